From an optimization exercise on the open Yosys and OpenROAD flow, aimed at small area, a short achievable clock period and few clock cycles; shortcuts taken in it are not production practice. RTL that was checked went through simulation tests only; none was proved equivalent to the original. The runs stand in the order in which they began. Some may have run side by side, so a run need not build on the results above it, and the first need not be the original design. Some runs may be left out. An edit can pass the tests and still lose a function that they never use. Only the layout flow was run in runs 5 to 8, 10, 12 to 21, 23, 24 and 36 to 38; the RTL was not checked for function there.

==> flow/design.v <==
module MatrixMultUnit(
  input wire reset_n                      ,  
  input wire clk                          ,
  input wire dut_valid                    , 
  output wire dut_ready                   ,
  output wire                           dut__tb__sram_input_write_enable  ,
  output wire [16-1 : 0     ]   dut__tb__sram_input_write_address ,
  output wire [32-1 : 0     ]   dut__tb__sram_input_write_data    ,
  output reg  [16-1 : 0     ]   dut__tb__sram_input_read_address  , 
  input  wire [32-1 : 0     ]   tb__dut__sram_input_read_data     ,     
  output wire                           dut__tb__sram_weight_write_enable  ,
  output wire [16-1 : 0     ]   dut__tb__sram_weight_write_address ,
  output wire [32-1 : 0     ]   dut__tb__sram_weight_write_data    ,
  output reg  [16-1 : 0     ]   dut__tb__sram_weight_read_address  , 
  input  wire [32-1 : 0     ]   tb__dut__sram_weight_read_data     ,     
  output wire                           dut__tb__sram_result_write_enable  ,
  output reg  [16-1 : 0     ]   dut__tb__sram_result_write_address ,
  output wire [32-1 : 0     ]   dut__tb__sram_result_write_data    ,
  output reg  [16-1 : 0     ]   dut__tb__sram_result_read_address  , 
  input  wire [32-1 : 0     ]   tb__dut__sram_result_read_data     ,    
  output wire                           dut__tb__sram_scratchpad_write_enable  ,
  output reg  [16-1 : 0     ]   dut__tb__sram_scratchpad_write_address ,
  output wire [32-1 : 0     ]   dut__tb__sram_scratchpad_write_data    ,
  output reg  [16-1 : 0     ]   dut__tb__sram_scratchpad_read_address  , 
  input  wire [32-1 : 0     ]   tb__dut__sram_scratchpad_read_data  
);
parameter one_address_offset = 12'h1;
parameter idle_state = 4'd0;
parameter get_dimension_state = 4'd1;
parameter accumulating_state = 4'd2;
parameter writing_state = 4'd3;
parameter next_multiplication_setup_state = 4'd4;
parameter setup_multiplication_2_state = 4'd5;
parameter setup_multiplication_3_state = 4'd6;
parameter setup_multiplication_4_state = 4'd7;
parameter setup_multiplication_5_state = 4'd8;
wire my_clock; 
assign my_clock = clk; 
reg [3:0] next_state, current_state;
reg  [32-1 : 0     ]  input_data;
reg  [32-1 : 0     ]  weight_data;
reg  [32-1 : 0     ]  accumulated_result; 
wire [32-1 : 0     ]  mac_result_z;
reg [16-1 : 0     ] input_read_address_next;
reg [16-1 : 0     ] weight_read_address_next;
reg [16-1 : 0     ] result_write_address_next;
reg [16-1 : 0     ] scratchpad_write_address_next;
reg [16-1 : 0     ] next_input_matrix_first_address;
reg [16-1 : 0     ] next_weight_matrix_first_address;
reg [16-1 : 0     ] first_element_of_calculated_input_row_address;
reg [16-1 : 0     ] last_element_of_calculated_input_row_address;
reg [16-1 : 0     ] first_element_of_calculated_weight_matrix_address;
reg [16-1 : 0     ] last_element_of_calculated_weight_matrix_address;
reg [7:0] counter_total_element_in_result_matrix; 
reg [7:0] counter_go_write; 
reg [2:0] counter_next_step;
reg [1:0] counter_3_cycle;
reg [7:0] number_of_input_rows, number_of_input_cols;
reg [7:0] number_of_weight_rows, number_of_weight_cols;
assign dut__tb__sram_input_write_enable = 0;
assign dut__tb__sram_weight_write_enable = 0;
assign dut__tb__sram_input_write_address = 0;
assign dut__tb__sram_input_write_data = 0;
assign dut__tb__sram_weight_write_address = 0;
assign dut__tb__sram_weight_write_data = 0;
always @(posedge clk or negedge reset_n)begin
  if(!reset_n)
    input_read_address_next <= 0;
  else if(current_state == idle_state)
    input_read_address_next <= dut_valid ? one_address_offset : 0;
  else if(dut_valid == 1)
    input_read_address_next <= input_read_address_next + one_address_offset; 
  else if(current_state == idle_state)
    input_read_address_next <= 0;
  else if(current_state == get_dimension_state)
    input_read_address_next <= input_read_address_next + one_address_offset;
  else if((counter_next_step == 6) && (weight_read_address_next == last_element_of_calculated_weight_matrix_address + number_of_weight_cols)) 
    input_read_address_next <= last_element_of_calculated_input_row_address + one_address_offset; 
  else if((counter_next_step == 6) && (weight_read_address_next > last_element_of_calculated_weight_matrix_address))
    input_read_address_next <= first_element_of_calculated_input_row_address; 
  else if((weight_read_address_next == last_element_of_calculated_weight_matrix_address + one_address_offset) && ((current_state == accumulating_state) || (current_state == writing_state) || (current_state == get_dimension_state) || (current_state == setup_multiplication_2_state) || (current_state == setup_multiplication_3_state) || (current_state == setup_multiplication_4_state) || (current_state == setup_multiplication_5_state)))
    input_read_address_next <= last_element_of_calculated_input_row_address + one_address_offset; 
  else if((input_read_address_next == last_element_of_calculated_input_row_address + one_address_offset) && ((current_state == accumulating_state) || (current_state == writing_state) || (current_state == get_dimension_state) || (current_state == setup_multiplication_2_state) || (current_state == setup_multiplication_3_state) || (current_state == setup_multiplication_4_state) || (current_state == setup_multiplication_5_state)))
    input_read_address_next <= first_element_of_calculated_input_row_address; 
  else if((current_state == accumulating_state) || (current_state == writing_state))
    input_read_address_next <= input_read_address_next + one_address_offset;
  else if((current_state == next_multiplication_setup_state) && (counter_next_step == 2))
    input_read_address_next <= next_input_matrix_first_address;
  else if((current_state == next_multiplication_setup_state) && (counter_next_step == 3))
    input_read_address_next <= next_input_matrix_first_address;
  else if((current_state == next_multiplication_setup_state) && (counter_next_step == 4))
    input_read_address_next <= next_input_matrix_first_address;
  else if((current_state == next_multiplication_setup_state) && (counter_next_step == 5))
    input_read_address_next <= next_input_matrix_first_address;
  else 
    input_read_address_next <= input_read_address_next + one_address_offset;
end
always @(posedge clk or negedge reset_n) begin
  if(!reset_n)
    dut__tb__sram_input_read_address <= 0; 
  else if((current_state == idle_state) || (next_state == idle_state))
    dut__tb__sram_input_read_address <= 0; 
  else if(counter_next_step <= 4)
    dut__tb__sram_input_read_address <= input_read_address_next;
end
always @(posedge clk or negedge reset_n) begin
  if(!reset_n)
    dut__tb__sram_result_read_address <= 0;
  else if(current_state == idle_state)
    dut__tb__sram_result_read_address <= 0;
  else if(counter_next_step > 4)
    dut__tb__sram_result_read_address <= input_read_address_next; 
end
always @(posedge clk or negedge reset_n)begin
  if(!reset_n)
    weight_read_address_next <= 0; 
  else if(current_state == idle_state)
    weight_read_address_next <= dut_valid ? one_address_offset : 0;
  else if(dut_valid == 1)
    weight_read_address_next <= weight_read_address_next + one_address_offset;
  else if(current_state == idle_state)
    weight_read_address_next <= 0;
  else if(current_state == get_dimension_state)
    weight_read_address_next <= weight_read_address_next + one_address_offset;
  else if((counter_next_step == 6) && (weight_read_address_next == last_element_of_calculated_weight_matrix_address + number_of_weight_cols) && ((current_state == accumulating_state) || (current_state == writing_state) || (current_state == get_dimension_state) || (current_state == setup_multiplication_2_state) || (current_state == setup_multiplication_3_state) || (current_state == setup_multiplication_4_state) || (current_state == setup_multiplication_5_state)))
    weight_read_address_next <= first_element_of_calculated_weight_matrix_address;
  else if((counter_next_step == 6) && (weight_read_address_next > last_element_of_calculated_weight_matrix_address) && ((current_state == accumulating_state) || (current_state == writing_state) || (current_state == get_dimension_state) || (current_state == setup_multiplication_2_state) || (current_state == setup_multiplication_3_state) || (current_state == setup_multiplication_4_state) || (current_state == setup_multiplication_5_state)))
    weight_read_address_next <= weight_read_address_next - number_of_input_rows*(number_of_weight_cols) + one_address_offset;  
  else if(counter_next_step == 6) 
    weight_read_address_next <= weight_read_address_next + number_of_weight_cols;  
  else if((counter_next_step < 6) && (weight_read_address_next == last_element_of_calculated_weight_matrix_address + one_address_offset) && (input_read_address_next == last_element_of_calculated_input_row_address + one_address_offset)) 
    weight_read_address_next <= first_element_of_calculated_weight_matrix_address; 
  else if(input_read_address_next == last_element_of_calculated_input_row_address + one_address_offset)
    weight_read_address_next <= weight_read_address_next; 
  else if((current_state == next_multiplication_setup_state) && (counter_next_step == 2))
    weight_read_address_next <= next_weight_matrix_first_address;
  else if((current_state == next_multiplication_setup_state) && (counter_next_step == 3))
    weight_read_address_next <= next_weight_matrix_first_address;
  else if((current_state == next_multiplication_setup_state) && (counter_next_step == 4))
    weight_read_address_next <= next_weight_matrix_first_address;
  else if((current_state == next_multiplication_setup_state) && (counter_next_step == 5))
    weight_read_address_next <= next_weight_matrix_first_address;
  else 
    weight_read_address_next <= weight_read_address_next + one_address_offset;
end
always @(posedge clk or negedge reset_n) begin
  if(!reset_n)
    dut__tb__sram_weight_read_address <= 0; 
  else if((current_state == idle_state) || (next_state == idle_state))
    dut__tb__sram_weight_read_address <= 0; 
  else if(counter_next_step <= 4)
    dut__tb__sram_weight_read_address <= weight_read_address_next;
end
always @(posedge clk or negedge reset_n) begin
  if(!reset_n)
    dut__tb__sram_scratchpad_read_address <= 0;
  else if(current_state == idle_state)
    dut__tb__sram_scratchpad_read_address <= 0; 
  else if(counter_next_step > 4)
    dut__tb__sram_scratchpad_read_address <= weight_read_address_next; 
end
always @(posedge clk or negedge reset_n) begin
  if(!reset_n)
    result_write_address_next <= 0;
  else if(current_state == idle_state)
    result_write_address_next <= 0;
  else if(current_state == writing_state)
    result_write_address_next <= result_write_address_next + one_address_offset;
  else 
    result_write_address_next <= result_write_address_next;
end
always @(posedge clk or negedge reset_n) 
begin
    if (!reset_n) 
      dut__tb__sram_result_write_address <= 0;         
    else if(current_state == idle_state)
      dut__tb__sram_result_write_address <= 0; 
    else
      dut__tb__sram_result_write_address <= result_write_address_next;           
end
always @(posedge clk or negedge reset_n)begin
  if(!reset_n)
      scratchpad_write_address_next <= 0;            
  else if(current_state == idle_state)
      scratchpad_write_address_next <= 0;  
  else if(current_state == writing_state)
      scratchpad_write_address_next <= scratchpad_write_address_next + one_address_offset; 
  else 
      scratchpad_write_address_next <= scratchpad_write_address_next; 
end
always @(posedge clk or negedge reset_n)begin
  if (!reset_n) 
    dut__tb__sram_scratchpad_write_address <= 0;         
  else if(current_state == idle_state)
    dut__tb__sram_scratchpad_write_address <= 0;
  else
    dut__tb__sram_scratchpad_write_address <= scratchpad_write_address_next;           
end
always @(posedge clk or negedge reset_n) begin
  if(!reset_n)  
    first_element_of_calculated_input_row_address <= 0;
  else if(current_state == idle_state)
    first_element_of_calculated_input_row_address <= 0;
  else if(current_state == get_dimension_state) 
    first_element_of_calculated_input_row_address <= 1;
  else if((counter_next_step == 6) && (weight_read_address_next == last_element_of_calculated_weight_matrix_address + number_of_weight_cols))  
    first_element_of_calculated_input_row_address <= first_element_of_calculated_input_row_address + number_of_input_rows;
  else if((counter_next_step == 5) && (weight_read_address_next == last_element_of_calculated_weight_matrix_address + one_address_offset))
    first_element_of_calculated_input_row_address <= first_element_of_calculated_input_row_address + number_of_weight_cols;
  else if((counter_next_step < 5) && (weight_read_address_next == last_element_of_calculated_weight_matrix_address + one_address_offset))
    first_element_of_calculated_input_row_address <= first_element_of_calculated_input_row_address + number_of_input_cols;
  else if((current_state == next_multiplication_setup_state) && (counter_next_step == 2))
    first_element_of_calculated_input_row_address <= 1;
  else if((current_state == next_multiplication_setup_state) && (counter_next_step == 3))
    first_element_of_calculated_input_row_address <= 1;
  else if((current_state == next_multiplication_setup_state) && (counter_next_step == 4))
    first_element_of_calculated_input_row_address <= 0;
  else if((current_state == next_multiplication_setup_state) && (counter_next_step == 5))
    first_element_of_calculated_input_row_address <= 3*(number_of_input_rows * number_of_weight_cols);  
  else 
    first_element_of_calculated_input_row_address <= first_element_of_calculated_input_row_address;
end
always @(posedge clk or negedge reset_n) begin
  if(!reset_n)
    last_element_of_calculated_input_row_address <= 0;
  else if(current_state == idle_state)
    last_element_of_calculated_input_row_address <= 0;
  else if(current_state == get_dimension_state)
    last_element_of_calculated_input_row_address <= input_data[15:0];
  else if((counter_next_step == 6) && (weight_read_address_next == last_element_of_calculated_weight_matrix_address + number_of_weight_cols) && (input_read_address_next == last_element_of_calculated_input_row_address + one_address_offset))
    last_element_of_calculated_input_row_address <= last_element_of_calculated_input_row_address + number_of_input_rows; 
  else if((counter_next_step == 5) && (weight_read_address_next == last_element_of_calculated_weight_matrix_address + one_address_offset) && (input_read_address_next == last_element_of_calculated_input_row_address + one_address_offset))
    last_element_of_calculated_input_row_address <= last_element_of_calculated_input_row_address + number_of_weight_cols;
  else if((counter_next_step < 5) && (weight_read_address_next == last_element_of_calculated_weight_matrix_address + one_address_offset) && (input_read_address_next == last_element_of_calculated_input_row_address + one_address_offset))
    last_element_of_calculated_input_row_address <= last_element_of_calculated_input_row_address + number_of_input_cols;
  else if((current_state == next_multiplication_setup_state) && (counter_next_step == 2))
    last_element_of_calculated_input_row_address <= number_of_input_cols;
  else if((current_state == next_multiplication_setup_state) && (counter_next_step == 3))
    last_element_of_calculated_input_row_address <= number_of_input_cols; 
  else if((current_state == next_multiplication_setup_state) && (counter_next_step == 4))
    last_element_of_calculated_input_row_address <= number_of_weight_cols - 1;
  else if((current_state == next_multiplication_setup_state) && (counter_next_step == 5))
    last_element_of_calculated_input_row_address <=  (3*(number_of_input_rows * number_of_weight_cols)) + number_of_input_rows - 1;  
  else 
    last_element_of_calculated_input_row_address <= last_element_of_calculated_input_row_address;
end
always @(posedge clk or negedge reset_n) begin
  if(!reset_n)
    first_element_of_calculated_weight_matrix_address <= 0;
  else if(current_state == idle_state)
    first_element_of_calculated_weight_matrix_address <= 0;
  else if(current_state == get_dimension_state)
    first_element_of_calculated_weight_matrix_address <= 1;  
  else if((current_state == next_multiplication_setup_state) && (counter_next_step == 2))
    first_element_of_calculated_weight_matrix_address <= first_element_of_calculated_weight_matrix_address + number_of_weight_rows * number_of_weight_cols;  
  else if((current_state == next_multiplication_setup_state) && (counter_next_step == 3))
    first_element_of_calculated_weight_matrix_address <= first_element_of_calculated_weight_matrix_address + number_of_weight_rows * number_of_weight_cols;  
  else if((current_state == next_multiplication_setup_state) && (counter_next_step == 4))
    first_element_of_calculated_weight_matrix_address <= number_of_input_rows * number_of_weight_cols;  
  else if((current_state == next_multiplication_setup_state) && (counter_next_step == 5))
    first_element_of_calculated_weight_matrix_address <= first_element_of_calculated_weight_matrix_address + (number_of_input_rows * number_of_weight_cols);  
  else
    first_element_of_calculated_weight_matrix_address <= first_element_of_calculated_weight_matrix_address;
end
always @(posedge clk or negedge reset_n) begin
  if(!reset_n)
    last_element_of_calculated_weight_matrix_address <= 0;
  else if(current_state == idle_state)
    last_element_of_calculated_weight_matrix_address <= 0;
  else if(current_state == get_dimension_state)
    last_element_of_calculated_weight_matrix_address <= number_of_weight_rows * number_of_weight_cols;  
  else if((current_state == next_multiplication_setup_state) && (counter_next_step == 2))
    last_element_of_calculated_weight_matrix_address <= last_element_of_calculated_weight_matrix_address + number_of_weight_rows * number_of_weight_cols;  
  else if((current_state == next_multiplication_setup_state) && (counter_next_step == 3))
    last_element_of_calculated_weight_matrix_address <= last_element_of_calculated_weight_matrix_address + number_of_weight_rows * number_of_weight_cols;  
  else if((current_state == next_multiplication_setup_state) && (counter_next_step == 4))
    last_element_of_calculated_weight_matrix_address <= 2 * number_of_input_rows * number_of_weight_cols - 1;  
  else if((current_state == next_multiplication_setup_state) && (counter_next_step == 5))
    last_element_of_calculated_weight_matrix_address <= last_element_of_calculated_weight_matrix_address + (number_of_input_rows * number_of_weight_cols);  
  else
    last_element_of_calculated_weight_matrix_address <= last_element_of_calculated_weight_matrix_address;
end
always @(posedge clk or negedge reset_n)
begin
  if(!reset_n) 
    next_input_matrix_first_address <= 0;
  else if(current_state == idle_state)
    next_input_matrix_first_address <= 0;
  else if(current_state == get_dimension_state)
    next_input_matrix_first_address <= 1; 
  else if((current_state == next_multiplication_setup_state) && (counter_next_step == 2))
    next_input_matrix_first_address <= 1; 
  else if((current_state == next_multiplication_setup_state) && (counter_next_step == 3))
    next_input_matrix_first_address <= 0; 
  else if((current_state == next_multiplication_setup_state) && (counter_next_step == 4))
    next_input_matrix_first_address <= 3*(number_of_input_rows * number_of_weight_cols);  
  else 
    next_input_matrix_first_address <= next_input_matrix_first_address;
end
always @(posedge clk or negedge reset_n)begin
  if(!reset_n)
    next_weight_matrix_first_address <= 0;
  else if(current_state == idle_state)
    next_weight_matrix_first_address <= 0;
  else if(current_state == get_dimension_state)
    next_weight_matrix_first_address <= number_of_weight_rows * number_of_weight_cols + 1;  
  else if((current_state == next_multiplication_setup_state) && ((counter_next_step == 2)))
    next_weight_matrix_first_address <= next_weight_matrix_first_address + (number_of_weight_rows * number_of_weight_cols);  
  else if((current_state == next_multiplication_setup_state) && (counter_next_step == 3))
    next_weight_matrix_first_address <= number_of_input_rows * number_of_weight_cols;  
  else if((current_state == next_multiplication_setup_state) && (counter_next_step == 4))
    next_weight_matrix_first_address <= 2 * number_of_input_rows * number_of_weight_cols;  
  else 
    next_weight_matrix_first_address <= next_weight_matrix_first_address;
end
always @(posedge clk or negedge reset_n) 
begin
    if(!reset_n)begin
      number_of_input_rows <= 0;
      number_of_input_cols <= 0;
      number_of_weight_rows <= 0;
      number_of_weight_cols <= 0;
    end else if(current_state == idle_state)begin
      number_of_input_rows <= 0;
      number_of_input_cols <= 0;
      number_of_weight_rows <= 0;
      number_of_weight_cols <= 0;
    end else if(current_state == get_dimension_state)   begin
      number_of_input_rows <= input_data[31:16];  
      number_of_input_cols <= input_data[15:0];
      number_of_weight_rows <= weight_data[31:16];
      number_of_weight_cols <= weight_data[15:0];
    end else begin
      number_of_input_rows <= number_of_input_rows;
      number_of_input_cols <= number_of_input_cols;
      number_of_weight_rows <= number_of_weight_rows;
      number_of_weight_cols <= number_of_weight_cols;
    end        
end
always @(posedge clk or negedge reset_n)begin
  if(!reset_n)
    counter_go_write <= 0;
  else if(current_state == idle_state)
    counter_go_write <= 0; 
  else if(current_state == get_dimension_state)
    counter_go_write <= input_data[15:0] - 1;  
  else if(current_state == accumulating_state) 
    counter_go_write <= counter_go_write - 1;
  else if((current_state == writing_state) && (counter_next_step == 6))
    counter_go_write <= number_of_input_rows - 1; 
  else if((current_state == writing_state) && (counter_next_step == 5)) 
    counter_go_write <= number_of_weight_cols - 1;  
  else if((current_state == writing_state) && (counter_next_step < 5))
    counter_go_write <= number_of_input_cols - 1;
  else if(current_state == setup_multiplication_2_state)
    counter_go_write <= number_of_input_cols - 1;
  else if(current_state == setup_multiplication_3_state)
    counter_go_write <= number_of_input_cols - 1;
  else if(current_state == setup_multiplication_4_state)
    counter_go_write <= number_of_weight_cols - 1;  
  else if(current_state == setup_multiplication_5_state)
    counter_go_write <= number_of_input_rows - 1;  
  else 
    counter_go_write <= counter_go_write; 
end
always @(posedge clk or negedge reset_n) 
begin
  if(!reset_n)
    counter_total_element_in_result_matrix <= 0;
  else if (current_state == idle_state)
    counter_total_element_in_result_matrix <= 0;     
  else if (current_state == get_dimension_state)
    counter_total_element_in_result_matrix <= (input_data[31:16] * weight_data[15:0]) - 1; 
  else if (current_state == writing_state) 
    counter_total_element_in_result_matrix <= counter_total_element_in_result_matrix - 1;
  else if (current_state == setup_multiplication_2_state) 
    counter_total_element_in_result_matrix <= (number_of_input_rows * number_of_weight_cols) - 1;
  else if (current_state == setup_multiplication_3_state) 
    counter_total_element_in_result_matrix <= (number_of_input_rows * number_of_weight_cols) - 1;
  else if (current_state == setup_multiplication_4_state) 
    counter_total_element_in_result_matrix <= (number_of_input_rows * number_of_input_rows) - 1;   
  else if (current_state == setup_multiplication_5_state) 
    counter_total_element_in_result_matrix <= (number_of_input_rows * number_of_weight_cols) - 1; 
  else 
    counter_total_element_in_result_matrix <= counter_total_element_in_result_matrix;  
end
always @(posedge clk or negedge reset_n) begin
  if(!reset_n)begin
    counter_next_step <= 0;
  end else if(current_state == idle_state) begin
    counter_next_step <= 2;
  end else if(current_state == next_multiplication_setup_state)begin
    counter_next_step <= counter_next_step + 1;
  end else
    counter_next_step <= counter_next_step;
end
always @(posedge clk or negedge reset_n)begin
  if(!reset_n)
    counter_3_cycle <= 0;
  else if(current_state == idle_state) 
    counter_3_cycle <= 2;
  else if (current_state == get_dimension_state)
    counter_3_cycle <= counter_3_cycle - 1;
  else if(current_state == setup_multiplication_2_state) 
    counter_3_cycle <= counter_3_cycle - 1;
  else if(current_state == setup_multiplication_3_state) 
    counter_3_cycle <= counter_3_cycle - 1;
  else if(current_state == setup_multiplication_4_state) 
    counter_3_cycle <= counter_3_cycle - 1;
  else if(current_state == setup_multiplication_5_state) 
    counter_3_cycle <= counter_3_cycle - 1;
  else 
    counter_3_cycle <= 2;
end
always @(posedge clk or negedge reset_n) 
begin
    if(!reset_n)begin
      input_data <= 0;      
      weight_data <= 0;        
    end else if(current_state == idle_state)begin
      input_data <= 0;      
      weight_data <= 0;  
    end else if(counter_next_step <= 4)begin 
      input_data <= tb__dut__sram_input_read_data;      
      weight_data <= tb__dut__sram_weight_read_data;
    end else begin 
      input_data <= tb__dut__sram_result_read_data;      
      weight_data <= tb__dut__sram_scratchpad_read_data;
    end 
end
interger_accumulated_matrix_multiplication u1( 
  .input_data(input_data),   
  .weight_data(weight_data),  
  .accumulated_result_data(accumulated_result),
  .result_data(mac_result_z)
);
always @(posedge clk or negedge reset_n)begin
  if(!reset_n)
    accumulated_result <= 0;
  else if (current_state == idle_state)
    accumulated_result <= 0;
  else if((current_state == accumulating_state))
    accumulated_result <= mac_result_z;
  else if(current_state == writing_state)
    accumulated_result <= 0;
  else if(current_state == next_multiplication_setup_state)
    accumulated_result <= 0;
  else if(current_state == setup_multiplication_2_state)
    accumulated_result <= 0;
  else if(current_state == setup_multiplication_3_state)
    accumulated_result <= 0;
  else if(current_state == setup_multiplication_4_state)
    accumulated_result <= 0;
  else if(current_state == setup_multiplication_5_state)
    accumulated_result <= 0;
  else 
    accumulated_result <= accumulated_result;
end
assign dut__tb__sram_result_write_data = accumulated_result;
assign dut__tb__sram_result_write_enable = (current_state == writing_state) ? 1 : 0;
assign dut__tb__sram_scratchpad_write_data = accumulated_result;
assign dut__tb__sram_scratchpad_write_enable = (current_state == writing_state) ? 1 : 0;
always @(posedge clk or negedge reset_n) begin
  if(!reset_n)
    current_state <= 0;
  else 
    current_state <= next_state;
end
always @(*) begin
  case (current_state)
    idle_state:begin
      if (dut_valid == 1)  
        next_state = get_dimension_state;
      else  
        next_state = idle_state;
    end
    get_dimension_state:begin
      if(counter_3_cycle != 0)
        next_state = get_dimension_state;
      else 
        next_state = accumulating_state;
    end
    accumulating_state: begin 
      if(counter_go_write == 0)
        next_state = writing_state;
      else 
        next_state = accumulating_state;
    end
    writing_state:begin
      if(counter_total_element_in_result_matrix != 0) 
        next_state = accumulating_state;
      else 
        next_state = next_multiplication_setup_state;
    end
    next_multiplication_setup_state:begin
      if(counter_next_step == 2)
        next_state = setup_multiplication_2_state;
      else if(counter_next_step == 3)
        next_state = setup_multiplication_3_state;
      else if(counter_next_step == 4)
        next_state = setup_multiplication_4_state;
      else if(counter_next_step == 5)
        next_state = setup_multiplication_5_state;
      else if(counter_next_step == 6)
        next_state = idle_state; 
      else 
        next_state = next_multiplication_setup_state;
    end
    setup_multiplication_2_state:begin
      if(counter_3_cycle == 0) 
        next_state = accumulating_state;
      else  
        next_state = setup_multiplication_2_state;
    end
    setup_multiplication_3_state:begin
      if(counter_3_cycle == 0) 
        next_state = accumulating_state;
      else  
        next_state = setup_multiplication_3_state;
    end
    setup_multiplication_4_state:begin
      if(counter_3_cycle == 0) 
        next_state = accumulating_state;
      else  
        next_state = setup_multiplication_4_state;
    end
    setup_multiplication_5_state:begin
      if(counter_3_cycle == 0) 
        next_state = accumulating_state;
      else  
        next_state = setup_multiplication_5_state;
    end
    default: next_state = idle_state;
  endcase
end
assign dut_ready = (current_state == idle_state) ? 1:0;
endmodule
module interger_accumulated_matrix_multiplication ( 
  input wire [32-1  : 0] input_data,
  input wire [32-1  : 0] weight_data,
  input wire [32-1 : 0] accumulated_result_data,
  output wire [32-1 : 0] result_data
);
  assign result_data = (input_data * weight_data) + accumulated_result_data;
endmodule
==> flow/run.sh <==
#!/bin/bash
# synth_recipe.tcl (not shown) runs the flow's synth.tcl, then flattens the netlist and writes it again
# the make line also repeats each setting of config.mk as NAME=value (left out here)
make -C /OpenROAD-flow-scripts/flow DESIGN_CONFIG=/design/flow/config.mk WORK_HOME=/design/flow/orfs CLKGATE_MAP_FILE= SYNTH_SCRIPT=/design/flow/synth_recipe.tcl finish
==> flow/config.mk <==
export PLATFORM = sky130hd
export DESIGN_NAME = MatrixMultUnit
export DESIGN_NICKNAME = MatrixMultUnit
export VERILOG_FILES = /design/flow/design.v
export SDC_FILE = /design/flow/constraint.sdc
export NUM_CORES = 4
export LEC_CHECK = 0
export CAP_MARGIN = 20
export CORE_MARGIN = 2
export CORE_UTILIZATION = 40
export SLEW_MARGIN = 20
==> flow/constraint.sdc <==
create_clock -name core_clock -period 10.0 [get_ports {clk}]
set_input_delay 2.0000 -clock core_clock [delete_from_list [all_inputs] [get_ports {clk}]]
set_output_delay 2.0000 -clock core_clock [all_outputs]
set_load 0.01 [all_outputs]
==> results of run 1 <==
through the flow:
stage	hold slack, ns	area, um2	setup WS (ns)	std cells
5_1_grt	0.4577	61300	1.429	8590
3_3_place_gp	0.4148	59370	2.110	8489
6_report	0.4243	61300	1.830	8593
3_5_place_dp	0.4178	59370	1.962	8489
2_1_floorplan	0.4021	55660	2.621	6793
4_1_cts	0.4251	61290	1.944	8590
cell type report:
class                      instances  area [um2]  area share, %
clock inverter                    32       392.9         0.6409
inverter                         826        3105          5.066
sequential                       409       10230          16.70
timing repair buffer             398        3739          6.099
multi-input combinational       5062       40050          65.33
antenna                            3       7.507        0.01225
clock buffer                      69        1529          2.494
tap                             1794        2245          3.662
final timing paths:
| path | from | to | slack, ns | depth (start not counted) |
|---|---|---|---|---|
| worst max-delay path | weight_data[2] | accumulated_result[31] | 1.83 | 25 |
| worst min-delay path | counter_3_cycle[0] | counter_3_cycle[0] | 0.42 | 1 |
| worst max register to register | weight_data[2] | accumulated_result[31] | 1.83 | 25 |
| worst min register to register | counter_3_cycle[0] | counter_3_cycle[0] | 0.42 | 1 |
| max in group asynchronous | reset_n | number_of_weight_cols[7] | 6.62 | 3 |
| min in group asynchronous | reset_n | dut__tb__sram_scratchpad_read_address[8] | 1.38 | 1 |
metal layers:
layer / global-route usage, % / routed length (um) / vias to the layer above
li1: - / - / 21896
met1: 36.62 / 80340 / 23581
met2: 42.54 / 85790 / 2048
met3: 4.346 / 15890 / 332
met4: 8.578 / 6673 / 0
met5: 0 / 0 / -
kinds of logic (layout without fill, tap and decap cells):
kind of cell,Yosys count,count (layout),synth area share (%)
other cells,1,101,0.006781
buf+inv,1322,1325,9.938
xor+xnor,479,479,7.639
simple gates,2099,2099,17.35
fa+ha+maj,1030,1030,30.84
mux,28,28,0.5317
flops,409,409,18.51
compound gates,1328,1328,15.19
critical path, delay by kind of cell (launching register included):
| kind | cells | cell delay [ns] |
|---|---|---|
| fa+ha+maj | 9 | 4.00 |
| compound gates | 9 | 2.26 |
| xor+xnor | 1 | 0.12 |
| buf+inv | 4 | 0.48 |
| simple gates | 2 | 0.31 |
| flops | 1 | 0.90 |
cell usage after synthesis (all sizes together), types with 69 or more instances:
master     n
dfrtp    409
nor3      82
fa       555
xor2     147
and2     233
nor2     325
a21o      69
clkbuf   320
nand2   1097
buf      176
ha       475
inv      820
nand3     96
xnor2    330
a21oi    426
o21ai    303
==> results by group, run 1 <==
Run status
  • Outcome: timing/DRC/antenna clean

Detailed routing
  • DRT Wirelength: 188,700 um
  • Post-route DRC violation count: 0
  • Routed wire per std cell: 21.96 um
  • Total number of vias: 47,857
  • TritonRoute pass-1 iters: 6
  • DRT iter0 DRCs: 4,332
  • Remaining antenna violation count: 0
  • Vias per std cell: 5.569

Global routing
  • Vias in the first global route: 47,381
  • Initial antenna violation count: 1
  • First-pass GRT wire length: 289,500 um
  • GRT Overall Usage: 26.59%
  • Pin count of the biggest net entering global routing: 134
  • GRT Residual Overflow: 0

Floorplan
  • # IOs: 392
  • Die Span X: 375.8 um
  • Die area: 141,200 um2
  • Die height: 375.8 um
  • Starting Density: 40.27%
  • Rows: 136
  • Core area: 137,300 um2

Synthesis
  • Post-Syn Area: 55,300 um2
  • Post-Syn Area per Cell: 8.258 um2
  • Cells after Synth: 6,696
  • Register area share after synthesis: 18.51%
  • Asr flop ratio synth: 100.0%
  • Post-synth cell types: 89
  • Register bit total from synthesis: 409
  • Yosys top cell area share: 20.09%
  • Main synth FF type: dfrtp_1
  • Top post-synthesis cells by area: fa_1 20%, dfrtp_1 19%, ha_1 11%
  • Yosys warnings: 1
  • Area leader, netlist: fa_1
  • EDFF count, synth: 0

Finish
  • Commonest cells after routing, fill and taps aside: 1,096 x nand2_1, 820 x inv_1, 555 x fa_1
  • Largest regs: accumulated_result x32, input_data x32, weight_data x32
  • # fillers: 13,516
  • Commonest non-fill, non-tap cell in the layout: nand2_1
  • Final core occ: 44.64%
  • Layout cells sized above 1: 4.149%
  • Synthesis-to-finish area growth: 10.86%
  • Nets: 7,912

Timing
  • RSZ-0062 raised after global routing: no
  • Slew margin rel.: 31.41%
  • Tightest Pin Transition: 1.029 ns
  • Max frequency: 122.4 MHz
  • Final slew viol count: 0
  • Hold Fails Final Rpt: 0
  • Final Setup Violations: 0
  • Period utilization: 81.70%
  • Min Tclk post-route: 8.170 ns
  • Setup TNS: 0 ns
  • Clock skew: 0.02904 ns

Clock network
  • Clock slew at reported path FFs: 0.06 ns
  • Post-CTS Setup Inserts: 0
  • CTS sink cnt: 409
  • Maximum clock insertion buffer count: 3
  • CTS Hold Bufs: 0
  • Clock Tree Root: clkbuf_16
  • H-tree levels: 2
  • Clk Latency, worst-skew pair: 0.68 ns
  • CTS tree: built
  • TritonCTS Buffers: 54
  • # resized after CTS: 0

Worst setup path
  • Cell mode on critical path: fa_1
  • Worst Path Class, Setup: reg -> reg
  • CP peak stage delay: 0.90 ns
  • Worst Path Required: 10.59 ns
  • Peak fanout along the critical path: 20
  • Crit path launch type: register
  • Worst path slowest cell: dfrtp_1
  • Critical Path AT: 8.76 ns
  • CP Capture Type: register

Min path
  • Min-delay worst type: reg -> reg

Placement
  • I/O Buffers: 293
  • HPWL after detailed placement: 145,100 um
  • Final Wtd Congestion: 0.9596

Flow run
  • Max Cap Viol: 0
Testbench counts, summed over its fixed seeds: cycles 595,934.
Power of run 1 is not shown: default switching activity piles up to over one toggle a cycle in this logic, so the estimate is an artifact.
## Run 2: large edit since run 1, in outline
flow/design.v: 545 -> 2930 lines; modules unchanged: 0
  MatrixMultUnit: edited, 537 -> 222 lines, not shown
  mmu_mac: new, 2708 lines, shown in part
  removed: interger_accumulated_matrix_multiplication
==> module mmu_mac as of run 2, first 99 of 2708 lines <==
module mmu_mac(
  input  wire        clk,
  input  wire [31:0] a,
  input  wire [31:0] b,
  input  wire        zero_acc,
  output reg  [31:0] acc
);
wire xs1;
wire xc2;
wire xs3;
wire xc4;
wire xs5;
wire xc6;
wire xs7;
wire xc8;
wire xs9;
wire xc10;
wire xs11;
wire xc12;
wire xs13;
wire xs14;
wire xs15;
wire xs16;
wire xs17;
wire xc18;
wire xs19;
wire xc20;
wire xs21;
wire xc22;
wire xs23;
wire xc24;
wire xs25;
wire xc26;
wire xs27;
wire xc28;
wire xs29;
wire xc30;
wire xs31;
wire xc32;
wire xs33;
wire xc34;
wire xs35;
wire xc36;
wire xs37;
wire xc38;
wire xs39;
wire xc40;
wire xs41;
wire xc42;
wire xs43;
wire xc44;
wire xs45;
wire xc46;
wire xs47;
wire xc48;
wire xs49;
wire xc50;
wire xs51;
wire xc52;
wire xs53;
wire xc54;
wire xs55;
wire xc56;
wire xs57;
wire xc58;
wire xs59;
wire xc60;
wire xs61;
wire xc62;
wire xs63;
wire xc64;
wire xs65;
wire xc66;
wire xs67;
wire xc68;
wire xs69;
wire xc70;
wire xs71;
wire xc72;
wire xs73;
wire xc74;
wire xs75;
wire xc76;
wire xs77;
wire xc78;
wire xs79;
wire xc80;
wire xs81;
wire xc82;
wire xs83;
wire xc84;
wire xs85;
wire xc86;
wire xs87;
wire xc88;
wire xs89;
wire xc90;
wire xs91;
wire xc92;
==> results by group, run 2 <==
Run status
  • Outcome: timing/DRC/antenna clean

Synthesis
  • Post-Syn Area: 31,060 um2
  • Area leader, netlist: fa_1
  • EDFF count, synth: 96
  • Synth top cells by count: 535 x inv_1, 446 x fa_1, 381 x and2_1
  • Asr flop ratio synth: 2.299%
  • Top post-synthesis cells by area: fa_1 29%, dfxtp_1 16%, edfxtp_1 9.3%
  • Register area share after synthesis: 25.65%
  • Yosys warnings: 2
  • Main synth FF type: dfxtp_1
  • Yosys top cell area share: 28.74%
  • Post-Syn Area per Cell: 9.708 um2
  • Register bit total from synthesis: 348
  • Cells after Synth: 3,200
  • Most frequent cell after synthesis: inv_1
  • Post-synth cell types: 75

Global routing
  • First-pass GRT wire length: 131,700 um
  • GRT Residual Overflow: 0
  • Pin count of the biggest net entering global routing: 59
  • GRT Overall Usage: 21.96%
  • Initial antenna violation count: 3
  • Vias in the first global route: 22,383

Timing
  • Slew margin rel.: 24.81%
  • Max frequency: 220.0 MHz
  • Tightest Pin Transition: 1.126 ns
  • Clock skew: 0.02287 ns
  • RSZ-0062 raised after global routing: no
  • Hold Fails Final Rpt: 0
  • Final Setup Violations: 0
  • Period utilization: 45.46%
  • Final slew viol count: 0
  • Min Tclk post-route: 4.546 ns
  • Setup TNS: 0 ns

Worst setup path
  • CP Buf/Inv Count: 3
  • CP Capture Type: register
  • Crit path launch type: register
  • Crit-path cells: buf_4 > nor2b_1 > fa_1 > inv_1 > fa_1 > inv_1 > ha_1 > a211oi_1 > o21bai_1 > o31a_1 > a221o_1 > a311o_1 > a2111o_1 > o211a_1
  • Worst path slowest cell: fa_1
  • Reg2Reg Setup Slack: 5.45 ns
  • Worst Path Required: 10.45 ns
  • CP peak stage delay: 0.55 ns
  • CP delay by family, top: compound AO/OA/AOI/OAI gates
  • Critical Path AT: 5.00 ns
  • Worst Path Class, Setup: reg -> reg
  • Peak fanout along the critical path: 32

Detailed routing
  • DRT iter0 DRCs: 1,270
  • Total number of vias: 21,472
  • Vias per std cell: 4.867
  • Remaining antenna violation count: 0
  • Met1 WL: 35,840 um
  • TritonRoute pass-1 iters: 6
  • DRT Wirelength: 85,290 um
  • Met3 wire len: 5451 um
  • Routed wire per std cell: 19.33 um
  • Highest metal used: met4
  • Post-route DRC violation count: 0
  • Met2 routed WL: 41,630 um

Placement
  • I/O Buffers: 265
  • HPWL after detailed placement: 61,590 um
  • Final Wtd Congestion: 0.8605

Clock network
  • # resized after CTS: 0
  • Clock slew at reported path FFs: 0.06 ns
  • TritonCTS Buffers: 41
  • Clock Tree Root: clkbuf_16
  • CTS sink cnt: 348
  • CTS Hold Bufs: 0
  • Maximum clock insertion buffer count: 3
  • Post-CTS Setup Inserts: 0
  • H-tree levels: 2
  • CTS tree: built
  • Clk Latency, worst-skew pair: 0.58 ns

Finish
  • Ant diodes: 0
  • Commonest cells after routing, fill and taps aside: 535 x inv_1, 446 x fa_1, 381 x and2_1
  • Area of the multi-input gates: 19,610 um2
  • Storage element area: 7978 um2
  • # fillers: 7,501
  • Largest regs: op_a x32, op_b x32, u_mac.acc x32
  • Nets: 4,018
  • Commonest non-fill, non-tap cell in the layout: inv_1
  • Layout cells sized above 1: 6.109%
  • Synthesis-to-finish area growth: 13.51%

Floorplan
  • Rows: 102
  • Die height: 282.7 um
  • Starting Density: 40.23%
  • # IOs: 392
  • Die Span X: 282.7 um
  • Core area: 77,210 um2
  • Die area: 79,910 um2

Min path
  • Min-delay worst type: reg -> reg

Flow run
  • Max Cap Viol: 0
## run 2: path summary, 6_finish.rpt
| check | endpoint | from | cells past startpoint |
|---|---|---|---|
| max | u_mac.acc[28] | first3 | 14 |
| max reg2reg | u_mac.acc[28] | first3 | 14 |
| min | first2 | first1 | 0 |
| min reg2reg | first2 | first1 | 0 |
| max in group asynchronous | ready | reset_n | 1 |
| min in group asynchronous | last1 | reset_n | 1 |
## run 2: worst register-to-register path: stages (launching register included)
cell and delay (ns):
dfxtp_1 0.31, buf_4 0.31, nor2b_1 0.14, fa_1 0.55, inv_1 0.05, fa_1 0.47
inv_1 0.04, ha_1 0.35, a211oi_1 0.28, o21bai_1 0.16, o31a_1 0.34, a221o_1 0.46
a311o_1 0.44, a2111o_1 0.42, o211a_1 0.11
## run 2: cell families after synthesis
| kind of cell | Yosys count | share of synthesized area (%) |
|---|---|---|
| buffers and inverters | 867 | 12.81 |
| other | 1 | 0.01207 |
| xor gates and xnor gates | 164 | 4.624 |
| AOI/OAI and AO/OA | 278 | 6.054 |
| and+or+nand+nor | 919 | 15.30 |
| muxes | 76 | 2.739 |
| DFF | 348 | 25.65 |
| adders and majority gates | 547 | 32.81 |
## run 2: area by class of cell
cell class / instances / area share, %
Inverter: 535 / 5.695
Multi-Input combinational cell: 2110 / 55.61
Clock inverter: 23 / 0.6777
Sequential cell: 348 / 22.62
Tap cell: 1040 / 3.690
Clock buffer: 52 / 3.350
Timing Repair Buffer: 304 / 8.353
## run 2: metal layers
layer	track usage [%]	vias up
met2	37.36	702
met4	6.227	0
li1	-	9796
met5	0	-
met1	28.58	10825
met3	3.989	149
## run 2: through the flow
step                util (%)  instances  area [um2]  worst slack [ns]  hold WS [ns]
floorplan                  -       3325       31530             5.779        0.3096
global placement       43.83       4337       33840             5.557        0.3148
detailed placement     43.83       4337       33840             5.506        0.3147
CTS                    45.67       4412       35260             5.452        0.3290
global route           45.67       4412       35260             5.308        0.3425
finish                 45.67       4412       35260             5.454        0.3274
Testbench counts for the RTL of run 2, summed over its fixed seeds: cycles 565,045.
Power of run 2 is left out for the same reason.
==> run 3, diff against run 2 <==
==> flow/flow/run.sh (new file) <==
#!/bin/bash
# Standard layout, with timing repair aiming at 6 ns of setup slack.
set -euo pipefail
bash standard.sh SETUP_SLACK_MARGIN=6 finish > standard_flow.log 2>&1
==> flow/standard.sh (new file) <==
#!/bin/bash
# synth_recipe.tcl (not shown) runs the flow's synth.tcl, then flattens the netlist and writes it again
# the make line also repeats each setting of config.mk as NAME=value (left out here)
make -C /OpenROAD-flow-scripts/flow DESIGN_CONFIG=/design/flow/config.mk WORK_HOME=/design/flow/orfs CLKGATE_MAP_FILE= SYNTH_SCRIPT=/design/flow/synth_recipe.tcl "${@:-finish}"
--- a/flow/config.mk
+++ b/flow/config.mk
@@ -5,6 +5,7 @@
 export SDC_FILE = /design/flow/constraint.sdc
 export NUM_CORES = 4
 export LEC_CHECK = 0
+export ABC_CLOCK_PERIOD_IN_PS = 3000
 export CAP_MARGIN = 20
 export CORE_MARGIN = 2
 export CORE_UTILIZATION = 40
removed: flow/run.sh
==> results by group, run 3 <==
Worst setup path
  • CP Buf/Inv Count: 4
  • Peak fanout along the critical path: 4
  • RR Startpoint: u_mac.q4_0
  • Worst Path Class, Setup: reg -> reg
  • Critical Path AT: 4.37 ns
  • CP delay by family, top: adder cells
  • R2R depth: 15
  • Worst r2r dst: u_mac.acc[20]
  • Worst path slowest cell: fa_1
  • Crit-path cells: fa_2 > fa_1 > inv_1 > fa_1 > inv_2 > ha_4 > a211oi_2 > o21bai_2 > o31a_1 > a221o_1 > buf_4 > buf_4 > a21boi_0 > o21ai_0 > xor2_1
  • CP peak stage delay: 0.53 ns
  • Worst Path Required: 10.46 ns
  • Reg2Reg Setup Slack: 6.09 ns
  • Crit path launch type: register
  • CP Capture Type: register

Clock network
  • Maximum clock insertion buffer count: 3
  • Clock Tree Root: clkbuf_16
  • Clock slew at reported path FFs: 0.06 ns
  • H-tree levels: 2
  • Clk Latency, worst-skew pair: 0.59 ns
  • CTS sink cnt: 348
  • TritonCTS Buffers: 42
  • CTS tree: built

Synthesis
  • Post-Syn Area per Cell: 9.708 um2
  • EDFF count, synth: 96
  • Register area share after synthesis: 25.65%
  • Top post-synthesis cells by area: fa_1 29%, dfxtp_1 16%, edfxtp_1 9.3%
  • Area leader, netlist: fa_1
  • Synth top cells by count: 535 x inv_1, 446 x fa_1, 381 x and2_1
  • Main synth FF type: dfxtp_1
  • Yosys warnings: 2
  • Register bit total from synthesis: 348
  • Cells after Synth: 3,200
  • Post-Syn Area: 31,060 um2
  • Asr flop ratio synth: 2.299%
  • Most frequent cell after synthesis: inv_1
  • Post-synth cell types: 75
  • Yosys top cell area share: 28.74%

Detailed routing
  • Post-route DRC violation count: 0
  • Remaining antenna violation count: 0
  • Total number of vias: 21,595
  • Vias per std cell: 4.884
  • DRT Wirelength: 85,610 um
  • TritonRoute pass-1 iters: 6
  • Routed wire per std cell: 19.36 um
  • DRT iter0 DRCs: 1,564

Finish
  • Nets: 4,026
  • Synthesis-to-finish area growth: 14.47%
  • Commonest cells after routing, fill and taps aside: 532 x inv_1, 445 x fa_1, 380 x and2_1
  • # fillers: 7,426
  • Layout cells sized above 1: 7.098%
  • Commonest non-fill, non-tap cell in the layout: inv_1
  • Largest regs: op_a x32, op_b x32, u_mac.acc x32

Placement
  • HPWL after detailed placement: 61,070 um
  • Final Wtd Congestion: 0.8784
  • I/O Buffers: 265
  • Dpl ws: 5.747 ns

Global routing
  • Vias in the first global route: 22,274
  • Initial antenna violation count: 4
  • GRT Overall Usage: 22.08%
  • GRT Residual Overflow: 0
  • First-pass GRT wire length: 132,000 um
  • Pin count of the biggest net entering global routing: 65

Timing
  • Period utilization: 39.12%
  • Final Setup Violations: 0
  • Slew margin rel.: 34.03%
  • RSZ-0062 raised after global routing: yes
  • Setup TNS: 0 ns
  • Tightest Pin Transition: 0.9896 ns
  • Max frequency: 255.6 MHz
  • Hold Fails Final Rpt: 0
  • Clock skew: 0.02195 ns
  • Final slew viol count: 0
  • Min Tclk post-route: 3.912 ns
  • Setup ws final: 6.088 ns

Floorplan
  • Starting Density: 40.23%
  • Rows: 102
  • Core area: 77,210 um2
  • Die Span X: 282.7 um
  • Die area: 79,910 um2
  • Die height: 282.7 um
  • # IOs: 392

Min path
  • HP Start: first1
  • Min-delay worst type: reg -> reg
  • Hold Crit Depth: 0
  • Worst hold endpoint: first2

Run status
  • Outcome: timing/DRC/antenna clean

Flow run
  • Max Cap Viol: 0
[run 3: cell types whose count changed in the layout (fill, tap and decap cells not counted), sizes merged]
cell | previous run | this run
bufinv | 2 | 6
clkinvlp | 6 | 4
bufbuf | 0 | 1
clkinv | 7 | 12
clkbuf | 52 | 47
buf | 39 | 45
diode | 0 | 1
[run 3: stage by stage]
stage	hold slack (ns)	instances	instance area [um2]	utilization (%)
2_1_floorplan	0.3096	3325	31550	-
3_3_place_gp	0.3166	4336	33850	43.84
3_5_place_dp	0.3157	4336	33850	43.84
4_1_cts	0.3301	4418	35470	45.94
5_1_grt	0.3465	4421	35560	46.05
6_report	0.3288	4422	35560	46.06
[run 3: final cells by class]
class,instances,area (um2),area share [%]
Multi-Input combinational cell,2110,19730,55.49
Clock inverter,30,379.1,1.066
Antenna cell,1,2.502,0.007037
Timing Repair Buffer,311,3035,8.536
Tap cell,1040,1301,3.659
Inverter,535,2008,5.647
Sequential cell,348,7990,22.47
Clock buffer,47,1110,3.121
[run 3: worst max-delay path by stage]
stage,startpoint,endpoint,cells past startpoint
2_1_floorplan,u_mac.q4_2,u_mac.acc[28],13
3_3_place_gp,first3,u_mac.acc[28],14
3_5_place_dp,first3,u_mac.acc[28],14
4_1_cts,u_mac.q4_0,u_mac.acc[28],13
5_1_grt,u_mac.q5_2,u_mac.acc[28],15
6_report,u_mac.q4_0,u_mac.acc[20],15
[run 3: kinds of logic after synthesis]
kind of cell	count (synthesis)	synth area share [%]
xor gates and xnor gates	164	4.624
buffers and inverters	867	12.81
and+or+nand+nor	919	15.30
other	1	0.01207
adders and majority gates	547	32.81
muxes	76	2.739
AOI/OAI and AO/OA	278	6.054
DFF	348	25.65
[run 3: what timing repair did]
item | in CTS | in global routing
resized for setup | 16 | 20
setup endpoints to repair | 7 | 19
setup buffers | 4 | 3
cloned | 1 | 0
hold buffers | 0 | 0
endpoints found under the hold margin | 0 | 0
pin swaps | 10 | 6
[run 3: metal layers]
metal / global-route usage, % / share of wire, % / up-vias
met5: 0 / 0 / -
met4: 6.105 / 2.4 / 0
met3: 4.295 / 7.8 / 120
met2: 36.93 / 48 / 802
met1: 29.16 / 42 / 10836
li1: - / - / 9837
Power of run 3 is left out for the same reason.
==> run 4, diff against run 3 <==
==> flow/flow/run.sh (replaced) <==
#!/bin/bash
# Standard layout, with timing repair aiming at 7 ns of setup slack.
set -euo pipefail
bash standard.sh SETUP_SLACK_MARGIN=7 finish > standard_flow.log 2>&1
==> results by group, run 4 <==
Run status
  • Outcome: timing/DRC/antenna clean

Placement
  • I/O Buffers: 265
  • Area post-placement: 34,020 um2
  • Final Wtd Congestion: 0.8686
  • HPWL after detailed placement: 61,660 um

Synthesis
  • Cells after Synth: 3,200
  • Yosys warnings: 2
  • Synth top cells by count: 535 x inv_1, 446 x fa_1, 381 x and2_1
  • Area leader, netlist: fa_1
  • Post-Syn Area per Cell: 9.708 um2
  • Register bit total from synthesis: 348
  • Main synth FF type: dfxtp_1
  • Asr flop ratio synth: 2.299%
  • Top post-synthesis cells by area: fa_1 29%, dfxtp_1 16%, edfxtp_1 9.3%
  • Register area share after synthesis: 25.65%
  • Post-synth cell types: 75
  • Post-Syn Area: 31,060 um2
  • Yosys top cell area share: 28.74%
  • EDFF count, synth: 96
  • Most frequent cell after synthesis: inv_1

Global routing
  • GRT Residual Overflow: 0
  • Initial antenna violation count: 8
  • Vias in the first global route: 24,563
  • Pin count of the biggest net entering global routing: 65
  • First-pass GRT wire length: 148,500 um
  • GRT Overall Usage: 25.03%

Detailed routing
  • Vias per std cell: 4.994
  • Post-route DRC violation count: 0
  • DRT Wirelength: 100,000 um
  • Total number of vias: 23,681
  • Routed wire per std cell: 21.09 um
  • Remaining antenna violation count: 0
  • DRT iter0 DRCs: 1,549
  • TritonRoute pass-1 iters: 5

Timing
  • Final Setup Violations: 0
  • RSZ-0062 raised after global routing: yes
  • Final slew viol count: 0
  • Min Tclk post-route: 3.915 ns
  • Clock skew: 0.03943 ns
  • Setup TNS: 0 ns
  • Slew margin rel.: 28.96%
  • Tightest Pin Transition: 1.066 ns
  • Max frequency: 255.4 MHz
  • Period utilization: 39.15%
  • Hold Fails Final Rpt: 0

Clock network
  • CTS Hold Bufs: 0
  • Clock Tree Root: clkbuf_16
  • H-tree levels: 2
  • Clock slew at reported path FFs: 0.06 ns
  • CTS sink cnt: 348
  • Maximum clock insertion buffer count: 3
  • CTS tree: built
  • Clk Latency, worst-skew pair: 0.61 ns
  • TritonCTS Buffers: 41

Worst setup path
  • CP Capture Type: register
  • Crit path launch type: register
  • Peak fanout along the critical path: 4
  • Worst Path Class, Setup: reg -> reg
  • Critical Path AT: 4.38 ns
  • Worst Path Required: 10.47 ns

Floorplan
  • Die Span X: 282.7 um
  • Die area: 79,910 um2
  • Starting Density: 40.23%
  • Core area: 77,210 um2
  • # IOs: 392
  • Rows: 102
  • Die height: 282.7 um

Flow run
  • Max Cap Viol: 0

Finish
  • Storage element area: 8284 um2
  • # fillers: 6,824
  • Nets: 4,345
  • Largest regs: op_a x32, op_b x32, u_mac.acc x32
  • Design area: 40,750 um2
  • Commonest cells after routing, fill and taps aside: 451 x inv_1, 340 x fa_1, 303 x and2_1
  • Area of the multi-input gates: 20,880 um2
  • Commonest non-fill, non-tap cell in the layout: inv_1
  • Synthesis-to-finish area growth: 31.16%
  • Layout cells sized above 1: 30.77%

Min path
  • Min-delay worst type: reg -> reg
-- run 4: cell counts after synthesis --
No cell type changed its count.
-- run 4: per-layer routing --
| layer | up-vias | wire length, um | global-route usage (%) |
|---|---|---|---|
| met1 | 11971 | 39390 | 31.45 |
| met3 | 256 | 7693 | 4.551 |
| met4 | 4 | 4583 | 10.88 |
| met5 | - | 26 | 0 |
| li1 | 10501 | - | - |
| met2 | 949 | 48320 | 42.14 |
-- run 4: cell type report --
class	count	area share (%)
inverter	535	4.929
antenna	4	0.02457
sequential	348	20.33
tap	1040	3.194
multi-input combinational	2110	51.25
clock inverter	23	0.6019
timing repair buffer	631	16.90
clock buffer	51	2.764
-- run 4: stage by stage --
step / hold slack [ns] / worst slack, ns / utilization [%] / std cells
6_report: 0.3284 / 6.085 / 52.77 / 4742
5_1_grt: 0.3336 / 5.942 / 52.76 / 4739
4_1_cts: 0.3305 / 6.054 / 50.85 / 4650
3_5_place_dp: 0.3164 / 5.564 / 44.06 / 4329
3_3_place_gp: 0.3135 / 5.655 / 44.06 / 4329
2_1_floorplan: 0.3095 / 6.249 / - / 3325
-- run 4: timing repair --
action                      CTS  global route
hold endpoints to repair      0             0
setup buffers               231            83
gates resized for setup    1081           272
cloned                       16             5
pin swaps                   123           121
setup endpoints to repair   310           283
-- run 4: logic make-up after synthesis --
| family | share of synthesized area [%] |
|---|---|
| adder cells (fa/ha/maj) | 32.81 |
| XOR/XNOR | 4.624 |
| AND/OR/NAND/NOR | 15.30 |
| other | 0.01207 |
| AO/OA/AOI/OAI | 6.054 |
| flip-flops | 25.65 |
| multiplexers | 2.739 |
| buffers and inverters | 12.81 |
-- run 4: final timing paths --
kind,start,to,slack [ns],depth (start not counted)
hold / removal,first1,first2,0.33,0
setup / recovery,u_mac.q4_0,u_mac.acc[28],6.08,13
min in group asynchronous,reset_n,last2,1.71,1
hold reg to reg,first1,first2,0.33,0
setup reg to reg,u_mac.q4_0,u_mac.acc[28],6.08,13
max in group asynchronous,reset_n,ready,7.98,1
-- run 4: worst max-delay path, cell delays in order (launching register included) --
cell and delay [ns]:
dfxtp_2 0.32, fa_2 0.39, fa_1 0.50, inv_2 0.04, fa_1 0.53, inv_2 0.05, ha_4 0.22, a211oi_2 0.20
o21bai_2 0.10, o31a_1 0.29, a221o_1 0.38, a311o_1 0.32, a2111o_1 0.37, o211a_1 0.11
Power of run 4 is left out for the same reason.
--- run 5: outline of the changes from run 4 ---
flow/design.v: 2930 -> 2924 lines; modules unchanged: 0
  MatrixMultUnit: edited, 222 -> 225 lines, not shown
  mmu_mac: edited, 2708 -> 2699 lines, shown in part
==> module mmu_mac, changes in run 5, first 75 of 1269 lines <==
@@ -681,114 +681,114 @@
 wire xs674;
 wire xs675;
 wire xs676;
-wire xs677;
-wire xc678;
-wire xs679;
-wire xc680;
-wire xs681;
-wire xc682;
-wire xs683;
-wire xc684;
-wire xs685;
-wire xc686;
-wire xs687;
-wire xc688;
-wire xs689;
-wire xc690;
-wire xs691;
-wire xc692;
-wire xs693;
-wire xc694;
-wire xs695;
-wire xc696;
-wire xs697;
-wire xc698;
-wire xs699;
-wire xc700;
-wire xs701;
-wire xc702;
-wire xs703;
-wire xc704;
-wire xs705;
-wire xc706;
-wire xs707;
-wire xc708;
-wire xs709;
-wire xc710;
-wire xs711;
-wire xc712;
-wire xs713;
-wire xc714;
-wire xs715;
-wire xc716;
-wire xs717;
-wire xc718;
-wire xs719;
-wire xc720;
-wire xs721;
-wire xc722;
-wire xs723;
-wire xc724;
-wire xs725;
-wire xc726;
-wire xs727;
-wire xc728;
-wire xs729;
-wire xc730;
-wire xs731;
-wire xc732;
-wire xs733;
-wire xc734;
-wire xs735;
-wire xc736;
-wire xs737;
-wire xc738;
-wire xs739;
-wire xc740;
-wire xs741;
-wire xc742;
-wire xs743;
-wire xc744;
-wire xs745;
-wire xc746;
-wire xs747;
==> flow/flow/run.sh (replaced) <==
#!/bin/bash
# The standard layout, with timing repair aiming at 6.5 ns of setup slack.
set -euo pipefail
bash standard.sh SETUP_SLACK_MARGIN=6.5 finish > standard_flow.log 2>&1
==> results by group, run 5 <==
Run status
  • Outcome: timing/DRC/antenna clean

Clock network
  • Clock slew at reported path FFs: 0.06 ns
  • CTS Hold Bufs: 0
  • Clock Tree Root: clkbuf_16
  • Clk Latency, worst-skew pair: 0.63 ns
  • CTS sink cnt: 469
  • H-tree levels: 2
  • Maximum clock insertion buffer count: 3
  • CTS tree: built
  • TritonCTS Buffers: 54

Timing
  • Slew margin rel.: 24.52%
  • Final Setup Violations: 0
  • Hold Fails Final Rpt: 0
  • Min Tclk post-route: 3.523 ns
  • Tightest Pin Transition: 1.131 ns
  • Final slew viol count: 0
  • Hold_ws: 0.3260 ns
  • Setup TNS: 0 ns
  • RSZ-0062 raised after global routing: yes
  • Max frequency: 283.8 MHz
  • Clock skew: 0.03968 ns
  • Period utilization: 35.23%

Global routing
  • Pin count of the biggest net entering global routing: 63
  • Initial antenna violation count: 4
  • M2 GR Usage: 36.51%
  • Global routing usage on met1: 26.71%
  • GRT Residual Overflow: 0
  • GR Layer Usage met3: 3.380%
  • Most Used Layer, Global Route: met2
  • Vias in the first global route: 23,555
  • GRT Overall Usage: 21.34%
  • First-pass GRT wire length: 138,300 um

Synthesis
  • Post-Syn Area per Cell: 9.975 um2
  • Yosys top cell area share: 26.98%
  • Most frequent cell after synthesis: inv_1
  • Top post-synthesis cells by area: fa_1 27%, dfxtp_1 22%, edfxtp_1 8.7%
  • Register bit total from synthesis: 469
  • Synth top cells by count: 629 x inv_1, 447 x fa_1, 364 x dfxtp_1
  • Asr flop ratio synth: 1.919%
  • Cells after Synth: 3,325
  • Yosys warnings: 2
  • Area leader, netlist: fa_1
  • EDFF count, synth: 96
  • Post-synth cell types: 71
  • Register area share after synthesis: 31.34%
  • Post-Syn Area: 33,170 um2
  • Main synth FF type: dfxtp_1

Detailed routing
  • DRT Wirelength: 88,750 um
  • Total number of vias: 22,261
  • Routed wire per std cell: 19.07 um
  • TritonRoute pass-1 iters: 7
  • Vias per std cell: 4.782
  • Remaining antenna violation count: 0
  • Post-route DRC violation count: 0
  • DRT iter0 DRCs: 1,365

Flow run
  • Max Cap Viol: 0

Finish
  • Nets: 4,216
  • Storage element area: 10,460 um2
  • Commonest non-fill, non-tap cell in the layout: inv_1
  • Layout cells sized above 1: 9.830%
  • Synthesis-to-finish area growth: 15.72%
  • Commonest cells after routing, fill and taps aside: 629 x inv_1, 446 x fa_1, 329 x dfxtp_1
  • Area of the multi-input gates: 19,130 um2
  • # fillers: 7,700

Placement
  • HPWL after detailed placement: 62,270 um
  • Final Wtd Congestion: 0.8605
  • I/O Buffers: 265

Worst setup path
  • Worst path slowest cell: edfxtp_1
  • CP Capture Type: output port
  • R2R depth: 14
  • CP Buf/Inv Count: 2
  • CP peak stage delay: 0.45 ns
  • Worst Path Class, Setup: reg -> out
  • Crit-path cells: buf_4 > dlygate4sd2_1
  • Critical Path AT: 1.52 ns
  • Reg2Reg Setup Slack: 6.51 ns
  • Peak fanout along the critical path: 3
  • Worst r2r dst: u_mac.acc[31]
  • RR Startpoint: first4
  • Worst Path Required: 8.00 ns
  • CP delay by family, top: flip-flops
  • Crit path launch type: register

Min path
  • Worst hold endpoint: u_mac.pc[2]
  • Min-delay worst type: reg -> reg
  • Hold Crit Depth: 0
  • HP Start: u_mac.q2_2

Floorplan
  • # IOs: 392
  • Die height: 292.0 um
  • Die area: 85,240 um2
  • Starting Density: 40.39%
  • Core area: 82,110 um2
  • Rows: 105
  • Die Span X: 292.0 um
## run 5: cell count changes in the layout (fill, tap and decap cells not counted), sizes merged, moves of 14 or more
cell	before	now
o21ai	39	53
nand2	281	309
a21o	34	12
buf	473	93
and2	382	322
inv	537	634
dlygate4sd2	0	132
dfxtp	244	364
nand2b	19	35
## run 5: worst reg2reg max path: stages, from the launching register on
cell	delay, ns
dfxtp_1	0.32
buf_12	0.16
nand2b_1	0.22
fa_1	0.54
inv_1	0.04
ha_2	0.37
o21ai_1	0.14
a2111oi_2	0.40
o211ai_1	0.17
nand3_2	0.16
o31ai_4	0.09
o311a_1	0.36
o21bai_1	0.17
a21oi_1	0.10
xnor2_1	0.13
## run 5: how the worst max path moves through the flow
stage               slack [ns]       from                                   end  cells past startpoint
floorplan                 6.76     first4                         u_mac.acc[31]                     16
global placement          6.22       t[5]                             a_base[9]                      9
detailed placement        6.31     first4                         u_mac.acc[30]                     13
CTS                       6.31  a_addr[0]  dut__tb__sram_result_read_address[0]                      1
global route              6.37     first4                         u_mac.acc[30]                     13
finish                    6.48  a_addr[0]   dut__tb__sram_input_read_address[0]                      2
## run 5: through the flow
| stage | cells | utilization, % | cell area (um2) | setup slack (ns) |
|---|---|---|---|---|
| final | 4655 | 46.74 | 38380 | 6.477 |
| after CTS | 4620 | 46.24 | 37970 | 6.308 |
| after global routing | 4652 | 46.73 | 38370 | 6.366 |
| after floorplan | 3450 | - | 33640 | 6.762 |
| after global placement | 4489 | 43.77 | 35940 | 6.220 |
| after detailed placement | 4489 | 43.78 | 35950 | 6.312 |
## run 5: cell families (layout without fill, tap and decap cells)
| group | after synthesis | after routing | share of synthesized area [%] |
|---|---|---|---|
| DFF | 469 | 469 | 31.34 |
| adders and majority gates | 548 | 548 | 30.79 |
| AOI/OAI and AO/OA | 238 | 238 | 4.798 |
| xor gates and xnor gates | 169 | 169 | 4.463 |
| and+or+nand+nor | 873 | 873 | 13.17 |
| other | 1 | 130 | 0.01131 |
| muxes | 71 | 71 | 2.403 |
| buffers and inverters | 956 | 1087 | 13.02 |
## run 5: timing repair
| item | in CTS | in global routing |
|---|---|---|
| setup buffers | 31 | 31 |
| resized for setup | 172 | 40 |
| pin swaps | 4 | 9 |
| endpoints found under the setup margin | 157 | 58 |
## run 5: layer usage
layer / share of wire, % / vias to the layer above
met5: 0.015 / -
met4: 4.4 / 2
met3: 6.6 / 216
met2: 49 / 907
met1: 40 / 10997
li1: - / 10139
## run 5: cell type report
class,instances,share of cell area (%)
Sequential cell,469,27.24
Clock inverter,28,0.8932
Antenna cell,4,0.02608
Clock buffer,72,3.958
Multi-Input combinational cell,2025,49.84
Timing Repair Buffer,358,8.401
Tap cell,1070,3.488
Inverter,629,6.152
Power of run 5 is not shown: the default activity estimate is doubtful for this run.
==> run 6, diff against run 5 <==
==> flow/flow/run.sh (replaced) <==
#!/bin/bash
# The standard layout, with timing repair aiming at 6.8 ns of setup slack.
set -euo pipefail
bash standard.sh SETUP_SLACK_MARGIN=6.8 finish > standard_flow.log 2>&1
==> results by group, run 6 <==
Synthesis
  • Yosys top cell area share: 26.98%
  • Adder-cell area share of the yosys netlist: 30.79%
  • Post-synth cell types: 71
  • Area leader, netlist: fa_1
  • Yosys warnings: 2
  • Cells after Synth: 3,325
  • Top post-synthesis cells by area: fa_1 27%, dfxtp_1 22%, edfxtp_1 8.7%
  • Mux cell area share after synthesis: 2.403%
  • Asr flop ratio synth: 1.919%
  • Compound-Gate Fraction of Synth Area: 4.798%
  • Synth top cells by count: 629 x inv_1, 447 x fa_1, 364 x dfxtp_1
  • Simple-gate share of the synthesized area: 13.17%
  • EDFF count, synth: 96
  • Register area share after synthesis: 31.34%
  • Largest family of logic cells by synthesized area: adder cells
  • Main synth FF type: dfxtp_1
  • Post-Syn Area per Cell: 9.975 um2
  • Most frequent cell after synthesis: inv_1
  • Register bit total from synthesis: 469
  • Post-Syn Area: 33,170 um2
  • Post-synthesis xor/xnor area fraction: 4.463%

Placement
  • HPWL after detailed placement: 62,540 um
  • Placed Cells: 4,492
  • I/O Buffers: 265
  • Area post-placement: 35,970 um2
  • Final Wtd Congestion: 0.8997

Floorplan
  • Die Span X: 292.0 um
  • # IOs: 392
  • Rows: 105
  • Starting Density: 40.39%
  • Core area: 82,110 um2
  • Die area: 85,240 um2
  • Die height: 292.0 um

Timing
  • Setup TNS: 0 ns
  • Tightest Pin Transition: 0.8667 ns
  • Min Tclk post-route: 3.421 ns
  • Final Setup Violations: 0
  • Max frequency: 292.3 MHz
  • Slew margin rel.: 42.22%
  • Period utilization: 34.21%
  • Final slew viol count: 0
  • Clock skew: 0.04498 ns
  • Hold Fails Final Rpt: 0
  • RSZ-0062 raised after global routing: yes

Worst setup path
  • Peak fanout along the critical path: 2
  • Cell mode on critical path: buf_6
  • Worst path slowest cell: edfxtp_1
  • Worst Path Class, Setup: reg -> out
  • CP Capture Type: output port
  • Critical Path AT: 1.42 ns
  • CP peak stage delay: 0.43 ns
  • Worst Path Required: 8.00 ns
  • Crit path launch type: register
  • Crit-path cells: buf_6 > buf_6 > buf_6

Clock network
  • Maximum clock insertion buffer count: 3
  • CTS Hold Bufs: 0
  • CTS sink cnt: 469
  • CTS tree: built
  • Clock slew at reported path FFs: 0.06 ns
  • Clock Tree Root: clkbuf_16
  • Clk Latency, worst-skew pair: 0.63 ns
  • H-tree levels: 2
  • TritonCTS Buffers: 53

Global routing
  • GRT Residual Overflow: 0
  • GR Layer Usage met3: 3.311%
  • Most Used Layer, Global Route: met2
  • Global routing usage on met1: 28.04%
  • GRT Overall Usage: 21.70%
  • First-pass GRT wire length: 141,300 um
  • Initial antenna violation count: 2
  • M2 GR Usage: 36.86%
  • Pin count of the biggest net entering global routing: 62
  • Vias in the first global route: 24,135

Finish
  • # fillers: 7,608
  • Commonest non-fill, non-tap cell in the layout: inv_1
  • Final Non-Filler Cells: 4,723
  • Layout cells sized above 1: 17.83%
  • Commonest cells after routing, fill and taps aside: 620 x inv_1, 443 x fa_1, 319 x and2_1
  • Synthesis-to-finish area growth: 18.88%
  • Design area: 39,430 um2
  • Nets: 4,285

Detailed routing
  • TritonRoute pass-1 iters: 5
  • Remaining antenna violation count: 0
  • DRT iter0 DRCs: 1,420
  • Post-route DRC violation count: 0
  • DRT Wirelength: 91,610 um
  • Routed wire per std cell: 19.40 um
  • Vias per std cell: 4.795
  • Total number of vias: 22,649

Min path
  • Min-delay worst type: reg -> reg

Flow run
  • Max Cap Viol: 0

Run status
  • Outcome: timing/DRC/antenna clean
==> run 6: cell counts after synthesis <==
Identical to the previous run, type by type.
==> run 6: metrics by stage <==
stage / hold slack [ns] / worst slack [ns] / util (%)
6_report: 0.3236 / 6.579 / 48.02
5_1_grt: 0.3248 / 6.502 / 48.02
4_1_cts: 0.3252 / 6.550 / 47.13
3_5_place_dp: 0.3143 / 6.369 / 43.80
3_3_place_gp: 0.3102 / 6.463 / 43.80
2_1_floorplan: 0.3096 / 6.808 / -
==> run 6: kinds of logic (layout without fill, tap and decap cells) <==
group	Yosys count	in the layout
adder cells (fa/ha/maj)	548	548
multiplexers	71	71
other	1	128
flip-flops	469	469
buffers and inverters	956	1157
AO/OA/AOI/OAI	238	238
XOR/XNOR	169	169
AND/OR/NAND/NOR	873	873
==> run 6: worst paths after layout <==
check | startpoint | to | slack [ns] | cells after the start
min in group asynchronous | reset_n | state[1] | 1.70 | 1
worst min register to register | first2 | first3 | 0.32 | 0
worst max register to register | first4 | u_mac.acc[31] | 6.64 | 15
worst max-delay path | b_addr[1] | dut__tb__sram_scratchpad_read_address[1] | 6.58 | 3
max in group asynchronous | reset_n | we | 7.95 | 1
worst min-delay path | first2 | first3 | 0.32 | 0
==> run 6: critical path: cells and delay by family (launching register included) <==
| family | cells | cell delay [ns] |
|---|---|---|
| DFF | 1 | 0.43 |
| buffers and inverters | 3 | 0.36 |
==> run 6: cell type report <==
| type | count | area (um2) | share of cell area (%) |
|---|---|---|---|
| antenna | 2 | 5.005 | 0.01269 |
| clock inverter | 25 | 381.6 | 0.9678 |
| timing repair buffer | 428 | 3689 | 9.354 |
| inverter | 629 | 2365 | 5.997 |
| multi-input combinational | 2025 | 19570 | 49.63 |
| sequential | 469 | 10570 | 26.81 |
| clock buffer | 75 | 1510 | 3.830 |
| tap | 1070 | 1339 | 3.395 |
==> run 6: per-layer routing <==
layer | part of all wire [%] | up-vias
li1 | - | 10265
met1 | 41 | 11382
met2 | 48 | 815
met3 | 6.4 | 187
met4 | 3.9 | 0
met5 | 0 | -
==> run 6: what timing repair did <==
action | in CTS | in global routing
resized for setup | 739 | 105
pin swaps | 43 | 64
cloned | 2 | 0
setup buffers | 90 | 37
setup endpoints to repair | 236 | 135
Power of run 6 is not shown: the default activity estimate is doubtful for this run.
--- run 7: outline of the changes from run 6 ---
flow/design.v: 2924 -> 2504 lines; modules unchanged: 0
  MatrixMultUnit: edited, 225 -> 230 lines, not shown
  mmu_mac: edited, 2699 -> 2266 lines, not shown
  mmu_fa: new, 4 lines
  mmu_han: new, 4 lines
==> module mmu_fa as of run 7 <==
module mmu_fa(input wire a, input wire b, input wire c, output wire s, output wire co);
assign s  = a ^ b ^ c;
assign co = (a & b) | (a & c) | (b & c);
endmodule
==> module mmu_han as of run 7 <==
module mmu_han(input wire a, input wire b, output wire s, output wire co);
assign s  = ~(a ^ b);
assign co = a | b;
endmodule
==> flow/flow/run.sh (replaced) <==
#!/bin/bash
# The standard layout, with timing repair aiming at 7.0 ns of setup slack.
set -euo pipefail
bash standard.sh SETUP_SLACK_MARGIN=7.0 finish > standard_flow.log 2>&1
--- a/flow/config.mk
+++ b/flow/config.mk
@@ -10,3 +10,4 @@
 export CORE_MARGIN = 2
 export CORE_UTILIZATION = 40
 export SLEW_MARGIN = 20
+export SYNTH_HIERARCHICAL = 1
==> results by group, run 7 <==
Detailed routing
  • Remaining antenna violation count: 0
  • Routed wire per std cell: 20.83 um
  • TritonRoute pass-1 iters: 5
  • Vias per std cell: 5.065
  • Post-route DRC violation count: 0
  • DRT Wirelength: 91,380 um
  • Total number of vias: 22,224
  • DRT iter0 DRCs: 1,786

Synthesis
  • Post-Syn Area: 31,530 um2
  • Yosys warnings: 8
  • Post-synth cell types: 84
  • Area leader, netlist: fa_1
  • Compound-Gate Fraction of Synth Area: 5.647%
  • Register bit total from synthesis: 469
  • Main synth FF type: dfxtp_1
  • Largest family of logic cells by synthesized area: adder cells
  • Cells after Synth: 3,020
  • Mux cell area share after synthesis: 2.790%
  • Top post-synthesis cells by area: fa_1 28%, dfxtp_1 23%, edfxtp_1 9.1%
  • Synth top cells by count: 638 x nand2_1, 447 x fa_1, 364 x dfxtp_1
  • Post-synthesis xor/xnor area fraction: 4.611%
  • Adder-cell area share of the yosys netlist: 32.43%
  • Register area share after synthesis: 32.97%
  • Yosys top cell area share: 28.38%
  • Simple-gate share of the synthesized area: 12.53%
  • Most frequent cell after synthesis: nand2_1
  • Post-Syn Area per Cell: 10.44 um2
  • Asr flop ratio synth: 1.919%
  • EDFF count, synth: 96

Timing
  • Period utilization: 33.38%
  • Final slew viol count: 0
  • Max frequency: 299.5 MHz
  • Final Setup Violations: 0
  • Min Tclk post-route: 3.338 ns
  • Slew margin rel.: 30.03%
  • Clock skew: 0.02121 ns
  • Hold Fails Final Rpt: 0
  • Setup TNS: 0 ns
  • RSZ-0062 raised after global routing: yes
  • Tightest Pin Transition: 1.046 ns

Global routing
  • GRT Overall Usage: 22.02%
  • Vias in the first global route: 23,120
  • Pin count of the biggest net entering global routing: 63
  • Initial antenna violation count: 0
  • GRT Residual Overflow: 0
  • First-pass GRT wire length: 137,600 um

Floorplan
  • Die height: 284.7 um
  • # IOs: 392
  • Die area: 81,080 um2
  • Rows: 102
  • Die Span X: 284.7 um
  • Core area: 77,720 um2
  • Starting Density: 40.56%

Clock network
  • Clk Latency, worst-skew pair: 0.62 ns
  • Clock slew at reported path FFs: 0.06 ns
  • CTS tree: built
  • CTS sink cnt: 469
  • TritonCTS Buffers: 52
  • H-tree levels: 2
  • Maximum clock insertion buffer count: 3
  • Clock Tree Root: clkbuf_16
  • CTS Hold Bufs: 0

Finish
  • Commonest cells after routing, fill and taps aside: 630 x nand2_1, 442 x fa_1, 282 x dfxtp_1
  • Layout cells sized above 1: 20.79%
  • Ant diodes: 0
  • Nets: 3,984
  • Synthesis-to-finish area growth: 22.20%
  • # fillers: 6,988
  • Storage element area: 10,650 um2
  • Commonest non-fill, non-tap cell in the layout: nand2_1
  • Area of the multi-input gates: 19,450 um2

Worst setup path
  • CP delay by family, top: flip-flops
  • Worst Path Required: 8.00 ns
  • Worst Path Class, Setup: reg -> out
  • CP Buf/Inv Count: 2
  • CP Capture Type: output port
  • Critical Path AT: 1.34 ns
  • Worst path slowest cell: edfxtp_1
  • Crit-path cells: buf_12 > buf_6
  • CP peak stage delay: 0.44 ns
  • Peak fanout along the critical path: 3
  • Crit path launch type: register

Placement
  • HPWL after detailed placement: 60,210 um
  • Final Wtd Congestion: 0.8786
  • I/O Buffers: 265

Min path
  • Min-delay worst type: reg -> reg

Run status
  • Outcome: timing/DRC/antenna clean

Flow run
  • Max Cap Viol: 0
## run 7: cell families after synthesis
family | count (synthesis)
other | 1
AOI/OAI and AO/OA | 264
xor gates and xnor gates | 166
DFF | 469
buffers and inverters | 560
and+or+nand+nor | 932
adders and majority gates | 549
muxes | 79
## run 7: layout make-up
cell class | count | share of cell area, %
Sequential cell | 469 | 27.63
Tap cell | 1040 | 3.377
Inverter | 216 | 2.127
Timing Repair Buffer | 449 | 11.34
Clock buffer | 71 | 4.131
Multi-Input combinational cell | 2116 | 50.47
Clock inverter | 27 | 0.9190
## run 7: worst paths after layout
| kind | from | to | slack (ns) | cells after the start |
|---|---|---|---|---|
| max | a_addr[0] | dut__tb__sram_input_read_address[0] | 6.66 | 2 |
| min | first2 | first3 | 0.33 | 0 |
| max reg2reg | first4 | u_mac.acc[31] | 6.77 | 12 |
| min reg2reg | first2 | first3 | 0.33 | 0 |
| max in group asynchronous | reset_n | ready | 8.02 | 1 |
| min in group asynchronous | reset_n | state[0] | 1.67 | 1 |
## run 7: metal layers
| metal | vias to the layer above | part of all wire, % | global-route usage [%] |
|---|---|---|---|
| li1 | 9852 | - | - |
| met1 | 11104 | 41 | 29.85 |
| met2 | 1093 | 48 | 36.02 |
| met3 | 175 | 8.6 | 4.240 |
| met4 | 0 | 2.7 | 6.171 |
| met5 | - | 0 | 0 |
## run 7: repair_timing
item | 4_1_cts | 5_1_grt
pin swaps | 37 | 47
resized for setup | 827 | 101
endpoints found under the setup margin | 259 | 212
buffers inserted | 111 | 41
gates cloned | 1 | 2
## run 7: modules after synthesis, one instance, submodules excluded
module	area, um2	copies in the design
MatrixMultUnit	11580	1
mmu_fa	20.02	406
mmu_mac	11030	1
mmu_han	27.53	29
## run 7: stage by stage
| step | hold WS, ns | util (%) | setup slack (ns) | area [um2] | std cells |
|---|---|---|---|---|---|
| after floorplan | 0.3095 | - | 6.850 | 32110 | 3145 |
| after detailed placement | 0.3136 | 44.08 | 6.191 | 34260 | 4135 |
| after global routing | 0.3353 | 49.57 | 6.632 | 38530 | 4388 |
| after CTS | 0.3277 | 48.47 | 6.644 | 37670 | 4345 |
| after global placement | 0.3115 | 44.08 | 6.210 | 34260 | 4135 |
| final | 0.3269 | 49.57 | 6.662 | 38530 | 4388 |
Power of run 7 is not shown: the default activity estimate is doubtful for this run.
==> run 8, diff against run 7 <==
==> flow/flow/run.sh (replaced) <==
#!/bin/bash
# The standard layout, with timing repair aiming at 6.8 ns of setup slack.
set -euo pipefail
bash standard.sh SETUP_SLACK_MARGIN=6.8 finish > standard_flow.log 2>&1
==> results by group, run 8 <==
Synthesis
  • Synth top cells by count: 638 x nand2_1, 447 x fa_1, 364 x dfxtp_1
  • Post-Syn Area: 31,530 um2
  • Post-Syn Area per Cell: 10.44 um2
  • Post-synth cell types: 84
  • Register bit total from synthesis: 469
  • Main synth FF type: dfxtp_1
  • Yosys warnings: 8
  • Area leader, netlist: fa_1
  • Most frequent cell after synthesis: nand2_1
  • Cells after Synth: 3,020
  • Asr flop ratio synth: 1.919%
  • Yosys top cell area share: 28.38%
  • Top post-synthesis cells by area: fa_1 28%, dfxtp_1 23%, edfxtp_1 9.1%
  • EDFF count, synth: 96
  • Register area share after synthesis: 32.97%

Global routing
  • Vias in the first global route: 23,532
  • GRT Overall Usage: 21.90%
  • First-pass GRT wire length: 136,400 um
  • Initial antenna violation count: 3
  • Pin count of the biggest net entering global routing: 63
  • GRT Residual Overflow: 0

Detailed routing
  • Total number of vias: 21,938
  • DRT iter0 DRCs: 1,677
  • Routed wire per std cell: 20.38 um
  • Remaining antenna violation count: 0
  • DRT Wirelength: 88,490 um
  • TritonRoute pass-1 iters: 7
  • Post-route DRC violation count: 0
  • Vias per std cell: 5.051

Finish
  • Synthesis-to-finish area growth: 17.26%
  • Final Non-Filler Cells: 4,343
  • Layout cells sized above 1: 18.32%
  • Commonest cells after routing, fill and taps aside: 635 x nand2_1, 444 x fa_1, 294 x dfxtp_1
  • Nets: 3,940
  • # fillers: 7,194
  • Commonest non-fill, non-tap cell in the layout: nand2_1

Worst setup path
  • Worst Path Required: 10.49 ns
  • Crit path launch type: register
  • CP Capture Type: register
  • Worst Path Class, Setup: reg -> reg
  • Critical Path AT: 3.84 ns
  • Peak fanout along the critical path: 7
  • Reg2Reg Setup Slack: 6.65 ns

Clock network
  • TritonCTS Buffers: 51
  • Clock slew at reported path FFs: 0.06 ns
  • H-tree levels: 2
  • Clk Latency, worst-skew pair: 0.62 ns
  • CTS sink cnt: 469
  • Maximum clock insertion buffer count: 3
  • CTS Hold Bufs: 0
  • Clock Tree Root: clkbuf_16
  • CTS tree: built

Timing
  • Hold Fails Final Rpt: 0
  • Period utilization: 33.46%
  • Slew margin rel.: 21.53%
  • Setup TNS: 0 ns
  • RSZ-0062 raised after global routing: yes
  • Final slew viol count: 0
  • Clock skew: 0.03919 ns
  • Max frequency: 298.8 MHz
  • Min Tclk post-route: 3.346 ns
  • Tightest Pin Transition: 1.173 ns
  • Final Setup Violations: 0

Floorplan
  • Die area: 81,080 um2
  • Die height: 284.7 um
  • Die Span X: 284.7 um
  • Rows: 102
  • Core area: 77,720 um2
  • Starting Density: 40.56%
  • # IOs: 392

Flow run
  • Max Cap Viol: 0

Run status
  • Outcome: timing/DRC/antenna clean

Min path
  • Min-delay worst type: reg -> reg

Placement
  • Placed Cells: 4,142
  • HPWL after detailed placement: 61,020 um
  • Final Wtd Congestion: 0.8833
  • I/O Buffers: 265
==> run 8: cell counts after synthesis <==
Identical to the previous run, type by type.
==> run 8: critical path, cell delays in order (launching register included) <==
cell,delay (ns)
dfxtp_4,0.38
buf_12,0.13
buf_16,0.14
nor2b_4,0.11
fa_1,0.46
ha_4,0.19
or4_4,0.54
o221ai_4,0.20
a31oi_1,0.13
o21ai_1,0.25
a21boi_2,0.11
buf_4,0.14
buf_4,0.12
a311o_1,0.33
==> run 8: Yosys stat by module (local to each module, per instance) <==
module / cells / times used / cell area, um2 / flip-flops and latches
mmu_han: 5 / 29 / 27.53 / 0
mmu_mac: 1320 / 1 / 11030 / 272
MatrixMultUnit: 1149 / 1 / 11580 / 197
mmu_fa: 1 / 406 / 20.02 / 0
==> run 8: cell families after synthesis <==
| group | count (synthesis) | share of synthesized area [%] |
|---|---|---|
| AOI/OAI and AO/OA | 264 | 5.647 |
| xor gates and xnor gates | 166 | 4.611 |
| adders and majority gates | 549 | 32.43 |
| buffers and inverters | 560 | 9.005 |
| DFF | 469 | 32.97 |
| muxes | 79 | 2.790 |
| other | 1 | 0.01189 |
| and+or+nand+nor | 932 | 12.53 |
==> run 8: area by class of cell <==
cell class                      count  area (um2)  share of cell area, %
Clock inverter                     29       341.6                 0.9239
Inverter                          216       814.5                  2.203
Multi-Input combinational cell   2116       19250                  52.08
Clock buffer                       66        1435                  3.882
Timing Repair Buffer              406        3268                  8.840
Antenna cell                        1       2.502               0.006769
Sequential cell                   469       10550                  28.55
Tap cell                         1040        1301                  3.520
==> run 8: through the flow <==
stage               hold slack (ns)  utilization (%)  setup slack (ns)  area [um2]
floorplan                    0.3096                -             6.802       32000
global placement             0.3127            44.02             6.395       34210
detailed placement           0.3121            44.02             6.323       34210
CTS                          0.3259            47.07             6.660       36580
global route                 0.3341            47.56             6.541       36970
finish                       0.3252            47.57             6.654       36970
==> run 8: timing repair <==
action / CTS / global route
pin swaps: 38 / 36
gates resized for setup: 686 / 76
buffers inserted: 83 / 20
gates cloned: 2 / 0
endpoints found under the setup margin: 194 / 125
==> run 8: path summary, 6_finish.rpt <==
check / endpoint / startpoint / depth (start not counted)
setup reg to reg: u_mac.acc[19] / first4 / 13
hold / removal: first2 / first1 / 0
min in group asynchronous: we / reset_n / 1
setup / recovery: u_mac.acc[19] / first4 / 13
max in group asynchronous: ready / reset_n / 1
hold reg to reg: first2 / first1 / 0
==> run 8: layer usage <==
| layer | global-route usage (%) | routed length, um | up-vias |
|---|---|---|---|
| met2 | 35.75 | 41520 | 970 |
| met1 | 28.77 | 37080 | 11001 |
| met5 | 0 | 13 | - |
| li1 | - | - | 9770 |
| met3 | 4.536 | 6736 | 195 |
| met4 | 8.079 | 3140 | 2 |
Power of run 8 is not shown: the default activity estimate is doubtful for this run.
==> run 9, diff against run 8 <==
--- a/flow/design.v
+++ b/flow/design.v
@@ -154,8 +154,11 @@
             a_base <= nd3;
             b_addr <= nd2;
             b_base <= nd2;
-          end else
-            phase <= P_END;
+          end else begin
+            phase  <= P_END;
+            a_addr <= a_base;
+            b_addr <= b_base;
+          end
         end
       end
     end
@@ -171,7 +174,7 @@
   else dcnt <= dcnt - 3'd1;
 end
 reg        src1;
-reg        first1, first2, first3, first4;
+reg        first1, first2, first3;
 reg        last1, last2, last3, last4, we;
 reg [31:0] op_a, op_b;
 wire [31:0] acc;
@@ -180,7 +183,6 @@
   first1 <= (t == 7'd1);
   first2 <= first1;
   first3 <= first2;
-  first4 <= first3;
   op_a   <= src1 ? tb__dut__sram_result_read_data : tb__dut__sram_input_read_data;
   op_b   <= src1 ? tb__dut__sram_scratchpad_read_data : tb__dut__sram_weight_read_data;
 end
@@ -207,7 +209,7 @@
   .clk(clk),
   .a(op_a),
   .b(op_b),
-  .zero_acc(first4),
+  .zero_acc(first3),
   .acc(acc)
 );
 assign dut_ready = ready;
@@ -1076,65 +1078,189 @@
 wire ys1244;
 wire yc1245;
 wire ys1247;
-wire ys1248;
-wire yc1249;
-wire ys1251;
-wire yc1252;
-wire ys1254;
-wire yc1255;
-wire ys1257;
-wire yc1258;
-wire ys1260;
-wire yc1261;
-wire ys1263;
-wire yc1264;
-wire ys1266;
-wire yc1267;
-wire ys1269;
-wire yc1270;
-wire ys1272;
-wire yc1273;
-wire ys1275;
-wire yc1276;
-wire ys1278;
-wire yc1279;
-wire ys1281;
-wire yc1282;
-wire ys1284;
-wire yc1285;
-wire ys1287;
-wire yc1288;
-wire ys1290;
-wire yc1291;
-wire ys1293;
-wire yc1294;
-wire ys1296;
-wire yc1297;
-wire ys1299;
-wire yc1300;
-wire ys1302;
-wire yc1303;
-wire ys1305;
-wire yc1306;
-wire ys1308;
-wire yc1309;
-wire ys1311;
-wire yc1312;
-wire ys1314;
-wire yc1315;
-wire ys1317;
-wire yc1318;
-wire ys1320;
-wire yc1321;
-wire ys1323;
-wire yc1324;
-wire ys1326;
-wire yc1327;
-wire ys1329;
-wire yc1330;
-wire ys1332;
-wire yc1333;
+wire yc1248;
+wire ys1250;
+wire yc1251;
+wire ys1253;
+wire yc1254;
+wire ys1256;
+wire yc1257;
+wire ys1259;
+wire yc1260;
+wire ys1262;
+wire yc1263;
+wire ys1265;
+wire yc1266;
+wire ys1268;
+wire yc1269;
+wire ys1271;
+wire yc1272;
+wire ys1274;
+wire yc1275;
+wire ys1277;
+wire yc1278;
+wire ys1280;
+wire yc1281;
+wire ys1283;
+wire yc1284;
+wire ys1286;
+wire yc1287;
+wire ys1289;
+wire yc1290;
+wire ys1292;
+wire yc1293;
+wire ys1295;
+wire yc1296;
+wire ys1298;
+wire yc1299;
+wire ys1301;
+wire yc1302;
+wire ys1304;
+wire yc1305;
+wire ys1307;
+wire yc1308;
+wire ys1310;
+wire yc1311;
+wire ys1313;
+wire yc1314;
+wire ys1316;
+wire yc1317;
+wire ys1319;
+wire yc1320;
+wire ys1322;
+wire yc1323;
+wire ys1325;
+wire yc1326;
+wire ys1328;
+wire yc1329;
+wire ys1331;
+wire yc1332;
+wire ys1334;
 wire ys1335;
+wire ys1336;
+wire yc1337;
+wire ys1339;
+wire yc1340;
+wire ys1342;
+wire yc1343;
+wire ys1345;
+wire yc1346;
+wire ys1348;
+wire yc1349;
+wire ys1351;
+wire yc1352;
+wire ys1354;
+wire yc1355;
+wire ys1357;
+wire yc1358;
+wire ys1360;
+wire yc1361;
+wire ys1363;
+wire yc1364;
+wire ys1366;
+wire yc1367;
+wire ys1369;
+wire yc1370;
+wire ys1372;
+wire yc1373;
+wire ys1375;
+wire yc1376;
+wire ys1378;
+wire yc1379;
+wire ys1381;
+wire yc1382;
+wire ys1384;
+wire yc1385;
+wire ys1387;
+wire yc1388;
+wire ys1390;
+wire yc1391;
+wire ys1393;
+wire yc1394;
+wire ys1396;
+wire yc1397;
+wire ys1399;
+wire yc1400;
+wire ys1402;
+wire yc1403;
+wire ys1405;
+wire yc1406;
+wire ys1408;
+wire yc1409;
+wire ys1411;
+wire yc1412;
+wire ys1414;
+wire yc1415;
+wire ys1417;
+wire yc1418;
+wire ys1420;
+wire yc1421;
+wire ys1423;
+wire yc1424;
+wire ys1426;
+wire ys1427;
+wire yc1428;
+wire ys1430;
+wire yc1431;
+wire ys1433;
+wire yc1434;
+wire ys1436;
+wire yc1437;
+wire ys1439;
+wire yc1440;
+wire ys1442;
+wire yc1443;
+wire ys1445;
+wire yc1446;
+wire ys1448;
+wire yc1449;
+wire ys1451;
+wire yc1452;
+wire ys1454;
+wire yc1455;
+wire ys1457;
+wire yc1458;
+wire ys1460;
+wire yc1461;
+wire ys1463;
+wire yc1464;
+wire ys1466;
+wire yc1467;
+wire ys1469;
+wire yc1470;
+wire ys1472;
+wire yc1473;
+wire ys1475;
+wire yc1476;
+wire ys1478;
+wire yc1479;
+wire ys1481;
+wire yc1482;
+wire ys1484;
+wire yc1485;
+wire ys1487;
+wire yc1488;
+wire ys1490;
+wire yc1491;
+wire ys1493;
+wire yc1494;
+wire ys1496;
+wire yc1497;
+wire ys1499;
+wire yc1500;
+wire ys1502;
+wire yc1503;
+wire ys1505;
+wire yc1506;
+wire ys1508;
+wire yc1509;
+wire ys1511;
+wire yc1512;
+wire ys1514;
+wire yc1515;
+wire ys1517;
+wire yc1518;
+wire ys1520;
 reg q0_0;
 reg q1_0;
 reg q1_1;
@@ -1312,7 +1438,9 @@
 reg q31_3;
 reg q31_4;
 reg q31_5;
-reg [31:0] ps_n, pc_n;    
+reg [31:0] acc_s, acc_c;
+wire [31:0] am_s = acc_s | {32{zero_acc}};
+wire [31:0] am_c = acc_c | {32{zero_acc}};
 wire pp0_0 = ~(a[0] & b[0]);
 wire pp0_1 = ~(a[1] & b[0]);
 wire pp0_2 = ~(a[2] & b[0]);
@@ -2247,70 +2375,130 @@
 mmu_fa f1160 (.a(q30_3), .b(q30_4), .c(q30_5), .s(ys1158), .co(yc1159));
 assign ys1161 = q31_0 ^ q31_1 ^ q31_2;
 assign ys1162 = q31_3 ^ q31_4 ^ q31_5;
-mmu_han h1165 (.a(q3_0), .b(q3_1), .s(ys1163), .co(yc1164));
-mmu_fa f1168 (.a(q4_2), .b(q4_3), .c(q4_4), .s(ys1166), .co(yc1167));
-mmu_fa f1171 (.a(q5_5), .b(yc1003), .c(ys1008), .s(ys1169), .co(yc1170));
-mmu_fa f1174 (.a(yc1009), .b(yc1006), .c(ys1011), .s(ys1172), .co(yc1173));
-mmu_fa f1177 (.a(yc1012), .b(yc1015), .c(ys1017), .s(ys1175), .co(yc1176));
-mmu_fa f1180 (.a(yc1018), .b(yc1021), .c(ys1023), .s(ys1178), .co(yc1179));
-mmu_fa f1183 (.a(yc1024), .b(yc1027), .c(ys1029), .s(ys1181), .co(yc1182));
-mmu_fa f1186 (.a(yc1030), .b(yc1033), .c(ys1035), .s(ys1184), .co(yc1185));
-mmu_fa f1189 (.a(yc1036), .b(yc1039), .c(ys1041), .s(ys1187), .co(yc1188));
-mmu_fa f1192 (.a(yc1042), .b(yc1045), .c(ys1047), .s(ys1190), .co(yc1191));
-mmu_fa f1195 (.a(yc1048), .b(yc1051), .c(ys1053), .s(ys1193), .co(yc1194));
-mmu_fa f1198 (.a(yc1054), .b(yc1057), .c(ys1059), .s(ys1196), .co(yc1197));
-mmu_fa f1201 (.a(yc1060), .b(yc1063), .c(ys1065), .s(ys1199), .co(yc1200));
-mmu_fa f1204 (.a(yc1066), .b(yc1069), .c(ys1071), .s(ys1202), .co(yc1203));
-mmu_fa f1207 (.a(yc1072), .b(yc1075), .c(ys1077), .s(ys1205), .co(yc1206));
-mmu_fa f1210 (.a(yc1078), .b(yc1081), .c(ys1083), .s(ys1208), .co(yc1209));
-mmu_fa f1213 (.a(yc1084), .b(yc1087), .c(ys1089), .s(ys1211), .co(yc1212));
-mmu_fa f1216 (.a(yc1090), .b(yc1093), .c(ys1095), .s(ys1214), .co(yc1215));
-mmu_fa f1219 (.a(yc1096), .b(yc1099), .c(ys1101), .s(ys1217), .co(yc1218));
-mmu_fa f1222 (.a(yc1102), .b(yc1105), .c(ys1107), .s(ys1220), .co(yc1221));
-mmu_fa f1225 (.a(yc1108), .b(yc1111), .c(ys1113), .s(ys1223), .co(yc1224));
-mmu_fa f1228 (.a(yc1114), .b(yc1117), .c(ys1119), .s(ys1226), .co(yc1227));
-mmu_fa f1231 (.a(yc1120), .b(yc1123), .c(ys1125), .s(ys1229), .co(yc1230));
-mmu_fa f1234 (.a(yc1126), .b(yc1129), .c(ys1131), .s(ys1232), .co(yc1233));
-mmu_fa f1237 (.a(yc1132), .b(yc1135), .c(ys1137), .s(ys1235), .co(yc1236));
-mmu_fa f1240 (.a(yc1138), .b(yc1141), .c(ys1143), .s(ys1238), .co(yc1239));
-mmu_fa f1243 (.a(yc1144), .b(yc1147), .c(ys1149), .s(ys1241), .co(yc1242));
-mmu_fa f1246 (.a(yc1150), .b(yc1153), .c(ys1155), .s(ys1244), .co(yc1245));
-assign ys1247 = yc1156 ^ yc1159 ^ ys1161;
-mmu_han h1250 (.a(q2_0), .b(q2_1), .s(ys1248), .co(yc1249));
-mmu_fa f1253 (.a(q3_2), .b(q3_3), .c(ys1163), .s(ys1251), .co(yc1252));
-mmu_fa f1256 (.a(yc1164), .b(ys1002), .c(ys1166), .s(ys1254), .co(yc1255));
-mmu_fa f1259 (.a(yc1167), .b(ys1005), .c(ys1169), .s(ys1257), .co(yc1258));
-mmu_fa f1262 (.a(ys1014), .b(yc1170), .c(ys1172), .s(ys1260), .co(yc1261));
-mmu_fa f1265 (.a(ys1020), .b(yc1173), .c(ys1175), .s(ys1263), .co(yc1264));
-mmu_fa f1268 (.a(ys1026), .b(yc1176), .c(ys1178), .s(ys1266), .co(yc1267));
-mmu_fa f1271 (.a(ys1032), .b(yc1179), .c(ys1181), .s(ys1269), .co(yc1270));
-mmu_fa f1274 (.a(ys1038), .b(yc1182), .c(ys1184), .s(ys1272), .co(yc1273));
-mmu_fa f1277 (.a(ys1044), .b(yc1185), .c(ys1187), .s(ys1275), .co(yc1276));
-mmu_fa f1280 (.a(ys1050), .b(yc1188), .c(ys1190), .s(ys1278), .co(yc1279));
-mmu_fa f1283 (.a(ys1056), .b(yc1191), .c(ys1193), .s(ys1281), .co(yc1282));
-mmu_fa f1286 (.a(ys1062), .b(yc1194), .c(ys1196), .s(ys1284), .co(yc1285));
-mmu_fa f1289 (.a(ys1068), .b(yc1197), .c(ys1199), .s(ys1287), .co(yc1288));
-mmu_fa f1292 (.a(ys1074), .b(yc1200), .c(ys1202), .s(ys1290), .co(yc1291));
-mmu_fa f1295 (.a(ys1080), .b(yc1203), .c(ys1205), .s(ys1293), .co(yc1294));
-mmu_fa f1298 (.a(ys1086), .b(yc1206), .c(ys1208), .s(ys1296), .co(yc1297));
-mmu_fa f1301 (.a(ys1092), .b(yc1209), .c(ys1211), .s(ys1299), .co(yc1300));
-mmu_fa f1304 (.a(ys1098), .b(yc1212), .c(ys1214), .s(ys1302), .co(yc1303));
-mmu_fa f1307 (.a(ys1104), .b(yc1215), .c(ys1217), .s(ys1305), .co(yc1306));
-mmu_fa f1310 (.a(ys1110), .b(yc1218), .c(ys1220), .s(ys1308), .co(yc1309));
-mmu_fa f1313 (.a(ys1116), .b(yc1221), .c(ys1223), .s(ys1311), .co(yc1312));
-mmu_fa f1316 (.a(ys1122), .b(yc1224), .c(ys1226), .s(ys1314), .co(yc1315));
-mmu_fa f1319 (.a(ys1128), .b(yc1227), .c(ys1229), .s(ys1317), .co(yc1318));
-mmu_fa f1322 (.a(ys1134), .b(yc1230), .c(ys1232), .s(ys1320), .co(yc1321));
-mmu_fa f1325 (.a(ys1140), .b(yc1233), .c(ys1235), .s(ys1323), .co(yc1324));
-mmu_fa f1328 (.a(ys1146), .b(yc1236), .c(ys1238), .s(ys1326), .co(yc1327));
-mmu_fa f1331 (.a(ys1152), .b(yc1239), .c(ys1241), .s(ys1329), .co(yc1330));
-mmu_fa f1334 (.a(ys1158), .b(yc1242), .c(ys1244), .s(ys1332), .co(yc1333));
-assign ys1335 = ys1162 ^ yc1245 ^ ys1247;
-wire [31:0] ps = ~ps_n;
-wire [31:0] pc = ~pc_n;
-wire [31:0] accm = zero_acc ? 32'd0 : acc;
-wire [31:0] fs = ps ^ pc ^ accm;
-wire [31:0] fc = (ps & pc) | (ps & accm) | (pc & accm);
+mmu_han h1165 (.a(q2_0), .b(q2_1), .s(ys1163), .co(yc1164));
+mmu_fa f1168 (.a(q3_0), .b(q3_1), .c(q3_2), .s(ys1166), .co(yc1167));
+mmu_han h1171 (.a(q3_3), .b(am_s[3]), .s(ys1169), .co(yc1170));
+mmu_fa f1174 (.a(q4_2), .b(q4_3), .c(q4_4), .s(ys1172), .co(yc1173));
+mmu_fa f1177 (.a(am_s[4]), .b(am_c[4]), .c(ys1002), .s(ys1175), .co(yc1176));
+mmu_fa f1180 (.a(q5_5), .b(am_s[5]), .c(am_c[5]), .s(ys1178), .co(yc1179));
+mmu_fa f1183 (.a(yc1003), .b(ys1008), .c(ys1005), .s(ys1181), .co(yc1182));
+mmu_fa f1186 (.a(am_s[6]), .b(am_c[6]), .c(yc1009), .s(ys1184), .co(yc1185));
+mmu_fa f1189 (.a(yc1006), .b(ys1011), .c(ys1014), .s(ys1187), .co(yc1188));
+mmu_fa f1192 (.a(am_s[7]), .b(am_c[7]), .c(yc1012), .s(ys1190), .co(yc1191));
+mmu_fa f1195 (.a(yc1015), .b(ys1017), .c(ys1020), .s(ys1193), .co(yc1194));
+mmu_fa f1198 (.a(am_s[8]), .b(am_c[8]), .c(yc1018), .s(ys1196), .co(yc1197));
+mmu_fa f1201 (.a(yc1021), .b(ys1023), .c(ys1026), .s(ys1199), .co(yc1200));
+mmu_fa f1204 (.a(am_s[9]), .b(am_c[9]), .c(yc1024), .s(ys1202), .co(yc1203));
+mmu_fa f1207 (.a(yc1027), .b(ys1029), .c(ys1032), .s(ys1205), .co(yc1206));
+mmu_fa f1210 (.a(am_s[10]), .b(am_c[10]), .c(yc1030), .s(ys1208), .co(yc1209));
+mmu_fa f1213 (.a(yc1033), .b(ys1035), .c(ys1038), .s(ys1211), .co(yc1212));
+mmu_fa f1216 (.a(am_s[11]), .b(am_c[11]), .c(yc1036), .s(ys1214), .co(yc1215));
+mmu_fa f1219 (.a(yc1039), .b(ys1041), .c(ys1044), .s(ys1217), .co(yc1218));
+mmu_fa f1222 (.a(am_s[12]), .b(am_c[12]), .c(yc1042), .s(ys1220), .co(yc1221));
+mmu_fa f1225 (.a(yc1045), .b(ys1047), .c(ys1050), .s(ys1223), .co(yc1224));
+mmu_fa f1228 (.a(am_s[13]), .b(am_c[13]), .c(yc1048), .s(ys1226), .co(yc1227));
+mmu_fa f1231 (.a(yc1051), .b(ys1053), .c(ys1056), .s(ys1229), .co(yc1230));
+mmu_fa f1234 (.a(am_s[14]), .b(am_c[14]), .c(yc1054), .s(ys1232), .co(yc1233));
+mmu_fa f1237 (.a(yc1057), .b(ys1059), .c(ys1062), .s(ys1235), .co(yc1236));
+mmu_fa f1240 (.a(am_s[15]), .b(am_c[15]), .c(yc1060), .s(ys1238), .co(yc1239));
+mmu_fa f1243 (.a(yc1063), .b(ys1065), .c(ys1068), .s(ys1241), .co(yc1242));
+mmu_fa f1246 (.a(am_s[16]), .b(am_c[16]), .c(yc1066), .s(ys1244), .co(yc1245));
+mmu_fa f1249 (.a(yc1069), .b(ys1071), .c(ys1074), .s(ys1247), .co(yc1248));
+mmu_fa f1252 (.a(am_s[17]), .b(am_c[17]), .c(yc1072), .s(ys1250), .co(yc1251));
+mmu_fa f1255 (.a(yc1075), .b(ys1077), .c(ys1080), .s(ys1253), .co(yc1254));
+mmu_fa f1258 (.a(am_s[18]), .b(am_c[18]), .c(yc1078), .s(ys1256), .co(yc1257));
+mmu_fa f1261 (.a(yc1081), .b(ys1083), .c(ys1086), .s(ys1259), .co(yc1260));
+mmu_fa f1264 (.a(am_s[19]), .b(am_c[19]), .c(yc1084), .s(ys1262), .co(yc1263));
+mmu_fa f1267 (.a(yc1087), .b(ys1089), .c(ys1092), .s(ys1265), .co(yc1266));
+mmu_fa f1270 (.a(am_s[20]), .b(am_c[20]), .c(yc1090), .s(ys1268), .co(yc1269));
+mmu_fa f1273 (.a(yc1093), .b(ys1095), .c(ys1098), .s(ys1271), .co(yc1272));
+mmu_fa f1276 (.a(am_s[21]), .b(am_c[21]), .c(yc1096), .s(ys1274), .co(yc1275));
+mmu_fa f1279 (.a(yc1099), .b(ys1101), .c(ys1104), .s(ys1277), .co(yc1278));
+mmu_fa f1282 (.a(am_s[22]), .b(am_c[22]), .c(yc1102), .s(ys1280), .co(yc1281));
+mmu_fa f1285 (.a(yc1105), .b(ys1107), .c(ys1110), .s(ys1283), .co(yc1284));
+mmu_fa f1288 (.a(am_s[23]), .b(am_c[23]), .c(yc1108), .s(ys1286), .co(yc1287));
+mmu_fa f1291 (.a(yc1111), .b(ys1113), .c(ys1116), .s(ys1289), .co(yc1290));
+mmu_fa f1294 (.a(am_s[24]), .b(am_c[24]), .c(yc1114), .s(ys1292), .co(yc1293));
+mmu_fa f1297 (.a(yc1117), .b(ys1119), .c(ys1122), .s(ys1295), .co(yc1296));
+mmu_fa f1300 (.a(am_s[25]), .b(am_c[25]), .c(yc1120), .s(ys1298), .co(yc1299));
+mmu_fa f1303 (.a(yc1123), .b(ys1125), .c(ys1128), .s(ys1301), .co(yc1302));
+mmu_fa f1306 (.a(am_s[26]), .b(am_c[26]), .c(yc1126), .s(ys1304), .co(yc1305));
+mmu_fa f1309 (.a(yc1129), .b(ys1131), .c(ys1134), .s(ys1307), .co(yc1308));
+mmu_fa f1312 (.a(am_s[27]), .b(am_c[27]), .c(yc1132), .s(ys1310), .co(yc1311));
+mmu_fa f1315 (.a(yc1135), .b(ys1137), .c(ys1140), .s(ys1313), .co(yc1314));
+mmu_fa f1318 (.a(am_s[28]), .b(am_c[28]), .c(yc1138), .s(ys1316), .co(yc1317));
+mmu_fa f1321 (.a(yc1141), .b(ys1143), .c(ys1146), .s(ys1319), .co(yc1320));
+mmu_fa f1324 (.a(am_s[29]), .b(am_c[29]), .c(yc1144), .s(ys1322), .co(yc1323));
+mmu_fa f1327 (.a(yc1147), .b(ys1149), .c(ys1152), .s(ys1325), .co(yc1326));
+mmu_fa f1330 (.a(am_s[30]), .b(am_c[30]), .c(yc1150), .s(ys1328), .co(yc1329));
+mmu_fa f1333 (.a(yc1153), .b(ys1155), .c(ys1158), .s(ys1331), .co(yc1332));
+assign ys1334 = am_s[31] ^ am_c[31] ^ yc1156;
+assign ys1335 = yc1159 ^ ys1161 ^ ys1162;
+mmu_han h1338 (.a(q1_0), .b(q1_1), .s(ys1336), .co(yc1337));
+mmu_fa f1341 (.a(q2_2), .b(am_s[2]), .c(am_c[2]), .s(ys1339), .co(yc1340));
+mmu_fa f1344 (.a(am_c[3]), .b(yc1164), .c(ys1169), .s(ys1342), .co(yc1343));
+mmu_fa f1347 (.a(yc1170), .b(yc1167), .c(ys1172), .s(ys1345), .co(yc1346));
+mmu_fa f1350 (.a(yc1173), .b(ys1178), .c(yc1176), .s(ys1348), .co(yc1349));
+mmu_fa f1353 (.a(yc1179), .b(ys1184), .c(yc1182), .s(ys1351), .co(yc1352));
+mmu_fa f1356 (.a(yc1185), .b(yc1188), .c(ys1190), .s(ys1354), .co(yc1355));
+mmu_fa f1359 (.a(yc1191), .b(yc1194), .c(ys1196), .s(ys1357), .co(yc1358));
+mmu_fa f1362 (.a(yc1197), .b(yc1200), .c(ys1202), .s(ys1360), .co(yc1361));
+mmu_fa f1365 (.a(yc1203), .b(yc1206), .c(ys1208), .s(ys1363), .co(yc1364));
+mmu_fa f1368 (.a(yc1209), .b(yc1212), .c(ys1214), .s(ys1366), .co(yc1367));
+mmu_fa f1371 (.a(yc1215), .b(yc1218), .c(ys1220), .s(ys1369), .co(yc1370));
+mmu_fa f1374 (.a(yc1221), .b(yc1224), .c(ys1226), .s(ys1372), .co(yc1373));
+mmu_fa f1377 (.a(yc1227), .b(yc1230), .c(ys1232), .s(ys1375), .co(yc1376));
+mmu_fa f1380 (.a(yc1233), .b(yc1236), .c(ys1238), .s(ys1378), .co(yc1379));
+mmu_fa f1383 (.a(yc1239), .b(yc1242), .c(ys1244), .s(ys1381), .co(yc1382));
+mmu_fa f1386 (.a(yc1245), .b(yc1248), .c(ys1250), .s(ys1384), .co(yc1385));
+mmu_fa f1389 (.a(yc1251), .b(yc1254), .c(ys1256), .s(ys1387), .co(yc1388));
+mmu_fa f1392 (.a(yc1257), .b(yc1260), .c(ys1262), .s(ys1390), .co(yc1391));
+mmu_fa f1395 (.a(yc1263), .b(yc1266), .c(ys1268), .s(ys1393), .co(yc1394));
+mmu_fa f1398 (.a(yc1269), .b(yc1272), .c(ys1274), .s(ys1396), .co(yc1397));
+mmu_fa f1401 (.a(yc1275), .b(yc1278), .c(ys1280), .s(ys1399), .co(yc1400));
+mmu_fa f1404 (.a(yc1281), .b(yc1284), .c(ys1286), .s(ys1402), .co(yc1403));
+mmu_fa f1407 (.a(yc1287), .b(yc1290), .c(ys1292), .s(ys1405), .co(yc1406));
+mmu_fa f1410 (.a(yc1293), .b(yc1296), .c(ys1298), .s(ys1408), .co(yc1409));
+mmu_fa f1413 (.a(yc1299), .b(yc1302), .c(ys1304), .s(ys1411), .co(yc1412));
+mmu_fa f1416 (.a(yc1305), .b(yc1308), .c(ys1310), .s(ys1414), .co(yc1415));
+mmu_fa f1419 (.a(yc1311), .b(yc1314), .c(ys1316), .s(ys1417), .co(yc1418));
+mmu_fa f1422 (.a(yc1317), .b(yc1320), .c(ys1322), .s(ys1420), .co(yc1421));
+mmu_fa f1425 (.a(yc1323), .b(yc1326), .c(ys1328), .s(ys1423), .co(yc1424));
+assign ys1426 = yc1329 ^ yc1332 ^ ys1334;
+mmu_han h1429 (.a(q0_0), .b(am_s[0]), .s(ys1427), .co(yc1428));
+mmu_fa f1432 (.a(am_s[1]), .b(am_c[1]), .c(ys1336), .s(ys1430), .co(yc1431));
+mmu_fa f1435 (.a(yc1337), .b(ys1163), .c(ys1339), .s(ys1433), .co(yc1434));
+mmu_fa f1438 (.a(yc1340), .b(ys1166), .c(ys1342), .s(ys1436), .co(yc1437));
+mmu_fa f1441 (.a(yc1343), .b(ys1175), .c(ys1345), .s(ys1439), .co(yc1440));
+mmu_fa f1444 (.a(yc1346), .b(ys1181), .c(ys1348), .s(ys1442), .co(yc1443));
+mmu_fa f1447 (.a(ys1187), .b(yc1349), .c(ys1351), .s(ys1445), .co(yc1446));
+mmu_fa f1450 (.a(ys1193), .b(yc1352), .c(ys1354), .s(ys1448), .co(yc1449));
+mmu_fa f1453 (.a(ys1199), .b(yc1355), .c(ys1357), .s(ys1451), .co(yc1452));
+mmu_fa f1456 (.a(ys1205), .b(yc1358), .c(ys1360), .s(ys1454), .co(yc1455));
+mmu_fa f1459 (.a(ys1211), .b(yc1361), .c(ys1363), .s(ys1457), .co(yc1458));
+mmu_fa f1462 (.a(ys1217), .b(yc1364), .c(ys1366), .s(ys1460), .co(yc1461));
+mmu_fa f1465 (.a(ys1223), .b(yc1367), .c(ys1369), .s(ys1463), .co(yc1464));
+mmu_fa f1468 (.a(ys1229), .b(yc1370), .c(ys1372), .s(ys1466), .co(yc1467));
+mmu_fa f1471 (.a(ys1235), .b(yc1373), .c(ys1375), .s(ys1469), .co(yc1470));
+mmu_fa f1474 (.a(ys1241), .b(yc1376), .c(ys1378), .s(ys1472), .co(yc1473));
+mmu_fa f1477 (.a(ys1247), .b(yc1379), .c(ys1381), .s(ys1475), .co(yc1476));
+mmu_fa f1480 (.a(ys1253), .b(yc1382), .c(ys1384), .s(ys1478), .co(yc1479));
+mmu_fa f1483 (.a(ys1259), .b(yc1385), .c(ys1387), .s(ys1481), .co(yc1482));
+mmu_fa f1486 (.a(ys1265), .b(yc1388), .c(ys1390), .s(ys1484), .co(yc1485));
+mmu_fa f1489 (.a(ys1271), .b(yc1391), .c(ys1393), .s(ys1487), .co(yc1488));
+mmu_fa f1492 (.a(ys1277), .b(yc1394), .c(ys1396), .s(ys1490), .co(yc1491));
+mmu_fa f1495 (.a(ys1283), .b(yc1397), .c(ys1399), .s(ys1493), .co(yc1494));
+mmu_fa f1498 (.a(ys1289), .b(yc1400), .c(ys1402), .s(ys1496), .co(yc1497));
+mmu_fa f1501 (.a(ys1295), .b(yc1403), .c(ys1405), .s(ys1499), .co(yc1500));
+mmu_fa f1504 (.a(ys1301), .b(yc1406), .c(ys1408), .s(ys1502), .co(yc1503));
+mmu_fa f1507 (.a(ys1307), .b(yc1409), .c(ys1411), .s(ys1505), .co(yc1506));
+mmu_fa f1510 (.a(ys1313), .b(yc1412), .c(ys1414), .s(ys1508), .co(yc1509));
+mmu_fa f1513 (.a(ys1319), .b(yc1415), .c(ys1417), .s(ys1511), .co(yc1512));
+mmu_fa f1516 (.a(ys1325), .b(yc1418), .c(ys1420), .s(ys1514), .co(yc1515));
+mmu_fa f1519 (.a(ys1331), .b(yc1421), .c(ys1423), .s(ys1517), .co(yc1518));
+assign ys1520 = ys1335 ^ yc1424 ^ ys1426;
+wire [31:0] as_t = ~acc_s;
+wire [31:0] ac_t = ~acc_c;
 always @(posedge clk) begin
   q0_0 <= pp0_0;
   q1_0 <= pp0_1;
@@ -2489,9 +2677,9 @@
   q31_3 <= xs999;
   q31_4 <= xs1000;
   q31_5 <= xs1001;
-  ps_n <= {yc1333, yc1330, yc1327, yc1324, yc1321, yc1318, yc1315, yc1312, yc1309, yc1306, yc1303, yc1300, yc1297, yc1294, yc1291, yc1288, yc1285, yc1282, yc1279, yc1276, yc1273, yc1270, yc1267, yc1264, yc1261, yc1258, yc1255, yc1252, yc1249, ys1248, q1_0, q0_0};
-  pc_n <= {ys1335, ys1332, ys1329, ys1326, ys1323, ys1320, ys1317, ys1314, ys1311, ys1308, ys1305, ys1302, ys1299, ys1296, ys1293, ys1290, ys1287, ys1284, ys1281, ys1278, ys1275, ys1272, ys1269, ys1266, ys1263, ys1260, ys1257, ys1254, ys1251, q2_2, q1_1, 1'b1};
-  acc  <= fs + {fc[30:0], 1'b0};
+  acc_s <= {yc1518, yc1515, yc1512, yc1509, yc1506, yc1503, yc1500, yc1497, yc1494, yc1491, yc1488, yc1485, yc1482, yc1479, yc1476, yc1473, yc1470, yc1467, yc1464, yc1461, yc1458, yc1455, yc1452, yc1449, yc1446, yc1443, yc1440, yc1437, yc1434, yc1431, yc1428, ys1427};
+  acc_c <= {ys1520, ys1517, ys1514, ys1511, ys1508, ys1505, ys1502, ys1499, ys1496, ys1493, ys1490, ys1487, ys1484, ys1481, ys1478, ys1475, ys1472, ys1469, ys1466, ys1463, ys1460, ys1457, ys1454, ys1451, ys1448, ys1445, ys1442, ys1439, ys1436, ys1433, ys1430, am_c[0]};
+  acc   <= as_t + ac_t;
 end
 endmodule
 module mmu_fa(input wire a, input wire b, input wire c, output wire s, output wire co);
==> flow/flow/run.sh (replaced) <==
#!/bin/bash
# The standard layout (standard synthesis included), with timing repair
# aiming at 6.9 ns of setup slack instead of 0.
set -euo pipefail
bash standard.sh SETUP_SLACK_MARGIN=6.9 finish > standard_flow.log 2>&1
==> results by group, run 9 <==
Run status
  • Outcome: timing/DRC/antenna clean

Synthesis
  • Cells after Synth: 3,117
  • Simple-gate share of the synthesized area: 12.27%
  • Adder-cell area share of the yosys netlist: 33.26%
  • Post-synth cell types: 90
  • Top post-synthesis cells by area: fa_1 29%, dfxtp_1 24%, nand2_1 7.1%
  • Most frequent cell after synthesis: nand2_1
  • Post-synthesis xor/xnor area fraction: 4.410%
  • EDFF count, synth: 73
  • Synth top cells by count: 614 x nand2_1, 476 x fa_1, 387 x dfxtp_1
  • Area leader, netlist: fa_1
  • Compound-Gate Fraction of Synth Area: 6.858%
  • Yosys top cell area share: 29.26%
  • Post-Syn Area: 32,570 um2
  • Largest family of logic cells by synthesized area: adder cells
  • Yosys warnings: 8
  • Register bit total from synthesis: 469
  • Asr flop ratio synth: 1.919%
  • Main synth FF type: dfxtp_1
  • Post-Syn Area per Cell: 10.45 um2
  • Register area share after synthesis: 31.22%
  • Mux cell area share after synthesis: 2.989%

Detailed routing
  • TritonRoute pass-1 iters: 5
  • Routed wire per std cell: 20.44 um
  • Post-route DRC violation count: 0
  • DRT Wirelength: 90,380 um
  • Vias per std cell: 5.065
  • DRT iter0 DRCs: 1,567
  • Total number of vias: 22,398
  • Remaining antenna violation count: 0

Worst setup path
  • CP Buf/Inv Count: 1
  • CP peak stage delay: 0.54 ns
  • CP Capture Type: output port
  • Critical Path AT: 1.26 ns
  • Worst path slowest cell: dfstp_2
  • Peak fanout along the critical path: 2
  • Crit path launch type: register
  • CP delay by family, top: flip-flops
  • Worst Path Required: 8.00 ns
  • Worst Path Class, Setup: reg -> out
  • Crit-path cells: buf_6

Placement
  • Final Wtd Congestion: 0.8952
  • I/O Buffers: 265
  • HPWL after detailed placement: 62,810 um

Clock network
  • Clock slew at reported path FFs: 0.06 ns
  • Clk Latency, worst-skew pair: 0.64 ns
  • CTS Hold Bufs: 0
  • Maximum clock insertion buffer count: 3
  • H-tree levels: 2
  • CTS sink cnt: 469
  • Clock Tree Root: clkbuf_16
  • CTS tree: built
  • TritonCTS Buffers: 54

Finish
  • Commonest non-fill, non-tap cell in the layout: nand2_1
  • Commonest cells after routing, fill and taps aside: 612 x nand2_1, 475 x fa_1, 289 x dfxtp_1
  • Nets: 4,027
  • Ant diodes: 0
  • Layout cells sized above 1: 18.68%
  • Synthesis-to-finish area growth: 17.67%

Timing
  • Period utilization: 32.58%
  • Hold Fails Final Rpt: 0
  • Slew margin rel.: 30.42%
  • Min Tclk post-route: 3.258 ns
  • Clock skew: 0.03767 ns
  • Final Setup Violations: 0
  • RSZ-0062 raised after global routing: yes
  • Final slew viol count: 0
  • Setup TNS: 0 ns
  • Tightest Pin Transition: 1.044 ns
  • Max frequency: 306.9 MHz

Floorplan
  • Starting Density: 40.43%
  • Core area: 80,550 um2
  • # IOs: 392
  • Die Span X: 289.3 um
  • Rows: 104
  • Die height: 289.3 um
  • Die area: 83,720 um2

Min path
  • Min-delay worst type: reg -> reg

Flow run
  • Max Cap Viol: 0

Global routing
  • Vias in the first global route: 23,262
  • GRT Residual Overflow: 0
  • First-pass GRT wire length: 137,300 um
  • Initial antenna violation count: 0
  • Pin count of the biggest net entering global routing: 65
  • GRT Overall Usage: 21.44%
## run 9: cell type report
| type | count | area [um2] |
|---|---|---|
| inverter | 226 | 864.6 |
| sequential | 469 | 10420 |
| tap | 1060 | 1326 |
| fill | 7351 | 42220 |
| timing repair buffer | 370 | 3706 |
| multi-input combinational | 2195 | 20090 |
| clock inverter | 35 | 409.1 |
| clock buffer | 67 | 1514 |
## run 9: path summary, 6_finish.rpt
path                       depth (start not counted)  slack, ns  startpoint   endpoint
max                                                1       6.74       ready  dut_ready
min                                                0       0.33      first2     first3
max reg2reg                                       13       6.91      d_r[3]      nd[8]
min reg2reg                                        0       0.33      first2     first3
max in group asynchronous                          1       8.02     reset_n      ready
min in group asynchronous                          1       1.66     reset_n      last2
## run 9: routing by layer
layer	up-vias	track usage, %	part of all wire [%]
met5	-	0	0
met4	0	7.861	3.9
met3	191	3.843	8.1
met2	1087	33.80	46
met1	11081	29.59	42
li1	10039	-	-
## run 9: what timing repair did
action / CTS / global route
pin swaps: 7 / 8
endpoints found under the setup margin: 236 / 173
gates resized for setup: 780 / 63
cloned: 0 / 5
setup buffers: 55 / 11
## run 9: cell families (layout without fill, tap and decap cells)
kind of cell	after synthesis	after routing
AO/OA/AOI/OAI	316	316
XOR/XNOR	164	164
adder cells (fa/ha/maj)	580	580
buffers and inverters	578	698
flip-flops	469	469
multiplexers	88	88
other	1	126
AND/OR/NAND/NOR	921	921
## run 9: per-module statistics from Yosys (local to each module, per instance)
| module | flops+latches | times used | area, um2 | cells inside |
|---|---|---|---|---|
| MatrixMultUnit | 196 | 1 | 11570 | 1167 |
| mmu_fa | 0 | 465 | 20.02 | 1 |
| mmu_han | 0 | 31 | 27.53 | 5 |
| mmu_mac | 273 | 1 | 10830 | 1330 |
## run 9: stage by stage
step                      setup slack [ns]  instances  cell area [um2]  hold WS, ns  utilization (%)
after floorplan                      6.909       3242            33050       0.3096                -
after global placement               6.234       4249            35250       0.3115            43.77
after detailed placement             6.169       4249            35250       0.3216            43.77
after CTS                            6.709       4406            37900       0.3361            47.06
after global routing                 6.712       4422            38320       0.3410            47.58
final                                6.742       4422            38320       0.3308            47.58
Testbench counts for the RTL of run 9, summed over its fixed seeds: cycles 565,141.
Power of run 9 is not shown: the default activity estimate is doubtful for this run.
==> run 10, diff against run 9 <==
--- a/flow/design.v
+++ b/flow/design.v
@@ -35,7 +35,7 @@
 localparam P_Z   = 2'd2;
 localparam P_END = 2'd3;
 reg  [2:0]  state;
-reg         ready;
+reg         busy;
 reg  [1:0]  phase;
 reg  [1:0]  m;           
 reg  [6:0]  t;           
@@ -62,19 +62,19 @@
 always @(posedge clk or negedge reset_n) begin
   if (!reset_n) begin
     state <= S_IDLE;
-    ready <= 1'b1;
+    busy  <= 1'b0;
   end else begin
     case (state)
-      S_IDLE:  if (dut_valid) begin state <= S_LOAD0; ready <= 1'b0; end
+      S_IDLE:  if (dut_valid) begin state <= S_LOAD0; busy <= 1'b1; end
       S_LOAD0: state <= S_LOAD1;
       S_LOAD1: state <= S_LOAD2;
       S_LOAD2: state <= S_RUN;
       S_RUN:   if (lt & lj & li & (phase != P_QKV)) state <= S_DRAIN;
       S_DRAIN: if (dcnt == 3'd0) begin
-                 if (phase == P_END) begin state <= S_IDLE; ready <= 1'b1; end
+                 if (phase == P_END) begin state <= S_IDLE; busy <= 1'b0; end
                  else state <= S_RUN;
                end
-      default: begin state <= S_IDLE; ready <= 1'b1; end
+      default: begin state <= S_IDLE; busy <= 1'b0; end
     endcase
   end
 end
@@ -212,7 +212,7 @@
   .zero_acc(first3),
   .acc(acc)
 );
-assign dut_ready = ready;
+assign dut_ready = ~busy;
 assign dut__tb__sram_input_write_enable   = 1'b0;
 assign dut__tb__sram_input_write_address  = 16'd0;
 assign dut__tb__sram_input_write_data     = 32'd0;
==> flow/flow/run.sh (replaced) <==
#!/bin/bash
# The standard layout (standard synthesis included), with timing repair
# aiming at 7.0 ns of setup slack instead of 0.
set -euo pipefail
bash standard.sh SETUP_SLACK_MARGIN=7.0 finish > standard_flow.log 2>&1
==> results by group, run 10 <==
Timing
  • Slew margin rel.: 42.53%
  • Tightest Pin Transition: 0.8611 ns
  • Clock skew: 0.03949 ns
  • RSZ-0062 raised after global routing: yes
  • Max frequency: 313.1 MHz
  • Min Tclk post-route: 3.194 ns
  • Period utilization: 31.94%
  • Final slew viol count: 0
  • Final Setup Violations: 0
  • Hold Fails Final Rpt: 0
  • Setup TNS: 0 ns

Synthesis
  • Post-synth cell types: 93
  • Synth top cells by count: 616 x nand2_1, 476 x fa_1, 387 x dfxtp_1
  • Yosys warnings: 8
  • Post-synthesis xor/xnor area fraction: 4.469%
  • Cells after Synth: 3,134
  • Area leader, netlist: fa_1
  • Simple-gate share of the synthesized area: 12.54%
  • Largest family of logic cells by synthesized area: adder cells
  • Main synth FF type: dfxtp_1
  • Adder-cell area share of the yosys netlist: 33.29%
  • Post-Syn Area per Cell: 10.38 um2
  • Register area share after synthesis: 31.25%
  • Post-Syn Area: 32,530 um2
  • Register bit total from synthesis: 469
  • Asr flop ratio synth: 1.919%
  • Mux cell area share after synthesis: 2.735%
  • EDFF count, synth: 73
  • Compound-Gate Fraction of Synth Area: 6.454%
  • Most frequent cell after synthesis: nand2_1
  • Yosys top cell area share: 29.29%
  • Top post-synthesis cells by area: fa_1 29%, dfxtp_1 24%, nand2_1 7.1%

Floorplan
  • Die height: 289.2 um
  • Core area: 80,550 um2
  • # IOs: 392
  • Die Span X: 289.2 um
  • Starting Density: 40.39%
  • Die area: 83,630 um2
  • Rows: 104

Worst setup path
  • CP startpoint: busy
  • Worst r2r dst: nd[8]
  • Worst Path Required: 8.00 ns
  • Peak fanout along the critical path: 2
  • CP Capture Type: output port
  • RR Startpoint: d_r[2]
  • Setup crit end: dut_ready
  • R2R depth: 12
  • Critical Path AT: 1.19 ns
  • Reg2Reg Setup Slack: 6.98 ns
  • Worst Path Class, Setup: reg -> out
  • Crit path launch type: register

Global routing
  • Initial antenna violation count: 0
  • Vias in the first global route: 23,515
  • Pin count of the biggest net entering global routing: 65
  • GRT Residual Overflow: 0
  • GRT Overall Usage: 21.11%
  • First-pass GRT wire length: 134,900 um

Clock network
  • Clock slew at reported path FFs: 0.06 ns
  • Clock Tree Root: clkbuf_16
  • H-tree levels: 2
  • CTS sink cnt: 469
  • TritonCTS Buffers: 54
  • Maximum clock insertion buffer count: 3
  • CTS tree: built
  • Clk Latency, worst-skew pair: 0.64 ns

Detailed routing
  • Post-route DRC violation count: 0
  • DRT iter0 DRCs: 1,681
  • TritonRoute pass-1 iters: 5
  • Total number of vias: 22,550
  • Routed wire per std cell: 20.14 um
  • Vias per std cell: 5.081
  • Remaining antenna violation count: 0
  • DRT Wirelength: 89,360 um

Finish
  • Ant diodes: 0
  • Commonest cells after routing, fill and taps aside: 614 x nand2_1, 472 x fa_1, 288 x dfxtp_1
  • Layout cells sized above 1: 18.68%
  • Commonest non-fill, non-tap cell in the layout: nand2_1
  • # fillers: 7,401
  • Synthesis-to-finish area growth: 17.98%
  • Nets: 4,045

Placement
  • I/O Buffers: 265
  • Final Wtd Congestion: 0.8953
  • HPWL after detailed placement: 61,510 um

Flow run
  • Max Cap Viol: 0

Min path
  • Min-delay worst type: reg -> reg

Run status
  • Outcome: timing/DRC/antenna clean
[run 10: cells by family (layout without fill, tap and decap cells)]
group / Yosys count / after routing
xor+xnor: 166 / 166
fa+ha+maj: 580 / 580
mux: 80 / 80
buf+inv: 595 / 714
flops: 469 / 469
simple gates: 940 / 940
other cells: 1 / 126
compound gates: 303 / 303
[run 10: through the flow]
stage	cells	utilization, %	setup slack, ns	cell area (um2)	hold slack, ns
floorplan	3259	-	6.999	33050	0.3096
global placement	4260	43.63	6.226	35150	0.3113
detailed placement	4260	43.64	6.086	35150	0.3136
CTS	4415	47.00	6.754	37860	0.3292
global route	4438	47.65	6.754	38380	0.3512
finish	4438	47.65	6.806	38380	0.3262
[run 10: area by class of cell]
class	instances	area, um2	area share [%]
multi-input cells	2195	20010	52.13
flip-flops and latches	469	10420	27.14
repair buffers	375	3855	10.04
clock buffers	74	1501	3.912
well taps	1060	1326	3.455
inverters	239	903.4	2.354
clock inverters	26	372.9	0.9714
[run 10: repair_timing]
| action | CTS | global route |
|---|---|---|
| hold buffers | 0 | 0 |
| gates resized for setup | 810 | 72 |
| gates cloned | 0 | 3 |
| buffers inserted | 55 | 20 |
| endpoints found under the setup margin | 244 | 206 |
| pin swaps | 10 | 20 |
[run 10: how the worst min path moves through the flow]
stage	start	endpoint	slack, ns	cells after the start
2_1_floorplan	first1	first2	0.31	0
3_3_place_gp	first2	first3	0.31	0
3_5_place_dp	first1	first2	0.31	0
4_1_cts	first1	first2	0.33	0
5_1_grt	first2	first3	0.35	0
6_report	first1	first2	0.33	0
[run 10: worst max-delay path, stage by stage (launching register included)]
cell,delay [ns]
dfrtp_1,0.39
inv_2,0.07
buf_6,0.10
[run 10: Yosys stat by module (local to each module, per instance)]
module | flip-flops and latches | area, um2 | cells | times used
MatrixMultUnit | 196 | 11540 | 1184 | 1
mmu_fa | 0 | 20.02 | 1 | 465
mmu_han | 0 | 27.53 | 5 | 31
mmu_mac | 273 | 10830 | 1330 | 1
[run 10: metal layers]
metal	global-route usage, %	routed length, um	vias to the layer above
met5	0	0	-
met4	6.340	2909	0
met3	4.142	7233	184
met2	34.03	41220	1063
met1	28.81	38000	11253
li1	-	-	10050
Power of run 10 is not shown: the default activity estimate is doubtful for this run.
==> run 11, diff against run 10 <==
--- a/flow/design.v
+++ b/flow/design.v
@@ -24,194 +24,386 @@
   output wire [15:0] dut__tb__sram_scratchpad_read_address,
   input  wire [31:0] tb__dut__sram_scratchpad_read_data
 );
-localparam S_IDLE  = 3'd0;
-localparam S_LOAD0 = 3'd1;    
-localparam S_LOAD1 = 3'd2;    
-localparam S_LOAD2 = 3'd3;    
-localparam S_RUN   = 3'd4;    
-localparam S_DRAIN = 3'd5;    
-localparam P_QKV = 2'd0;
-localparam P_S   = 2'd1;
-localparam P_Z   = 2'd2;
-localparam P_END = 2'd3;
-reg  [2:0]  state;
+localparam ST_IDLE  = 4'd0;
+localparam ST_LOAD0 = 4'd1;    
+localparam ST_LOAD1 = 4'd2;    
+localparam ST_LOAD2 = 4'd3;
+localparam ST_LOAD3 = 4'd4;
+localparam ST_CP    = 4'd5;
+localparam ST_CPEND = 4'd6;    
+localparam ST_PF    = 4'd7;    
+localparam ST_MN    = 4'd8;
+localparam ST_PL    = 4'd9;    
+localparam ST_DRAIN = 4'd10;
+localparam SL_ETA = 2'd0;
+localparam SL_BUB = 2'd1;
+localparam SL_ROW = 2'd2;
+localparam K_ACC = 2'd0;       
+localparam K_ROW = 2'd1;       
+localparam K_ETA = 2'd2;       
+localparam K_CPY = 2'd3;       
+reg  [3:0]  st;
 reg         busy;
-reg  [1:0]  phase;
-reg  [1:0]  m;           
-reg  [6:0]  t;           
-reg  [4:0]  j;           
-reg  [4:0]  i;           
+reg         zph;         
+reg         fin;         
+reg  [2:0]  dcnt;
+reg         sbf;         
 reg  [4:0]  n_r, d_r;
 reg  [6:0]  k_r;
-reg  [6:0]  tl;
-reg  [4:0]  jl;
 reg  [8:0]  nd;
-reg  [10:0] a_addr, a_base;
-reg  [11:0] b_addr, b_base;
-reg  [10:0] waddr;
-reg  [2:0]  dcnt;
+reg  [8:0]  lastoff;     
+reg  [9:0]  ndm;         
+reg  [6:0]  tl;          
+reg  [5:0]  jl;          
+reg  [4:0]  pl;          
+reg  [6:0]  t;           
+reg  [5:0]  j;           
+reg  [4:0]  jj;          
+reg  [4:0]  i;
+reg  [1:0]  slot;
+reg  [10:0] a_addr, a_base;      
+reg  [11:0] b_addr, b_base;      
+reg  [10:0] oaddr;               
+reg  [10:0] rra;                 
+wire kodd = k_r[0];
 wire lt = (t == tl);
 wire lj = (j == jl);
 wire li = (i == n_r);
-wire is_z = (phase == P_Z);
+wire [10:0] nd3 = {2'b00, nd} + {1'b0, nd, 1'b0};
+wire [11:0] nd2 = {2'b00, nd, 1'b0};
+reg  [3:0]  st_n;
+reg         busy_n, zph_n, fin_n, sbf_n;
+reg  [2:0]  dcnt_n;
+reg  [6:0]  t_n, tl_n;
+reg  [5:0]  j_n, jl_n;
+reg  [4:0]  jj_n, i_n;
+reg  [1:0]  slot_n;
+reg  [10:0] a_n, ab_n, oa_n, rra_n;
+reg  [11:0] b_n, bb_n;
+reg         o_v;                
+reg  [1:0]  o_kind;
+reg         o_first, o_p0, o_plast, o_wres, o_wscr, o_cin;
+reg         o_ax, o_ayw, o_ayr, o_bx, o_by, o_one;
+reg         o_xs, o_xab, o_xbm, o_xa_cp;
+reg  [12:0] o_wa;
 wire [10:0] a_inc = a_addr + 11'd1;
-wire [11:0] b_inc = b_addr + (is_z ? {7'd0, d_r} : 12'd1);
+wire [11:0] b_inc = b_addr + (zph ? {7'd0, d_r} : 12'd1);
 wire [11:0] b_col = b_base + 12'd1;
-wire [11:0] nd2 = {2'b00, nd, 1'b0};
-wire [10:0] nd3 = {2'b00, nd} + {1'b0, nd, 1'b0};
-always @(posedge clk or negedge reset_n) begin
-  if (!reset_n) begin
-    state <= S_IDLE;
-    busy  <= 1'b0;
-  end else begin
-    case (state)
-      S_IDLE:  if (dut_valid) begin state <= S_LOAD0; busy <= 1'b1; end
-      S_LOAD0: state <= S_LOAD1;
-      S_LOAD1: state <= S_LOAD2;
-      S_LOAD2: state <= S_RUN;
-      S_RUN:   if (lt & lj & li & (phase != P_QKV)) state <= S_DRAIN;
-      S_DRAIN: if (dcnt == 3'd0) begin
-                 if (phase == P_END) begin state <= S_IDLE; busy <= 1'b0; end
-                 else state <= S_RUN;
-               end
-      default: begin state <= S_IDLE; busy <= 1'b0; end
-    endcase
-  end
-end
-always @(posedge clk) begin
-  case (state)
-    S_IDLE, S_LOAD0: begin
-      a_addr <= 11'd0;
-      b_addr <= 12'd0;
+wire [11:0] b_k   = b_addr + {5'd0, k_r};
+wire [10:0] colnx = (jj == d_r - 5'd1) ? a_base + ndm[9:0] : a_base + 11'd1;
+wire        col_wrap = (jj == d_r - 5'd1);
+wire        p0 = (t[4:0] == 5'd0);
+wire        plast = (t[4:0] == pl);
+wire        li0 = (i == n_r - 5'd1);    
+wire        has_next = !(plast && li0);
+wire        next_plast = !plast && (t[4:0] + 5'd1 == pl);
+always @(*) begin
+  st_n = st; busy_n = busy; zph_n = zph; fin_n = fin; sbf_n = sbf;
+  dcnt_n = dcnt - 3'd1;
+  t_n = t; tl_n = tl; j_n = j; jl_n = jl; jj_n = jj; i_n = i; slot_n = slot;
+  a_n = a_addr; ab_n = a_base; oa_n = oaddr;
+  b_n = b_addr; bb_n = b_base;
+  o_v = 1'b0; o_kind = K_ACC; o_first = 1'b0; o_p0 = 1'b0; o_plast = 1'b0;
+  o_wres = 1'b0; o_wscr = 1'b0; o_cin = 1'b0;
+  o_ax = 1'b0; o_ayw = 1'b0; o_ayr = 1'b0; o_bx = 1'b0; o_by = 1'b0; o_one = 1'b0;
+  o_xs = 1'b0; o_xab = 1'b0; o_xbm = 1'b0; o_xa_cp = 1'b0;
+  o_wa = {2'b00, oaddr};
+  rra_n = rra;
+  case (st)
+    ST_IDLE: begin
+      a_n = 11'd0;
+      b_n = 12'd0;
+      if (dut_valid) begin st_n = ST_LOAD0; busy_n = 1'b1; end
+    end
+    ST_LOAD0: begin
+      a_n = 11'd0;
+      b_n = 12'd0;
+      st_n = ST_LOAD1;
     end
-    S_LOAD1: begin
-      a_addr <= 11'd0;
-      b_addr <= 12'd0;
-      n_r <= tb__dut__sram_input_read_data[20:16];
-      k_r <= tb__dut__sram_input_read_data[6:0];
-      d_r <= tb__dut__sram_weight_read_data[4:0];
+    ST_LOAD1: st_n = ST_LOAD2;
+    ST_LOAD2: begin
+      tl_n = k_r - 7'd1 - {6'd0, kodd};                  
+      jl_n = {1'b0, d_r} + {d_r, 1'b0} - 6'd1;           
+      st_n = ST_LOAD3;
+    end
+    ST_LOAD3: begin
+      t_n = 7'd0; j_n = 6'd0; jj_n = 5'd0;
+      ab_n = 11'd0;
+      b_n = 12'd1;
+      sbf_n = 1'b1;
+      zph_n = 1'b0;
+      st_n = ST_CP;
+    end
+    ST_CP, ST_CPEND: begin
+      o_v = (st == ST_CP);
+      o_xa_cp = 1'b1;
+      o_ayw = 1'b1;
+      if (t[0]) begin
+        o_kind = K_ETA; o_bx = 1'b1;
+        o_first = (t == 7'd1);
+        o_wres = (t == tl);
+        o_wa = {2'b00, a_base + {2'b00, lastoff}};
+      end else begin
+        o_kind = K_CPY; o_ayw = 1'b0; o_one = 1'b1; o_bx = 1'b1;
+        o_wscr = (b_addr != 12'd1);
+        o_wa = {1'b1, b_addr - 12'd2};
+        o_v = 1'b1;
+      end
+      b_n = b_inc;
+      if (st == ST_CPEND) begin
+        st_n = ST_PF;
+        t_n = 7'd0; i_n = 5'd0; j_n = 6'd0; jj_n = 5'd0;
+        a_n = 11'd1; ab_n = 11'd0; oa_n = 11'd0;
+        b_n = 12'd1; bb_n = 12'd1;
+      end else if (t == k_r - 7'd1) begin
+        t_n = 7'd0;
+        j_n = j + 6'd1;
+        jj_n = col_wrap ? 5'd0 : jj + 5'd1;
+        ab_n = colnx;
+        if (lj) st_n = ST_CPEND;
+      end else
+        t_n = t + 7'd1;
     end
-    S_LOAD2: begin
-      phase  <= P_QKV;
-      m      <= 2'd0;
-      t      <= 7'd1;
-      j      <= 5'd1;
-      i      <= 5'd1;
-      tl     <= k_r;
-      jl     <= d_r;
-      a_addr <= 11'd1;
-      a_base <= 11'd1;
-      b_addr <= 12'd1;
-      b_base <= 12'd1;
+    ST_PF: begin
+      a_n = a_inc;
+      if (!t[0]) begin
+        o_xs = 1'b1;
+        t_n = 7'd1;
+      end else begin
+        o_xab = 1'b1;
+        t_n = 7'd0;
+        slot_n = SL_ETA;
+        st_n = ST_MN;
+      end
     end
-    S_RUN: begin
+    ST_MN: begin
+      case (slot)
+        SL_ETA: begin
+          o_v = 1'b1; o_kind = K_ETA; o_ax = 1'b1; o_bx = 1'b1; o_p0 = p0;
+          slot_n = plast ? SL_BUB : SL_ROW;
+        end
+        SL_BUB: slot_n = SL_ROW;
+        default: begin
+          o_v = 1'b1; o_kind = K_ROW;
+          o_ax = 1'b1; o_ayw = 1'b1; o_bx = 1'b1; o_by = !(kodd && plast);
+          o_p0 = p0; o_plast = plast; o_cin = p0 | plast;
+          o_wres = 1'b1; o_wscr = 1'b1;
+          o_wa = {2'b00, a_base + oaddr};
+          if (has_next && j == jl - 6'd1) begin
+            o_xs = 1'b1;
+            a_n = a_inc;
+          end
+          if (has_next && lj) begin
+            o_xab = 1'b1;
+            o_xbm = kodd && (plast ? 1'b0 : next_plast);
+            a_n = (kodd && (plast ? 1'b0 : next_plast)) ? a_addr : a_inc;
+          end
+          b_n = b_k;
+          j_n = j + 6'd1;
+          jj_n = col_wrap ? 5'd0 : jj + 5'd1;
+          ab_n = colnx;
+          if (lj) begin
+            j_n = 6'd0; jj_n = 5'd0; ab_n = 11'd0;
+            slot_n = SL_ETA;
+            if (plast) begin
+              t_n = 7'd0;
+              bb_n = 12'd1;
+              b_n = 12'd1;
+              oa_n = oaddr + {6'd0, d_r};
+              i_n = i + 5'd1;
+              if (li0) begin
+                st_n = ST_DRAIN; dcnt_n = 3'd0; fin_n = 1'b0;
+                sbf_n = 1'b0; zph_n = 1'b0;
+                t_n = 7'd1; j_n = 6'd1; i_n = 5'd1;
+                tl_n = {2'b00, d_r}; jl_n = {1'b0, n_r};
+                a_n = 11'd0; ab_n = 11'd0;
+                b_n = {3'b000, nd}; bb_n = {3'b000, nd};
+                oa_n = nd3;
+              end
+            end else begin
+              t_n = t + 7'd1;
+              bb_n = b_base + 12'd2;
+              b_n = b_base + 12'd2;
+            end
+          end
+        end
+      endcase
+    end
+    ST_PL: begin
+      o_v = 1'b1; o_kind = K_ACC; o_ayr = 1'b1; o_by = 1'b1;
+      o_first = (t == 7'd1);
+      o_wres = lt; o_wscr = lt;
       if (!lt) begin
-        t      <= t + 7'd1;
-        a_addr <= a_inc;
-        b_addr <= b_inc;
+        t_n = t + 7'd1;
+        a_n = a_inc;
+        b_n = b_inc;
       end else begin
-        t <= 7'd1;
+        t_n = 7'd1;
+        oa_n = oaddr + 11'd1;
         if (!lj) begin
-          j      <= j + 5'd1;
-          a_addr <= a_base;
-          if (is_z) begin
-            b_addr <= b_col;
-            b_base <= b_col;
-          end else
-            b_addr <= b_inc;
+          j_n = j + 6'd1;
+          a_n = a_base;
+          if (zph) begin b_n = b_col; bb_n = b_col; end
+          else b_n = b_inc;
         end else if (!li) begin
-          j      <= 5'd1;
-          i      <= i + 5'd1;
-          a_addr <= a_inc;
-          a_base <= a_inc;
-          if (is_z) begin
-            b_addr <= nd2;
-            b_base <= nd2;
-          end else
-            b_addr <= b_base;
+          j_n = 6'd1;
+          i_n = i + 5'd1;
+          a_n = a_inc; ab_n = a_inc;
+          if (zph) begin b_n = nd2; bb_n = nd2; end
+          else b_n = b_base;
+        end else if (!zph) begin
+          j_n = 6'd1; i_n = 5'd1;
+          st_n = ST_DRAIN; dcnt_n = 3'd4; fin_n = 1'b0;
+          zph_n = 1'b1;
+          tl_n = {2'b00, n_r}; jl_n = {1'b0, d_r};
+          a_n = nd3; ab_n = nd3;
+          b_n = nd2; bb_n = nd2;
         end else begin
-          j <= 5'd1;
-          i <= 5'd1;
-          if (phase == P_QKV && m != 2'd2) begin
-            m      <= m + 2'd1;
-            a_addr <= 11'd1;
-            a_base <= 11'd1;
-            b_addr <= b_inc;
-            b_base <= b_inc;
-          end else if (phase == P_QKV) begin
-            phase  <= P_S;
-            tl     <= {2'b00, d_r};
-            jl     <= n_r;
-            a_addr <= 11'd0;
-            a_base <= 11'd0;
-            b_addr <= {3'b000, nd};
-            b_base <= {3'b000, nd};
-          end else if (phase == P_S) begin
-            phase  <= P_Z;
-            tl     <= {2'b00, n_r};
-            jl     <= d_r;
-            a_addr <= nd3;
-            a_base <= nd3;
-            b_addr <= nd2;
-            b_base <= nd2;
-          end else begin
-            phase  <= P_END;
-            a_addr <= a_base;
-            b_addr <= b_base;
-          end
+          st_n = ST_DRAIN; dcnt_n = 3'd4; fin_n = 1'b1;
+          a_n = a_base; b_n = b_base;
         end
       end
     end
-    default: begin
-      a_addr <= a_base;
-      b_addr <= b_base;
+    ST_DRAIN: begin
+      if (dcnt == 3'd0) begin
+        if (fin) begin st_n = ST_IDLE; busy_n = 1'b0; end
+        else st_n = ST_PL;
+      end
     end
+    default: begin st_n = ST_IDLE; busy_n = 1'b0; end
   endcase
+  if (st == ST_MN && slot == SL_ROW)
+    rra_n = a_base + (p0 ? {2'b00, lastoff} : oaddr);
+  else if (st_n == ST_PL || st_n == ST_DRAIN)
+    rra_n = a_n;
+end
+always @(posedge clk or negedge reset_n) begin
+  if (!reset_n) begin
+    st   <= ST_IDLE;
+    busy <= 1'b0;
+  end else begin
+    st   <= st_n;
+    busy <= busy_n;
+  end
 end
 always @(posedge clk) begin
-  nd <= n_r * d_r;
-  if (state == S_RUN) dcnt <= 3'd4;
-  else dcnt <= dcnt - 3'd1;
+  zph <= zph_n; fin <= fin_n; sbf <= sbf_n; dcnt <= dcnt_n;
+  t <= t_n; tl <= tl_n; j <= j_n; jl <= jl_n; jj <= jj_n; i <= i_n;
+  slot <= slot_n;
+  a_addr <= a_n; a_base <= ab_n; oaddr <= oa_n;
+  b_addr <= b_n; b_base <= bb_n;
+  rra <= rra_n;
+  if (st == ST_LOAD1) begin
+    n_r <= tb__dut__sram_input_read_data[20:16];
+    k_r <= tb__dut__sram_input_read_data[6:0];
+    d_r <= tb__dut__sram_weight_read_data[4:0];
+  end
+  if (st == ST_LOAD2) begin
+    nd <= n_r * d_r;
+    pl <= k_r[5:1] - {4'd0, ~kodd} + {k_r[6], 4'd0} + {k_r[6], 4'd0};    
+  end
+  if (st == ST_LOAD3) begin
+    lastoff <= nd - {4'd0, d_r};
+    ndm     <= {1'b0, nd} - {5'd0, d_r} + 10'd1;
+  end
 end
-reg        src1;
-reg        first1, first2, first3;
-reg        last1, last2, last3, last4, we;
-reg [31:0] op_a, op_b;
-wire [31:0] acc;
+reg        f1_v, f1_xa_cp, f1_ax, f1_ayw, f1_ayr, f1_bx, f1_by, f1_one;
+reg        f1_xs, f1_xab, f1_xbm;
+reg  [1:0] f1_kind;
+reg        f1_first, f1_p0, f1_plast, f1_cin;
+reg  [12:0] f1_wa;
+reg  [1:0] f2_kind, f3_kind;
+reg        f2_first, f3_first, f2_p0, f3_p0, f2_plast, f3_plast;
+reg        f2_cin, f3_cin, f4_cin, f4_eta;
+reg  [12:0] f2_wa, f3_wa, f4_wa;
+reg        f1_wres, f2_wres, f3_wres, f4_wres;
+reg        f1_wscr, f2_wscr, f3_wscr, f4_wscr;
+reg        we_res, we_scr;
+reg  [12:0] wa;
 always @(posedge clk) begin
-  src1   <= (phase != P_QKV);
-  first1 <= (t == 7'd1);
-  first2 <= first1;
-  first3 <= first2;
-  op_a   <= src1 ? tb__dut__sram_result_read_data : tb__dut__sram_input_read_data;
-  op_b   <= src1 ? tb__dut__sram_scratchpad_read_data : tb__dut__sram_weight_read_data;
+  f1_xa_cp <= o_xa_cp;
+  f1_ax <= o_ax; f1_ayw <= o_ayw; f1_ayr <= o_ayr;
+  f1_bx <= o_bx; f1_by <= o_by; f1_one <= o_one;
+  f1_xs <= o_xs; f1_xab <= o_xab; f1_xbm <= o_xbm;
+  f1_kind <= o_kind; f1_first <= o_first; f1_p0 <= o_p0; f1_plast <= o_plast;
+  f1_cin <= o_cin; f1_wa <= o_wa;
+  f2_kind <= f1_kind; f2_first <= f1_first; f2_p0 <= f1_p0; f2_plast <= f1_plast;
+  f2_cin <= f1_cin; f2_wa <= f1_wa;
+  f3_kind <= f2_kind; f3_first <= f2_first; f3_p0 <= f2_p0; f3_plast <= f2_plast;
+  f3_cin <= f2_cin; f3_wa <= f2_wa;
+  f4_cin <= f3_cin; f4_eta <= (f3_kind == K_ETA); f4_wa <= f3_wa;
+  wa <= f4_wa;
 end
 always @(posedge clk or negedge reset_n) begin
   if (!reset_n) begin
-    last1 <= 1'b0;
-    last2 <= 1'b0;
-    last3 <= 1'b0;
-    last4 <= 1'b0;
-    we    <= 1'b0;
+    f1_v <= 1'b0;
+    f1_wres <= 1'b0; f2_wres <= 1'b0; f3_wres <= 1'b0; f4_wres <= 1'b0;
+    f1_wscr <= 1'b0; f2_wscr <= 1'b0; f3_wscr <= 1'b0; f4_wscr <= 1'b0;
+    we_res <= 1'b0; we_scr <= 1'b0;
   end else begin
-    last1 <= (state == S_RUN) & lt;
-    last2 <= last1;
-    last3 <= last2;
-    last4 <= last3;
-    we    <= last4;
+    f1_v <= o_v;
+    f1_wres <= o_v & o_wres; f2_wres <= f1_wres; f3_wres <= f2_wres; f4_wres <= f3_wres;
+    f1_wscr <= o_v & o_wscr; f2_wscr <= f1_wscr; f3_wscr <= f2_wscr; f4_wscr <= f3_wscr;
+    we_res <= f4_wres; we_scr <= f4_wscr;
   end
 end
+reg  [31:0] xa, xb, xs;
+reg  [31:0] pa, pb;
+reg  [31:0] r, h, w;
+wire [31:0] d_in = tb__dut__sram_input_read_data;
+wire [31:0] d_w  = tb__dut__sram_weight_read_data;
+wire [31:0] d_r_ = tb__dut__sram_result_read_data;
+wire [31:0] d_s  = tb__dut__sram_scratchpad_read_data;
+wire [31:0] ax = f1_ax ? xb : 32'd0;
+wire [31:0] ay = (f1_ayw ? d_w : 32'd0) | (f1_ayr ? d_r_ : 32'd0) | {31'd0, f1_one};
+wire [31:0] bx = f1_bx ? xa : 32'd0;
+wire [31:0] by = f1_by ? d_s : 32'd0;
 always @(posedge clk) begin
-  if (state == S_LOAD2) waddr <= 11'd0;
-  else waddr <= waddr + {10'd0, we};
+  if (f1_xs) xs <= d_in;
+  if (f1_xa_cp) xa <= d_w;
+  else if (f1_xab) xa <= xs;
+  if (f1_xab) xb <= f1_xbm ? 32'd0 : d_in;
+  pa <= ax + ay;
+  pb <= bx + by;
+  r  <= d_r_;
+end
+wire [31:0] acc_s, acc_c, sum;
+reg  [31:0] e1, e2;
+always @(*) begin
+  case (f3_kind)
+    K_ACC: begin
+      e1 = acc_s | {32{f3_first}};
+      e2 = acc_c | {32{f3_first}};
+    end
+    K_ROW: begin
+      e1 = r ^ {32{~f3_p0}};               
+      e2 = f3_plast ? h : 32'hffffffff;    
+    end
+    K_ETA: begin
+      e1 = f3_first | f3_p0 ? 32'hffffffff : ~h;
+      e2 = 32'hffffffff;
+    end
+    default: begin
+      e1 = 32'hffffffff;
+      e2 = 32'hffffffff;
+    end
+  endcase
 end
 mmu_mac u_mac (
   .clk(clk),
-  .a(op_a),
-  .b(op_b),
-  .zero_acc(first3),
-  .acc(acc)
+  .a(pa),
+  .b(pb),
+  .e1(e1),
+  .e2(e2),
+  .cin(f4_cin),
+  .acc_s(acc_s),
+  .acc_c(acc_c),
+  .sum(sum)
 );
+always @(posedge clk) begin
+  w <= sum;
+  if (f4_eta) h <= sum;
+end
 assign dut_ready = ~busy;
 assign dut__tb__sram_input_write_enable   = 1'b0;
 assign dut__tb__sram_input_write_address  = 16'd0;
@@ -220,22 +412,26 @@
 assign dut__tb__sram_weight_write_address = 16'd0;
 assign dut__tb__sram_weight_write_data    = 32'd0;
 assign dut__tb__sram_input_read_address      = {5'd0, a_addr};
-assign dut__tb__sram_result_read_address     = {5'd0, a_addr};
 assign dut__tb__sram_weight_read_address     = {4'd0, b_addr};
-assign dut__tb__sram_scratchpad_read_address = {4'd0, b_addr};
-assign dut__tb__sram_result_write_enable      = we;
-assign dut__tb__sram_result_write_address     = {5'd0, waddr};
-assign dut__tb__sram_result_write_data        = acc;
-assign dut__tb__sram_scratchpad_write_enable  = we;
-assign dut__tb__sram_scratchpad_write_address = {5'd0, waddr};
-assign dut__tb__sram_scratchpad_write_data    = acc;
+assign dut__tb__sram_result_read_address     = {5'd0, rra};
+assign dut__tb__sram_scratchpad_read_address = {3'd0, sbf, b_addr};
+assign dut__tb__sram_result_write_enable      = we_res;
+assign dut__tb__sram_result_write_address     = {5'd0, wa[10:0]};
+assign dut__tb__sram_result_write_data        = w;
+assign dut__tb__sram_scratchpad_write_enable  = we_scr;
+assign dut__tb__sram_scratchpad_write_address = {3'd0, wa};
+assign dut__tb__sram_scratchpad_write_data    = w;
 endmodule
 module mmu_mac(
   input  wire        clk,
   input  wire [31:0] a,
   input  wire [31:0] b,
-  input  wire        zero_acc,
-  output reg  [31:0] acc
+  input  wire [31:0] e1,
+  input  wire [31:0] e2,
+  input  wire        cin,
+  output reg  [31:0] acc_s,
+  output reg  [31:0] acc_c,
+  output wire [31:0] sum
 );
 wire xs1;
 wire xc2;
@@ -1438,9 +1634,6 @@
 reg q31_3;
 reg q31_4;
 reg q31_5;
-reg [31:0] acc_s, acc_c;
-wire [31:0] am_s = acc_s | {32{zero_acc}};
-wire [31:0] am_c = acc_c | {32{zero_acc}};
 wire pp0_0 = ~(a[0] & b[0]);
 wire pp0_1 = ~(a[1] & b[0]);
 wire pp0_2 = ~(a[2] & b[0]);
@@ -2377,68 +2570,68 @@
 assign ys1162 = q31_3 ^ q31_4 ^ q31_5;
 mmu_han h1165 (.a(q2_0), .b(q2_1), .s(ys1163), .co(yc1164));
 mmu_fa f1168 (.a(q3_0), .b(q3_1), .c(q3_2), .s(ys1166), .co(yc1167));
-mmu_han h1171 (.a(q3_3), .b(am_s[3]), .s(ys1169), .co(yc1170));
+mmu_han h1171 (.a(q3_3), .b(e1[3]), .s(ys1169), .co(yc1170));
 mmu_fa f1174 (.a(q4_2), .b(q4_3), .c(q4_4), .s(ys1172), .co(yc1173));
-mmu_fa f1177 (.a(am_s[4]), .b(am_c[4]), .c(ys1002), .s(ys1175), .co(yc1176));
-mmu_fa f1180 (.a(q5_5), .b(am_s[5]), .c(am_c[5]), .s(ys1178), .co(yc1179));
+mmu_fa f1177 (.a(e1[4]), .b(e2[4]), .c(ys1002), .s(ys1175), .co(yc1176));
+mmu_fa f1180 (.a(q5_5), .b(e1[5]), .c(e2[5]), .s(ys1178), .co(yc1179));
 mmu_fa f1183 (.a(yc1003), .b(ys1008), .c(ys1005), .s(ys1181), .co(yc1182));
-mmu_fa f1186 (.a(am_s[6]), .b(am_c[6]), .c(yc1009), .s(ys1184), .co(yc1185));
+mmu_fa f1186 (.a(e1[6]), .b(e2[6]), .c(yc1009), .s(ys1184), .co(yc1185));
 mmu_fa f1189 (.a(yc1006), .b(ys1011), .c(ys1014), .s(ys1187), .co(yc1188));
-mmu_fa f1192 (.a(am_s[7]), .b(am_c[7]), .c(yc1012), .s(ys1190), .co(yc1191));
+mmu_fa f1192 (.a(e1[7]), .b(e2[7]), .c(yc1012), .s(ys1190), .co(yc1191));
 mmu_fa f1195 (.a(yc1015), .b(ys1017), .c(ys1020), .s(ys1193), .co(yc1194));
-mmu_fa f1198 (.a(am_s[8]), .b(am_c[8]), .c(yc1018), .s(ys1196), .co(yc1197));
+mmu_fa f1198 (.a(e1[8]), .b(e2[8]), .c(yc1018), .s(ys1196), .co(yc1197));
 mmu_fa f1201 (.a(yc1021), .b(ys1023), .c(ys1026), .s(ys1199), .co(yc1200));
-mmu_fa f1204 (.a(am_s[9]), .b(am_c[9]), .c(yc1024), .s(ys1202), .co(yc1203));
+mmu_fa f1204 (.a(e1[9]), .b(e2[9]), .c(yc1024), .s(ys1202), .co(yc1203));
 mmu_fa f1207 (.a(yc1027), .b(ys1029), .c(ys1032), .s(ys1205), .co(yc1206));
-mmu_fa f1210 (.a(am_s[10]), .b(am_c[10]), .c(yc1030), .s(ys1208), .co(yc1209));
+mmu_fa f1210 (.a(e1[10]), .b(e2[10]), .c(yc1030), .s(ys1208), .co(yc1209));
 mmu_fa f1213 (.a(yc1033), .b(ys1035), .c(ys1038), .s(ys1211), .co(yc1212));
-mmu_fa f1216 (.a(am_s[11]), .b(am_c[11]), .c(yc1036), .s(ys1214), .co(yc1215));
+mmu_fa f1216 (.a(e1[11]), .b(e2[11]), .c(yc1036), .s(ys1214), .co(yc1215));
 mmu_fa f1219 (.a(yc1039), .b(ys1041), .c(ys1044), .s(ys1217), .co(yc1218));
-mmu_fa f1222 (.a(am_s[12]), .b(am_c[12]), .c(yc1042), .s(ys1220), .co(yc1221));
+mmu_fa f1222 (.a(e1[12]), .b(e2[12]), .c(yc1042), .s(ys1220), .co(yc1221));
 mmu_fa f1225 (.a(yc1045), .b(ys1047), .c(ys1050), .s(ys1223), .co(yc1224));
-mmu_fa f1228 (.a(am_s[13]), .b(am_c[13]), .c(yc1048), .s(ys1226), .co(yc1227));
+mmu_fa f1228 (.a(e1[13]), .b(e2[13]), .c(yc1048), .s(ys1226), .co(yc1227));
 mmu_fa f1231 (.a(yc1051), .b(ys1053), .c(ys1056), .s(ys1229), .co(yc1230));
-mmu_fa f1234 (.a(am_s[14]), .b(am_c[14]), .c(yc1054), .s(ys1232), .co(yc1233));
+mmu_fa f1234 (.a(e1[14]), .b(e2[14]), .c(yc1054), .s(ys1232), .co(yc1233));
 mmu_fa f1237 (.a(yc1057), .b(ys1059), .c(ys1062), .s(ys1235), .co(yc1236));
-mmu_fa f1240 (.a(am_s[15]), .b(am_c[15]), .c(yc1060), .s(ys1238), .co(yc1239));
+mmu_fa f1240 (.a(e1[15]), .b(e2[15]), .c(yc1060), .s(ys1238), .co(yc1239));
 mmu_fa f1243 (.a(yc1063), .b(ys1065), .c(ys1068), .s(ys1241), .co(yc1242));
-mmu_fa f1246 (.a(am_s[16]), .b(am_c[16]), .c(yc1066), .s(ys1244), .co(yc1245));
+mmu_fa f1246 (.a(e1[16]), .b(e2[16]), .c(yc1066), .s(ys1244), .co(yc1245));
 mmu_fa f1249 (.a(yc1069), .b(ys1071), .c(ys1074), .s(ys1247), .co(yc1248));
-mmu_fa f1252 (.a(am_s[17]), .b(am_c[17]), .c(yc1072), .s(ys1250), .co(yc1251));
+mmu_fa f1252 (.a(e1[17]), .b(e2[17]), .c(yc1072), .s(ys1250), .co(yc1251));
 mmu_fa f1255 (.a(yc1075), .b(ys1077), .c(ys1080), .s(ys1253), .co(yc1254));
-mmu_fa f1258 (.a(am_s[18]), .b(am_c[18]), .c(yc1078), .s(ys1256), .co(yc1257));
+mmu_fa f1258 (.a(e1[18]), .b(e2[18]), .c(yc1078), .s(ys1256), .co(yc1257));
 mmu_fa f1261 (.a(yc1081), .b(ys1083), .c(ys1086), .s(ys1259), .co(yc1260));
-mmu_fa f1264 (.a(am_s[19]), .b(am_c[19]), .c(yc1084), .s(ys1262), .co(yc1263));
+mmu_fa f1264 (.a(e1[19]), .b(e2[19]), .c(yc1084), .s(ys1262), .co(yc1263));
 mmu_fa f1267 (.a(yc1087), .b(ys1089), .c(ys1092), .s(ys1265), .co(yc1266));
-mmu_fa f1270 (.a(am_s[20]), .b(am_c[20]), .c(yc1090), .s(ys1268), .co(yc1269));
+mmu_fa f1270 (.a(e1[20]), .b(e2[20]), .c(yc1090), .s(ys1268), .co(yc1269));
 mmu_fa f1273 (.a(yc1093), .b(ys1095), .c(ys1098), .s(ys1271), .co(yc1272));
-mmu_fa f1276 (.a(am_s[21]), .b(am_c[21]), .c(yc1096), .s(ys1274), .co(yc1275));
+mmu_fa f1276 (.a(e1[21]), .b(e2[21]), .c(yc1096), .s(ys1274), .co(yc1275));
 mmu_fa f1279 (.a(yc1099), .b(ys1101), .c(ys1104), .s(ys1277), .co(yc1278));
-mmu_fa f1282 (.a(am_s[22]), .b(am_c[22]), .c(yc1102), .s(ys1280), .co(yc1281));
+mmu_fa f1282 (.a(e1[22]), .b(e2[22]), .c(yc1102), .s(ys1280), .co(yc1281));
 mmu_fa f1285 (.a(yc1105), .b(ys1107), .c(ys1110), .s(ys1283), .co(yc1284));
-mmu_fa f1288 (.a(am_s[23]), .b(am_c[23]), .c(yc1108), .s(ys1286), .co(yc1287));
+mmu_fa f1288 (.a(e1[23]), .b(e2[23]), .c(yc1108), .s(ys1286), .co(yc1287));
 mmu_fa f1291 (.a(yc1111), .b(ys1113), .c(ys1116), .s(ys1289), .co(yc1290));
-mmu_fa f1294 (.a(am_s[24]), .b(am_c[24]), .c(yc1114), .s(ys1292), .co(yc1293));
+mmu_fa f1294 (.a(e1[24]), .b(e2[24]), .c(yc1114), .s(ys1292), .co(yc1293));
 mmu_fa f1297 (.a(yc1117), .b(ys1119), .c(ys1122), .s(ys1295), .co(yc1296));
-mmu_fa f1300 (.a(am_s[25]), .b(am_c[25]), .c(yc1120), .s(ys1298), .co(yc1299));
+mmu_fa f1300 (.a(e1[25]), .b(e2[25]), .c(yc1120), .s(ys1298), .co(yc1299));
 mmu_fa f1303 (.a(yc1123), .b(ys1125), .c(ys1128), .s(ys1301), .co(yc1302));
-mmu_fa f1306 (.a(am_s[26]), .b(am_c[26]), .c(yc1126), .s(ys1304), .co(yc1305));
+mmu_fa f1306 (.a(e1[26]), .b(e2[26]), .c(yc1126), .s(ys1304), .co(yc1305));
 mmu_fa f1309 (.a(yc1129), .b(ys1131), .c(ys1134), .s(ys1307), .co(yc1308));
-mmu_fa f1312 (.a(am_s[27]), .b(am_c[27]), .c(yc1132), .s(ys1310), .co(yc1311));
+mmu_fa f1312 (.a(e1[27]), .b(e2[27]), .c(yc1132), .s(ys1310), .co(yc1311));
 mmu_fa f1315 (.a(yc1135), .b(ys1137), .c(ys1140), .s(ys1313), .co(yc1314));
-mmu_fa f1318 (.a(am_s[28]), .b(am_c[28]), .c(yc1138), .s(ys1316), .co(yc1317));
+mmu_fa f1318 (.a(e1[28]), .b(e2[28]), .c(yc1138), .s(ys1316), .co(yc1317));
 mmu_fa f1321 (.a(yc1141), .b(ys1143), .c(ys1146), .s(ys1319), .co(yc1320));
-mmu_fa f1324 (.a(am_s[29]), .b(am_c[29]), .c(yc1144), .s(ys1322), .co(yc1323));
+mmu_fa f1324 (.a(e1[29]), .b(e2[29]), .c(yc1144), .s(ys1322), .co(yc1323));
 mmu_fa f1327 (.a(yc1147), .b(ys1149), .c(ys1152), .s(ys1325), .co(yc1326));
-mmu_fa f1330 (.a(am_s[30]), .b(am_c[30]), .c(yc1150), .s(ys1328), .co(yc1329));
+mmu_fa f1330 (.a(e1[30]), .b(e2[30]), .c(yc1150), .s(ys1328), .co(yc1329));
 mmu_fa f1333 (.a(yc1153), .b(ys1155), .c(ys1158), .s(ys1331), .co(yc1332));
-assign ys1334 = am_s[31] ^ am_c[31] ^ yc1156;
+assign ys1334 = e1[31] ^ e2[31] ^ yc1156;
 assign ys1335 = yc1159 ^ ys1161 ^ ys1162;
 mmu_han h1338 (.a(q1_0), .b(q1_1), .s(ys1336), .co(yc1337));
-mmu_fa f1341 (.a(q2_2), .b(am_s[2]), .c(am_c[2]), .s(ys1339), .co(yc1340));
-mmu_fa f1344 (.a(am_c[3]), .b(yc1164), .c(ys1169), .s(ys1342), .co(yc1343));
-mmu_fa f1347 (.a(yc1170), .b(yc1167), .c(ys1172), .s(ys1345), .co(yc1346));
-mmu_fa f1350 (.a(yc1173), .b(ys1178), .c(yc1176), .s(ys1348), .co(yc1349));
+mmu_fa f1341 (.a(q2_2), .b(e1[2]), .c(e2[2]), .s(ys1339), .co(yc1340));
+mmu_fa f1344 (.a(e2[3]), .b(yc1164), .c(ys1166), .s(ys1342), .co(yc1343));
+mmu_fa f1347 (.a(yc1167), .b(yc1170), .c(ys1172), .s(ys1345), .co(yc1346));
+mmu_fa f1350 (.a(yc1173), .b(yc1176), .c(ys1178), .s(ys1348), .co(yc1349));
 mmu_fa f1353 (.a(yc1179), .b(ys1184), .c(yc1182), .s(ys1351), .co(yc1352));
 mmu_fa f1356 (.a(yc1185), .b(yc1188), .c(ys1190), .s(ys1354), .co(yc1355));
 mmu_fa f1359 (.a(yc1191), .b(yc1194), .c(ys1196), .s(ys1357), .co(yc1358));
@@ -2465,11 +2658,11 @@
 mmu_fa f1422 (.a(yc1317), .b(yc1320), .c(ys1322), .s(ys1420), .co(yc1421));
 mmu_fa f1425 (.a(yc1323), .b(yc1326), .c(ys1328), .s(ys1423), .co(yc1424));
 assign ys1426 = yc1329 ^ yc1332 ^ ys1334;
-mmu_han h1429 (.a(q0_0), .b(am_s[0]), .s(ys1427), .co(yc1428));
-mmu_fa f1432 (.a(am_s[1]), .b(am_c[1]), .c(ys1336), .s(ys1430), .co(yc1431));
+mmu_han h1429 (.a(q0_0), .b(e1[0]), .s(ys1427), .co(yc1428));
+mmu_fa f1432 (.a(e1[1]), .b(e2[1]), .c(ys1336), .s(ys1430), .co(yc1431));
 mmu_fa f1435 (.a(yc1337), .b(ys1163), .c(ys1339), .s(ys1433), .co(yc1434));
-mmu_fa f1438 (.a(yc1340), .b(ys1166), .c(ys1342), .s(ys1436), .co(yc1437));
-mmu_fa f1441 (.a(yc1343), .b(ys1175), .c(ys1345), .s(ys1439), .co(yc1440));
+mmu_fa f1438 (.a(ys1169), .b(yc1340), .c(ys1342), .s(ys1436), .co(yc1437));
+mmu_fa f1441 (.a(ys1175), .b(yc1343), .c(ys1345), .s(ys1439), .co(yc1440));
 mmu_fa f1444 (.a(yc1346), .b(ys1181), .c(ys1348), .s(ys1442), .co(yc1443));
 mmu_fa f1447 (.a(ys1187), .b(yc1349), .c(ys1351), .s(ys1445), .co(yc1446));
 mmu_fa f1450 (.a(ys1193), .b(yc1352), .c(ys1354), .s(ys1448), .co(yc1449));
@@ -2497,8 +2690,7 @@
 mmu_fa f1516 (.a(ys1325), .b(yc1418), .c(ys1420), .s(ys1514), .co(yc1515));
 mmu_fa f1519 (.a(ys1331), .b(yc1421), .c(ys1423), .s(ys1517), .co(yc1518));
 assign ys1520 = ys1335 ^ yc1424 ^ ys1426;
-wire [31:0] as_t = ~acc_s;
-wire [31:0] ac_t = ~acc_c;
+assign sum = ~acc_s + ~acc_c + {31'd0, cin};
 always @(posedge clk) begin
   q0_0 <= pp0_0;
   q1_0 <= pp0_1;
@@ -2678,8 +2870,7 @@
   q31_4 <= xs1000;
   q31_5 <= xs1001;
   acc_s <= {yc1518, yc1515, yc1512, yc1509, yc1506, yc1503, yc1500, yc1497, yc1494, yc1491, yc1488, yc1485, yc1482, yc1479, yc1476, yc1473, yc1470, yc1467, yc1464, yc1461, yc1458, yc1455, yc1452, yc1449, yc1446, yc1443, yc1440, yc1437, yc1434, yc1431, yc1428, ys1427};
-  acc_c <= {ys1520, ys1517, ys1514, ys1511, ys1508, ys1505, ys1502, ys1499, ys1496, ys1493, ys1490, ys1487, ys1484, ys1481, ys1478, ys1475, ys1472, ys1469, ys1466, ys1463, ys1460, ys1457, ys1454, ys1451, ys1448, ys1445, ys1442, ys1439, ys1436, ys1433, ys1430, am_c[0]};
-  acc   <= as_t + ac_t;
+  acc_c <= {ys1520, ys1517, ys1514, ys1511, ys1508, ys1505, ys1502, ys1499, ys1496, ys1493, ys1490, ys1487, ys1484, ys1481, ys1478, ys1475, ys1472, ys1469, ys1466, ys1463, ys1460, ys1457, ys1454, ys1451, ys1448, ys1445, ys1442, ys1439, ys1436, ys1433, ys1430, e2[0]};
 end
 endmodule
 module mmu_fa(input wire a, input wire b, input wire c, output wire s, output wire co);
==> flow/flow/run.sh (replaced) <==
#!/bin/bash
# The standard layout (standard synthesis included), with timing repair
# aiming at 6.8 ns of setup slack instead of 0.
set -euo pipefail
bash standard.sh SETUP_SLACK_MARGIN=6.8 finish > standard_flow.log 2>&1
==> results by group, run 11 <==
Finish
  • Final Non-Filler Cells: 7,002
  • Commonest non-fill, non-tap cell in the layout: nand2_1
  • Layout cells sized above 1: 21.80%
  • Nets: 6,154
  • Synthesis-to-finish area growth: 23.16%
  • Design area: 61,790 um2
  • Commonest cells after routing, fill and taps aside: 754 x nand2_1, 479 x fa_1, 398 x dfxtp_1

Worst setup path
  • Peak fanout along the critical path: 3
  • Critical Path AT: 4.63 ns
  • Worst Path Required: 10.57 ns
  • Worst Path Class, Setup: in -> reg
  • Crit path launch type: input pin
  • CP Capture Type: register

Synthesis
  • Area leader, netlist: fa_1
  • Most frequent cell after synthesis: nand2_1
  • Register area share after synthesis: 36.34%
  • Post-synth cell types: 102
  • EDFF count, synth: 276
  • Asr flop ratio synth: 1.951%
  • Synth top cells by count: 768 x nand2_1, 489 x fa_1, 478 x dfxtp_1
  • Top post-synthesis cells by area: fa_1 20%, dfxtp_1 19%, edfxtp_1 17%
  • Yosys warnings: 8
  • Post-Syn Area per Cell: 10.32 um2
  • Main synth FF type: dfxtp_1
  • Yosys top cell area share: 19.51%
  • Post-Syn Area: 50,170 um2
  • Register bit total from synthesis: 769
  • Cells after Synth: 4,860

Floorplan
  • # IOs: 392
  • Rows: 129
  • Die height: 358.1 um
  • Die Span X: 358.1 um
  • Starting Density: 40.42%
  • Die area: 128,300 um2
  • Core area: 124,100 um2

Global routing
  • Vias in the first global route: 37,509
  • Most Used Layer, Global Route: met2
  • Initial antenna violation count: 11
  • Pin count of the biggest net entering global routing: 68
  • GRT Overall Usage: 25.52%
  • GR Layer Usage met3: 6.473%
  • M2 GR Usage: 37.49%
  • Global routing usage on met1: 36.72%
  • GRT Residual Overflow: 0
  • First-pass GRT wire length: 242,600 um

Run status
  • Outcome: timing/DRC/antenna clean

Clock network
  • Clock slew at reported path FFs: 0.06 ns
  • Maximum clock insertion buffer count: 3
  • Clk Latency, worst-skew pair: 0.72 ns
  • CTS Hold Bufs: 0
  • CTS sink cnt: 769
  • Clock Tree Root: clkbuf_16
  • H-tree levels: 3
  • CTS tree: built
  • TritonCTS Buffers: 89

Timing
  • Setup TNS: 0 ns
  • Clock skew: 0.04058 ns
  • RSZ-0062 raised after global routing: yes
  • Hold Fails Final Rpt: 0
  • Setup ws final: 5.940 ns
  • Slew margin rel.: 30.41%
  • Tightest Pin Transition: 1.044 ns
  • Max frequency: 246.3 MHz
  • Final Setup Violations: 0
  • Min Tclk post-route: 4.060 ns
  • Period utilization: 40.60%
  • Final slew viol count: 0

Detailed routing
  • DRT iter0 DRCs: 3,993
  • TritonRoute pass-1 iters: 7
  • Total number of vias: 37,923
  • Post-route DRC violation count: 0
  • Routed wire per std cell: 24.03 um
  • Vias per std cell: 5.416
  • DRT Wirelength: 168,300 um
  • Remaining antenna violation count: 0

Placement
  • I/O Buffers: 268
  • Area post-placement: 54,040 um2
  • HPWL after detailed placement: 118,500 um
  • Dpl ws: 4.626 ns
  • Final Wtd Congestion: 0.9190
  • Placed Cells: 6,534

Min path
  • Min-delay worst type: reg -> reg

Flow run
  • Max Cap Viol: 0
run 11: cell families (layout without fill, tap and decap cells):
family,after synthesis,count (layout),share of synthesized area [%]
and+or+nand+nor,1369,1369,12.09
AOI/OAI and AO/OA,810,811,10.83
DFF,769,769,36.34
adders and majority gates,740,740,25.77
buffers and inverters,729,1105,6.899
xor gates and xnor gates,383,383,6.754
muxes,59,59,1.294
other,1,129,0.007475
run 11: critical path, cell delays in order:
cell,delay (ns)
buf_8,0.11
a221o_1,0.34
ha_4,0.18
fa_2,0.34
a21o_1,0.18
nand4_1,0.12
nand3_4,0.13
a21oi_4,0.28
o21ai_2,0.10
or4b_4,0.50
o2111ai_2,0.11
a21oi_2,0.08
xor2_1,0.15
run 11: worst paths after layout:
| kind | startpoint | to | slack (ns) | cells past startpoint |
|---|---|---|---|---|
| worst max-delay path | tb__dut__sram_weight_read_data[0] | pa[24] | 5.94 | 13 |
| worst min-delay path | f3_wa[2] | f4_wa[2] | 0.32 | 0 |
| worst max register to register | d_r[0] | a_base[8] | 6.44 | 18 |
| worst min register to register | f3_wa[2] | f4_wa[2] | 0.32 | 0 |
| max in group asynchronous | reset_n | st[0] | 7.48 | 1 |
| min in group asynchronous | reset_n | f1_wscr | 1.84 | 1 |
run 11: routing by layer:
| metal | wire length (um) | share of wire, % |
|---|---|---|
| met1 | 73120 | 43 |
| met3 | 17980 | 11 |
| met5 | 27 | 0.016 |
| met2 | 71620 | 43 |
| met4 | 5500 | 3.3 |
run 11: layout make-up:
class,instances,area [um2]
Fill cell,11082,62330
Timing Repair Buffer,623,5791
Multi-Input combinational cell,3485,31200
Antenna cell,6,15.01
Clock buffer,117,2516
Clock inverter,50,568.0
Sequential cell,769,18420
Inverter,315,1234
Tap cell,1637,2048
run 11: repair_timing:
item | 4_1_cts | 5_1_grt
gates cloned | 1 | 7
pin swaps | 172 | 105
resized for setup | 1115 | 200
setup endpoints to repair | 416 | 219
buffers inserted | 198 | 88
run 11: per-stage QoR:
stage                     util (%)  hold slack [ns]
final                        49.78           0.3187
after global routing         49.77           0.3237
after CTS                    48.40           0.3141
after detailed placement     43.54           0.3121
after global placement       43.54           0.3099
after floorplan                  -           0.3096
run 11: modules after synthesis (local to each module, per instance):
module	cell area [um2]	times used	cells inside	flip-flops and latches
mmu_fa	20.02	465	1	0
MatrixMultUnit	30410	1	3019	528
mmu_han	27.53	31	5	0
mmu_mac	9595	1	1221	241
Testbench counts for the RTL of run 11, summed over its fixed seeds: cycles 401,826.
Power of run 11 is not shown: the default activity estimate is doubtful for this run.
==> run 12, diff against run 11 <==
==> flow/design.v: back to that of run 10 <==
==> flow/flow/run.sh (replaced) <==
#!/bin/bash
# The standard layout (standard synthesis included), with timing repair
# aiming at 7.0 ns of setup slack instead of 0.
set -euo pipefail
bash standard.sh SETUP_SLACK_MARGIN=7.0 finish > standard_flow.log 2>&1
--- a/flow/config.mk
+++ b/flow/config.mk
@@ -9,5 +9,7 @@
 export CAP_MARGIN = 20
 export CORE_MARGIN = 2
 export CORE_UTILIZATION = 40
+export CTS_CLUSTER_DIAMETER = 60
+export CTS_CLUSTER_SIZE = 25
 export SLEW_MARGIN = 20
 export SYNTH_HIERARCHICAL = 1
==> results by group, run 12 <==
Run status
  • Outcome: timing/DRC/antenna clean

Synthesis
  • Yosys top cell area share: 29.29%
  • Post-Syn Area: 32,530 um2
  • Register bit total from synthesis: 469
  • Most frequent cell after synthesis: nand2_1
  • Main synth FF type: dfxtp_1
  • EDFF count, synth: 73
  • Register area share after synthesis: 31.25%
  • Cells after Synth: 3,134
  • Post-Syn Area per Cell: 10.38 um2
  • Synth top cells by count: 616 x nand2_1, 476 x fa_1, 387 x dfxtp_1
  • Area leader, netlist: fa_1
  • Yosys warnings: 8
  • Post-synth cell types: 93
  • Top post-synthesis cells by area: fa_1 29%, dfxtp_1 24%, nand2_1 7.1%
  • Asr flop ratio synth: 1.919%

Detailed routing
  • DRT Wirelength: 88,270 um
  • Remaining antenna violation count: 0
  • Vias per std cell: 5.053
  • Routed wire per std cell: 19.96 um
  • Post-route DRC violation count: 0
  • TritonRoute pass-1 iters: 5
  • Total number of vias: 22,349
  • DRT iter0 DRCs: 1,721

Global routing
  • Initial antenna violation count: 0
  • GRT Residual Overflow: 0
  • Vias in the first global route: 23,324
  • GRT Overall Usage: 20.92%
  • First-pass GRT wire length: 134,000 um
  • Pin count of the biggest net entering global routing: 65

Worst setup path
  • Worst Path Required: 8.00 ns
  • Crit path launch type: register
  • Critical Path AT: 1.19 ns
  • Peak fanout along the critical path: 2
  • CP peak stage delay: 0.39 ns
  • CP Buf/Inv Count: 2
  • Worst Path Class, Setup: reg -> out
  • Crit-path cells: inv_2 > buf_6
  • CP Capture Type: output port
  • CP delay by family, top: flip-flops
  • Worst path slowest cell: dfrtp_1

Placement
  • Final Wtd Congestion: 0.8953
  • I/O Buffers: 265
  • HPWL after detailed placement: 61,510 um

Timing
  • Min Tclk post-route: 3.188 ns
  • Tightest Pin Transition: 0.8825 ns
  • Hold Fails Final Rpt: 0
  • Slew margin rel.: 41.10%
  • Period utilization: 31.88%
  • Final Setup Violations: 0
  • Clock skew: 0.02841 ns
  • RSZ-0062 raised after global routing: yes
  • Max frequency: 313.7 MHz
  • Setup TNS: 0 ns
  • Final slew viol count: 0

Floorplan
  • Starting Density: 40.39%
  • Rows: 104
  • # IOs: 392
  • Core area: 80,550 um2
  • Die height: 289.2 um
  • Die area: 83,630 um2
  • Die Span X: 289.2 um

Clock network
  • CTS Hold Bufs: 0
  • Clock slew at reported path FFs: 0.07 ns
  • Clk Latency, worst-skew pair: 0.62 ns
  • TritonCTS Buffers: 46
  • CTS sink cnt: 469
  • H-tree levels: 2
  • Clock Tree Root: clkbuf_16
  • CTS tree: built
  • Maximum clock insertion buffer count: 3

Flow run
  • Max Cap Viol: 0

Finish
  • Commonest non-fill, non-tap cell in the layout: nand2_1
  • Layout cells sized above 1: 18.64%
  • Nets: 4,036
  • Ant diodes: 0
  • Synthesis-to-finish area growth: 17.43%
  • Commonest cells after routing, fill and taps aside: 615 x nand2_1, 472 x fa_1, 287 x dfxtp_1

Min path
  • Min-delay worst type: reg -> reg
run 12: cell types whose count changed in the layout (fill, tap and decap cells not counted), sizes merged, moves of 72 or more:
cell	previous run	this run
nor2	225	98
a21oi	197	86
and2	116	28
clkbuf	125	53
o21ai	146	64
xnor2	229	119
dfxtp	478	387
xor2	154	47
ha	251	104
edfxtp	276	73
nand2	768	620
buf	496	240
run 12: kinds of logic (layout without fill, tap and decap cells):
family          Yosys count  after routing  synth area share [%]
simple gates            940            940                 12.54
flops                   469            469                 31.25
other cells               1            126               0.01153
mux                      80             80                 2.735
fa+ha+maj               580            580                 33.29
compound gates          303            303                 6.454
buf+inv                 595            699                 9.254
xor+xnor                166            166                 4.469
run 12: layout make-up:
type	count	area, um2
fill	7423	42350
multi-input combinational	2195	19990
sequential	469	10410
timing repair buffer	374	3847
tap	1060	1326
clock buffer	49	1172
inverter	239	903.4
clock inverter	37	546.8
run 12: worst paths after layout:
| path | startpoint | endpoint | slack (ns) | cells after the start |
|---|---|---|---|---|
| hold / removal | first1 | first2 | 0.33 | 0 |
| setup / recovery | busy | dut_ready | 6.81 | 2 |
| max in group asynchronous | reset_n | state[2] | 7.98 | 1 |
| hold reg to reg | first1 | first2 | 0.33 | 0 |
| setup reg to reg | phase[1] | b_addr[8] | 6.97 | 12 |
| min in group asynchronous | reset_n | we | 1.68 | 1 |
run 12: layer usage:
metal	global-route usage [%]	vias to the layer above	routed length, um
met5	0	-	0
met4	6.456	0	2938
met2	33.75	1017	40760
met3	3.283	178	6948
li1	-	10031	-
met1	28.98	11123	37620
run 12: repair_timing:
action                                  CTS  global route
gates resized for setup                 795            86
endpoints found under the setup margin  244           204
gates cloned                              0             3
pin swaps                                10            15
buffers inserted                         55            19
run 12: worst register-to-register path: stages (launching register included):
cell	delay, ns
edfxtp_1	0.46
buf_6	0.15
nand2b_4	0.06
or2_4	0.24
ha_4	0.18
fa_2	0.40
a211o_1	0.33
a21oi_4	0.23
nor3_1	0.08
xor2_1	0.17
mux2_2	0.28
a222oi_1	0.23
o21ai_1	0.10
run 12: stage by stage:
stage          worst slack (ns)  utilization [%]  instance area (um2)  hold WS, ns  cells
2_1_floorplan             6.999                -                33050       0.3096   3259
3_3_place_gp              6.226            43.63                35150       0.3113   4260
3_5_place_dp              6.086            43.64                35150       0.3136   4260
4_1_cts                   6.777            46.68                37600       0.3304   4401
5_1_grt                   6.776            47.43                38200       0.3464   4423
6_report                  6.812            47.43                38200       0.3283   4423
run 12: Yosys stat by module (local to each module, per instance):
module	times used	flops+latches
mmu_han	31	0
MatrixMultUnit	1	196
mmu_fa	465	0
mmu_mac	1	273
Power of run 12 is not shown: the default activity estimate is doubtful for this run.
==> run 13, diff against run 12 <==
==> flow/flow/run.sh (replaced) <==
#!/bin/bash
# The standard layout (standard synthesis included), with timing repair
# aiming at 7.0 ns of setup slack instead of 0, and buf_2 as the port buffer.
set -euo pipefail
bash standard.sh SETUP_SLACK_MARGIN=7.0 "BUFFER_PORTS_ARGS=-buffer_cell sky130_fd_sc_hd__buf_2" finish > standard_flow.log 2>&1
==> results by group, run 13 <==
Clock network
  • Clock slew at reported path FFs: 0.08 ns
  • Clk Latency, worst-skew pair: 0.63 ns
  • CTS sink cnt: 469
  • H-tree levels: 2
  • TritonCTS Buffers: 48
  • CTS tree: built
  • Maximum clock insertion buffer count: 3
  • Clock Tree Root: clkbuf_16

Global routing
  • GRT Residual Overflow: 0
  • Vias in the first global route: 23,188
  • GRT Overall Usage: 20.94%
  • Initial antenna violation count: 0
  • Pin count of the biggest net entering global routing: 65
  • First-pass GRT wire length: 134,200 um

Synthesis
  • Register area share after synthesis: 31.25%
  • Yosys top cell area share: 29.29%
  • Cells after Synth: 3,134
  • Synth top cells by count: 616 x nand2_1, 476 x fa_1, 387 x dfxtp_1
  • Most frequent cell after synthesis: nand2_1
  • Top post-synthesis cells by area: fa_1 29%, dfxtp_1 24%, nand2_1 7.1%
  • Yosys warnings: 8
  • Post-synth cell types: 93
  • Main synth FF type: dfxtp_1
  • Register bit total from synthesis: 469
  • Post-Syn Area: 32,530 um2
  • Asr flop ratio synth: 1.919%
  • Area leader, netlist: fa_1
  • EDFF count, synth: 73
  • Post-Syn Area per Cell: 10.38 um2

Floorplan
  • Die height: 289.2 um
  • Die area: 83,630 um2
  • Die Span X: 289.2 um
  • Starting Density: 40.39%
  • Rows: 104
  • Core area: 80,550 um2
  • # IOs: 392

Worst setup path
  • Worst Path Class, Setup: reg -> out
  • Critical Path AT: 1.21 ns
  • Peak fanout along the critical path: 3
  • Worst r2r dst: nd[7]
  • Worst Path Required: 8.00 ns
  • CP peak stage delay: 0.43 ns
  • CP delay by family, top: flip-flops
  • CP Capture Type: output port
  • Crit-path cells: buf_6
  • CP Buf/Inv Count: 1
  • R2R depth: 11
  • RR Startpoint: d_r[3]
  • Crit path launch type: register
  • Reg2Reg Setup Slack: 6.94 ns
  • Worst path slowest cell: dfrtp_1

Finish
  • Synthesis-to-finish area growth: 16.79%
  • Nets: 4,059
  • Layout cells sized above 1: 23.38%
  • # fillers: 7,337
  • Commonest non-fill, non-tap cell in the layout: nand2_1
  • Design area: 37,990 um2
  • Storage element area: 10,450 um2
  • Commonest cells after routing, fill and taps aside: 613 x nand2_1, 471 x fa_1, 285 x dfxtp_1
  • Area of the multi-input gates: 20,040 um2

Timing
  • Slew margin rel.: 44.20%
  • Hold Fails Final Rpt: 0
  • Final slew viol count: 0
  • Max frequency: 311.6 MHz
  • Clock skew: 0.03446 ns
  • RSZ-0062 raised after global routing: yes
  • Tightest Pin Transition: 0.8352 ns
  • Period utilization: 32.09%
  • Min Tclk post-route: 3.209 ns
  • Final Setup Violations: 0
  • Setup TNS: 0 ns

Placement
  • Final Wtd Congestion: 0.8754
  • Area post-placement: 33,820 um2
  • HPWL after detailed placement: 60,720 um
  • I/O Buffers: 265

Detailed routing
  • Vias per std cell: 5.050
  • TritonRoute pass-1 iters: 7
  • Remaining antenna violation count: 0
  • Routed wire per std cell: 20.14 um
  • Post-route DRC violation count: 0
  • DRT Wirelength: 89,600 um
  • Total number of vias: 22,468
  • DRT iter0 DRCs: 1,602

Min path
  • HP Start: first1
  • Hold Crit Depth: 0
  • Min-delay worst type: reg -> reg
  • Worst hold endpoint: first2

Run status
  • Outcome: timing/DRC/antenna clean

Flow run
  • Max Cap Viol: 0
## run 13: changes by cell type in the layout (fill, tap and decap cells not counted), sizes merged
cell	previous run	this run
inv	260	254
clkdlybuf4s50	130	0
clkinv	12	22
clkbuf	53	52
diode	0	1
buf	240	392
## run 13: modules after synthesis (local to each module, per instance)
module / flops+latches / times used
mmu_fa: 0 / 465
MatrixMultUnit: 196 / 1
mmu_mac: 273 / 1
mmu_han: 0 / 31
## run 13: worst max path at each step
stage	start	cells past startpoint	slack, ns	endpoint
2_1_floorplan	phase[0]	12	7.00	b_addr[8]
3_3_place_gp	phase[1]	11	6.15	b_addr[8]
3_5_place_dp	phase[1]	11	6.11	b_addr[8]
4_1_cts	busy	2	6.75	dut_ready
5_1_grt	we	1	6.75	dut__tb__sram_scratchpad_write_enable
6_report	we	1	6.79	dut__tb__sram_scratchpad_write_enable
## run 13: repair_timing
item,CTS,global route
gates cloned,0,4
pin swaps,7,27
hold buffers,0,0
setup endpoints to repair,238,203
gates resized for setup,284,72
setup buffers,60,34
## run 13: layer usage
metal	GRT usage, %	share of wire (%)	vias up	routed length, um
li1	-	-	10071	-
met1	28.92	43	11179	38150
met2	33.56	46	1032	41580
met3	3.488	7.5	186	6705
met4	6.869	3.5	0	3157
met5	0	0	-	0
## run 13: cell type report
| cell class | instances | share of cell area, % |
|---|---|---|
| Antenna cell | 1 | 0.006586 |
| Clock buffer | 49 | 3.227 |
| Clock inverter | 41 | 1.637 |
| Inverter | 239 | 2.371 |
| Multi-Input combinational cell | 2195 | 52.75 |
| Sequential cell | 469 | 27.50 |
| Tap cell | 1060 | 3.491 |
| Timing Repair Buffer | 395 | 9.013 |
## run 13: per-stage QoR
step / setup WS, ns / util (%) / std cells / hold slack, ns
final: 6.791 / 47.17 / 4449 / 0.3326
after global routing: 6.753 / 47.17 / 4448 / 0.3390
after CTS: 6.755 / 46.29 / 4410 / 0.3343
after detailed placement: 6.114 / 41.99 / 4260 / 0.3143
after global placement: 6.151 / 41.99 / 4260 / 0.3124
after floorplan: 6.999 / - / 3259 / 0.3096
## run 13: cell families (layout without fill, tap and decap cells)
family,after synthesis,after routing,share of synthesized area [%]
fa+ha+maj,580,580,33.29
buf+inv,595,724,9.254
simple gates,940,940,12.54
xor+xnor,166,166,4.469
mux,80,80,2.735
flops,469,469,31.25
other cells,1,127,0.01153
compound gates,303,303,6.454
Power of run 13 is not shown: the default activity estimate is doubtful for this run.
==> run 14, diff against run 13 <==
--- a/flow/design.v
+++ b/flow/design.v
@@ -913,114 +913,114 @@
 wire xs999;
 wire xs1000;
 wire xs1001;
-wire ys1002;
-wire yc1003;
-wire ys1005;
-wire yc1006;
-wire ys1008;
-wire yc1009;
-wire ys1011;
-wire yc1012;
-wire ys1014;
-wire yc1015;
-wire ys1017;
-wire yc1018;
-wire ys1020;
-wire yc1021;
-wire ys1023;
-wire yc1024;
-wire ys1026;
-wire yc1027;
-wire ys1029;
-wire yc1030;
-wire ys1032;
-wire yc1033;
-wire ys1035;
-wire yc1036;
-wire ys1038;
-wire yc1039;
-wire ys1041;
-wire yc1042;
-wire ys1044;
-wire yc1045;
-wire ys1047;
-wire yc1048;
-wire ys1050;
-wire yc1051;
-wire ys1053;
-wire yc1054;
-wire ys1056;
-wire yc1057;
-wire ys1059;
-wire yc1060;
-wire ys1062;
-wire yc1063;
-wire ys1065;
-wire yc1066;
-wire ys1068;
-wire yc1069;
-wire ys1071;
-wire yc1072;
-wire ys1074;
-wire yc1075;
-wire ys1077;
-wire yc1078;
-wire ys1080;
-wire yc1081;
-wire ys1083;
-wire yc1084;
-wire ys1086;
-wire yc1087;
-wire ys1089;
-wire yc1090;
-wire ys1092;
-wire yc1093;
-wire ys1095;
-wire yc1096;
-wire ys1098;
-wire yc1099;
-wire ys1101;
-wire yc1102;
-wire ys1104;
-wire yc1105;
-wire ys1107;
-wire yc1108;
-wire ys1110;
-wire yc1111;
-wire ys1113;
-wire yc1114;
-wire ys1116;
-wire yc1117;
-wire ys1119;
-wire yc1120;
-wire ys1122;
-wire yc1123;
-wire ys1125;
-wire yc1126;
-wire ys1128;
-wire yc1129;
-wire ys1131;
-wire yc1132;
-wire ys1134;
-wire yc1135;
-wire ys1137;
-wire yc1138;
-wire ys1140;
-wire yc1141;
-wire ys1143;
-wire yc1144;
-wire ys1146;
-wire yc1147;
-wire ys1149;
-wire yc1150;
-wire ys1152;
-wire yc1153;
-wire ys1155;
-wire yc1156;
-wire ys1158;
-wire yc1159;
-wire ys1161;
-wire ys1162;
+wire xs1002;
+wire xc1003;
+wire xs1005;
+wire xc1006;
+wire xs1008;
+wire xc1009;
+wire xs1011;
+wire xc1012;
+wire xs1014;
+wire xc1015;
+wire xs1017;
+wire xc1018;
+wire xs1020;
+wire xc1021;
+wire xs1023;
+wire xc1024;
+wire xs1026;
+wire xc1027;
+wire xs1029;
+wire xc1030;
+wire xs1032;
+wire xc1033;
+wire xs1035;
+wire xc1036;
+wire xs1038;
+wire xc1039;
+wire xs1041;
+wire xc1042;
+wire xs1044;
+wire xc1045;
+wire xs1047;
+wire xc1048;
+wire xs1050;
+wire xc1051;
+wire xs1053;
+wire xc1054;
+wire xs1056;
+wire xc1057;
+wire xs1059;
+wire xc1060;
+wire xs1062;
+wire xc1063;
+wire xs1065;
+wire xc1066;
+wire xs1068;
+wire xc1069;
+wire xs1071;
+wire xc1072;
+wire xs1074;
+wire xc1075;
+wire xs1077;
+wire xc1078;
+wire xs1080;
+wire xc1081;
+wire xs1083;
+wire xc1084;
+wire xs1086;
+wire xc1087;
+wire xs1089;
+wire xc1090;
+wire xs1092;
+wire xc1093;
+wire xs1095;
+wire xc1096;
+wire xs1098;
+wire xc1099;
+wire xs1101;
+wire xc1102;
+wire xs1104;
+wire xc1105;
+wire xs1107;
+wire xc1108;
+wire xs1110;
+wire xc1111;
+wire xs1113;
+wire xc1114;
+wire xs1116;
+wire xc1117;
+wire xs1119;
+wire xc1120;
+wire xs1122;
+wire xc1123;
+wire xs1125;
+wire xc1126;
+wire xs1128;
+wire xc1129;
+wire xs1131;
+wire xc1132;
+wire xs1134;
+wire xc1135;
+wire xs1137;
+wire xc1138;
+wire xs1140;
+wire xc1141;
+wire xs1143;
+wire xc1144;
+wire xs1146;
+wire xc1147;
+wire xs1149;
+wire xc1150;
+wire xs1152;
+wire xc1153;
+wire xs1155;
+wire xc1156;
+wire xs1158;
+wire xc1159;
+wire xs1161;
+wire xs1162;
 wire ys1163;
 wire yc1164;
 wire ys1166;
@@ -1275,169 +1275,114 @@
 reg q4_1;
 reg q4_2;
 reg q4_3;
-reg q4_4;
 reg q5_0;
 reg q5_1;
 reg q5_2;
 reg q5_3;
-reg q5_4;
-reg q5_5;
 reg q6_0;
 reg q6_1;
 reg q6_2;
 reg q6_3;
-reg q6_4;
-reg q6_5;
 reg q7_0;
 reg q7_1;
 reg q7_2;
 reg q7_3;
-reg q7_4;
-reg q7_5;
 reg q8_0;
 reg q8_1;
 reg q8_2;
 reg q8_3;
-reg q8_4;
-reg q8_5;
 reg q9_0;
 reg q9_1;
 reg q9_2;
 reg q9_3;
-reg q9_4;
-reg q9_5;
 reg q10_0;
 reg q10_1;
 reg q10_2;
 reg q10_3;
-reg q10_4;
-reg q10_5;
 reg q11_0;
 reg q11_1;
 reg q11_2;
 reg q11_3;
-reg q11_4;
-reg q11_5;
 reg q12_0;
 reg q12_1;
 reg q12_2;
 reg q12_3;
-reg q12_4;
-reg q12_5;
 reg q13_0;
 reg q13_1;
 reg q13_2;
 reg q13_3;
-reg q13_4;
-reg q13_5;
 reg q14_0;
 reg q14_1;
 reg q14_2;
 reg q14_3;
-reg q14_4;
-reg q14_5;
 reg q15_0;
 reg q15_1;
 reg q15_2;
 reg q15_3;
-reg q15_4;
-reg q15_5;
 reg q16_0;
 reg q16_1;
 reg q16_2;
 reg q16_3;
-reg q16_4;
-reg q16_5;
 reg q17_0;
 reg q17_1;
 reg q17_2;
 reg q17_3;
-reg q17_4;
-reg q17_5;
 reg q18_0;
 reg q18_1;
 reg q18_2;
 reg q18_3;
-reg q18_4;
-reg q18_5;
 reg q19_0;
 reg q19_1;
 reg q19_2;
 reg q19_3;
-reg q19_4;
-reg q19_5;
 reg q20_0;
 reg q20_1;
 reg q20_2;
 reg q20_3;
-reg q20_4;
-reg q20_5;
 reg q21_0;
 reg q21_1;
 reg q21_2;
 reg q21_3;
-reg q21_4;
-reg q21_5;
 reg q22_0;
 reg q22_1;
 reg q22_2;
 reg q22_3;
-reg q22_4;
-reg q22_5;
 reg q23_0;
 reg q23_1;
 reg q23_2;
 reg q23_3;
-reg q23_4;
-reg q23_5;
 reg q24_0;
 reg q24_1;
 reg q24_2;
 reg q24_3;
-reg q24_4;
-reg q24_5;
 reg q25_0;
 reg q25_1;
 reg q25_2;
 reg q25_3;
-reg q25_4;
-reg q25_5;
 reg q26_0;
 reg q26_1;
 reg q26_2;
 reg q26_3;
-reg q26_4;
-reg q26_5;
 reg q27_0;
 reg q27_1;
 reg q27_2;
 reg q27_3;
-reg q27_4;
-reg q27_5;
 reg q28_0;
 reg q28_1;
 reg q28_2;
 reg q28_3;
-reg q28_4;
-reg q28_5;
 reg q29_0;
 reg q29_1;
 reg q29_2;
 reg q29_3;
-reg q29_4;
-reg q29_5;
 reg q30_0;
 reg q30_1;
 reg q30_2;
 reg q30_3;
-reg q30_4;
-reg q30_5;
 reg q31_0;
 reg q31_1;
 reg q31_2;
 reg q31_3;
-reg q31_4;
-reg q31_5;
 reg [31:0] acc_s, acc_c;
 wire [31:0] am_s = acc_s | {32{zero_acc}};
 wire [31:0] am_c = acc_c | {32{zero_acc}};
@@ -2320,126 +2265,126 @@
 assign xs999 = xc768 ^ xc771 ^ xc774;
 assign xs1000 = xc777 ^ xs779 ^ xs780;
 assign xs1001 = xs532 ^ xs781 ^ xs782;
-mmu_han h1004 (.a(q4_0), .b(q4_1), .s(ys1002), .co(yc1003));
-mmu_fa f1007 (.a(q5_0), .b(q5_1), .c(q5_2), .s(ys1005), .co(yc1006));
-mmu_han h1010 (.a(q5_3), .b(q5_4), .s(ys1008), .co(yc1009));
-mmu_fa f1013 (.a(q6_0), .b(q6_1), .c(q6_2), .s(ys1011), .co(yc1012));
-mmu_fa f1016 (.a(q6_3), .b(q6_4), .c(q6_5), .s(ys1014), .co(yc1015));
-mmu_fa f1019 (.a(q7_0), .b(q7_1), .c(q7_2), .s(ys1017), .co(yc1018));
-mmu_fa f1022 (.a(q7_3), .b(q7_4), .c(q7_5), .s(ys1020), .co(yc1021));
-mmu_fa f1025 (.a(q8_0), .b(q8_1), .c(q8_2), .s(ys1023), .co(yc1024));
-mmu_fa f1028 (.a(q8_3), .b(q8_4), .c(q8_5), .s(ys1026), .co(yc1027));
-mmu_fa f1031 (.a(q9_0), .b(q9_1), .c(q9_2), .s(ys1029), .co(yc1030));
-mmu_fa f1034 (.a(q9_3), .b(q9_4), .c(q9_5), .s(ys1032), .co(yc1033));
-mmu_fa f1037 (.a(q10_0), .b(q10_1), .c(q10_2), .s(ys1035), .co(yc1036));
-mmu_fa f1040 (.a(q10_3), .b(q10_4), .c(q10_5), .s(ys1038), .co(yc1039));
-mmu_fa f1043 (.a(q11_0), .b(q11_1), .c(q11_2), .s(ys1041), .co(yc1042));
-mmu_fa f1046 (.a(q11_3), .b(q11_4), .c(q11_5), .s(ys1044), .co(yc1045));
-mmu_fa f1049 (.a(q12_0), .b(q12_1), .c(q12_2), .s(ys1047), .co(yc1048));
-mmu_fa f1052 (.a(q12_3), .b(q12_4), .c(q12_5), .s(ys1050), .co(yc1051));
-mmu_fa f1055 (.a(q13_0), .b(q13_1), .c(q13_2), .s(ys1053), .co(yc1054));
-mmu_fa f1058 (.a(q13_3), .b(q13_4), .c(q13_5), .s(ys1056), .co(yc1057));
-mmu_fa f1061 (.a(q14_0), .b(q14_1), .c(q14_2), .s(ys1059), .co(yc1060));
-mmu_fa f1064 (.a(q14_3), .b(q14_4), .c(q14_5), .s(ys1062), .co(yc1063));
-mmu_fa f1067 (.a(q15_0), .b(q15_1), .c(q15_2), .s(ys1065), .co(yc1066));
-mmu_fa f1070 (.a(q15_3), .b(q15_4), .c(q15_5), .s(ys1068), .co(yc1069));
-mmu_fa f1073 (.a(q16_0), .b(q16_1), .c(q16_2), .s(ys1071), .co(yc1072));
-mmu_fa f1076 (.a(q16_3), .b(q16_4), .c(q16_5), .s(ys1074), .co(yc1075));
-mmu_fa f1079 (.a(q17_0), .b(q17_1), .c(q17_2), .s(ys1077), .co(yc1078));
-mmu_fa f1082 (.a(q17_3), .b(q17_4), .c(q17_5), .s(ys1080), .co(yc1081));
-mmu_fa f1085 (.a(q18_0), .b(q18_1), .c(q18_2), .s(ys1083), .co(yc1084));
-mmu_fa f1088 (.a(q18_3), .b(q18_4), .c(q18_5), .s(ys1086), .co(yc1087));
-mmu_fa f1091 (.a(q19_0), .b(q19_1), .c(q19_2), .s(ys1089), .co(yc1090));
-mmu_fa f1094 (.a(q19_3), .b(q19_4), .c(q19_5), .s(ys1092), .co(yc1093));
-mmu_fa f1097 (.a(q20_0), .b(q20_1), .c(q20_2), .s(ys1095), .co(yc1096));
-mmu_fa f1100 (.a(q20_3), .b(q20_4), .c(q20_5), .s(ys1098), .co(yc1099));
-mmu_fa f1103 (.a(q21_0), .b(q21_1), .c(q21_2), .s(ys1101), .co(yc1102));
-mmu_fa f1106 (.a(q21_3), .b(q21_4), .c(q21_5), .s(ys1104), .co(yc1105));
-mmu_fa f1109 (.a(q22_0), .b(q22_1), .c(q22_2), .s(ys1107), .co(yc1108));
-mmu_fa f1112 (.a(q22_3), .b(q22_4), .c(q22_5), .s(ys1110), .co(yc1111));
-mmu_fa f1115 (.a(q23_0), .b(q23_1), .c(q23_2), .s(ys1113), .co(yc1114));
-mmu_fa f1118 (.a(q23_3), .b(q23_4), .c(q23_5), .s(ys1116), .co(yc1117));
-mmu_fa f1121 (.a(q24_0), .b(q24_1), .c(q24_2), .s(ys1119), .co(yc1120));
-mmu_fa f1124 (.a(q24_3), .b(q24_4), .c(q24_5), .s(ys1122), .co(yc1123));
-mmu_fa f1127 (.a(q25_0), .b(q25_1), .c(q25_2), .s(ys1125), .co(yc1126));
-mmu_fa f1130 (.a(q25_3), .b(q25_4), .c(q25_5), .s(ys1128), .co(yc1129));
-mmu_fa f1133 (.a(q26_0), .b(q26_1), .c(q26_2), .s(ys1131), .co(yc1132));
-mmu_fa f1136 (.a(q26_3), .b(q26_4), .c(q26_5), .s(ys1134), .co(yc1135));
-mmu_fa f1139 (.a(q27_0), .b(q27_1), .c(q27_2), .s(ys1137), .co(yc1138));
-mmu_fa f1142 (.a(q27_3), .b(q27_4), .c(q27_5), .s(ys1140), .co(yc1141));
-mmu_fa f1145 (.a(q28_0), .b(q28_1), .c(q28_2), .s(ys1143), .co(yc1144));
-mmu_fa f1148 (.a(q28_3), .b(q28_4), .c(q28_5), .s(ys1146), .co(yc1147));
-mmu_fa f1151 (.a(q29_0), .b(q29_1), .c(q29_2), .s(ys1149), .co(yc1150));
-mmu_fa f1154 (.a(q29_3), .b(q29_4), .c(q29_5), .s(ys1152), .co(yc1153));
-mmu_fa f1157 (.a(q30_0), .b(q30_1), .c(q30_2), .s(ys1155), .co(yc1156));
-mmu_fa f1160 (.a(q30_3), .b(q30_4), .c(q30_5), .s(ys1158), .co(yc1159));
-assign ys1161 = q31_0 ^ q31_1 ^ q31_2;
-assign ys1162 = q31_3 ^ q31_4 ^ q31_5;
+mmu_han h1004 (.a(pp0_4), .b(pp1_3), .s(xs1002), .co(xc1003));
+mmu_fa f1007 (.a(pp0_5), .b(pp1_4), .c(pp2_3), .s(xs1005), .co(xc1006));
+mmu_han h1010 (.a(pp3_2), .b(pp4_1), .s(xs1008), .co(xc1009));
+mmu_fa f1013 (.a(pp2_4), .b(pp3_3), .c(pp4_2), .s(xs1011), .co(xc1012));
+mmu_fa f1016 (.a(pp5_1), .b(pp6_0), .c(xs783), .s(xs1014), .co(xc1015));
+mmu_fa f1019 (.a(pp5_2), .b(pp6_1), .c(pp7_0), .s(xs1017), .co(xc1018));
+mmu_fa f1022 (.a(xc784), .b(xs789), .c(xs786), .s(xs1020), .co(xc1021));
+mmu_fa f1025 (.a(pp8_0), .b(xc790), .c(xs798), .s(xs1023), .co(xc1024));
+mmu_fa f1028 (.a(xc787), .b(xs792), .c(xs795), .s(xs1026), .co(xc1027));
+mmu_fa f1031 (.a(xc799), .b(xc793), .c(xc796), .s(xs1029), .co(xc1030));
+mmu_fa f1034 (.a(xs801), .b(xs804), .c(xs807), .s(xs1032), .co(xc1033));
+mmu_fa f1037 (.a(xc802), .b(xc805), .c(xs810), .s(xs1035), .co(xc1036));
+mmu_fa f1040 (.a(xs813), .b(xc808), .c(xs816), .s(xs1038), .co(xc1039));
+mmu_fa f1043 (.a(xc811), .b(xc814), .c(xs819), .s(xs1041), .co(xc1042));
+mmu_fa f1046 (.a(xs822), .b(xc817), .c(xs825), .s(xs1044), .co(xc1045));
+mmu_fa f1049 (.a(xc820), .b(xc823), .c(xs828), .s(xs1047), .co(xc1048));
+mmu_fa f1052 (.a(xc826), .b(xs831), .c(xs834), .s(xs1050), .co(xc1051));
+mmu_fa f1055 (.a(xc829), .b(xc832), .c(xc835), .s(xs1053), .co(xc1054));
+mmu_fa f1058 (.a(xs837), .b(xs840), .c(xs843), .s(xs1056), .co(xc1057));
+mmu_fa f1061 (.a(xc838), .b(xc841), .c(xc844), .s(xs1059), .co(xc1060));
+mmu_fa f1064 (.a(xs846), .b(xs849), .c(xs852), .s(xs1062), .co(xc1063));
+mmu_fa f1067 (.a(xc847), .b(xc850), .c(xs855), .s(xs1065), .co(xc1066));
+mmu_fa f1070 (.a(xs858), .b(xc853), .c(xs861), .s(xs1068), .co(xc1069));
+mmu_fa f1073 (.a(xc856), .b(xc859), .c(xs864), .s(xs1071), .co(xc1072));
+mmu_fa f1076 (.a(xs867), .b(xc862), .c(xs870), .s(xs1074), .co(xc1075));
+mmu_fa f1079 (.a(xc865), .b(xs873), .c(xc868), .s(xs1077), .co(xc1078));
+mmu_fa f1082 (.a(xs876), .b(xc871), .c(xs879), .s(xs1080), .co(xc1081));
+mmu_fa f1085 (.a(xc874), .b(xc877), .c(xs882), .s(xs1083), .co(xc1084));
+mmu_fa f1088 (.a(xc880), .b(xs885), .c(xs888), .s(xs1086), .co(xc1087));
+mmu_fa f1091 (.a(xc883), .b(xc886), .c(xs891), .s(xs1089), .co(xc1090));
+mmu_fa f1094 (.a(xc889), .b(xs894), .c(xs897), .s(xs1092), .co(xc1093));
+mmu_fa f1097 (.a(xc892), .b(xc895), .c(xs900), .s(xs1095), .co(xc1096));
+mmu_fa f1100 (.a(xc898), .b(xs903), .c(xs906), .s(xs1098), .co(xc1099));
+mmu_fa f1103 (.a(xc901), .b(xc904), .c(xc907), .s(xs1101), .co(xc1102));
+mmu_fa f1106 (.a(xs909), .b(xs912), .c(xs915), .s(xs1104), .co(xc1105));
+mmu_fa f1109 (.a(xc910), .b(xc913), .c(xs918), .s(xs1107), .co(xc1108));
+mmu_fa f1112 (.a(xs921), .b(xc916), .c(xs924), .s(xs1110), .co(xc1111));
+mmu_fa f1115 (.a(xc919), .b(xc922), .c(xs927), .s(xs1113), .co(xc1114));
+mmu_fa f1118 (.a(xs930), .b(xc925), .c(xs933), .s(xs1116), .co(xc1117));
+mmu_fa f1121 (.a(xc928), .b(xc931), .c(xs936), .s(xs1119), .co(xc1120));
+mmu_fa f1124 (.a(xs939), .b(xc934), .c(xs942), .s(xs1122), .co(xc1123));
+mmu_fa f1127 (.a(xc937), .b(xs945), .c(xc940), .s(xs1125), .co(xc1126));
+mmu_fa f1130 (.a(xs948), .b(xc943), .c(xs951), .s(xs1128), .co(xc1129));
+mmu_fa f1133 (.a(xc946), .b(xs954), .c(xc949), .s(xs1131), .co(xc1132));
+mmu_fa f1136 (.a(xs957), .b(xc952), .c(xs960), .s(xs1134), .co(xc1135));
+mmu_fa f1139 (.a(xc955), .b(xc958), .c(xs963), .s(xs1137), .co(xc1138));
+mmu_fa f1142 (.a(xs966), .b(xc961), .c(xs969), .s(xs1140), .co(xc1141));
+mmu_fa f1145 (.a(xc964), .b(xc967), .c(xs972), .s(xs1143), .co(xc1144));
+mmu_fa f1148 (.a(xc970), .b(xs975), .c(xs978), .s(xs1146), .co(xc1147));
+mmu_fa f1151 (.a(xc973), .b(xc976), .c(xs981), .s(xs1149), .co(xc1150));
+mmu_fa f1154 (.a(xc979), .b(xs984), .c(xs987), .s(xs1152), .co(xc1153));
+mmu_fa f1157 (.a(xc982), .b(xc985), .c(xs990), .s(xs1155), .co(xc1156));
+mmu_fa f1160 (.a(xc988), .b(xs993), .c(xs996), .s(xs1158), .co(xc1159));
+assign xs1161 = xc991 ^ xc994 ^ xc997;
+assign xs1162 = xs999 ^ xs1000 ^ xs1001;
 mmu_han h1165 (.a(q2_0), .b(q2_1), .s(ys1163), .co(yc1164));
 mmu_fa f1168 (.a(q3_0), .b(q3_1), .c(q3_2), .s(ys1166), .co(yc1167));
 mmu_han h1171 (.a(q3_3), .b(am_s[3]), .s(ys1169), .co(yc1170));
-mmu_fa f1174 (.a(q4_2), .b(q4_3), .c(q4_4), .s(ys1172), .co(yc1173));
-mmu_fa f1177 (.a(am_s[4]), .b(am_c[4]), .c(ys1002), .s(ys1175), .co(yc1176));
-mmu_fa f1180 (.a(q5_5), .b(am_s[5]), .c(am_c[5]), .s(ys1178), .co(yc1179));
-mmu_fa f1183 (.a(yc1003), .b(ys1008), .c(ys1005), .s(ys1181), .co(yc1182));
-mmu_fa f1186 (.a(am_s[6]), .b(am_c[6]), .c(yc1009), .s(ys1184), .co(yc1185));
-mmu_fa f1189 (.a(yc1006), .b(ys1011), .c(ys1014), .s(ys1187), .co(yc1188));
-mmu_fa f1192 (.a(am_s[7]), .b(am_c[7]), .c(yc1012), .s(ys1190), .co(yc1191));
-mmu_fa f1195 (.a(yc1015), .b(ys1017), .c(ys1020), .s(ys1193), .co(yc1194));
-mmu_fa f1198 (.a(am_s[8]), .b(am_c[8]), .c(yc1018), .s(ys1196), .co(yc1197));
-mmu_fa f1201 (.a(yc1021), .b(ys1023), .c(ys1026), .s(ys1199), .co(yc1200));
-mmu_fa f1204 (.a(am_s[9]), .b(am_c[9]), .c(yc1024), .s(ys1202), .co(yc1203));
-mmu_fa f1207 (.a(yc1027), .b(ys1029), .c(ys1032), .s(ys1205), .co(yc1206));
-mmu_fa f1210 (.a(am_s[10]), .b(am_c[10]), .c(yc1030), .s(ys1208), .co(yc1209));
-mmu_fa f1213 (.a(yc1033), .b(ys1035), .c(ys1038), .s(ys1211), .co(yc1212));
-mmu_fa f1216 (.a(am_s[11]), .b(am_c[11]), .c(yc1036), .s(ys1214), .co(yc1215));
-mmu_fa f1219 (.a(yc1039), .b(ys1041), .c(ys1044), .s(ys1217), .co(yc1218));
-mmu_fa f1222 (.a(am_s[12]), .b(am_c[12]), .c(yc1042), .s(ys1220), .co(yc1221));
-mmu_fa f1225 (.a(yc1045), .b(ys1047), .c(ys1050), .s(ys1223), .co(yc1224));
-mmu_fa f1228 (.a(am_s[13]), .b(am_c[13]), .c(yc1048), .s(ys1226), .co(yc1227));
-mmu_fa f1231 (.a(yc1051), .b(ys1053), .c(ys1056), .s(ys1229), .co(yc1230));
-mmu_fa f1234 (.a(am_s[14]), .b(am_c[14]), .c(yc1054), .s(ys1232), .co(yc1233));
-mmu_fa f1237 (.a(yc1057), .b(ys1059), .c(ys1062), .s(ys1235), .co(yc1236));
-mmu_fa f1240 (.a(am_s[15]), .b(am_c[15]), .c(yc1060), .s(ys1238), .co(yc1239));
-mmu_fa f1243 (.a(yc1063), .b(ys1065), .c(ys1068), .s(ys1241), .co(yc1242));
-mmu_fa f1246 (.a(am_s[16]), .b(am_c[16]), .c(yc1066), .s(ys1244), .co(yc1245));
-mmu_fa f1249 (.a(yc1069), .b(ys1071), .c(ys1074), .s(ys1247), .co(yc1248));
-mmu_fa f1252 (.a(am_s[17]), .b(am_c[17]), .c(yc1072), .s(ys1250), .co(yc1251));
-mmu_fa f1255 (.a(yc1075), .b(ys1077), .c(ys1080), .s(ys1253), .co(yc1254));
-mmu_fa f1258 (.a(am_s[18]), .b(am_c[18]), .c(yc1078), .s(ys1256), .co(yc1257));
-mmu_fa f1261 (.a(yc1081), .b(ys1083), .c(ys1086), .s(ys1259), .co(yc1260));
-mmu_fa f1264 (.a(am_s[19]), .b(am_c[19]), .c(yc1084), .s(ys1262), .co(yc1263));
-mmu_fa f1267 (.a(yc1087), .b(ys1089), .c(ys1092), .s(ys1265), .co(yc1266));
-mmu_fa f1270 (.a(am_s[20]), .b(am_c[20]), .c(yc1090), .s(ys1268), .co(yc1269));
-mmu_fa f1273 (.a(yc1093), .b(ys1095), .c(ys1098), .s(ys1271), .co(yc1272));
-mmu_fa f1276 (.a(am_s[21]), .b(am_c[21]), .c(yc1096), .s(ys1274), .co(yc1275));
-mmu_fa f1279 (.a(yc1099), .b(ys1101), .c(ys1104), .s(ys1277), .co(yc1278));
-mmu_fa f1282 (.a(am_s[22]), .b(am_c[22]), .c(yc1102), .s(ys1280), .co(yc1281));
-mmu_fa f1285 (.a(yc1105), .b(ys1107), .c(ys1110), .s(ys1283), .co(yc1284));
-mmu_fa f1288 (.a(am_s[23]), .b(am_c[23]), .c(yc1108), .s(ys1286), .co(yc1287));
-mmu_fa f1291 (.a(yc1111), .b(ys1113), .c(ys1116), .s(ys1289), .co(yc1290));
-mmu_fa f1294 (.a(am_s[24]), .b(am_c[24]), .c(yc1114), .s(ys1292), .co(yc1293));
-mmu_fa f1297 (.a(yc1117), .b(ys1119), .c(ys1122), .s(ys1295), .co(yc1296));
-mmu_fa f1300 (.a(am_s[25]), .b(am_c[25]), .c(yc1120), .s(ys1298), .co(yc1299));
-mmu_fa f1303 (.a(yc1123), .b(ys1125), .c(ys1128), .s(ys1301), .co(yc1302));
-mmu_fa f1306 (.a(am_s[26]), .b(am_c[26]), .c(yc1126), .s(ys1304), .co(yc1305));
-mmu_fa f1309 (.a(yc1129), .b(ys1131), .c(ys1134), .s(ys1307), .co(yc1308));
-mmu_fa f1312 (.a(am_s[27]), .b(am_c[27]), .c(yc1132), .s(ys1310), .co(yc1311));
-mmu_fa f1315 (.a(yc1135), .b(ys1137), .c(ys1140), .s(ys1313), .co(yc1314));
-mmu_fa f1318 (.a(am_s[28]), .b(am_c[28]), .c(yc1138), .s(ys1316), .co(yc1317));
-mmu_fa f1321 (.a(yc1141), .b(ys1143), .c(ys1146), .s(ys1319), .co(yc1320));
-mmu_fa f1324 (.a(am_s[29]), .b(am_c[29]), .c(yc1144), .s(ys1322), .co(yc1323));
-mmu_fa f1327 (.a(yc1147), .b(ys1149), .c(ys1152), .s(ys1325), .co(yc1326));
-mmu_fa f1330 (.a(am_s[30]), .b(am_c[30]), .c(yc1150), .s(ys1328), .co(yc1329));
-mmu_fa f1333 (.a(yc1153), .b(ys1155), .c(ys1158), .s(ys1331), .co(yc1332));
-assign ys1334 = am_s[31] ^ am_c[31] ^ yc1156;
-assign ys1335 = yc1159 ^ ys1161 ^ ys1162;
+mmu_fa f1174 (.a(q4_0), .b(q4_1), .c(q4_2), .s(ys1172), .co(yc1173));
+mmu_fa f1177 (.a(q4_3), .b(am_s[4]), .c(am_c[4]), .s(ys1175), .co(yc1176));
+mmu_fa f1180 (.a(q5_0), .b(q5_1), .c(q5_2), .s(ys1178), .co(yc1179));
+mmu_fa f1183 (.a(q5_3), .b(am_s[5]), .c(am_c[5]), .s(ys1181), .co(yc1182));
+mmu_fa f1186 (.a(q6_0), .b(q6_1), .c(q6_2), .s(ys1184), .co(yc1185));
+mmu_fa f1189 (.a(q6_3), .b(am_s[6]), .c(am_c[6]), .s(ys1187), .co(yc1188));
+mmu_fa f1192 (.a(q7_0), .b(q7_1), .c(q7_2), .s(ys1190), .co(yc1191));
+mmu_fa f1195 (.a(q7_3), .b(am_s[7]), .c(am_c[7]), .s(ys1193), .co(yc1194));
+mmu_fa f1198 (.a(q8_0), .b(q8_1), .c(q8_2), .s(ys1196), .co(yc1197));
+mmu_fa f1201 (.a(q8_3), .b(am_s[8]), .c(am_c[8]), .s(ys1199), .co(yc1200));
+mmu_fa f1204 (.a(q9_0), .b(q9_1), .c(q9_2), .s(ys1202), .co(yc1203));
+mmu_fa f1207 (.a(q9_3), .b(am_s[9]), .c(am_c[9]), .s(ys1205), .co(yc1206));
+mmu_fa f1210 (.a(q10_0), .b(q10_1), .c(q10_2), .s(ys1208), .co(yc1209));
+mmu_fa f1213 (.a(q10_3), .b(am_s[10]), .c(am_c[10]), .s(ys1211), .co(yc1212));
+mmu_fa f1216 (.a(q11_0), .b(q11_1), .c(q11_2), .s(ys1214), .co(yc1215));
+mmu_fa f1219 (.a(q11_3), .b(am_s[11]), .c(am_c[11]), .s(ys1217), .co(yc1218));
+mmu_fa f1222 (.a(q12_0), .b(q12_1), .c(q12_2), .s(ys1220), .co(yc1221));
+mmu_fa f1225 (.a(q12_3), .b(am_s[12]), .c(am_c[12]), .s(ys1223), .co(yc1224));
+mmu_fa f1228 (.a(q13_0), .b(q13_1), .c(q13_2), .s(ys1226), .co(yc1227));
+mmu_fa f1231 (.a(q13_3), .b(am_s[13]), .c(am_c[13]), .s(ys1229), .co(yc1230));
+mmu_fa f1234 (.a(q14_0), .b(q14_1), .c(q14_2), .s(ys1232), .co(yc1233));
+mmu_fa f1237 (.a(q14_3), .b(am_s[14]), .c(am_c[14]), .s(ys1235), .co(yc1236));
+mmu_fa f1240 (.a(q15_0), .b(q15_1), .c(q15_2), .s(ys1238), .co(yc1239));
+mmu_fa f1243 (.a(q15_3), .b(am_s[15]), .c(am_c[15]), .s(ys1241), .co(yc1242));
+mmu_fa f1246 (.a(q16_0), .b(q16_1), .c(q16_2), .s(ys1244), .co(yc1245));
+mmu_fa f1249 (.a(q16_3), .b(am_s[16]), .c(am_c[16]), .s(ys1247), .co(yc1248));
+mmu_fa f1252 (.a(q17_0), .b(q17_1), .c(q17_2), .s(ys1250), .co(yc1251));
+mmu_fa f1255 (.a(q17_3), .b(am_s[17]), .c(am_c[17]), .s(ys1253), .co(yc1254));
+mmu_fa f1258 (.a(q18_0), .b(q18_1), .c(q18_2), .s(ys1256), .co(yc1257));
+mmu_fa f1261 (.a(q18_3), .b(am_s[18]), .c(am_c[18]), .s(ys1259), .co(yc1260));
+mmu_fa f1264 (.a(q19_0), .b(q19_1), .c(q19_2), .s(ys1262), .co(yc1263));
+mmu_fa f1267 (.a(q19_3), .b(am_s[19]), .c(am_c[19]), .s(ys1265), .co(yc1266));
+mmu_fa f1270 (.a(q20_0), .b(q20_1), .c(q20_2), .s(ys1268), .co(yc1269));
+mmu_fa f1273 (.a(q20_3), .b(am_s[20]), .c(am_c[20]), .s(ys1271), .co(yc1272));
+mmu_fa f1276 (.a(q21_0), .b(q21_1), .c(q21_2), .s(ys1274), .co(yc1275));
+mmu_fa f1279 (.a(q21_3), .b(am_s[21]), .c(am_c[21]), .s(ys1277), .co(yc1278));
+mmu_fa f1282 (.a(q22_0), .b(q22_1), .c(q22_2), .s(ys1280), .co(yc1281));
+mmu_fa f1285 (.a(q22_3), .b(am_s[22]), .c(am_c[22]), .s(ys1283), .co(yc1284));
+mmu_fa f1288 (.a(q23_0), .b(q23_1), .c(q23_2), .s(ys1286), .co(yc1287));
+mmu_fa f1291 (.a(q23_3), .b(am_s[23]), .c(am_c[23]), .s(ys1289), .co(yc1290));
+mmu_fa f1294 (.a(q24_0), .b(q24_1), .c(q24_2), .s(ys1292), .co(yc1293));
+mmu_fa f1297 (.a(q24_3), .b(am_s[24]), .c(am_c[24]), .s(ys1295), .co(yc1296));
+mmu_fa f1300 (.a(q25_0), .b(q25_1), .c(q25_2), .s(ys1298), .co(yc1299));
+mmu_fa f1303 (.a(q25_3), .b(am_s[25]), .c(am_c[25]), .s(ys1301), .co(yc1302));
+mmu_fa f1306 (.a(q26_0), .b(q26_1), .c(q26_2), .s(ys1304), .co(yc1305));
+mmu_fa f1309 (.a(q26_3), .b(am_s[26]), .c(am_c[26]), .s(ys1307), .co(yc1308));
+mmu_fa f1312 (.a(q27_0), .b(q27_1), .c(q27_2), .s(ys1310), .co(yc1311));
+mmu_fa f1315 (.a(q27_3), .b(am_s[27]), .c(am_c[27]), .s(ys1313), .co(yc1314));
+mmu_fa f1318 (.a(q28_0), .b(q28_1), .c(q28_2), .s(ys1316), .co(yc1317));
+mmu_fa f1321 (.a(q28_3), .b(am_s[28]), .c(am_c[28]), .s(ys1319), .co(yc1320));
+mmu_fa f1324 (.a(q29_0), .b(q29_1), .c(q29_2), .s(ys1322), .co(yc1323));
+mmu_fa f1327 (.a(q29_3), .b(am_s[29]), .c(am_c[29]), .s(ys1325), .co(yc1326));
+mmu_fa f1330 (.a(q30_0), .b(q30_1), .c(q30_2), .s(ys1328), .co(yc1329));
+mmu_fa f1333 (.a(q30_3), .b(am_s[30]), .c(am_c[30]), .s(ys1331), .co(yc1332));
+assign ys1334 = q31_0 ^ q31_1 ^ q31_2;
+assign ys1335 = q31_3 ^ am_s[31] ^ am_c[31];
 mmu_han h1338 (.a(q1_0), .b(q1_1), .s(ys1336), .co(yc1337));
 mmu_fa f1341 (.a(q2_2), .b(am_s[2]), .c(am_c[2]), .s(ys1339), .co(yc1340));
 mmu_fa f1344 (.a(am_c[3]), .b(yc1164), .c(ys1169), .s(ys1342), .co(yc1343));
 mmu_fa f1347 (.a(yc1170), .b(yc1167), .c(ys1172), .s(ys1345), .co(yc1346));
-mmu_fa f1350 (.a(yc1173), .b(ys1178), .c(yc1176), .s(ys1348), .co(yc1349));
-mmu_fa f1353 (.a(yc1179), .b(ys1184), .c(yc1182), .s(ys1351), .co(yc1352));
+mmu_fa f1350 (.a(yc1173), .b(yc1176), .c(ys1178), .s(ys1348), .co(yc1349));
+mmu_fa f1353 (.a(yc1179), .b(yc1182), .c(ys1184), .s(ys1351), .co(yc1352));
 mmu_fa f1356 (.a(yc1185), .b(yc1188), .c(ys1190), .s(ys1354), .co(yc1355));
 mmu_fa f1359 (.a(yc1191), .b(yc1194), .c(ys1196), .s(ys1357), .co(yc1358));
 mmu_fa f1362 (.a(yc1197), .b(yc1200), .c(ys1202), .s(ys1360), .co(yc1361));
@@ -2469,8 +2414,8 @@
 mmu_fa f1432 (.a(am_s[1]), .b(am_c[1]), .c(ys1336), .s(ys1430), .co(yc1431));
 mmu_fa f1435 (.a(yc1337), .b(ys1163), .c(ys1339), .s(ys1433), .co(yc1434));
 mmu_fa f1438 (.a(yc1340), .b(ys1166), .c(ys1342), .s(ys1436), .co(yc1437));
-mmu_fa f1441 (.a(yc1343), .b(ys1175), .c(ys1345), .s(ys1439), .co(yc1440));
-mmu_fa f1444 (.a(yc1346), .b(ys1181), .c(ys1348), .s(ys1442), .co(yc1443));
+mmu_fa f1441 (.a(ys1175), .b(yc1343), .c(ys1345), .s(ys1439), .co(yc1440));
+mmu_fa f1444 (.a(ys1181), .b(yc1346), .c(ys1348), .s(ys1442), .co(yc1443));
 mmu_fa f1447 (.a(ys1187), .b(yc1349), .c(ys1351), .s(ys1445), .co(yc1446));
 mmu_fa f1450 (.a(ys1193), .b(yc1352), .c(ys1354), .s(ys1448), .co(yc1449));
 mmu_fa f1453 (.a(ys1199), .b(yc1355), .c(ys1357), .s(ys1451), .co(yc1452));
@@ -2510,173 +2455,118 @@
   q3_1 <= pp1_2;
   q3_2 <= pp2_1;
   q3_3 <= pp3_0;
-  q4_0 <= pp0_4;
-  q4_1 <= pp1_3;
-  q4_2 <= pp2_2;
-  q4_3 <= pp3_1;
-  q4_4 <= pp4_0;
-  q5_0 <= pp0_5;
-  q5_1 <= pp1_4;
-  q5_2 <= pp2_3;
-  q5_3 <= pp3_2;
-  q5_4 <= pp4_1;
-  q5_5 <= pp5_0;
-  q6_0 <= xs783;
-  q6_1 <= pp2_4;
-  q6_2 <= pp3_3;
-  q6_3 <= pp4_2;
-  q6_4 <= pp5_1;
-  q6_5 <= pp6_0;
-  q7_0 <= xc784;
-  q7_1 <= xs786;
-  q7_2 <= xs789;
-  q7_3 <= pp5_2;
-  q7_4 <= pp6_1;
-  q7_5 <= pp7_0;
-  q8_0 <= xc787;
-  q8_1 <= xc790;
-  q8_2 <= xs792;
-  q8_3 <= xs795;
-  q8_4 <= xs798;
-  q8_5 <= pp8_0;
-  q9_0 <= xc793;
-  q9_1 <= xc796;
-  q9_2 <= xc799;
-  q9_3 <= xs801;
-  q9_4 <= xs804;
-  q9_5 <= xs807;
-  q10_0 <= xc802;
-  q10_1 <= xc805;
-  q10_2 <= xc808;
-  q10_3 <= xs810;
-  q10_4 <= xs813;
-  q10_5 <= xs816;
-  q11_0 <= xc811;
-  q11_1 <= xc814;
-  q11_2 <= xc817;
-  q11_3 <= xs819;
-  q11_4 <= xs822;
-  q11_5 <= xs825;
-  q12_0 <= xc820;
-  q12_1 <= xc823;
-  q12_2 <= xc826;
-  q12_3 <= xs828;
-  q12_4 <= xs831;
-  q12_5 <= xs834;
-  q13_0 <= xc829;
-  q13_1 <= xc832;
-  q13_2 <= xc835;
-  q13_3 <= xs837;
-  q13_4 <= xs840;
-  q13_5 <= xs843;
-  q14_0 <= xc838;
-  q14_1 <= xc841;
-  q14_2 <= xc844;
-  q14_3 <= xs846;
-  q14_4 <= xs849;
-  q14_5 <= xs852;
-  q15_0 <= xc847;
-  q15_1 <= xc850;
-  q15_2 <= xc853;
-  q15_3 <= xs855;
-  q15_4 <= xs858;
-  q15_5 <= xs861;
-  q16_0 <= xc856;
-  q16_1 <= xc859;
-  q16_2 <= xc862;
-  q16_3 <= xs864;
-  q16_4 <= xs867;
-  q16_5 <= xs870;
-  q17_0 <= xc865;
-  q17_1 <= xc868;
-  q17_2 <= xc871;
-  q17_3 <= xs873;
-  q17_4 <= xs876;
-  q17_5 <= xs879;
-  q18_0 <= xc874;
-  q18_1 <= xc877;
-  q18_2 <= xc880;
-  q18_3 <= xs882;
-  q18_4 <= xs885;
-  q18_5 <= xs888;
-  q19_0 <= xc883;
-  q19_1 <= xc886;
-  q19_2 <= xc889;
-  q19_3 <= xs891;
-  q19_4 <= xs894;
-  q19_5 <= xs897;
-  q20_0 <= xc892;
-  q20_1 <= xc895;
-  q20_2 <= xc898;
-  q20_3 <= xs900;
-  q20_4 <= xs903;
-  q20_5 <= xs906;
-  q21_0 <= xc901;
-  q21_1 <= xc904;
-  q21_2 <= xc907;
-  q21_3 <= xs909;
-  q21_4 <= xs912;
-  q21_5 <= xs915;
-  q22_0 <= xc910;
-  q22_1 <= xc913;
-  q22_2 <= xc916;
-  q22_3 <= xs918;
-  q22_4 <= xs921;
-  q22_5 <= xs924;
-  q23_0 <= xc919;
-  q23_1 <= xc922;
-  q23_2 <= xc925;
-  q23_3 <= xs927;
-  q23_4 <= xs930;
-  q23_5 <= xs933;
-  q24_0 <= xc928;
-  q24_1 <= xc931;
-  q24_2 <= xc934;
-  q24_3 <= xs936;
-  q24_4 <= xs939;
-  q24_5 <= xs942;
-  q25_0 <= xc937;
-  q25_1 <= xc940;
-  q25_2 <= xc943;
-  q25_3 <= xs945;
-  q25_4 <= xs948;
-  q25_5 <= xs951;
-  q26_0 <= xc946;
-  q26_1 <= xc949;
-  q26_2 <= xc952;
-  q26_3 <= xs954;
-  q26_4 <= xs957;
-  q26_5 <= xs960;
-  q27_0 <= xc955;
-  q27_1 <= xc958;
-  q27_2 <= xc961;
-  q27_3 <= xs963;
-  q27_4 <= xs966;
-  q27_5 <= xs969;
-  q28_0 <= xc964;
-  q28_1 <= xc967;
-  q28_2 <= xc970;
-  q28_3 <= xs972;
-  q28_4 <= xs975;
-  q28_5 <= xs978;
-  q29_0 <= xc973;
-  q29_1 <= xc976;
-  q29_2 <= xc979;
-  q29_3 <= xs981;
-  q29_4 <= xs984;
-  q29_5 <= xs987;
-  q30_0 <= xc982;
-  q30_1 <= xc985;
-  q30_2 <= xc988;
-  q30_3 <= xs990;
-  q30_4 <= xs993;
-  q30_5 <= xs996;
-  q31_0 <= xc991;
-  q31_1 <= xc994;
-  q31_2 <= xc997;
-  q31_3 <= xs999;
-  q31_4 <= xs1000;
-  q31_5 <= xs1001;
+  q4_0 <= xs1002;
+  q4_1 <= pp2_2;
+  q4_2 <= pp3_1;
+  q4_3 <= pp4_0;
+  q5_0 <= xc1003;
+  q5_1 <= xs1005;
+  q5_2 <= xs1008;
+  q5_3 <= pp5_0;
+  q6_0 <= xc1006;
+  q6_1 <= xc1009;
+  q6_2 <= xs1011;
+  q6_3 <= xs1014;
+  q7_0 <= xc1012;
+  q7_1 <= xc1015;
+  q7_2 <= xs1017;
+  q7_3 <= xs1020;
+  q8_0 <= xc1018;
+  q8_1 <= xc1021;
+  q8_2 <= xs1023;
+  q8_3 <= xs1026;
+  q9_0 <= xc1024;
+  q9_1 <= xc1027;
+  q9_2 <= xs1029;
+  q9_3 <= xs1032;
+  q10_0 <= xc1030;
+  q10_1 <= xc1033;
+  q10_2 <= xs1035;
+  q10_3 <= xs1038;
+  q11_0 <= xc1036;
+  q11_1 <= xc1039;
+  q11_2 <= xs1041;
+  q11_3 <= xs1044;
+  q12_0 <= xc1042;
+  q12_1 <= xc1045;
+  q12_2 <= xs1047;
+  q12_3 <= xs1050;
+  q13_0 <= xc1048;
+  q13_1 <= xc1051;
+  q13_2 <= xs1053;
+  q13_3 <= xs1056;
+  q14_0 <= xc1054;
+  q14_1 <= xc1057;
+  q14_2 <= xs1059;
+  q14_3 <= xs1062;
+  q15_0 <= xc1060;
+  q15_1 <= xc1063;
+  q15_2 <= xs1065;
+  q15_3 <= xs1068;
+  q16_0 <= xc1066;
+  q16_1 <= xc1069;
+  q16_2 <= xs1071;
+  q16_3 <= xs1074;
+  q17_0 <= xc1072;
+  q17_1 <= xc1075;
+  q17_2 <= xs1077;
+  q17_3 <= xs1080;
+  q18_0 <= xc1078;
+  q18_1 <= xc1081;
+  q18_2 <= xs1083;
+  q18_3 <= xs1086;
+  q19_0 <= xc1084;
+  q19_1 <= xc1087;
+  q19_2 <= xs1089;
+  q19_3 <= xs1092;
+  q20_0 <= xc1090;
+  q20_1 <= xc1093;
+  q20_2 <= xs1095;
+  q20_3 <= xs1098;
+  q21_0 <= xc1096;
+  q21_1 <= xc1099;
+  q21_2 <= xs1101;
+  q21_3 <= xs1104;
+  q22_0 <= xc1102;
+  q22_1 <= xc1105;
+  q22_2 <= xs1107;
+  q22_3 <= xs1110;
+  q23_0 <= xc1108;
+  q23_1 <= xc1111;
+  q23_2 <= xs1113;
+  q23_3 <= xs1116;
+  q24_0 <= xc1114;
+  q24_1 <= xc1117;
+  q24_2 <= xs1119;
+  q24_3 <= xs1122;
+  q25_0 <= xc1120;
+  q25_1 <= xc1123;
+  q25_2 <= xs1125;
+  q25_3 <= xs1128;
+  q26_0 <= xc1126;
+  q26_1 <= xc1129;
+  q26_2 <= xs1131;
+  q26_3 <= xs1134;
+  q27_0 <= xc1132;
+  q27_1 <= xc1135;
+  q27_2 <= xs1137;
+  q27_3 <= xs1140;
+  q28_0 <= xc1138;
+  q28_1 <= xc1141;
+  q28_2 <= xs1143;
+  q28_3 <= xs1146;
+  q29_0 <= xc1144;
+  q29_1 <= xc1147;
+  q29_2 <= xs1149;
+  q29_3 <= xs1152;
+  q30_0 <= xc1150;
+  q30_1 <= xc1153;
+  q30_2 <= xs1155;
+  q30_3 <= xs1158;
+  q31_0 <= xc1156;
+  q31_1 <= xc1159;
+  q31_2 <= xs1161;
+  q31_3 <= xs1162;
   acc_s <= {yc1518, yc1515, yc1512, yc1509, yc1506, yc1503, yc1500, yc1497, yc1494, yc1491, yc1488, yc1485, yc1482, yc1479, yc1476, yc1473, yc1470, yc1467, yc1464, yc1461, yc1458, yc1455, yc1452, yc1449, yc1446, yc1443, yc1440, yc1437, yc1434, yc1431, yc1428, ys1427};
   acc_c <= {ys1520, ys1517, ys1514, ys1511, ys1508, ys1505, ys1502, ys1499, ys1496, ys1493, ys1490, ys1487, ys1484, ys1481, ys1478, ys1475, ys1472, ys1469, ys1466, ys1463, ys1460, ys1457, ys1454, ys1451, ys1448, ys1445, ys1442, ys1439, ys1436, ys1433, ys1430, am_c[0]};
   acc   <= as_t + ac_t;
==> flow/flow/run.sh (replaced) <==
#!/bin/bash
# The standard layout (standard synthesis included), with timing repair
# aiming at 7.0 ns of setup slack instead of 0.
set -euo pipefail
bash standard.sh SETUP_SLACK_MARGIN=7.0 finish > standard_flow.log 2>&1
--- a/flow/config.mk
+++ b/flow/config.mk
@@ -9,7 +9,5 @@
 export CAP_MARGIN = 20
 export CORE_MARGIN = 2
 export CORE_UTILIZATION = 40
-export CTS_CLUSTER_DIAMETER = 60
-export CTS_CLUSTER_SIZE = 25
 export SLEW_MARGIN = 20
 export SYNTH_HIERARCHICAL = 1
==> results by group, run 14 <==
Run status
  • Outcome: timing/DRC/antenna clean

Synthesis
  • Synth top cells by count: 616 x nand2_1, 476 x fa_1, 332 x dfxtp_1
  • Asr flop ratio synth: 2.174%
  • Area leader, netlist: fa_1
  • Cells after Synth: 3,048
  • Post-Syn Area per Cell: 10.22 um2
  • Yosys top cell area share: 30.59%
  • EDFF count, synth: 73
  • Top post-synthesis cells by area: fa_1 31%, dfxtp_1 21%, nand2_1 7.4%
  • Main synth FF type: dfxtp_1
  • Most frequent cell after synthesis: nand2_1
  • Yosys warnings: 8
  • Post-synth cell types: 86
  • Register bit total from synthesis: 414
  • Post-Syn Area: 31,150 um2
  • Register area share after synthesis: 29.09%

Placement
  • I/O Buffers: 265
  • Final Wtd Congestion: 0.8803
  • HPWL after detailed placement: 60,090 um
  • Dpl ws: 6.153 ns
  • Area post-placement: 33,790 um2

Detailed routing
  • TritonRoute pass-1 iters: 6
  • DRT iter0 DRCs: 2,266
  • Vias per std cell: 5.121
  • DRT Wirelength: 94,500 um
  • Total number of vias: 23,162
  • Remaining antenna violation count: 0
  • Routed wire per std cell: 20.89 um
  • Post-route DRC violation count: 0

Worst setup path
  • Worst Path Required: 10.55 ns
  • CP peak stage delay: 0.56 ns
  • Critical Path AT: 3.85 ns
  • Peak fanout along the critical path: 6
  • CP startpoint: op_a[20]
  • CP Capture Type: register
  • Worst path slowest cell: fa_2
  • Crit-path cells: buf_6 > buf_12 > nand2_4 > fa_2 > fa_1 > fa_2 > fa_1 > fa_2
  • RR Startpoint: op_a[20]
  • Crit path launch type: register
  • Worst Path Class, Setup: reg -> reg
  • Cell mode on critical path: fa_2

Global routing
  • Initial antenna violation count: 2
  • GRT Overall Usage: 23.14%
  • First-pass GRT wire length: 142,000 um
  • GRT Residual Overflow: 0
  • Vias in the first global route: 24,028
  • Pin count of the biggest net entering global routing: 61

Clock network
  • Clock slew at reported path FFs: 0.06 ns
  • CTS sink cnt: 414
  • CTS tree: built
  • Maximum clock insertion buffer count: 3
  • TritonCTS Buffers: 50
  • CTS Hold Bufs: 0
  • Clock Tree Root: clkbuf_16
  • H-tree levels: 2
  • Clk Latency, worst-skew pair: 0.64 ns

Timing
  • Slew margin rel.: 40.35%
  • Clock skew: 0.03824 ns
  • Setup TNS: 0 ns
  • Min Tclk post-route: 3.303 ns
  • Max frequency: 302.8 MHz
  • Setup ws final: 6.697 ns
  • Tightest Pin Transition: 0.8947 ns
  • Final slew viol count: 0
  • Hold Fails Final Rpt: 0
  • Final Setup Violations: 0
  • RSZ-0062 raised after global routing: yes
  • Period utilization: 33.03%

Finish
  • Commonest cells after routing, fill and taps aside: 578 x nand2_1, 375 x fa_1, 216 x inv_1
  • Design area: 40,130 um2
  • Commonest non-fill, non-tap cell in the layout: nand2_1
  • Synthesis-to-finish area growth: 28.81%
  • Final core occ: 51.88%
  • Nets: 4,150
  • Layout cells sized above 1: 29.45%

Floorplan
  • Rows: 102
  • # IOs: 392
  • Die area: 80,130 um2
  • Die height: 283.1 um
  • Die Span X: 283.1 um
  • Starting Density: 40.28%
  • Core area: 77,340 um2

Min path
  • HP Start: first1
  • Min-delay worst type: reg -> reg

Flow run
  • Max Cap Viol: 0
run 14: cell type report:
type / instances / area [um2]
fillers: 6760 / 37210
multi-input cells: 2172 / 20550
clock inverters: 21 / 370.4
clock buffers: 72 / 1456
diodes: 3 / 7.507
flip-flops and latches: 414 / 9418
well taps: 1040 / 1301
inverters: 233 / 880.8
repair buffers: 568 / 6142
run 14: kinds of logic after synthesis:
| group | Yosys count | share of synthesized area (%) |
|---|---|---|
| compound gates | 276 | 5.912 |
| xor+xnor | 169 | 4.751 |
| fa+ha+maj | 580 | 34.77 |
| buf+inv | 587 | 9.551 |
| flops | 414 | 29.09 |
| mux | 79 | 2.820 |
| other cells | 1 | 0.01204 |
| simple gates | 942 | 13.09 |
run 14: worst paths after layout:
| check | endpoint | slack (ns) | cells after the start |
|---|---|---|---|
| setup reg to reg | u_mac.q25_3 | 6.70 | 8 |
| setup / recovery | u_mac.q25_3 | 6.70 | 8 |
| hold / removal | first2 | 0.33 | 0 |
| hold reg to reg | first2 | 0.33 | 0 |
| min in group asynchronous | we | 1.66 | 1 |
| max in group asynchronous | state[1] | 8.05 | 1 |
run 14: critical path: cells and delay by family (launching register included):
family        cells  cell delay, ns
buf+inv           2            0.24
flops             1            0.41
simple gates      1            0.04
fa+ha+maj         5            2.53
run 14: through the flow:
| stage | instances | hold slack, ns |
|---|---|---|
| 2_1_floorplan | 3173 | 0.3096 |
| 3_5_place_dp | 4150 | 0.3165 |
| 6_report | 4523 | 0.3287 |
| 4_1_cts | 4467 | 0.3313 |
| 5_1_grt | 4520 | 0.3440 |
| 3_3_place_gp | 4150 | 0.3111 |
run 14: per-layer routing:
metal,vias up,part of all wire [%],global-route usage [%]
met1,11361,39,29.85
met3,322,9.3,4.952
li1,10139,-,-
met2,1340,45,36.38
met4,0,5.9,12.58
met5,-,0,0.2381
run 14: timing repair:
action | 4_1_cts | 5_1_grt
buffers inserted | 214 | 52
gates cloned | 10 | 1
pin swaps | 70 | 82
gates resized for setup | 1016 | 183
setup endpoints to repair | 227 | 236
run 14: per-module statistics from Yosys (local to each module, per instance):
| module | flip-flops and latches | area, um2 | cells inside |
|---|---|---|---|
| mmu_mac | 218 | 9454 | 1244 |
| MatrixMultUnit | 196 | 11540 | 1184 |
| mmu_han | 0 | 27.53 | 5 |
| mmu_fa | 0 | 20.02 | 1 |
Power of run 14 is not shown: the default activity estimate is doubtful for this run.
==> run 15, diff against run 14 <==
==> flow/design.v: back to that of run 10 <==
==> flow/flow/run.sh (replaced) <==
#!/bin/bash
# The standard layout (standard synthesis included), with timing repair
# aiming at 6.85 ns of setup slack instead of 0.
set -euo pipefail
bash standard.sh SETUP_SLACK_MARGIN=6.85 finish > standard_flow.log 2>&1
==> results by group, run 15 <==
Timing
  • Final Setup Violations: 0
  • Slew margin rel.: 42.01%
  • RSZ-0062 raised after global routing: yes
  • Setup ws final: 6.789 ns
  • Setup TNS: 0 ns
  • Period utilization: 32.11%
  • Hold Fails Final Rpt: 0
  • Final slew viol count: 0
  • Tightest Pin Transition: 0.8681 ns
  • Clock skew: 0.03245 ns
  • Min Tclk post-route: 3.211 ns
  • Max frequency: 311.4 MHz

Worst setup path
  • Peak fanout along the critical path: 2
  • Critical Path AT: 1.21 ns
  • CP startpoint: busy
  • Worst Path Required: 8.00 ns
  • Worst Path Class, Setup: reg -> out
  • Crit path launch type: register
  • CP Capture Type: output port
  • RR Startpoint: t[3]

Clock network
  • H-tree levels: 2
  • TritonCTS Buffers: 55
  • CTS sink cnt: 469
  • CTS tree: built
  • Clk Latency, worst-skew pair: 0.64 ns
  • CTS Hold Bufs: 0
  • Clock slew at reported path FFs: 0.06 ns
  • Clock Tree Root: clkbuf_16
  • Maximum clock insertion buffer count: 3

Placement
  • Dpl ws: 6.000 ns
  • HPWL after detailed placement: 62,150 um
  • Area post-placement: 35,180 um2
  • Final Wtd Congestion: 0.8957
  • I/O Buffers: 265

Synthesis
  • Register area share after synthesis: 31.25%
  • Asr flop ratio synth: 1.919%
  • Register bit total from synthesis: 469
  • Main synth FF type: dfxtp_1
  • Yosys warnings: 8
  • Post-Syn Area: 32,530 um2
  • Top post-synthesis cells by area: fa_1 29%, dfxtp_1 24%, nand2_1 7.1%
  • Cells after Synth: 3,134
  • Area leader, netlist: fa_1
  • Post-synth cell types: 93
  • Post-Syn Area per Cell: 10.38 um2
  • EDFF count, synth: 73
  • Synth top cells by count: 616 x nand2_1, 476 x fa_1, 387 x dfxtp_1
  • Most frequent cell after synthesis: nand2_1
  • Yosys top cell area share: 29.29%

Detailed routing
  • Total number of vias: 22,401
  • TritonRoute pass-1 iters: 6
  • Vias per std cell: 5.052
  • DRT Wirelength: 88,020 um
  • Remaining antenna violation count: 0
  • Post-route DRC violation count: 0
  • Routed wire per std cell: 19.85 um
  • DRT iter0 DRCs: 1,467

Floorplan
  • # IOs: 392
  • Starting Density: 40.39%
  • Die Span X: 289.2 um
  • Core area: 80,550 um2
  • Die height: 289.2 um
  • Die area: 83,630 um2
  • Rows: 104

Global routing
  • Vias in the first global route: 23,444
  • M2 GR Usage: 34.45%
  • Pin count of the biggest net entering global routing: 65
  • GRT Overall Usage: 21.19%
  • Most Used Layer, Global Route: met2
  • Initial antenna violation count: 1
  • Global routing usage on met1: 28.56%
  • GR Layer Usage met3: 3.693%
  • GRT Residual Overflow: 0
  • First-pass GRT wire length: 135,600 um

Finish
  • Design area: 37,660 um2
  • Ant diodes: 0
  • Commonest cells after routing, fill and taps aside: 615 x nand2_1, 474 x fa_1, 309 x dfxtp_1
  • Nets: 4,040
  • Area of the multi-input gates: 19,890 um2
  • Storage element area: 10,340 um2
  • Commonest non-fill, non-tap cell in the layout: nand2_1
  • # fillers: 7,470
  • Synthesis-to-finish area growth: 15.78%
  • Layout cells sized above 1: 17.49%

Flow run
  • Max Cap Viol: 0

Min path
  • HP Start: first2
  • Min-delay worst type: reg -> reg

Run status
  • Outcome: timing/DRC/antenna clean
run 15: critical path, cell delays in order, from the launching register on:
cell and delay, ns:
dfrtp_1 0.39, inv_2 0.08, buf_6 0.10
run 15: final timing paths:
kind / end / slack [ns] / cells past startpoint
max: dut_ready / 6.79 / 2
min: first3 / 0.33 / 0
max reg2reg: tl[0] / 6.88 / 8
min reg2reg: first3 / 0.33 / 0
max in group asynchronous: last1 / 8.01 / 1
min in group asynchronous: we / 1.67 / 1
run 15: metrics by stage:
step / cells / util, % / hold slack [ns]
after CTS: 4423 / 46.35 / 0.3334
final: 4434 / 46.76 / 0.3272
after global placement: 4268 / 43.67 / 0.3113
after detailed placement: 4268 / 43.67 / 0.3193
after floorplan: 3259 / - / 0.3096
after global routing: 4434 / 46.76 / 0.3459
run 15: timing repair:
action / CTS / global route
gates resized for setup: 694 / 65
setup endpoints to repair: 197 / 137
buffers inserted: 53 / 11
pin swaps: 1 / 11
run 15: per-module statistics from Yosys, one instance, submodules excluded:
module,area [um2],cells inside
mmu_mac,10830,1330
MatrixMultUnit,11540,1184
mmu_han,27.53,5
mmu_fa,20.02,1
run 15: kinds of logic after synthesis:
logic type,after synthesis,share of synthesized area [%]
fa+ha+maj,580,33.29
xor+xnor,166,4.469
mux,80,2.735
buf+inv,595,9.254
flops,469,31.25
compound gates,303,6.454
simple gates,940,12.54
other cells,1,0.01153
run 15: cell type report:
| class | instances | share of cell area [%] |
|---|---|---|
| tap | 1060 | 3.521 |
| timing repair buffer | 369 | 8.840 |
| inverter | 239 | 2.392 |
| clock buffer | 75 | 4.016 |
| multi-input combinational | 2195 | 52.82 |
| sequential | 469 | 27.47 |
| clock inverter | 27 | 0.9467 |
run 15: metal layers:
layer  share of wire (%)  routed length [um]
met4                 3.4                2986
met2                  46               40740
met5               0.015                  13
met3                 7.7                6796
met1                  43               37480
Power of run 15 is not shown: the default activity estimate is doubtful for this run.
==> run 16, diff against run 15 <==
--- a/flow/config.mk
+++ b/flow/config.mk
@@ -5,7 +5,7 @@
 export SDC_FILE = /design/flow/constraint.sdc
 export NUM_CORES = 4
 export LEC_CHECK = 0
-export ABC_CLOCK_PERIOD_IN_PS = 3000
+export ABC_CLOCK_PERIOD_IN_PS = 4000
 export CAP_MARGIN = 20
 export CORE_MARGIN = 2
 export CORE_UTILIZATION = 40
==> results by group, run 16 <==
Run status
  • Outcome: timing/DRC/antenna clean

Synthesis
  • EDFF count, synth: 73
  • Largest family of logic cells by synthesized area: adder cells
  • Mux cell area share after synthesis: 2.735%
  • Compound-Gate Fraction of Synth Area: 6.454%
  • Register bit total from synthesis: 469
  • Cells after Synth: 3,134
  • Yosys warnings: 8
  • Simple-gate share of the synthesized area: 12.54%
  • Asr flop ratio synth: 1.919%
  • Post-Syn Area: 32,530 um2
  • Most frequent cell after synthesis: nand2_1
  • Synth top cells by count: 616 x nand2_1, 476 x fa_1, 387 x dfxtp_1
  • Top post-synthesis cells by area: fa_1 29%, dfxtp_1 24%, nand2_1 7.1%
  • Post-Syn Area per Cell: 10.38 um2
  • Post-synth cell types: 93
  • Register area share after synthesis: 31.25%
  • Area leader, netlist: fa_1
  • Post-synthesis xor/xnor area fraction: 4.469%
  • Yosys top cell area share: 29.29%
  • Adder-cell area share of the yosys netlist: 33.29%
  • Main synth FF type: dfxtp_1

Placement
  • I/O Buffers: 265
  • Final Wtd Congestion: 0.8957
  • HPWL after detailed placement: 62,150 um

Global routing
  • GRT Overall Usage: 21.19%
  • GRT Residual Overflow: 0
  • First-pass GRT wire length: 135,600 um
  • Pin count of the biggest net entering global routing: 65
  • Vias in the first global route: 23,444
  • Initial antenna violation count: 1

Detailed routing
  • Met3 wire len: 6796 um
  • DRT Wirelength: 88,020 um
  • Met2 routed WL: 40,740 um
  • Highest metal used: met5
  • Routed wire per std cell: 19.85 um
  • Remaining antenna violation count: 0
  • Met1 WL: 37,480 um
  • Total number of vias: 22,401
  • DRT iter0 DRCs: 1,467
  • Post-route DRC violation count: 0
  • Vias per std cell: 5.052
  • TritonRoute pass-1 iters: 6

Clock network
  • Clock Tree Root: clkbuf_16
  • Maximum clock insertion buffer count: 3
  • Clk Latency, worst-skew pair: 0.64 ns
  • CTS Hold Bufs: 0
  • CTS tree: built
  • Clock slew at reported path FFs: 0.06 ns
  • CTS sink cnt: 469
  • H-tree levels: 2
  • TritonCTS Buffers: 55

Floorplan
  • Die Span X: 289.2 um
  • Rows: 104
  • Die area: 83,630 um2
  • Core area: 80,550 um2
  • # IOs: 392
  • Starting Density: 40.39%
  • Die height: 289.2 um

Worst setup path
  • Reg2Reg Setup Slack: 6.88 ns
  • Crit path launch type: register
  • CP Capture Type: output port
  • Peak fanout along the critical path: 2
  • Critical Path AT: 1.21 ns
  • Worst path slowest cell: dfrtp_1
  • Worst Path Required: 8.00 ns
  • Crit-path cells: inv_2 > buf_6
  • CP peak stage delay: 0.39 ns
  • Worst Path Class, Setup: reg -> out

Finish
  • Nets: 4,040
  • Layout cells sized above 1: 17.49%
  • # fillers: 7,470
  • Synthesis-to-finish area growth: 15.78%
  • Ant diodes: 0
  • Commonest cells after routing, fill and taps aside: 615 x nand2_1, 474 x fa_1, 309 x dfxtp_1
  • Commonest non-fill, non-tap cell in the layout: nand2_1

Timing
  • Tightest Pin Transition: 0.8681 ns
  • Max frequency: 311.4 MHz
  • Setup TNS: 0 ns
  • Final Setup Violations: 0
  • Min Tclk post-route: 3.211 ns
  • Period utilization: 32.11%
  • RSZ-0062 raised after global routing: yes
  • Slew margin rel.: 42.01%
  • Hold Fails Final Rpt: 0
  • Final slew viol count: 0
  • Clock skew: 0.03245 ns

Flow run
  • Max Cap Viol: 0

Min path
  • Min-delay worst type: reg -> reg
## run 16: cell counts after synthesis
No cell type changed its count.
## run 16: per-layer routing
layer | track usage, % | up-vias
met3 | 3.693 | 201
met5 | 0 | -
met2 | 34.45 | 1055
met4 | 7.423 | 2
met1 | 28.56 | 11118
li1 | - | 10025
## run 16: critical path: cells and delay by family, from the launching register on
| family | cells | cell delay (ns) |
|---|---|---|
| DFF | 1 | 0.39 |
| buffers and inverters | 2 | 0.18 |
## run 16: worst paths after layout
check | startpoint | endpoint | cells past startpoint
max | busy | dut_ready | 2
min | first2 | first3 | 0
max reg2reg | t[3] | tl[0] | 8
min reg2reg | first2 | first3 | 0
max in group asynchronous | reset_n | last1 | 1
min in group asynchronous | reset_n | we | 1
## run 16: per-stage QoR
| stage | setup slack, ns | cell area (um2) | util, % | hold slack, ns | cells |
|---|---|---|---|---|---|
| 6_report | 6.789 | 37660 | 46.76 | 0.3272 | 4434 |
| 5_1_grt | 6.741 | 37660 | 46.76 | 0.3459 | 4434 |
| 3_3_place_gp | 6.055 | 35180 | 43.67 | 0.3113 | 4268 |
| 3_5_place_dp | 6.000 | 35180 | 43.67 | 0.3193 | 4268 |
| 4_1_cts | 6.746 | 37340 | 46.35 | 0.3334 | 4423 |
| 2_1_floorplan | 6.858 | 33000 | - | 0.3096 | 3259 |
## run 16: cell families after synthesis
family,Yosys count
simple gates,940
buf+inv,595
fa+ha+maj,580
flops,469
compound gates,303
xor+xnor,166
mux,80
other cells,1
## run 16: final cells by class
class,count,area [um2],share of cell area (%)
clock inverters,27,356.6,0.9467
clock buffers,75,1513,4.016
well taps,1060,1326,3.521
inverters,239,900.9,2.392
repair buffers,369,3329,8.840
multi-input cells,2195,19890,52.82
flip-flops and latches,469,10340,27.47
## run 16: repair_timing
action | in CTS | in global routing
setup buffers | 53 | 11
setup endpoints to repair | 197 | 137
resized for setup | 694 | 65
pin swaps | 1 | 11
## run 16: per-module statistics from Yosys, one instance, submodules excluded
module	cell area [um2]	times used	cells inside	flip-flops and latches
mmu_fa	20.02	465	1	0
MatrixMultUnit	11540	1	1184	196
mmu_han	27.53	31	5	0
mmu_mac	10830	1	1330	273
Power of run 16 is not shown: the default activity estimate is doubtful for this run.
==> run 17, diff against run 16 <==
--- a/flow/config.mk
+++ b/flow/config.mk
@@ -5,9 +5,9 @@
 export SDC_FILE = /design/flow/constraint.sdc
 export NUM_CORES = 4
 export LEC_CHECK = 0
-export ABC_CLOCK_PERIOD_IN_PS = 4000
+export ABC_CLOCK_PERIOD_IN_PS = 3000
 export CAP_MARGIN = 20
 export CORE_MARGIN = 2
-export CORE_UTILIZATION = 40
+export CORE_UTILIZATION = 65
 export SLEW_MARGIN = 20
 export SYNTH_HIERARCHICAL = 1
==> results by group, run 17 <==
Run status
  • Outcome: timing/DRC/antenna clean

Global routing
  • Initial antenna violation count: 0
  • GRT Overall Usage: 35.97%
  • First-pass GRT wire length: 143,100 um
  • Pin count of the biggest net entering global routing: 65
  • GRT Residual Overflow: 0
  • Vias in the first global route: 25,517

Worst setup path
  • R2R depth: 5
  • Crit path launch type: register
  • Peak fanout along the critical path: 2
  • CP startpoint: busy
  • Setup crit end: dut_ready
  • Critical Path AT: 1.16 ns
  • Worst r2r dst: u_mac.q29_5
  • RR Startpoint: op_b[22]
  • Worst Path Required: 8.00 ns
  • Worst Path Class, Setup: reg -> out
  • CP Capture Type: output port
  • Reg2Reg Setup Slack: 6.86 ns

Placement
  • HPWL after detailed placement: 64,340 um
  • Final Wtd Congestion: 0.9504
  • I/O Buffers: 265
  • Placed Cells: 3,862

Floorplan
  • Starting Density: 66.18%
  • Die height: 227.7 um
  • # IOs: 392
  • Core area: 49,150 um2
  • Die area: 51,850 um2
  • Die Span X: 227.7 um
  • Rows: 81

Synthesis
  • Most frequent cell after synthesis: nand2_1
  • Post-Syn Area per Cell: 10.38 um2
  • Asr flop ratio synth: 1.919%
  • Synth top cells by count: 616 x nand2_1, 476 x fa_1, 387 x dfxtp_1
  • Register bit total from synthesis: 469
  • Cells after Synth: 3,134
  • Yosys top cell area share: 29.29%
  • Main synth FF type: dfxtp_1
  • Area leader, netlist: fa_1
  • Register area share after synthesis: 31.25%
  • EDFF count, synth: 73
  • Post-Syn Area: 32,530 um2
  • Post-synth cell types: 93
  • Top post-synthesis cells by area: fa_1 29%, dfxtp_1 24%, nand2_1 7.1%
  • Yosys warnings: 8

Min path
  • Min-delay worst type: reg -> reg

Timing
  • Final Setup Violations: 0
  • Min Tclk post-route: 3.163 ns
  • Clock skew: 0.01596 ns
  • Final slew viol count: 0
  • Tightest Pin Transition: 0.8271 ns
  • RSZ-0062 raised after global routing: yes
  • Setup TNS: 0 ns
  • Hold Fails Final Rpt: 0
  • Slew margin rel.: 44.86%
  • Period utilization: 31.63%
  • Max frequency: 316.1 MHz

Finish
  • Commonest cells after routing, fill and taps aside: 614 x nand2_1, 473 x fa_1, 308 x dfxtp_1
  • Area of the multi-input gates: 19,940 um2
  • Ant diodes: 0
  • Commonest non-fill, non-tap cell in the layout: nand2_1
  • Final Non-Filler Cells: 4,013
  • Synthesis-to-finish area growth: 12.12%
  • Layout cells sized above 1: 16.96%
  • Storage element area: 10,350 um2
  • # fillers: 3,414
  • Nets: 4,017

Clock network
  • CTS tree: built
  • Clock slew at reported path FFs: 0.06 ns
  • CTS Hold Bufs: 0
  • H-tree levels: 2
  • TritonCTS Buffers: 51
  • Maximum clock insertion buffer count: 3
  • CTS sink cnt: 469
  • Clock Tree Root: clkbuf_16
  • Clk Latency, worst-skew pair: 0.61 ns

Detailed routing
  • DRT Wirelength: 94,330 um
  • Post-route DRC violation count: 0
  • TritonRoute pass-1 iters: 8
  • DRT iter0 DRCs: 2,128
  • Remaining antenna violation count: 0
  • Total number of vias: 23,569
  • Routed wire per std cell: 23.50 um
  • Vias per std cell: 5.873

Flow run
  • Max Cap Viol: 0
[run 17: cell counts after synthesis]
No cell type changed its count.
[run 17: per-layer routing]
layer	GRT usage, %	routed length, um	vias up
met5	0	0	-
met2	59.95	45530	1534
met1	44.07	33680	11619
met4	17.48	5418	0
li1	-	-	9988
met3	8.829	9700	428
[run 17: layout make-up]
class	count	share of cell area [%]
clock inverter	25	0.6278
multi-input combinational	2195	54.66
timing repair buffer	350	7.681
tap	664	2.278
clock buffer	71	3.900
inverter	239	2.470
sequential	469	28.39
[run 17: kinds of logic after synthesis]
kind of cell / Yosys count / share of synthesized area, %
AO/OA/AOI/OAI: 303 / 6.454
AND/OR/NAND/NOR: 940 / 12.54
adder cells (fa/ha/maj): 580 / 33.29
XOR/XNOR: 166 / 4.469
flip-flops: 469 / 31.25
multiplexers: 80 / 2.735
buffers and inverters: 595 / 9.254
other: 1 / 0.01153
[run 17: worst min path at each step]
stage               startpoint  slack, ns  cells after the start      to
detailed placement      first1       0.31                      0  first2
finish                  first1       0.33                      0  first2
floorplan               first1       0.31                      0  first2
global route            first1       0.34                      0  first2
global placement        first1       0.31                      0  first2
CTS                     first1       0.33                      0  first2
[run 17: Yosys stat by module, one instance, submodules excluded]
module | flip-flops and latches | copies in the design
mmu_mac | 273 | 1
mmu_fa | 0 | 465
MatrixMultUnit | 196 | 1
mmu_han | 0 | 31
[run 17: through the flow]
stage	utilization (%)	setup slack [ns]	hold WS, ns	area, um2
after floorplan	-	6.858	0.3096	33000
after global placement	70.42	6.193	0.3125	34610
after detailed placement	70.42	6.106	0.3143	34610
after CTS	73.48	6.792	0.3315	36120
after global routing	74.20	6.759	0.3439	36470
final	74.20	6.837	0.3276	36470
[run 17: critical path: stages, from the launching register on]
cell and delay, ns:
dfrtp_1 0.39, inv_2 0.07, buf_6 0.10
[run 17: timing repair]
action,CTS,global route
cloned,0,4
gates resized for setup,631,56
endpoints found under the hold margin,0,0
buffers inserted,42,9
pin swaps,3,14
endpoints found under the setup margin,214,93
Power of run 17 is not shown: the default activity estimate is doubtful for this run.
==> run 18, diff against run 17 <==
--- a/flow/config.mk
+++ b/flow/config.mk
@@ -8,6 +8,6 @@
 export ABC_CLOCK_PERIOD_IN_PS = 3000
 export CAP_MARGIN = 20
 export CORE_MARGIN = 2
-export CORE_UTILIZATION = 65
+export CORE_UTILIZATION = 55
 export SLEW_MARGIN = 20
 export SYNTH_HIERARCHICAL = 1
==> results by group, run 18 <==
Floorplan
  • Rows: 89
  • Core area: 58,800 um2
  • Die height: 247.2 um
  • # IOs: 392
  • Die Span X: 247.2 um
  • Starting Density: 55.33%
  • Die area: 61,110 um2

Min path
  • Worst hold endpoint: first2
  • Min-delay worst type: reg -> reg
  • HP Start: first1
  • Hold Crit Depth: 0

Timing
  • Max frequency: 306.0 MHz
  • Tightest Pin Transition: 0.9018 ns
  • Period utilization: 32.68%
  • Final slew viol count: 0
  • Min Tclk post-route: 3.268 ns
  • Hold Fails Final Rpt: 0
  • Final Setup Violations: 0
  • Clock skew: 0.01166 ns
  • Hold_ws: 0.3271 ns
  • RSZ-0062 raised after global routing: yes
  • Slew margin rel.: 39.42%
  • Setup TNS: 0 ns
  • Setup ws final: 6.732 ns

Run status
  • Outcome: timing/DRC/antenna clean

Synthesis
  • Yosys warnings: 8
  • Post-Syn Area: 32,530 um2
  • Most frequent cell after synthesis: nand2_1
  • Synth top cells by count: 616 x nand2_1, 476 x fa_1, 387 x dfxtp_1
  • Post-synth cell types: 93
  • Main synth FF type: dfxtp_1
  • Area leader, netlist: fa_1
  • Cells after Synth: 3,134
  • EDFF count, synth: 73
  • Top post-synthesis cells by area: fa_1 29%, dfxtp_1 24%, nand2_1 7.1%
  • Post-Syn Area per Cell: 10.38 um2
  • Register area share after synthesis: 31.25%
  • Yosys top cell area share: 29.29%
  • Asr flop ratio synth: 1.919%
  • Register bit total from synthesis: 469

Detailed routing
  • DRT iter0 DRCs: 1,903
  • DRT Wirelength: 92,440 um
  • Vias per std cell: 5.555
  • TritonRoute pass-1 iters: 6
  • Routed wire per std cell: 22.40 um
  • Post-route DRC violation count: 0
  • Remaining antenna violation count: 0
  • Total number of vias: 22,925

Worst setup path
  • Worst Path Required: 8.00 ns
  • RR Startpoint: op_a[23]
  • CP startpoint: we
  • Peak fanout along the critical path: 3
  • Worst r2r dst: u_mac.q29_5
  • Cell mode on critical path: buf_6
  • Worst path slowest cell: dfrtp_1
  • Crit-path cells: buf_6 > buf_6
  • CP peak stage delay: 0.42 ns
  • Reg2Reg Setup Slack: 6.85 ns
  • Worst Path Class, Setup: reg -> out
  • CP Capture Type: output port
  • Crit path launch type: register
  • Critical Path AT: 1.27 ns
  • R2R depth: 5

Clock network
  • Clock Tree Root: clkbuf_16
  • Clk Latency, worst-skew pair: 0.63 ns
  • TritonCTS Buffers: 53
  • Maximum clock insertion buffer count: 3
  • CTS Hold Bufs: 0
  • CTS tree: built
  • H-tree levels: 2
  • Clock slew at reported path FFs: 0.06 ns
  • CTS sink cnt: 469

Finish
  • Layout cells sized above 1: 17.47%
  • Final core occ: 63.09%
  • Synthesis-to-finish area growth: 14.03%
  • Ant diodes: 0
  • Commonest non-fill, non-tap cell in the layout: nand2_1
  • Nets: 4,022
  • Commonest cells after routing, fill and taps aside: 614 x nand2_1, 473 x fa_1, 308 x dfxtp_1

Placement
  • I/O Buffers: 265
  • Final Wtd Congestion: 0.9036
  • HPWL after detailed placement: 64,750 um
  • Dpl ws: 6.004 ns

Global routing
  • GRT Overall Usage: 30.60%
  • GRT Residual Overflow: 0
  • Pin count of the biggest net entering global routing: 65
  • First-pass GRT wire length: 140,700 um
  • Initial antenna violation count: 2
  • Vias in the first global route: 24,261

Flow run
  • Max Cap Viol: 0
==> run 18: worst max-delay path by stage <==
stage / to / slack [ns] / cells past startpoint
6_report: dut__tb__sram_result_write_enable / 6.73 / 2
5_1_grt: dut__tb__sram_result_write_enable / 6.68 / 2
4_1_cts: dut__tb__sram_result_write_enable / 6.67 / 2
3_5_place_dp: b_addr[8] / 6.00 / 11
3_3_place_gp: b_addr[8] / 6.05 / 11
2_1_floorplan: nd[8] / 6.86 / 12
==> run 18: per-module statistics from Yosys, one instance, submodules excluded <==
module | cells inside | area [um2]
MatrixMultUnit | 1184 | 11540
mmu_fa | 1 | 20.02
mmu_han | 5 | 27.53
mmu_mac | 1330 | 10830
==> run 18: worst max-delay path: cells and delay by family, from the launching register on <==
kind,cells,cell delay [ns]
buf+inv,2,0.24
flops,1,0.42
==> run 18: cell families after synthesis <==
group | Yosys count | synth area share, %
AND/OR/NAND/NOR | 940 | 12.54
flip-flops | 469 | 31.25
AO/OA/AOI/OAI | 303 | 6.454
other | 1 | 0.01153
adder cells (fa/ha/maj) | 580 | 33.29
multiplexers | 80 | 2.735
buffers and inverters | 595 | 9.254
XOR/XNOR | 166 | 4.469
==> run 18: routing by layer <==
metal | GRT usage (%) | part of all wire, % | vias up
met1 | 39.64 | 39 | 11444
met5 | 0 | 0.014 | -
li1 | - | - | 10009
met2 | 51.07 | 48 | 1207
met4 | 11.98 | 4.2 | 2
met3 | 5.622 | 8.6 | 263
==> run 18: timing repair <==
action,CTS,global route
cloned,0,2
resized for setup,675,40
endpoints found under the setup margin,236,81
pin swaps,3,15
setup buffers,46,18
==> run 18: metrics by stage <==
stage	area (um2)	std cells
final	37100	4127
after floorplan	33000	3259
after global routing	37100	4127
after CTS	36700	4107
after global placement	34700	3963
after detailed placement	34700	3963
==> run 18: final cells by class <==
cell class                 count  area (um2)
multi-input combinational   2196       19960
clock buffer                  67        1449
sequential                   469       10370
inverter                     239       900.9
clock inverter                31       506.7
tap                          773       967.2
timing repair buffer         352        2935
fill                        4815       21700
Power of run 18 is not shown: the default activity estimate is doubtful for this run.
==> run 19, diff against run 18 <==
--- a/flow/config.mk
+++ b/flow/config.mk
@@ -8,6 +8,7 @@
 export ABC_CLOCK_PERIOD_IN_PS = 3000
 export CAP_MARGIN = 20
 export CORE_MARGIN = 2
-export CORE_UTILIZATION = 55
+export CORE_UTILIZATION = 70
+export PLACE_DENSITY = 0.8
 export SLEW_MARGIN = 20
 export SYNTH_HIERARCHICAL = 1
==> results by group, run 19 <==
Global routing
  • GRT Residual Overflow: 0
  • Initial antenna violation count: 0
  • Pin count of the biggest net entering global routing: 65
  • Vias in the first global route: 25,972
  • GRT Overall Usage: 40.80%
  • First-pass GRT wire length: 146,400 um

Worst setup path
  • Critical Path AT: 1.27 ns
  • Worst Path Required: 8.00 ns
  • Worst Path Class, Setup: reg -> out
  • Crit path launch type: register
  • Worst r2r dst: u_mac.q28_5
  • R2R depth: 5
  • CP Capture Type: output port
  • Reg2Reg Setup Slack: 6.86 ns
  • Peak fanout along the critical path: 3
  • RR Startpoint: op_b[22]

Timing
  • Setup ws final: 6.731 ns
  • Max frequency: 305.9 MHz
  • Min Tclk post-route: 3.269 ns
  • Period utilization: 32.69%
  • Hold Fails Final Rpt: 0
  • Final slew viol count: 0
  • Tightest Pin Transition: 0.9543 ns
  • Setup TNS: 0 ns
  • Clock skew: 0.01285 ns
  • Final Setup Violations: 0
  • Slew margin rel.: 36.15%
  • RSZ-0062 raised after global routing: yes

Synthesis
  • Post-synth cell types: 93
  • Post-Syn Area per Cell: 10.38 um2
  • Most frequent cell after synthesis: nand2_1
  • Synth top cells by count: 616 x nand2_1, 476 x fa_1, 387 x dfxtp_1
  • Top post-synthesis cells by area: fa_1 29%, dfxtp_1 24%, nand2_1 7.1%
  • Asr flop ratio synth: 1.919%
  • Post-Syn Area: 32,530 um2
  • Register bit total from synthesis: 469
  • Register area share after synthesis: 31.25%
  • Yosys warnings: 8
  • EDFF count, synth: 73
  • Yosys top cell area share: 29.29%
  • Cells after Synth: 3,134
  • Main synth FF type: dfxtp_1
  • Area leader, netlist: fa_1

Finish
  • Commonest non-fill, non-tap cell in the layout: nand2_1
  • Area of the multi-input gates: 19,910 um2
  • Commonest cells after routing, fill and taps aside: 616 x nand2_1, 474 x fa_1, 311 x dfxtp_1
  • Layout cells sized above 1: 17.04%
  • Design area: 36,450 um2
  • Synthesis-to-finish area growth: 12.03%
  • Storage element area: 10,350 um2
  • # fillers: 2,684
  • Ant diodes: 0
  • Nets: 4,019
  • Final Non-Filler Cells: 3,950

Detailed routing
  • Post-route DRC violation count: 0
  • DRT Wirelength: 97,950 um
  • Vias per std cell: 6.195
  • Total number of vias: 24,469
  • DRT iter0 DRCs: 2,751
  • Remaining antenna violation count: 0
  • TritonRoute pass-1 iters: 9
  • Routed wire per std cell: 24.80 um

Clock network
  • CTS sink cnt: 469
  • CTS Hold Bufs: 0
  • TritonCTS Buffers: 50
  • Clock slew at reported path FFs: 0.06 ns
  • Clock Tree Root: clkbuf_16
  • H-tree levels: 2
  • Clk Latency, worst-skew pair: 0.61 ns
  • CTS tree: built
  • Maximum clock insertion buffer count: 3

Floorplan
  • Core area: 45,580 um2
  • Die area: 48,210 um2
  • # IOs: 392
  • Die Span X: 219.6 um
  • Die height: 219.6 um
  • Starting Density: 71.38%
  • Rows: 78

Min path
  • Hold Crit Depth: 0
  • HP Start: first1
  • Min-delay worst type: reg -> reg
  • Worst hold endpoint: first2

Placement
  • Dpl ws: 6.076 ns
  • Area post-placement: 34,540 um2
  • Placed Cells: 3,799
  • HPWL after detailed placement: 65,380 um
  • I/O Buffers: 265
  • Final Wtd Congestion: 0.9598

Run status
  • Outcome: timing/DRC/antenna clean

Flow run
  • Max Cap Viol: 0
## run 19: worst max-delay path: stages (launching register included)
cell and delay (ns):
dfrtp_1 0.42, buf_6 0.13, buf_6 0.11
## run 19: cells by family (layout without fill, tap and decap cells)
logic type	count (synthesis)	count (layout)	share of synthesized area [%]
buf+inv	595	686	9.254
other cells	1	126	0.01153
compound gates	303	303	6.454
xor+xnor	166	166	4.469
mux	80	80	2.735
flops	469	469	31.25
simple gates	940	940	12.54
fa+ha+maj	580	580	33.29
## run 19: timing repair
| item | CTS | global route |
|---|---|---|
| setup buffers | 46 | 10 |
| cloned | 0 | 1 |
| setup endpoints to repair | 235 | 50 |
| gates resized for setup | 645 | 36 |
| pin swaps | 4 | 5 |
| hold endpoints to repair | 0 | 0 |
## run 19: layout make-up
type                    instances  area share, %
clock inverters                28         0.9166
well taps                     600          2.060
flip-flops and latches        469          28.39
clock buffers                  66          3.934
multi-input cells            2195          54.62
repair buffers                353          7.608
inverters                     239          2.472
## run 19: modules after synthesis, one instance, submodules excluded
module | area (um2) | flops+latches | times used | cells inside
mmu_mac | 10830 | 273 | 1 | 1330
mmu_fa | 20.02 | 0 | 465 | 1
mmu_han | 27.53 | 0 | 31 | 5
MatrixMultUnit | 11540 | 196 | 1 | 1184
## run 19: worst max path at each step
| stage | from | end | slack [ns] | cells past startpoint |
|---|---|---|---|---|
| 6_report | we | dut__tb__sram_scratchpad_write_enable | 6.73 | 2 |
| 5_1_grt | we | dut__tb__sram_scratchpad_write_enable | 6.70 | 2 |
| 4_1_cts | we | dut__tb__sram_scratchpad_write_enable | 6.70 | 2 |
| 3_5_place_dp | phase[1] | b_addr[8] | 6.08 | 11 |
| 3_3_place_gp | phase[1] | b_addr[8] | 6.16 | 11 |
| 2_1_floorplan | n_r[0] | nd[8] | 6.86 | 12 |
## run 19: layer usage
metal  GRT usage [%]  routed length (um)  vias up
li1                -                   -    10010
met1           48.56               32990    11813
met2           66.51               46270     2030
met3           12.31               11970      616
met4           22.84                6721        0
met5               0                   0        -
## run 19: through the flow
stage	utilization, %	hold slack, ns
after floorplan	-	0.3096
after global placement	75.79	0.3117
after detailed placement	75.79	0.3143
after CTS	79.50	0.3294
after global routing	79.97	0.3489
final	79.97	0.3293
Power of run 19 is not shown: the default activity estimate is doubtful for this run.
==> run 20, diff against run 19 <==
--- a/flow/config.mk
+++ b/flow/config.mk
@@ -8,7 +8,6 @@
 export ABC_CLOCK_PERIOD_IN_PS = 3000
 export CAP_MARGIN = 20
 export CORE_MARGIN = 2
-export CORE_UTILIZATION = 70
-export PLACE_DENSITY = 0.8
+export CORE_UTILIZATION = 75
 export SLEW_MARGIN = 20
 export SYNTH_HIERARCHICAL = 1
==> results by group, run 20 <==
Clock network
  • Clock slew at reported path FFs: 0.06 ns
  • CTS Hold Bufs: 0
  • TritonCTS Buffers: 50
  • Maximum clock insertion buffer count: 3
  • Clk Latency, worst-skew pair: 0.63 ns
  • CTS tree: built
  • H-tree levels: 2
  • CTS sink cnt: 469
  • Clock Tree Root: clkbuf_16

Synthesis
  • Register area share after synthesis: 31.25%
  • Yosys top cell area share: 29.29%
  • Post-Syn Area per Cell: 10.38 um2
  • Most frequent cell after synthesis: nand2_1
  • EDFF count, synth: 73
  • Post-synth cell types: 93
  • Top post-synthesis cells by area: fa_1 29%, dfxtp_1 24%, nand2_1 7.1%
  • Cells after Synth: 3,134
  • Asr flop ratio synth: 1.919%
  • Register bit total from synthesis: 469
  • Synth top cells by count: 616 x nand2_1, 476 x fa_1, 387 x dfxtp_1
  • Area leader, netlist: fa_1
  • Yosys warnings: 8
  • Post-Syn Area: 32,530 um2
  • Main synth FF type: dfxtp_1

Global routing
  • First-pass GRT wire length: 156,400 um
  • GRT Overall Usage: 47.24%
  • GRT Residual Overflow: 0
  • Pin count of the biggest net entering global routing: 65
  • Vias in the first global route: 27,670
  • Initial antenna violation count: 2

Timing
  • Tightest Pin Transition: 0.8619 ns
  • Max frequency: 303.7 MHz
  • Hold Fails Final Rpt: 0
  • Setup TNS: 0 ns
  • Setup ws final: 6.708 ns
  • Min Tclk post-route: 3.292 ns
  • Slew margin rel.: 42.54%
  • Period utilization: 32.92%
  • Final Setup Violations: 0
  • Final slew viol count: 0
  • Clock skew: 0.02692 ns
  • RSZ-0062 raised after global routing: yes

Floorplan
  • Rows: 76
  • Die area: 45,060 um2
  • Die height: 212.3 um
  • Die Span X: 212.3 um
  • Starting Density: 75.69%
  • # IOs: 392
  • Core area: 42,980 um2

Detailed routing
  • Vias per std cell: 6.659
  • DRT Wirelength: 109,000 um
  • Remaining antenna violation count: 0
  • DRT iter0 DRCs: 3,875
  • Post-route DRC violation count: 0
  • TritonRoute pass-1 iters: 14
  • Total number of vias: 26,235
  • Routed wire per std cell: 27.67 um

Placement
  • I/O Buffers: 265
  • HPWL after detailed placement: 67,770 um
  • Final Wtd Congestion: 0.9628
  • Dpl ws: 6.108 ns
  • Area post-placement: 34,500 um2

Finish
  • Commonest cells after routing, fill and taps aside: 615 x nand2_1, 473 x fa_1, 310 x dfxtp_1
  • Synthesis-to-finish area growth: 12.02%
  • Nets: 4,024
  • Commonest non-fill, non-tap cell in the layout: nand2_1
  • Design area: 36,440 um2
  • Layout cells sized above 1: 17.20%

Worst setup path
  • Crit path launch type: register
  • Cell mode on critical path: fa_1
  • CP peak stage delay: 0.52 ns
  • Worst path slowest cell: fa_1
  • Critical Path AT: 3.82 ns
  • Peak fanout along the critical path: 3
  • CP Capture Type: register
  • Crit-path cells: nand2_1 > fa_1 > fa_1 > fa_1 > inv_1 > ha_4 > a21oi_2 > nor2_1 > nor2_1 > o21bai_1 > a21oi_2 > xnor2_1
  • CP Buf/Inv Count: 1
  • CP delay by family, top: adder cells
  • Worst Path Class, Setup: reg -> reg
  • Worst Path Required: 10.52 ns

Min path
  • Min-delay worst type: reg -> reg

Run status
  • Outcome: timing/DRC/antenna clean

Flow run
  • Max Cap Viol: 0
==> run 20: layer usage <==
layer	vias to the layer above	global-route usage (%)	routed length, um
li1	10006	-	-
met1	12451	52.74	33390
met2	2726	75.07	49970
met5	-	1.224	62
met3	1048	16.09	14890
met4	4	35.88	10700
==> run 20: final cells by class <==
cell class,count,area [um2]
clock inverters,23,197.7
fillers,2138,6541
multi-input cells,2196,20010
repair buffers,357,2845
clock buffers,70,1396
diodes,1,2.502
flip-flops and latches,469,10350
well taps,585,732.0
inverters,239,900.9
==> run 20: logic make-up (layout without fill, tap and decap cells) <==
group	after synthesis	in the layout	synth area share, %
AO/OA/AOI/OAI	303	303	6.454
adder cells (fa/ha/maj)	580	580	33.29
buffers and inverters	595	689	9.254
multiplexers	80	80	2.735
flip-flops	469	469	31.25
other	1	127	0.01153
AND/OR/NAND/NOR	940	941	12.54
XOR/XNOR	166	166	4.469
==> run 20: path summary, 6_finish.rpt <==
| check | from | to | slack (ns) | depth (start not counted) |
|---|---|---|---|---|
| setup / recovery | n_r[0] | nd[8] | 6.71 | 12 |
| hold / removal | first2 | first3 | 0.33 | 0 |
| setup reg to reg | n_r[0] | nd[8] | 6.71 | 12 |
| hold reg to reg | first2 | first3 | 0.33 | 0 |
| max in group asynchronous | reset_n | last1 | 7.94 | 1 |
| min in group asynchronous | reset_n | last3 | 1.71 | 1 |
==> run 20: Yosys stat by module, one instance, submodules excluded <==
module,times used,flip-flops and latches,cells,cell area [um2]
mmu_han,31,0,5,27.53
mmu_mac,1,273,1330,10830
mmu_fa,465,0,1,20.02
MatrixMultUnit,1,196,1184,11540
==> run 20: what timing repair did <==
action	4_1_cts	5_1_grt
pin swaps	9	14
cloned	0	3
buffers inserted	40	22
gates resized for setup	647	60
endpoints found under the setup margin	239	84
==> run 20: metrics by stage <==
step                instances  util [%]  hold slack, ns
finish                   3940     84.78          0.3308
global route             3940     84.78          0.3340
CTS                      3914     83.70          0.3328
detailed placement       3781     80.26          0.3160
global placement         3781     80.26          0.3152
floorplan                3259         -          0.3096
Power of run 20 is not shown: the default activity estimate is doubtful for this run.
==> run 21, diff against run 20 <==
--- a/flow/design.v
+++ b/flow/design.v
@@ -169,7 +169,8 @@
   endcase
 end
 always @(posedge clk) begin
-  nd <= n_r * d_r;
+  if (state == S_LOAD2) nd <= 9'd0;
+  else if (state == S_RUN && lt && lj && phase == P_QKV && m == 2'd0) nd <= nd + {4'd0, d_r};
   if (state == S_RUN) dcnt <= 3'd4;
   else dcnt <= dcnt - 3'd1;
 end
--- a/flow/config.mk
+++ b/flow/config.mk
@@ -8,6 +8,6 @@
 export ABC_CLOCK_PERIOD_IN_PS = 3000
 export CAP_MARGIN = 20
 export CORE_MARGIN = 2
-export CORE_UTILIZATION = 75
+export CORE_UTILIZATION = 65
 export SLEW_MARGIN = 20
 export SYNTH_HIERARCHICAL = 1
==> results by group, run 21 <==
Placement
  • HPWL after detailed placement: 63,180 um
  • Placed Cells: 3,795
  • I/O Buffers: 265
  • Area post-placement: 34,090 um2
  • Final Wtd Congestion: 0.9533

Worst setup path
  • CP Capture Type: output port
  • CP peak stage delay: 0.43 ns
  • Peak fanout along the critical path: 2
  • Worst path slowest cell: dfrtp_1
  • Crit-path cells: inv_2 > buf_6
  • Worst Path Class, Setup: reg -> out
  • Critical Path AT: 1.23 ns
  • Crit path launch type: register
  • Worst Path Required: 8.00 ns

Clock network
  • Clk Latency, worst-skew pair: 0.62 ns
  • CTS tree: built
  • CTS sink cnt: 469
  • Maximum clock insertion buffer count: 3
  • Clock slew at reported path FFs: 0.06 ns
  • H-tree levels: 2
  • Clock Tree Root: clkbuf_16
  • TritonCTS Buffers: 51
  • CTS Hold Bufs: 0

Floorplan
  • # IOs: 392
  • Die Span X: 225.8 um
  • Die height: 225.8 um
  • Starting Density: 65.58%
  • Core area: 48,750 um2
  • Die area: 50,980 um2
  • Rows: 81

Detailed routing
  • DRT iter0 DRCs: 2,110
  • Total number of vias: 22,991
  • Post-route DRC violation count: 0
  • TritonRoute pass-1 iters: 6
  • Vias per std cell: 5.835
  • Routed wire per std cell: 23.25 um
  • DRT Wirelength: 91,600 um
  • Remaining antenna violation count: 0

Timing
  • RSZ-0062 raised after global routing: yes
  • Tightest Pin Transition: 1.070 ns
  • Final slew viol count: 0
  • Hold Fails Final Rpt: 0
  • Setup TNS: 0 ns
  • Clock skew: 0.01785 ns
  • Final Setup Violations: 0
  • Max frequency: 309.7 MHz
  • Period utilization: 32.29%
  • Min Tclk post-route: 3.229 ns
  • Slew margin rel.: 28.31%

Flow run
  • Max Cap Viol: 0

Synthesis
  • Largest family of logic cells by synthesized area: adder cells
  • Main synth FF type: dfxtp_1
  • Yosys top cell area share: 29.37%
  • Simple-gate share of the synthesized area: 12.28%
  • Yosys warnings: 8
  • Compound-Gate Fraction of Synth Area: 6.442%
  • Cells after Synth: 3,063
  • Most frequent cell after synthesis: nand2_1
  • Post-Syn Area: 31,970 um2
  • Asr flop ratio synth: 1.919%
  • Post-Syn Area per Cell: 10.44 um2
  • EDFF count, synth: 73
  • Post-synth cell types: 91
  • Mux cell area share after synthesis: 2.943%
  • Register area share after synthesis: 31.79%
  • Adder-cell area share of the yosys netlist: 33.01%
  • Top post-synthesis cells by area: fa_1 29%, dfxtp_1 24%, nand2_1 7.2%
  • Synth top cells by count: 616 x nand2_1, 469 x fa_1, 387 x dfxtp_1
  • Post-synthesis xor/xnor area fraction: 4.411%
  • Area leader, netlist: fa_1
  • Register bit total from synthesis: 469

Global routing
  • First-pass GRT wire length: 137,400 um
  • Pin count of the biggest net entering global routing: 65
  • GRT Residual Overflow: 0
  • Vias in the first global route: 24,092
  • GRT Overall Usage: 36.07%
  • Initial antenna violation count: 2

Finish
  • Nets: 3,924
  • Final Non-Filler Cells: 3,940
  • Layout cells sized above 1: 17.04%
  • Design area: 35,910 um2
  • Final core occ: 73.67%
  • Commonest cells after routing, fill and taps aside: 614 x nand2_1, 467 x fa_1, 312 x dfxtp_1
  • Synthesis-to-finish area growth: 12.33%
  • Commonest non-fill, non-tap cell in the layout: nand2_1

Min path
  • Min-delay worst type: reg -> reg

Run status
  • Outcome: timing/DRC/antenna clean
==> run 21: cell count changes after synthesis, sizes merged, moves of 5 or more <==
cell	previous run	this run
xnor2	119	106
a22oi	6	11
a31oi	13	7
a21oi	86	79
clkbuf	123	128
ha	104	93
buf	233	220
and2	28	13
o21ai	64	55
nand3	53	43
inv	239	228
fa	476	469
xor2	47	55
==> run 21: kinds of logic after synthesis <==
family          count (synthesis)
xor+xnor                      161
buf+inv                       577
mux                            85
fa+ha+maj                     562
flops                         469
other cells                     1
compound gates                294
simple gates                  914
==> run 21: path summary, 6_finish.rpt <==
check / from / end / slack [ns] / depth (start not counted)
worst max register to register: op_a[22] / u_mac.q27_5 / 6.81 / 5
worst min register to register: first1 / first2 / 0.33 / 0
worst min-delay path: first1 / first2 / 0.33 / 0
max in group asynchronous: reset_n / state[0] / 7.88 / 1
worst max-delay path: busy / dut_ready / 6.77 / 2
min in group asynchronous: reset_n / last4 / 1.74 / 1
==> run 21: per-module statistics from Yosys, one instance, submodules excluded <==
module          times used  flops+latches
mmu_han                 31              0
mmu_mac                  1            273
MatrixMultUnit           1            196
mmu_fa                 465              0
==> run 21: area by class of cell <==
class	count	area, um2
well taps	664	830.8
clock buffers	68	1450
flip-flops and latches	469	10330
inverters	229	859.6
clock inverters	28	344.1
diodes	2	5.005
multi-input cells	2142	19430
fillers	3515	12830
repair buffers	338	2665
==> run 21: worst max-delay path: cells and delay by family, from the launching register on <==
family                 cells  cell delay [ns]
DFF                        1             0.43
buffers and inverters      2             0.18
==> run 21: metrics by stage <==
step                      setup slack (ns)  hold slack (ns)
final                                6.771           0.3258
after detailed placement             6.446           0.3146
after global placement               6.518           0.3151
after floorplan                      6.899           0.3096
after global routing                 6.734           0.3306
after CTS                            6.733           0.3272
==> run 21: repair_timing <==
action / 4_1_cts / 5_1_grt
endpoints found under the hold margin: 0 / 0
resized for setup: 633 / 42
setup buffers: 31 / 13
gates cloned: 0 / 3
setup endpoints to repair: 210 / 54
pin swaps: 0 / 6
==> run 21: per-layer routing <==
layer,GRT usage (%),routed length (um),up-vias
met2,59.72,43710,1492
met5,0,0,-
met3,7.689,8864,383
met4,19.10,5745,0
li1,-,-,9749
met1,44.61,33280,11367
Power of run 21 is not shown: the default activity estimate is doubtful for this run.
==> run 22, diff against run 21 <==
--- a/flow/design.v
+++ b/flow/design.v
@@ -53,9 +53,10 @@
 wire lt = (t == tl);
 wire lj = (j == jl);
 wire li = (i == n_r);
-wire is_z = (phase == P_Z);
+reg        is_z;         
+reg  [4:0] b_step;       
 wire [10:0] a_inc = a_addr + 11'd1;
-wire [11:0] b_inc = b_addr + (is_z ? {7'd0, d_r} : 12'd1);
+wire [11:0] b_inc = b_addr + {7'd0, b_step};
 wire [11:0] b_col = b_base + 12'd1;
 wire [11:0] nd2 = {2'b00, nd, 1'b0};
 wire [10:0] nd3 = {2'b00, nd} + {1'b0, nd, 1'b0};
@@ -99,6 +100,8 @@
       i      <= 5'd1;
       tl     <= k_r;
       jl     <= d_r;
+      is_z   <= 1'b0;
+      b_step <= 5'd1;
       a_addr <= 11'd1;
       a_base <= 11'd1;
       b_addr <= 12'd1;
@@ -148,6 +151,8 @@
             b_base <= {3'b000, nd};
           end else if (phase == P_S) begin
             phase  <= P_Z;
+            is_z   <= 1'b1;
+            b_step <= d_r;
             tl     <= {2'b00, n_r};
             jl     <= d_r;
             a_addr <= nd3;
==> results by group, run 22 <==
Worst setup path
  • Peak fanout along the critical path: 3
  • Crit-path cells: buf_2
  • Worst r2r dst: u_mac.q28_5
  • CP Capture Type: output port
  • CP delay by family, top: flip-flops
  • RR Startpoint: op_a[21]
  • Critical Path AT: 1.16 ns
  • Worst Path Required: 8.00 ns
  • Reg2Reg Setup Slack: 6.87 ns
  • Crit path launch type: register
  • Worst Path Class, Setup: reg -> out
  • CP Buf/Inv Count: 1
  • Worst path slowest cell: dfrtp_1
  • CP peak stage delay: 0.40 ns
  • R2R depth: 5

Detailed routing
  • Routed wire per std cell: 22.61 um
  • Remaining antenna violation count: 0
  • DRT iter0 DRCs: 2,070
  • Vias per std cell: 5.840
  • DRT Wirelength: 90,420 um
  • TritonRoute pass-1 iters: 6
  • Post-route DRC violation count: 0
  • Total number of vias: 23,354

Placement
  • HPWL after detailed placement: 64,110 um
  • Final Wtd Congestion: 0.9429
  • I/O Buffers: 265
  • Placed Cells: 3,869

Floorplan
  • Core area: 49,860 um2
  • Die Span X: 228.0 um
  • Rows: 82
  • Die height: 228.0 um
  • Starting Density: 65.41%
  • # IOs: 392
  • Die area: 51,980 um2

Synthesis
  • Area leader, netlist: fa_1
  • Synth top cells by count: 622 x nand2_1, 469 x fa_1, 387 x dfxtp_1
  • Yosys top cell area share: 28.79%
  • Cells after Synth: 3,130
  • Register area share after synthesis: 31.72%
  • Top post-synthesis cells by area: fa_1 29%, dfxtp_1 24%, edfxtp_1 7.3%
  • Post-synth cell types: 93
  • Asr flop ratio synth: 1.895%
  • Register bit total from synthesis: 475
  • EDFF count, synth: 79
  • Post-Syn Area per Cell: 10.42 um2
  • Post-Syn Area: 32,610 um2
  • Main synth FF type: dfxtp_1
  • Most frequent cell after synthesis: nand2_1
  • Yosys warnings: 8

Min path
  • HP Start: first1
  • Worst hold endpoint: first2
  • Hold Crit Depth: 0
  • Min-delay worst type: reg -> reg

Timing
  • Clock skew: 0.02901 ns
  • Min Tclk post-route: 3.164 ns
  • Final slew viol count: 0
  • Final Setup Violations: 0
  • Setup TNS: 0 ns
  • Slew margin rel.: 34.99%
  • RSZ-0062 raised after global routing: yes
  • Hold Fails Final Rpt: 0
  • Max frequency: 316.1 MHz
  • Period utilization: 31.64%
  • Tightest Pin Transition: 0.9732 ns

Global routing
  • Initial antenna violation count: 0
  • First-pass GRT wire length: 140,600 um
  • GRT Overall Usage: 35.22%
  • Pin count of the biggest net entering global routing: 65
  • Vias in the first global route: 24,839
  • GRT Residual Overflow: 0

Clock network
  • H-tree levels: 2
  • Clock Tree Root: clkbuf_16
  • Clock slew at reported path FFs: 0.06 ns
  • TritonCTS Buffers: 53
  • Clk Latency, worst-skew pair: 0.62 ns
  • CTS sink cnt: 475
  • Maximum clock insertion buffer count: 3
  • CTS tree: built

Finish
  • Layout cells sized above 1: 16.06%
  • Nets: 3,976
  • Synthesis-to-finish area growth: 11.47%
  • Final Non-Filler Cells: 3,999
  • Commonest cells after routing, fill and taps aside: 622 x nand2_1, 469 x fa_1, 314 x dfxtp_1
  • Commonest non-fill, non-tap cell in the layout: nand2_1

Run status
  • Outcome: timing/DRC/antenna clean

Flow run
  • Max Cap Viol: 0
## run 22: cell count changes after synthesis, sizes merged, moves of 5 or more
| cell | previous run | this run |
|---|---|---|
| nor3 | 9 | 15 |
| nor2 | 99 | 91 |
| a31oi | 7 | 16 |
| o221ai | 10 | 5 |
| edfxtp | 73 | 79 |
| nand2 | 618 | 624 |
| o211ai | 14 | 19 |
| nand4 | 7 | 13 |
| nand3 | 43 | 48 |
| mux2i | 13 | 25 |
## run 22: metal layers
| metal | share of wire (%) | vias up | global-route usage, % |
|---|---|---|---|
| met5 | 0 | - | 0 |
| met4 | 4.8 | 0 | 15.85 |
| met3 | 9.9 | 352 | 7.938 |
| met2 | 48 | 1498 | 58.40 |
| met1 | 37 | 11505 | 44.48 |
| li1 | - | 9999 | - |
## run 22: kinds of logic after synthesis
family,synth area share (%)
AO/OA/AOI/OAI,6.679
XOR/XNOR,4.243
adder cells (fa/ha/maj),32.36
flip-flops,31.72
multiplexers,3.322
other,0.01150
AND/OR/NAND/NOR,12.59
buffers and inverters,9.081
## run 22: area by class of cell
cell class                 instances  area (um2)
inverter                         228       860.8
tap                              672       840.8
clock inverter                    19       182.7
fill                            3602       13510
antenna                            1       2.502
multi-input combinational       2197       19840
timing repair buffer             328        2546
sequential                       475       10500
clock buffer                      79        1583
## run 22: repair_timing
item | 4_1_cts | 5_1_grt
resized for setup | 639 | 19
setup buffers | 26 | 5
hold buffers | 0 | 0
setup endpoints to repair | 204 | 69
## run 22: metrics by stage
stage	instance area, um2	hold WS [ns]	utilization, %	setup WS (ns)
2_1_floorplan	33080	0.3096	-	7.069
3_3_place_gp	34720	0.3183	69.64	6.189
3_5_place_dp	34740	0.3178	69.67	6.091
4_1_cts	36270	0.3338	72.74	6.770
5_1_grt	36350	0.3463	72.90	6.694
6_report	36350	0.3297	72.91	6.836
## run 22: worst reg2reg max path: stages (launching register included)
cell,delay [ns]
dfxtp_1,0.79
nand2_1,0.16
fa_1,0.54
fa_1,0.48
fa_1,0.59
fa_1,0.44
## run 22: modules after synthesis, one instance, submodules excluded
module,cells inside,copies in the design
MatrixMultUnit,1180,1
mmu_mac,1330,1
mmu_han,5,31
mmu_fa,1,465
## run 22: how the worst max path moves through the flow
stage                   from                                   to  slack [ns]  depth (start not counted)
6_report                  we    dut__tb__sram_result_write_enable        6.84                          1
5_1_grt              op_b[3]                          u_mac.q31_5        6.69                         14
4_1_cts        u_mac.acc[27]  dut__tb__sram_result_write_data[27]        6.77                          1
3_5_place_dp        state[2]                                tl[4]        6.09                          7
3_3_place_gp        state[2]                                tl[5]        6.19                          7
2_1_floorplan        op_b[4]                          u_mac.q24_5        7.07                          7
Testbench counts for the RTL of run 22, summed over its fixed seeds: cycles 565,141.
Power of run 22 is not shown: the default activity estimate is doubtful for this run.
## Run 23: large edit since run 22, in outline
flow/design.v: 2698 -> 2008 lines; modules unchanged: 3
  mmu_mac: edited, 2452 -> 1759 lines, not shown
  mmu_bsel: new, 3 lines
==> module mmu_bsel as of run 23 <==
module mmu_bsel(input wire a0, input wire a1, input wire one, input wire two, input wire neg, output wire p);
assign p = ~(((one & a0) | (two & a1)) ^ neg);
endmodule
--- a/flow/config.mk
+++ b/flow/config.mk
@@ -5,6 +5,7 @@
 export SDC_FILE = /design/flow/constraint.sdc
 export NUM_CORES = 4
 export LEC_CHECK = 0
+export ABC_AREA = 1
 export ABC_CLOCK_PERIOD_IN_PS = 3000
 export CAP_MARGIN = 20
 export CORE_MARGIN = 2
==> results by group, run 23 <==
Run status
  • Outcome: timing/DRC/antenna clean

Synthesis
  • Main synth FF type: dfxtp_1
  • Top post-synthesis cells by area: nand2_1 23%, dfxtp_1 20%, fa_1 15%
  • Post-synth cell types: 51
  • Post-Syn Area: 33,500 um2
  • Yosys warnings: 8
  • EDFF count, synth: 79
  • Adder-cell area share of the yosys netlist: 18.99%
  • Cells after Synth: 4,797
  • Area leader, netlist: nand2_1
  • Largest family of logic cells by synthesized area: simple AND/OR/NAND/NOR gates
  • Post-synthesis xor/xnor area fraction: 1.935%
  • Asr flop ratio synth: 2.158%
  • Register area share after synthesis: 27.41%
  • Register bit total from synthesis: 417
  • Most frequent cell after synthesis: nand2_1
  • Synth top cells by count: 2,009 x nand2_1, 745 x inv_1, 425 x nand3_1
  • Yosys top cell area share: 22.51%
  • Simple-gate share of the synthesized area: 32.71%
  • Compound-Gate Fraction of Synth Area: 3.234%
  • Mux cell area share after synthesis: 2.151%
  • Post-Syn Area per Cell: 6.983 um2

Finish
  • Storage element area: 9345 um2
  • Commonest non-fill, non-tap cell in the layout: nand2_1
  • Design area: 39,390 um2
  • Ant diodes: 0
  • Commonest cells after routing, fill and taps aside: 1,971 x nand2_1, 728 x inv_1, 419 x nand3_1
  • Layout cells sized above 1: 13.68%
  • Synthesis-to-finish area growth: 17.59%
  • Area of the multi-input gates: 21,060 um2
  • Nets: 5,665
  • Final core occ: 77.10%
  • # fillers: 3,884
  • Final Non-Filler Cells: 5,899

Clock network
  • H-tree levels: 2
  • Clk Latency, worst-skew pair: 0.62 ns
  • Maximum clock insertion buffer count: 3
  • Clock slew at reported path FFs: 0.06 ns
  • CTS tree: built
  • CTS sink cnt: 417
  • TritonCTS Buffers: 47
  • CTS Hold Bufs: 0
  • Clock Tree Root: clkbuf_16

Placement
  • Placed Cells: 5,672
  • Final Wtd Congestion: 0.9303
  • HPWL after detailed placement: 74,040 um
  • I/O Buffers: 265
  • Area post-placement: 36,290 um2

Worst setup path
  • CP peak stage delay: 0.54 ns
  • Worst Path Class, Setup: reg -> reg
  • Peak fanout along the critical path: 5
  • Crit path launch type: register
  • Cell mode on critical path: nand2_1
  • Worst Path Required: 10.52 ns
  • Critical Path AT: 3.87 ns
  • Crit-path cells: nor2_4 > buf_6 > nor2_4 > nand2_1 > nand2_1 > nand2_1 > nand2_2 > fa_1 > fa_1 > fa_2 > inv_2 > nand2_2 > nand2_2 > nand2_2 > nand2_1 > nand2_1 > nand2_1 > nand2_1 > nand2_1 > inv_1 > nand2_1 > nand2_1
  • Worst path slowest cell: fa_1
  • CP Capture Type: register

Floorplan
  • Starting Density: 65.56%
  • # IOs: 392
  • Die height: 231.0 um
  • Die area: 53,370 um2
  • Die Span X: 231.0 um
  • Rows: 83
  • Core area: 51,090 um2

Detailed routing
  • Post-route DRC violation count: 0
  • Routed wire per std cell: 18.23 um
  • Met2 routed WL: 48,620 um
  • Remaining antenna violation count: 0
  • Met3 wire len: 11,630 um
  • TritonRoute pass-1 iters: 7
  • Total number of vias: 32,225
  • Met1 WL: 39,600 um
  • Vias per std cell: 5.463
  • Highest metal used: met5
  • DRT Wirelength: 107,600 um
  • DRT iter0 DRCs: 3,711

Timing
  • Setup TNS: 0 ns
  • Slew margin rel.: 31.18%
  • Period utilization: 33.52%
  • Clock skew: 0.02088 ns
  • Final slew viol count: 0
  • RSZ-0062 raised after global routing: yes
  • Max frequency: 298.3 MHz
  • Tightest Pin Transition: 1.031 ns
  • Min Tclk post-route: 3.352 ns
  • Hold Fails Final Rpt: 0
  • Final Setup Violations: 0

Min path
  • Min-delay worst type: reg -> reg

Global routing
  • Vias in the first global route: 29,885
  • GRT Residual Overflow: 0
  • GRT Overall Usage: 39.90%
  • First-pass GRT wire length: 164,700 um
  • Initial antenna violation count: 2
  • Pin count of the biggest net entering global routing: 64

Flow run
  • Max Cap Viol: 0
==> run 23: cell count changes after synthesis, moves of 80 or more <==
cell,before,now
xnor2_1,107,27
nand2_1,622,2009
nor2_1,86,197
inv_1,226,745
nand3_1,47,425
fa_1,469,259
clkbuf_1,131,21
==> run 23: routing by layer <==
metal	GRT usage, %	up-vias
met3	6.139	441
met5	0	-
met2	63.26	1848
li1	-	15154
met4	24.54	2
met1	51.60	14780
==> run 23: worst paths after layout <==
path                       depth (start not counted)     from     endpoint  slack, ns
max                                               22  op_b[5]  u_mac.q31_3       6.65
min                                                0   first1       first2       0.33
max reg2reg                                       22  op_b[5]  u_mac.q31_3       6.65
min reg2reg                                        0   first1       first2       0.33
max in group asynchronous                          1  reset_n           we       8.02
min in group asynchronous                          1  reset_n        last2       1.68
==> run 23: cells by family (layout without fill, tap and decap cells) <==
| kind of cell | Yosys count | after routing |
|---|---|---|
| DFF | 417 | 417 |
| AOI/OAI and AO/OA | 186 | 192 |
| buffers and inverters | 998 | 1269 |
| adders and majority gates | 353 | 353 |
| and+or+nand+nor | 2703 | 2708 |
| xor gates and xnor gates | 74 | 74 |
| muxes | 64 | 64 |
| other | 2 | 142 |
==> run 23: final cells by class <==
| class | count | area share (%) |
|---|---|---|
| inverter | 757 | 7.280 |
| tap | 680 | 2.160 |
| clock inverter | 28 | 1.093 |
| clock buffer | 59 | 3.306 |
| multi-input combinational | 3533 | 53.47 |
| timing repair buffer | 425 | 8.973 |
| sequential | 417 | 23.72 |
==> run 23: worst max-delay path: cells and delay by family (launching register included) <==
| family | cells | cell delay [ns] |
|---|---|---|
| DFF | 1 | 0.43 |
| adders and majority gates | 3 | 1.38 |
| buffers and inverters | 3 | 0.23 |
| and+or+nand+nor | 16 | 1.20 |
==> run 23: per-module statistics from Yosys (local to each module, per instance) <==
module / flip-flops and latches / cell area [um2] / copies in the design / cells inside
MatrixMultUnit: 202 / 12040 / 1 / 1439
mmu_fa: 0 / 20.02 / 255 / 1
mmu_bsel: 0 / 27.53 / 272 / 7
mmu_han: 0 / 27.53 / 32 / 5
mmu_mac: 215 / 7989 / 1 / 1039
==> run 23: stage by stage <==
| stage | hold WS, ns | setup slack, ns |
|---|---|---|
| after global placement | 0.3117 | 5.994 |
| after floorplan | 0.3096 | 6.534 |
| final | 0.3256 | 6.648 |
| after CTS | 0.3276 | 6.732 |
| after detailed placement | 0.3143 | 5.953 |
| after global routing | 0.3375 | 6.515 |
==> run 23: what timing repair did <==
item / CTS / global route
endpoints found under the setup margin: 221 / 64
pin swaps: 32 / 43
gates resized for setup: 694 / 100
hold endpoints to repair: 0 / 0
setup buffers: 102 / 24
cloned: 13 / 1
Power of run 23 is not shown: the default activity estimate is doubtful for this run.
==> run 24, diff against run 23 <==
--- a/flow/config.mk
+++ b/flow/config.mk
@@ -5,7 +5,6 @@
 export SDC_FILE = /design/flow/constraint.sdc
 export NUM_CORES = 4
 export LEC_CHECK = 0
-export ABC_AREA = 1
 export ABC_CLOCK_PERIOD_IN_PS = 3000
 export CAP_MARGIN = 20
 export CORE_MARGIN = 2
==> results by group, run 24 <==
Floorplan
  • Die area: 49,150 um2
  • Starting Density: 66.03%
  • Die Span X: 221.7 um
  • Core area: 46,650 um2
  • Rows: 79
  • Die height: 221.7 um
  • # IOs: 392

Placement
  • HPWL after detailed placement: 63,420 um
  • I/O Buffers: 265
  • Final Wtd Congestion: 0.9410
  • Dpl ws: 5.875 ns
  • Area post-placement: 33,840 um2

Timing
  • Max frequency: 291.1 MHz
  • Setup TNS: 0 ns
  • Slew margin rel.: 31.21%
  • Hold Fails Final Rpt: 0
  • Min Tclk post-route: 3.435 ns
  • RSZ-0062 raised after global routing: yes
  • Final Setup Violations: 0
  • Period utilization: 34.35%
  • Clock skew: 0.02324 ns
  • Setup ws final: 6.565 ns
  • Final slew viol count: 0
  • Tightest Pin Transition: 1.021 ns

Clock network
  • CTS Hold Bufs: 0
  • Clock Tree Root: clkbuf_16
  • Maximum clock insertion buffer count: 3
  • Clock slew at reported path FFs: 0.06 ns
  • Clk Latency, worst-skew pair: 0.60 ns
  • H-tree levels: 2
  • TritonCTS Buffers: 44
  • CTS tree: built
  • CTS sink cnt: 417

Worst setup path
  • Crit path launch type: register
  • Peak fanout along the critical path: 7
  • Worst Path Required: 10.48 ns
  • Critical Path AT: 3.91 ns
  • CP Capture Type: register
  • Worst Path Class, Setup: reg -> reg

Min path
  • Min-delay worst type: reg -> reg

Detailed routing
  • Highest metal used: met4
  • Routed wire per std cell: 24.25 um
  • Vias per std cell: 6.132
  • Met1 WL: 36,450 um
  • Total number of vias: 23,680
  • Post-route DRC violation count: 0
  • Met2 routed WL: 43,310 um
  • Remaining antenna violation count: 0
  • DRT Wirelength: 93,670 um
  • TritonRoute pass-1 iters: 19
  • DRT iter0 DRCs: 2,250
  • Met3 wire len: 9158 um

Synthesis
  • Register area share after synthesis: 29.81%
  • Post-Syn Area per Cell: 10.86 um2
  • Yosys warnings: 8
  • Yosys top cell area share: 21.38%
  • Area leader, netlist: dfxtp_1
  • Register bit total from synthesis: 417
  • Top post-synthesis cells by area: dfxtp_1 21%, fa_1 17%, a22oi_2 11%
  • Cells after Synth: 2,837
  • Post-synth cell types: 88
  • Post-Syn Area: 30,810 um2
  • Main synth FF type: dfxtp_1
  • Asr flop ratio synth: 2.158%
  • Synth top cells by count: 337 x xor2_1, 329 x dfxtp_1, 272 x a22oi_2
  • Most frequent cell after synthesis: xor2_1
  • EDFF count, synth: 79

Finish
  • Design area: 37,090 um2
  • Synthesis-to-finish area growth: 20.39%
  • Commonest non-fill, non-tap cell in the layout: xor2_1
  • Storage element area: 9375 um2
  • Layout cells sized above 1: 31.68%
  • # fillers: 2,821
  • Area of the multi-input gates: 20,360 um2
  • Nets: 3,702
  • Commonest cells after routing, fill and taps aside: 303 x xor2_1, 272 x a22oi_2, 249 x dfxtp_1

Flow run
  • Max Cap Viol: 0

Global routing
  • GRT Residual Overflow: 0
  • Initial antenna violation count: 2
  • Vias in the first global route: 24,272
  • Pin count of the biggest net entering global routing: 64
  • First-pass GRT wire length: 142,800 um
  • GRT Overall Usage: 37.97%

Run status
  • Outcome: timing/DRC/antenna clean
-- run 24: changes by cell type in the layout (fill, tap and decap cells not counted), sizes merged, moves of 124 or more --
cell,before,now
nand3,430,62
a22oi,2,285
inv,756,244
xor2,47,338
nand2,2020,101
nor2,218,94
-- run 24: area by class of cell --
type / count / area share (%)
clock buffer: 59 / 3.539
tap: 607 / 2.048
sequential: 417 / 25.28
inverter: 241 / 2.486
clock inverter: 23 / 0.6073
multi-input combinational: 2062 / 54.89
antenna: 1 / 0.006747
timing repair buffer: 452 / 11.14
-- run 24: per-layer routing --
layer | vias up | GRT usage, %
li1 | 10187 | -
met1 | 11728 | 50.28
met2 | 1473 | 59.55
met3 | 292 | 8.481
met4 | 0 | 17.96
met5 | - | 0
-- run 24: per-stage QoR --
step                      instances  utilization, %  hold WS (ns)
after floorplan                2977               -        0.3096
after global placement         3638           72.53        0.3189
after detailed placement       3638           72.53        0.3252
after CTS                      3836           78.44        0.3345
after global routing           3861           79.49        0.3452
final                          3862           79.49        0.3319
-- run 24: final timing paths --
check,cells after the start,slack (ns),start,to
max in group asynchronous,1,7.82,reset_n,state[2]
worst max register to register,14,6.57,op_b[5],u_mac.q31_3
worst min-delay path,0,0.33,first2,first3
min in group asynchronous,1,1.77,reset_n,last1
worst min register to register,0,0.33,first2,first3
worst max-delay path,14,6.57,op_b[5],u_mac.q31_3
-- run 24: timing repair --
item | CTS | global route
pin swaps | 31 | 41
resized for setup | 686 | 70
gates cloned | 14 | 0
setup buffers | 102 | 25
endpoints found under the setup margin | 219 | 102
-- run 24: cells by family (layout without fill, tap and decap cells) --
group	after synthesis	in the layout	synth area share [%]
compound gates	601	602	18.16
xor+xnor	419	420	11.91
fa+ha+maj	353	353	20.65
buf+inv	500	775	8.586
flops	417	417	29.81
mux	98	98	3.481
other cells	2	143	0.02438
simple gates	447	447	7.372
-- run 24: modules after synthesis (local to each module, per instance) --
module	cell area [um2]	copies in the design
MatrixMultUnit	11620	1
mmu_bsel	21.27	272
mmu_fa	20.02	255
mmu_han	27.53	32
mmu_mac	7416	1
-- run 24: worst max-delay path, stage by stage, from the launching register on --
cell     delay, ns
dfxtp_4       0.47
inv_4         0.07
nand3_4       0.08
o21ai_4       0.07
buf_12        0.14
a22oi_2       0.13
xor2_1        0.22
fa_1          0.48
fa_2          0.53
fa_2          0.38
xnor2_2       0.15
xnor2_1       0.14
xnor2_1       0.20
xnor2_1       0.17
xnor2_1       0.09
Power of run 24 is not shown: the default activity estimate is doubtful for this run.
==> run 25, diff against run 24 <==
--- a/flow/design.v
+++ b/flow/design.v
@@ -182,7 +182,11 @@
 reg        src1;
 reg        first1, first2, first3;
 reg        last1, last2, last3, last4, we;
-reg [31:0] op_a, op_b;
+reg [31:0] op_a;
+reg [15:0] op_one, op_two, op_neg;    
+wire [31:0] b_in = src1 ? tb__dut__sram_scratchpad_read_data : tb__dut__sram_weight_read_data;
+wire [15:0] b_one, b_two, b_neg;
+mmu_booth_enc u_enc (.b(b_in), .one(b_one), .two(b_two), .neg(b_neg));
 wire [31:0] acc;
 always @(posedge clk) begin
   src1   <= (phase != P_QKV);
@@ -190,7 +194,9 @@
   first2 <= first1;
   first3 <= first2;
   op_a   <= src1 ? tb__dut__sram_result_read_data : tb__dut__sram_input_read_data;
-  op_b   <= src1 ? tb__dut__sram_scratchpad_read_data : tb__dut__sram_weight_read_data;
+  op_one <= b_one;
+  op_two <= b_two;
+  op_neg <= b_neg;
 end
 always @(posedge clk or negedge reset_n) begin
   if (!reset_n) begin
@@ -214,7 +220,9 @@
 mmu_mac u_mac (
   .clk(clk),
   .a(op_a),
-  .b(op_b),
+  .b_one(op_one),
+  .b_two(op_two),
+  .b_neg(op_neg),
   .zero_acc(first3),
   .acc(acc)
 );
@@ -239,7 +247,9 @@
 module mmu_mac(
   input  wire        clk,
   input  wire [31:0] a,
-  input  wire [31:0] b,
+  input  wire [15:0] b_one,    
+  input  wire [15:0] b_two,    
+  input  wire [15:0] b_neg,    
   input  wire        zero_acc,
   output reg  [31:0] acc
 );
@@ -1228,9 +1238,9 @@
 reg [31:0] acc_s, acc_c;
 wire [31:0] am_s = acc_s | {32{zero_acc}};
 wire [31:0] am_c = acc_c | {32{zero_acc}};
-wire bo0 = b[0] ^ 1'b0;
-wire bt0 = (b[1] & ~b[0] & ~1'b0) | (~b[1] & b[0] & 1'b0);
-wire bn0 = b[1];
+wire bo0 = b_one[0];
+wire bt0 = b_two[0];
+wire bn0 = b_neg[0];
 mmu_bsel s1 (.a0(a[0]), .a1(1'b0), .one(bo0), .two(bt0), .neg(bn0), .p(pp0_0));
 mmu_bsel s2 (.a0(a[1]), .a1(a[0]), .one(bo0), .two(bt0), .neg(bn0), .p(pp0_1));
 mmu_bsel s3 (.a0(a[2]), .a1(a[1]), .one(bo0), .two(bt0), .neg(bn0), .p(pp0_2));
@@ -1264,9 +1274,9 @@
 mmu_bsel s31 (.a0(a[30]), .a1(a[29]), .one(bo0), .two(bt0), .neg(bn0), .p(pp0_30));
 mmu_bsel s32 (.a0(a[31]), .a1(a[30]), .one(bo0), .two(bt0), .neg(bn0), .p(pp0_31));
 wire ng0 = ~bn0;
-wire bo1 = b[2] ^ b[1];
-wire bt1 = (b[3] & ~b[2] & ~b[1]) | (~b[3] & b[2] & b[1]);
-wire bn1 = b[3];
+wire bo1 = b_one[1];
+wire bt1 = b_two[1];
+wire bn1 = b_neg[1];
 mmu_bsel s33 (.a0(a[0]), .a1(1'b0), .one(bo1), .two(bt1), .neg(bn1), .p(pp1_0));
 mmu_bsel s34 (.a0(a[1]), .a1(a[0]), .one(bo1), .two(bt1), .neg(bn1), .p(pp1_1));
 mmu_bsel s35 (.a0(a[2]), .a1(a[1]), .one(bo1), .two(bt1), .neg(bn1), .p(pp1_2));
@@ -1298,9 +1308,9 @@
 mmu_bsel s61 (.a0(a[28]), .a1(a[27]), .one(bo1), .two(bt1), .neg(bn1), .p(pp1_28));
 mmu_bsel s62 (.a0(a[29]), .a1(a[28]), .one(bo1), .two(bt1), .neg(bn1), .p(pp1_29));
 wire ng1 = ~bn1;
-wire bo2 = b[4] ^ b[3];
-wire bt2 = (b[5] & ~b[4] & ~b[3]) | (~b[5] & b[4] & b[3]);
-wire bn2 = b[5];
+wire bo2 = b_one[2];
+wire bt2 = b_two[2];
+wire bn2 = b_neg[2];
 mmu_bsel s63 (.a0(a[0]), .a1(1'b0), .one(bo2), .two(bt2), .neg(bn2), .p(pp2_0));
 mmu_bsel s64 (.a0(a[1]), .a1(a[0]), .one(bo2), .two(bt2), .neg(bn2), .p(pp2_1));
 mmu_bsel s65 (.a0(a[2]), .a1(a[1]), .one(bo2), .two(bt2), .neg(bn2), .p(pp2_2));
@@ -1330,9 +1340,9 @@
 mmu_bsel s89 (.a0(a[26]), .a1(a[25]), .one(bo2), .two(bt2), .neg(bn2), .p(pp2_26));
 mmu_bsel s90 (.a0(a[27]), .a1(a[26]), .one(bo2), .two(bt2), .neg(bn2), .p(pp2_27));
 wire ng2 = ~bn2;
-wire bo3 = b[6] ^ b[5];
-wire bt3 = (b[7] & ~b[6] & ~b[5]) | (~b[7] & b[6] & b[5]);
-wire bn3 = b[7];
+wire bo3 = b_one[3];
+wire bt3 = b_two[3];
+wire bn3 = b_neg[3];
 mmu_bsel s91 (.a0(a[0]), .a1(1'b0), .one(bo3), .two(bt3), .neg(bn3), .p(pp3_0));
 mmu_bsel s92 (.a0(a[1]), .a1(a[0]), .one(bo3), .two(bt3), .neg(bn3), .p(pp3_1));
 mmu_bsel s93 (.a0(a[2]), .a1(a[1]), .one(bo3), .two(bt3), .neg(bn3), .p(pp3_2));
@@ -1360,9 +1370,9 @@
 mmu_bsel s115 (.a0(a[24]), .a1(a[23]), .one(bo3), .two(bt3), .neg(bn3), .p(pp3_24));
 mmu_bsel s116 (.a0(a[25]), .a1(a[24]), .one(bo3), .two(bt3), .neg(bn3), .p(pp3_25));
 wire ng3 = ~bn3;
-wire bo4 = b[8] ^ b[7];
-wire bt4 = (b[9] & ~b[8] & ~b[7]) | (~b[9] & b[8] & b[7]);
-wire bn4 = b[9];
+wire bo4 = b_one[4];
+wire bt4 = b_two[4];
+wire bn4 = b_neg[4];
 mmu_bsel s117 (.a0(a[0]), .a1(1'b0), .one(bo4), .two(bt4), .neg(bn4), .p(pp4_0));
 mmu_bsel s118 (.a0(a[1]), .a1(a[0]), .one(bo4), .two(bt4), .neg(bn4), .p(pp4_1));
 mmu_bsel s119 (.a0(a[2]), .a1(a[1]), .one(bo4), .two(bt4), .neg(bn4), .p(pp4_2));
@@ -1388,9 +1398,9 @@
 mmu_bsel s139 (.a0(a[22]), .a1(a[21]), .one(bo4), .two(bt4), .neg(bn4), .p(pp4_22));
 mmu_bsel s140 (.a0(a[23]), .a1(a[22]), .one(bo4), .two(bt4), .neg(bn4), .p(pp4_23));
 wire ng4 = ~bn4;
-wire bo5 = b[10] ^ b[9];
-wire bt5 = (b[11] & ~b[10] & ~b[9]) | (~b[11] & b[10] & b[9]);
-wire bn5 = b[11];
+wire bo5 = b_one[5];
+wire bt5 = b_two[5];
+wire bn5 = b_neg[5];
 mmu_bsel s141 (.a0(a[0]), .a1(1'b0), .one(bo5), .two(bt5), .neg(bn5), .p(pp5_0));
 mmu_bsel s142 (.a0(a[1]), .a1(a[0]), .one(bo5), .two(bt5), .neg(bn5), .p(pp5_1));
 mmu_bsel s143 (.a0(a[2]), .a1(a[1]), .one(bo5), .two(bt5), .neg(bn5), .p(pp5_2));
@@ -1414,9 +1424,9 @@
 mmu_bsel s161 (.a0(a[20]), .a1(a[19]), .one(bo5), .two(bt5), .neg(bn5), .p(pp5_20));
 mmu_bsel s162 (.a0(a[21]), .a1(a[20]), .one(bo5), .two(bt5), .neg(bn5), .p(pp5_21));
 wire ng5 = ~bn5;
-wire bo6 = b[12] ^ b[11];
-wire bt6 = (b[13] & ~b[12] & ~b[11]) | (~b[13] & b[12] & b[11]);
-wire bn6 = b[13];
+wire bo6 = b_one[6];
+wire bt6 = b_two[6];
+wire bn6 = b_neg[6];
 mmu_bsel s163 (.a0(a[0]), .a1(1'b0), .one(bo6), .two(bt6), .neg(bn6), .p(pp6_0));
 mmu_bsel s164 (.a0(a[1]), .a1(a[0]), .one(bo6), .two(bt6), .neg(bn6), .p(pp6_1));
 mmu_bsel s165 (.a0(a[2]), .a1(a[1]), .one(bo6), .two(bt6), .neg(bn6), .p(pp6_2));
@@ -1438,9 +1448,9 @@
 mmu_bsel s181 (.a0(a[18]), .a1(a[17]), .one(bo6), .two(bt6), .neg(bn6), .p(pp6_18));
 mmu_bsel s182 (.a0(a[19]), .a1(a[18]), .one(bo6), .two(bt6), .neg(bn6), .p(pp6_19));
 wire ng6 = ~bn6;
-wire bo7 = b[14] ^ b[13];
-wire bt7 = (b[15] & ~b[14] & ~b[13]) | (~b[15] & b[14] & b[13]);
-wire bn7 = b[15];
+wire bo7 = b_one[7];
+wire bt7 = b_two[7];
+wire bn7 = b_neg[7];
 mmu_bsel s183 (.a0(a[0]), .a1(1'b0), .one(bo7), .two(bt7), .neg(bn7), .p(pp7_0));
 mmu_bsel s184 (.a0(a[1]), .a1(a[0]), .one(bo7), .two(bt7), .neg(bn7), .p(pp7_1));
 mmu_bsel s185 (.a0(a[2]), .a1(a[1]), .one(bo7), .two(bt7), .neg(bn7), .p(pp7_2));
@@ -1460,9 +1470,9 @@
 mmu_bsel s199 (.a0(a[16]), .a1(a[15]), .one(bo7), .two(bt7), .neg(bn7), .p(pp7_16));
 mmu_bsel s200 (.a0(a[17]), .a1(a[16]), .one(bo7), .two(bt7), .neg(bn7), .p(pp7_17));
 wire ng7 = ~bn7;
-wire bo8 = b[16] ^ b[15];
-wire bt8 = (b[17] & ~b[16] & ~b[15]) | (~b[17] & b[16] & b[15]);
-wire bn8 = b[17];
+wire bo8 = b_one[8];
+wire bt8 = b_two[8];
+wire bn8 = b_neg[8];
 mmu_bsel s201 (.a0(a[0]), .a1(1'b0), .one(bo8), .two(bt8), .neg(bn8), .p(pp8_0));
 mmu_bsel s202 (.a0(a[1]), .a1(a[0]), .one(bo8), .two(bt8), .neg(bn8), .p(pp8_1));
 mmu_bsel s203 (.a0(a[2]), .a1(a[1]), .one(bo8), .two(bt8), .neg(bn8), .p(pp8_2));
@@ -1480,9 +1490,9 @@
 mmu_bsel s215 (.a0(a[14]), .a1(a[13]), .one(bo8), .two(bt8), .neg(bn8), .p(pp8_14));
 mmu_bsel s216 (.a0(a[15]), .a1(a[14]), .one(bo8), .two(bt8), .neg(bn8), .p(pp8_15));
 wire ng8 = ~bn8;
-wire bo9 = b[18] ^ b[17];
-wire bt9 = (b[19] & ~b[18] & ~b[17]) | (~b[19] & b[18] & b[17]);
-wire bn9 = b[19];
+wire bo9 = b_one[9];
+wire bt9 = b_two[9];
+wire bn9 = b_neg[9];
 mmu_bsel s217 (.a0(a[0]), .a1(1'b0), .one(bo9), .two(bt9), .neg(bn9), .p(pp9_0));
 mmu_bsel s218 (.a0(a[1]), .a1(a[0]), .one(bo9), .two(bt9), .neg(bn9), .p(pp9_1));
 mmu_bsel s219 (.a0(a[2]), .a1(a[1]), .one(bo9), .two(bt9), .neg(bn9), .p(pp9_2));
@@ -1498,9 +1508,9 @@
 mmu_bsel s229 (.a0(a[12]), .a1(a[11]), .one(bo9), .two(bt9), .neg(bn9), .p(pp9_12));
 mmu_bsel s230 (.a0(a[13]), .a1(a[12]), .one(bo9), .two(bt9), .neg(bn9), .p(pp9_13));
 wire ng9 = ~bn9;
-wire bo10 = b[20] ^ b[19];
-wire bt10 = (b[21] & ~b[20] & ~b[19]) | (~b[21] & b[20] & b[19]);
-wire bn10 = b[21];
+wire bo10 = b_one[10];
+wire bt10 = b_two[10];
+wire bn10 = b_neg[10];
 mmu_bsel s231 (.a0(a[0]), .a1(1'b0), .one(bo10), .two(bt10), .neg(bn10), .p(pp10_0));
 mmu_bsel s232 (.a0(a[1]), .a1(a[0]), .one(bo10), .two(bt10), .neg(bn10), .p(pp10_1));
 mmu_bsel s233 (.a0(a[2]), .a1(a[1]), .one(bo10), .two(bt10), .neg(bn10), .p(pp10_2));
@@ -1514,9 +1524,9 @@
 mmu_bsel s241 (.a0(a[10]), .a1(a[9]), .one(bo10), .two(bt10), .neg(bn10), .p(pp10_10));
 mmu_bsel s242 (.a0(a[11]), .a1(a[10]), .one(bo10), .two(bt10), .neg(bn10), .p(pp10_11));
 wire ng10 = ~bn10;
-wire bo11 = b[22] ^ b[21];
-wire bt11 = (b[23] & ~b[22] & ~b[21]) | (~b[23] & b[22] & b[21]);
-wire bn11 = b[23];
+wire bo11 = b_one[11];
+wire bt11 = b_two[11];
+wire bn11 = b_neg[11];
 mmu_bsel s243 (.a0(a[0]), .a1(1'b0), .one(bo11), .two(bt11), .neg(bn11), .p(pp11_0));
 mmu_bsel s244 (.a0(a[1]), .a1(a[0]), .one(bo11), .two(bt11), .neg(bn11), .p(pp11_1));
 mmu_bsel s245 (.a0(a[2]), .a1(a[1]), .one(bo11), .two(bt11), .neg(bn11), .p(pp11_2));
@@ -1528,9 +1538,9 @@
 mmu_bsel s251 (.a0(a[8]), .a1(a[7]), .one(bo11), .two(bt11), .neg(bn11), .p(pp11_8));
 mmu_bsel s252 (.a0(a[9]), .a1(a[8]), .one(bo11), .two(bt11), .neg(bn11), .p(pp11_9));
 wire ng11 = ~bn11;
-wire bo12 = b[24] ^ b[23];
-wire bt12 = (b[25] & ~b[24] & ~b[23]) | (~b[25] & b[24] & b[23]);
-wire bn12 = b[25];
+wire bo12 = b_one[12];
+wire bt12 = b_two[12];
+wire bn12 = b_neg[12];
 mmu_bsel s253 (.a0(a[0]), .a1(1'b0), .one(bo12), .two(bt12), .neg(bn12), .p(pp12_0));
 mmu_bsel s254 (.a0(a[1]), .a1(a[0]), .one(bo12), .two(bt12), .neg(bn12), .p(pp12_1));
 mmu_bsel s255 (.a0(a[2]), .a1(a[1]), .one(bo12), .two(bt12), .neg(bn12), .p(pp12_2));
@@ -1540,9 +1550,9 @@
 mmu_bsel s259 (.a0(a[6]), .a1(a[5]), .one(bo12), .two(bt12), .neg(bn12), .p(pp12_6));
 mmu_bsel s260 (.a0(a[7]), .a1(a[6]), .one(bo12), .two(bt12), .neg(bn12), .p(pp12_7));
 wire ng12 = ~bn12;
-wire bo13 = b[26] ^ b[25];
-wire bt13 = (b[27] & ~b[26] & ~b[25]) | (~b[27] & b[26] & b[25]);
-wire bn13 = b[27];
+wire bo13 = b_one[13];
+wire bt13 = b_two[13];
+wire bn13 = b_neg[13];
 mmu_bsel s261 (.a0(a[0]), .a1(1'b0), .one(bo13), .two(bt13), .neg(bn13), .p(pp13_0));
 mmu_bsel s262 (.a0(a[1]), .a1(a[0]), .one(bo13), .two(bt13), .neg(bn13), .p(pp13_1));
 mmu_bsel s263 (.a0(a[2]), .a1(a[1]), .one(bo13), .two(bt13), .neg(bn13), .p(pp13_2));
@@ -1550,17 +1560,17 @@
 mmu_bsel s265 (.a0(a[4]), .a1(a[3]), .one(bo13), .two(bt13), .neg(bn13), .p(pp13_4));
 mmu_bsel s266 (.a0(a[5]), .a1(a[4]), .one(bo13), .two(bt13), .neg(bn13), .p(pp13_5));
 wire ng13 = ~bn13;
-wire bo14 = b[28] ^ b[27];
-wire bt14 = (b[29] & ~b[28] & ~b[27]) | (~b[29] & b[28] & b[27]);
-wire bn14 = b[29];
+wire bo14 = b_one[14];
+wire bt14 = b_two[14];
+wire bn14 = b_neg[14];
 mmu_bsel s267 (.a0(a[0]), .a1(1'b0), .one(bo14), .two(bt14), .neg(bn14), .p(pp14_0));
 mmu_bsel s268 (.a0(a[1]), .a1(a[0]), .one(bo14), .two(bt14), .neg(bn14), .p(pp14_1));
 mmu_bsel s269 (.a0(a[2]), .a1(a[1]), .one(bo14), .two(bt14), .neg(bn14), .p(pp14_2));
 mmu_bsel s270 (.a0(a[3]), .a1(a[2]), .one(bo14), .two(bt14), .neg(bn14), .p(pp14_3));
 wire ng14 = ~bn14;
-wire bo15 = b[30] ^ b[29];
-wire bt15 = (b[31] & ~b[30] & ~b[29]) | (~b[31] & b[30] & b[29]);
-wire bn15 = b[31];
+wire bo15 = b_one[15];
+wire bt15 = b_two[15];
+wire bn15 = b_neg[15];
 mmu_bsel s271 (.a0(a[0]), .a1(1'b0), .one(bo15), .two(bt15), .neg(bn15), .p(pp15_0));
 mmu_bsel s272 (.a0(a[1]), .a1(a[0]), .one(bo15), .two(bt15), .neg(bn15), .p(pp15_1));
 wire ng15 = ~bn15;
@@ -1999,6 +2009,57 @@
 assign s  = a ^ b ^ c;
 assign co = (a & b) | (a & c) | (b & c);
 endmodule
+module mmu_booth_enc(input wire [31:0] b, output wire [15:0] one, output wire [15:0] two, output wire [15:0] neg);
+wire [32:0] bx = {b, 1'b0};
+assign one[0] = bx[1] ^ bx[0];
+assign two[0] = (bx[2] & ~bx[1] & ~bx[0]) | (~bx[2] & bx[1] & bx[0]);
+assign neg[0] = bx[2];
+assign one[1] = bx[3] ^ bx[2];
+assign two[1] = (bx[4] & ~bx[3] & ~bx[2]) | (~bx[4] & bx[3] & bx[2]);
+assign neg[1] = bx[4];
+assign one[2] = bx[5] ^ bx[4];
+assign two[2] = (bx[6] & ~bx[5] & ~bx[4]) | (~bx[6] & bx[5] & bx[4]);
+assign neg[2] = bx[6];
+assign one[3] = bx[7] ^ bx[6];
+assign two[3] = (bx[8] & ~bx[7] & ~bx[6]) | (~bx[8] & bx[7] & bx[6]);
+assign neg[3] = bx[8];
+assign one[4] = bx[9] ^ bx[8];
+assign two[4] = (bx[10] & ~bx[9] & ~bx[8]) | (~bx[10] & bx[9] & bx[8]);
+assign neg[4] = bx[10];
+assign one[5] = bx[11] ^ bx[10];
+assign two[5] = (bx[12] & ~bx[11] & ~bx[10]) | (~bx[12] & bx[11] & bx[10]);
+assign neg[5] = bx[12];
+assign one[6] = bx[13] ^ bx[12];
+assign two[6] = (bx[14] & ~bx[13] & ~bx[12]) | (~bx[14] & bx[13] & bx[12]);
+assign neg[6] = bx[14];
+assign one[7] = bx[15] ^ bx[14];
+assign two[7] = (bx[16] & ~bx[15] & ~bx[14]) | (~bx[16] & bx[15] & bx[14]);
+assign neg[7] = bx[16];
+assign one[8] = bx[17] ^ bx[16];
+assign two[8] = (bx[18] & ~bx[17] & ~bx[16]) | (~bx[18] & bx[17] & bx[16]);
+assign neg[8] = bx[18];
+assign one[9] = bx[19] ^ bx[18];
+assign two[9] = (bx[20] & ~bx[19] & ~bx[18]) | (~bx[20] & bx[19] & bx[18]);
+assign neg[9] = bx[20];
+assign one[10] = bx[21] ^ bx[20];
+assign two[10] = (bx[22] & ~bx[21] & ~bx[20]) | (~bx[22] & bx[21] & bx[20]);
+assign neg[10] = bx[22];
+assign one[11] = bx[23] ^ bx[22];
+assign two[11] = (bx[24] & ~bx[23] & ~bx[22]) | (~bx[24] & bx[23] & bx[22]);
+assign neg[11] = bx[24];
+assign one[12] = bx[25] ^ bx[24];
+assign two[12] = (bx[26] & ~bx[25] & ~bx[24]) | (~bx[26] & bx[25] & bx[24]);
+assign neg[12] = bx[26];
+assign one[13] = bx[27] ^ bx[26];
+assign two[13] = (bx[28] & ~bx[27] & ~bx[26]) | (~bx[28] & bx[27] & bx[26]);
+assign neg[13] = bx[28];
+assign one[14] = bx[29] ^ bx[28];
+assign two[14] = (bx[30] & ~bx[29] & ~bx[28]) | (~bx[30] & bx[29] & bx[28]);
+assign neg[14] = bx[30];
+assign one[15] = bx[31] ^ bx[30];
+assign two[15] = (bx[32] & ~bx[31] & ~bx[30]) | (~bx[32] & bx[31] & bx[30]);
+assign neg[15] = bx[32];
+endmodule
 module mmu_bsel(input wire a0, input wire a1, input wire one, input wire two, input wire neg, output wire p);
 assign p = ~(((one & a0) | (two & a1)) ^ neg);
 endmodule
==> results by group, run 25 <==
Timing
  • Final slew viol count: 0
  • Setup ws final: 6.850 ns
  • Period utilization: 31.50%
  • Final Setup Violations: 0
  • Tightest Pin Transition: 1.061 ns
  • Clock skew: 0.02411 ns
  • Max frequency: 317.5 MHz
  • Hold Fails Final Rpt: 0
  • RSZ-0062 raised after global routing: yes
  • Setup TNS: 0 ns
  • Hold_ws: 0.3292 ns
  • Slew margin rel.: 29.13%
  • Min Tclk post-route: 3.150 ns

Synthesis
  • Yosys top cell area share: 22.13%
  • Post-Syn Area: 31,210 um2
  • Most frequent cell after synthesis: dfxtp_1
  • Cells after Synth: 2,864
  • Top post-synthesis cells by area: dfxtp_1 22%, fa_1 17%, a22oi_2 11%
  • Area leader, netlist: dfxtp_1
  • Main synth FF type: dfxtp_1
  • EDFF count, synth: 79
  • Synth top cells by count: 345 x dfxtp_1, 333 x xor2_1, 272 x a22oi_2
  • Asr flop ratio synth: 2.079%
  • Register area share after synthesis: 30.45%
  • Register bit total from synthesis: 433
  • Yosys warnings: 8
  • Post-synth cell types: 87
  • Post-Syn Area per Cell: 10.90 um2

Worst setup path
  • Worst path slowest cell: dfrtp_1
  • Peak fanout along the critical path: 2
  • Reg2Reg Setup Slack: 6.88 ns
  • Crit path launch type: register
  • Worst Path Required: 8.00 ns
  • Critical Path AT: 1.15 ns
  • CP Capture Type: output port
  • R2R depth: 10
  • Worst r2r dst: u_mac.q31_3
  • Worst Path Class, Setup: reg -> out
  • CP peak stage delay: 0.39 ns
  • Crit-path cells: inv_2 > buf_6
  • RR Startpoint: op_a[27]

Detailed routing
  • DRT iter0 DRCs: 1,808
  • Remaining antenna violation count: 0
  • Routed wire per std cell: 22.27 um
  • Post-route DRC violation count: 0
  • Vias per std cell: 5.921
  • Total number of vias: 22,492
  • DRT Wirelength: 84,590 um
  • TritonRoute pass-1 iters: 5

Min path
  • Hold Crit Depth: 0
  • Worst hold endpoint: first2
  • HP Start: first1
  • Min-delay worst type: reg -> reg

Floorplan
  • Die Span X: 223.1 um
  • Starting Density: 65.64%
  • Die area: 49,790 um2
  • Die height: 223.1 um
  • Rows: 80
  • # IOs: 392
  • Core area: 47,550 um2

Clock network
  • Clock Tree Root: clkbuf_16
  • H-tree levels: 2
  • CTS sink cnt: 433
  • CTS tree: built
  • Maximum clock insertion buffer count: 3
  • TritonCTS Buffers: 48
  • Clk Latency, worst-skew pair: 0.60 ns
  • CTS Hold Bufs: 0
  • Clock slew at reported path FFs: 0.06 ns

Finish
  • Layout cells sized above 1: 26.70%
  • Final core occ: 74.99%
  • Storage element area: 9762 um2
  • Area of the multi-input gates: 19,530 um2
  • Commonest cells after routing, fill and taps aside: 332 x xor2_1, 272 x a22oi_2, 259 x fa_1
  • Commonest non-fill, non-tap cell in the layout: xor2_1
  • Nets: 3,629
  • # fillers: 3,325
  • Ant diodes: 0
  • Synthesis-to-finish area growth: 14.24%

Global routing
  • Vias in the first global route: 23,458
  • First-pass GRT wire length: 131,400 um
  • GRT Overall Usage: 34.20%
  • Initial antenna violation count: 0
  • Pin count of the biggest net entering global routing: 65
  • GRT Residual Overflow: 0

Placement
  • I/O Buffers: 265
  • Final Wtd Congestion: 0.9452
  • HPWL after detailed placement: 60,090 um
  • Dpl ws: 5.992 ns

Flow run
  • Max Cap Viol: 0

Run status
  • Outcome: timing/DRC/antenna clean
==> run 25: cell count changes in the layout (fill, tap and decap cells not counted), sizes merged, moves of 6 or more <==
cell / previous run / this run
clkdlybuf4s15: 12 / 0
o21bai: 3 / 9
bufbuf: 12 / 0
nand3: 62 / 45
o21ai: 78 / 66
nand3b: 2 / 16
buf: 297 / 236
clkbuf: 60 / 67
dfxtp: 329 / 345
==> run 25: timing repair <==
item | in CTS | in global routing
hold endpoints to repair | 0 | 0
setup buffers | 55 | 26
resized for setup | 633 | 28
setup endpoints to repair | 185 | 48
pin swaps | 0 | 1
==> run 25: metrics by stage <==
stage / instance area (um2) / cells
3_3_place_gp: 33530 / 3629
5_1_grt: 35660 / 3799
4_1_cts: 35400 / 3773
3_5_place_dp: 33530 / 3629
6_report: 35660 / 3799
2_1_floorplan: 31790 / 3004
==> run 25: cell type report <==
cell class | instances | area share [%]
clock buffer | 65 | 3.951
clock inverter | 24 | 0.6562
inverter | 240 | 2.541
multi-input combinational | 2054 | 54.78
timing repair buffer | 368 | 8.538
sequential | 433 | 27.38
tap | 615 | 2.158
==> run 25: worst max path at each step <==
stage	depth (start not counted)	start	end
floorplan	5	op_a[1]	u_mac.q29_3
detailed placement	7	state[2]	tl[1]
global placement	7	state[2]	tl[1]
global route	10	op_a[27]	u_mac.q31_3
finish	2	busy	dut_ready
CTS	1	u_mac.acc[0]	dut__tb__sram_scratchpad_write_data[0]
==> run 25: routing by layer <==
layer  vias to the layer above  global-route usage [%]  part of all wire (%)
met1                     11183                   41.98                    38
li1                      10074                       -                     -
met5                         -                       0                     0
met4                         0                   16.35                   5.1
met3                       215                   6.387                   7.4
met2                      1020                   58.34                    49
==> run 25: worst max-delay path: cells and delay by family, from the launching register on <==
kind	cells	cell delay [ns]
flip-flops	1	0.39
buffers and inverters	2	0.18
==> run 25: cells by family (layout without fill, tap and decap cells) <==
family | Yosys count | count (layout) | share of synthesized area (%)
AOI/OAI and AO/OA | 587 | 587 | 17.54
other | 2 | 142 | 0.02406
xor gates and xnor gates | 419 | 419 | 11.76
buffers and inverters | 517 | 697 | 8.859
adders and majority gates | 353 | 353 | 20.38
DFF | 433 | 433 | 30.45
and+or+nand+nor | 455 | 455 | 7.549
muxes | 98 | 98 | 3.436
==> run 25: per-module statistics from Yosys (local to each module, per instance) <==
module | flip-flops and latches | times used | cell area [um2] | cells inside
mmu_fa | 0 | 255 | 20.02 | 1
mmu_booth_enc | 0 | 1 | 544.3 | 78
mmu_mac | 215 | 1 | 6957 | 631
mmu_bsel | 0 | 272 | 21.27 | 2
mmu_han | 0 | 32 | 27.53 | 5
MatrixMultUnit | 218 | 1 | 11940 | 1196
Testbench counts for the RTL of run 25, summed over its fixed seeds: cycles 565,141.
Power of run 25 is not shown: the default activity estimate is doubtful for this run.
==> run 26, diff against run 25 <==
--- a/flow/config.mk
+++ b/flow/config.mk
@@ -5,7 +5,6 @@
 export SDC_FILE = /design/flow/constraint.sdc
 export NUM_CORES = 4
 export LEC_CHECK = 0
-export ABC_CLOCK_PERIOD_IN_PS = 3000
 export CAP_MARGIN = 20
 export CORE_MARGIN = 2
 export CORE_UTILIZATION = 65
==> results by group, run 26 <==
Detailed routing
  • TritonRoute pass-1 iters: 5
  • Total number of vias: 22,492
  • Routed wire per std cell: 22.27 um
  • Vias per std cell: 5.921
  • Post-route DRC violation count: 0
  • Remaining antenna violation count: 0
  • DRT Wirelength: 84,590 um
  • DRT iter0 DRCs: 1,808

Timing
  • RSZ-0062 raised after global routing: yes
  • Min Tclk post-route: 3.150 ns
  • Slew margin rel.: 29.13%
  • Max frequency: 317.5 MHz
  • Clock skew: 0.02411 ns
  • Tightest Pin Transition: 1.061 ns
  • Setup TNS: 0 ns
  • Hold Fails Final Rpt: 0
  • Final Setup Violations: 0
  • Period utilization: 31.50%
  • Final slew viol count: 0

Floorplan
  • Rows: 80
  • Core area: 47,550 um2
  • Starting Density: 65.64%
  • Die height: 223.1 um
  • Die Span X: 223.1 um
  • # IOs: 392
  • Die area: 49,790 um2

Placement
  • Final Wtd Congestion: 0.9452
  • HPWL after detailed placement: 60,090 um
  • I/O Buffers: 265
  • Placed Cells: 3,629

Worst setup path
  • CP startpoint: busy
  • Worst path slowest cell: dfrtp_1
  • Crit path launch type: register
  • RR Startpoint: op_a[27]
  • Worst Path Required: 8.00 ns
  • Worst Path Class, Setup: reg -> out
  • CP peak stage delay: 0.39 ns
  • R2R depth: 10
  • Crit-path cells: inv_2 > buf_6
  • Peak fanout along the critical path: 2
  • CP Capture Type: output port
  • Critical Path AT: 1.15 ns

Synthesis
  • Post-synth cell types: 87
  • Synth top cells by count: 345 x dfxtp_1, 333 x xor2_1, 272 x a22oi_2
  • Yosys top cell area share: 22.13%
  • Area leader, netlist: dfxtp_1
  • Most frequent cell after synthesis: dfxtp_1
  • Top post-synthesis cells by area: dfxtp_1 22%, fa_1 17%, a22oi_2 11%
  • Asr flop ratio synth: 2.079%
  • Cells after Synth: 2,864
  • Register area share after synthesis: 30.45%
  • EDFF count, synth: 79
  • Yosys warnings: 8
  • Main synth FF type: dfxtp_1
  • Register bit total from synthesis: 433
  • Post-Syn Area per Cell: 10.90 um2
  • Post-Syn Area: 31,210 um2

Finish
  • Final Non-Filler Cells: 3,799
  • Commonest non-fill, non-tap cell in the layout: xor2_1
  • Ant diodes: 0
  • Synthesis-to-finish area growth: 14.24%
  • Layout cells sized above 1: 26.70%
  • Final core occ: 74.99%
  • Nets: 3,629
  • Commonest cells after routing, fill and taps aside: 332 x xor2_1, 272 x a22oi_2, 259 x fa_1

Clock network
  • Maximum clock insertion buffer count: 3
  • H-tree levels: 2
  • Clock Tree Root: clkbuf_16
  • Clk Latency, worst-skew pair: 0.60 ns
  • TritonCTS Buffers: 48
  • CTS tree: built
  • Clock slew at reported path FFs: 0.06 ns
  • CTS Hold Bufs: 0
  • CTS sink cnt: 433

Global routing
  • First-pass GRT wire length: 131,400 um
  • GRT Residual Overflow: 0
  • GRT Overall Usage: 34.20%
  • Pin count of the biggest net entering global routing: 65
  • Initial antenna violation count: 0
  • Vias in the first global route: 23,458

Min path
  • Min-delay worst type: reg -> reg
  • Hold Crit Depth: 0
  • HP Start: first1

Flow run
  • Max Cap Viol: 0

Run status
  • Outcome: timing/DRC/antenna clean
## run 26: cell counts in the layout (fill, tap and decap cells not counted)
No cell type changed its count.
## run 26: layout make-up
class	instances	area, um2
Tap cell	615	769.5
Inverter	240	905.9
Clock inverter	24	234.0
Fill cell	3325	11890
Clock buffer	65	1409
Timing Repair Buffer	368	3044
Sequential cell	433	9762
Multi-Input combinational cell	2054	19530
## run 26: logic make-up (layout without fill, tap and decap cells)
| logic type | Yosys count | in the layout | synth area share [%] |
|---|---|---|---|
| AOI/OAI and AO/OA | 587 | 587 | 17.54 |
| other | 2 | 142 | 0.02406 |
| and+or+nand+nor | 455 | 455 | 7.549 |
| adders and majority gates | 353 | 353 | 20.38 |
| DFF | 433 | 433 | 30.45 |
| muxes | 98 | 98 | 3.436 |
| buffers and inverters | 517 | 697 | 8.859 |
| xor gates and xnor gates | 419 | 419 | 11.76 |
## run 26: worst max-delay path: cells and delay by family, from the launching register on
family,cells,cell delay [ns]
buf+inv,2,0.18
flops,1,0.39
## run 26: worst paths after layout
kind	end	slack, ns
min	first2	0.33
min in group asynchronous	state[0]	1.75
max reg2reg	u_mac.q31_3	6.88
max in group asynchronous	last4	7.90
max	dut_ready	6.85
min reg2reg	first2	0.33
## run 26: repair_timing
item | in CTS | in global routing
cloned | 0 | 0
gates resized for setup | 633 | 28
setup endpoints to repair | 185 | 48
buffers inserted | 55 | 26
pin swaps | 0 | 1
## run 26: modules after synthesis, one instance, submodules excluded
module	cells	times used
mmu_fa	1	255
mmu_han	5	32
mmu_mac	631	1
mmu_booth_enc	78	1
MatrixMultUnit	1196	1
mmu_bsel	2	272
## run 26: stage by stage
stage	hold slack, ns	instance area, um2	worst slack [ns]
2_1_floorplan	0.3096	31790	6.852
3_3_place_gp	0.3108	33530	6.165
3_5_place_dp	0.3142	33530	5.992
4_1_cts	0.3342	35400	6.778
5_1_grt	0.3520	35660	6.729
6_report	0.3292	35660	6.850
## run 26: metal layers
metal	part of all wire (%)	GRT usage (%)	up-vias
met4	5.1	16.35	0
met1	38	41.98	11183
met3	7.4	6.387	215
met5	0	0	-
met2	49	58.34	1020
li1	-	-	10074
Power of run 26 is not shown: the default activity estimate is doubtful for this run.
==> run 27, diff against run 26 <==
==> flow/run.sh (new file) <==
#!/bin/bash
# synth_recipe.tcl (not shown) runs the flow's synth.tcl, then flattens the netlist and writes it again
# the make line also repeats each setting of config.mk as NAME=value (left out here)
make -C /OpenROAD-flow-scripts/flow DESIGN_CONFIG=/design/flow/config.mk WORK_HOME=/design/flow/orfs CLKGATE_MAP_FILE= SYNTH_SCRIPT=/design/flow/synth_recipe.tcl finish
--- a/flow/config.mk
+++ b/flow/config.mk
@@ -8,5 +8,6 @@
 export CAP_MARGIN = 20
 export CORE_MARGIN = 2
 export CORE_UTILIZATION = 65
+export SETUP_SLACK_MARGIN = 5
 export SLEW_MARGIN = 20
 export SYNTH_HIERARCHICAL = 1
removed: flow/flow/run.sh
removed: flow/standard.sh
==> results by group, run 27 <==
Global routing
  • First-pass GRT wire length: 127,200 um
  • Initial antenna violation count: 1
  • GRT Overall Usage: 32.81%
  • GR Layer Usage met3: 6.546%
  • Global routing usage on met1: 40.24%
  • GRT Residual Overflow: 0
  • M2 GR Usage: 56.95%
  • Vias in the first global route: 22,936
  • Most Used Layer, Global Route: met2
  • Pin count of the biggest net entering global routing: 65

Finish
  • Commonest non-fill, non-tap cell in the layout: dfxtp_1
  • Ant diodes: 0
  • Layout cells sized above 1: 17.94%
  • Commonest cells after routing, fill and taps aside: 336 x dfxtp_1, 333 x xor2_1, 272 x a22oi_2
  • Nets: 3,564
  • Synthesis-to-finish area growth: 12.78%

Synthesis
  • Post-synth cell types: 87
  • Most frequent cell after synthesis: dfxtp_1
  • Top post-synthesis cells by area: dfxtp_1 22%, fa_1 17%, a22oi_2 11%
  • Area leader, netlist: dfxtp_1
  • Cells after Synth: 2,864
  • Synth top cells by count: 345 x dfxtp_1, 333 x xor2_1, 272 x a22oi_2
  • Post-Syn Area: 31,210 um2
  • Asr flop ratio synth: 2.079%
  • Yosys top cell area share: 22.13%
  • Main synth FF type: dfxtp_1
  • EDFF count, synth: 79
  • Yosys warnings: 8
  • Register area share after synthesis: 30.45%
  • Post-Syn Area per Cell: 10.90 um2
  • Register bit total from synthesis: 433

Clock network
  • Maximum clock insertion buffer count: 3
  • Post-CTS Setup Inserts: 0
  • Clock slew at reported path FFs: 0.06 ns
  • CTS Hold Bufs: 0
  • Clock Tree Root: clkbuf_16
  • CTS tree: built
  • Clk Latency, worst-skew pair: 0.59 ns
  • H-tree levels: 2
  • TritonCTS Buffers: 47
  • # resized after CTS: 0
  • CTS sink cnt: 433

Timing
  • Tightest Pin Transition: 1.148 ns
  • RSZ-0062 raised after global routing: no
  • Min Tclk post-route: 4.087 ns
  • Hold Fails Final Rpt: 0
  • Max frequency: 244.7 MHz
  • Setup TNS: 0 ns
  • Period utilization: 40.87%
  • Final Setup Violations: 0
  • Final slew viol count: 0
  • Clock skew: 0.02440 ns
  • Slew margin rel.: 23.48%

Worst setup path
  • CP delay by family, top: simple AND/OR/NAND/NOR gates
  • Worst path slowest cell: a211oi_1
  • Critical Path AT: 4.30 ns
  • Crit path launch type: register
  • Worst Path Class, Setup: reg -> reg
  • Worst Path Required: 10.21 ns
  • Crit-path cells: or3b_1 > buf_4 > clkinv_4 > nand3_1 > nor2_2 > nor2_1 > a211oi_1
  • CP Buf/Inv Count: 2
  • Peak fanout along the critical path: 42
  • CP Capture Type: register
  • CP peak stage delay: 0.75 ns

Detailed routing
  • DRT iter0 DRCs: 1,855
  • Total number of vias: 22,080
  • DRT Wirelength: 80,560 um
  • Remaining antenna violation count: 0
  • Routed wire per std cell: 21.59 um
  • Vias per std cell: 5.918
  • Post-route DRC violation count: 0
  • TritonRoute pass-1 iters: 6

Floorplan
  • Starting Density: 65.64%
  • # IOs: 392
  • Die area: 49,790 um2
  • Core area: 47,550 um2
  • Die Span X: 223.1 um
  • Die height: 223.1 um
  • Rows: 80

Placement
  • I/O Buffers: 265
  • Final Wtd Congestion: 0.9592
  • HPWL after detailed placement: 58,990 um

Run status
  • Outcome: timing/DRC/antenna clean

Min path
  • Min-delay worst type: reg -> reg

Flow run
  • Max Cap Viol: 0
[run 27: cells by family (layout without fill, tap and decap cells)]
| group | after synthesis | after routing | share of synthesized area [%] |
|---|---|---|---|
| buffers and inverters | 517 | 629 | 8.859 |
| other | 2 | 142 | 0.02406 |
| and+or+nand+nor | 455 | 455 | 7.549 |
| xor gates and xnor gates | 419 | 419 | 11.76 |
| DFF | 433 | 433 | 30.45 |
| adders and majority gates | 353 | 353 | 20.38 |
| muxes | 98 | 98 | 3.436 |
| AOI/OAI and AO/OA | 587 | 587 | 17.54 |
[run 27: layout make-up]
type / count / area (um2)
repair buffers: 304 / 2949
multi-input cells: 2054 / 19480
well taps: 615 / 769.5
fillers: 3342 / 12340
clock inverters: 20 / 191.4
inverters: 240 / 905.9
clock buffers: 65 / 1386
flip-flops and latches: 433 / 9515
[run 27: stage by stage]
stage          util [%]  area [um2]  hold WS, ns  std cells  worst slack (ns)
2_1_floorplan         -       31740       0.3096       3004             6.160
3_3_place_gp      70.67       33600       0.3149       3645             6.140
3_5_place_dp      70.67       33600       0.3143       3645             5.926
4_1_cts           73.99       35180       0.3280       3730             5.901
5_1_grt           74.04       35200       0.3439       3731             5.654
6_report          74.04       35200       0.3255       3731             5.913
[run 27: worst paths after layout]
path / cells after the start / startpoint / slack [ns] / to
setup / recovery: 7 / state[2] / 5.91 / b_step[4]
hold / removal: 0 / first1 / 0.33 / first2
setup reg to reg: 7 / state[2] / 5.91 / b_step[4]
hold reg to reg: 0 / first1 / 0.33 / first2
max in group asynchronous: 1 / reset_n / 8.00 / busy
min in group asynchronous: 1 / reset_n / 1.71 / last3
[run 27: metal layers]
layer	part of all wire, %	vias to the layer above
met2	50	967
li1	-	9931
met3	7.0	210
met4	4.0	2
met5	0.016	-
met1	39	10970
[run 27: per-module statistics from Yosys (local to each module, per instance)]
module | flops+latches | times used | cell area [um2] | cells inside
mmu_fa | 0 | 255 | 20.02 | 1
mmu_han | 0 | 32 | 27.53 | 5
MatrixMultUnit | 218 | 1 | 11940 | 1196
mmu_booth_enc | 0 | 1 | 544.3 | 78
mmu_mac | 215 | 1 | 6957 | 631
mmu_bsel | 0 | 272 | 21.27 | 2
[run 27: worst reg2reg max path: cells and delay by family (launching register included)]
family / cells / cell delay [ns]
compound gates: 1 / 0.75
buf+inv: 2 / 0.55
flops: 1 / 0.53
simple gates: 4 / 1.88
Power of run 27 is not shown: the default activity estimate is doubtful for this run.
==> run 28, diff against run 27 <==
==> flow/flow/run.sh (new file) <==
#!/bin/bash
# The standard layout (standard synthesis included), with timing repair
# aiming at 6.85 ns of setup slack instead of 0.
set -euo pipefail
bash standard.sh SETUP_SLACK_MARGIN=6.85 finish > standard_flow.log 2>&1
==> flow/standard.sh (new file) <==
#!/bin/bash
# synth_recipe.tcl (not shown) runs the flow's synth.tcl, then flattens the netlist and writes it again
# the make line also repeats each setting of config.mk as NAME=value (left out here)
make -C /OpenROAD-flow-scripts/flow DESIGN_CONFIG=/design/flow/config.mk WORK_HOME=/design/flow/orfs CLKGATE_MAP_FILE= SYNTH_SCRIPT=/design/flow/synth_recipe.tcl "${@:-finish}"
--- a/flow/config.mk
+++ b/flow/config.mk
@@ -5,9 +5,9 @@
 export SDC_FILE = /design/flow/constraint.sdc
 export NUM_CORES = 4
 export LEC_CHECK = 0
+export ABC_AREA = 1
 export CAP_MARGIN = 20
 export CORE_MARGIN = 2
 export CORE_UTILIZATION = 65
-export SETUP_SLACK_MARGIN = 5
 export SLEW_MARGIN = 20
 export SYNTH_HIERARCHICAL = 1
removed: flow/run.sh
==> results by group, run 28 <==
Run status
  • Outcome: timing/DRC/antenna clean

Clock network
  • CTS Hold Bufs: 0
  • Clk Latency, worst-skew pair: 0.60 ns
  • TritonCTS Buffers: 47
  • Clock Tree Root: clkbuf_16
  • Clock slew at reported path FFs: 0.06 ns
  • Maximum clock insertion buffer count: 3
  • CTS sink cnt: 433
  • H-tree levels: 2
  • CTS tree: built

Timing
  • Final slew viol count: 0
  • Min Tclk post-route: 3.166 ns
  • Setup TNS: 0 ns
  • Hold_ws: 0.3272 ns
  • Final Setup Violations: 0
  • Hold Fails Final Rpt: 0
  • Clock skew: 0.02535 ns
  • Period utilization: 31.66%
  • Tightest Pin Transition: 0.9694 ns
  • Slew margin rel.: 35.37%
  • RSZ-0062 raised after global routing: yes
  • Max frequency: 315.9 MHz

Min path
  • Worst hold endpoint: first3
  • HP Start: first2
  • Min-delay worst type: reg -> reg
  • Hold Crit Depth: 0

Floorplan
  • Core area: 51,510 um2
  • Die Span X: 232.9 um
  • Die height: 232.9 um
  • Die area: 54,240 um2
  • Rows: 83
  • Starting Density: 66.11%
  • # IOs: 392

Worst setup path
  • Reg2Reg Setup Slack: 6.93 ns
  • Worst path slowest cell: dfrtp_1
  • CP Capture Type: output port
  • Critical Path AT: 1.17 ns
  • CP peak stage delay: 0.41 ns
  • CP delay by family, top: flip-flops
  • Worst Path Required: 8.00 ns
  • CP Buf/Inv Count: 1
  • R2R depth: 16
  • Worst r2r dst: u_mac.q31_3
  • Peak fanout along the critical path: 3
  • Crit path launch type: register
  • Crit-path cells: buf_2
  • RR Startpoint: op_a[20]
  • Worst Path Class, Setup: reg -> out

Global routing
  • GRT Overall Usage: 35.90%
  • GRT Residual Overflow: 0
  • Initial antenna violation count: 0
  • First-pass GRT wire length: 152,700 um
  • Vias in the first global route: 29,227
  • Pin count of the biggest net entering global routing: 66

Finish
  • Nets: 5,583
  • Ant diodes: 0
  • # fillers: 4,097
  • Commonest non-fill, non-tap cell in the layout: nand2_1
  • Commonest cells after routing, fill and taps aside: 2,000 x nand2_1, 759 x inv_1, 455 x nand3_1
  • Layout cells sized above 1: 9.772%
  • Final core occ: 74.42%
  • Synthesis-to-finish area growth: 12.57%

Synthesis
  • Asr flop ratio synth: 2.079%
  • Area leader, netlist: nand2_1
  • Post-Syn Area: 34,050 um2
  • Yosys warnings: 8
  • Register bit total from synthesis: 433
  • Synth top cells by count: 2,004 x nand2_1, 759 x inv_1, 455 x nand3_1
  • Register area share after synthesis: 27.91%
  • Cells after Synth: 4,829
  • Most frequent cell after synthesis: nand2_1
  • Main synth FF type: dfxtp_1
  • Post-synth cell types: 52
  • Post-Syn Area per Cell: 7.052 um2
  • Yosys top cell area share: 22.09%
  • Top post-synthesis cells by area: nand2_1 22%, dfxtp_1 20%, fa_1 15%
  • EDFF count, synth: 79

Detailed routing
  • Remaining antenna violation count: 0
  • Post-route DRC violation count: 0
  • Vias per std cell: 5.351
  • DRT Wirelength: 98,940 um
  • Total number of vias: 31,128
  • TritonRoute pass-1 iters: 6
  • Routed wire per std cell: 17.01 um
  • DRT iter0 DRCs: 2,760

Placement
  • HPWL after detailed placement: 70,510 um
  • Final Wtd Congestion: 0.9552
  • I/O Buffers: 265

Flow run
  • Max Cap Viol: 0
==> run 28: changes by cell type in the layout (fill, tap and decap cells not counted), sizes merged, moves of 20 or more <==
cell	delta
nand2	+1916
or2	-60
nand2b	-20
buf	+162
xnor2	-59
nor2	+73
a22oi	-283
mux2i	-25
clkdlybuf4s50	-135
xor2	-271
inv	+533
nand3	+415
==> run 28: area by class of cell <==
class                      instances  area (um2)  share of cell area [%]
clock buffer                      70        1354                   3.532
clock inverter                    17       242.7                  0.6332
sequential                       433        9732                   25.39
inverter                         773        2904                   7.576
multi-input combinational       3505       20380                   53.17
tap                              680       850.8                   2.220
timing repair buffer             339        2867                   7.478
==> run 28: worst max-delay path by stage <==
stage / to / start / depth (start not counted) / slack (ns)
floorplan: u_mac.q31_3 / op_two[0] / 19 / 6.86
global placement: tl[6] / j[0] / 11 / 5.90
detailed placement: tl[4] / j[0] / 11 / 5.85
CTS: dut__tb__sram_result_write_data[31] / u_mac.acc[31] / 1 / 6.81
global route: u_mac.q31_3 / op_a[20] / 18 / 6.78
finish: dut__tb__sram_scratchpad_write_enable / we / 1 / 6.83
==> run 28: Yosys stat by module, one instance, submodules excluded <==
module / flip-flops and latches / times used
MatrixMultUnit: 218 / 1
mmu_mac: 215 / 1
mmu_booth_enc: 0 / 1
mmu_bsel: 0 / 272
mmu_han: 0 / 32
mmu_fa: 0 / 255
==> run 28: logic make-up after synthesis <==
| family | count (synthesis) | share of synthesized area [%] |
|---|---|---|
| AOI/OAI and AO/OA | 172 | 2.983 |
| xor gates and xnor gates | 89 | 2.289 |
| adders and majority gates | 353 | 18.68 |
| buffers and inverters | 1031 | 13.88 |
| DFF | 433 | 27.91 |
| muxes | 64 | 2.116 |
| other | 2 | 0.02205 |
| and+or+nand+nor | 2685 | 32.12 |
==> run 28: per-layer routing <==
metal | share of wire [%] | global-route usage, %
met1 | 39 | 45.22
met2 | 48 | 61.76
met3 | 8.0 | 4.767
met4 | 5.2 | 15.61
met5 | 0 | 0
==> run 28: per-stage QoR <==
step	std cells	cell area, um2	setup slack, ns
after floorplan	4969	34590	6.861
after global placement	5683	36480	5.900
after detailed placement	5683	36480	5.851
after CTS	5798	37850	6.810
after global routing	5817	38330	6.784
final	5817	38330	6.834
==> run 28: what timing repair did <==
item,CTS,global route
endpoints found under the setup margin,182,42
hold endpoints to repair,0,0
gates cloned,0,6
buffers inserted,28,13
pin swaps,0,1
gates resized for setup,628,63
Power of run 28 is not shown: the default activity estimate is doubtful for this run.
==> run 29, diff against run 28 <==
--- a/flow/config.mk
+++ b/flow/config.mk
@@ -5,9 +5,10 @@
 export SDC_FILE = /design/flow/constraint.sdc
 export NUM_CORES = 4
 export LEC_CHECK = 0
-export ABC_AREA = 1
 export CAP_MARGIN = 20
 export CORE_MARGIN = 2
 export CORE_UTILIZATION = 65
+export CTS_CLUSTER_DIAMETER = 60
+export CTS_CLUSTER_SIZE = 25
 export SLEW_MARGIN = 20
 export SYNTH_HIERARCHICAL = 1
==> results by group, run 29 <==
Floorplan
  • Die area: 49,790 um2
  • Rows: 80
  • Core area: 47,550 um2
  • Die Span X: 223.1 um
  • Die height: 223.1 um
  • Starting Density: 65.64%
  • # IOs: 392

Detailed routing
  • Remaining antenna violation count: 0
  • Post-route DRC violation count: 0
  • Vias per std cell: 5.959
  • Routed wire per std cell: 22.38 um
  • Total number of vias: 22,574
  • TritonRoute pass-1 iters: 7
  • DRT iter0 DRCs: 1,978
  • DRT Wirelength: 84,780 um

Finish
  • Layout cells sized above 1: 27.23%
  • Storage element area: 9794 um2
  • Commonest cells after routing, fill and taps aside: 332 x xor2_1, 272 x a22oi_2, 258 x fa_1
  • Nets: 3,628
  • Area of the multi-input gates: 19,550 um2
  • Synthesis-to-finish area growth: 14.28%
  • Ant diodes: 0
  • # fillers: 3,356
  • Final core occ: 75.02%
  • Commonest non-fill, non-tap cell in the layout: xor2_1

Synthesis
  • Area leader, netlist: dfxtp_1
  • Cells after Synth: 2,864
  • Asr flop ratio synth: 2.079%
  • Simple-gate share of the synthesized area: 7.549%
  • Top post-synthesis cells by area: dfxtp_1 22%, fa_1 17%, a22oi_2 11%
  • Mux cell area share after synthesis: 3.436%
  • Register area share after synthesis: 30.45%
  • Compound-Gate Fraction of Synth Area: 17.54%
  • Post-Syn Area per Cell: 10.90 um2
  • Yosys warnings: 8
  • Post-synth cell types: 87
  • Synth top cells by count: 345 x dfxtp_1, 333 x xor2_1, 272 x a22oi_2
  • Most frequent cell after synthesis: dfxtp_1
  • Post-synthesis xor/xnor area fraction: 11.76%
  • EDFF count, synth: 79
  • Main synth FF type: dfxtp_1
  • Register bit total from synthesis: 433
  • Adder-cell area share of the yosys netlist: 20.38%
  • Largest family of logic cells by synthesized area: adder cells
  • Yosys top cell area share: 22.13%
  • Post-Syn Area: 31,210 um2

Worst setup path
  • Worst path slowest cell: dfxtp_1
  • CP Buf/Inv Count: 1
  • CP delay by family, top: flip-flops
  • RR Startpoint: op_neg[0]
  • CP startpoint: u_mac.acc[5]
  • Crit-path cells: dlygate4sd2_1
  • Peak fanout along the critical path: 2
  • Critical Path AT: 1.17 ns
  • Worst Path Required: 8.00 ns
  • CP Capture Type: output port
  • Crit path launch type: register
  • Worst Path Class, Setup: reg -> out
  • CP peak stage delay: 0.33 ns

Clock network
  • H-tree levels: 2
  • Clock Tree Root: clkbuf_16
  • CTS Hold Bufs: 0
  • TritonCTS Buffers: 37
  • Clock slew at reported path FFs: 0.09 ns
  • CTS tree: built
  • Maximum clock insertion buffer count: 3
  • Clk Latency, worst-skew pair: 0.60 ns
  • CTS sink cnt: 433

Placement
  • HPWL after detailed placement: 60,090 um
  • Final Wtd Congestion: 0.9452
  • I/O Buffers: 265

Min path
  • Min-delay worst type: reg -> reg
  • HP Start: first2

Global routing
  • GRT Overall Usage: 34.26%
  • Initial antenna violation count: 0
  • GRT Residual Overflow: 0
  • Pin count of the biggest net entering global routing: 65
  • Vias in the first global route: 23,579
  • First-pass GRT wire length: 132,000 um

Timing
  • Final slew viol count: 0
  • Tightest Pin Transition: 1.150 ns
  • Setup TNS: 0 ns
  • Final Setup Violations: 0
  • Min Tclk post-route: 3.168 ns
  • Max frequency: 315.7 MHz
  • Period utilization: 31.68%
  • Hold Fails Final Rpt: 0
  • Clock skew: 0.04502 ns
  • RSZ-0062 raised after global routing: yes
  • Slew margin rel.: 23.16%

Flow run
  • Max Cap Viol: 0

Run status
  • Outcome: timing/DRC/antenna clean
-- run 29: what timing repair did --
| item | CTS | global route |
|---|---|---|
| setup endpoints to repair | 187 | 68 |
| buffers inserted | 68 | 23 |
| gates cloned | 0 | 0 |
| gates resized for setup | 592 | 54 |
| pin swaps | 0 | 2 |
-- run 29: worst paths after layout --
path | to | slack, ns | cells past startpoint
max | dut__tb__sram_scratchpad_write_data[5] | 6.83 | 1
min | first3 | 0.34 | 0
max reg2reg | u_mac.q31_3 | 6.89 | 9
min reg2reg | first3 | 0.34 | 0
max in group asynchronous | we | 7.93 | 1
min in group asynchronous | last1 | 1.73 | 1
-- run 29: modules after synthesis (local to each module, per instance) --
module / cell area [um2] / cells inside / copies in the design
MatrixMultUnit: 11940 / 1196 / 1
mmu_han: 27.53 / 5 / 32
mmu_booth_enc: 544.3 / 78 / 1
mmu_fa: 20.02 / 1 / 255
mmu_mac: 6957 / 631 / 1
mmu_bsel: 21.27 / 2 / 272
-- run 29: cell families (layout without fill, tap and decap cells) --
group                      after synthesis  count (layout)
AOI/OAI and AO/OA                      587             587
buffers and inverters                  517             686
and+or+nand+nor                        455             455
DFF                                    433             433
xor gates and xnor gates               419             419
adders and majority gates              353             353
muxes                                   98              98
other                                    2             142
-- run 29: per-layer routing --
layer | track usage [%] | wire length, um
met1 | 41.90 | 32280
met2 | 59.20 | 42000
met3 | 5.268 | 5956
met4 | 17.00 | 4546
met5 | 0 | 0
-- run 29: cell type report --
cell class	count	area share [%]
Clock inverter	26	0.9822
Sequential cell	433	27.46
Inverter	240	2.540
Multi-Input combinational cell	2054	54.81
Tap cell	615	2.157
Timing Repair Buffer	378	9.257
Clock buffer	42	2.796
-- run 29: per-stage QoR --
stage,std cells,hold slack [ns],setup WS (ns),instance area [um2]
after floorplan,3004,0.3096,6.852,31790
after global placement,3629,0.3108,6.165,33530
after detailed placement,3629,0.3142,5.992,33530
after CTS,3765,0.3414,6.803,35480
after global routing,3788,0.3551,6.776,35670
final,3788,0.3367,6.832,35670
Power of run 29 is not shown: the default activity estimate is doubtful for this run.
==> run 30, diff against run 29 <==
==> flow/flow/run.sh (replaced) <==
#!/bin/bash
# The standard layout (standard synthesis included), with timing repair
# aiming at 6.95 ns of setup slack instead of 0.
set -euo pipefail
bash standard.sh SETUP_SLACK_MARGIN=6.95 finish > standard_flow.log 2>&1
--- a/flow/config.mk
+++ b/flow/config.mk
@@ -5,10 +5,9 @@
 export SDC_FILE = /design/flow/constraint.sdc
 export NUM_CORES = 4
 export LEC_CHECK = 0
+export ABC_CLOCK_PERIOD_IN_PS = 3000
 export CAP_MARGIN = 20
 export CORE_MARGIN = 2
 export CORE_UTILIZATION = 65
-export CTS_CLUSTER_DIAMETER = 60
-export CTS_CLUSTER_SIZE = 25
 export SLEW_MARGIN = 20
 export SYNTH_HIERARCHICAL = 1
==> results by group, run 30 <==
Run status
  • Outcome: timing/DRC/antenna clean

Floorplan
  • Die height: 223.1 um
  • Starting Density: 65.64%
  • Rows: 80
  • Core area: 47,550 um2
  • Die area: 49,790 um2
  • Die Span X: 223.1 um
  • # IOs: 392

Worst setup path
  • Crit path launch type: register
  • Critical Path AT: 1.17 ns
  • Worst r2r dst: u_mac.q30_2
  • RR Startpoint: op_one[10]
  • Worst Path Required: 8.00 ns
  • Reg2Reg Setup Slack: 6.97 ns
  • R2R depth: 5
  • Worst Path Class, Setup: reg -> out
  • Peak fanout along the critical path: 2
  • CP Capture Type: output port

Global routing
  • Initial antenna violation count: 0
  • GRT Overall Usage: 34.91%
  • First-pass GRT wire length: 133,800 um
  • Pin count of the biggest net entering global routing: 65
  • Vias in the first global route: 23,659
  • GRT Residual Overflow: 0

Detailed routing
  • TritonRoute pass-1 iters: 5
  • Total number of vias: 22,774
  • DRT Wirelength: 86,960 um
  • Post-route DRC violation count: 0
  • DRT iter0 DRCs: 1,842
  • Remaining antenna violation count: 0
  • Routed wire per std cell: 22.72 um
  • Vias per std cell: 5.951

Placement
  • Final Wtd Congestion: 0.9229
  • I/O Buffers: 265
  • HPWL after detailed placement: 60,320 um

Synthesis
  • Register area share after synthesis: 30.45%
  • Synth top cells by count: 345 x dfxtp_1, 333 x xor2_1, 272 x a22oi_2
  • EDFF count, synth: 79
  • Register bit total from synthesis: 433
  • Post-synth cell types: 87
  • Yosys top cell area share: 22.13%
  • Post-Syn Area per Cell: 10.90 um2
  • Area leader, netlist: dfxtp_1
  • Top post-synthesis cells by area: dfxtp_1 22%, fa_1 17%, a22oi_2 11%
  • Most frequent cell after synthesis: dfxtp_1
  • Yosys warnings: 8
  • Post-Syn Area: 31,210 um2
  • Main synth FF type: dfxtp_1
  • Cells after Synth: 2,864
  • Asr flop ratio synth: 2.079%

Timing
  • Max frequency: 316.0 MHz
  • Setup TNS: 0 ns
  • RSZ-0062 raised after global routing: yes
  • Min Tclk post-route: 3.165 ns
  • Tightest Pin Transition: 1.051 ns
  • Period utilization: 31.65%
  • Hold Fails Final Rpt: 0
  • Clock skew: 0.01965 ns
  • Final Setup Violations: 0
  • Slew margin rel.: 29.78%
  • Final slew viol count: 0
  • Hold_ws: 0.3255 ns

Finish
  • Layout cells sized above 1: 28.11%
  • Commonest cells after routing, fill and taps aside: 333 x xor2_1, 272 x a22oi_2, 257 x fa_1
  • Commonest non-fill, non-tap cell in the layout: xor2_1
  • Synthesis-to-finish area growth: 17.62%
  • Nets: 3,659
  • Ant diodes: 0

Clock network
  • Clock Tree Root: clkbuf_16
  • CTS tree: built
  • Clock slew at reported path FFs: 0.06 ns
  • Maximum clock insertion buffer count: 3
  • H-tree levels: 2
  • TritonCTS Buffers: 47
  • CTS Hold Bufs: 0
  • Clk Latency, worst-skew pair: 0.61 ns
  • CTS sink cnt: 433

Min path
  • Min-delay worst type: reg -> reg
  • Worst hold endpoint: first2
  • Hold Crit Depth: 0
  • HP Start: first1

Flow run
  • Max Cap Viol: 0
-- run 30: cell types whose count changed in the layout (fill, tap and decap cells not counted), moves of 5 or more --
cell and change:
buf_2 -93, buf_4 +21, buf_6 +134, clkbuf_1 +9, clkbuf_16 +8, clkbuf_2 -5, clkbuf_8 +7, clkdlybuf4s15_2 -32
dfxtp_1 -6, dfxtp_2 -8, dfxtp_4 +14, inv_12 -5
-- run 30: layer usage --
layer	GRT usage [%]	up-vias	routed length, um
met3	5.097	274	5829
met1	42.18	11294	32330
met4	17.51	0	4952
li1	-	10152	-
met2	61.04	1054	43840
met5	0	-	0
-- run 30: final cells by class --
| cell class | count | area [um2] |
|---|---|---|
| clock inverter | 20 | 272.8 |
| multi-input combinational | 2054 | 19570 |
| fill | 3075 | 10840 |
| sequential | 433 | 9837 |
| inverter | 240 | 908.4 |
| clock buffer | 66 | 1328 |
| tap | 615 | 769.5 |
| timing repair buffer | 399 | 4030 |
-- run 30: worst max-delay path, cell delays in order, from the launching register on --
cell     delay (ns)
dfrtp_1        0.39
inv_2          0.07
buf_6          0.10
-- run 30: worst max path at each step --
stage	start	end	depth (start not counted)	slack, ns
5_1_grt	busy	dut_ready	2	6.81
3_5_place_dp	state[2]	jl[3]	7	6.03
3_3_place_gp	state[2]	jl[3]	7	6.21
6_report	busy	dut_ready	2	6.83
2_1_floorplan	op_a[15]	u_mac.q31_3	12	6.90
4_1_cts	busy	dut_ready	2	6.81
-- run 30: per-module statistics from Yosys (local to each module, per instance) --
module | copies in the design | cells
mmu_han | 32 | 5
MatrixMultUnit | 1 | 1196
mmu_fa | 255 | 1
mmu_mac | 1 | 631
mmu_booth_enc | 1 | 78
mmu_bsel | 272 | 2
-- run 30: cell families after synthesis --
logic type               count (synthesis)  share of synthesized area [%]
flip-flops                             433                          30.45
other                                    2                        0.02406
adder cells (fa/ha/maj)                353                          20.38
AND/OR/NAND/NOR                        455                          7.549
AO/OA/AOI/OAI                          587                          17.54
multiplexers                            98                          3.436
XOR/XNOR                               419                          11.76
buffers and inverters                  517                          8.859
-- run 30: stage by stage --
step	instances	instance area (um2)	setup slack (ns)	util, %
after detailed placement	3626	33520	6.035	70.50
after CTS	3783	36200	6.813	76.13
after global placement	3626	33520	6.207	70.50
after global routing	3827	36710	6.806	77.21
final	3827	36710	6.835	77.21
after floorplan	3004	31800	6.900	-
-- run 30: repair_timing --
action                     4_1_cts  5_1_grt
resized for setup              809       33
gates cloned                     0        0
setup endpoints to repair      194      179
buffers inserted                71       44
pin swaps                        0       15
Power of run 30 is not shown: the default activity estimate is doubtful for this run.
--- run 31: outline of the changes from run 30 ---
flow/design.v: 2069 -> 1794 lines; modules unchanged: 4
  mmu_mac: edited, 1761 -> 1489 lines, shown in part
  removed: mmu_bsel
==> module mmu_mac as of run 31, first 80 of 1489 lines <==
module mmu_mac(
  input  wire        clk,
  input  wire [31:0] a,
  input  wire [15:0] b_one,    
  input  wire [15:0] b_two,    
  input  wire [15:0] b_neg,    
  input  wire        zero_acc,
  output reg  [31:0] acc
);
wire xs1;
wire xc2;
wire xs4;
wire xc5;
wire xs7;
wire xc8;
wire xs10;
wire xc11;
wire xs13;
wire xc14;
wire xs16;
wire xc17;
wire xs19;
wire xc20;
wire xs22;
wire xc23;
wire xs25;
wire xc26;
wire xs28;
wire xc29;
wire xs31;
wire xc32;
wire xs34;
wire xc35;
wire xs37;
wire xc38;
wire xs40;
wire xc41;
wire xs43;
wire xc44;
wire xs46;
wire xc47;
wire xs49;
wire xs50;
wire xs51;
wire xs52;
wire xs53;
wire xc54;
wire xs56;
wire xc57;
wire xs59;
wire xc60;
wire xs62;
wire xc63;
wire xs65;
wire xc66;
wire xs68;
wire xc69;
wire xs71;
wire xc72;
wire xs74;
wire xc75;
wire xs77;
wire xc78;
wire xs80;
wire xc81;
wire xs83;
wire xc84;
wire xs86;
wire xc87;
wire xs89;
wire xc90;
wire xs92;
wire xc93;
wire xs95;
wire xc96;
wire xs98;
wire xc99;
wire xs101;
wire xc102;
wire xs104;
==> flow/flow/run.sh (replaced) <==
#!/bin/bash
# The standard layout (standard synthesis included), with timing repair
# aiming at 6.85 ns of setup slack instead of 0.
set -euo pipefail
bash standard.sh SETUP_SLACK_MARGIN=6.85 finish > standard_flow.log 2>&1
==> results by group, run 31 <==
Clock network
  • CTS sink cnt: 433
  • Maximum clock insertion buffer count: 3
  • H-tree levels: 2
  • TritonCTS Buffers: 47
  • Clock Tree Root: clkbuf_16
  • Clock slew at reported path FFs: 0.06 ns
  • Clk Latency, worst-skew pair: 0.60 ns
  • CTS tree: built
  • CTS Hold Bufs: 0

Detailed routing
  • Routed wire per std cell: 22.66 um
  • TritonRoute pass-1 iters: 7
  • Post-route DRC violation count: 0
  • DRT Wirelength: 85,410 um
  • Vias per std cell: 6.000
  • Remaining antenna violation count: 0
  • Total number of vias: 22,621
  • DRT iter0 DRCs: 2,319

Synthesis
  • Register bit total from synthesis: 433
  • Post-Syn Area: 30,250 um2
  • Yosys warnings: 8
  • Area leader, netlist: dfxtp_1
  • Main synth FF type: dfxtp_1
  • Post-synth cell types: 85
  • Most frequent cell after synthesis: xnor2_1
  • EDFF count, synth: 79
  • Register area share after synthesis: 31.42%
  • Cells after Synth: 2,979
  • Synth top cells by count: 351 x xnor2_1, 345 x dfxtp_1, 269 x a22oi_1
  • Asr flop ratio synth: 2.079%
  • Top post-synthesis cells by area: dfxtp_1 23%, fa_1 17%, xnor2_1 10%
  • Yosys top cell area share: 22.83%
  • Post-Syn Area per Cell: 10.16 um2

Placement
  • HPWL after detailed placement: 60,750 um
  • Final Wtd Congestion: 0.9402
  • Area post-placement: 31,990 um2
  • I/O Buffers: 265

Worst setup path
  • Peak fanout along the critical path: 2
  • Worst Path Class, Setup: reg -> out
  • Reg2Reg Setup Slack: 6.82 ns
  • Critical Path AT: 1.19 ns
  • CP Capture Type: output port
  • Worst Path Required: 8.00 ns
  • Crit path launch type: register

Timing
  • Final slew viol count: 0
  • Hold Fails Final Rpt: 0
  • Min Tclk post-route: 3.191 ns
  • Clock skew: 0.03417 ns
  • Tightest Pin Transition: 1.069 ns
  • Final Setup Violations: 0
  • RSZ-0062 raised after global routing: yes
  • Period utilization: 31.91%
  • Max frequency: 313.4 MHz
  • Setup TNS: 0 ns
  • Hold_ws: 0.3278 ns
  • Slew margin rel.: 28.58%

Floorplan
  • Starting Density: 65.40%
  • Die height: 219.7 um
  • Die area: 48,280 um2
  • Die Span X: 219.7 um
  • # IOs: 392
  • Rows: 79
  • Core area: 46,260 um2

Global routing
  • Initial antenna violation count: 1
  • Pin count of the biggest net entering global routing: 65
  • Most Used Layer, Global Route: met2
  • First-pass GRT wire length: 130,200 um
  • GRT Overall Usage: 35.59%
  • Vias in the first global route: 22,538
  • M2 GR Usage: 56.58%
  • Global routing usage on met1: 47.52%
  • GR Layer Usage met3: 5.714%
  • GRT Residual Overflow: 0

Finish
  • Nets: 3,608
  • Layout cells sized above 1: 19.06%
  • Commonest cells after routing, fill and taps aside: 346 x xnor2_1, 264 x a22oi_1, 256 x fa_1
  • Final core occ: 73.58%
  • Design area: 34,040 um2
  • Commonest non-fill, non-tap cell in the layout: xnor2_1
  • # fillers: 3,411
  • Synthesis-to-finish area growth: 12.52%
  • Ant diodes: 0

Run status
  • Outcome: timing/DRC/antenna clean

Min path
  • Min-delay worst type: reg -> reg

Flow run
  • Max Cap Viol: 0
==> run 31: cell count changes in the layout (fill, tap and decap cells not counted), sizes merged, moves of 4 or more <==
cell    delta
xnor2    +265
xor2     -264
buf       -40
clkinv    +17
a22oi     -16
conb      -16
nand2      +9
nor2       +6
a31oi      -4
==> run 31: critical path, stage by stage, from the launching register on <==
cell and delay [ns]:
dfxtp_4 0.36, buf_8 0.13, buf_6 0.11
==> run 31: area by class of cell <==
type	count	area [um2]	share of cell area [%]
multi-input cells	2032	18150	53.32
flip-flops and latches	433	9757	28.66
repair buffers	365	2856	8.392
clock buffers	61	1270	3.731
inverters	243	993.5	2.919
well taps	607	759.5	2.231
clock inverters	27	241.5	0.7094
repair inverters	2	10.01	0.02941
==> run 31: modules after synthesis, one instance, submodules excluded <==
module          cells  flip-flops and latches
mmu_mac          1290                     215
mmu_fa              1                       0
MatrixMultUnit   1196                     218
mmu_booth_enc      78                       0
mmu_han             5                       0
==> run 31: logic make-up after synthesis <==
group | Yosys count | synth area share, %
other | 1 | 0.01240
and+or+nand+nor | 465 | 7.883
adders and majority gates | 353 | 21.03
AOI/OAI and AO/OA | 570 | 13.31
buffers and inverters | 639 | 10.65
muxes | 98 | 3.544
xor gates and xnor gates | 420 | 12.16
DFF | 433 | 31.42
==> run 31: worst paths after layout <==
kind                                                                 end       from  depth (start not counted)
worst max-delay path            dut__tb__sram_scratchpad_read_address[5]  b_addr[5]                          2
max in group asynchronous                                          last3    reset_n                          1
worst max register to register                               u_mac.q31_3  op_neg[1]                         12
worst min-delay path                                              first2     first1                          0
min in group asynchronous                                       state[1]    reset_n                          1
worst min register to register                                    first2     first1                          0
==> run 31: stage by stage <==
step	setup WS (ns)	std cells
6_report	6.809	3770
5_1_grt	6.718	3770
4_1_cts	6.785	3763
3_5_place_dp	5.840	3599
3_3_place_gp	6.046	3599
2_1_floorplan	6.852	3104
==> run 31: what timing repair did <==
item	in CTS	in global routing
gates resized for setup	708	36
cloned	3	0
pin swaps	13	7
endpoints found under the setup margin	217	65
setup buffers	73	6
==> run 31: metal layers <==
metal / share of wire [%] / vias to the layer above / wire (um)
li1: - / 10004 / -
met4: 5.5 / 0 / 4738
met1: 40 / 11043 / 34300
met5: 0 / - / 0
met2: 46 / 1289 / 39350
met3: 8.2 / 285 / 7019
Testbench counts for the RTL of run 31, summed over its fixed seeds: cycles 565,141.
Power of run 31 is not shown: the default activity estimate is doubtful for this run.
==> run 32, diff against run 31 <==
==> flow/run.sh (new file) <==
#!/bin/bash
# synth_recipe.tcl (not shown) runs the flow's synth.tcl, then flattens the netlist and writes it again
# the make line also repeats each setting of config.mk as NAME=value (left out here)
make -C /OpenROAD-flow-scripts/flow DESIGN_CONFIG=/design/flow/config.mk WORK_HOME=/design/flow/orfs CLKGATE_MAP_FILE= SYNTH_SCRIPT=/design/flow/synth_recipe.tcl finish
--- a/flow/config.mk
+++ b/flow/config.mk
@@ -5,9 +5,9 @@
 export SDC_FILE = /design/flow/constraint.sdc
 export NUM_CORES = 4
 export LEC_CHECK = 0
-export ABC_CLOCK_PERIOD_IN_PS = 3000
 export CAP_MARGIN = 20
 export CORE_MARGIN = 2
 export CORE_UTILIZATION = 65
+export SETUP_SLACK_MARGIN = 5
 export SLEW_MARGIN = 20
 export SYNTH_HIERARCHICAL = 1
removed: flow/flow/run.sh
removed: flow/standard.sh
==> results by group, run 32 <==
Flow run
  • Max Cap Viol: 0

Synthesis
  • Area leader, netlist: dfxtp_1
  • Post-Syn Area per Cell: 10.16 um2
  • Cells after Synth: 2,979
  • Main synth FF type: dfxtp_1
  • Register bit total from synthesis: 433
  • Register area share after synthesis: 31.42%
  • Top post-synthesis cells by area: dfxtp_1 23%, fa_1 17%, xnor2_1 10%
  • Post-synth cell types: 85
  • Asr flop ratio synth: 2.079%
  • Synth top cells by count: 351 x xnor2_1, 345 x dfxtp_1, 269 x a22oi_1
  • EDFF count, synth: 79
  • Yosys top cell area share: 22.83%
  • Most frequent cell after synthesis: xnor2_1
  • Yosys warnings: 8
  • Post-Syn Area: 30,250 um2

Finish
  • Final Non-Filler Cells: 3,695
  • Final core occ: 73.02%
  • Storage element area: 9510 um2
  • Ant diodes: 0
  • Commonest cells after routing, fill and taps aside: 351 x xnor2_1, 340 x dfxtp_1, 269 x a22oi_1
  • Synthesis-to-finish area growth: 11.65%
  • Area of the multi-input gates: 18,010 um2
  • Nets: 3,533
  • # fillers: 3,304
  • Layout cells sized above 1: 9.294%
  • Commonest non-fill, non-tap cell in the layout: xnor2_1

Global routing
  • First-pass GRT wire length: 127,000 um
  • Pin count of the biggest net entering global routing: 65
  • GRT Overall Usage: 34.46%
  • GRT Residual Overflow: 0
  • Vias in the first global route: 21,939
  • Initial antenna violation count: 2

Worst setup path
  • R2R depth: 11
  • Worst r2r dst: u_mac.q31_3
  • Worst Path Class, Setup: reg -> reg
  • Worst Path Required: 10.53 ns
  • Peak fanout along the critical path: 27
  • CP Capture Type: register
  • Critical Path AT: 4.51 ns
  • Reg2Reg Setup Slack: 6.02 ns
  • RR Startpoint: op_two[2]
  • Crit path launch type: register

Detailed routing
  • DRT iter0 DRCs: 2,424
  • DRT Wirelength: 82,840 um
  • Remaining antenna violation count: 0
  • Total number of vias: 22,208
  • Vias per std cell: 6.010
  • Routed wire per std cell: 22.42 um
  • Post-route DRC violation count: 0
  • TritonRoute pass-1 iters: 6

Placement
  • HPWL after detailed placement: 61,240 um
  • I/O Buffers: 265
  • Placed Cells: 3,605
  • Final Wtd Congestion: 0.9502

Clock network
  • Clock slew at reported path FFs: 0.06 ns
  • H-tree levels: 2
  • # resized after CTS: 0
  • CTS tree: built
  • CTS sink cnt: 433
  • CTS Hold Bufs: 0
  • Post-CTS Setup Inserts: 0
  • TritonCTS Buffers: 48
  • Clock Tree Root: clkbuf_16
  • Maximum clock insertion buffer count: 3
  • Clk Latency, worst-skew pair: 0.61 ns

Floorplan
  • Core area: 46,260 um2
  • Die Span X: 219.7 um
  • Die area: 48,280 um2
  • Starting Density: 65.40%
  • Die height: 219.7 um
  • # IOs: 392
  • Rows: 79

Timing
  • Slew margin rel.: 20.18%
  • Tightest Pin Transition: 1.196 ns
  • RSZ-0062 raised after global routing: no
  • Final slew viol count: 0
  • Clock skew: 0.02291 ns
  • Period utilization: 39.83%
  • Max frequency: 251.1 MHz
  • Final Setup Violations: 0
  • Setup TNS: 0 ns
  • Min Tclk post-route: 3.983 ns
  • Hold Fails Final Rpt: 0

Run status
  • Outcome: timing/DRC/antenna clean

Min path
  • Hold Crit Depth: 0
  • HP Start: first1
  • Min-delay worst type: reg -> reg
  • Worst hold endpoint: first2
[run 32: cell counts after synthesis]
No cell type changed its count.
[run 32: worst max-delay path: stages, from the launching register on]
cell     delay [ns]
dfxtp_1        1.11
a22oi_1        0.20
xnor2_1        0.22
fa_1           0.59
fa_1           0.43
fa_1           0.40
xnor2_1        0.15
xnor2_1        0.20
xnor2_1        0.15
xnor2_1        0.16
xnor2_1        0.16
xnor2_1        0.14
[run 32: area by class of cell]
type / count / share of cell area (%)
Timing Repair Buffer: 291 / 8.483
Inverter: 243 / 2.715
Clock buffer: 66 / 4.182
Clock inverter: 23 / 0.9001
Tap cell: 607 / 2.248
Sequential cell: 433 / 28.16
Multi-Input combinational cell: 2032 / 53.32
[run 32: how the worst max path moves through the flow]
| stage | start | to | slack (ns) | cells past startpoint |
|---|---|---|---|---|
| after floorplan | op_two[1] | u_mac.q31_3 | 6.58 | 13 |
| after global routing | op_one[3] | u_mac.q31_3 | 5.87 | 11 |
| after global placement | op_two[0] | u_mac.q31_3 | 6.09 | 11 |
| after detailed placement | op_two[0] | u_mac.q31_3 | 6.02 | 11 |
| final | op_two[2] | u_mac.q31_3 | 6.02 | 11 |
| after CTS | op_two[0] | u_mac.q31_3 | 5.97 | 11 |
[run 32: stage by stage]
stage               instance area [um2]  setup WS [ns]  hold slack (ns)
finish                            33780          6.017           0.3259
floorplan                         30720          6.585           0.3096
CTS                               33740          5.974           0.3285
detailed placement                32030          6.025           0.3157
global placement                  32030          6.089           0.3148
global route                      33780          5.869           0.3437
[run 32: routing by layer]
layer / vias to the layer above / GRT usage [%] / part of all wire (%)
met4: 4 / 12.42 / 3.7
met1: 10900 / 46.61 / 41
met3: 234 / 4.762 / 7.8
met2: 1229 / 56.82 / 48
li1: 9841 / - / -
met5: - / 0 / 0.025
[run 32: cell families after synthesis]
logic type | Yosys count | share of synthesized area [%]
fa+ha+maj | 353 | 21.03
simple gates | 465 | 7.883
flops | 433 | 31.42
compound gates | 570 | 13.31
buf+inv | 639 | 10.65
other cells | 1 | 0.01240
xor+xnor | 420 | 12.16
mux | 98 | 3.544
[run 32: modules after synthesis (local to each module, per instance)]
module	cell area [um2]	flops+latches
mmu_booth_enc	544.3	0
mmu_mac	11780	215
mmu_han	27.53	0
MatrixMultUnit	11940	218
mmu_fa	20.02	0
Power of run 32 is not shown: the default activity estimate is doubtful for this run.
==> run 33, diff against run 32 <==
==> flow/flow/run.sh (new file) <==
#!/bin/bash
# The standard layout (standard synthesis included), with timing repair
# aiming at 6.75 ns of setup slack instead of 0.
set -euo pipefail
bash standard.sh SETUP_SLACK_MARGIN=6.75 finish > standard_flow.log 2>&1
==> flow/standard.sh (new file) <==
#!/bin/bash
# synth_recipe.tcl (not shown) runs the flow's synth.tcl, then flattens the netlist and writes it again
# the make line also repeats each setting of config.mk as NAME=value (left out here)
make -C /OpenROAD-flow-scripts/flow DESIGN_CONFIG=/design/flow/config.mk WORK_HOME=/design/flow/orfs CLKGATE_MAP_FILE= SYNTH_SCRIPT=/design/flow/synth_recipe.tcl "${@:-finish}"
--- a/flow/config.mk
+++ b/flow/config.mk
@@ -5,9 +5,9 @@
 export SDC_FILE = /design/flow/constraint.sdc
 export NUM_CORES = 4
 export LEC_CHECK = 0
+export ABC_CLOCK_PERIOD_IN_PS = 3000
 export CAP_MARGIN = 20
 export CORE_MARGIN = 2
 export CORE_UTILIZATION = 65
-export SETUP_SLACK_MARGIN = 5
 export SLEW_MARGIN = 20
 export SYNTH_HIERARCHICAL = 1
removed: flow/run.sh
==> results by group, run 33 <==
Worst setup path
  • CP startpoint: op_neg[2]
  • Worst path slowest cell: fa_1
  • Reg2Reg Setup Slack: 6.78 ns
  • R2R depth: 11
  • RR Startpoint: op_neg[2]
  • Cell mode on critical path: xnor2_1
  • CP Buf/Inv Count: 1
  • Crit-path cells: inv_8 > xnor2_1 > fa_1 > fa_1 > fa_2 > xnor2_2 > xnor2_1 > xnor2_1 > xnor2_1 > xnor2_1 > xnor2_1
  • Worst Path Required: 10.52 ns
  • CP Depth: 11
  • Peak fanout along the critical path: 28
  • Critical Path AT: 3.74 ns
  • CP peak stage delay: 0.47 ns
  • Worst Path Class, Setup: reg -> reg
  • CP Capture Type: register
  • Worst r2r dst: u_mac.q31_3
  • CP delay by family, top: adder cells
  • Crit path launch type: register

Timing
  • Final Setup Violations: 0
  • Setup TNS: 0 ns
  • Min Tclk post-route: 3.218 ns
  • RSZ-0062 raised after global routing: yes
  • Max frequency: 310.8 MHz
  • Slew margin rel.: 26.67%
  • Tightest Pin Transition: 1.100 ns
  • Period utilization: 32.18%
  • Setup ws final: 6.782 ns
  • Clock skew: 0.01074 ns
  • Hold Fails Final Rpt: 0
  • Final slew viol count: 0
  • Hold_ws: 0.3278 ns

Detailed routing
  • Vias per std cell: 5.972
  • Remaining antenna violation count: 0
  • Routed wire per std cell: 22.28 um
  • TritonRoute pass-1 iters: 7
  • Post-route DRC violation count: 0
  • DRT iter0 DRCs: 2,494
  • Total number of vias: 22,161
  • DRT Wirelength: 82,660 um

Finish
  • Storage element area: 9679 um2
  • Final core occ: 73.76%
  • Area of the multi-input gates: 18,090 um2
  • Commonest cells after routing, fill and taps aside: 348 x xnor2_1, 270 x dfxtp_1, 268 x a22oi_1
  • # fillers: 3,342
  • Ant diodes: 0
  • Commonest non-fill, non-tap cell in the layout: xnor2_1
  • Nets: 3,551
  • Layout cells sized above 1: 14.01%
  • Synthesis-to-finish area growth: 12.79%

Global routing
  • Global routing usage on met1: 45.64%
  • GRT Residual Overflow: 0
  • First-pass GRT wire length: 125,400 um
  • GR Layer Usage met3: 6.170%
  • Most Used Layer, Global Route: met2
  • GRT Overall Usage: 33.90%
  • M2 GR Usage: 54.41%
  • Vias in the first global route: 21,961
  • Pin count of the biggest net entering global routing: 65
  • Initial antenna violation count: 0

Placement
  • I/O Buffers: 265
  • Final Wtd Congestion: 0.9576
  • HPWL after detailed placement: 59,870 um
  • Dpl ws: 5.990 ns

Floorplan
  • Die Span X: 219.7 um
  • Rows: 79
  • # IOs: 392
  • Die height: 219.7 um
  • Die area: 48,280 um2
  • Core area: 46,260 um2
  • Starting Density: 65.40%

Clock network
  • TritonCTS Buffers: 48
  • CTS tree: built
  • H-tree levels: 2
  • Maximum clock insertion buffer count: 3
  • Clock slew at reported path FFs: 0.06 ns
  • Clock Tree Root: clkbuf_16
  • CTS sink cnt: 433
  • Clk Latency, worst-skew pair: 0.59 ns

Synthesis
  • Asr flop ratio synth: 2.079%
  • Most frequent cell after synthesis: xnor2_1
  • Yosys warnings: 8
  • Synth top cells by count: 351 x xnor2_1, 345 x dfxtp_1, 269 x a22oi_1
  • Main synth FF type: dfxtp_1
  • Register area share after synthesis: 31.42%
  • Post-synth cell types: 85
  • Yosys top cell area share: 22.83%
  • Register bit total from synthesis: 433
  • Area leader, netlist: dfxtp_1
  • Post-Syn Area: 30,250 um2
  • Post-Syn Area per Cell: 10.16 um2
  • Top post-synthesis cells by area: dfxtp_1 23%, fa_1 17%, xnor2_1 10%
  • EDFF count, synth: 79
  • Cells after Synth: 2,979

Min path
  • Min-delay worst type: reg -> reg
  • Hold Crit Depth: 0
  • HP Start: first2
  • Worst hold endpoint: first3

Run status
  • Outcome: timing/DRC/antenna clean

Flow run
  • Max Cap Viol: 0
[run 33: cell counts after synthesis]
Identical to the previous run, type by type.
[run 33: worst max-delay path by stage]
stage / endpoint / slack, ns
after floorplan: u_mac.q31_3 / 6.76
after CTS: u_mac.q31_3 / 6.48
final: u_mac.q31_3 / 6.78
after detailed placement: u_mac.q31_3 / 5.99
after global routing: u_mac.q31_3 / 6.65
after global placement: u_mac.q31_3 / 6.01
[run 33: layout make-up]
type                            instances  share of cell area [%]
Timing Repair Buffer                  308                   8.547
Sequential cell                       433                   28.37
Clock inverter                         18                  0.6564
Clock buffer                           69                   4.371
Multi-Input combinational cell       2032                   53.03
Tap cell                              607                   2.226
Timing Repair inverter                  1                 0.01467
Inverter                              243                   2.794
[run 33: per-stage QoR]
stage,instance area (um2),std cells
4_1_cts,33850,3694
2_1_floorplan,30730,3104
3_5_place_dp,32000,3601
5_1_grt,34120,3711
3_3_place_gp,32000,3601
6_report,34120,3711
[run 33: cell families (layout without fill, tap and decap cells)]
logic type               Yosys count  in the layout  synth area share [%]
adder cells (fa/ha/maj)          353            353                 21.03
flip-flops                       433            433                 31.42
XOR/XNOR                         420            420                 12.16
buffers and inverters            639            639                 10.65
AO/OA/AOI/OAI                    570            570                 13.31
multiplexers                      98             98                 3.544
AND/OR/NAND/NOR                  465            465                 7.883
other                              1            126               0.01240
[run 33: Yosys stat by module, one instance, submodules excluded]
module / cells inside / cell area, um2
MatrixMultUnit: 1196 / 11940
mmu_mac: 1290 / 11780
mmu_booth_enc: 78 / 544.3
mmu_han: 5 / 27.53
mmu_fa: 1 / 20.02
[run 33: per-layer routing]
layer	share of wire, %	wire length, um
met5	0	0
met4	4.8	3962
met3	9.0	7474
met2	46	38050
met1	40	33180
[run 33: timing repair]
action                     4_1_cts  5_1_grt
setup endpoints to repair      201       79
gates cloned                     1        0
buffers inserted                 5       17
resized for setup              324       92
hold buffers                     0        0
[run 33: worst reg2reg max path: stages, from the launching register on]
cell     delay (ns)
dfxtp_1        0.46
inv_8          0.15
xnor2_1        0.31
fa_1           0.46
fa_1           0.47
fa_2           0.37
xnor2_2        0.14
xnor2_1        0.19
xnor2_1        0.16
xnor2_1        0.16
xnor2_1        0.15
xnor2_1        0.13
Power of run 33 is not shown: the default activity estimate is doubtful for this run.
==> run 34, diff against run 33 <==
==> flow/flow/run.sh (replaced) <==
#!/bin/bash
# The standard layout (standard synthesis included), with timing repair
# aiming at 6.85 ns of setup slack instead of 0.
set -euo pipefail
bash standard.sh SETUP_SLACK_MARGIN=6.85 finish > standard_flow.log 2>&1
--- a/flow/config.mk
+++ b/flow/config.mk
@@ -5,9 +5,10 @@
 export SDC_FILE = /design/flow/constraint.sdc
 export NUM_CORES = 4
 export LEC_CHECK = 0
-export ABC_CLOCK_PERIOD_IN_PS = 3000
 export CAP_MARGIN = 20
 export CORE_MARGIN = 2
 export CORE_UTILIZATION = 65
+export CTS_CLUSTER_DIAMETER = 60
+export CTS_CLUSTER_SIZE = 25
 export SLEW_MARGIN = 20
 export SYNTH_HIERARCHICAL = 1
==> results by group, run 34 <==
Placement
  • Placed Cells: 3,599
  • HPWL after detailed placement: 60,750 um
  • Final Wtd Congestion: 0.9402
  • I/O Buffers: 265

Finish
  • Commonest non-fill, non-tap cell in the layout: xnor2_1
  • Ant diodes: 0
  • Synthesis-to-finish area growth: 12.31%
  • Layout cells sized above 1: 19.49%
  • Commonest cells after routing, fill and taps aside: 347 x xnor2_1, 263 x a22oi_1, 256 x fa_1
  • Final Non-Filler Cells: 3,752
  • Nets: 3,601
  • # fillers: 3,413

Worst setup path
  • Worst Path Class, Setup: reg -> reg
  • Cell mode on critical path: xnor2_1
  • CP Buf/Inv Count: 2
  • CP Capture Type: register
  • Worst Path Required: 10.50 ns
  • Crit-path cells: clkinv_4 > buf_12 > xnor2_2 > fa_1 > fa_1 > fa_2 > xnor2_2 > xnor2_1 > xnor2_1 > xnor2_1 > xnor2_1 > xnor2_1
  • Crit path launch type: register
  • Peak fanout along the critical path: 5
  • Critical Path AT: 3.73 ns
  • Reg2Reg Setup Slack: 6.77 ns
  • CP peak stage delay: 0.53 ns
  • CP delay by family, top: adder cells
  • Worst path slowest cell: fa_1

Floorplan
  • # IOs: 392
  • Die area: 48,280 um2
  • Starting Density: 65.40%
  • Rows: 79
  • Core area: 46,260 um2
  • Die height: 219.7 um
  • Die Span X: 219.7 um

Synthesis
  • Post-synth cell types: 85
  • Register bit total from synthesis: 433
  • Top post-synthesis cells by area: dfxtp_1 23%, fa_1 17%, xnor2_1 10%
  • Yosys warnings: 8
  • Post-Syn Area per Cell: 10.16 um2
  • Most frequent cell after synthesis: xnor2_1
  • Main synth FF type: dfxtp_1
  • Register area share after synthesis: 31.42%
  • Yosys top cell area share: 22.83%
  • Area leader, netlist: dfxtp_1
  • Cells after Synth: 2,979
  • EDFF count, synth: 79
  • Synth top cells by count: 351 x xnor2_1, 345 x dfxtp_1, 269 x a22oi_1
  • Post-Syn Area: 30,250 um2
  • Asr flop ratio synth: 2.079%

Detailed routing
  • Routed wire per std cell: 22.78 um
  • Vias per std cell: 5.999
  • DRT Wirelength: 85,460 um
  • Remaining antenna violation count: 0
  • Post-route DRC violation count: 0
  • Total number of vias: 22,508
  • DRT iter0 DRCs: 2,370
  • TritonRoute pass-1 iters: 6

Timing
  • Max frequency: 309.7 MHz
  • RSZ-0062 raised after global routing: yes
  • Period utilization: 32.29%
  • Hold Fails Final Rpt: 0
  • Min Tclk post-route: 3.229 ns
  • Slew margin rel.: 26.36%
  • Tightest Pin Transition: 1.102 ns
  • Final Setup Violations: 0
  • Hold_ws: 0.3340 ns
  • Clock skew: 0.03845 ns
  • Setup TNS: 0 ns
  • Final slew viol count: 0

Global routing
  • GRT Overall Usage: 35.54%
  • First-pass GRT wire length: 130,000 um
  • Initial antenna violation count: 0
  • Pin count of the biggest net entering global routing: 65
  • GRT Residual Overflow: 0
  • Vias in the first global route: 22,491

Clock network
  • Clock slew at reported path FFs: 0.09 ns
  • Clk Latency, worst-skew pair: 0.60 ns
  • TritonCTS Buffers: 36
  • CTS sink cnt: 433
  • Clock Tree Root: clkbuf_16
  • CTS tree: built
  • Maximum clock insertion buffer count: 3
  • H-tree levels: 2

Min path
  • Min-delay worst type: reg -> reg

Flow run
  • Max Cap Viol: 0

Run status
  • Outcome: timing/DRC/antenna clean
==> run 34: changes by cell type in the layout (fill, tap and decap cells not counted), sizes merged <==
cell / delta
clkinv: -2
bufinv: -4
clkbuf: -35
bufbuf: +1
dlygate4sd2: -52
clkdlybuf4s15: -47
buf: +163
inv: +19
clkinvlp: -2
==> run 34: final timing paths <==
kind,start,endpoint,cells past startpoint
max,op_neg[1],u_mac.q31_3,12
min in group asynchronous,reset_n,last1,1
max reg2reg,op_neg[1],u_mac.q31_3,12
min reg2reg,first1,first2,0
min,first1,first2,0
max in group asynchronous,reset_n,we,1
==> run 34: modules after synthesis (local to each module, per instance) <==
module / copies in the design / flip-flops and latches
mmu_booth_enc: 1 / 0
mmu_han: 32 / 0
MatrixMultUnit: 1 / 218
mmu_fa: 255 / 0
mmu_mac: 1 / 215
==> run 34: area by class of cell <==
cell class	count	area, um2	area share, %
Clock buffer	40	978.4	2.880
Inverter	243	1001	2.946
Clock inverter	26	319.1	0.9391
Multi-Input combinational cell	2032	18150	53.43
Tap cell	607	759.5	2.235
Sequential cell	433	9778	28.78
Timing Repair inverter	4	25.02	0.07365
Timing Repair Buffer	367	2962	8.717
==> run 34: logic make-up after synthesis <==
| group | synth area share [%] |
|---|---|
| buffers and inverters | 10.65 |
| AOI/OAI and AO/OA | 13.31 |
| and+or+nand+nor | 7.883 |
| DFF | 31.42 |
| xor gates and xnor gates | 12.16 |
| adders and majority gates | 21.03 |
| muxes | 3.544 |
| other | 0.01240 |
==> run 34: routing by layer <==
metal	wire, um	global-route usage, %	share of wire, %	vias to the layer above
met1	33790	46.85	40	10952
li1	-	-	-	9987
met4	4432	16.78	5.2	0
met5	0	0	0	-
met2	39700	56.96	46	1333
met3	7537	6.515	8.8	236
==> run 34: worst reg2reg max path: stages (launching register included) <==
cell and delay (ns):
dfxtp_2 0.37, clkinv_4 0.11, buf_12 0.15, xnor2_2 0.14, fa_1 0.51, fa_1 0.53
fa_2 0.39, xnor2_2 0.15, xnor2_1 0.14, xnor2_1 0.21, xnor2_1 0.16, xnor2_1 0.17
xnor2_1 0.14
==> run 34: what timing repair did <==
item,in CTS,in global routing
pin swaps,13,9
gates resized for setup,684,53
endpoints found under the setup margin,220,69
setup buffers,80,2
hold buffers,0,0
cloned,5,0
==> run 34: stage by stage <==
stage	setup slack (ns)	utilization (%)	cell area, um2
after floorplan	6.852	-	30750
after global placement	6.046	69.15	31990
after detailed placement	5.840	69.15	31990
after CTS	6.780	73.67	34080
after global routing	6.701	73.45	33980
final	6.771	73.45	33980
Power of run 34 is not shown: the default activity estimate is doubtful for this run.
==> run 35, diff against run 34 <==
==> flow/config.mk (replaced) <==
export PLATFORM = sky130hd
export DESIGN_NAME = MatrixMultUnit
export DESIGN_NICKNAME = MatrixMultUnit
export VERILOG_FILES = /design/flow/design.v
export SDC_FILE = /design/flow/constraint.sdc
export NUM_CORES = 4
export LEC_CHECK = 0
export CAP_MARGIN = 5
export CORE_MARGIN = 2
export CORE_UTILIZATION = 65
export SLEW_MARGIN = 5
export SYNTH_HIERARCHICAL = 1
==> results by group, run 35 <==
Floorplan
  • Die height: 219.7 um
  • Starting Density: 65.40%
  • Core area: 46,260 um2
  • Rows: 79
  • Die area: 48,280 um2
  • Die Span X: 219.7 um
  • # IOs: 392

Detailed routing
  • Post-route DRC violation count: 0
  • Routed wire per std cell: 22.68 um
  • DRT iter0 DRCs: 2,327
  • Vias per std cell: 6.015
  • TritonRoute pass-1 iters: 8
  • Total number of vias: 22,672
  • DRT Wirelength: 85,470 um
  • Remaining antenna violation count: 0

Worst setup path
  • Worst r2r dst: u_mac.q31_3
  • Worst Path Class, Setup: reg -> reg
  • Critical Path AT: 3.67 ns
  • Worst Path Required: 10.47 ns
  • Crit path launch type: register
  • R2R depth: 12
  • CP startpoint: op_neg[1]
  • Setup crit end: u_mac.q31_3
  • Peak fanout along the critical path: 5
  • RR Startpoint: op_neg[1]
  • Reg2Reg Setup Slack: 6.80 ns
  • CP Capture Type: register

Finish
  • Nets: 3,607
  • Final Non-Filler Cells: 3,769
  • Commonest non-fill, non-tap cell in the layout: xnor2_1
  • Synthesis-to-finish area growth: 12.48%
  • Commonest cells after routing, fill and taps aside: 346 x xnor2_1, 264 x a22oi_1, 256 x fa_1
  • Layout cells sized above 1: 19.04%
  • Ant diodes: 0
  • Design area: 34,030 um2

Timing
  • Final slew viol count: 0
  • Max frequency: 312.8 MHz
  • Slew margin rel.: 26.99%
  • Tightest Pin Transition: 1.093 ns
  • Clock skew: 0.03660 ns
  • Min Tclk post-route: 3.197 ns
  • RSZ-0062 raised after global routing: yes
  • Setup TNS: 0 ns
  • Final Setup Violations: 0
  • Period utilization: 31.97%
  • Setup ws final: 6.803 ns
  • Hold Fails Final Rpt: 0

Placement
  • Area post-placement: 31,990 um2
  • Placed Cells: 3,599
  • Dpl ws: 5.840 ns
  • Final Wtd Congestion: 0.9402
  • HPWL after detailed placement: 60,750 um
  • I/O Buffers: 265

Synthesis
  • Yosys top cell area share: 22.83%
  • Register area share after synthesis: 31.42%
  • Yosys warnings: 8
  • EDFF count, synth: 79
  • Post-Syn Area per Cell: 10.16 um2
  • Top post-synthesis cells by area: dfxtp_1 23%, fa_1 17%, xnor2_1 10%
  • Post-Syn Area: 30,250 um2
  • Post-synth cell types: 85
  • Most frequent cell after synthesis: xnor2_1
  • Asr flop ratio synth: 2.079%
  • Register bit total from synthesis: 433
  • Main synth FF type: dfxtp_1
  • Synth top cells by count: 351 x xnor2_1, 345 x dfxtp_1, 269 x a22oi_1
  • Area leader, netlist: dfxtp_1
  • Cells after Synth: 2,979

Clock network
  • H-tree levels: 2
  • Maximum clock insertion buffer count: 3
  • CTS sink cnt: 433
  • Clock Tree Root: clkbuf_16
  • Clk Latency, worst-skew pair: 0.60 ns
  • TritonCTS Buffers: 47
  • CTS tree: built
  • CTS Hold Bufs: 0
  • Clock slew at reported path FFs: 0.06 ns

Global routing
  • Pin count of the biggest net entering global routing: 65
  • GRT Overall Usage: 35.59%
  • GRT Residual Overflow: 0
  • Vias in the first global route: 22,538
  • First-pass GRT wire length: 130,200 um
  • Initial antenna violation count: 1

Run status
  • Outcome: timing/DRC/antenna clean

Min path
  • Min-delay worst type: reg -> reg

Flow run
  • Max Cap Viol: 0
## run 35: kinds of logic after synthesis
group | Yosys count | share of synthesized area [%]
DFF | 433 | 31.42
xor gates and xnor gates | 420 | 12.16
and+or+nand+nor | 465 | 7.883
buffers and inverters | 639 | 10.65
adders and majority gates | 353 | 21.03
other | 1 | 0.01240
muxes | 98 | 3.544
AOI/OAI and AO/OA | 570 | 13.31
## run 35: worst min path at each step
stage,endpoint,slack [ns],depth (start not counted),start
global route,first2,0.34,0,first1
finish,first2,0.33,0,first1
global placement,first3,0.32,0,first2
CTS,first2,0.33,0,first1
floorplan,first2,0.31,0,first1
detailed placement,first2,0.31,0,first1
## run 35: repair_timing
action | 4_1_cts | 5_1_grt
gates cloned | 3 | 0
endpoints found under the setup margin | 217 | 65
setup buffers | 73 | 6
resized for setup | 708 | 37
pin swaps | 13 | 7
## run 35: per-module statistics from Yosys (local to each module, per instance)
module,copies in the design,flops+latches
mmu_fa,255,0
mmu_booth_enc,1,0
mmu_han,32,0
MatrixMultUnit,1,218
mmu_mac,1,215
## run 35: area by class of cell
cell class	instances	area, um2
clock buffers	61	1270
clock inverters	27	241.5
fillers	3411	12230
inverters	243	993.5
multi-input cells	2032	18160
flip-flops and latches	433	9757
well taps	607	759.5
repair buffers	364	2841
repair inverters	2	10.01
## run 35: per-layer routing
metal / part of all wire [%] / vias to the layer above / track usage [%]
met5: 0 / - / 0
met4: 5.5 / 0 / 17.63
met3: 8.9 / 278 / 5.714
met2: 46 / 1371 / 56.58
met1: 40 / 11019 / 47.52
li1: - / 10004 / -
## run 35: stage by stage
| step | hold slack [ns] | util [%] |
|---|---|---|
| global route | 0.3388 | 73.56 |
| finish | 0.3277 | 73.56 |
| global placement | 0.3164 | 69.15 |
| detailed placement | 0.3143 | 69.15 |
| floorplan | 0.3096 | - |
| CTS | 0.3290 | 73.63 |
## run 35: critical path, cell delays in order, from the launching register on
cell and delay [ns]:
dfxtp_2 0.36, clkinv_4 0.10, buf_12 0.15, xnor2_2 0.14
fa_1 0.51, fa_1 0.52, fa_2 0.38, xnor2_2 0.15
xnor2_1 0.14, xnor2_1 0.21, xnor2_1 0.16, xnor2_1 0.17
xnor2_1 0.10
Power of run 35 is not shown: the default activity estimate is doubtful for this run.
## Run 36: large edit since run 35, in outline
flow/design.v: 1794 -> 1810 lines; modules unchanged: 4
  mmu_mac: edited, 1489 -> 1505 lines, shown in part
==> module mmu_mac, changes in run 36, first 64 of 1456 lines <==
@@ -40,13 +40,12 @@
 wire xs46;
 wire xc47;
 wire xs49;
-wire xs50;
-wire xs51;
+wire xu50;
 wire xs52;
-wire xs53;
-wire xc54;
-wire xs56;
-wire xc57;
+wire xu53;
+wire xs55;
+wire xu56;
+wire xs58;
 wire xs59;
 wire xc60;
 wire xs62;
@@ -140,240 +139,237 @@
 wire xs194;
 wire xc195;
 wire xs197;
-wire xs198;
-wire xs199;
+wire xc198;
 wire xs200;
-wire xs201;
-wire xc202;
-wire xs204;
-wire xc205;
-wire xs207;
-wire xc208;
-wire xs210;
-wire xc211;
-wire xs213;
-wire xc214;
-wire xs216;
-wire xc217;
-wire xs219;
-wire xc220;
-wire xs222;
-wire xc223;
-wire xs225;
-wire xc226;
-wire xs228;
-wire xc229;
-wire xs231;
-wire xc232;
-wire xs234;
-wire xc235;
-wire xs237;
-wire xc238;
-wire xs240;
-wire xc241;
-wire xs243;
-wire xc244;
-wire xs246;
-wire xc247;
-wire xs249;
-wire xc250;
-wire xs252;
-wire xc253;
-wire xs255;
--- a/flow/config.mk
+++ b/flow/config.mk
@@ -5,8 +5,9 @@
 export SDC_FILE = /design/flow/constraint.sdc
 export NUM_CORES = 4
 export LEC_CHECK = 0
-export CAP_MARGIN = 5
+export ABC_CLOCK_PERIOD_IN_PS = 3000
+export CAP_MARGIN = 20
 export CORE_MARGIN = 2
 export CORE_UTILIZATION = 65
-export SLEW_MARGIN = 5
+export SLEW_MARGIN = 20
 export SYNTH_HIERARCHICAL = 1
==> results by group, run 36 <==
Worst setup path
  • Reg2Reg Setup Slack: 6.90 ns
  • CP Capture Type: output port
  • Worst Path Class, Setup: reg -> out
  • Peak fanout along the critical path: 3
  • Critical Path AT: 1.28 ns
  • Crit path launch type: register
  • Worst Path Required: 8.00 ns

Synthesis
  • Area leader, netlist: dfxtp_1
  • Register area share after synthesis: 31.04%
  • Cells after Synth: 3,007
  • Most frequent cell after synthesis: dfxtp_1
  • Post-Syn Area per Cell: 10.18 um2
  • Yosys top cell area share: 22.55%
  • Synth top cells by count: 345 x dfxtp_1, 324 x xnor2_1, 275 x fa_1
  • Top post-synthesis cells by area: dfxtp_1 23%, fa_1 18%, xnor2_1 9.3%
  • Register bit total from synthesis: 433
  • Main synth FF type: dfxtp_1
  • Post-synth cell types: 93
  • Yosys warnings: 8
  • Asr flop ratio synth: 2.079%
  • Post-Syn Area: 30,620 um2
  • EDFF count, synth: 79

Finish
  • # fillers: 3,347
  • Synthesis-to-finish area growth: 10.98%
  • Layout cells sized above 1: 17.39%
  • Commonest cells after routing, fill and taps aside: 323 x xnor2_1, 275 x fa_1, 273 x dfxtp_1
  • Nets: 3,602
  • Commonest non-fill, non-tap cell in the layout: xnor2_1
  • Ant diodes: 0

Floorplan
  • Core area: 46,560 um2
  • Starting Density: 65.77%
  • # IOs: 392
  • Die height: 221.1 um
  • Die area: 48,860 um2
  • Rows: 79
  • Die Span X: 221.1 um

Min path
  • Min-delay worst type: reg -> reg

Timing
  • Period utilization: 32.81%
  • RSZ-0062 raised after global routing: yes
  • Tightest Pin Transition: 0.9290 ns
  • Hold Fails Final Rpt: 0
  • Slew margin rel.: 37.94%
  • Clock skew: 0.02069 ns
  • Final Setup Violations: 0
  • Setup TNS: 0 ns
  • Min Tclk post-route: 3.281 ns
  • Final slew viol count: 0
  • Max frequency: 304.8 MHz

Placement
  • Final Wtd Congestion: 0.9653
  • HPWL after detailed placement: 60,100 um
  • I/O Buffers: 265

Detailed routing
  • Total number of vias: 23,059
  • DRT iter0 DRCs: 2,789
  • DRT Wirelength: 85,120 um
  • Vias per std cell: 6.154
  • Post-route DRC violation count: 0
  • TritonRoute pass-1 iters: 7
  • Routed wire per std cell: 22.72 um
  • Remaining antenna violation count: 0

Global routing
  • GRT Residual Overflow: 0
  • Pin count of the biggest net entering global routing: 65
  • Vias in the first global route: 23,327
  • First-pass GRT wire length: 131,300 um
  • GRT Overall Usage: 34.22%
  • Initial antenna violation count: 0

Clock network
  • TritonCTS Buffers: 47
  • CTS sink cnt: 433
  • Clk Latency, worst-skew pair: 0.60 ns
  • H-tree levels: 2
  • Clock Tree Root: clkbuf_16
  • CTS tree: built
  • Maximum clock insertion buffer count: 3
  • Clock slew at reported path FFs: 0.06 ns

Run status
  • Outcome: timing/DRC/antenna clean

Flow run
  • Max Cap Viol: 0
[run 36: changes by cell type after synthesis, sizes merged, moves of 6 or more]
cell	delta
xor2	-8
fa	+16
xnor2	-27
buf	+21
o21ai	+8
nand3	+6
clkbuf	-12
[run 36: Yosys stat by module, one instance, submodules excluded]
module          cell area [um2]  flip-flops and latches  copies in the design  cells
MatrixMultUnit            11940                     218                     1   1196
mmu_mac                   11830                     215                     1   1302
mmu_booth_enc             544.3                       0                     1     78
mmu_han                   27.53                       0                    32      5
mmu_fa                    20.02                       0                   271      1
[run 36: worst paths after layout]
path                                                      to  startpoint  cells after the start
max in group asynchronous                              last3     reset_n                      1
min in group asynchronous                           state[0]     reset_n                      1
hold / removal                                        first3      first2                      0
hold reg to reg                                       first3      first2                      0
setup reg to reg                                 u_mac.q31_3    op_a[23]                      6
setup / recovery           dut__tb__sram_result_write_enable          we                      2
[run 36: routing by layer]
metal	track usage [%]	vias up	routed length (um)	part of all wire, %
met5	0	-	0	0
met4	14.31	0	3483	4.1
met3	5.975	287	8357	9.8
met2	54.61	1478	39210	46
met1	46.35	11281	34060	40
li1	-	10013	-	-
[run 36: worst max-delay path, stage by stage, from the launching register on]
cell and delay, ns:
dfrtp_1 0.44, buf_6 0.15, buf_6 0.11
[run 36: what timing repair did]
| item | CTS | global route |
|---|---|---|
| resized for setup | 620 | 42 |
| endpoints found under the hold margin | 0 | 0 |
| setup endpoints to repair | 200 | 63 |
| hold buffers | 0 | 0 |
| pin swaps | 0 | 0 |
| buffers inserted | 28 | 1 |
[run 36: cell type report]
type / instances / area, um2 / share of cell area [%]
multi-input combinational: 2055 / 18410 / 54.16
sequential: 433 / 9664 / 28.44
timing repair buffer: 326 / 2561 / 7.537
clock buffer: 69 / 1434 / 4.219
inverter: 239 / 915.9 / 2.695
tap: 607 / 759.5 / 2.235
clock inverter: 18 / 242.7 / 0.7143
[run 36: logic make-up (layout without fill, tap and decap cells)]
family	after synthesis	after routing	synth area share, %
buffers and inverters	644	652	10.67
AO/OA/AOI/OAI	589	589	13.68
AND/OR/NAND/NOR	487	487	8.237
flip-flops	433	433	31.04
XOR/XNOR	385	385	11.01
adder cells (fa/ha/maj)	369	369	21.82
multiplexers	99	99	3.534
other	1	126	0.01225
[run 36: per-stage QoR]
stage | cell area [um2] | util [%] | cells | hold slack (ns) | setup WS, ns
after floorplan | 31090 | - | 3132 | 0.3096 | 6.968
after global placement | 32390 | 69.57 | 3631 | 0.3115 | 6.247
after detailed placement | 32390 | 69.57 | 3631 | 0.3150 | 6.004
after CTS | 33900 | 72.82 | 3746 | 0.3316 | 6.719
after global routing | 33980 | 73.00 | 3747 | 0.3305 | 6.698
final | 33980 | 73.00 | 3747 | 0.3316 | 6.719
Power of run 36 is not shown: the default activity estimate is doubtful for this run.
==> run 37, diff against run 36 <==
==> flow/flow/run.sh (replaced) <==
#!/bin/bash
# The standard layout (standard synthesis included), with timing repair
# aiming at 6.9 ns of setup slack instead of 0.
set -euo pipefail
bash standard.sh SETUP_SLACK_MARGIN=6.9 finish > standard_flow.log 2>&1
==> results by group, run 37 <==
Finish
  • Area of the multi-input gates: 18,420 um2
  • Nets: 3,606
  • Commonest cells after routing, fill and taps aside: 323 x xnor2_1, 277 x dfxtp_1, 275 x fa_1
  • Commonest non-fill, non-tap cell in the layout: xnor2_1
  • Final Non-Filler Cells: 3,751
  • Storage element area: 9663 um2
  • Synthesis-to-finish area growth: 11.33%
  • # fillers: 3,337
  • Layout cells sized above 1: 17.49%
  • Ant diodes: 0

Global routing
  • Vias in the first global route: 23,377
  • Initial antenna violation count: 0
  • Pin count of the biggest net entering global routing: 65
  • GRT Overall Usage: 34.27%
  • First-pass GRT wire length: 131,500 um
  • GRT Residual Overflow: 0

Timing
  • Setup TNS: 0 ns
  • Final slew viol count: 0
  • Min Tclk post-route: 3.211 ns
  • Max frequency: 311.5 MHz
  • Slew margin rel.: 31.19%
  • Tightest Pin Transition: 1.030 ns
  • Hold_ws: 0.3315 ns
  • Final Setup Violations: 0
  • Clock skew: 0.02105 ns
  • RSZ-0062 raised after global routing: yes
  • Period utilization: 32.11%
  • Hold Fails Final Rpt: 0
  • Setup ws final: 6.789 ns

Floorplan
  • Rows: 79
  • Die area: 48,860 um2
  • Starting Density: 65.77%
  • Core area: 46,560 um2
  • Die height: 221.1 um
  • Die Span X: 221.1 um
  • # IOs: 392

Clock network
  • Clock Tree Root: clkbuf_16
  • H-tree levels: 2
  • Clk Latency, worst-skew pair: 0.60 ns
  • Maximum clock insertion buffer count: 3
  • TritonCTS Buffers: 47
  • CTS sink cnt: 433
  • Clock slew at reported path FFs: 0.06 ns
  • CTS tree: built

Placement
  • Dpl ws: 6.004 ns
  • I/O Buffers: 265
  • HPWL after detailed placement: 60,100 um
  • Placed Cells: 3,631
  • Final Wtd Congestion: 0.9653

Worst setup path
  • Peak fanout along the critical path: 3
  • Critical Path AT: 1.21 ns
  • CP delay by family, top: flip-flops
  • CP peak stage delay: 0.44 ns
  • Reg2Reg Setup Slack: 6.93 ns
  • Worst Path Class, Setup: reg -> out
  • Crit path launch type: register
  • Crit-path cells: buf_2
  • CP Capture Type: output port
  • Worst path slowest cell: dfrtp_1
  • Worst Path Required: 8.00 ns
  • CP Buf/Inv Count: 1

Synthesis
  • Post-Syn Area per Cell: 10.18 um2
  • Register area share after synthesis: 31.04%
  • Cells after Synth: 3,007
  • Register bit total from synthesis: 433
  • Yosys warnings: 8
  • EDFF count, synth: 79
  • Most frequent cell after synthesis: dfxtp_1
  • Post-synth cell types: 93
  • Synth top cells by count: 345 x dfxtp_1, 324 x xnor2_1, 275 x fa_1
  • Top post-synthesis cells by area: dfxtp_1 23%, fa_1 18%, xnor2_1 9.3%
  • Yosys top cell area share: 22.55%
  • Main synth FF type: dfxtp_1
  • Post-Syn Area: 30,620 um2
  • Asr flop ratio synth: 2.079%
  • Area leader, netlist: dfxtp_1

Detailed routing
  • Total number of vias: 22,975
  • DRT Wirelength: 85,230 um
  • DRT iter0 DRCs: 2,501
  • TritonRoute pass-1 iters: 6
  • Post-route DRC violation count: 0
  • Routed wire per std cell: 22.72 um
  • Vias per std cell: 6.125
  • Remaining antenna violation count: 0

Flow run
  • Max Cap Viol: 0

Min path
  • Min-delay worst type: reg -> reg

Run status
  • Outcome: timing/DRC/antenna clean
==> run 37: layout make-up <==
cell class	instances	area share, %
multi-input combinational	2055	54.02
clock buffer	69	4.206
tap	607	2.228
inverter	239	2.694
sequential	433	28.34
timing repair buffer	330	7.795
clock inverter	18	0.7120
==> run 37: worst paths after layout <==
kind	from	end	cells after the start
max	we	dut__tb__sram_result_write_enable	1
min	first2	first3	0
max reg2reg	op_two[6]	u_mac.q31_3	6
min reg2reg	first2	first3	0
max in group asynchronous	reset_n	state[2]	1
min in group asynchronous	reset_n	state[2]	1
==> run 37: kinds of logic after synthesis <==
logic type                 synth area share, %
buffers and inverters                    10.67
AOI/OAI and AO/OA                        13.68
and+or+nand+nor                          8.237
DFF                                      31.04
xor gates and xnor gates                 11.01
adders and majority gates                21.82
muxes                                    3.534
other                                  0.01225
==> run 37: metrics by stage <==
| step | instance area (um2) | util, % |
|---|---|---|
| 6_report | 34090 | 73.23 |
| 5_1_grt | 34090 | 73.23 |
| 4_1_cts | 33880 | 72.78 |
| 3_5_place_dp | 32390 | 69.57 |
| 3_3_place_gp | 32390 | 69.57 |
| 2_1_floorplan | 31090 | - |
==> run 37: metal layers <==
metal | routed length (um) | track usage (%) | up-vias
met4 | 3538 | 15.02 | 0
met2 | 39360 | 54.43 | 1466
met3 | 8526 | 5.975 | 303
li1 | - | - | 10013
met5 | 0 | 0 | -
met1 | 33800 | 46.37 | 11193
==> run 37: modules after synthesis, one instance, submodules excluded <==
module          copies in the design  cells inside  flip-flops and latches  area [um2]
MatrixMultUnit                     1          1196                     218       11940
mmu_booth_enc                      1            78                       0       544.3
mmu_fa                           271             1                       0       20.02
mmu_han                           32             5                       0       27.53
mmu_mac                            1          1302                     215       11830
==> run 37: timing repair <==
action | 4_1_cts | 5_1_grt
endpoints found under the setup margin | 210 | 64
hold buffers | 0 | 0
setup buffers | 27 | 6
resized for setup | 658 | 40
Power of run 37 is not shown: the default activity estimate is doubtful for this run.
==> run 38, diff against run 37 <==
==> flow/flow/run.sh (replaced) <==
#!/bin/bash
# The standard layout (standard synthesis included), with timing repair
# aiming at 6.8 ns of setup slack instead of 0.
set -euo pipefail
bash standard.sh SETUP_SLACK_MARGIN=6.8 finish > standard_flow.log 2>&1
==> results by group, run 38 <==
Run status
  • Outcome: timing/DRC/antenna clean

Detailed routing
  • Vias per std cell: 6.126
  • DRT iter0 DRCs: 2,703
  • Remaining antenna violation count: 0
  • Total number of vias: 22,888
  • DRT Wirelength: 84,760 um
  • Post-route DRC violation count: 0
  • TritonRoute pass-1 iters: 7
  • Routed wire per std cell: 22.69 um

Timing
  • Tightest Pin Transition: 0.9386 ns
  • Min Tclk post-route: 3.283 ns
  • Clock skew: 0.01884 ns
  • Period utilization: 32.83%
  • Final Setup Violations: 0
  • RSZ-0062 raised after global routing: yes
  • Setup TNS: 0 ns
  • Final slew viol count: 0
  • Max frequency: 304.6 MHz
  • Slew margin rel.: 37.43%
  • Hold Fails Final Rpt: 0

Global routing
  • Pin count of the biggest net entering global routing: 65
  • GRT Overall Usage: 34.12%
  • Vias in the first global route: 23,202
  • GRT Residual Overflow: 0
  • Initial antenna violation count: 0
  • First-pass GRT wire length: 130,900 um

Floorplan
  • Die Span X: 221.1 um
  • Rows: 79
  • Core area: 46,560 um2
  • # IOs: 392
  • Die height: 221.1 um
  • Die area: 48,860 um2
  • Starting Density: 65.77%

Finish
  • Design area: 34,340 um2
  • # fillers: 3,291
  • Ant diodes: 0
  • Synthesis-to-finish area growth: 12.16%
  • Area of the multi-input gates: 18,390 um2
  • Commonest cells after routing, fill and taps aside: 323 x xnor2_1, 284 x dfxtp_1, 275 x fa_1
  • Nets: 3,591
  • Commonest non-fill, non-tap cell in the layout: xnor2_1
  • Storage element area: 9658 um2
  • Layout cells sized above 1: 14.99%

Worst setup path
  • Crit path launch type: register
  • CP Capture Type: output port
  • Worst Path Required: 8.00 ns
  • Worst Path Class, Setup: reg -> out
  • Critical Path AT: 1.28 ns
  • Peak fanout along the critical path: 3

Clock network
  • Clock slew at reported path FFs: 0.06 ns
  • Clock Tree Root: clkbuf_16
  • H-tree levels: 2
  • CTS sink cnt: 433
  • Clk Latency, worst-skew pair: 0.59 ns
  • CTS tree: built
  • Maximum clock insertion buffer count: 3
  • TritonCTS Buffers: 47
  • CTS Hold Bufs: 0

Placement
  • I/O Buffers: 265
  • HPWL after detailed placement: 60,100 um
  • Area post-placement: 32,390 um2
  • Final Wtd Congestion: 0.9653

Synthesis
  • Post-Syn Area: 30,620 um2
  • Post-Syn Area per Cell: 10.18 um2
  • Yosys top cell area share: 22.55%
  • Synth top cells by count: 345 x dfxtp_1, 324 x xnor2_1, 275 x fa_1
  • EDFF count, synth: 79
  • Top post-synthesis cells by area: dfxtp_1 23%, fa_1 18%, xnor2_1 9.3%
  • Main synth FF type: dfxtp_1
  • Register area share after synthesis: 31.04%
  • Yosys warnings: 8
  • Register bit total from synthesis: 433
  • Cells after Synth: 3,007
  • Area leader, netlist: dfxtp_1
  • Asr flop ratio synth: 2.079%
  • Post-synth cell types: 93
  • Most frequent cell after synthesis: dfxtp_1

Flow run
  • Max Cap Viol: 0

Min path
  • Min-delay worst type: reg -> reg
-- run 38: kinds of logic after synthesis --
group	Yosys count	share of synthesized area, %
other	1	0.01225
buffers and inverters	644	10.67
AO/OA/AOI/OAI	589	13.68
flip-flops	433	31.04
multiplexers	99	3.534
AND/OR/NAND/NOR	487	8.237
XOR/XNOR	385	11.01
adder cells (fa/ha/maj)	369	21.82
-- run 38: area by class of cell --
class	count	area share (%)
Tap cell	607	2.211
Inverter	239	2.659
Clock buffer	69	4.175
Multi-Input combinational cell	2055	53.54
Sequential cell	433	28.12
Clock inverter	18	0.7068
Timing Repair Buffer	315	8.583
-- run 38: per-module statistics from Yosys (local to each module, per instance) --
module          cells  flip-flops and latches  cell area [um2]
mmu_han             5                       0            27.53
mmu_booth_enc      78                       0            544.3
MatrixMultUnit   1196                     218            11940
mmu_fa              1                       0            20.02
mmu_mac          1302                     215            11830
-- run 38: worst paths after layout --
check / startpoint / endpoint / slack, ns / depth (start not counted)
hold / removal: first2 / first3 / 0.33 / 0
hold reg to reg: first2 / first3 / 0.33 / 0
setup / recovery: we / dut__tb__sram_result_write_enable / 6.72 / 2
min in group asynchronous: reset_n / state[2] / 1.75 / 1
max in group asynchronous: reset_n / last2 / 7.91 / 1
setup reg to reg: op_a[21] / u_mac.q30_3 / 6.86 / 6
-- run 38: through the flow --
| stage | hold WS, ns | setup slack [ns] | cells | utilization, % |
|---|---|---|---|---|
| 4_1_cts | 0.3316 | 6.702 | 3733 | 73.70 |
| 3_5_place_dp | 0.3150 | 6.004 | 3631 | 69.57 |
| 2_1_floorplan | 0.3096 | 6.968 | 3132 | - |
| 3_3_place_gp | 0.3115 | 6.247 | 3631 | 69.57 |
| 5_1_grt | 0.3303 | 6.698 | 3736 | 73.77 |
| 6_report | 0.3307 | 6.717 | 3736 | 73.77 |
-- run 38: routing by layer --
metal	global-route usage (%)	wire, um	vias to the layer above
li1	-	-	9987
met1	46.38	33770	11185
met2	54.55	39160	1432
met3	5.736	8471	284
met4	13.99	3362	0
met5	0	0	-
-- run 38: critical path, stage by stage, from the launching register on --
cell and delay, ns:
dfrtp_1 0.44, buf_6 0.15, buf_6 0.11
-- run 38: repair_timing --
action / 4_1_cts / 5_1_grt
endpoints found under the setup margin: 191 / 102
resized for setup: 393 / 82
setup buffers: 15 / 3
Power of run 38 is not shown: the default activity estimate is doubtful for this run.

==> re-timing with driven ports <==
In the flow no input, the clock included, has a driving cell. The finished layouts below were timed again as built, in two steps.
Step 1, drivers: a clkbuf_16 drives clk and a buf_2 each remaining input, both assumed.
Step 2 also shifts input and output timing later by t, the mid clock arrival at the registers, as if the neighbouring blocks saw the same clock.
Slacks: ideal ports / drivers / drivers and shift; pairs: ideal ports / drivers.
| run | t (ns) | setup WS [ns] | pins driven straight from the clock port |
|---|---|---|---|
| run 1 | 0.737 | 1.830 / 1.830 / 1.830 | 1 |
| run 2 | 0.635 | 5.454 / 5.454 / 5.454 | 1 |
| run 3 | 0.647 | 6.088 / 6.088 / 6.088 | 1 |
| run 4 | 0.651 | 6.085 / 6.085 / 6.085 | 1 |
| run 5 | 0.674 | 6.477 / 6.415 / 6.511 | 1 |
| run 6 | 0.671 | 6.579 / 6.515 / 6.638 | 1 |
| run 7 | 0.667 | 6.662 / 6.605 / 6.770 | 1 |
| run 8 | 0.665 | 6.654 / 6.611 / 6.654 | 1 |
| run 9 | 0.684 | 6.742 / 6.677 / 6.685 | 1 |
| run 10 | 0.685 | 6.806 / 6.742 / 6.596 | 1 |
| run 11 | 0.778 | 5.940 / 5.932 / 5.153 | 1 |
| run 12 | 0.672 | 6.812 / 6.751 / 6.604 | 1 |
| run 13 | 0.683 | 6.791 / 6.721 / 6.940 | 1 |
| run 14 | 0.682 | 6.697 / 6.697 / 6.573 | 1 |
| run 15 | 0.697 | 6.789 / 6.724 / 6.593 | 1 |
| run 16 | 0.697 | 6.789 / 6.724 / 6.593 | 1 |
| run 17 | 0.659 | 6.837 / 6.777 / 6.726 | 1 |
| run 18 | 0.676 | 6.732 / 6.673 / 6.602 | 1 |
| run 19 | 0.664 | 6.731 / 6.671 / 6.565 | 1 |
| run 20 | 0.676 | 6.708 / 6.708 / 6.680 | 1 |
| run 21 | 0.670 | 6.771 / 6.710 / 6.807 | 1 |
| run 22 | 0.671 | 6.836 / 6.771 / 6.874 | 1 |
| run 23 | 0.671 | 6.648 / 6.648 / 6.648 | 1 |
| run 24 | 0.649 | 6.565 / 6.565 / 6.565 | 1 |
| run 25 | 0.651 | 6.850 / 6.789 / 6.771 | 1 |
| run 26 | 0.651 | 6.850 / 6.789 / 6.771 | 1 |
| run 27 | 0.637 | 5.913 / 5.913 / 5.913 | 1 |
| run 28 | 0.651 | 6.834 / 6.774 / 6.815 | 1 |
| run 29 | 0.639 | 6.832 / 6.770 / 6.816 | 1 |
| run 30 | 0.665 | 6.835 / 6.774 / 6.844 | 1 |
| run 31 | 0.642 | 6.809 / 6.752 / 6.709 | 1 |
| run 32 | 0.654 | 6.017 / 6.017 / 6.017 | 1 |
| run 33 | 0.649 | 6.782 / 6.723 / 6.621 | 1 |
| run 34 | 0.633 | 6.771 / 6.753 / 6.678 | 1 |
| run 35 | 0.643 | 6.803 / 6.752 / 6.701 | 1 |
| run 36 | 0.647 | 6.719 / 6.659 / 6.831 | 1 |
| run 37 | 0.647 | 6.789 / 6.730 / 6.839 | 1 |
| run 38 | 0.649 | 6.717 / 6.653 / 6.837 | 1 |
After both steps every run listed still meets setup and hold. The setup slack of run 11, which loses most, moves by -0.008 ns with the drivers and by -0.787 ns with both steps.
